This design comes from an exercise in tuning for small area on the open sky130 flow, not from production work.
Where RTL was checked, it was by simulation tests only, not by an equivalence proof against the original.
Order is by start time. A run may have started before the one above it ended, and the first run may already hold edits.
The series may have gaps, and a smaller design here may also do less where the tests do not look.
Function not checked in runs 2 to 7, 30, 34 and 36: the RTL went through the layout flow alone.
The flow treats the clock pin as an ideal source, which a real chip does not have.
No activity file was given, so power comes from the tool's default toggle rates.

==> design.v <==
module c6288_top (clk,
    in256, in239, in222, in205, in188, in171, in154, in137, in120, in103, in86, in69, in52, in35, in18, in1, in528, in511, in494, in477, in460, in443, in426, in409, in392, in375, in358, in341, in324, in307, in290, in273,
    out6287, out6288, out6280, out6270, out6260, out6250, out6240, out6230, out6220, out6210, out6200, out6190, out6180, out6170, out6160, out6150, out6123, out5971, out5672, out5308, out4946, out4591, out4241, out3895, out3552, out3211, out2877, out2548, out2223, out1901, out1581, out545);
  input clk;
  input in256, in239, in222, in205, in188, in171, in154, in137, in120, in103, in86, in69, in52, in35, in18, in1, in528, in511, in494, in477, in460, in443, in426, in409, in392, in375, in358, in341, in324, in307, in290, in273;
  output reg out6287, out6288, out6280, out6270, out6260, out6250, out6240, out6230, out6220, out6210, out6200, out6190, out6180, out6170, out6160, out6150, out6123, out5971, out5672, out5308, out4946, out4591, out4241, out3895, out3552, out3211, out2877, out2548, out2223, out1901, out1581, out545;
  wire c_out6287;
  wire c_out6288;
  wire c_out6280;
  wire c_out6270;
  wire c_out6260;
  wire c_out6250;
  wire c_out6240;
  wire c_out6230;
  wire c_out6220;
  wire c_out6210;
  wire c_out6200;
  wire c_out6190;
  wire c_out6180;
  wire c_out6170;
  wire c_out6160;
  wire c_out6150;
  wire c_out6123;
  wire c_out5971;
  wire c_out5672;
  wire c_out5308;
  wire c_out4946;
  wire c_out4591;
  wire c_out4241;
  wire c_out3895;
  wire c_out3552;
  wire c_out3211;
  wire c_out2877;
  wire c_out2548;
  wire c_out2223;
  wire c_out1901;
  wire c_out1581;
  wire c_out545;
  Circuit6288h core (
    .in256(in256),
    .in239(in239),
    .in222(in222),
    .in205(in205),
    .in188(in188),
    .in171(in171),
    .in154(in154),
    .in137(in137),
    .in120(in120),
    .in103(in103),
    .in86(in86),
    .in69(in69),
    .in52(in52),
    .in35(in35),
    .in18(in18),
    .in1(in1),
    .in528(in528),
    .in511(in511),
    .in494(in494),
    .in477(in477),
    .in460(in460),
    .in443(in443),
    .in426(in426),
    .in409(in409),
    .in392(in392),
    .in375(in375),
    .in358(in358),
    .in341(in341),
    .in324(in324),
    .in307(in307),
    .in290(in290),
    .in273(in273),
    .out6287(c_out6287),
    .out6288(c_out6288),
    .out6280(c_out6280),
    .out6270(c_out6270),
    .out6260(c_out6260),
    .out6250(c_out6250),
    .out6240(c_out6240),
    .out6230(c_out6230),
    .out6220(c_out6220),
    .out6210(c_out6210),
    .out6200(c_out6200),
    .out6190(c_out6190),
    .out6180(c_out6180),
    .out6170(c_out6170),
    .out6160(c_out6160),
    .out6150(c_out6150),
    .out6123(c_out6123),
    .out5971(c_out5971),
    .out5672(c_out5672),
    .out5308(c_out5308),
    .out4946(c_out4946),
    .out4591(c_out4591),
    .out4241(c_out4241),
    .out3895(c_out3895),
    .out3552(c_out3552),
    .out3211(c_out3211),
    .out2877(c_out2877),
    .out2548(c_out2548),
    .out2223(c_out2223),
    .out1901(c_out1901),
    .out1581(c_out1581),
    .out545(c_out545)
  );
  always @(posedge clk) begin
    out6287 <= c_out6287;
    out6288 <= c_out6288;
    out6280 <= c_out6280;
    out6270 <= c_out6270;
    out6260 <= c_out6260;
    out6250 <= c_out6250;
    out6240 <= c_out6240;
    out6230 <= c_out6230;
    out6220 <= c_out6220;
    out6210 <= c_out6210;
    out6200 <= c_out6200;
    out6190 <= c_out6190;
    out6180 <= c_out6180;
    out6170 <= c_out6170;
    out6160 <= c_out6160;
    out6150 <= c_out6150;
    out6123 <= c_out6123;
    out5971 <= c_out5971;
    out5672 <= c_out5672;
    out5308 <= c_out5308;
    out4946 <= c_out4946;
    out4591 <= c_out4591;
    out4241 <= c_out4241;
    out3895 <= c_out3895;
    out3552 <= c_out3552;
    out3211 <= c_out3211;
    out2877 <= c_out2877;
    out2548 <= c_out2548;
    out2223 <= c_out2223;
    out1901 <= c_out1901;
    out1581 <= c_out1581;
    out545 <= c_out545;
  end
endmodule

module Circuit6288h (in256, in239, in222, in205, in188, in171, in154, in137, 
                 in120, in103, in86, in69, in52, in35, in18, in1,
                 in528, in511, in494, in477, in460, in443, in426, in409,
                 in392, in375, in358, in341, in324, in307, in290, in273,
                 out6287, out6288, out6280, out6270,
                 out6260, out6250, out6240, out6230, 
                 out6220, out6210, out6200, out6190, 
                 out6180, out6170, out6160, out6150, 
                 out6123, out5971, out5672, out5308, 
                 out4946, out4591, out4241, out3895,
                 out3552, out3211, out2877, out2548,
                 out2223, out1901, out1581, out545);
  input          in256, in239, in222, in205, in188, in171, in154, in137, 
                 in120, in103, in86, in69, in52, in35, in18, in1,
                 in528, in511, in494, in477, in460, in443, in426, in409,
                 in392, in375, in358, in341, in324, in307, in290, in273;
  output         out6287, out6288, out6280, out6270,
                 out6260, out6250, out6240, out6230, 
                 out6220, out6210, out6200, out6190, 
                 out6180, out6170, out6160, out6150, 
                 out6123, out5971, out5672, out5308, 
                 out4946, out4591, out4241, out3895,
                 out3552, out3211, out2877, out2548,
                 out2223, out1901, out1581, out545;
  wire [15:0]   A, B;
  wire [31:0]   P;
  assign
      A[15:0] = {in256, in239, in222, in205, in188, in171, in154, in137, 
                 in120, in103, in86, in69, in52, in35, in18, in1},
      B[15:0] = {in528, in511, in494, in477, in460, in443, in426, in409,
                 in392, in375, in358, in341, in324, in307, in290, in273},
      {out6287, out6288, out6280, out6270,
       out6260, out6250, out6240, out6230, 
       out6220, out6210, out6200, out6190, 
       out6180, out6170, out6160, out6150, 
       out6123, out5971, out5672, out5308, 
       out4946, out4591, out4241, out3895,
       out3552, out3211, out2877, out2548,
       out2223, out1901, out1581, out545} = P[31:0];
  TopLevel6288b Ckt6288b (A, B, P);
endmodule  
module TopLevel6288b (A, B, P);
  input[15:0]	A, B;
  output[31:0]	P;
  assign P = A*B;
endmodule  
==> run.sh <==
#!/bin/bash
# synth_recipe.tcl (not shown) runs the flow's synth.tcl, then flattens the netlist and writes it again
# the make line also repeats each setting of config.mk as NAME=value (left out here)
make -C /OpenROAD-flow-scripts/flow DESIGN_CONFIG=/design/flow/config.mk WORK_HOME=/design/flow/orfs CLKGATE_MAP_FILE= SYNTH_SCRIPT=/design/flow/synth_recipe.tcl finish
==> config.mk <==
export PLATFORM = sky130hd
export DESIGN_NAME = c6288_top
export DESIGN_NICKNAME = c6288_top
export VERILOG_FILES = /design/flow/design.v
export SDC_FILE = /design/flow/constraint.sdc
export NUM_CORES = 4
export LEC_CHECK = 0
export CAP_MARGIN = 20
export CORE_MARGIN = 2
export CORE_UTILIZATION = 40
export SLEW_MARGIN = 20
==> constraint.sdc <==
create_clock -name core_clock -period 10.0 [get_ports {clk}]
set_input_delay 2.0000 -clock core_clock [delete_from_list [all_inputs] [get_ports {clk}]]
set_output_delay 2.0000 -clock core_clock [all_outputs]
set_load 0.01 [all_outputs]
==> impl_metrics.tcl, run 1 <==
set metrics [dict create \
    routabilityCongestion 0.8820 \
    initial_core_util 0.4072 \
    drt_first_pass_iters 5 \
    most-common-layout-cells "inv_1, fa_1, nand2_1" \
    synth_area_um2 9191 \
    crit_path_cell_trace "clkdlybuf4s50_1 > and2_1 > fa_1 > inv_1 > fa_1 > fa_1 > inv_1 > fa_1 > fa_1 > inv_1 > fa_1 > inv_1 > ha_1 > a21oi_1 > a211oi_1 > o21a_1 > a211oi_1 > nor3_1 > o22ai_1 > xnor2_1" \
    yosys.area_share.adder 0.5641 \
    syn-num-nets 1357 \
    synth_compound_area_frac 0.06221 \
    arrival_ns 8.35 \
    n_fill_cell 2241 \
    clockBufferDepth 2 \
    setup_viol 0 \
    ys_top_cells_by_area "fa_1, ha_1, inv_1" \
    yosys.area_share.simple 0.1699 \
    n_antenna_cell 0 \
    ys_ff_latch 32 \
    timing.setup.tns_ns 0 \
    fp.dieW_um 155.6 \
    crit_buf_inv 5 \
    relSlewSlack 0.4187 \
    post_cts.repair.setup_buffers 0 \
    routed_wl_um 22240 \
    hp-class "in -> reg" \
    port_buffers 64 \
    hpwlAfterDp_um 17700 \
    via_per_inst 5.075 \
    hold_buffers 0 \
    wl_per_cell_um 16.57 \
    core_area_um2 22570 \
    drv_cap 0 \
    drt_first_iter_violations 323 \
    max_stage_delay_ns 0.87 \
    slowest_stage "clkdlybuf4s50_1" \
    status "complete, no violations" \
    cts_tree "yes" \
    final_common_cell "inv_1" \
    crit_fanout 16 \
    tightestPinTransition_ns 0.8692 \
    synth_cell_types 44 \
    htree_levels 2 \
    synth_top_area_frac 0.4225 \
    hold_viol 0 \
    netlist_instances 1026 \
    synth_area_per_cell_um2 8.958 \
    vias 6810 \
    grt_overflow 0 \
    dieArea_um2 24210 \
    required_ns 10.20 \
    ctsResizeCount 0 \
    layout-drive-gt1-share 0.01419 \
    rows 55 \
    yosysTopAreaCell "fa_1" \
    drv_slew 0 \
    grt_pass1_wl_um 36790 \
    nNetsFinal 1388 \
    synth_top_family_by_area "adder cells" \
    final_core_util 0.4514 \
    grt_pass1_vias 7165 \
    antenna_found_initial 0 \
    synth-xor-area-share 0.02573 \
    cts_sinks 32 \
    async_reset_ff_frac 0 \
    seq_area_um2 640.6 \
    rsz0062_at_grt "false" \
    track_usage 0.1927 \
    io_pins 65 \
    multi_input_area_um2 7555 \
    cts_buffers 5 \
    crit_path_start_kind "primary input" \
    muxShareOfSynthArea 0 \
    end_kind "register" \
    yosysWarnings 1 \
    fmax_mhz 122.7 \
    ant_nets 0 \
    cp_top_family "adder cells" \
    min_period_ns 8.148 \
    synth-edff-count 0 \
    remaining_drc_errors 0 \
    critPathKind "in -> reg" \
    whs_ns 2.807 \
    clockRootBuffer "clkbuf_16" \
    synth-main-ff-cell "dfxtp_1" \
    grt_max_degree 17 \
    clk_pin_slew_worst_paths_ns 0.05 \
    die_y_um 155.6 \
    synth.yosys.seq_area_share 0.06970 \
    cp_common_cell "fa_1" \
    period_share 0.8148 \
    syn_to_final_growth_pct 10.86 \
]
-- stage by stage --
step	std cells	setup WS (ns)	area [um2]
2_1_floorplan	1026	2.882	9191
3_3_place_gp	1335	1.548	10040
3_5_place_dp	1335	1.581	10040
4_1_cts	1342	1.861	10190
5_1_grt	1342	1.582	10190
6_report	1342	1.852	10190
-- cells by family (layout without fill, tap and decap cells) --
family / Yosys count / count (layout)
AO/OA/AOI/OAI: 88 / 88
XOR/XNOR: 27 / 27
adder cells (fa/ha/maj): 298 / 298
buffers and inverters: 264 / 295
flip-flops: 32 / 32
AND/OR/NAND/NOR: 317 / 317
-- cell type report --
type | instances | share of cell area
clock buffers | 7 | 0.01498
inverters | 223 | 0.08215
multi-input cells | 730 | 0.7414
flip-flops and latches | 32 | 0.06287
well taps | 285 | 0.03499
repair buffers | 65 | 0.06360
-- Yosys cell counts (all sizes together), types with 2 or more instances --
cell type / instances
inv: 223
fa: 194
nand2: 154
and2: 123
ha: 104
clkbuf: 39
dfxtp: 32
a21oi: 27
xnor2: 20
o21ai: 17
nor2: 14
a21o: 10
nand4: 7
xor2: 7
a211oi: 5
a31oi: 5
and3: 5
nor3: 5
nand3: 4
o21a: 4
o21bai: 3
o22ai: 3
a21boi: 2
a22oi: 2
buf: 2
-- path summary, 6_finish.rpt --
check,endpoint,cells past startpoint,slack (ns),start
setup / recovery,out6280,20,1.85,in171
hold / removal,out545,2,2.81,in273
-- routing by layer --
metal,vias up,share of wire,global-route usage
li1,3150,-,-
met1,3461,0.43,0.2543
met2,173,0.51,0.3407
met3,26,0.042,0.02722
met4,0,0.019,0.03582
met5,-,0,0
Power of run 1 is not shown: default switching activity piles up to over one toggle a cycle in this logic, so the estimate is an artifact.
==> run 2, diff against run 1 <==
--- a/design.v
+++ b/design.v
@@ -181,6 +181,959 @@
 endmodule  
 module TopLevel6288b (A, B, P);
-  input[15:0]	A, B;
-  output[31:0]	P;
-  assign P = A*B;
+  input  [15:0] A, B;
+  output [31:0] P;
+  wire pp_0_0 = A[0] & B[0];
+  wire pp_0_1 = A[1] & B[0];
+  wire pp_0_2 = A[2] & B[0];
+  wire pp_0_3 = A[3] & B[0];
+  wire pp_0_4 = A[4] & B[0];
+  wire pp_0_5 = A[5] & B[0];
+  wire pp_0_6 = A[6] & B[0];
+  wire pp_0_7 = A[7] & B[0];
+  wire pp_0_8 = A[8] & B[0];
+  wire pp_0_9 = A[9] & B[0];
+  wire pp_0_10 = A[10] & B[0];
+  wire pp_0_11 = A[11] & B[0];
+  wire pp_0_12 = A[12] & B[0];
+  wire pp_0_13 = A[13] & B[0];
+  wire pp_0_14 = A[14] & B[0];
+  wire pp_0_15 = A[15] & B[0];
+  wire pp_1_0 = A[0] & B[1];
+  wire pp_1_1 = A[1] & B[1];
+  wire pp_1_2 = A[2] & B[1];
+  wire pp_1_3 = A[3] & B[1];
+  wire pp_1_4 = A[4] & B[1];
+  wire pp_1_5 = A[5] & B[1];
+  wire pp_1_6 = A[6] & B[1];
+  wire pp_1_7 = A[7] & B[1];
+  wire pp_1_8 = A[8] & B[1];
+  wire pp_1_9 = A[9] & B[1];
+  wire pp_1_10 = A[10] & B[1];
+  wire pp_1_11 = A[11] & B[1];
+  wire pp_1_12 = A[12] & B[1];
+  wire pp_1_13 = A[13] & B[1];
+  wire pp_1_14 = A[14] & B[1];
+  wire pp_1_15 = A[15] & B[1];
+  wire pp_2_0 = A[0] & B[2];
+  wire pp_2_1 = A[1] & B[2];
+  wire pp_2_2 = A[2] & B[2];
+  wire pp_2_3 = A[3] & B[2];
+  wire pp_2_4 = A[4] & B[2];
+  wire pp_2_5 = A[5] & B[2];
+  wire pp_2_6 = A[6] & B[2];
+  wire pp_2_7 = A[7] & B[2];
+  wire pp_2_8 = A[8] & B[2];
+  wire pp_2_9 = A[9] & B[2];
+  wire pp_2_10 = A[10] & B[2];
+  wire pp_2_11 = A[11] & B[2];
+  wire pp_2_12 = A[12] & B[2];
+  wire pp_2_13 = A[13] & B[2];
+  wire pp_2_14 = A[14] & B[2];
+  wire pp_2_15 = A[15] & B[2];
+  wire pp_3_0 = A[0] & B[3];
+  wire pp_3_1 = A[1] & B[3];
+  wire pp_3_2 = A[2] & B[3];
+  wire pp_3_3 = A[3] & B[3];
+  wire pp_3_4 = A[4] & B[3];
+  wire pp_3_5 = A[5] & B[3];
+  wire pp_3_6 = A[6] & B[3];
+  wire pp_3_7 = A[7] & B[3];
+  wire pp_3_8 = A[8] & B[3];
+  wire pp_3_9 = A[9] & B[3];
+  wire pp_3_10 = A[10] & B[3];
+  wire pp_3_11 = A[11] & B[3];
+  wire pp_3_12 = A[12] & B[3];
+  wire pp_3_13 = A[13] & B[3];
+  wire pp_3_14 = A[14] & B[3];
+  wire pp_3_15 = A[15] & B[3];
+  wire pp_4_0 = A[0] & B[4];
+  wire pp_4_1 = A[1] & B[4];
+  wire pp_4_2 = A[2] & B[4];
+  wire pp_4_3 = A[3] & B[4];
+  wire pp_4_4 = A[4] & B[4];
+  wire pp_4_5 = A[5] & B[4];
+  wire pp_4_6 = A[6] & B[4];
+  wire pp_4_7 = A[7] & B[4];
+  wire pp_4_8 = A[8] & B[4];
+  wire pp_4_9 = A[9] & B[4];
+  wire pp_4_10 = A[10] & B[4];
+  wire pp_4_11 = A[11] & B[4];
+  wire pp_4_12 = A[12] & B[4];
+  wire pp_4_13 = A[13] & B[4];
+  wire pp_4_14 = A[14] & B[4];
+  wire pp_4_15 = A[15] & B[4];
+  wire pp_5_0 = A[0] & B[5];
+  wire pp_5_1 = A[1] & B[5];
+  wire pp_5_2 = A[2] & B[5];
+  wire pp_5_3 = A[3] & B[5];
+  wire pp_5_4 = A[4] & B[5];
+  wire pp_5_5 = A[5] & B[5];
+  wire pp_5_6 = A[6] & B[5];
+  wire pp_5_7 = A[7] & B[5];
+  wire pp_5_8 = A[8] & B[5];
+  wire pp_5_9 = A[9] & B[5];
+  wire pp_5_10 = A[10] & B[5];
+  wire pp_5_11 = A[11] & B[5];
+  wire pp_5_12 = A[12] & B[5];
+  wire pp_5_13 = A[13] & B[5];
+  wire pp_5_14 = A[14] & B[5];
+  wire pp_5_15 = A[15] & B[5];
+  wire pp_6_0 = A[0] & B[6];
+  wire pp_6_1 = A[1] & B[6];
+  wire pp_6_2 = A[2] & B[6];
+  wire pp_6_3 = A[3] & B[6];
+  wire pp_6_4 = A[4] & B[6];
+  wire pp_6_5 = A[5] & B[6];
+  wire pp_6_6 = A[6] & B[6];
+  wire pp_6_7 = A[7] & B[6];
+  wire pp_6_8 = A[8] & B[6];
+  wire pp_6_9 = A[9] & B[6];
+  wire pp_6_10 = A[10] & B[6];
+  wire pp_6_11 = A[11] & B[6];
+  wire pp_6_12 = A[12] & B[6];
+  wire pp_6_13 = A[13] & B[6];
+  wire pp_6_14 = A[14] & B[6];
+  wire pp_6_15 = A[15] & B[6];
+  wire pp_7_0 = A[0] & B[7];
+  wire pp_7_1 = A[1] & B[7];
+  wire pp_7_2 = A[2] & B[7];
+  wire pp_7_3 = A[3] & B[7];
+  wire pp_7_4 = A[4] & B[7];
+  wire pp_7_5 = A[5] & B[7];
+  wire pp_7_6 = A[6] & B[7];
+  wire pp_7_7 = A[7] & B[7];
+  wire pp_7_8 = A[8] & B[7];
+  wire pp_7_9 = A[9] & B[7];
+  wire pp_7_10 = A[10] & B[7];
+  wire pp_7_11 = A[11] & B[7];
+  wire pp_7_12 = A[12] & B[7];
+  wire pp_7_13 = A[13] & B[7];
+  wire pp_7_14 = A[14] & B[7];
+  wire pp_7_15 = A[15] & B[7];
+  wire pp_8_0 = A[0] & B[8];
+  wire pp_8_1 = A[1] & B[8];
+  wire pp_8_2 = A[2] & B[8];
+  wire pp_8_3 = A[3] & B[8];
+  wire pp_8_4 = A[4] & B[8];
+  wire pp_8_5 = A[5] & B[8];
+  wire pp_8_6 = A[6] & B[8];
+  wire pp_8_7 = A[7] & B[8];
+  wire pp_8_8 = A[8] & B[8];
+  wire pp_8_9 = A[9] & B[8];
+  wire pp_8_10 = A[10] & B[8];
+  wire pp_8_11 = A[11] & B[8];
+  wire pp_8_12 = A[12] & B[8];
+  wire pp_8_13 = A[13] & B[8];
+  wire pp_8_14 = A[14] & B[8];
+  wire pp_8_15 = A[15] & B[8];
+  wire pp_9_0 = A[0] & B[9];
+  wire pp_9_1 = A[1] & B[9];
+  wire pp_9_2 = A[2] & B[9];
+  wire pp_9_3 = A[3] & B[9];
+  wire pp_9_4 = A[4] & B[9];
+  wire pp_9_5 = A[5] & B[9];
+  wire pp_9_6 = A[6] & B[9];
+  wire pp_9_7 = A[7] & B[9];
+  wire pp_9_8 = A[8] & B[9];
+  wire pp_9_9 = A[9] & B[9];
+  wire pp_9_10 = A[10] & B[9];
+  wire pp_9_11 = A[11] & B[9];
+  wire pp_9_12 = A[12] & B[9];
+  wire pp_9_13 = A[13] & B[9];
+  wire pp_9_14 = A[14] & B[9];
+  wire pp_9_15 = A[15] & B[9];
+  wire pp_10_0 = A[0] & B[10];
+  wire pp_10_1 = A[1] & B[10];
+  wire pp_10_2 = A[2] & B[10];
+  wire pp_10_3 = A[3] & B[10];
+  wire pp_10_4 = A[4] & B[10];
+  wire pp_10_5 = A[5] & B[10];
+  wire pp_10_6 = A[6] & B[10];
+  wire pp_10_7 = A[7] & B[10];
+  wire pp_10_8 = A[8] & B[10];
+  wire pp_10_9 = A[9] & B[10];
+  wire pp_10_10 = A[10] & B[10];
+  wire pp_10_11 = A[11] & B[10];
+  wire pp_10_12 = A[12] & B[10];
+  wire pp_10_13 = A[13] & B[10];
+  wire pp_10_14 = A[14] & B[10];
+  wire pp_10_15 = A[15] & B[10];
+  wire pp_11_0 = A[0] & B[11];
+  wire pp_11_1 = A[1] & B[11];
+  wire pp_11_2 = A[2] & B[11];
+  wire pp_11_3 = A[3] & B[11];
+  wire pp_11_4 = A[4] & B[11];
+  wire pp_11_5 = A[5] & B[11];
+  wire pp_11_6 = A[6] & B[11];
+  wire pp_11_7 = A[7] & B[11];
+  wire pp_11_8 = A[8] & B[11];
+  wire pp_11_9 = A[9] & B[11];
+  wire pp_11_10 = A[10] & B[11];
+  wire pp_11_11 = A[11] & B[11];
+  wire pp_11_12 = A[12] & B[11];
+  wire pp_11_13 = A[13] & B[11];
+  wire pp_11_14 = A[14] & B[11];
+  wire pp_11_15 = A[15] & B[11];
+  wire pp_12_0 = A[0] & B[12];
+  wire pp_12_1 = A[1] & B[12];
+  wire pp_12_2 = A[2] & B[12];
+  wire pp_12_3 = A[3] & B[12];
+  wire pp_12_4 = A[4] & B[12];
+  wire pp_12_5 = A[5] & B[12];
+  wire pp_12_6 = A[6] & B[12];
+  wire pp_12_7 = A[7] & B[12];
+  wire pp_12_8 = A[8] & B[12];
+  wire pp_12_9 = A[9] & B[12];
+  wire pp_12_10 = A[10] & B[12];
+  wire pp_12_11 = A[11] & B[12];
+  wire pp_12_12 = A[12] & B[12];
+  wire pp_12_13 = A[13] & B[12];
+  wire pp_12_14 = A[14] & B[12];
+  wire pp_12_15 = A[15] & B[12];
+  wire pp_13_0 = A[0] & B[13];
+  wire pp_13_1 = A[1] & B[13];
+  wire pp_13_2 = A[2] & B[13];
+  wire pp_13_3 = A[3] & B[13];
+  wire pp_13_4 = A[4] & B[13];
+  wire pp_13_5 = A[5] & B[13];
+  wire pp_13_6 = A[6] & B[13];
+  wire pp_13_7 = A[7] & B[13];
+  wire pp_13_8 = A[8] & B[13];
+  wire pp_13_9 = A[9] & B[13];
+  wire pp_13_10 = A[10] & B[13];
+  wire pp_13_11 = A[11] & B[13];
+  wire pp_13_12 = A[12] & B[13];
+  wire pp_13_13 = A[13] & B[13];
+  wire pp_13_14 = A[14] & B[13];
+  wire pp_13_15 = A[15] & B[13];
+  wire pp_14_0 = A[0] & B[14];
+  wire pp_14_1 = A[1] & B[14];
+  wire pp_14_2 = A[2] & B[14];
+  wire pp_14_3 = A[3] & B[14];
+  wire pp_14_4 = A[4] & B[14];
+  wire pp_14_5 = A[5] & B[14];
+  wire pp_14_6 = A[6] & B[14];
+  wire pp_14_7 = A[7] & B[14];
+  wire pp_14_8 = A[8] & B[14];
+  wire pp_14_9 = A[9] & B[14];
+  wire pp_14_10 = A[10] & B[14];
+  wire pp_14_11 = A[11] & B[14];
+  wire pp_14_12 = A[12] & B[14];
+  wire pp_14_13 = A[13] & B[14];
+  wire pp_14_14 = A[14] & B[14];
+  wire pp_14_15 = A[15] & B[14];
+  wire pp_15_0 = A[0] & B[15];
+  wire pp_15_1 = A[1] & B[15];
+  wire pp_15_2 = A[2] & B[15];
+  wire pp_15_3 = A[3] & B[15];
+  wire pp_15_4 = A[4] & B[15];
+  wire pp_15_5 = A[5] & B[15];
+  wire pp_15_6 = A[6] & B[15];
+  wire pp_15_7 = A[7] & B[15];
+  wire pp_15_8 = A[8] & B[15];
+  wire pp_15_9 = A[9] & B[15];
+  wire pp_15_10 = A[10] & B[15];
+  wire pp_15_11 = A[11] & B[15];
+  wire pp_15_12 = A[12] & B[15];
+  wire pp_15_13 = A[13] & B[15];
+  wire pp_15_14 = A[14] & B[15];
+  wire pp_15_15 = A[15] & B[15];
+  wire s1;
+  wire c2;
+  ha u2 (.a(pp_0_1), .b(pp_1_0), .s(s1), .co(c2));
+  wire s3;
+  wire c4;
+  fa u4 (.a(pp_0_2), .b(pp_1_1), .c(pp_2_0), .s(s3), .co(c4));
+  wire s5;
+  wire c6;
+  ha u6 (.a(c2), .b(s3), .s(s5), .co(c6));
+  wire s7;
+  wire c8;
+  fa u8 (.a(pp_0_3), .b(pp_1_2), .c(pp_2_1), .s(s7), .co(c8));
+  wire s9;
+  wire c10;
+  fa u10 (.a(pp_3_0), .b(c4), .c(s7), .s(s9), .co(c10));
+  wire s11;
+  wire c12;
+  ha u12 (.a(c6), .b(s9), .s(s11), .co(c12));
+  wire s13;
+  wire c14;
+  fa u14 (.a(pp_0_4), .b(pp_1_3), .c(pp_2_2), .s(s13), .co(c14));
+  wire s15;
+  wire c16;
+  fa u16 (.a(pp_3_1), .b(pp_4_0), .c(c8), .s(s15), .co(c16));
+  wire s17;
+  wire c18;
+  fa u18 (.a(s13), .b(c10), .c(s15), .s(s17), .co(c18));
+  wire s19;
+  wire c20;
+  ha u20 (.a(c12), .b(s17), .s(s19), .co(c20));
+  wire s21;
+  wire c22;
+  fa u22 (.a(pp_0_5), .b(pp_1_4), .c(pp_2_3), .s(s21), .co(c22));
+  wire s23;
+  wire c24;
+  fa u24 (.a(pp_3_2), .b(pp_4_1), .c(pp_5_0), .s(s23), .co(c24));
+  wire s25;
+  wire c26;
+  fa u26 (.a(c14), .b(s21), .c(s23), .s(s25), .co(c26));
+  wire s27;
+  wire c28;
+  fa u28 (.a(c16), .b(s25), .c(c18), .s(s27), .co(c28));
+  wire s29;
+  wire c30;
+  ha u30 (.a(c20), .b(s27), .s(s29), .co(c30));
+  wire s31;
+  wire c32;
+  fa u32 (.a(pp_0_6), .b(pp_1_5), .c(pp_2_4), .s(s31), .co(c32));
+  wire s33;
+  wire c34;
+  fa u34 (.a(pp_3_3), .b(pp_4_2), .c(pp_5_1), .s(s33), .co(c34));
+  wire s35;
+  wire c36;
+  fa u36 (.a(pp_6_0), .b(c22), .c(c24), .s(s35), .co(c36));
+  wire s37;
+  wire c38;
+  fa u38 (.a(s31), .b(s33), .c(c26), .s(s37), .co(c38));
+  wire s39;
+  wire c40;
+  fa u40 (.a(s35), .b(s37), .c(c28), .s(s39), .co(c40));
+  wire s41;
+  wire c42;
+  ha u42 (.a(c30), .b(s39), .s(s41), .co(c42));
+  wire s43;
+  wire c44;
+  fa u44 (.a(pp_0_7), .b(pp_1_6), .c(pp_2_5), .s(s43), .co(c44));
+  wire s45;
+  wire c46;
+  fa u46 (.a(pp_3_4), .b(pp_4_3), .c(pp_5_2), .s(s45), .co(c46));
+  wire s47;
+  wire c48;
+  fa u48 (.a(pp_6_1), .b(pp_7_0), .c(c32), .s(s47), .co(c48));
+  wire s49;
+  wire c50;
+  fa u50 (.a(c34), .b(s43), .c(s45), .s(s49), .co(c50));
+  wire s51;
+  wire c52;
+  fa u52 (.a(c36), .b(s47), .c(s49), .s(s51), .co(c52));
+  wire s53;
+  wire c54;
+  fa u54 (.a(c38), .b(s51), .c(c40), .s(s53), .co(c54));
+  wire s55;
+  wire c56;
+  ha u56 (.a(c42), .b(s53), .s(s55), .co(c56));
+  wire s57;
+  wire c58;
+  fa u58 (.a(pp_0_8), .b(pp_1_7), .c(pp_2_6), .s(s57), .co(c58));
+  wire s59;
+  wire c60;
+  fa u60 (.a(pp_3_5), .b(pp_4_4), .c(pp_5_3), .s(s59), .co(c60));
+  wire s61;
+  wire c62;
+  fa u62 (.a(pp_6_2), .b(pp_7_1), .c(pp_8_0), .s(s61), .co(c62));
+  wire s63;
+  wire c64;
+  fa u64 (.a(c44), .b(c46), .c(s57), .s(s63), .co(c64));
+  wire s65;
+  wire c66;
+  fa u66 (.a(s59), .b(s61), .c(c48), .s(s65), .co(c66));
+  wire s67;
+  wire c68;
+  fa u68 (.a(c50), .b(s63), .c(s65), .s(s67), .co(c68));
+  wire s69;
+  wire c70;
+  fa u70 (.a(c52), .b(s67), .c(c54), .s(s69), .co(c70));
+  wire s71;
+  wire c72;
+  ha u72 (.a(c56), .b(s69), .s(s71), .co(c72));
+  wire s73;
+  wire c74;
+  fa u74 (.a(pp_0_9), .b(pp_1_8), .c(pp_2_7), .s(s73), .co(c74));
+  wire s75;
+  wire c76;
+  fa u76 (.a(pp_3_6), .b(pp_4_5), .c(pp_5_4), .s(s75), .co(c76));
+  wire s77;
+  wire c78;
+  fa u78 (.a(pp_6_3), .b(pp_7_2), .c(pp_8_1), .s(s77), .co(c78));
+  wire s79;
+  wire c80;
+  fa u80 (.a(pp_9_0), .b(c58), .c(c60), .s(s79), .co(c80));
+  wire s81;
+  wire c82;
+  fa u82 (.a(c62), .b(s73), .c(s75), .s(s81), .co(c82));
+  wire s83;
+  wire c84;
+  fa u84 (.a(s77), .b(c64), .c(s79), .s(s83), .co(c84));
+  wire s85;
+  wire c86;
+  fa u86 (.a(s81), .b(c66), .c(s83), .s(s85), .co(c86));
+  wire s87;
+  wire c88;
+  fa u88 (.a(c68), .b(s85), .c(c70), .s(s87), .co(c88));
+  wire s89;
+  wire c90;
+  ha u90 (.a(c72), .b(s87), .s(s89), .co(c90));
+  wire s91;
+  wire c92;
+  fa u92 (.a(pp_0_10), .b(pp_10_0), .c(pp_1_9), .s(s91), .co(c92));
+  wire s93;
+  wire c94;
+  fa u94 (.a(pp_2_8), .b(pp_3_7), .c(pp_4_6), .s(s93), .co(c94));
+  wire s95;
+  wire c96;
+  fa u96 (.a(pp_5_5), .b(pp_6_4), .c(pp_7_3), .s(s95), .co(c96));
+  wire s97;
+  wire c98;
+  fa u98 (.a(pp_8_2), .b(pp_9_1), .c(c74), .s(s97), .co(c98));
+  wire s99;
+  wire c100;
+  fa u100 (.a(c76), .b(c78), .c(s91), .s(s99), .co(c100));
+  wire s101;
+  wire c102;
+  fa u102 (.a(s93), .b(s95), .c(c80), .s(s101), .co(c102));
+  wire s103;
+  wire c104;
+  fa u104 (.a(s97), .b(c82), .c(s99), .s(s103), .co(c104));
+  wire s105;
+  wire c106;
+  fa u106 (.a(c84), .b(s101), .c(s103), .s(s105), .co(c106));
+  wire s107;
+  wire c108;
+  fa u108 (.a(c86), .b(s105), .c(c88), .s(s107), .co(c108));
+  wire s109;
+  wire c110;
+  ha u110 (.a(c90), .b(s107), .s(s109), .co(c110));
+  wire s111;
+  wire c112;
+  fa u112 (.a(pp_0_11), .b(pp_10_1), .c(pp_11_0), .s(s111), .co(c112));
+  wire s113;
+  wire c114;
+  fa u114 (.a(pp_1_10), .b(pp_2_9), .c(pp_3_8), .s(s113), .co(c114));
+  wire s115;
+  wire c116;
+  fa u116 (.a(pp_4_7), .b(pp_5_6), .c(pp_6_5), .s(s115), .co(c116));
+  wire s117;
+  wire c118;
+  fa u118 (.a(pp_7_4), .b(pp_8_3), .c(pp_9_2), .s(s117), .co(c118));
+  wire s119;
+  wire c120;
+  fa u120 (.a(c92), .b(c94), .c(c96), .s(s119), .co(c120));
+  wire s121;
+  wire c122;
+  fa u122 (.a(s111), .b(s113), .c(s115), .s(s121), .co(c122));
+  wire s123;
+  wire c124;
+  fa u124 (.a(s117), .b(c98), .c(c100), .s(s123), .co(c124));
+  wire s125;
+  wire c126;
+  fa u126 (.a(s119), .b(s121), .c(c102), .s(s125), .co(c126));
+  wire s127;
+  wire c128;
+  fa u128 (.a(c104), .b(s123), .c(s125), .s(s127), .co(c128));
+  wire s129;
+  wire c130;
+  fa u130 (.a(c106), .b(s127), .c(c108), .s(s129), .co(c130));
+  wire s131;
+  wire c132;
+  ha u132 (.a(c110), .b(s129), .s(s131), .co(c132));
+  wire s133;
+  wire c134;
+  fa u134 (.a(pp_0_12), .b(pp_10_2), .c(pp_11_1), .s(s133), .co(c134));
+  wire s135;
+  wire c136;
+  fa u136 (.a(pp_12_0), .b(pp_1_11), .c(pp_2_10), .s(s135), .co(c136));
+  wire s137;
+  wire c138;
+  fa u138 (.a(pp_3_9), .b(pp_4_8), .c(pp_5_7), .s(s137), .co(c138));
+  wire s139;
+  wire c140;
+  fa u140 (.a(pp_6_6), .b(pp_7_5), .c(pp_8_4), .s(s139), .co(c140));
+  wire s141;
+  wire c142;
+  fa u142 (.a(pp_9_3), .b(c112), .c(c114), .s(s141), .co(c142));
+  wire s143;
+  wire c144;
+  fa u144 (.a(c116), .b(c118), .c(s133), .s(s143), .co(c144));
+  wire s145;
+  wire c146;
+  fa u146 (.a(s135), .b(s137), .c(s139), .s(s145), .co(c146));
+  wire s147;
+  wire c148;
+  fa u148 (.a(c120), .b(s141), .c(c122), .s(s147), .co(c148));
+  wire s149;
+  wire c150;
+  fa u150 (.a(s143), .b(s145), .c(c124), .s(s149), .co(c150));
+  wire s151;
+  wire c152;
+  fa u152 (.a(s147), .b(c126), .c(s149), .s(s151), .co(c152));
+  wire s153;
+  wire c154;
+  fa u154 (.a(c128), .b(s151), .c(c130), .s(s153), .co(c154));
+  wire s155;
+  wire c156;
+  ha u156 (.a(c132), .b(s153), .s(s155), .co(c156));
+  wire s157;
+  wire c158;
+  fa u158 (.a(pp_0_13), .b(pp_10_3), .c(pp_11_2), .s(s157), .co(c158));
+  wire s159;
+  wire c160;
+  fa u160 (.a(pp_12_1), .b(pp_13_0), .c(pp_1_12), .s(s159), .co(c160));
+  wire s161;
+  wire c162;
+  fa u162 (.a(pp_2_11), .b(pp_3_10), .c(pp_4_9), .s(s161), .co(c162));
+  wire s163;
+  wire c164;
+  fa u164 (.a(pp_5_8), .b(pp_6_7), .c(pp_7_6), .s(s163), .co(c164));
+  wire s165;
+  wire c166;
+  fa u166 (.a(pp_8_5), .b(pp_9_4), .c(c134), .s(s165), .co(c166));
+  wire s167;
+  wire c168;
+  fa u168 (.a(c136), .b(c138), .c(c140), .s(s167), .co(c168));
+  wire s169;
+  wire c170;
+  fa u170 (.a(s157), .b(s159), .c(s161), .s(s169), .co(c170));
+  wire s171;
+  wire c172;
+  fa u172 (.a(s163), .b(c142), .c(c144), .s(s171), .co(c172));
+  wire s173;
+  wire c174;
+  fa u174 (.a(s165), .b(s167), .c(c146), .s(s173), .co(c174));
+  wire s175;
+  wire c176;
+  fa u176 (.a(s169), .b(c148), .c(s171), .s(s175), .co(c176));
+  wire s177;
+  wire c178;
+  fa u178 (.a(s173), .b(c150), .c(s175), .s(s177), .co(c178));
+  wire s179;
+  wire c180;
+  fa u180 (.a(c152), .b(s177), .c(c154), .s(s179), .co(c180));
+  wire s181;
+  wire c182;
+  ha u182 (.a(c156), .b(s179), .s(s181), .co(c182));
+  wire s183;
+  wire c184;
+  fa u184 (.a(pp_0_14), .b(pp_10_4), .c(pp_11_3), .s(s183), .co(c184));
+  wire s185;
+  wire c186;
+  fa u186 (.a(pp_12_2), .b(pp_13_1), .c(pp_14_0), .s(s185), .co(c186));
+  wire s187;
+  wire c188;
+  fa u188 (.a(pp_1_13), .b(pp_2_12), .c(pp_3_11), .s(s187), .co(c188));
+  wire s189;
+  wire c190;
+  fa u190 (.a(pp_4_10), .b(pp_5_9), .c(pp_6_8), .s(s189), .co(c190));
+  wire s191;
+  wire c192;
+  fa u192 (.a(pp_7_7), .b(pp_8_6), .c(pp_9_5), .s(s191), .co(c192));
+  wire s193;
+  wire c194;
+  fa u194 (.a(c158), .b(c160), .c(c162), .s(s193), .co(c194));
+  wire s195;
+  wire c196;
+  fa u196 (.a(c164), .b(s183), .c(s185), .s(s195), .co(c196));
+  wire s197;
+  wire c198;
+  fa u198 (.a(s187), .b(s189), .c(s191), .s(s197), .co(c198));
+  wire s199;
+  wire c200;
+  fa u200 (.a(c166), .b(c168), .c(s193), .s(s199), .co(c200));
+  wire s201;
+  wire c202;
+  fa u202 (.a(c170), .b(s195), .c(s197), .s(s201), .co(c202));
+  wire s203;
+  wire c204;
+  fa u204 (.a(c172), .b(c174), .c(s199), .s(s203), .co(c204));
+  wire s205;
+  wire c206;
+  fa u206 (.a(s201), .b(c176), .c(s203), .s(s205), .co(c206));
+  wire s207;
+  wire c208;
+  fa u208 (.a(c178), .b(s205), .c(c180), .s(s207), .co(c208));
+  wire s209;
+  wire c210;
+  fa u210 (.a(pp_0_15), .b(pp_10_5), .c(pp_11_4), .s(s209), .co(c210));
+  wire s211;
+  wire c212;
+  fa u212 (.a(pp_12_3), .b(pp_13_2), .c(pp_14_1), .s(s211), .co(c212));
+  wire s213;
+  wire c214;
+  fa u214 (.a(pp_15_0), .b(pp_1_14), .c(pp_2_13), .s(s213), .co(c214));
+  wire s215;
+  wire c216;
+  fa u216 (.a(pp_3_12), .b(pp_4_11), .c(pp_5_10), .s(s215), .co(c216));
+  wire s217;
+  wire c218;
+  fa u218 (.a(pp_6_9), .b(pp_7_8), .c(pp_8_7), .s(s217), .co(c218));
+  wire s219;
+  wire c220;
+  fa u220 (.a(pp_9_6), .b(c184), .c(c186), .s(s219), .co(c220));
+  wire s221;
+  wire c222;
+  fa u222 (.a(c188), .b(c190), .c(c192), .s(s221), .co(c222));
+  wire s223;
+  wire c224;
+  fa u224 (.a(s209), .b(s211), .c(s213), .s(s223), .co(c224));
+  wire s225;
+  wire c226;
+  fa u226 (.a(s215), .b(s217), .c(c194), .s(s225), .co(c226));
+  wire s227;
+  wire c228;
+  fa u228 (.a(c196), .b(s219), .c(s221), .s(s227), .co(c228));
+  wire s229;
+  wire c230;
+  fa u230 (.a(c198), .b(s223), .c(c200), .s(s229), .co(c230));
+  wire s231;
+  wire c232;
+  fa u232 (.a(s225), .b(c202), .c(s227), .s(s231), .co(c232));
+  wire s233;
+  wire c234;
+  fa u234 (.a(c204), .b(s229), .c(s231), .s(s233), .co(c234));
+  wire s235;
+  wire c236;
+  fa u236 (.a(c206), .b(s233), .c(c208), .s(s235), .co(c236));
+  wire s237;
+  wire c238;
+  fa u238 (.a(pp_10_6), .b(pp_11_5), .c(pp_12_4), .s(s237), .co(c238));
+  wire s239;
+  wire c240;
+  fa u240 (.a(pp_13_3), .b(pp_14_2), .c(pp_15_1), .s(s239), .co(c240));
+  wire s241;
+  wire c242;
+  fa u242 (.a(pp_1_15), .b(pp_2_14), .c(pp_3_13), .s(s241), .co(c242));
+  wire s243;
+  wire c244;
+  fa u244 (.a(pp_4_12), .b(pp_5_11), .c(pp_6_10), .s(s243), .co(c244));
+  wire s245;
+  wire c246;
+  fa u246 (.a(pp_7_9), .b(pp_8_8), .c(pp_9_7), .s(s245), .co(c246));
+  wire s247;
+  wire c248;
+  fa u248 (.a(c210), .b(c212), .c(c214), .s(s247), .co(c248));
+  wire s249;
+  wire c250;
+  fa u250 (.a(c216), .b(c218), .c(s237), .s(s249), .co(c250));
+  wire s251;
+  wire c252;
+  fa u252 (.a(s239), .b(s241), .c(s243), .s(s251), .co(c252));
+  wire s253;
+  wire c254;
+  fa u254 (.a(s245), .b(c220), .c(c222), .s(s253), .co(c254));
+  wire s255;
+  wire c256;
+  fa u256 (.a(s247), .b(c224), .c(s249), .s(s255), .co(c256));
+  wire s257;
+  wire c258;
+  fa u258 (.a(s251), .b(c226), .c(s253), .s(s257), .co(c258));
+  wire s259;
+  wire c260;
+  fa u260 (.a(c228), .b(s255), .c(c230), .s(s259), .co(c260));
+  wire s261;
+  wire c262;
+  fa u262 (.a(s257), .b(c232), .c(s259), .s(s261), .co(c262));
+  wire s263;
+  wire c264;
+  fa u264 (.a(c234), .b(s261), .c(c236), .s(s263), .co(c264));
+  wire s265;
+  wire c266;
+  fa u266 (.a(pp_10_7), .b(pp_11_6), .c(pp_12_5), .s(s265), .co(c266));
+  wire s267;
+  wire c268;
+  fa u268 (.a(pp_13_4), .b(pp_14_3), .c(pp_15_2), .s(s267), .co(c268));
+  wire s269;
+  wire c270;
+  fa u270 (.a(pp_2_15), .b(pp_3_14), .c(pp_4_13), .s(s269), .co(c270));
+  wire s271;
+  wire c272;
+  fa u272 (.a(pp_5_12), .b(pp_6_11), .c(pp_7_10), .s(s271), .co(c272));
+  wire s273;
+  wire c274;
+  fa u274 (.a(pp_8_9), .b(pp_9_8), .c(c238), .s(s273), .co(c274));
+  wire s275;
+  wire c276;
+  fa u276 (.a(c240), .b(c242), .c(c244), .s(s275), .co(c276));
+  wire s277;
+  wire c278;
+  fa u278 (.a(c246), .b(s265), .c(s267), .s(s277), .co(c278));
+  wire s279;
+  wire c280;
+  fa u280 (.a(s269), .b(s271), .c(c248), .s(s279), .co(c280));
+  wire s281;
+  wire c282;
+  fa u282 (.a(c250), .b(s273), .c(s275), .s(s281), .co(c282));
+  wire s283;
+  wire c284;
+  fa u284 (.a(c252), .b(s277), .c(c254), .s(s283), .co(c284));
+  wire s285;
+  wire c286;
+  fa u286 (.a(s279), .b(c256), .c(s281), .s(s285), .co(c286));
+  wire s287;
+  wire c288;
+  fa u288 (.a(s283), .b(c258), .c(s285), .s(s287), .co(c288));
+  wire s289;
+  wire c290;
+  fa u290 (.a(c260), .b(s287), .c(c262), .s(s289), .co(c290));
+  wire s291;
+  wire c292;
+  fa u292 (.a(pp_10_8), .b(pp_11_7), .c(pp_12_6), .s(s291), .co(c292));
+  wire s293;
+  wire c294;
+  fa u294 (.a(pp_13_5), .b(pp_14_4), .c(pp_15_3), .s(s293), .co(c294));
+  wire s295;
+  wire c296;
+  fa u296 (.a(pp_3_15), .b(pp_4_14), .c(pp_5_13), .s(s295), .co(c296));
+  wire s297;
+  wire c298;
+  fa u298 (.a(pp_6_12), .b(pp_7_11), .c(pp_8_10), .s(s297), .co(c298));
+  wire s299;
+  wire c300;
+  fa u300 (.a(pp_9_9), .b(c266), .c(c268), .s(s299), .co(c300));
+  wire s301;
+  wire c302;
+  fa u302 (.a(c270), .b(c272), .c(s291), .s(s301), .co(c302));
+  wire s303;
+  wire c304;
+  fa u304 (.a(s293), .b(s295), .c(s297), .s(s303), .co(c304));
+  wire s305;
+  wire c306;
+  fa u306 (.a(c274), .b(c276), .c(c278), .s(s305), .co(c306));
+  wire s307;
+  wire c308;
+  fa u308 (.a(s299), .b(s301), .c(s303), .s(s307), .co(c308));
+  wire s309;
+  wire c310;
+  fa u310 (.a(c280), .b(c282), .c(s305), .s(s309), .co(c310));
+  wire s311;
+  wire c312;
+  fa u312 (.a(s307), .b(c284), .c(c286), .s(s311), .co(c312));
+  wire s313;
+  wire c314;
+  fa u314 (.a(s309), .b(c288), .c(s311), .s(s313), .co(c314));
+  wire s315;
+  wire c316;
+  fa u316 (.a(pp_10_9), .b(pp_11_8), .c(pp_12_7), .s(s315), .co(c316));
+  wire s317;
+  wire c318;
+  fa u318 (.a(pp_13_6), .b(pp_14_5), .c(pp_15_4), .s(s317), .co(c318));
+  wire s319;
+  wire c320;
+  fa u320 (.a(pp_4_15), .b(pp_5_14), .c(pp_6_13), .s(s319), .co(c320));
+  wire s321;
+  wire c322;
+  fa u322 (.a(pp_7_12), .b(pp_8_11), .c(pp_9_10), .s(s321), .co(c322));
+  wire s323;
+  wire c324;
+  fa u324 (.a(c292), .b(c294), .c(c296), .s(s323), .co(c324));
+  wire s325;
+  wire c326;
+  fa u326 (.a(c298), .b(s315), .c(s317), .s(s325), .co(c326));
+  wire s327;
+  wire c328;
+  fa u328 (.a(s319), .b(s321), .c(c300), .s(s327), .co(c328));
+  wire s329;
+  wire c330;
+  fa u330 (.a(c302), .b(s323), .c(c304), .s(s329), .co(c330));
+  wire s331;
+  wire c332;
+  fa u332 (.a(s325), .b(c306), .c(s327), .s(s331), .co(c332));
+  wire s333;
+  wire c334;
+  fa u334 (.a(c308), .b(s329), .c(c310), .s(s333), .co(c334));
+  wire s335;
+  wire c336;
+  fa u336 (.a(s331), .b(c312), .c(s333), .s(s335), .co(c336));
+  wire s337;
+  wire c338;
+  fa u338 (.a(pp_10_10), .b(pp_11_9), .c(pp_12_8), .s(s337), .co(c338));
+  wire s339;
+  wire c340;
+  fa u340 (.a(pp_13_7), .b(pp_14_6), .c(pp_15_5), .s(s339), .co(c340));
+  wire s341;
+  wire c342;
+  fa u342 (.a(pp_5_15), .b(pp_6_14), .c(pp_7_13), .s(s341), .co(c342));
+  wire s343;
+  wire c344;
+  fa u344 (.a(pp_8_12), .b(pp_9_11), .c(c316), .s(s343), .co(c344));
+  wire s345;
+  wire c346;
+  fa u346 (.a(c318), .b(c320), .c(c322), .s(s345), .co(c346));
+  wire s347;
+  wire c348;
+  fa u348 (.a(s337), .b(s339), .c(s341), .s(s347), .co(c348));
+  wire s349;
+  wire c350;
+  fa u350 (.a(c324), .b(s343), .c(c326), .s(s349), .co(c350));
+  wire s351;
+  wire c352;
+  fa u352 (.a(s345), .b(s347), .c(c328), .s(s351), .co(c352));
+  wire s353;
+  wire c354;
+  fa u354 (.a(c330), .b(s349), .c(s351), .s(s353), .co(c354));
+  wire s355;
+  wire c356;
+  fa u356 (.a(c332), .b(c334), .c(s353), .s(s355), .co(c356));
+  wire s357;
+  wire c358;
+  fa u358 (.a(pp_10_11), .b(pp_11_10), .c(pp_12_9), .s(s357), .co(c358));
+  wire s359;
+  wire c360;
+  fa u360 (.a(pp_13_8), .b(pp_14_7), .c(pp_15_6), .s(s359), .co(c360));
+  wire s361;
+  wire c362;
+  fa u362 (.a(pp_6_15), .b(pp_7_14), .c(pp_8_13), .s(s361), .co(c362));
+  wire s363;
+  wire c364;
+  fa u364 (.a(pp_9_12), .b(c338), .c(c340), .s(s363), .co(c364));
+  wire s365;
+  wire c366;
+  fa u366 (.a(c342), .b(s357), .c(s359), .s(s365), .co(c366));
+  wire s367;
+  wire c368;
+  fa u368 (.a(s361), .b(c344), .c(c346), .s(s367), .co(c368));
+  wire s369;
+  wire c370;
+  fa u370 (.a(s363), .b(c348), .c(s365), .s(s369), .co(c370));
+  wire s371;
+  wire c372;
+  fa u372 (.a(c350), .b(s367), .c(s369), .s(s371), .co(c372));
+  wire s373;
+  wire c374;
+  fa u374 (.a(c352), .b(s371), .c(c354), .s(s373), .co(c374));
+  wire s375;
+  wire c376;
+  fa u376 (.a(pp_10_12), .b(pp_11_11), .c(pp_12_10), .s(s375), .co(c376));
+  wire s377;
+  wire c378;
+  fa u378 (.a(pp_13_9), .b(pp_14_8), .c(pp_15_7), .s(s377), .co(c378));
+  wire s379;
+  wire c380;
+  fa u380 (.a(pp_7_15), .b(pp_8_14), .c(pp_9_13), .s(s379), .co(c380));
+  wire s381;
+  wire c382;
+  fa u382 (.a(c358), .b(c360), .c(c362), .s(s381), .co(c382));
+  wire s383;
+  wire c384;
+  fa u384 (.a(s375), .b(s377), .c(s379), .s(s383), .co(c384));
+  wire s385;
+  wire c386;
+  fa u386 (.a(c364), .b(c366), .c(s381), .s(s385), .co(c386));
+  wire s387;
+  wire c388;
+  fa u388 (.a(s383), .b(c368), .c(c370), .s(s387), .co(c388));
+  wire s389;
+  wire c390;
+  fa u390 (.a(s385), .b(c372), .c(s387), .s(s389), .co(c390));
+  wire s391;
+  wire c392;
+  fa u392 (.a(pp_10_13), .b(pp_11_12), .c(pp_12_11), .s(s391), .co(c392));
+  wire s393;
+  wire c394;
+  fa u394 (.a(pp_13_10), .b(pp_14_9), .c(pp_15_8), .s(s393), .co(c394));
+  wire s395;
+  wire c396;
+  fa u396 (.a(pp_8_15), .b(pp_9_14), .c(c376), .s(s395), .co(c396));
+  wire s397;
+  wire c398;
+  fa u398 (.a(c378), .b(c380), .c(s391), .s(s397), .co(c398));
+  wire s399;
+  wire c400;
+  fa u400 (.a(s393), .b(c382), .c(s395), .s(s399), .co(c400));
+  wire s401;
+  wire c402;
+  fa u402 (.a(c384), .b(s397), .c(c386), .s(s401), .co(c402));
+  wire s403;
+  wire c404;
+  fa u404 (.a(s399), .b(c388), .c(s401), .s(s403), .co(c404));
+  wire s405;
+  wire c406;
+  fa u406 (.a(pp_10_14), .b(pp_11_13), .c(pp_12_12), .s(s405), .co(c406));
+  wire s407;
+  wire c408;
+  fa u408 (.a(pp_13_11), .b(pp_14_10), .c(pp_15_9), .s(s407), .co(c408));
+  wire s409;
+  wire c410;
+  fa u410 (.a(pp_9_15), .b(c392), .c(c394), .s(s409), .co(c410));
+  wire s411;
+  wire c412;
+  fa u412 (.a(s405), .b(s407), .c(c396), .s(s411), .co(c412));
+  wire s413;
+  wire c414;
+  fa u414 (.a(c398), .b(s409), .c(c400), .s(s413), .co(c414));
+  wire s415;
+  wire c416;
+  fa u416 (.a(s411), .b(c402), .c(s413), .s(s415), .co(c416));
+  wire s417;
+  wire c418;
+  fa u418 (.a(pp_10_15), .b(pp_11_14), .c(pp_12_13), .s(s417), .co(c418));
+  wire s419;
+  wire c420;
+  fa u420 (.a(pp_13_12), .b(pp_14_11), .c(pp_15_10), .s(s419), .co(c420));
+  wire s421;
+  wire c422;
+  fa u422 (.a(c406), .b(c408), .c(s417), .s(s421), .co(c422));
+  wire s423;
+  wire c424;
+  fa u424 (.a(s419), .b(c410), .c(s421), .s(s423), .co(c424));
+  wire s425;
+  wire c426;
+  fa u426 (.a(c412), .b(s423), .c(c414), .s(s425), .co(c426));
+  wire s427;
+  wire c428;
+  fa u428 (.a(pp_11_15), .b(pp_12_14), .c(pp_13_13), .s(s427), .co(c428));
+  wire s429;
+  wire c430;
+  fa u430 (.a(pp_14_12), .b(pp_15_11), .c(c418), .s(s429), .co(c430));
+  wire s431;
+  wire c432;
+  fa u432 (.a(c420), .b(s427), .c(c422), .s(s431), .co(c432));
+  wire s433;
+  wire c434;
+  fa u434 (.a(s429), .b(c424), .c(s431), .s(s433), .co(c434));
+  wire s435;
+  wire c436;
+  fa u436 (.a(pp_12_15), .b(pp_13_14), .c(pp_14_13), .s(s435), .co(c436));
+  wire s437;
+  wire c438;
+  fa u438 (.a(pp_15_12), .b(c428), .c(s435), .s(s437), .co(c438));
+  wire s439;
+  wire c440;
+  fa u440 (.a(c430), .b(s437), .c(c432), .s(s439), .co(c440));
+  wire s441;
+  wire c442;
+  fa u442 (.a(pp_13_15), .b(pp_14_14), .c(pp_15_13), .s(s441), .co(c442));
+  wire s443;
+  wire c444;
+  fa u444 (.a(c436), .b(s441), .c(c438), .s(s443), .co(c444));
+  wire s445;
+  wire c446;
+  fa u446 (.a(pp_14_15), .b(pp_15_14), .c(c442), .s(s445), .co(c446));
+  assign P[0] = pp_0_0;
+  assign P[1] = s1;
+  assign P[2] = s5;
+  assign P[3] = s11;
+  assign P[4] = s19;
+  assign P[5] = s29;
+  assign P[6] = s41;
+  assign P[7] = s55;
+  assign P[8] = s71;
+  assign P[9] = s89;
+  assign P[10] = s109;
+  assign P[11] = s131;
+  assign P[12] = s155;
+  assign P[13] = s181;
+  wire [17:0] fx = {1'b0, pp_15_15, s445, s443, s439, s433, c416, c404, c390, s389, s373, c336, c314, s313, s289, s263, s235, c182};
+  wire [17:0] fy = {1'b0, c446, c444, c440, c434, c426, s425, s415, s403, c374, c356, s355, s335, c290, c264, 1'b0, 1'b0, s207};
+  assign P[31:14] = fx + fy;
 endmodule  
+module fa (a, b, c, s, co);
+  input  a, b, c;
+  output s, co;
+  assign s  = a ^ b ^ c;
+  assign co = (a & b) | (c & (a ^ b));
+endmodule
+module ha (a, b, s, co);
+  input  a, b;
+  output s, co;
+  assign s  = a ^ b;
+  assign co = a & b;
+endmodule
==> impl_metrics.tcl, run 2 <==
set metrics [dict create \
    dp_slack_ns 0.1213 \
    grt_max_degree 17 \
    fmax_mhz 104.9 \
    routabilityCongestion 0.8471 \
    synth_area_per_cell_um2 9.611 \
    critPathKind "in -> reg" \
    synth-main-ff-cell "dfxtp_1" \
    tightestPinTransition_ns 0.7203 \
    hold_buffers 0 \
    dieArea_um2 20840 \
    ant_nets 0 \
    max-vdd-ir-drop_v 0.0002844 \
    min_period_ns 9.531 \
    vias 5547 \
    ys_top_cells_by_area "fa_1, and2_1, inv_1" \
    power_switching_w 0.001376 \
    drt_first_pass_iters 4 \
    required_ns 10.18 \
    timing.setup.tns_ns 0 \
    remaining_drc_errors 0 \
    grt_pass1_vias 6258 \
    clk_pin_slew_worst_paths_ns 0.06 \
    cp_common_cell "fa_1" \
    cts_tree "yes" \
    slowest_stage "clkdlybuf4s50_1" \
    netlist_instances 820 \
    yosysMostFrequentCell "fa_1" \
    max_stage_delay_ns 0.53 \
    crit_path_cell_trace "clkdlybuf4s50_1 > nand2_1 > fa_1 > fa_1 > fa_1 > fa_1 > fa_1 > fa_1 > fa_1 > fa_1 > fa_1 > fa_1 > fa_1 > fa_1 > inv_1 > fa_1 > fa_1 > fa_1 > nand3_2 > o2111ai_1 > and3b_1 > a2111oi_4 > a21oi_2 > xor2_1" \
    drt_first_iter_violations 274 \
    startpoint "in273" \
    clockRootBuffer "clkbuf_16" \
    ys_ff_latch 32 \
    crit_buf_inv 2 \
    io_pins 65 \
    final_common_cell "fa_1" \
    wl_per_cell_um 16.83 \
    syn-num-nets 1092 \
    antenna_found_initial 1 \
    routed_wl_um 19490 \
    htree_levels 2 \
    p_total_w 0.002848 \
    synth_area_um2 7881 \
    rows 51 \
    crit_fanout 4 \
    final_core_util 0.4724 \
    p_clk_frac 0.068 \
    drv_slew 0 \
    initial_core_util 0.4063 \
    synth_cell_types 34 \
    hpwlAfterDp_um 15610 \
    combPwrFrac 0.845 \
    yosysTopAreaCell "fa_1" \
    setup_viol 0 \
    ctsResizeCount 0 \
    powerDensity_nw_per_um2 310.7 \
    post_cts.repair.setup_buffers 0 \
    status "complete, no violations" \
    clockBufferDepth 2 \
    synth_top_area_frac 0.5334 \
    end_kind "register" \
    relSlewSlack 0.5183 \
    die_y_um 144.4 \
    nNetsFinal 1164 \
    most-common-layout-cells "fa_1, inv_1, and2_1" \
    via_per_inst 4.790 \
    period_share 0.9531 \
    port_buffers 64 \
    track_usage 0.2110 \
    synth-edff-count 0 \
    swShare 0.4831 \
    hp-class "in -> reg" \
    fp.dieW_um 144.4 \
    syn_to_final_growth_pct 16.27 \
    grt_pass1_wl_um 32780 \
    cts_buffers 5 \
    fin_ws_ns 0.4691 \
    cts_sinks 32 \
    cp_top_family "adder cells" \
    core_area_um2 19400 \
    n_antenna_cell 0 \
    hold_start "in1" \
    arrival_ns 9.71 \
    synth.yosys.seq_area_share 0.08128 \
    yosysWarnings 1 \
    grt_overflow 0 \
    p_leak_nw 4.332 \
    seq_power_share 0.087 \
    n_fill_cell 1927 \
    rsz0062_at_grt "false" \
    intPower_w 0.001472 \
    hold_viol 0 \
    layout-drive-gt1-share 0.05823 \
    async_reset_ff_frac 0 \
    synthTopCellsByCount "fa_1, inv_1, and2_1, nand2_1, clkbuf_1" \
    drv_cap 0 \
    crit_path_start_kind "primary input" \
]
-- run 2: per-stage QoR --
| step | cell area, um2 | hold WS (ns) | std cells |
|---|---|---|---|
| floorplan | 7881 | 2.122 | 820 |
| global placement | 8981 | 2.735 | 1150 |
| detailed placement | 8981 | 2.735 | 1150 |
| CTS | 9164 | 2.537 | 1158 |
| global route | 9164 | 2.570 | 1158 |
| finish | 9164 | 2.544 | 1158 |
-- run 2: final timing paths --
kind | cells past startpoint | slack [ns] | to
setup / recovery | 24 | 0.47 | out6280
hold / removal | 3 | 2.54 | out545
-- run 2: power groups by stage --
| stage | combinational, W | sequential, W | clock [W] |
|---|---|---|---|
| 3_3_place_gp | 0.00244 | 0.000251 | 0 |
| 3_5_place_dp | 0.00244 | 0.000250 | 0 |
| 6_report | 0.00241 | 0.000247 | 0.000193 |
| 4_1_cts | 0.00245 | 0.000248 | 0.000200 |
| 2_1_floorplan | 0.00175 | 0.000282 | 0 |
| 5_1_grt | 0.00277 | 0.000252 | 0.000204 |
-- run 2: cell families after synthesis --
group / count (synthesis) / synth area share
multiplexers: 1 / 0.001270
AND/OR/NAND/NOR: 288 / 0.1872
flip-flops: 32 / 0.08128
XOR/XNOR: 14 / 0.01556
adder cells (fa/ha/maj): 239 / 0.5795
buffers and inverters: 210 / 0.1010
AO/OA/AOI/OAI: 36 / 0.03429
-- run 2: cell type report --
cell class              instances  area (um2)  area share
clock buffers                   7       152.6     0.01666
clock inverters                 1       30.03    0.003277
inverters                     176       660.6     0.07209
multi-input cells             578        6445      0.7033
flip-flops and latches         32       640.6     0.06991
well taps                     265       331.6     0.03618
repair buffers                 99       903.4     0.09858
-- run 2: metal layers --
layer / global-route usage / vias up / wire [um]
met4: 0.07409 / 2 / 615
met3: 0.03543 / 39 / 1343
met2: 0.3607 / 166 / 9604
met1: 0.2723 / 2839 / 7912
met5: 0 / - / 19
li1: - / 2501 / -
==> run 3, diff against run 2 <==
--- a/design.v
+++ b/design.v
@@ -1124,5 +1124,42 @@
   wire [17:0] fx = {1'b0, pp_15_15, s445, s443, s439, s433, c416, c404, c390, s389, s373, c336, c314, s313, s289, s263, s235, c182};
   wire [17:0] fy = {1'b0, c446, c444, c440, c434, c426, s425, s415, s403, c374, c356, s355, s335, c290, c264, 1'b0, 1'b0, s207};
-  assign P[31:14] = fx + fy;
+  wire [18:0] rc;
+  assign rc[0] = 1'b0;
+  assign P[14] = fx[0] ^ fy[0] ^ rc[0];
+  assign rc[1] = (fx[0] & fy[0]) | (rc[0] & (fx[0] ^ fy[0]));
+  assign P[15] = fx[1] ^ fy[1] ^ rc[1];
+  assign rc[2] = (fx[1] & fy[1]) | (rc[1] & (fx[1] ^ fy[1]));
+  assign P[16] = fx[2] ^ fy[2] ^ rc[2];
+  assign rc[3] = (fx[2] & fy[2]) | (rc[2] & (fx[2] ^ fy[2]));
+  assign P[17] = fx[3] ^ fy[3] ^ rc[3];
+  assign rc[4] = (fx[3] & fy[3]) | (rc[3] & (fx[3] ^ fy[3]));
+  assign P[18] = fx[4] ^ fy[4] ^ rc[4];
+  assign rc[5] = (fx[4] & fy[4]) | (rc[4] & (fx[4] ^ fy[4]));
+  assign P[19] = fx[5] ^ fy[5] ^ rc[5];
+  assign rc[6] = (fx[5] & fy[5]) | (rc[5] & (fx[5] ^ fy[5]));
+  assign P[20] = fx[6] ^ fy[6] ^ rc[6];
+  assign rc[7] = (fx[6] & fy[6]) | (rc[6] & (fx[6] ^ fy[6]));
+  assign P[21] = fx[7] ^ fy[7] ^ rc[7];
+  assign rc[8] = (fx[7] & fy[7]) | (rc[7] & (fx[7] ^ fy[7]));
+  assign P[22] = fx[8] ^ fy[8] ^ rc[8];
+  assign rc[9] = (fx[8] & fy[8]) | (rc[8] & (fx[8] ^ fy[8]));
+  assign P[23] = fx[9] ^ fy[9] ^ rc[9];
+  assign rc[10] = (fx[9] & fy[9]) | (rc[9] & (fx[9] ^ fy[9]));
+  assign P[24] = fx[10] ^ fy[10] ^ rc[10];
+  assign rc[11] = (fx[10] & fy[10]) | (rc[10] & (fx[10] ^ fy[10]));
+  assign P[25] = fx[11] ^ fy[11] ^ rc[11];
+  assign rc[12] = (fx[11] & fy[11]) | (rc[11] & (fx[11] ^ fy[11]));
+  assign P[26] = fx[12] ^ fy[12] ^ rc[12];
+  assign rc[13] = (fx[12] & fy[12]) | (rc[12] & (fx[12] ^ fy[12]));
+  assign P[27] = fx[13] ^ fy[13] ^ rc[13];
+  assign rc[14] = (fx[13] & fy[13]) | (rc[13] & (fx[13] ^ fy[13]));
+  assign P[28] = fx[14] ^ fy[14] ^ rc[14];
+  assign rc[15] = (fx[14] & fy[14]) | (rc[14] & (fx[14] ^ fy[14]));
+  assign P[29] = fx[15] ^ fy[15] ^ rc[15];
+  assign rc[16] = (fx[15] & fy[15]) | (rc[15] & (fx[15] ^ fy[15]));
+  assign P[30] = fx[16] ^ fy[16] ^ rc[16];
+  assign rc[17] = (fx[16] & fy[16]) | (rc[16] & (fx[16] ^ fy[16]));
+  assign P[31] = fx[17] ^ fy[17] ^ rc[17];
+  assign rc[18] = (fx[17] & fy[17]) | (rc[17] & (fx[17] ^ fy[17]));
 endmodule  
 module fa (a, b, c, s, co);
==> impl_metrics.tcl, run 3 <==
set metrics [dict create \
    drv_slew 0 \
    status "failed layout checks" \
    n_antenna_cell 0 \
    grt_pass1_vias 5752 \
    synth-edff-count 0 \
    critPathKind "in -> reg" \
    p_total_w 0.002184 \
    fin_ws_ns -2.169 \
    cts_sinks 32 \
    synth.yosys.seq_area_share 0.08665 \
    syn_to_final_growth_pct 18.87 \
    period_share 1.217 \
    yosysTopAreaCell "fa_1" \
    cp_top_family "adder cells" \
    port_buffers 64 \
    required_ns 10.25 \
    final_common_cell "fa_1" \
    rows 49 \
    antenna_found_initial 0 \
    cts_tree "yes" \
    hp-class "in -> reg" \
    hold_buffers 0 \
    remaining_drc_errors 0 \
    slowest_stage "fa_2" \
    syn-num-nets 1003 \
    design_area_um2 8788 \
    wl_per_cell_um 18.15 \
    dp_slack_ns -3.082 \
    routabilityCongestion 0.9108 \
    async_reset_ff_frac 0 \
    arrival_ns 12.42 \
    multi_input_area_um2 5951 \
    cts_buffers 5 \
    synth_area_um2 7393 \
    synth-main-ff-cell "dfxtp_1" \
    nNetsFinal 1100 \
    ys_top_cells_by_area "fa_1, nand2_1, dfxtp_1" \
    max_stage_delay_ns 0.52 \
    synthTopCellsByCount "fa_1, nand2_1, inv_1, and2_1, dfxtp_1" \
    yosysWarnings 1 \
    vias 5081 \
    crit_path_start_kind "primary input" \
    p_leak_nw 4.364 \
    clockRootBuffer "clkbuf_16" \
    die_y_um 140.0 \
    initial_core_util 0.4102 \
    hpwlAfterDp_um 15590 \
    grt_max_degree 16 \
    drt_first_iter_violations 254 \
    drv_cap 0 \
    crit_fanout 2 \
    setup_viol 9 \
    grt_overflow 0 \
    most-common-layout-cells "fa_1, nand2_1, inv_1" \
    max-vdd-ir-drop_v 0.0002703 \
    final_core_util 0.4876 \
    place_area_um2 8554 \
    fmax_mhz 82.18 \
    synth_cell_types 8 \
    failed_checks "negative setup slack" \
    rsz0062_at_grt "true" \
    dieArea_um2 19590 \
    routed_wl_um 19180 \
    synth_top_area_frac 0.6065 \
    drt_first_pass_iters 4 \
    cp_common_cell "fa_2" \
    via_per_inst 4.807 \
    clk_pin_slew_worst_paths_ns 0.06 \
    io_pins 65 \
    hold_viol 0 \
    fp.dieW_um 140.0 \
    place_inst 1049 \
    ys_ff_latch 32 \
    netlist_instances 730 \
    seq_area_um2 640.6 \
    n_fill_cell 1742 \
    tightestPinTransition_ns 0.2622 \
    yosysMostFrequentCell "fa_1" \
    layout-drive-gt1-share 0.1486 \
    relSlewSlack 0.8247 \
    min_period_ns 12.17 \
    finalNonFillerCells 1057 \
    grt_pass1_wl_um 31180 \
    track_usage 0.2115 \
    post_cts.repair.setup_buffers 0 \
    htree_levels 2 \
    synth_area_per_cell_um2 10.13 \
    core_area_um2 18020 \
    clockBufferDepth 2 \
    ant_nets 0 \
    end_kind "register" \
    crit_buf_inv 8 \
    powerDensity_nw_per_um2 248.5 \
]
run 3: final cells by class:
type | instances | share of cell area
sequential | 32 | 0.07289
inverter | 170 | 0.07261
multi-input combinational | 496 | 0.6771
timing repair buffer | 122 | 0.1240
clock buffer | 7 | 0.01737
tap | 229 | 0.03260
clock inverter | 1 | 0.003417
run 3: cell families (layout without fill, tap and decap cells):
group | after synthesis | after routing | share of synthesized area
adder cells (fa/ha/maj) | 240 | 240 | 0.6336
buffers and inverters | 202 | 300 | 0.1224
AND/OR/NAND/NOR | 256 | 256 | 0.1574
flip-flops | 32 | 32 | 0.08665
run 3: path summary, 6_finish.rpt:
kind / start / to / slack, ns / cells after the start
setup / recovery: in273 / out6288 / -2.17 / 39
hold / removal: in273 / out545 / 2.03 / 3
run 3: metrics by stage:
step | setup TNS [ns] | hold WS [ns]
floorplan | -10.70 | 2.122
global placement | -19.87 | 2.734
detailed placement | -20.56 | 2.734
CTS | -11.76 | 2.044
global route | -13.11 | 2.048
finish | -10.84 | 2.031
run 3: routing by layer:
layer,share of wire,global-route usage,up-vias
met3,0.078,0.04274,27
li1,-,-,2202
met4,0.022,0.05895,0
met5,0,0,-
met1,0.42,0.2888,2680
met2,0.48,0.3474,172
run 3: report_power, final:
part | switching, W | internal, W
clock network | 0.0000700 | 0.000131
registers | 0.0000140 | 0.000231
logic | 0.000902 | 0.000835
run 3: what timing repair did:
item / in CTS / in global routing
resized for setup: 64 / 19
pin swaps: 11 / 3
endpoints found under the setup margin: 11 / 10
cloned: 0 / 0
==> run 4: too many edits to list; what changed since run 3 <==
design.v: 1176 -> 973 lines; modules unchanged: 3
  TopLevel6288b: edited, 983 -> 786 lines, shown in part
  removed: ha
==> module TopLevel6288b as of run 4, first 55 of 786 lines <==
module TopLevel6288b (A, B, P);
  input  [15:0] A, B;
  output [31:0] P;
  wire np_0_0 = ~(A[0] & B[0]);
  wire np_0_1 = ~(A[1] & B[0]);
  wire np_0_2 = ~(A[2] & B[0]);
  wire np_0_3 = ~(A[3] & B[0]);
  wire np_0_4 = ~(A[4] & B[0]);
  wire np_0_5 = ~(A[5] & B[0]);
  wire np_0_6 = ~(A[6] & B[0]);
  wire np_0_7 = ~(A[7] & B[0]);
  wire np_0_8 = ~(A[8] & B[0]);
  wire np_0_9 = ~(A[9] & B[0]);
  wire np_0_10 = ~(A[10] & B[0]);
  wire np_0_11 = ~(A[11] & B[0]);
  wire np_0_12 = ~(A[12] & B[0]);
  wire np_0_13 = ~(A[13] & B[0]);
  wire np_0_14 = ~(A[14] & B[0]);
  wire np_0_15 = ~(A[15] & B[0]);
  wire np_1_0 = ~(A[0] & B[1]);
  wire np_1_1 = ~(A[1] & B[1]);
  wire np_1_2 = ~(A[2] & B[1]);
  wire np_1_3 = ~(A[3] & B[1]);
  wire np_1_4 = ~(A[4] & B[1]);
  wire np_1_5 = ~(A[5] & B[1]);
  wire np_1_6 = ~(A[6] & B[1]);
  wire np_1_7 = ~(A[7] & B[1]);
  wire np_1_8 = ~(A[8] & B[1]);
  wire np_1_9 = ~(A[9] & B[1]);
  wire np_1_10 = ~(A[10] & B[1]);
  wire np_1_11 = ~(A[11] & B[1]);
  wire np_1_12 = ~(A[12] & B[1]);
  wire np_1_13 = ~(A[13] & B[1]);
  wire np_1_14 = ~(A[14] & B[1]);
  wire np_1_15 = ~(A[15] & B[1]);
  wire np_2_0 = ~(A[0] & B[2]);
  wire np_2_1 = ~(A[1] & B[2]);
  wire np_2_2 = ~(A[2] & B[2]);
  wire np_2_3 = ~(A[3] & B[2]);
  wire np_2_4 = ~(A[4] & B[2]);
  wire np_2_5 = ~(A[5] & B[2]);
  wire np_2_6 = ~(A[6] & B[2]);
  wire np_2_7 = ~(A[7] & B[2]);
  wire np_2_8 = ~(A[8] & B[2]);
  wire np_2_9 = ~(A[9] & B[2]);
  wire np_2_10 = ~(A[10] & B[2]);
  wire np_2_11 = ~(A[11] & B[2]);
  wire np_2_12 = ~(A[12] & B[2]);
  wire np_2_13 = ~(A[13] & B[2]);
  wire np_2_14 = ~(A[14] & B[2]);
  wire np_2_15 = ~(A[15] & B[2]);
  wire np_3_0 = ~(A[0] & B[3]);
  wire np_3_1 = ~(A[1] & B[3]);
  wire np_3_2 = ~(A[2] & B[3]);
  wire np_3_3 = ~(A[3] & B[3]);
==> impl_metrics.tcl, run 4 <==
set metrics [dict create \
    drt_first_pass_iters 4 \
    via_per_inst 5.031 \
    ant_nets 0 \
    grt_overflow 0 \
    timing.setup.tns_ns 0 \
    cts_buffers 5 \
    async_reset_ff_frac 0 \
    rsz0062_at_grt "false" \
    period_share 0.9599 \
    crit_fanout 5 \
    post_cts.repair.setup_buffers 0 \
    routed_wl_um 18970 \
    synth-xor-area-share 0.01530 \
    status "complete, no violations" \
    ctsResizeCount 0 \
    seq_power_share 0.101 \
    relSlewSlack 0.5292 \
    tightestPinTransition_ns 0.7039 \
    layout-drive-gt1-share 0.04708 \
    track_usage 0.2105 \
    synth_area_per_cell_um2 11.64 \
    power_switching_w 0.001168 \
    seq_area_um2 640.6 \
    synth-edff-count 0 \
    core_area_um2 18090 \
    initial_core_util 0.4114 \
    yosys.area_share.adder 0.6316 \
    clockRootBuffer "clkbuf_16" \
    multi_input_area_um2 6519 \
    n_fill_cell 1632 \
    hold_buffers 0 \
    ys_top_cells_by_area "fa_1, and2_1, dfxtp_1" \
    max-vdd-ir-drop_v 0.0002256 \
    die_y_um 140.4 \
    final_core_util 0.4754 \
    drv_cap 0 \
    dieArea_um2 19710 \
    synth-main-ff-cell "dfxtp_1" \
    clk_pin_slew_worst_paths_ns 0.06 \
    drv_slew 0 \
    yosys.area_share.simple 0.2225 \
    cts_sinks 32 \
    wl_per_cell_um 20.37 \
    grt_pass1_vias 5781 \
    combPwrFrac 0.819 \
    hold_viol 0 \
    fmax_mhz 104.2 \
    setup_viol 0 \
    routabilityCongestion 0.8428 \
    synth_cell_types 19 \
    met2_length_um 10160 \
    syn-num-nets 915 \
    p_leak_nw 3.866 \
    wl_met1_um 7872 \
    hp-class "in -> reg" \
    synthTopCellsByCount "and2_1, fa_1, inv_1, clkbuf_1, dfxtp_1" \
    grt_max_degree 17 \
    vias 4684 \
    nNetsFinal 976 \
    p_clk_frac 0.080 \
    grt_pass1_wl_um 31480 \
    antenna_found_initial 0 \
    synth_top_area_frac 0.5946 \
    yosysWarnings 1 \
    netlist_instances 639 \
    powerDensity_nw_per_um2 291.6 \
    yosysTopAreaCell "fa_1" \
    remaining_drc_errors 0 \
    htree_levels 2 \
    io_pins 65 \
    synth.yosys.seq_area_share 0.08609 \
    swShare 0.4658 \
    final_common_cell "and2_1" \
    syn_to_final_growth_pct 15.55 \
    highest_layer "met4" \
    wl_met3_um 458 \
    min_period_ns 9.599 \
    ys_ff_latch 32 \
    drt_first_iter_violations 176 \
    crit_path_start_kind "primary input" \
    end_kind "register" \
    arrival_ns 9.78 \
    muxShareOfSynthArea 0 \
    port_buffers 64 \
    most-common-layout-cells "and2_1, fa_1, clkdlybuf4s50_1" \
    synth_compound_area_frac 0.006726 \
    synth_top_family_by_area "adder cells" \
    intPower_w 0.001339 \
    cts_tree "yes" \
    yosysMostFrequentCell "and2_1" \
    required_ns 10.18 \
    synth_area_um2 7441 \
    fp.dieW_um 140.4 \
    hpwlAfterDp_um 14880 \
    critPathKind "in -> reg" \
    clockBufferDepth 2 \
    rows 49 \
]
-- run 4: area by class of cell --
type                       count  area share
sequential                    32     0.07451
timing repair buffer          86     0.09371
antenna                        1   0.0002910
tap                          229     0.03332
clock buffer                   7     0.01775
multi-input combinational    532      0.7581
clock inverter                 1    0.003492
inverter                      43     0.01877
-- run 4: logic make-up (layout without fill, tap and decap cells) --
kind of cell | count (synthesis) | in the layout
DFF | 32 | 32
other | 0 | 1
xor gates and xnor gates | 13 | 13
buffers and inverters | 75 | 137
and+or+nand+nor | 273 | 273
adders and majority gates | 243 | 243
AOI/OAI and AO/OA | 3 | 3
-- run 4: power by group through the flow --
stage | combinational (W) | sequential [W] | clock (W)
finish | 0.00205 | 0.000253 | 0.000201
global route | 0.00236 | 0.000259 | 0.000210
CTS | 0.00212 | 0.000255 | 0.000208
detailed placement | 0.00211 | 0.000257 | 0
global placement | 0.00206 | 0.000257 | 0
floorplan | 0.00145 | 0.000287 | 0
-- run 4: final timing paths --
kind / start / endpoint / slack (ns) / cells past startpoint
setup / recovery: in18 / out6230 / 0.40 / 22
hold / removal: in273 / out545 / 2.40 / 2
-- run 4: metrics by stage --
step	power (W)	area [um2]	worst slack, ns	cells	hold WS [ns]
after floorplan	0.001733	7441	0.8745	639	2.127
after global placement	0.002318	8413	0.1348	922	2.702
after detailed placement	0.002363	8413	0.1050	922	2.699
after CTS	0.002580	8596	0.3900	930	2.396
after global routing	0.002834	8596	0.1300	930	2.451
final	0.002507	8598	0.4009	931	2.401
-- run 4: metal layers --
| layer | vias to the layer above | GRT usage |
|---|---|---|
| met5 | - | 0 |
| met4 | 0 | 0.06911 |
| met3 | 30 | 0.02359 |
| met2 | 96 | 0.3689 |
| met1 | 2545 | 0.2742 |
| li1 | 2013 | - |
-- run 4: critical path, cell delays in order --
cell and delay [ns]:
clkdlybuf4s50_1 0.50, and2_1 0.21, ha_1 0.29, fa_1 0.42, fa_1 0.41, fa_1 0.44
fa_1 0.41, fa_1 0.40, fa_1 0.40, fa_1 0.39, fa_1 0.39, fa_1 0.40
fa_1 0.41, fa_1 0.42, fa_1 0.40, fa_1 0.39, fa_1 0.42, a31oi_2 0.29
nor4b_1 0.12, or2_2 0.29, ha_1 0.20, xor2_1 0.15
==> run 5, diff against run 4 <==
--- a/design.v
+++ b/design.v
@@ -904,34 +904,30 @@
   fa r15 (.a(tc390), .b(ts391), .c(rc14), .s(rs15), .co(rc15));
   assign P[15] = ~rs15;
-  wire bs16 = ~(tc392 ^ ts393);
-  wire bc16 = tc392 | ts393;
-  wire bs17, bc17;
-  fa b17 (.a(tc394), .b(ts395), .c(bc16), .s(bs17), .co(bc17));
-  assign P[16] = bs16 ^ rc15;
-  assign P[17] = ~(bs17 ^ ~(rc15 | bs16));
-  wire bu17 = bs16 | bs17;
-  wire bco0 = bc17 & (rc15 | bu17);
+  wire rs16, rc16;
+  fa r16 (.a(tc392), .b(ts393), .c(rc15), .s(rs16), .co(rc16));
+  assign P[16] = ~rs16;
+  wire rs17, rc17;
+  fa r17 (.a(tc394), .b(ts395), .c(rc16), .s(rs17), .co(rc17));
+  assign P[17] = ~rs17;
   wire bs18 = ~(tc396 ^ ts397);
   wire bc18 = tc396 | ts397;
   wire bs19, bc19;
   fa b19 (.a(tc398), .b(ts399), .c(bc18), .s(bs19), .co(bc19));
-  wire bs20, bc20;
-  fa b20 (.a(tc400), .b(ts401), .c(bc19), .s(bs20), .co(bc20));
+  assign P[18] = bs18 ^ rc17;
+  assign P[19] = ~(bs19 ^ ~(rc17 | bs18));
+  wire bu19 = bs18 | bs19;
+  wire bco0 = bc19 & (rc17 | bu19);
+  wire bs20 = ~(tc400 ^ ts401);
+  wire bc20 = tc400 | ts401;
   wire bs21, bc21;
   fa b21 (.a(tc402), .b(ts403), .c(bc20), .s(bs21), .co(bc21));
-  wire bs22, bc22;
-  fa b22 (.a(tc404), .b(ts405), .c(bc21), .s(bs22), .co(bc22));
-  assign P[18] = bs18 ^ bco0;
-  assign P[19] = ~(bs19 ^ ~(bco0 | bs18));
-  wire bu19 = bs18 | bs19;
-  assign P[20] = ~(bs20 ^ ~(bco0 | bu19));
-  wire bu20 = bu19 | bs20;
-  assign P[21] = ~(bs21 ^ ~(bco0 | bu20));
-  wire bu21 = bu20 | bs21;
-  assign P[22] = ~(bs22 ^ ~(bco0 | bu21));
-  wire bu22 = bu21 | bs22;
-  wire bco1 = bc22 & (bco0 | bu22);
-  wire bs23 = ~(tc406 ^ ts407);
-  wire bc23 = tc406 | ts407;
+  assign P[20] = bs20 ^ bco0;
+  assign P[21] = ~(bs21 ^ ~(bco0 | bs20));
+  wire bu21 = bs20 | bs21;
+  wire bco1 = bc21 & (bco0 | bu21);
+  wire bs22 = ~(tc404 ^ ts405);
+  wire bc22 = tc404 | ts405;
+  wire bs23, bc23;
+  fa b23 (.a(tc406), .b(ts407), .c(bc22), .s(bs23), .co(bc23));
   wire bs24, bc24;
   fa b24 (.a(tc408), .b(ts409), .c(bc23), .s(bs24), .co(bc24));
@@ -948,7 +944,9 @@
   wire bs30, bc30;
   fa b30 (.a(np_15_15), .b(tc420), .c(bc29), .s(bs30), .co(bc30));
-  assign P[23] = bs23 ^ bco1;
-  assign P[24] = ~(bs24 ^ ~(bco1 | bs23));
-  wire bu24 = bs23 | bs24;
+  assign P[22] = bs22 ^ bco1;
+  assign P[23] = ~(bs23 ^ ~(bco1 | bs22));
+  wire bu23 = bs22 | bs23;
+  assign P[24] = ~(bs24 ^ ~(bco1 | bu23));
+  wire bu24 = bu23 | bs24;
   assign P[25] = ~(bs25 ^ ~(bco1 | bu24));
   wire bu25 = bu24 | bs25;
==> impl_metrics.tcl, run 5 <==
set metrics [dict create \
    relSlewSlack 0.6019 \
    cts_sinks 32 \
    powerDensity_nw_per_um2 258.6 \
    required_ns 10.18 \
    yosysTopAreaCell "fa_1" \
    n_antenna_cell 0 \
    most-common-layout-cells "and2_1, fa_1, clkdlybuf4s50_1" \
    p_clk_frac 0.072 \
    via_per_inst 5.049 \
    antenna_found_initial 0 \
    ys_top_cells_by_area "fa_1, and2_1, dfxtp_1" \
    crit_path_end "out6220" \
    nNetsFinal 988 \
    synthTopCellsByCount "and2_1, fa_1, inv_1, clkbuf_1, dfxtp_1" \
    crit_path_start_kind "primary input" \
    wl_per_cell_um 19.92 \
    grt_pass1_wl_um 31050 \
    rows 49 \
    netlist_instances 635 \
    layout-drive-gt1-share 0.08275 \
    seq_power_share 0.112 \
    startpoint "in324" \
    swShare 0.4433 \
    whs_ns 2.157 \
    remaining_drc_errors 0 \
    routabilityCongestion 0.8217 \
    grt_pass1_vias 5696 \
    max-vdd-ir-drop_v 0.0002067 \
    hpwlAfterDp_um 15380 \
    clockRootBuffer "clkbuf_16" \
    place_inst 934 \
    cts_buffers 5 \
    critPathKind "in -> reg" \
    synth_area_um2 7426 \
    vias 4756 \
    post_cts.repair.setup_buffers 0 \
    initial_core_util 0.4106 \
    n_fill_cell 1652 \
    clk_pin_slew_worst_paths_ns 0.06 \
    cts_tree "yes" \
    place_area_um2 8514 \
    track_usage 0.2100 \
    drt_first_pass_iters 4 \
    fp.dieW_um 140.3 \
    hp-class "in -> reg" \
    drv_slew 0 \
    finalNonFillerCells 942 \
    routed_wl_um 18760 \
    grt_max_degree 16 \
    synth_area_per_cell_um2 11.69 \
    grt_overflow 0 \
    arrival_ns 9.92 \
    htree_levels 2 \
    syn-num-nets 911 \
    port_buffers 64 \
    core_area_um2 18090 \
    yosysWarnings 1 \
    design_area_um2 8677 \
    hold_buffers 0 \
    intPower_w 0.001249 \
    drv_cap 0 \
    tightestPinTransition_ns 0.5953 \
    dieArea_um2 19670 \
    die_y_um 140.3 \
    period_share 0.9740 \
    rsz0062_at_grt "false" \
    combPwrFrac 0.816 \
    synth-main-ff-cell "dfxtp_1" \
    timing.setup.tns_ns 0 \
    io_pins 65 \
    end_kind "register" \
    ys_ff_latch 32 \
    crit_fanout 4 \
    synth_cell_types 19 \
    drt_first_iter_violations 210 \
    clockBufferDepth 2 \
    setup_viol 0 \
    power_switching_w 0.0009947 \
    fmax_mhz 102.7 \
    final_common_cell "and2_1" \
    hold_viol 0 \
    synth_top_area_frac 0.5958 \
    status "complete, no violations" \
    syn_to_final_growth_pct 16.85 \
    synth.yosys.seq_area_share 0.08627 \
    p_leak_nw 3.940 \
    ant_nets 0 \
    min_period_ns 9.740 \
    async_reset_ff_frac 0 \
    yosysMostFrequentCell "and2_1" \
    synth-edff-count 0 \
]
[run 5: changes by cell type in the layout (fill, tap and decap cells not counted), moves of 4 or more]
cell / change
clkdlybuf4s50_1: -5
nand2_1: -5
dlygate4sd2_1: +4
inv_1: +4
fa_1: -6
buf_4: +17
fa_2: +6
[run 5: worst max-delay path, stage by stage]
cell and delay, ns:
clkdlybuf4s50_1 0.49, and2_1 0.21, fa_1 0.53, fa_1 0.45, fa_1 0.43, fa_2 0.36, fa_2 0.35, fa_1 0.40
fa_1 0.40, fa_2 0.37, fa_1 0.40, fa_1 0.39, fa_1 0.39, fa_2 0.37, fa_1 0.40, fa_2 0.35
fa_1 0.42, fa_2 0.37, a31o_4 0.25, a31o_2 0.24, ha_1 0.20, xor2_1 0.15
[run 5: cell families (layout without fill, tap and decap cells)]
kind of cell / after synthesis / after routing / share of synthesized area
xor gates and xnor gates: 11 / 11 / 0.01297
AOI/OAI and AO/OA: 4 / 4 / 0.006067
and+or+nand+nor: 265 / 265 / 0.2204
adders and majority gates: 243 / 243 / 0.6329
buffers and inverters: 80 / 158 / 0.04145
DFF: 32 / 32 / 0.08627
[run 5: timing repair]
item	CTS	global route
hold endpoints to repair	0	0
gates resized for setup	8	4
setup endpoints to repair	11	11
gates cloned	0	0
[run 5: layer usage]
layer	up-vias	share of wire	global-route usage
met3	34	0.041	0.03316
met4	0	0.034	0.08506
met2	126	0.53	0.3700
li1	2025	-	-
met5	-	0	0
met1	2571	0.40	0.2589
[run 5: metrics by stage]
step | utilization | setup WS (ns) | total power, W
floorplan | - | 0.2793 | 0.001560
global placement | 0.4708 | -0.4964 | 0.002074
detailed placement | 0.4708 | -0.6047 | 0.002106
CTS | 0.4792 | 0.01004 | 0.002306
global route | 0.4798 | 0.01920 | 0.002534
finish | 0.4798 | 0.2597 | 0.002244
[run 5: how the worst min path moves through the flow]
| stage | start | endpoint | depth (start not counted) |
|---|---|---|---|
| 2_1_floorplan | in1 | out545 | 1 |
| 6_report | in273 | out545 | 2 |
| 5_1_grt | in273 | out545 | 2 |
| 3_3_place_gp | in273 | out545 | 2 |
| 3_5_place_dp | in273 | out545 | 2 |
| 4_1_cts | in273 | out545 | 2 |
[run 5: cell type report]
class                      count  area, um2  share of cell area
sequential                    32      640.6             0.07383
inverter                      47      176.4             0.02033
tap                          229      286.5             0.03302
clock buffer                   6      138.9             0.01601
timing repair buffer         103      930.9              0.1073
clock inverter                 2      10.01            0.001154
multi-input combinational    523       6494              0.7484
[run 5: power by group through the flow]
stage	logic, W	registers (W)	clock network, W
after CTS	0.00189	0.000253	0.000167
after detailed placement	0.00185	0.000254	0
after floorplan	0.00127	0.000285	0
after global routing	0.00210	0.000257	0.000174
final	0.00183	0.000251	0.000161
after global placement	0.00182	0.000256	0
==> run 6, diff against run 5 <==
--- a/config.mk
+++ b/config.mk
@@ -10,2 +10,4 @@
 export CORE_UTILIZATION = 40
 export SLEW_MARGIN = 20
+export SYNTH_HIERARCHICAL = 1
+export SYNTH_MINIMUM_KEEP_SIZE = 0
==> impl_metrics.tcl, run 6 <==
set metrics [dict create \
    status "complete, no violations" \
    synth_area_um2 6970 \
    final_core_util 0.4864 \
    htree_levels 2 \
    fp.dieW_um 136.0 \
    place_area_um2 8139 \
    n_antenna_cell 0 \
    n_fill_cell 1609 \
    synth_cell_types 18 \
    rsz0062_at_grt "false" \
    routed_wl_um 18020 \
    hold_viol 0 \
    grt_max_degree 17 \
    syn_to_final_growth_pct 19.85 \
    yosysMostFrequentCell "nand2_1" \
    arrival_ns 9.97 \
    core_area_um2 17180 \
    seq_area_um2 640.6 \
    drt_first_pass_iters 5 \
    cts_sinks 32 \
    required_ns 10.18 \
    cts_buffers 5 \
    syn-num-nets 932 \
    cts_tree "yes" \
    powerDensity_nw_per_um2 289.6 \
    remaining_drc_errors 0 \
    drv_cap 0 \
    busiest_layer "met2" \
    yosysTopAreaCell "fa_1" \
    hold_buffers 0 \
    gr-usage-met1 0.2823 \
    synthTopCellsByCount "nand2_1, fa_1, inv_1, clkbuf_1, and2_1" \
    async_reset_ff_frac 0 \
    grt_pass1_vias 5563 \
    synth.yosys.seq_area_share 0.09190 \
    synth-main-ff-cell "dfxtp_1" \
    min_period_ns 9.789 \
    wl_per_cell_um 18.70 \
    drt_first_iter_violations 314 \
    grt_pass1_wl_um 29460 \
    layout-drive-gt1-share 0.09743 \
    crit_fanout 8 \
    ys_ff_latch 32 \
    synth-edff-count 0 \
    initial_core_util 0.4058 \
    antenna_found_initial 0 \
    via_per_inst 5.133 \
    p_total_w 0.002420 \
    whs_ns 2.398 \
    p_leak_nw 3.128 \
    dieArea_um2 18500 \
    io_pins 65 \
    rows 48 \
    crit_path_start_kind "primary input" \
    most-common-layout-cells "nand2_1, fa_1, clkdlybuf4s50_1" \
    routabilityCongestion 0.9085 \
    nNetsFinal 1014 \
    max-vdd-ir-drop_v 0.0002871 \
    die_y_um 136.0 \
    tightestPinTransition_ns 0.5563 \
    design_area_um2 8354 \
    port_buffers 64 \
    netlist_instances 656 \
    grt_overflow 0 \
    period_share 0.9789 \
    fmax_mhz 102.2 \
    multi_input_area_um2 6002 \
    clk_pin_slew_worst_paths_ns 0.06 \
    timing.setup.tns_ns 0 \
    synth_area_per_cell_um2 10.63 \
    clockRootBuffer "clkbuf_16" \
    synth_top_area_frac 0.6347 \
    hpwlAfterDp_um 15100 \
    gr-usage-met3 0.04139 \
    hp-class "in -> reg" \
    final_common_cell "nand2_1" \
    relSlewSlack 0.6280 \
    critPathKind "in -> reg" \
    yosysWarnings 7 \
    drv_slew 0 \
    ant_nets 0 \
    track_usage 0.2122 \
    vias 4948 \
    ys_top_cells_by_area "fa_1, nand2_1, dfxtp_1" \
    end_kind "register" \
    use_met2 0.3568 \
    setup_viol 0 \
    clockBufferDepth 2 \
]
run 6: cell count changes after synthesis, moves of 3 or more:
cell | before | now
nand2_1 | 15 | 226
and2_1 | 243 | 34
clkbuf_1 | 32 | 39
inv_1 | 47 | 57
nand2b_1 | 0 | 3
run 6: worst max-delay path, stage by stage:
cell and delay, ns:
clkdlybuf4s50_1 0.44, and2_1 0.15, ha_1 0.27, inv_1 0.04
fa_1 0.46, fa_2 0.39, fa_2 0.38, fa_2 0.36
fa_2 0.35, fa_2 0.35, fa_2 0.35, fa_2 0.35
fa_2 0.36, fa_2 0.36, fa_1 0.39, fa_2 0.35
fa_1 0.38, fa_2 0.35, fa_2 0.35, fa_2 0.37
or3b_4 0.40, a221oi_4 0.31, buf_12 0.16, nand4b_1 0.12
xor2_1 0.18
run 6: what timing repair did:
| item | 4_1_cts | 5_1_grt |
|---|---|---|
| setup buffers | 1 | 0 |
| cloned | 0 | 0 |
| endpoints found under the hold margin | 0 | 0 |
| pin swaps | 1 | 5 |
| endpoints found under the setup margin | 12 | 8 |
| gates resized for setup | 10 | 8 |
run 6: through the flow:
step	setup slack [ns]	instances
after floorplan	0.1234	656
after global placement	-0.6221	955
after detailed placement	-0.7664	955
after CTS	0.03658	964
after global routing	0.003491	964
final	0.2113	964
run 6: final cells by class:
cell class	count	area share
Multi-Input combinational cell	528	0.7184
Tap cell	225	0.03370
Inverter	57	0.02561
Clock buffer	6	0.01543
Clock inverter	2	0.004194
Timing Repair Buffer	114	0.1260
Sequential cell	32	0.07668
run 6: Yosys stat by module (local to each module, per instance), excerpt:
| module | area, um2 | times used | flip-flops and latches | cells inside |
|---|---|---|---|---|
| TopLevel6288b | 1906 | 1 | 0 | 403 |
| c6288_top | 640.6 | 1 | 32 | 32 |
| fa | 20.02 | 221 | 0 | 1 |
run 6: kinds of logic (layout without fill, tap and decap cells):
logic type               after synthesis  in the layout  share of synthesized area
adder cells (fa/ha/maj)              243            243                     0.6742
buffers and inverters                 96            179                    0.05170
flip-flops                            32             32                    0.09190
XOR/XNOR                              11             11                    0.01382
AND/OR/NAND/NOR                      273            273                     0.1646
AO/OA/AOI/OAI                          1              1                   0.003770
run 6: final timing paths:
path / endpoint / startpoint / depth (start not counted) / slack [ns]
worst max-delay path: out6280 / in290 / 25 / 0.21
worst min-delay path: out545 / in1 / 2 / 2.40
run 6: layer usage:
layer,wire length (um),vias up
met1,6945,2622
met2,9279,218
met4,338,0
met5,0,-
li1,-,2078
met3,1458,30
run 6: power by group:
| group | internal [W] | switching [W] |
|---|---|---|
| registers | 0.000236 | 0.0000145 |
| clock network | 0.000117 | 0.0000643 |
| logic | 0.00100 | 0.000988 |
==> run 7, diff against run 6 <==
--- a/config.mk
+++ b/config.mk
@@ -6,4 +6,5 @@
 export NUM_CORES = 4
 export LEC_CHECK = 0
+export ABC_AREA = 1
 export CAP_MARGIN = 20
 export CORE_MARGIN = 2
==> impl_metrics.tcl, run 7 <==
set metrics [dict create \
    fmax_mhz 103.3 \
    arrival_ns 9.91 \
    ys_ff_latch 32 \
    period_share 0.9680 \
    hp-class "in -> reg" \
    cts_sinks 32 \
    synth_area_um2 7191 \
    grt_max_degree 16 \
    synth_cell_types 17 \
    seq_area_um2 640.6 \
    crit_path_start_kind "primary input" \
    tightestPinTransition_ns 0.5965 \
    power_switching_w 0.001123 \
    rows 49 \
    netlist_instances 735 \
    syn_to_final_growth_pct 16.48 \
    startpoint "in18" \
    die_y_um 138.1 \
    vias 4972 \
    min_period_ns 9.680 \
    hold_start "in273" \
    fin_ws_ns 0.3197 \
    async_reset_ff_frac 0 \
    htree_levels 2 \
    ys_top_cells_by_area "fa_1, nand2_1, dfxtp_1" \
    use_met2 0.3319 \
    status "complete, no violations" \
    crit_fanout 12 \
    drv_cap 0 \
    most-common-layout-cells "nand2_1, fa_1, inv_1" \
    nNetsFinal 1064 \
    ant_nets 0 \
    routed_wl_um 17420 \
    routabilityCongestion 0.8718 \
    fp.dieW_um 138.1 \
    relSlewSlack 0.6011 \
    drv_slew 0 \
    synth_area_per_cell_um2 9.783 \
    drt_first_iter_violations 280 \
    clockRootBuffer "clkbuf_16" \
    grt_overflow 0 \
    yosysTopAreaCell "fa_1" \
    layout-drive-gt1-share 0.08238 \
    p_clk_frac 0.075 \
    drt_first_pass_iters 5 \
    p_total_w 0.002449 \
    synthTopCellsByCount "nand2_1, fa_1, inv_1, clkbuf_1, dfxtp_1" \
    via_per_inst 4.884 \
    synth-main-ff-cell "dfxtp_1" \
    dieArea_um2 19060 \
    dp_slack_ns -0.2807 \
    required_ns 10.23 \
    final_common_cell "nand2_1" \
    hpwlAfterDp_um 14600 \
    initial_core_util 0.4044 \
    wl_per_cell_um 17.11 \
    max-vdd-ir-drop_v 0.0003057 \
    p_leak_nw 3.442 \
    seq_power_share 0.102 \
    synth-edff-count 0 \
    core_area_um2 17780 \
    final_core_util 0.4711 \
    swShare 0.4588 \
    timing.setup.tns_ns 0 \
    n_antenna_cell 0 \
    setup_viol 0 \
    clk_pin_slew_worst_paths_ns 0.06 \
    remaining_drc_errors 0 \
    io_pins 65 \
    combPwrFrac 0.823 \
    yosysMostFrequentCell "nand2_1" \
    hold_viol 0 \
    antenna_found_initial 0 \
    grt_pass1_wl_um 29640 \
    syn-num-nets 1011 \
    n_fill_cell 1700 \
    rsz0062_at_grt "false" \
    gr-usage-met1 0.2603 \
    cts_buffers 5 \
    synth_top_area_frac 0.6153 \
    yosysWarnings 7 \
    busiest_layer "met2" \
    track_usage 0.1994 \
    critPathKind "in -> reg" \
    clockBufferDepth 2 \
    whs_ns 2.108 \
    cts_tree "yes" \
    synth.yosys.seq_area_share 0.08909 \
    grt_pass1_vias 5727 \
    end_kind "register" \
    port_buffers 64 \
    powerDensity_nw_per_um2 292.4 \
    intPower_w 0.001325 \
    gr-usage-met3 0.03949 \
    multi_input_area_um2 5897 \
]
==> run 7: changes by cell type after synthesis, sizes merged, moves of 2 or more <==
cell	before	now
and2	34	0
nor2	2	7
nand3	2	4
inv	57	99
clkbuf	39	34
nand4	0	3
buf	0	31
nand2b	3	0
nand4b	2	0
xnor2	5	3
nand2	226	273
==> run 7: per-stage QoR <==
| step | std cells | cell area, um2 |
|---|---|---|
| detailed placement | 1010 | 8194 |
| floorplan | 735 | 7191 |
| finish | 1018 | 8376 |
| CTS | 1018 | 8358 |
| global route | 1018 | 8376 |
| global placement | 1010 | 8194 |
==> run 7: worst paths after layout <==
path | to | cells after the start
setup / recovery | out6220 | 27
hold / removal | out1581 | 4
==> run 7: metal layers <==
metal / wire length, um / share of wire
met1: 7024 / 0.40
met2: 8919 / 0.51
met3: 932 / 0.053
met4: 544 / 0.031
met5: 0 / 0
==> run 7: layout make-up <==
type	count	share of cell area
timing repair buffer	111	0.1213
tap	229	0.03421
multi-input combinational	539	0.7041
clock buffer	6	0.01539
sequential	32	0.07649
clock inverter	2	0.004183
inverter	99	0.04437
==> run 7: critical path, stage by stage <==
cell             delay, ns
clkdlybuf4s50_1       0.51
buf_4                 0.15
nand2_1               0.07
fa_1                  0.53
fa_1                  0.44
fa_2                  0.40
fa_1                  0.39
fa_1                  0.40
fa_2                  0.35
fa_1                  0.40
fa_1                  0.40
fa_1                  0.39
fa_1                  0.40
fa_1                  0.39
fa_1                  0.39
fa_1                  0.38
fa_1                  0.39
fa_1                  0.39
fa_2                  0.36
nor2_1                0.09
nand2_1               0.07
nand2_2               0.07
nand2_2               0.05
nand2_2               0.07
buf_12                0.14
ha_1                  0.16
xnor2_1               0.11
==> run 7: timing repair <==
item | CTS | global route
hold buffers | 0 | 0
setup buffers | 0 | 0
gates resized for setup | 0 | 7
setup endpoints to repair | 0 | 12
==> run 7: Yosys stat by module, one instance, submodules excluded, excerpt <==
module / times used / cells / flip-flops and latches
TopLevel6288b: 1 / 482 / 0
c6288_top: 1 / 32 / 32
fa: 221 / 1 / 0
==> run 7: cells by family (layout without fill, tap and decap cells) <==
logic type    Yosys count  in the layout  synth area share
simple gates          288            288            0.1557
fa+ha+maj             243            243            0.6536
buf+inv               164            218           0.09187
flops                  32             32           0.08909
xor+xnor                8              8          0.009745
==> run 7: power groups by stage <==
stage	registers (W)	logic, W	clock network (W)
6_report	0.000251	0.00201	0.000184
5_1_grt	0.000257	0.00237	0.000194
4_1_cts	0.000252	0.00209	0.000192
3_5_place_dp	0.000255	0.00208	0
3_3_place_gp	0.000255	0.00205	0
2_1_floorplan	0.000286	0.00145	0
==> run 8: too many edits to list; what changed since run 7 <==
design.v: 971 -> 1518 lines; modules unchanged: 2
  TopLevel6288b: edited, 784 -> 1298 lines, shown in part
  nd: new, 4 lines
  iv: new, 4 lines
  fa: edited, 6 -> 5 lines
  ha: new, 5 lines
  xn: new, 4 lines
  o2: new, 4 lines
  incb: new, 5 lines
  incl: new, 4 lines
  cco: new, 4 lines
==> module TopLevel6288b as of run 8, first 64 of 1298 lines <==
module TopLevel6288b (A, B, P);
  input  [15:0] A, B;
  output [31:0] P;
  wire n_0_0;
  nd u1 (.a(A[0]), .b(B[0]), .y(n_0_0));
  wire n_0_1;
  nd u2 (.a(A[1]), .b(B[0]), .y(n_0_1));
  wire n_0_2;
  nd u3 (.a(A[2]), .b(B[0]), .y(n_0_2));
  wire n_0_3;
  nd u4 (.a(A[3]), .b(B[0]), .y(n_0_3));
  wire n_0_4;
  nd u5 (.a(A[4]), .b(B[0]), .y(n_0_4));
  wire n_0_5;
  nd u6 (.a(A[5]), .b(B[0]), .y(n_0_5));
  wire n_0_6;
  nd u7 (.a(A[6]), .b(B[0]), .y(n_0_6));
  wire n_0_7;
  nd u8 (.a(A[7]), .b(B[0]), .y(n_0_7));
  wire n_0_8;
  nd u9 (.a(A[8]), .b(B[0]), .y(n_0_8));
  wire n_0_9;
  nd u10 (.a(A[9]), .b(B[0]), .y(n_0_9));
  wire n_0_10;
  nd u11 (.a(A[10]), .b(B[0]), .y(n_0_10));
  wire n_0_11;
  nd u12 (.a(A[11]), .b(B[0]), .y(n_0_11));
  wire n_0_12;
  nd u13 (.a(A[12]), .b(B[0]), .y(n_0_12));
  wire n_0_13;
  nd u14 (.a(A[13]), .b(B[0]), .y(n_0_13));
  wire n_0_14;
  nd u15 (.a(A[14]), .b(B[0]), .y(n_0_14));
  wire n_0_15;
  nd u16 (.a(A[15]), .b(B[0]), .y(n_0_15));
  wire n_1_0;
  nd u17 (.a(A[0]), .b(B[1]), .y(n_1_0));
  wire n_1_1;
  nd u18 (.a(A[1]), .b(B[1]), .y(n_1_1));
  wire n_1_2;
  nd u19 (.a(A[2]), .b(B[1]), .y(n_1_2));
  wire n_1_3;
  nd u20 (.a(A[3]), .b(B[1]), .y(n_1_3));
  wire n_1_4;
  nd u21 (.a(A[4]), .b(B[1]), .y(n_1_4));
  wire n_1_5;
  nd u22 (.a(A[5]), .b(B[1]), .y(n_1_5));
  wire n_1_6;
  nd u23 (.a(A[6]), .b(B[1]), .y(n_1_6));
  wire n_1_7;
  nd u24 (.a(A[7]), .b(B[1]), .y(n_1_7));
  wire n_1_8;
  nd u25 (.a(A[8]), .b(B[1]), .y(n_1_8));
  wire n_1_9;
  nd u26 (.a(A[9]), .b(B[1]), .y(n_1_9));
  wire n_1_10;
  nd u27 (.a(A[10]), .b(B[1]), .y(n_1_10));
  wire n_1_11;
  nd u28 (.a(A[11]), .b(B[1]), .y(n_1_11));
  wire n_1_12;
  nd u29 (.a(A[12]), .b(B[1]), .y(n_1_12));
  wire n_1_13;
  nd u30 (.a(A[13]), .b(B[1]), .y(n_1_13));
  wire n_1_14;
==> module nd as of run 8 <==
module nd (a, b, y);
  input a, b; output y;
  assign y = ~(a & b);
endmodule
==> module iv as of run 8 <==
module iv (a, y);
  input a; output y;
  assign y = ~a;
endmodule
==> module fa as of run 8 <==
module fa (a, b, c, s, co);
  input a, b, c; output s, co;
  assign s  = a ^ b ^ c;
  assign co = (a & b) | (c & (a ^ b));
endmodule
==> module ha as of run 8 <==
module ha (a, b, s, co);
  input a, b; output s, co;
  assign s  = a ^ b;
  assign co = a & b;
endmodule
==> module xn as of run 8 <==
module xn (a, b, y);
  input a, b; output y;
  assign y = ~(a ^ b);
endmodule
==> module o2 as of run 8 <==
module o2 (a, b, y);
  input a, b; output y;
  assign y = a | b;
endmodule
==> module incb as of run 8 <==
module incb (s0, cin, t, p, tn);
  input s0, cin, t; output p, tn;
  assign p  = ~(s0 ^ (cin & t));
  assign tn = t & s0;
endmodule
==> module incl as of run 8 <==
module incl (s0, cin, t, p);
  input s0, cin, t; output p;
  assign p = ~(s0 ^ (cin & t));
endmodule
==> module cco as of run 8 <==
module cco (g, cin, t, y);
  input g, cin, t; output y;
  assign y = g | (cin & t);
endmodule
==> impl_metrics.tcl, run 8 <==
set metrics [dict create \
    via_per_inst 4.921 \
    cts_sinks 32 \
    htree_levels 2 \
    synth_area_um2 7014 \
    ctsResizeCount 0 \
    finalNonFillerCells 1091 \
    antenna_found_initial 0 \
    netlist_instances 759 \
    multi_input_area_um2 5957 \
    routed_wl_um 18760 \
    status "complete, no violations" \
    hold_buffers 0 \
    dieArea_um2 18610 \
    timing.setup.tns_ns 0 \
    synth-main-ff-cell "dfxtp_1" \
    setup_viol 0 \
    port_buffers 64 \
    clk_pin_slew_worst_paths_ns 0.06 \
    rsz0062_at_grt "false" \
    p_leak_nw 3.681 \
    clockRootBuffer "clkbuf_16" \
    required_ns 10.18 \
    synth.yosys.seq_area_share 0.09133 \
    relSlewSlack 0.5432 \
    p_total_w 0.002742 \
    crit_path_start_kind "primary input" \
    grt_overflow 0 \
    syn-num-nets 1016 \
    track_usage 0.2285 \
    hpwlAfterDp_um 15140 \
    min_period_ns 9.571 \
    drv_cap 0 \
    grt_max_degree 19 \
    drt_first_iter_violations 325 \
    nNetsFinal 1122 \
    place_inst 1083 \
    tightestPinTransition_ns 0.6831 \
    ant_nets 0 \
    end_kind "register" \
    cts_tree "yes" \
    synthTopCellsByCount "nand2_1, fa_1, inv_1, dfxtp_1, nand3_1" \
    core_area_um2 17240 \
    whs_ns 2.456 \
    drv_slew 0 \
    crit_fanout 18 \
    grt_pass1_wl_um 31340 \
    die_y_um 136.4 \
    period_share 0.9571 \
    initial_core_util 0.4069 \
    cts_buffers 5 \
    seq_area_um2 640.6 \
    synth_area_per_cell_um2 9.241 \
    ys_top_cells_by_area "fa_1, nand2_1, dfxtp_1" \
    ys_ff_latch 32 \
    io_pins 65 \
    drt_first_pass_iters 5 \
    yosysMostFrequentCell "nand2_1" \
    async_reset_ff_frac 0 \
    arrival_ns 9.76 \
    clockBufferDepth 2 \
    vias 5369 \
    grt_pass1_vias 5989 \
    hold_viol 0 \
    wl_per_cell_um 17.20 \
    rows 48 \
    routabilityCongestion 0.8675 \
    n_antenna_cell 0 \
    layout-drive-gt1-share 0.04965 \
    n_fill_cell 1617 \
    most-common-layout-cells "nand2_1, fa_1, inv_1" \
    hp-class "in -> reg" \
    fmax_mhz 104.5 \
    critPathKind "in -> reg" \
    max-vdd-ir-drop_v 0.0003425 \
    powerDensity_nw_per_um2 328.5 \
    yosysTopAreaCell "fa_1" \
    syn_to_final_growth_pct 19.02 \
    synth_cell_types 6 \
    synth_top_area_frac 0.6336 \
    final_common_cell "nand2_1" \
    synth-edff-count 0 \
    post_cts.repair.setup_buffers 0 \
    remaining_drc_errors 0 \
    yosysWarnings 7 \
    fp.dieW_um 136.4 \
]
## run 8: worst max-delay path, stage by stage
cell and delay [ns]:
clkdlybuf4s50_1 0.59, nand2_1 0.13, inv_1 0.07, nand2_1 0.05, nand2_1 0.06, fa_1 0.44
fa_1 0.39, fa_1 0.38, fa_1 0.38, fa_1 0.38, fa_1 0.39, fa_1 0.39
fa_1 0.38, fa_1 0.38, fa_1 0.38, fa_1 0.38, fa_1 0.40, fa_1 0.40
fa_1 0.45, fa_1 0.59, nand2_1 0.13, nand2_1 0.32, nand3_1 0.20, nand2_1 0.07
## run 8: layer usage
metal,part of all wire,vias up,track usage
met5,0,-,0
li1,-,2405,-
met1,0.40,2712,0.2942
met2,0.50,208,0.3914
met3,0.074,44,0.04325
met4,0.027,0,0.07234
## run 8: stage by stage
| stage | setup slack [ns] | area, um2 | util |
|---|---|---|---|
| 2_1_floorplan | 1.176 | 7014 | - |
| 3_3_place_gp | 0.2056 | 8199 | 0.4757 |
| 3_5_place_dp | 0.09966 | 8199 | 0.4757 |
| 4_1_cts | 0.4164 | 8348 | 0.4843 |
| 5_1_grt | 0.1259 | 8348 | 0.4843 |
| 6_report | 0.4286 | 8348 | 0.4843 |
## run 8: logic make-up (layout without fill, tap and decap cells)
logic type,after synthesis,in the layout,share of synthesized area
simple gates,392,392,0.2121
fa+ha+maj,224,224,0.6372
flops,32,32,0.09133
buf+inv,111,218,0.05940
## run 8: report_power, final
part	leakage, nW	internal (W)	switching, W	total, W
clock network	0.0766	0.0000981	0.0000621	0.000160
registers	0.270	0.000236	0.0000178	0.000253
logic	3.33	0.00102	0.00131	0.00233
total	3.68	0.00135	0.00139	0.00274
## run 8: layout make-up
| type | instances | share of cell area |
|---|---|---|
| Timing Repair Buffer | 99 | 0.1082 |
| Tap cell | 225 | 0.03372 |
| Inverter | 111 | 0.04991 |
| Sequential cell | 32 | 0.07674 |
| Clock buffer | 6 | 0.01664 |
| Clock inverter | 2 | 0.001199 |
| Multi-Input combinational cell | 616 | 0.7136 |
## run 8: worst paths after layout
check	startpoint	end	slack, ns	depth (start not counted)
worst min-delay path	in273	out545	2.46	3
worst max-delay path	in273	out6288	0.43	24
## run 8: per-module statistics from Yosys (local to each module, per instance), a selection
module | cell area [um2] | times used | cells | flops+latches
c6288_top | 640.6 | 1 | 32 | 32
cco | 11.26 | 1 | 3 | 0
fa | 20.02 | 222 | 1 | 0
ha | 12.51 | 2 | 1 | 0
incb | 27.53 | 12 | 7 | 0
incl | 20.02 | 1 | 5 | 0
iv | 3.754 | 17 | 1 | 0
nd | 3.754 | 256 | 1 | 0
o2 | 11.26 | 16 | 3 | 0
xn | 18.77 | 18 | 5 | 0
==> run 9, diff against run 8 <==
==> flow/run.sh (new file) <==
#!/bin/bash
set -euo pipefail
BUF=${PORT_BUF:-sky130_fd_sc_hd__buf_1}
bash standard.sh "BUFFER_PORTS_ARGS=-buffer_cell $BUF" finish > standard_flow.log 2>&1
==> standard.sh (new file) <==
#!/bin/bash
# synth_recipe.tcl (not shown) runs the flow's synth.tcl, then flattens the netlist and writes it again
# the make line also repeats each setting of config.mk as NAME=value (left out here)
make -C /OpenROAD-flow-scripts/flow DESIGN_CONFIG=/design/flow/config.mk WORK_HOME=/design/flow/orfs CLKGATE_MAP_FILE= SYNTH_SCRIPT=/design/flow/synth_recipe.tcl "${@:-finish}"
--- a/config.mk
+++ b/config.mk
@@ -6,5 +6,4 @@
 export NUM_CORES = 4
 export LEC_CHECK = 0
-export ABC_AREA = 1
 export CAP_MARGIN = 20
 export CORE_MARGIN = 2
removed: run.sh
==> impl_metrics.tcl, run 9 <==
set metrics [dict create \
    antenna_found_initial 0 \
    syn_to_final_growth_pct 14.22 \
    synth-edff-count 0 \
    rows 47 \
    synth-main-ff-cell "dfxtp_1" \
    yosysWarnings 7 \
    die_y_um 133.0 \
    place_area_um2 7431 \
    hold_buffers 0 \
    remaining_drc_errors 0 \
    synthTopCellsByCount "nand2_1, fa_1, dfxtp_1, xnor2_1, inv_1" \
    crit_fanout 10 \
    rsz0062_at_grt "false" \
    drt_first_iter_violations 385 \
    track_usage 0.2258 \
    grt_pass1_wl_um 30080 \
    fmax_mhz 107.5 \
    hold_start "in1" \
    critPathKind "in -> reg" \
    relSlewSlack 0.3791 \
    drv_slew 0 \
    setup_viol 0 \
    synth.yosys.seq_area_share 0.09629 \
    period_share 0.9301 \
    final_core_util 0.4631 \
    min_period_ns 9.301 \
    yosysTopAreaCell "fa_1" \
    cts_tree "yes" \
    ys_ff_latch 32 \
    grt_overflow 0 \
    cts_buffers 5 \
    timing.setup.tns_ns 0 \
    dieArea_um2 17680 \
    startpoint "in18" \
    max-vdd-ir-drop_v 0.0002727 \
    fin_ws_ns 0.6987 \
    n_fill_cell 1532 \
    ant_nets 0 \
    grt_pass1_vias 5788 \
    tightestPinTransition_ns 0.9314 \
    via_per_inst 5.258 \
    port_buffers 64 \
    wl_per_cell_um 19.54 \
    dp_slack_ns 0.3524 \
    routabilityCongestion 0.9041 \
    design_area_um2 7599 \
    grt_max_degree 17 \
    hold_end "out545" \
    hpwlAfterDp_um 14820 \
    synth_area_um2 6653 \
    most-common-layout-cells "nand2_1, fa_1, buf_1" \
    synth_cell_types 10 \
    synth_area_per_cell_um2 11.05 \
    htree_levels 2 \
    final_common_cell "nand2_1" \
    ctsResizeCount 0 \
    post_cts.repair.setup_buffers 0 \
    hold_viol 0 \
    synth_top_area_frac 0.6680 \
    ys_top_cells_by_area "fa_1, nand2_1, dfxtp_1" \
    yosysMostFrequentCell "nand2_1" \
    p_leak_nw 2.646 \
    drv_cap 0 \
    routed_wl_um 18150 \
    nNetsFinal 965 \
    vias 4885 \
    status "complete, no violations" \
    min_path_cells 3 \
    clockRootBuffer "clkbuf_16" \
    initial_core_util 0.4055 \
    netlist_instances 602 \
    drt_first_pass_iters 5 \
    layout-drive-gt1-share 0.07757 \
    crit_path_start_kind "primary input" \
    cts_sinks 32 \
    required_ns 10.22 \
    fp.dieW_um 133.0 \
    hp-class "in -> reg" \
    io_pins 65 \
    clk_pin_slew_worst_paths_ns 0.07 \
    syn-num-nets 859 \
    powerDensity_nw_per_um2 325.4 \
    arrival_ns 9.52 \
    clockBufferDepth 2 \
    n_antenna_cell 0 \
    end_kind "register" \
    core_area_um2 16410 \
    async_reset_ff_frac 0 \
]
[run 9: critical path, stage by stage]
cell     delay (ns)
buf_1          0.37
nand2_1        0.15
or2_1          0.25
fa_1           0.39
fa_1           0.43
fa_1           0.39
fa_1           0.39
fa_1           0.40
fa_1           0.40
fa_1           0.38
fa_1           0.38
fa_1           0.39
fa_1           0.38
fa_1           0.38
fa_1           0.40
fa_1           0.45
fa_1           0.42
fa_1           0.52
a21o_1         0.34
nand2_1        0.13
xor2_1         0.17
[run 9: logic make-up after synthesis]
| kind of cell | Yosys count | synth area share |
|---|---|---|
| AO/OA/AOI/OAI | 1 | 0.001129 |
| XOR/XNOR | 31 | 0.04081 |
| adder cells (fa/ha/maj) | 224 | 0.6718 |
| buffers and inverters | 17 | 0.009592 |
| flip-flops | 32 | 0.09629 |
| AND/OR/NAND/NOR | 297 | 0.1804 |
[run 9: power breakdown]
part	leakage, nW	switching, W	internal (W)
Combinational	2.30	0.00109	0.000936
Sequential	0.270	0.0000184	0.000243
Clock	0.0798	0.0000701	0.000117
Total	2.65	0.00118	0.00130
[run 9: worst max path at each step]
| stage | to | slack, ns |
|---|---|---|
| floorplan | out6230 | 1.32 |
| global placement | out6250 | 0.53 |
| detailed placement | out6287 | 0.35 |
| CTS | out6287 | 0.64 |
| global route | out6287 | 0.39 |
| finish | out6287 | 0.70 |
[run 9: final cells by class]
class                           instances  area (um2)  area share
Multi-Input combinational cell        553        5948      0.7828
Clock buffer                            5       125.1     0.01647
Tap cell                              220       275.3     0.03623
Clock inverter                          3       42.54    0.005599
Timing Repair Buffer                   99       503.0     0.06619
Sequential cell                        32       640.6     0.08431
Inverter                               17       63.81    0.008398
[run 9: metrics by stage]
step                std cells  hold slack [ns]  power (W)
global placement          921            2.276   0.002273
global route              929            1.990   0.002785
finish                    929            1.978   0.002472
detailed placement        921            2.283   0.002321
CTS                       929            1.972   0.002524
floorplan                 602            2.093   0.001742
[run 9: Yosys stat by module, one instance, submodules excluded, a selection]
module	flip-flops and latches	cells
fa	0	1
incl	0	2
o2	0	1
incb	0	3
iv	0	1
ha	0	1
xn	0	1
[run 9: per-layer routing]
metal  GRT usage  routed length [um]
met4     0.06511                 505
met2      0.3808                9135
met1      0.2953                6670
met5           0                   0
met3     0.05019                1838
==> run 10, diff against run 9 <==
==> run.sh (new file) <==
#!/bin/bash
# synth_recipe.tcl (not shown) runs the flow's synth.tcl, then flattens the netlist and writes it again
# the make line also repeats each setting of config.mk as NAME=value (left out here)
make -C /OpenROAD-flow-scripts/flow DESIGN_CONFIG=/design/flow/config.mk WORK_HOME=/design/flow/orfs CLKGATE_MAP_FILE= SYNTH_SCRIPT=/design/flow/synth_recipe.tcl finish
removed: flow/run.sh
removed: standard.sh
==> impl_metrics.tcl, run 10 <==
set metrics [dict create \
    yosysTopAreaCell "fa_1" \
    hold_viol 0 \
    drv_cap 0 \
    whs_ns 2.369 \
    synth_area_um2 6653 \
    remaining_drc_errors 0 \
    arrival_ns 9.57 \
    antenna_found_initial 0 \
    highest_layer "met4" \
    wl_met3_um 1520 \
    ys_top_cells_by_area "fa_1, nand2_1, dfxtp_1" \
    drv_slew 0 \
    ant_nets 0 \
    min_path_cells 3 \
    required_ns 10.22 \
    rows 47 \
    htree_levels 2 \
    syn-num-nets 859 \
    design_area_um2 8014 \
    hold_start "in273" \
    relSlewSlack 0.5518 \
    nNetsFinal 967 \
    place_area_um2 7846 \
    most-common-layout-cells "nand2_1, fa_1, clkdlybuf4s50_1" \
    io_pins 65 \
    ctsResizeCount 0 \
    period_share 0.9356 \
    hold_buffers 0 \
    drt_first_iter_violations 300 \
    layout-drive-gt1-share 0.08017 \
    grt_pass1_wl_um 30810 \
    multi_input_area_um2 5948 \
    status "complete, no violations" \
    track_usage 0.2305 \
    dieArea_um2 17680 \
    synth.yosys.seq_area_share 0.09629 \
    critPathKind "in -> reg" \
    yosysMostFrequentCell "nand2_1" \
    slowest_stage "clkdlybuf4s50_1" \
    fmax_mhz 106.9 \
    port_buffers 64 \
    tightestPinTransition_ns 0.6702 \
    post_cts.repair.setup_buffers 0 \
    max_stage_delay_ns 0.61 \
    timing.setup.tns_ns 0 \
    end_kind "register" \
    powerDensity_nw_per_um2 318.7 \
    setup_viol 0 \
    drt_first_pass_iters 4 \
    netlist_instances 602 \
    fp.dieW_um 133.0 \
    n_fill_cell 1477 \
    synthTopCellsByCount "nand2_1, fa_1, dfxtp_1, xnor2_1, inv_1" \
    crit_path_cell_trace "clkdlybuf4s50_1 > nand2_1 > fa_1 > fa_1 > fa_1 > fa_1 > fa_1 > fa_1 > fa_1 > fa_1 > fa_1 > fa_1 > fa_1 > fa_1 > fa_1 > fa_1 > fa_1 > a21o_1 > nand2_1 > xor2_1" \
    cts_sinks 32 \
    final_common_cell "nand2_1" \
    clockBufferDepth 2 \
    n_antenna_cell 0 \
    grt_overflow 0 \
    synth_area_per_cell_um2 11.05 \
    routabilityCongestion 0.8955 \
    crit_fanout 9 \
    synth_top_area_frac 0.6680 \
    die_y_um 133.0 \
    initial_core_util 0.4055 \
    async_reset_ff_frac 0 \
    min_period_ns 9.356 \
    ys_ff_latch 32 \
    grt_max_degree 16 \
    wl_met1_um 6691 \
    clockRootBuffer "clkbuf_16" \
    yosysWarnings 7 \
    wl_per_cell_um 19.52 \
    crit_path_start_kind "primary input" \
    met2_length_um 9445 \
    synth-edff-count 0 \
    max-vdd-ir-drop_v 0.0003687 \
    vias 4867 \
    synth_cell_types 10 \
    synth-main-ff-cell "dfxtp_1" \
    hpwlAfterDp_um 14670 \
    hp-class "in -> reg" \
    cts_buffers 5 \
    clk_pin_slew_worst_paths_ns 0.06 \
    cts_tree "yes" \
    grt_pass1_vias 6036 \
    cp_common_cell "fa_1" \
    core_area_um2 16410 \
    hold_end "out545" \
    seq_area_um2 640.6 \
    via_per_inst 5.228 \
    final_core_util 0.4884 \
    syn_to_final_growth_pct 20.46 \
    p_leak_nw 2.829 \
    rsz0062_at_grt "false" \
    routed_wl_um 18170 \
]
-- run 10: cell count changes in the layout (fill, tap and decap cells not counted), sizes merged --
cell | before | now
buf | 99 | 37
clkdlybuf4s50 | 0 | 64
-- run 10: kinds of logic (layout without fill, tap and decap cells) --
family	after synthesis	after routing	synth area share
XOR/XNOR	31	31	0.04081
AND/OR/NAND/NOR	297	297	0.1804
buffers and inverters	17	126	0.009592
AO/OA/AOI/OAI	1	1	0.001129
adder cells (fa/ha/maj)	224	224	0.6718
flip-flops	32	32	0.09629
-- run 10: stage by stage --
stage / std cells / setup slack [ns] / total power, W
6_report: 931 / 0.6443 / 0.002554
5_1_grt: 931 / 0.4167 / 0.002878
4_1_cts: 931 / 0.5861 / 0.002611
3_5_place_dp: 923 / 0.2939 / 0.002407
3_3_place_gp: 923 / 0.4068 / 0.002359
2_1_floorplan: 602 / 1.320 / 0.001742
-- run 10: per-layer routing --
layer,global-route usage,vias to the layer above
li1,-,2012
met1,0.2902,2581
met2,0.4016,239
met3,0.04138,35
met4,0.08124,0
met5,0,-
-- run 10: how the worst max path moves through the flow --
stage / from / end / slack [ns] / cells past startpoint
after floorplan: in1 / out6230 / 1.32 / 20
after global placement: in307 / out6288 / 0.41 / 20
after detailed placement: in307 / out6288 / 0.29 / 20
after CTS: in307 / out6288 / 0.59 / 20
after global routing: in307 / out6270 / 0.42 / 20
final: in307 / out6288 / 0.64 / 20
-- run 10: final cells by class --
type,instances,area share
clock buffers,5,0.01561
clock inverters,3,0.005308
inverters,17,0.007963
multi-input cells,553,0.7422
flip-flops and latches,32,0.07994
well taps,220,0.03435
repair buffers,101,0.1146
-- run 10: modules after synthesis, one instance, submodules excluded, excerpt --
module / copies in the design / flip-flops and latches / cells inside
iv: 17 / 0 / 1
incb: 12 / 0 / 3
nd: 256 / 0 / 1
xn: 18 / 0 / 1
ha: 2 / 0 / 1
fa: 222 / 0 / 1
-- run 10: report_power, final --
part           internal [W]  leakage (nW)  switching (W)  total (W)
Sequential         0.000243         0.270      0.0000177   0.000261
Combinational       0.00103          2.48        0.00108    0.00211
Clock              0.000117        0.0798      0.0000683   0.000186
Total               0.00139          2.83        0.00117    0.00255
-- run 10: critical path: cells and delay by family --
family                   cells  cell delay [ns]
XOR/XNOR                     1             0.16
adder cells (fa/ha/maj)     15             6.26
AO/OA/AOI/OAI                1             0.30
buffers and inverters        1             0.61
AND/OR/NAND/NOR              2             0.24
==> run 11, diff against run 10 <==
==> flow/run.sh (new file) <==
#!/bin/bash
set -euo pipefail
BUF=${PORT_BUF:-sky130_fd_sc_hd__buf_2}
bash standard.sh "BUFFER_PORTS_ARGS=-buffer_cell $BUF" finish > standard_flow.log 2>&1
==> standard.sh (new file) <==
#!/bin/bash
# synth_recipe.tcl (not shown) runs the flow's synth.tcl, then flattens the netlist and writes it again
# the make line also repeats each setting of config.mk as NAME=value (left out here)
make -C /OpenROAD-flow-scripts/flow DESIGN_CONFIG=/design/flow/config.mk WORK_HOME=/design/flow/orfs CLKGATE_MAP_FILE= SYNTH_SCRIPT=/design/flow/synth_recipe.tcl "${@:-finish}"
removed: run.sh
==> impl_metrics.tcl, run 11 <==
set metrics [dict create \
    yosysTopAreaCell "fa_1" \
    end_kind "register" \
    nNetsFinal 935 \
    fin_ws_ns 0.7059 \
    fp.dieW_um 133.0 \
    post_cts.repair.setup_buffers 0 \
    arrival_ns 9.51 \
    seq_power_share 0.107 \
    most-common-layout-cells "nand2_1, fa_1, buf_2" \
    place_area_um2 7286 \
    hold_start "in273" \
    core_area_um2 16410 \
    syn-num-nets 859 \
    drt_first_pass_iters 4 \
    layout-drive-gt1-share 0.1311 \
    required_ns 10.22 \
    grt_pass1_wl_um 29060 \
    netlist_instances 602 \
    power_switching_w 0.001136 \
    grt_max_degree 17 \
    p_total_w 0.002405 \
    synth-edff-count 0 \
    status "complete, no violations" \
    multi_input_area_um2 5948 \
    powerDensity_nw_per_um2 323.7 \
    yosysWarnings 7 \
    clk_pin_slew_worst_paths_ns 0.06 \
    hold_buffers 0 \
    yosysMostFrequentCell "nand2_1" \
    initial_core_util 0.4055 \
    p_leak_nw 2.675 \
    ys_top_cells_by_area "fa_1, nand2_1, dfxtp_1" \
    setup_viol 0 \
    dieArea_um2 17680 \
    hp-class "in -> reg" \
    antenna_found_initial 0 \
    io_pins 65 \
    finalNonFillerCells 899 \
    routed_wl_um 17400 \
    synth_area_um2 6653 \
    synth_cell_types 10 \
    wl_per_cell_um 19.35 \
    grt_pass1_vias 5537 \
    muxShareOfSynthArea 0 \
    max-vdd-ir-drop_v 0.0003714 \
    routabilityCongestion 0.8580 \
    htree_levels 2 \
    fmax_mhz 107.6 \
    drv_cap 0 \
    timing.setup.tns_ns 0 \
    synth_top_area_frac 0.6680 \
    drt_first_iter_violations 405 \
    n_fill_cell 1525 \
    clockBufferDepth 2 \
    crit_fanout 16 \
    ant_nets 0 \
    p_clk_frac 0.066 \
    synth_compound_area_frac 0.001128 \
    via_per_inst 5.270 \
    combPwrFrac 0.827 \
    syn_to_final_growth_pct 11.68 \
    min_period_ns 9.294 \
    min_path_cells 3 \
    synth.yosys.seq_area_share 0.09629 \
    hpwlAfterDp_um 13320 \
    period_share 0.9294 \
    die_y_um 133.0 \
    grt_overflow 0 \
    critPathKind "in -> reg" \
    hold_viol 0 \
    yosys.area_share.simple 0.1804 \
    place_inst 891 \
    vias 4738 \
    synth-xor-area-share 0.04081 \
    synth-main-ff-cell "dfxtp_1" \
    rsz0062_at_grt "false" \
    hold_end "out545" \
    final_common_cell "nand2_1" \
    intPower_w 0.001269 \
    cts_tree "yes" \
    tightestPinTransition_ns 0.4804 \
    port_buffers 64 \
    async_reset_ff_frac 0 \
    cts_sinks 32 \
    synthTopCellsByCount "nand2_1, fa_1, dfxtp_1, xnor2_1, inv_1" \
    ctsResizeCount 0 \
    rows 47 \
    design_area_um2 7430 \
    cts_buffers 5 \
    remaining_drc_errors 0 \
    crit_path_start_kind "primary input" \
    ys_ff_latch 32 \
    seq_area_um2 640.6 \
    track_usage 0.2173 \
    drv_slew 0 \
    relSlewSlack 0.6798 \
    swShare 0.4723 \
    clockRootBuffer "clkbuf_16" \
    n_antenna_cell 0 \
    synth_top_family_by_area "adder cells" \
    yosys.area_share.adder 0.6718 \
    synth_area_per_cell_um2 11.05 \
    dp_slack_ns 0.3735 \
]
run 11: power groups by stage:
stage / clock [W] / combinational [W] / sequential (W)
global placement: 0 / 0.00199 / 0.000260
CTS: 0.000166 / 0.00204 / 0.000258
floorplan: 0 / 0.00145 / 0.000294
detailed placement: 0 / 0.00202 / 0.000259
global route: 0.000169 / 0.00228 / 0.000263
finish: 0.000158 / 0.00199 / 0.000257
run 11: logic make-up (layout without fill, tap and decap cells):
logic type | Yosys count | after routing
AND/OR/NAND/NOR | 297 | 297
adder cells (fa/ha/maj) | 224 | 224
flip-flops | 32 | 32
XOR/XNOR | 31 | 31
buffers and inverters | 17 | 94
AO/OA/AOI/OAI | 1 | 1
run 11: area by class of cell:
type,instances,area share
clock buffer,5,0.01684
clock inverter,3,0.002526
inverter,17,0.008589
sequential,32,0.08622
multi-input combinational,553,0.8006
tap,220,0.03705
timing repair buffer,69,0.04816
run 11: metrics by stage:
stage               hold slack [ns]  utilization
finish                        2.085       0.4528
global route                  2.106       0.4528
CTS                           2.074       0.4528
detailed placement            2.393       0.4441
global placement              2.382       0.4441
floorplan                     2.093            -
run 11: worst max-delay path by stage:
stage / cells past startpoint / from / slack [ns] / to
floorplan: 20 / in1 / 1.32 / out6230
global placement: 21 / in290 / 0.53 / out6230
detailed placement: 21 / in290 / 0.37 / out6230
CTS: 21 / in290 / 0.66 / out6230
global route: 21 / in290 / 0.45 / out6260
finish: 21 / in290 / 0.71 / out6280
run 11: Yosys stat by module (local to each module, per instance), a selection:
module,cell area [um2],cells
xn,8.758,1
o2,6.256,1
incb,20.02,3
iv,3.754,1
cco,7.507,1
incl,12.51,2
c6288_top,640.6,32
ha,12.51,1
run 11: critical path: stages:
cell and delay [ns]:
buf_2 0.29, nand2_1 0.15, or2_1 0.26, fa_1 0.41, fa_1 0.42, fa_1 0.41
fa_1 0.41, fa_1 0.39, fa_1 0.39, fa_1 0.39, fa_1 0.39, fa_1 0.39
fa_1 0.39, fa_1 0.39, fa_1 0.39, fa_1 0.48, fa_1 0.43, fa_1 0.51
a21o_1 0.34, nand2_1 0.13, xor2_1 0.16
run 11: layer usage:
layer  global-route usage  up-vias  part of all wire
met1               0.2766     2495              0.37
li1                     -     1951                 -
met2               0.3641      257              0.51
met3              0.05517       35             0.093
met4              0.07348        0             0.026
met5                    0        -                 0
==> run 12, diff against run 11 <==
--- a/config.mk
+++ b/config.mk
@@ -9,4 +9,7 @@
 export CORE_MARGIN = 2
 export CORE_UTILIZATION = 40
+export CTS_BUF_LIST = sky130_fd_sc_hd__clkbuf_8
+export CTS_CLUSTER_DIAMETER = 200
+export CTS_CLUSTER_SIZE = 40
 export SLEW_MARGIN = 20
 export SYNTH_HIERARCHICAL = 1
==> impl_metrics.tcl, run 12 <==
set metrics [dict create \
    synth-edff-count 0 \
    critPathKind "in -> reg" \
    clockBufferDepth 2 \
    ant_nets 0 \
    gr-usage-met1 0.2778 \
    yosysWarnings 7 \
    fmax_mhz 107.7 \
    synth_compound_area_frac 0.001128 \
    yosysMostFrequentCell "nand2_1" \
    hp-class "in -> reg" \
    cts_tree "yes" \
    p_leak_nw 2.650 \
    tightestPinTransition_ns 0.4851 \
    timing.setup.tns_ns 0 \
    track_usage 0.2173 \
    busiest_layer "met2" \
    remaining_drc_errors 0 \
    clockRootBuffer "clkbuf_8" \
    post_cts.repair.setup_buffers 0 \
    syn_to_final_growth_pct 10.83 \
    setup_viol 0 \
    wl_per_cell_um 19.32 \
    period_share 0.9285 \
    dieArea_um2 17680 \
    yosys.area_share.simple 0.1804 \
    drv_slew 0 \
    crit_fanout 16 \
    most-common-layout-cells "nand2_1, fa_1, buf_2" \
    syn-num-nets 859 \
    synth_top_area_frac 0.6680 \
    grt_pass1_wl_um 29100 \
    hold_viol 0 \
    grt_overflow 0 \
    hold_buffers 0 \
    relSlewSlack 0.6766 \
    hpwlAfterDp_um 13320 \
    layout-drive-gt1-share 0.1311 \
    p_total_w 0.002355 \
    muxShareOfSynthArea 0 \
    initial_core_util 0.4055 \
    synth-xor-area-share 0.04081 \
    nNetsFinal 935 \
    netlist_instances 602 \
    grt_max_degree 17 \
    ctsResizeCount 0 \
    synth_area_um2 6653 \
    vias 4754 \
    synthTopCellsByCount "nand2_1, fa_1, dfxtp_1, xnor2_1, inv_1" \
    synth_cell_types 10 \
    cts_buffers 5 \
    clk_pin_slew_worst_paths_ns 0.08 \
    powerDensity_nw_per_um2 319.4 \
    core_area_um2 16410 \
    drt_first_iter_violations 377 \
    required_ns 10.23 \
    max-vdd-ir-drop_v 0.0003739 \
    drt_first_pass_iters 5 \
    min_period_ns 9.285 \
    io_pins 65 \
    gr-usage-met3 0.05556 \
    yosys.area_share.adder 0.6718 \
    async_reset_ff_frac 0 \
    status "complete, no violations" \
    rows 47 \
    whs_ns 2.065 \
    htree_levels 2 \
    synth.yosys.seq_area_share 0.09629 \
    routed_wl_um 17370 \
    synth-main-ff-cell "dfxtp_1" \
    use_met2 0.3621 \
    routabilityCongestion 0.8580 \
    crit_path_start_kind "primary input" \
    drv_cap 0 \
    port_buffers 64 \
    via_per_inst 5.288 \
    yosysTopAreaCell "fa_1" \
    synth_top_family_by_area "adder cells" \
    final_common_cell "nand2_1" \
    antenna_found_initial 0 \
    end_kind "register" \
    ys_ff_latch 32 \
    cts_sinks 32 \
    fp.dieW_um 133.0 \
    rsz0062_at_grt "false" \
    arrival_ns 9.52 \
    ys_top_cells_by_area "fa_1, nand2_1, dfxtp_1" \
    synth_area_per_cell_um2 11.05 \
    final_core_util 0.4494 \
    n_antenna_cell 0 \
    grt_pass1_vias 5551 \
    die_y_um 133.0 \
]
==> run 12: worst max-delay path: stages <==
cell	delay [ns]
buf_2	0.28
nand2_1	0.15
or2_1	0.26
fa_1	0.41
fa_1	0.42
fa_1	0.41
fa_1	0.41
fa_1	0.39
fa_1	0.39
fa_1	0.39
fa_1	0.39
fa_1	0.39
fa_1	0.39
fa_1	0.39
fa_1	0.39
fa_1	0.47
fa_1	0.43
fa_1	0.51
a21o_1	0.34
nand2_1	0.13
xor2_1	0.16
==> run 12: final timing paths <==
check             cells after the start  endpoint  startpoint  slack (ns)
hold / removal                        3    out545       in273        2.06
setup / recovery                     21   out6280       in290        0.72
==> run 12: area by class of cell <==
cell class	count	area (um2)
Fill cell	1528	9034
Multi-Input combinational cell	553	5948
Sequential cell	32	640.6
Timing Repair Buffer	69	357.8
Tap cell	220	275.3
Clock buffer	5	68.82
Inverter	17	63.81
Clock inverter	3	18.77
==> run 12: power breakdown <==
| part | internal [W] | switching (W) | leakage [nW] | total, W |
|---|---|---|---|---|
| logic | 0.000934 | 0.00106 | 2.33 | 0.00199 |
| registers | 0.000243 | 0.0000138 | 0.270 | 0.000256 |
| clock network | 0.0000486 | 0.0000609 | 0.0479 | 0.000110 |
| total | 0.00122 | 0.00113 | 2.65 | 0.00235 |
==> run 12: kinds of logic after synthesis <==
| group | after synthesis |
|---|---|
| and+or+nand+nor | 297 |
| adders and majority gates | 224 |
| DFF | 32 |
| xor gates and xnor gates | 31 |
| buffers and inverters | 17 |
| AOI/OAI and AO/OA | 1 |
==> run 12: Yosys stat by module (local to each module, per instance), a selection <==
module / times used / cell area (um2) / flops+latches
c6288_top: 1 / 640.6 / 32
cco: 1 / 7.507 / 0
fa: 222 / 20.02 / 0
ha: 2 / 12.51 / 0
incb: 12 / 20.02 / 0
incl: 1 / 12.51 / 0
iv: 17 / 3.754 / 0
nd: 256 / 3.754 / 0
xn: 18 / 8.758 / 0
==> run 12: metrics by stage <==
step	setup slack [ns]	cell area, um2	cells
CTS	0.6831	7373	899
floorplan	1.320	6653	602
finish	0.7154	7373	899
global placement	0.5294	7286	891
detailed placement	0.3735	7286	891
global route	0.4797	7373	899
==> run 12: routing by layer <==
metal | routed length, um | up-vias
met3 | 1776 | 40
li1 | - | 1950
met4 | 465 | 0
met2 | 8729 | 271
met1 | 6394 | 2493
met5 | 0 | -
==> run 13, diff against run 12 <==
==> flow/run.sh (replaced) <==
#!/bin/bash
set -euo pipefail
bash standard.sh \
  "BUFFER_PORTS_ARGS=-inputs -buffer_cell sky130_fd_sc_hd__buf_2" \
  "PRE_GLOBAL_PLACE_TCL=$PWD/flow/outbuf.tcl" \
  finish > standard_flow.log 2>&1
==> flow/outbuf.tcl (new file) <==
# Buffer every output port with the smallest buffer (inputs are buffered by
# the standard buffer_ports call that follows this hook).
buffer_ports -outputs -buffer_cell sky130_fd_sc_hd__buf_1
==> impl_metrics.tcl, run 13 <==
set metrics [dict create \
    wl_per_cell_um 20.05 \
    ctsResizeCount 0 \
    clockRootBuffer "clkbuf_8" \
    fp.dieW_um 133.0 \
    n_antenna_cell 0 \
    yosys.area_share.adder 0.6718 \
    ant_nets 0 \
    drv_slew 0 \
    synth_compound_area_frac 0.001128 \
    critPathKind "in -> reg" \
    clockBufferDepth 2 \
    setup_viol 0 \
    async_reset_ff_frac 0 \
    remaining_drc_errors 0 \
    drt_first_pass_iters 5 \
    port_buffers 64 \
    drt_first_iter_violations 290 \
    most-common-layout-cells "nand2_1, fa_1, buf_2, dfxtp_1, inv_1" \
    final_common_cell "nand2_1" \
    grt_max_degree 17 \
    cts_buffers 5 \
    synth-main-ff-cell "dfxtp_1" \
    yosysWarnings 7 \
    synth_area_um2 6653 \
    synth-xor-area-share 0.04081 \
    arrival_ns 9.47 \
    layout-drive-gt1-share 0.08359 \
    muxShareOfSynthArea 0 \
    synth.yosys.seq_area_share 0.09629 \
    rows 47 \
    relSlewSlack 0.6880 \
    yosysTopAreaCell "fa_1" \
    routabilityCongestion 0.8699 \
    clk_pin_slew_worst_paths_ns 0.08 \
    syn_to_final_growth_pct 8.351 \
    ys_top_cells_by_area "fa_1, nand2_1, dfxtp_1" \
    hold_buffers 0 \
    dp_slack_ns 0.4110 \
    nNetsFinal 902 \
    die_y_um 133.0 \
    max-vdd-ir-drop_v 0.0002793 \
    crit_fanout 16 \
    synth_top_area_frac 0.6680 \
    drv_cap 0 \
    min_period_ns 9.216 \
    antenna_found_initial 0 \
    cts_tree "yes" \
    fin_ws_ns 0.7843 \
    powerDensity_nw_per_um2 322.8 \
    core_area_um2 16410 \
    htree_levels 2 \
    fmax_mhz 108.5 \
    via_per_inst 5.321 \
    post_cts.repair.setup_buffers 0 \
    period_share 0.9216 \
    grt_pass1_wl_um 29060 \
    netlist_instances 602 \
    synthTopCellsByCount "nand2_1, fa_1, dfxtp_1, xnor2_1, inv_1" \
    min_path_cells 3 \
    routed_wl_um 17360 \
    synth_area_per_cell_um2 11.05 \
    synth-edff-count 0 \
    crit_path_start_kind "primary input" \
    syn-num-nets 859 \
    vias 4608 \
    dieArea_um2 17680 \
    final_core_util 0.4393 \
    yosys.area_share.simple 0.1804 \
    io_pins 65 \
    hpwlAfterDp_um 13360 \
    tightestPinTransition_ns 0.4680 \
    grt_overflow 0 \
    synth_cell_types 10 \
    grt_pass1_vias 5502 \
    required_ns 10.25 \
    end_kind "register" \
    synth_top_family_by_area "adder cells" \
    hp-class "in -> reg" \
    status "complete, no violations" \
    hold_viol 0 \
    cts_sinks 32 \
    rsz0062_at_grt "false" \
    ys_ff_latch 32 \
    track_usage 0.2180 \
    yosysMostFrequentCell "nand2_1" \
    p_leak_nw 2.521 \
    timing.setup.tns_ns 0 \
    initial_core_util 0.4055 \
]
-- run 13: Yosys stat by module, one instance, submodules excluded, a selection --
module / flops+latches / copies in the design / cell area (um2)
c6288_top: 32 / 1 / 640.6
incb: 0 / 12 / 20.02
incl: 0 / 1 / 12.51
fa: 0 / 222 / 20.02
iv: 0 / 17 / 3.754
xn: 0 / 18 / 8.758
nd: 0 / 256 / 3.754
ha: 0 / 2 / 12.51
cco: 0 / 1 / 7.507
o2: 0 / 16 / 6.256
-- run 13: cells by family (layout without fill, tap and decap cells) --
family,after synthesis,in the layout
compound gates,1,1
fa+ha+maj,224,224
flops,32,32
simple gates,297,297
buf+inv,17,61
xor+xnor,31,31
-- run 13: worst max-delay path: stages --
cell,delay [ns]
buf_2,0.28
nand2_1,0.14
or2_1,0.26
fa_1,0.39
fa_1,0.43
fa_1,0.41
fa_1,0.41
fa_1,0.39
fa_1,0.39
fa_1,0.39
fa_1,0.38
fa_1,0.38
fa_1,0.38
fa_1,0.39
fa_1,0.38
fa_1,0.47
fa_1,0.43
fa_1,0.51
a21o_1,0.35
nand2_1,0.14
xor2_1,0.14
-- run 13: power by group --
part / internal [W] / total, W / switching (W)
sequential: 0.000244 / 0.000299 / 0.0000545
clock: 0.0000543 / 0.000115 / 0.0000605
combinational: 0.000902 / 0.00191 / 0.00101
-- run 13: routing by layer --
metal,up-vias,share of wire,track usage
met5,-,0,0
met1,2452,0.37,0.2785
li1,1881,-,-
met2,233,0.50,0.3621
met4,0,0.037,0.08542
met3,42,0.090,0.05096
-- run 13: path summary, 6_finish.rpt --
| kind | start | endpoint | slack (ns) |
|---|---|---|---|
| max | in290 | out6240 | 0.78 |
| min | in1 | out545 | 2.08 |
-- run 13: per-stage QoR --
stage	area [um2]	instances	hold slack (ns)	total power, W
after floorplan	6653	602	2.093	0.001742
after global placement	7118	858	2.307	0.002225
after detailed placement	7118	858	2.306	0.002270
after CTS	7208	866	2.065	0.002399
after global routing	7208	866	2.095	0.002638
final	7208	866	2.075	0.002327
-- run 13: cell type report --
| type | count | area, um2 |
|---|---|---|
| multi-input combinational | 553 | 5948 |
| clock buffer | 6 | 82.58 |
| fill | 1537 | 9199 |
| timing repair buffer | 36 | 190.2 |
| sequential | 32 | 640.6 |
| inverter | 17 | 63.81 |
| clock inverter | 2 | 7.507 |
| tap | 220 | 275.3 |
==> run 14, diff against run 13 <==
==> flow/outbuf.tcl (replaced) <==
# Buffer every output port with the smallest buffer and keep those buffers
# (global_place.tcl's remove_buffers would otherwise take them out again).
# The inputs are buffered by the standard buffer_ports call after this hook.
buffer_ports -outputs -buffer_cell sky130_fd_sc_hd__buf_1
foreach port [get_ports out*] {
  foreach pin [get_pins -of_objects [get_nets -of_objects $port] -filter "direction == output"] {
    set_dont_touch [get_cells -of_objects $pin]
  }
}
==> impl_metrics.tcl, run 14 <==
set metrics [dict create \
    syn-num-nets 859 \
    yosysTopAreaCell "fa_1" \
    synthTopCellsByCount "nand2_1, fa_1, dfxtp_1, xnor2_1, inv_1" \
    synth_area_per_cell_um2 11.05 \
    yosysMostFrequentCell "nand2_1" \
    netlist_instances 602 \
    ys_ff_latch 32 \
    port_buffers 32 \
    ys_top_cells_by_area "fa_1, nand2_1, dfxtp_1" \
    tool.error "[ERROR STA-0100] unsupported object type Port." \
    io_pins 65 \
    synth-edff-count 0 \
    die_y_um 133.0 \
    status "did not finish" \
    fp.dieW_um 133.0 \
    synth_area_um2 6653 \
    synth-main-ff-cell "dfxtp_1" \
    synth.yosys.seq_area_share 0.09629 \
    async_reset_ff_frac 0 \
    stop_stage "global placement" \
    yosysWarnings 7 \
    synth_cell_types 10 \
    rows 47 \
    initial_core_util 0.4055 \
    synth_top_area_frac 0.6680 \
]
[run 14: cell families after synthesis]
| logic type | share of synthesized area |
|---|---|
| compound gates | 0.001129 |
| xor+xnor | 0.04081 |
| fa+ha+maj | 0.6718 |
| buf+inv | 0.009592 |
| flops | 0.09629 |
| simple gates | 0.1804 |
[run 14: modules after synthesis, one instance, submodules excluded, excerpt]
module	times used	cells inside	area [um2]	flops+latches
cco	1	1	7.507	0
o2	16	1	6.256	0
xn	18	1	8.758	0
ha	2	1	12.51	0
c6288_top	1	32	640.6	32
incl	1	2	12.51	0
iv	17	1	3.754	0
incb	12	3	20.02	0
fa	222	1	20.02	0
nd	256	1	3.754	0
==> run 15, diff against run 14 <==
==> flow/outbuf.tcl (replaced) <==
# Buffer every output port with the smallest buffer and keep those buffers
# (global_place.tcl's remove_buffers would otherwise take them out again).
# The inputs are buffered by the standard buffer_ports call after this hook.
buffer_ports -outputs -buffer_cell sky130_fd_sc_hd__buf_1
set n 0
foreach port [get_ports out*] {
  set net [get_nets [get_full_name $port]]
  foreach pin [get_pins -of_objects $net -filter "direction == output"] {
    set_dont_touch [get_cells -of_objects $pin]
    incr n
  }
}
puts "dont_touch set on $n output buffers"
if { $n != 32 } { error "expected 32 output buffers, found $n" }
==> impl_metrics.tcl, run 15 <==
set metrics [dict create \
    syn_to_final_growth_pct 10.01 \
    slowest_stage "fa_1" \
    synth.yosys.seq_area_share 0.09629 \
    netlist_instances 602 \
    wl_per_cell_um 18.84 \
    rows 47 \
    clockRootBuffer "clkbuf_8" \
    setup_viol 0 \
    critPathKind "in -> reg" \
    synth-edff-count 0 \
    yosysTopAreaCell "fa_1" \
    wl_met1_um 6389 \
    initial_core_util 0.4055 \
    p_leak_nw 2.548 \
    max-vdd-ir-drop_v 0.0002979 \
    crit_path_cell_trace "buf_2 > nand2_1 > xnor2_1 > fa_1 > fa_1 > fa_1 > fa_1 > fa_1 > fa_1 > fa_1 > fa_1 > fa_1 > fa_1 > fa_1 > fa_1 > fa_1 > fa_1 > fa_1 > a21o_1 > nand2_1 > xor2_1" \
    met2_length_um 8638 \
    arrival_ns 9.50 \
    synth-xor-area-share 0.04081 \
    wl_met3_um 1500 \
    n_fill_cell 1563 \
    cts_buffers 5 \
    min_period_ns 9.263 \
    fin_ws_ns 0.7367 \
    io_pins 65 \
    max_stage_delay_ns 0.51 \
    tightestPinTransition_ns 0.4723 \
    highest_layer "met4" \
    layout-drive-gt1-share 0.08124 \
    synth-main-ff-cell "dfxtp_1" \
    hold_buffers 0 \
    synth_area_um2 6653 \
    synth_compound_area_frac 0.001128 \
    synth_cell_types 10 \
    grt_pass1_wl_um 28990 \
    period_share 0.9263 \
    final_core_util 0.4460 \
    clockBufferDepth 2 \
    cts_sinks 32 \
    end_kind "register" \
    async_reset_ff_frac 0 \
    synth_area_per_cell_um2 11.05 \
    vias 4708 \
    dieArea_um2 17680 \
    ys_top_cells_by_area "fa_1, nand2_1, dfxtp_1" \
    crit_buf_inv 1 \
    most-common-layout-cells "nand2_1, fa_1, buf_2, dfxtp_1, buf_1" \
    remaining_drc_errors 0 \
    htree_levels 2 \
    powerDensity_nw_per_um2 318.6 \
    final_common_cell "nand2_1" \
    fp.dieW_um 133.0 \
    drt_first_pass_iters 5 \
    muxShareOfSynthArea 0 \
    hp-class "in -> reg" \
    clk_pin_slew_worst_paths_ns 0.09 \
    design_area_um2 7318 \
    post_cts.repair.setup_buffers 0 \
    timing.setup.tns_ns 0 \
    hold_viol 0 \
    routed_wl_um 16900 \
    synth_top_family_by_area "adder cells" \
    ctsResizeCount 0 \
    cp_common_cell "fa_1" \
    n_antenna_cell 0 \
    relSlewSlack 0.6851 \
    synthTopCellsByCount "nand2_1, fa_1, dfxtp_1, xnor2_1, inv_1" \
    port_buffers 64 \
    cts_tree "yes" \
    yosysMostFrequentCell "nand2_1" \
    die_y_um 133.0 \
    core_area_um2 16410 \
    yosys.area_share.simple 0.1804 \
    via_per_inst 5.249 \
    drt_first_iter_violations 245 \
    synth_top_area_frac 0.6680 \
    syn-num-nets 859 \
    cp_top_family "adder cells" \
    drv_slew 0 \
    crit_path_start_kind "primary input" \
    hpwlAfterDp_um 13040 \
    place_area_um2 7231 \
    fmax_mhz 108.0 \
    dp_slack_ns 0.3873 \
    yosys.area_share.adder 0.6718 \
    crit_fanout 16 \
    nNetsFinal 933 \
    drv_cap 0 \
    grt_max_degree 17 \
    yosysWarnings 7 \
    antenna_found_initial 0 \
    seq_area_um2 640.6 \
    rsz0062_at_grt "false" \
    grt_overflow 0 \
    routabilityCongestion 0.8344 \
    track_usage 0.2144 \
    grt_pass1_vias 5684 \
    ant_nets 0 \
    multi_input_area_um2 5948 \
    required_ns 10.24 \
    ys_ff_latch 32 \
    status "complete, no violations" \
]
==> run 15: cell counts after synthesis <==
No cell type changed its count.
==> run 15: final timing paths <==
| check | slack (ns) | start | depth (start not counted) | endpoint |
|---|---|---|---|---|
| worst max-delay path | 0.74 | in290 | 21 | out6240 |
| worst min-delay path | 2.05 | in273 | 3 | out545 |
==> run 15: cell type report <==
class / count / area share
Multi-Input combinational cell: 553 / 0.8128
Timing Repair Buffer: 67 / 0.04137
Clock inverter: 3 / 0.002565
Tap cell: 220 / 0.03761
Sequential cell: 32 / 0.08754
Inverter: 17 / 0.008719
Clock buffer: 5 / 0.009403
==> run 15: kinds of logic after synthesis <==
logic type	after synthesis
flip-flops	32
AND/OR/NAND/NOR	297
XOR/XNOR	31
buffers and inverters	17
AO/OA/AOI/OAI	1
adder cells (fa/ha/maj)	224
==> run 15: power breakdown <==
part	total [W]	switching, W	internal (W)
combinational	0.00196	0.00105	0.000914
clock	0.000111	0.0000627	0.0000486
sequential	0.000258	0.0000148	0.000243
==> run 15: stage by stage <==
stage                     hold WS (ns)  std cells  total power, W
final                            2.045        897        0.002332
after global routing             2.068        897        0.002661
after CTS                        2.035        897        0.002395
after detailed placement         2.385        889        0.002268
after global placement           2.381        889        0.002242
after floorplan                  2.093        602        0.001742
==> run 15: layer usage <==
metal / vias up / global-route usage
met1: 2498 / 0.2776
met3: 30 / 0.04828
met5: - / 0
met4: 0 / 0.05795
met2: 236 / 0.3656
li1: 1944 / -
==> run 15: Yosys stat by module, one instance, submodules excluded, a selection <==
module | flops+latches | area, um2
c6288_top | 32 | 640.6
cco | 0 | 7.507
fa | 0 | 20.02
ha | 0 | 12.51
incb | 0 | 20.02
incl | 0 | 12.51
iv | 0 | 3.754
nd | 0 | 3.754
o2 | 0 | 6.256
xn | 0 | 8.758
==> run 16, diff against run 15 <==
==> flow/run.sh (replaced) <==
#!/bin/bash
set -euo pipefail
bash standard.sh \
  "BUFFER_PORTS_ARGS=-inputs -buffer_cell sky130_fd_sc_hd__buf_2" \
  "PRE_GLOBAL_PLACE_TCL=$PWD/flow/outbuf.tcl" \
  "CTS_ARGS=-sink_clustering_enable -repair_clock_nets -buf_list sky130_fd_sc_hd__clkbuf_8 -root_buf sky130_fd_sc_hd__clkbuf_8 -sink_clustering_size 32 -sink_clustering_max_diameter 400 -dont_use_dummy_load" \
  finish > standard_flow.log 2>&1
==> impl_metrics.tcl, run 16 <==
set metrics [dict create \
    status "complete, no violations" \
    port_buffers 64 \
    multi_input_area_um2 5948 \
    intPower_w 0.001201 \
    async_reset_ff_frac 0 \
    hold_buffers 0 \
    antenna_found_initial 0 \
    design_area_um2 7300 \
    die_y_um 133.0 \
    startpoint "in290" \
    yosysWarnings 7 \
    drv_slew 0 \
    end_kind "register" \
    fp.dieW_um 133.0 \
    remaining_drc_errors 0 \
    rows 47 \
    power_switching_w 0.001116 \
    synthTopCellsByCount "nand2_1, fa_1, dfxtp_1, xnor2_1, inv_1" \
    htree_levels 2 \
    ctsResizeCount 0 \
    core_area_um2 16410 \
    crit_path_end "out6240" \
    ys_top_cells_by_area "fa_1, nand2_1, dfxtp_1" \
    seq_power_share 0.111 \
    cts_sinks 32 \
    ys_ff_latch 32 \
    arrival_ns 9.50 \
    place_inst 889 \
    finalNonFillerCells 894 \
    grt_max_degree 17 \
    synth_area_um2 6653 \
    synth.yosys.seq_area_share 0.09629 \
    setup_viol 0 \
    cp_common_cell "fa_1" \
    crit_path_cell_trace "buf_2 > nand2_1 > xnor2_1 > fa_1 > fa_1 > fa_1 > fa_1 > fa_1 > fa_1 > fa_1 > fa_1 > fa_1 > fa_1 > fa_1 > fa_1 > fa_1 > fa_1 > fa_1 > a21o_1 > nand2_1 > xor2_1" \
    relSlewSlack 0.6857 \
    min_period_ns 9.283 \
    powerDensity_nw_per_um2 317.5 \
    synth_area_per_cell_um2 11.05 \
    hold_viol 0 \
    io_pins 65 \
    whs_ns 2.057 \
    n_fill_cell 1563 \
    synth_top_area_frac 0.6680 \
    vias 4708 \
    combPwrFrac 0.846 \
    p_leak_nw 2.537 \
    crit_fanout 16 \
    final_common_cell "nand2_1" \
    clockRootBuffer "clkbuf_8" \
    drt_first_pass_iters 5 \
    clk_pin_slew_worst_paths_ns 0.07 \
    place_area_um2 7231 \
    drt_first_iter_violations 281 \
    fmax_mhz 107.7 \
    timing.setup.tns_ns 0 \
    nNetsFinal 933 \
    layout-drive-gt1-share 0.07715 \
    cp.depth 21 \
    initial_core_util 0.4055 \
    slowest_stage "fa_1" \
    p_clk_frac 0.043 \
    period_share 0.9283 \
    n_antenna_cell 0 \
    cp_top_family "adder cells" \
    hp-class "in -> reg" \
    seq_area_um2 640.6 \
    grt_pass1_vias 5659 \
    hpwlAfterDp_um 13040 \
    ant_nets 0 \
    max_stage_delay_ns 0.51 \
    synth-main-ff-cell "dfxtp_1" \
    cts_buffers 5 \
    crit_buf_inv 1 \
    netlist_instances 602 \
    swShare 0.4817 \
    drv_cap 0 \
    most-common-layout-cells "nand2_1, fa_1, buf_2, dfxtp_1, buf_1" \
    routabilityCongestion 0.8344 \
    grt_pass1_wl_um 28890 \
    synth-edff-count 0 \
    via_per_inst 5.266 \
    crit_path_start_kind "primary input" \
    grt_overflow 0 \
    clockBufferDepth 2 \
    rsz0062_at_grt "false" \
    syn_to_final_growth_pct 9.724 \
    synth_cell_types 10 \
    yosysMostFrequentCell "nand2_1" \
    syn-num-nets 859 \
    required_ns 10.22 \
    max-vdd-ir-drop_v 0.0002979 \
    track_usage 0.2137 \
    yosysTopAreaCell "fa_1" \
    post_cts.repair.setup_buffers 0 \
    dieArea_um2 17680 \
    routed_wl_um 16880 \
    wl_per_cell_um 18.88 \
    tightestPinTransition_ns 0.4715 \
    cts_tree "yes" \
    critPathKind "in -> reg" \
]
## run 16: cell counts after synthesis
No cell type changed its count.
## run 16: cells by family (layout without fill, tap and decap cells)
logic type | after synthesis | after routing | synth area share
simple gates | 297 | 297 | 0.1804
fa+ha+maj | 224 | 224 | 0.6718
flops | 32 | 32 | 0.09629
xor+xnor | 31 | 31 | 0.04081
buf+inv | 17 | 89 | 0.009592
compound gates | 1 | 1 | 0.001129
## run 16: power by group through the flow
stage / Combinational, W / Sequential (W) / Clock, W
2_1_floorplan: 0.00145 / 0.000294 / 0
3_3_place_gp: 0.00198 / 0.000261 / 0
3_5_place_dp: 0.00201 / 0.000261 / 0
4_1_cts: 0.00202 / 0.000259 / 0.000105
5_1_grt: 0.00228 / 0.000264 / 0.000109
6_report: 0.00196 / 0.000258 / 0.0000994
## run 16: per-layer routing
metal | track usage | part of all wire | up-vias
met3 | 0.04828 | 0.091 | 29
met4 | 0.05795 | 0.022 | 0
met5 | 0 | 0 | -
li1 | - | - | 1942
met2 | 0.3633 | 0.51 | 256
met1 | 0.2777 | 0.38 | 2481
## run 16: worst min-delay path by stage
stage	startpoint	endpoint	depth (start not counted)	slack (ns)
floorplan	in273	out545	2	2.09
CTS	in273	out545	3	2.05
global route	in273	out545	3	2.08
finish	in273	out545	3	2.06
global placement	in273	out545	3	2.38
detailed placement	out2223	out2223	1	2.38
## run 16: final cells by class
class / instances / share of cell area
Clock buffer: 5 / 0.009427
Tap cell: 220 / 0.03771
Sequential cell: 32 / 0.08776
Inverter: 17 / 0.008742
Multi-Input combinational cell: 553 / 0.8149
Timing Repair Buffer: 67 / 0.04148
## run 16: worst min-delay path: cells and delay by family
family / cells / cell delay [ns]
and+or+nand+nor: 1 / 0.09
buffers and inverters: 2 / 0.23
## run 16: through the flow
stage | power, W | setup slack (ns) | util
after global placement | 0.002242 | 0.5333 | 0.4407
after floorplan | 0.001742 | 1.320 | -
after detailed placement | 0.002268 | 0.3873 | 0.4407
final | 0.002318 | 0.7167 | 0.4449
after global routing | 0.002649 | 0.4121 | 0.4449
after CTS | 0.002383 | 0.6973 | 0.4449
## run 16: per-module statistics from Yosys, one instance, submodules excluded, excerpt
module	copies in the design	area, um2
ha	2	12.51
fa	222	20.02
c6288_top	1	640.6
o2	16	6.256
iv	17	3.754
xn	18	8.758
nd	256	3.754
cco	1	7.507
incb	12	20.02
incl	1	12.51
==> run 17, diff against run 16 <==
--- a/design.v
+++ b/design.v
@@ -1412,69 +1412,71 @@
   wire c972;
   fa u973 (.a(c864), .b(s866), .c(c969), .s(s971), .co(c972));
-  wire s974;
-  wire c975;
-  fa u976 (.a(c867), .b(s869), .c(c972), .s(s974), .co(c975));
-  wire s977;
-  wire c978;
-  fa u979 (.a(c870), .b(s872), .c(c975), .s(s977), .co(c978));
-  wire s980;
-  wire c981;
-  fa u982 (.a(c873), .b(s875), .c(c978), .s(s980), .co(c981));
-  wire s983;
-  wire c984;
-  fa u985 (.a(c876), .b(s878), .c(c981), .s(s983), .co(c984));
-  xn u986 (.a(s968), .b(c949), .y(P[17]));
-  wire t987;
-  incb u988 (.s0(s971), .cin(c949), .t(s968), .p(P[18]), .tn(t987));
-  wire t989;
-  incb u990 (.s0(s974), .cin(c949), .t(t987), .p(P[19]), .tn(t989));
-  wire t991;
-  incb u992 (.s0(s977), .cin(c949), .t(t989), .p(P[20]), .tn(t991));
-  wire t993;
-  incb u994 (.s0(s980), .cin(c949), .t(t991), .p(P[21]), .tn(t993));
-  wire t995;
-  incb u996 (.s0(s983), .cin(c949), .t(t993), .p(P[22]), .tn(t995));
-  wire bco997;
-  cco u998 (.g(c984), .cin(c949), .t(t995), .y(bco997));
+  xn u974 (.a(s968), .b(c949), .y(P[17]));
+  wire t975;
+  incb u976 (.s0(s971), .cin(c949), .t(s968), .p(P[18]), .tn(t975));
+  wire bco977;
+  cco u978 (.g(c972), .cin(c949), .t(t975), .y(bco977));
+  wire s979;
+  wire c980;
+  ha u981 (.a(c867), .b(s869), .s(s979), .co(c980));
+  wire s982;
+  wire c983;
+  fa u984 (.a(c870), .b(s872), .c(c980), .s(s982), .co(c983));
+  xn u985 (.a(s979), .b(bco977), .y(P[19]));
+  wire t986;
+  incb u987 (.s0(s982), .cin(bco977), .t(s979), .p(P[20]), .tn(t986));
+  wire bco988;
+  cco u989 (.g(c983), .cin(bco977), .t(t986), .y(bco988));
+  wire s990;
+  wire c991;
+  ha u992 (.a(c873), .b(s875), .s(s990), .co(c991));
+  wire s993;
+  wire c994;
+  fa u995 (.a(c876), .b(s878), .c(c991), .s(s993), .co(c994));
+  wire s996;
+  wire c997;
+  fa u998 (.a(c879), .b(s881), .c(c994), .s(s996), .co(c997));
   wire s999;
   wire c1000;
-  ha u1001 (.a(c879), .b(s881), .s(s999), .co(c1000));
-  wire s1002;
-  wire c1003;
-  fa u1004 (.a(c882), .b(s884), .c(c1000), .s(s1002), .co(c1003));
-  wire s1005;
-  wire c1006;
-  fa u1007 (.a(s887), .b(c885), .c(c1003), .s(s1005), .co(c1006));
-  wire s1008;
-  wire c1009;
-  fa u1010 (.a(s890), .b(c888), .c(c1006), .s(s1008), .co(c1009));
+  fa u1001 (.a(c882), .b(s884), .c(c997), .s(s999), .co(c1000));
+  xn u1002 (.a(s990), .b(bco988), .y(P[21]));
+  wire t1003;
+  incb u1004 (.s0(s993), .cin(bco988), .t(s990), .p(P[22]), .tn(t1003));
+  wire t1005;
+  incb u1006 (.s0(s996), .cin(bco988), .t(t1003), .p(P[23]), .tn(t1005));
+  wire t1007;
+  incb u1008 (.s0(s999), .cin(bco988), .t(t1005), .p(P[24]), .tn(t1007));
+  wire bco1009;
+  cco u1010 (.g(c1000), .cin(bco988), .t(t1007), .y(bco1009));
   wire s1011;
   wire c1012;
-  fa u1013 (.a(s893), .b(c891), .c(c1009), .s(s1011), .co(c1012));
+  ha u1013 (.a(s887), .b(c885), .s(s1011), .co(c1012));
   wire s1014;
   wire c1015;
-  fa u1016 (.a(s896), .b(c894), .c(c1012), .s(s1014), .co(c1015));
+  fa u1016 (.a(s890), .b(c888), .c(c1012), .s(s1014), .co(c1015));
   wire s1017;
   wire c1018;
-  fa u1019 (.a(s899), .b(c897), .c(c1015), .s(s1017), .co(c1018));
+  fa u1019 (.a(s893), .b(c891), .c(c1015), .s(s1017), .co(c1018));
   wire s1020;
   wire c1021;
-  fa u1022 (.a(n_15_15), .b(c900), .c(c1018), .s(s1020), .co(c1021));
-  xn u1023 (.a(s999), .b(bco997), .y(P[23]));
-  wire t1024;
-  incb u1025 (.s0(s1002), .cin(bco997), .t(s999), .p(P[24]), .tn(t1024));
-  wire t1026;
-  incb u1027 (.s0(s1005), .cin(bco997), .t(t1024), .p(P[25]), .tn(t1026));
-  wire t1028;
-  incb u1029 (.s0(s1008), .cin(bco997), .t(t1026), .p(P[26]), .tn(t1028));
+  fa u1022 (.a(s896), .b(c894), .c(c1018), .s(s1020), .co(c1021));
+  wire s1023;
+  wire c1024;
+  fa u1025 (.a(s899), .b(c897), .c(c1021), .s(s1023), .co(c1024));
+  wire s1026;
+  wire c1027;
+  fa u1028 (.a(n_15_15), .b(c900), .c(c1024), .s(s1026), .co(c1027));
+  xn u1029 (.a(s1011), .b(bco1009), .y(P[25]));
   wire t1030;
-  incb u1031 (.s0(s1011), .cin(bco997), .t(t1028), .p(P[27]), .tn(t1030));
+  incb u1031 (.s0(s1014), .cin(bco1009), .t(s1011), .p(P[26]), .tn(t1030));
   wire t1032;
-  incb u1033 (.s0(s1014), .cin(bco997), .t(t1030), .p(P[28]), .tn(t1032));
+  incb u1033 (.s0(s1017), .cin(bco1009), .t(t1030), .p(P[27]), .tn(t1032));
   wire t1034;
-  incb u1035 (.s0(s1017), .cin(bco997), .t(t1032), .p(P[29]), .tn(t1034));
+  incb u1035 (.s0(s1020), .cin(bco1009), .t(t1032), .p(P[28]), .tn(t1034));
   wire t1036;
-  incb u1037 (.s0(s1020), .cin(bco997), .t(t1034), .p(P[30]), .tn(t1036));
-  incl u1038 (.s0(c1021), .cin(bco997), .t(t1036), .p(P[31]));
+  incb u1037 (.s0(s1023), .cin(bco1009), .t(t1034), .p(P[29]), .tn(t1036));
+  wire t1038;
+  incb u1039 (.s0(s1026), .cin(bco1009), .t(t1036), .p(P[30]), .tn(t1038));
+  incl u1040 (.s0(c1027), .cin(bco1009), .t(t1038), .p(P[31]));
 endmodule  
 module nd (a, b, y);
==> flow/run.sh (replaced) <==
#!/bin/bash
set -euo pipefail
bash standard.sh \
  "BUFFER_PORTS_ARGS=-inputs -buffer_cell sky130_fd_sc_hd__buf_2" \
  "PRE_GLOBAL_PLACE_TCL=$PWD/flow/outbuf.tcl" \
  finish > standard_flow.log 2>&1
==> impl_metrics.tcl, run 17 <==
set metrics [dict create \
    hp-class "in -> reg" \
    drv_slew 0 \
    syn_to_final_growth_pct 12.44 \
    synth_top_area_frac 0.6643 \
    dieArea_um2 17620 \
    drt_first_iter_violations 249 \
    most-common-layout-cells "nand2_1, fa_1, buf_2, dfxtp_1, buf_1" \
    p_leak_nw 2.653 \
    synth_cell_types 10 \
    ant_nets 0 \
    end_kind "register" \
    grt_pass1_vias 5534 \
    routabilityCongestion 0.8690 \
    relSlewSlack 0.7319 \
    period_share 0.9338 \
    drt_first_pass_iters 5 \
    layout-drive-gt1-share 0.09986 \
    track_usage 0.2150 \
    ys_ff_latch 32 \
    n_antenna_cell 0 \
    clockBufferDepth 2 \
    crit_fanout 12 \
    clk_pin_slew_worst_paths_ns 0.08 \
    yosysMostFrequentCell "nand2_1" \
    fin_ws_ns 0.6618 \
    ys_top_cells_by_area "fa_1, nand2_1, dfxtp_1" \
    drv_cap 0 \
    remaining_drc_errors 0 \
    hold_buffers 0 \
    syn-num-nets 857 \
    fmax_mhz 107.1 \
    synth.yosys.seq_area_share 0.09662 \
    required_ns 10.24 \
    io_pins 65 \
    timing.setup.tns_ns 0 \
    synthTopCellsByCount "nand2_1, fa_1, dfxtp_1, xnor2_1, inv_1" \
    core_area_um2 16410 \
    async_reset_ff_frac 0 \
    rsz0062_at_grt "false" \
    routed_wl_um 17560 \
    yosysWarnings 7 \
    crit_path_start_kind "primary input" \
    vias 4813 \
    status "complete, no violations" \
    setup_viol 0 \
    synth-main-ff-cell "dfxtp_1" \
    port_buffers 64 \
    synth_area_per_cell_um2 11.05 \
    ctsResizeCount 0 \
    hold_start "in273" \
    die_y_um 132.7 \
    via_per_inst 5.283 \
    rows 47 \
    grt_pass1_wl_um 28950 \
    htree_levels 2 \
    crit_path_end "out6260" \
    post_cts.repair.setup_buffers 0 \
    netlist_instances 600 \
    seq_area_um2 640.6 \
    initial_core_util 0.4041 \
    cts_tree "yes" \
    hold_viol 0 \
    n_fill_cell 1557 \
    antenna_found_initial 0 \
    grt_max_degree 17 \
    synth-edff-count 0 \
    grt_overflow 0 \
    arrival_ns 9.57 \
    min_period_ns 9.338 \
    dp_slack_ns 0.2704 \
    cts_buffers 5 \
    powerDensity_nw_per_um2 306.5 \
    tightestPinTransition_ns 0.4021 \
    nNetsFinal 947 \
    max-vdd-ir-drop_v 0.0002676 \
    yosysTopAreaCell "fa_1" \
    final_common_cell "nand2_1" \
    wl_per_cell_um 19.28 \
    clockRootBuffer "clkbuf_8" \
    hpwlAfterDp_um 14180 \
    cts_sinks 32 \
    multi_input_area_um2 5926 \
    startpoint "in18" \
    fp.dieW_um 132.7 \
    critPathKind "in -> reg" \
    synth_area_um2 6630 \
]
==> run 17: worst min-delay path by stage <==
stage / to / slack (ns) / cells after the start
4_1_cts: out545 / 1.93 / 3
6_report: out545 / 1.95 / 3
5_1_grt: out545 / 1.95 / 3
3_5_place_dp: out545 / 2.28 / 3
2_1_floorplan: out545 / 2.09 / 2
3_3_place_gp: out545 / 2.27 / 3
==> run 17: critical path: stages <==
cell and delay, ns:
buf_2 0.15, buf_4 0.21, nand2_1 0.09, xnor2_1 0.26
fa_1 0.48, fa_1 0.47, fa_1 0.42, fa_1 0.41
fa_1 0.40, fa_1 0.40, fa_1 0.39, fa_1 0.42
fa_1 0.42, fa_1 0.39, fa_1 0.39, fa_1 0.39
fa_1 0.39, fa_1 0.43, a21o_1 0.24, a21o_1 0.25
a21o_1 0.31, nand2_1 0.13, xor2_1 0.15
==> run 17: kinds of logic (layout without fill, tap and decap cells) <==
logic type | after synthesis | in the layout | share of synthesized area
xor+xnor | 31 | 31 | 0.04095
flops | 32 | 32 | 0.09662
buf+inv | 17 | 108 | 0.009624
fa+ha+maj | 224 | 224 | 0.6718
simple gates | 293 | 293 | 0.1776
compound gates | 3 | 3 | 0.003397
==> run 17: through the flow <==
stage               area (um2)  hold slack, ns  total power (W)  std cells    util
floorplan                 6630           2.093         0.001727        600       -
global placement          7328           2.274         0.002154        903  0.4467
detailed placement        7328           2.276         0.002192        903  0.4467
CTS                       7455           1.934         0.002354        911  0.4544
global route              7455           1.946         0.002613        911  0.4544
finish                    7455           1.950         0.002285        911  0.4544
==> run 17: area by class of cell <==
class	count	area share
well taps	220	0.03693
multi-input cells	551	0.7949
repair buffers	83	0.05673
clock inverters	1	0.004028
flip-flops and latches	32	0.08593
inverters	17	0.008560
clock buffers	7	0.01292
==> run 17: where the power goes <==
group | switching [W] | internal, W | total (W)
registers | 0.0000165 | 0.000244 | 0.000260
clock network | 0.0000565 | 0.0000880 | 0.000144
logic | 0.000982 | 0.000898 | 0.00188
==> run 17: Yosys stat by module, one instance, submodules excluded, excerpt <==
module,flops+latches,times used,cells inside,cell area (um2)
nd,0,256,1,3.754
incb,0,10,3,20.02
xn,0,20,1,8.758
ha,0,4,1,12.51
iv,0,17,1,3.754
fa,0,220,1,20.02
o2,0,16,1,6.256
c6288_top,32,1,32,640.6
cco,0,3,1,7.507
incl,0,1,2,12.51
==> run 17: metal layers <==
layer | vias up | global-route usage | part of all wire
li1 | 1976 | - | -
met2 | 236 | 0.3598 | 0.51
met5 | - | 0 | 0
met3 | 43 | 0.04176 | 0.075
met4 | 0 | 0.08483 | 0.036
met1 | 2558 | 0.2775 | 0.38
==> run 18, diff against run 17 <==
==> design.v: back to that of run 8 <==
==> flow/run.sh (replaced) <==
#!/bin/bash
set -euo pipefail
bash standard.sh \
  "BUFFER_PORTS_ARGS=-inputs -buffer_cell sky130_fd_sc_hd__buf_2" \
  "PRE_GLOBAL_PLACE_TCL=$PWD/flow/outbuf.tcl" \
  "CTS_ARGS=-sink_clustering_enable -repair_clock_nets -buf_list sky130_fd_sc_hd__clkbuf_8 -root_buf sky130_fd_sc_hd__clkbuf_8 -sink_clustering_size 32 -sink_clustering_max_diameter 400 -dont_use_dummy_load" \
  finish > standard_flow.log 2>&1
--- a/config.mk
+++ b/config.mk
@@ -9,7 +9,5 @@
 export CORE_MARGIN = 2
 export CORE_UTILIZATION = 40
-export CTS_BUF_LIST = sky130_fd_sc_hd__clkbuf_8
-export CTS_CLUSTER_DIAMETER = 200
-export CTS_CLUSTER_SIZE = 40
+export GPL_TIMING_DRIVEN = 0
 export SLEW_MARGIN = 20
 export SYNTH_HIERARCHICAL = 1
==> impl_metrics.tcl, run 18 <==
set metrics [dict create \
    status "complete, no violations" \
    antenna_found_initial 0 \
    fp.dieW_um 133.0 \
    timing.setup.tns_ns 0 \
    ys_ff_latch 32 \
    cts_buffers 5 \
    clk_pin_slew_worst_paths_ns 0.08 \
    p_leak_nw 2.522 \
    end_kind "register" \
    track_usage 0.2084 \
    synth_area_um2 6653 \
    routabilityCongestion 0.8585 \
    drv_slew 0 \
    most-common-layout-cells "nand2_1, fa_1, buf_2, dfxtp_1, buf_1" \
    hold_buffers 0 \
    synth_top_area_frac 0.6680 \
    gr-usage-met1 0.2677 \
    crit_fanout 16 \
    async_reset_ff_frac 0 \
    nNetsFinal 930 \
    tightestPinTransition_ns 0.4405 \
    vias 4740 \
    dieArea_um2 17680 \
    use_met2 0.3549 \
    wl_per_cell_um 18.71 \
    fin_ws_ns 0.6258 \
    yosysMostFrequentCell "nand2_1" \
    syn-num-nets 859 \
    via_per_inst 5.320 \
    drt_first_pass_iters 5 \
    crit_path_start_kind "primary input" \
    grt_pass1_vias 5568 \
    setup_viol 0 \
    syn_to_final_growth_pct 9.385 \
    cts_sinks 32 \
    grt_overflow 0 \
    rsz0062_at_grt "false" \
    grt_max_degree 17 \
    powerDensity_nw_per_um2 310.4 \
    min_period_ns 9.374 \
    critPathKind "in -> reg" \
    hold_viol 0 \
    post_cts.repair.setup_buffers 0 \
    htree_levels 2 \
    n_fill_cell 1528 \
    netlist_instances 602 \
    io_pins 65 \
    synthTopCellsByCount "nand2_1, fa_1, dfxtp_1, xnor2_1, inv_1" \
    ys_top_cells_by_area "fa_1, nand2_1, dfxtp_1" \
    period_share 0.9374 \
    remaining_drc_errors 0 \
    rows 47 \
    ctsResizeCount 0 \
    gr-usage-met3 0.03946 \
    initial_core_util 0.4055 \
    seq_area_um2 640.6 \
    synth.yosys.seq_area_share 0.09629 \
    hp-class "in -> reg" \
    drt_first_iter_violations 331 \
    clockRootBuffer "clkbuf_8" \
    hpwlAfterDp_um 12470 \
    die_y_um 133.0 \
    layout-drive-gt1-share 0.07303 \
    multi_input_area_um2 5948 \
    ant_nets 0 \
    grt_pass1_wl_um 28040 \
    synth-main-ff-cell "dfxtp_1" \
    arrival_ns 9.62 \
    yosysTopAreaCell "fa_1" \
    max-vdd-ir-drop_v 0.0003041 \
    drv_cap 0 \
    fmax_mhz 106.7 \
    synth_cell_types 10 \
    cts_tree "yes" \
    busiest_layer "met2" \
    routed_wl_um 16670 \
    port_buffers 64 \
    clockBufferDepth 2 \
    synth_area_per_cell_um2 11.05 \
    relSlewSlack 0.7064 \
    dp_slack_ns 0.2378 \
    n_antenna_cell 0 \
    final_common_cell "nand2_1" \
    core_area_um2 16410 \
    synth-edff-count 0 \
    required_ns 10.24 \
    yosysWarnings 7 \
]
[run 18: changes by cell type after synthesis]
cell     before  now
ha_1          4    2
and2_2       10   12
xnor2_1      20   18
fa_1        220  222
nand2_1     267  269
xor2_1       11   13
a21o_1        3    1
[run 18: logic make-up (layout without fill, tap and decap cells)]
group                      Yosys count  after routing  synth area share
xor gates and xnor gates            31             31           0.04081
buffers and inverters               17             86          0.009592
DFF                                 32             32           0.09629
adders and majority gates          224            224            0.6718
AOI/OAI and AO/OA                    1              1          0.001129
and+or+nand+nor                    297            297            0.1804
[run 18: path summary, 6_finish.rpt]
| check | startpoint | end | slack, ns | cells past startpoint |
|---|---|---|---|---|
| worst max-delay path | in35 | out6250 | 0.63 | 21 |
| worst min-delay path | in273 | out545 | 2.07 | 3 |
[run 18: modules after synthesis, one instance, submodules excluded, a selection]
module / cell area (um2) / cells inside / copies in the design / flip-flops and latches
iv: 3.754 / 1 / 17 / 0
o2: 6.256 / 1 / 16 / 0
incl: 12.51 / 2 / 1 / 0
c6288_top: 640.6 / 32 / 1 / 32
ha: 12.51 / 1 / 2 / 0
cco: 7.507 / 1 / 1 / 0
xn: 8.758 / 1 / 18 / 0
incb: 20.02 / 3 / 12 / 0
nd: 3.754 / 1 / 256 / 0
fa: 20.02 / 1 / 222 / 0
[run 18: final cells by class]
| cell class | count | share of cell area |
|---|---|---|
| Clock buffer | 5 | 0.009457 |
| Inverter | 17 | 0.008769 |
| Multi-Input combinational cell | 553 | 0.8174 |
| Sequential cell | 32 | 0.08803 |
| Tap cell | 220 | 0.03783 |
| Timing Repair Buffer | 64 | 0.03851 |
[run 18: critical path, stage by stage]
cell	delay (ns)
buf_2	0.34
nand2_1	0.16
xnor2_1	0.22
fa_1	0.45
fa_1	0.40
fa_1	0.40
fa_1	0.41
fa_1	0.39
fa_1	0.39
fa_1	0.39
fa_1	0.39
fa_1	0.38
fa_1	0.38
fa_1	0.38
fa_1	0.46
fa_1	0.44
fa_1	0.41
fa_1	0.52
a21o_1	0.36
nand2_1	0.14
xor2_1	0.16
[run 18: power breakdown]
| group | switching (W) | internal [W] | leakage (nW) |
|---|---|---|---|
| clock | 0.0000565 | 0.0000450 | 0.0359 |
| combinational | 0.00101 | 0.000888 | 2.22 |
| sequential | 0.0000147 | 0.000243 | 0.270 |
[run 18: layer usage]
layer  vias up  routed length, um
li1       1936                  -
met1      2523               6284
met2       243               8419
met3        38               1440
met4         0                529
met5         -                  0
[run 18: through the flow]
stage          utilization  area, um2  total power [W]  hold WS (ns)  cells
4_1_cts             0.4435       7277         0.002327         2.064    891
6_report            0.4435       7277         0.002259         2.075    891
3_3_place_gp        0.4393       7208         0.002158         2.388    886
5_1_grt             0.4435       7277         0.002590         2.108    891
2_1_floorplan            -       6653         0.001742         2.093    602
3_5_place_dp        0.4393       7208         0.002210         2.384    886
==> run 19, diff against run 18 <==
==> design.v: back to that of run 17 <==
==> flow/run.sh (replaced) <==
#!/bin/bash
set -euo pipefail
bash standard.sh \
  "BUFFER_PORTS_ARGS=-inputs -buffer_cell sky130_fd_sc_hd__buf_2" \
  "PRE_GLOBAL_PLACE_TCL=$PWD/flow/outbuf.tcl" \
  "CTS_ARGS=-sink_clustering_enable -repair_clock_nets -buf_list sky130_fd_sc_hd__clkbuf_16 -root_buf sky130_fd_sc_hd__clkbuf_16 -sink_clustering_size 32 -sink_clustering_max_diameter 1000 -dont_use_dummy_load" \
  finish > standard_flow.log 2>&1
==> impl_metrics.tcl, run 19 <==
set metrics [dict create \
    hold_viol 0 \
    status "complete, no violations" \
    synthTopCellsByCount "nand2_1, fa_1, dfxtp_1, xnor2_1, inv_1" \
    grt_overflow 0 \
    yosysWarnings 7 \
    initial_core_util 0.4041 \
    dp_slack_ns -0.04407 \
    max_stage_delay_ns 0.46 \
    io_pins 65 \
    cts_buffers 5 \
    via_per_inst 5.316 \
    htree_levels 2 \
    fmax_mhz 102.8 \
    cp_common_cell "fa_1" \
    max-vdd-ir-drop_v 0.0002293 \
    clockBufferDepth 2 \
    netlist_instances 600 \
    clockRootBuffer "clkbuf_16" \
    ctsResizeCount 0 \
    hold_buffers 0 \
    ys_ff_latch 32 \
    cts_tree "yes" \
    hold_start "in273" \
    antenna_found_initial 0 \
    post_cts.repair.setup_buffers 0 \
    dieArea_um2 17620 \
    min_period_ns 9.727 \
    final_common_cell "nand2_1" \
    synth_area_um2 6630 \
    period_share 0.9727 \
    final_core_util 0.4456 \
    die_y_um 132.7 \
    required_ns 10.21 \
    crit_buf_inv 1 \
    fp.dieW_um 132.7 \
    synth_area_per_cell_um2 11.05 \
    powerDensity_nw_per_um2 304.4 \
    drt_first_pass_iters 4 \
    routabilityCongestion 0.8490 \
    slowest_stage "fa_1" \
    yosysMostFrequentCell "nand2_1" \
    tightestPinTransition_ns 0.4583 \
    yosysTopAreaCell "fa_1" \
    ys_top_cells_by_area "fa_1, nand2_1, dfxtp_1" \
    async_reset_ff_frac 0 \
    synth-edff-count 0 \
    nNetsFinal 928 \
    synth-main-ff-cell "dfxtp_1" \
    routed_wl_um 16550 \
    clk_pin_slew_worst_paths_ns 0.06 \
    core_area_um2 16410 \
    syn_to_final_growth_pct 10.27 \
    vias 4726 \
    cp_top_family "adder cells" \
    rows 47 \
    synth_top_area_frac 0.6643 \
    end_kind "register" \
    port_buffers 64 \
    ant_nets 0 \
    p_leak_nw 2.558 \
    setup_viol 0 \
    fin_ws_ns 0.2735 \
    most-common-layout-cells "nand2_1, fa_1, buf_2, dfxtp_1, buf_1" \
    synth.yosys.seq_area_share 0.09662 \
    crit_path_cell_trace "buf_2 > nand2_1 > xnor2_1 > fa_1 > fa_1 > fa_1 > fa_1 > fa_1 > fa_1 > fa_1 > fa_1 > fa_1 > fa_1 > fa_1 > fa_1 > fa_1 > fa_1 > fa_1 > a21o_1 > a21o_1 > a21o_1 > nand2_1 > xor2_1" \
    drt_first_iter_violations 273 \
    cts_sinks 32 \
    layout-drive-gt1-share 0.07025 \
    hpwlAfterDp_um 12510 \
    rsz0062_at_grt "false" \
    grt_pass1_wl_um 27880 \
    crit_path_start_kind "primary input" \
    synth_cell_types 10 \
    critPathKind "in -> reg" \
    n_antenna_cell 0 \
    grt_pass1_vias 5531 \
    drv_cap 0 \
    wl_per_cell_um 18.62 \
    remaining_drc_errors 0 \
    startpoint "in35" \
    crit_fanout 16 \
    hp-class "in -> reg" \
    track_usage 0.2061 \
    relSlewSlack 0.6945 \
    syn-num-nets 857 \
    grt_max_degree 17 \
    drv_slew 0 \
    arrival_ns 9.94 \
]
[run 19: cell types whose count changed after synthesis, sizes merged]
| cell | change |
|---|---|
| a21o | +2 |
| and2 | -2 |
| fa | -2 |
| ha | +2 |
| nand2 | -2 |
| xnor2 | +2 |
| xor2 | -2 |
[run 19: worst paths after layout]
kind      end  slack [ns]  cells after the start
max   out6280        0.27                     23
min    out545        2.10                      3
[run 19: final cells by class]
class	count	area (um2)
timing repair buffer	64	280.3
inverter	17	63.81
tap	220	275.3
multi-input combinational	551	5926
fill	1554	9096
clock buffer	5	125.1
sequential	32	640.6
[run 19: kinds of logic (layout without fill, tap and decap cells)]
family,count (synthesis),in the layout,synth area share
simple gates,293,293,0.1776
buf+inv,17,86,0.009624
flops,32,32,0.09662
xor+xnor,31,31,0.04095
compound gates,3,3,0.003397
fa+ha+maj,224,224,0.6718
[run 19: modules after synthesis (local to each module, per instance), a selection]
module | cell area [um2] | copies in the design | flip-flops and latches | cells
c6288_top | 640.6 | 1 | 32 | 32
fa | 20.02 | 220 | 0 | 1
incb | 20.02 | 10 | 0 | 3
ha | 12.51 | 4 | 0 | 1
incl | 12.51 | 1 | 0 | 2
xn | 8.758 | 20 | 0 | 1
cco | 7.507 | 3 | 0 | 1
o2 | 6.256 | 16 | 0 | 1
iv | 3.754 | 17 | 0 | 1
nd | 3.754 | 256 | 0 | 1
[run 19: stage by stage]
stage          setup TNS [ns]  total power [W]  hold WS, ns  instances  instance area (um2)
2_1_floorplan               0         0.001727        2.093        600                 6630
3_3_place_gp                0         0.002099        2.389        884                 7186
6_report                    0         0.002226        2.101        889                 7311
4_1_cts                     0         0.002303        2.083        889                 7311
3_5_place_dp          -0.1113         0.002142        2.385        884                 7186
5_1_grt                     0         0.002572        2.135        889                 7311
[run 19: metal layers]
layer	share of wire	routed length, um	track usage
met4	0.029	476	0.07766
met5	0	0	0
met3	0.082	1352	0.03793
met2	0.51	8514	0.3451
met1	0.37	6205	0.2689
[run 19: worst min-delay path: stages]
cell and delay (ns):
buf_2 0.21, nand2_1 0.09, inv_1 0.04
[run 19: power by group]
part	switching (W)	internal (W)	total [W]
clock	0.0000546	0.0000877	0.000142
combinational	0.000947	0.000878	0.00182
sequential	0.0000148	0.000244	0.000259
total	0.00102	0.00121	0.00223
==> run 20, diff against run 19 <==
==> flow/run.sh (replaced) <==
#!/bin/bash
set -euo pipefail
bash standard.sh \
  "BUFFER_PORTS_ARGS=-inputs -buffer_cell sky130_fd_sc_hd__buf_2" \
  "PRE_GLOBAL_PLACE_TCL=$PWD/flow/outbuf.tcl" \
  "CTS_ARGS=-repair_clock_nets -buf_list sky130_fd_sc_hd__clkbuf_8 -root_buf sky130_fd_sc_hd__clkbuf_8 -dont_use_dummy_load" \
  finish > standard_flow.log 2>&1
==> impl_metrics.tcl, run 20 <==
set metrics [dict create \
    yosysMostFrequentCell "nand2_1" \
    setup_viol 0 \
    fmax_mhz 103.1 \
    final_common_cell "nand2_1" \
    grt_overflow 0 \
    die_y_um 132.7 \
    drv_cap 0 \
    period_share 0.9703 \
    hpwlAfterDp_um 12510 \
    status "complete, no violations" \
    synth_top_area_frac 0.6643 \
    hp-class "in -> reg" \
    rows 47 \
    hold_start "in273" \
    remaining_drc_errors 0 \
    min_period_ns 9.703 \
    min_path_cells 3 \
    dieArea_um2 17620 \
    track_usage 0.2060 \
    cts_tree "yes" \
    synth-edff-count 0 \
    drt_first_pass_iters 4 \
    fin_ws_ns 0.2969 \
    via_per_inst 5.251 \
    hold_end "out545" \
    yosysTopAreaCell "fa_1" \
    syn-num-nets 857 \
    crit_fanout 16 \
    synth_cell_types 10 \
    arrival_ns 9.93 \
    most-common-layout-cells "nand2_1, fa_1, buf_2, dfxtp_1, buf_1" \
    cts_buffers 5 \
    clockBufferDepth 2 \
    core_area_um2 16410 \
    io_pins 65 \
    critPathKind "in -> reg" \
    wl_per_cell_um 18.55 \
    ys_top_cells_by_area "fa_1, nand2_1, dfxtp_1" \
    grt_max_degree 17 \
    htree_levels 2 \
    drv_slew 0 \
    ctsResizeCount 0 \
    clockRootBuffer "clkbuf_8" \
    async_reset_ff_frac 0 \
    swShare 0.4648 \
    routabilityCongestion 0.8490 \
    hold_buffers 0 \
    ys_ff_latch 32 \
    post_cts.repair.setup_buffers 0 \
    antenna_found_initial 0 \
    routed_wl_um 16490 \
    combPwrFrac 0.837 \
    yosysWarnings 7 \
    synth.yosys.seq_area_share 0.09662 \
    cts_sinks 32 \
    crit_path_start_kind "primary input" \
    layout-drive-gt1-share 0.07025 \
    synth-main-ff-cell "dfxtp_1" \
    port_buffers 64 \
    netlist_instances 600 \
    n_fill_cell 1560 \
    max-vdd-ir-drop_v 0.0002291 \
    power_switching_w 0.001013 \
    initial_core_util 0.4041 \
    relSlewSlack 0.7125 \
    end_kind "register" \
    synthTopCellsByCount "nand2_1, fa_1, dfxtp_1, xnor2_1, inv_1" \
    place_area_um2 7186 \
    seq_area_um2 640.6 \
    p_clk_frac 0.044 \
    hold_viol 0 \
    grt_pass1_vias 5534 \
    fp.dieW_um 132.7 \
    seq_power_share 0.119 \
    intPower_w 0.001166 \
    tightestPinTransition_ns 0.4312 \
    drt_first_iter_violations 304 \
    n_antenna_cell 0 \
    synth_area_um2 6630 \
    p_leak_nw 2.533 \
    design_area_um2 7254 \
    synth_area_per_cell_um2 11.05 \
    dp_slack_ns -0.04407 \
    nNetsFinal 928 \
    ant_nets 0 \
    required_ns 10.23 \
    rsz0062_at_grt "false" \
    grt_pass1_wl_um 27930 \
    multi_input_area_um2 5926 \
    powerDensity_nw_per_um2 300.4 \
    syn_to_final_growth_pct 9.417 \
    vias 4668 \
    clk_pin_slew_worst_paths_ns 0.08 \
]
run 20: layout make-up:
class                      count  share of cell area
clock buffer                   5            0.009486
inverter                      17            0.008796
multi-input combinational    551              0.8168
sequential                    32             0.08831
tap                          220             0.03794
timing repair buffer          64             0.03863
run 20: cell families after synthesis:
group | synth area share
and+or+nand+nor | 0.1776
adders and majority gates | 0.6718
DFF | 0.09662
xor gates and xnor gates | 0.04095
buffers and inverters | 0.009624
AOI/OAI and AO/OA | 0.003397
run 20: power groups by stage:
stage               sequential [W]  clock [W]  combinational, W
finish                    0.000258  0.0000962           0.00182
global route              0.000263   0.000105           0.00216
CTS                       0.000260   0.000103           0.00189
detailed placement        0.000262          0           0.00188
global placement          0.000262          0           0.00184
floorplan                 0.000295          0           0.00143
run 20: how the worst max path moves through the flow:
stage	start	endpoint	slack, ns	cells past startpoint
after CTS	in35	out6280	0.25	23
final	in35	out6280	0.30	23
after detailed placement	in35	out6280	-0.04	23
after global placement	in52	out6270	0.009	23
after floorplan	in1	out6250	0.97	22
after global routing	in1	out6287	0.03	23
run 20: metal layers:
metal	wire length, um	GRT usage
met1	6057	0.2683
met2	8623	0.3483
met3	1381	0.03831
met4	428	0.07109
met5	0	0
run 20: critical path, cell delays in order:
cell	delay (ns)
buf_2	0.32
nand2_1	0.15
xnor2_1	0.23
fa_1	0.46
fa_1	0.39
fa_1	0.41
fa_1	0.41
fa_1	0.41
fa_1	0.41
fa_1	0.39
fa_1	0.42
fa_1	0.43
fa_1	0.42
fa_1	0.41
fa_1	0.39
fa_1	0.39
fa_1	0.39
fa_1	0.43
a21o_1	0.24
a21o_1	0.25
a21o_1	0.30
nand2_1	0.12
xor2_1	0.16
run 20: stage by stage:
stage / power [W] / TNS, ns / hold slack, ns / utilization / instances
after floorplan: 0.001727 / 0 / 2.093 / - / 600
final: 0.002179 / 0 / 2.076 / 0.4422 / 889
after global routing: 0.002526 / 0 / 2.109 / 0.4422 / 889
after global placement: 0.002099 / 0 / 2.389 / 0.4380 / 884
after CTS: 0.002255 / 0 / 2.054 / 0.4422 / 889
after detailed placement: 0.002142 / -0.1113 / 2.385 / 0.4380 / 884
run 20: Yosys stat by module, one instance, submodules excluded, excerpt:
module	cell area (um2)	copies in the design	cells	flops+latches
c6288_top	640.6	1	32	32
fa	20.02	220	1	0
incb	20.02	10	3	0
ha	12.51	4	1	0
incl	12.51	1	2	0
xn	8.758	20	1	0
cco	7.507	3	1	0
o2	6.256	16	1	0
iv	3.754	17	1	0
nd	3.754	256	1	0
==> run 21, diff against run 20 <==
==> flow/run.sh (replaced) <==
#!/bin/bash
set -euo pipefail
bash standard.sh \
  "BUFFER_PORTS_ARGS=-inputs -buffer_cell sky130_fd_sc_hd__buf_1" \
  "PRE_GLOBAL_PLACE_TCL=$PWD/flow/outbuf.tcl" \
  "CTS_ARGS=-sink_clustering_enable -repair_clock_nets -buf_list sky130_fd_sc_hd__clkbuf_8 -root_buf sky130_fd_sc_hd__clkbuf_8 -sink_clustering_size 32 -sink_clustering_max_diameter 400 -dont_use_dummy_load" \
  finish > standard_flow.log 2>&1
==> impl_metrics.tcl, run 21 <==
set metrics [dict create \
    status "complete, no violations" \
    port_buffers 64 \
    synth_area_um2 6630 \
    setup_viol 0 \
    critPathKind "in -> reg" \
    yosysTopAreaCell "fa_1" \
    core_area_um2 16410 \
    slowest_stage "buf_1" \
    end_kind "register" \
    htree_levels 2 \
    timing.setup.tns_ns 0 \
    synth_compound_area_frac 0.003397 \
    hpwlAfterDp_um 12350 \
    cp_common_cell "fa_1" \
    ys_ff_latch 32 \
    ant_nets 0 \
    netlist_instances 600 \
    grt_max_degree 17 \
    muxShareOfSynthArea 0 \
    drt_first_pass_iters 5 \
    synth_cell_types 10 \
    fp.dieW_um 132.7 \
    tightestPinTransition_ns 1.088 \
    synth_top_area_frac 0.6643 \
    async_reset_ff_frac 0 \
    track_usage 0.2048 \
    most-common-layout-cells "nand2_1, fa_1, buf_1" \
    finalNonFillerCells 889 \
    yosys.area_share.simple 0.1776 \
    synth-edff-count 0 \
    routed_wl_um 16460 \
    ys_top_cells_by_area "fa_1, nand2_1, dfxtp_1" \
    p_leak_nw 2.477 \
    multi_input_area_um2 5926 \
    crit_path_cell_trace "buf_1 > nand2_1 > fa_1 > fa_1 > fa_1 > fa_1 > fa_1 > fa_1 > fa_1 > fa_1 > fa_1 > fa_1 > fa_1 > fa_1 > fa_1 > fa_1 > a21o_1 > a21o_1 > a21o_1 > nand2_1 > xor2_1" \
    routabilityCongestion 0.8580 \
    synthTopCellsByCount "nand2_1, fa_1, dfxtp_1, xnor2_1, inv_1" \
    die_y_um 132.7 \
    synth.yosys.seq_area_share 0.09662 \
    syn-num-nets 857 \
    cts_tree "yes" \
    dieArea_um2 17620 \
    grt_overflow 0 \
    max-vdd-ir-drop_v 0.0002220 \
    nNetsFinal 928 \
    powerDensity_nw_per_um2 302.7 \
    required_ns 10.24 \
    arrival_ns 9.95 \
    yosysMostFrequentCell "nand2_1" \
    initial_core_util 0.4041 \
    cts_sinks 32 \
    vias 4739 \
    n_fill_cell 1582 \
    fmax_mhz 103.0 \
    max_stage_delay_ns 0.70 \
    final_core_util 0.4410 \
    min_period_ns 9.711 \
    clk_pin_slew_worst_paths_ns 0.08 \
    intPower_w 0.001166 \
    synth-xor-area-share 0.04095 \
    seq_area_um2 640.6 \
    rsz0062_at_grt "false" \
    hp-class "in -> reg" \
    layout-drive-gt1-share 0.03886 \
    antenna_found_initial 0 \
    via_per_inst 5.331 \
    crit_path_start_kind "primary input" \
    yosys.area_share.adder 0.6718 \
    remaining_drc_errors 0 \
    p_clk_frac 0.047 \
    yosysWarnings 7 \
    min_path_cells 3 \
    clockBufferDepth 2 \
    wl_per_cell_um 18.52 \
    post_cts.repair.setup_buffers 0 \
    grt_pass1_vias 5462 \
    clockRootBuffer "clkbuf_8" \
    period_share 0.9711 \
    synth_top_family_by_area "adder cells" \
    n_antenna_cell 0 \
    power_switching_w 0.001024 \
    final_common_cell "nand2_1" \
    drv_slew 0 \
    seq_power_share 0.118 \
    swShare 0.4677 \
    syn_to_final_growth_pct 9.134 \
    combPwrFrac 0.835 \
    hold_buffers 0 \
    grt_pass1_wl_um 27610 \
    io_pins 65 \
    drv_cap 0 \
    cts_buffers 5 \
    place_inst 884 \
    drt_first_iter_violations 318 \
    synth-main-ff-cell "dfxtp_1" \
    synth_area_per_cell_um2 11.05 \
    rows 47 \
    hold_viol 0 \
    relSlewSlack 0.2749 \
    crit_fanout 16 \
]
[run 21: cell counts after synthesis]
No cell type changed its count.
[run 21: area by class of cell]
| class | count | area share |
|---|---|---|
| inverter | 17 | 0.008819 |
| timing repair buffer | 64 | 0.03614 |
| tap | 220 | 0.03804 |
| clock buffer | 5 | 0.009511 |
| multi-input combinational | 551 | 0.8190 |
| sequential | 32 | 0.08854 |
[run 21: power groups by stage]
stage | registers (W) | clock network (W) | logic (W)
floorplan | 0.000295 | 0 | 0.00143
global placement | 0.000262 | 0 | 0.00184
detailed placement | 0.000262 | 0 | 0.00188
CTS | 0.000260 | 0.000111 | 0.00189
global route | 0.000265 | 0.000112 | 0.00214
finish | 0.000258 | 0.000102 | 0.00183
[run 21: path summary, 6_finish.rpt]
kind | from | end | slack (ns)
setup / recovery | in358 | out6270 | 0.29
hold / removal | in273 | out545 | 2.08
[run 21: layer usage]
metal	up-vias	routed length (um)	track usage
met5	-	0	0
met4	0	545	0.08961
met3	34	1254	0.03602
met2	237	8494	0.3414
met1	2531	6170	0.2644
li1	1937	-	-
[run 21: logic make-up (layout without fill, tap and decap cells)]
kind of cell,count (synthesis),count (layout)
and+or+nand+nor,293,293
adders and majority gates,224,224
DFF,32,32
xor gates and xnor gates,31,31
buffers and inverters,17,86
AOI/OAI and AO/OA,3,3
[run 21: what timing repair did]
item                       CTS  global route
gates resized for setup     14            17
hold endpoints to repair     0             0
setup endpoints to repair    7             7
[run 21: through the flow]
stage / power, W / cell area [um2] / worst slack (ns) / hold WS, ns
5_1_grt: 0.002516 / 7236 / 0.008888 / 2.113
3_3_place_gp: 0.002097 / 7146 / -0.3867 / 2.389
4_1_cts: 0.002264 / 7257 / 0.06347 / 2.060
6_report: 0.002190 / 7236 / 0.2893 / 2.077
2_1_floorplan: 0.001727 / 6630 / 0.9735 / 2.093
3_5_place_dp: 0.002146 / 7146 / -0.4672 / 2.384
[run 21: per-module statistics from Yosys, one instance, submodules excluded, excerpt]
module,cell area [um2],copies in the design,cells
c6288_top,640.6,1,32
cco,7.507,3,1
ha,12.51,4,1
fa,20.02,220,1
incl,12.51,1,2
incb,20.02,10,3
nd,3.754,256,1
xn,8.758,20,1
o2,6.256,16,1
iv,3.754,17,1
[run 21: critical path, delay by kind of cell]
family / cells / cell delay, ns
AO/OA/AOI/OAI: 3 / 0.79
XOR/XNOR: 1 / 0.15
adder cells (fa/ha/maj): 14 / 5.97
buffers and inverters: 1 / 0.70
AND/OR/NAND/NOR: 2 / 0.32
==> run 22, diff against run 21 <==
--- a/flow/outbuf.tcl
+++ b/flow/outbuf.tcl
@@ -3,4 +3,6 @@
 # The inputs are buffered by the standard buffer_ports call after this hook.
 buffer_ports -outputs -buffer_cell sky130_fd_sc_hd__buf_1
+# connect the new buffers' power and ground pins by the design's global rules
+global_connect
 set n 0
 foreach port [get_ports out*] {
==> impl_metrics.tcl, run 22 <==
set metrics [dict create \
    remaining_drc_errors 0 \
    p_leak_nw 2.477 \
    intPower_w 0.001166 \
    design_area_um2 7236 \
    port_buffers 64 \
    crit_fanout 16 \
    ys_ff_latch 32 \
    async_reset_ff_frac 0 \
    place_area_um2 7146 \
    combPwrFrac 0.835 \
    synth-main-ff-cell "dfxtp_1" \
    tightestPinTransition_ns 1.088 \
    fin_ws_ns 0.2893 \
    p_total_w 0.002190 \
    dieArea_um2 17620 \
    most-common-layout-cells "nand2_1, fa_1, buf_1" \
    die_y_um 132.7 \
    vias 4739 \
    hpwlAfterDp_um 12350 \
    hp-class "in -> reg" \
    drv_slew 0 \
    io_pins 65 \
    fmax_mhz 103.0 \
    core_area_um2 16410 \
    grt_pass1_wl_um 27610 \
    synth_cell_types 10 \
    min_period_ns 9.711 \
    ant_nets 0 \
    syn-num-nets 857 \
    drt_first_iter_violations 318 \
    synth.yosys.seq_area_share 0.09662 \
    required_ns 10.24 \
    initial_core_util 0.4041 \
    critPathKind "in -> reg" \
    synth_area_um2 6630 \
    end_kind "register" \
    hold_viol 0 \
    routabilityCongestion 0.8580 \
    arrival_ns 9.95 \
    met2_length_um 8494 \
    seq_power_share 0.118 \
    clockRootBuffer "clkbuf_8" \
    grt_max_degree 17 \
    cts_sinks 32 \
    rsz0062_at_grt "false" \
    synth-edff-count 0 \
    track_usage 0.2048 \
    dp_slack_ns -0.4672 \
    setup_viol 0 \
    p_clk_frac 0.047 \
    swShare 0.4677 \
    max-vdd-ir-drop_v 0.0002220 \
    fp.dieW_um 132.7 \
    grt_overflow 0 \
    n_antenna_cell 0 \
    wl_met1_um 6170 \
    grt_pass1_vias 5462 \
    rows 47 \
    ys_top_cells_by_area "fa_1, nand2_1, dfxtp_1" \
    clk_pin_slew_worst_paths_ns 0.08 \
    cts_buffers 5 \
    clockBufferDepth 2 \
    post_cts.repair.setup_buffers 0 \
    period_share 0.9711 \
    synth_top_area_frac 0.6643 \
    drt_first_pass_iters 5 \
    layout-drive-gt1-share 0.03886 \
    relSlewSlack 0.2749 \
    final_common_cell "nand2_1" \
    syn_to_final_growth_pct 9.134 \
    powerDensity_nw_per_um2 302.7 \
    power_switching_w 0.001024 \
    via_per_inst 5.331 \
    cts_tree "yes" \
    yosysMostFrequentCell "nand2_1" \
    highest_layer "met4" \
    wl_met3_um 1254 \
    netlist_instances 600 \
    hold_buffers 0 \
    htree_levels 2 \
    synthTopCellsByCount "nand2_1, fa_1, dfxtp_1, xnor2_1, inv_1" \
    wl_per_cell_um 18.52 \
    routed_wl_um 16460 \
    yosysWarnings 7 \
    crit_path_start_kind "primary input" \
    antenna_found_initial 0 \
    drv_cap 0 \
    yosysTopAreaCell "fa_1" \
    synth_area_per_cell_um2 11.05 \
    status "complete, no violations" \
    nNetsFinal 928 \
]
## run 22: cell counts in the layout (fill, tap and decap cells not counted)
No cell type changed its count.
## run 22: per-module statistics from Yosys (local to each module, per instance), excerpt
module     flip-flops and latches  area (um2)  copies in the design  cells inside
o2                              0       6.256                    16             1
nd                              0       3.754                   256             1
xn                              0       8.758                    20             1
ha                              0       12.51                     4             1
fa                              0       20.02                   220             1
c6288_top                      32       640.6                     1            32
iv                              0       3.754                    17             1
cco                             0       7.507                     3             1
incb                            0       20.02                    10             3
incl                            0       12.51                     1             2
## run 22: stage by stage
stage          setup TNS, ns  hold slack (ns)    util  std cells
2_1_floorplan              0            2.093       -        600
3_5_place_dp          -3.479            2.384  0.4355        884
6_report                   0            2.077  0.4410        889
5_1_grt                    0            2.113  0.4410        889
3_3_place_gp          -2.630            2.389  0.4355        884
4_1_cts                    0            2.060  0.4423        889
## run 22: routing by layer
metal,track usage,up-vias
met5,0,-
met4,0.08961,0
met3,0.03602,34
met2,0.3414,237
met1,0.2644,2531
li1,-,1937
## run 22: power by group through the flow
stage          clock (W)  combinational, W  sequential [W]
2_1_floorplan          0           0.00143        0.000295
3_3_place_gp           0           0.00184        0.000262
3_5_place_dp           0           0.00188        0.000262
4_1_cts         0.000111           0.00189        0.000260
5_1_grt         0.000112           0.00214        0.000265
6_report        0.000102           0.00183        0.000258
## run 22: cells by family after synthesis
kind of cell,Yosys count,synth area share
and+or+nand+nor,293,0.1776
AOI/OAI and AO/OA,3,0.003397
adders and majority gates,224,0.6718
DFF,32,0.09662
buffers and inverters,17,0.009624
xor gates and xnor gates,31,0.04095
## run 22: final timing paths
kind | start | end | cells after the start
worst max-delay path | in358 | out6270 | 21
worst min-delay path | in273 | out545 | 3
## run 22: worst max-delay path, cell delays in order
cell	delay, ns
buf_1	0.70
nand2_1	0.20
fa_1	0.60
fa_1	0.44
fa_1	0.44
fa_1	0.41
fa_1	0.42
fa_1	0.39
fa_1	0.40
fa_1	0.43
fa_1	0.41
fa_1	0.41
fa_1	0.39
fa_1	0.39
fa_1	0.39
fa_1	0.45
a21o_1	0.24
a21o_1	0.25
a21o_1	0.30
nand2_1	0.12
xor2_1	0.15
## run 22: timing repair
action | 4_1_cts | 5_1_grt
gates resized for setup | 14 | 17
gates cloned | 0 | 0
endpoints found under the setup margin | 7 | 7
pin swaps | 0 | 0
## run 22: cell type report
| type | count | area (um2) |
|---|---|---|
| Multi-Input combinational cell | 551 | 5926 |
| Inverter | 17 | 63.81 |
| Clock buffer | 5 | 68.82 |
| Sequential cell | 32 | 640.6 |
| Fill cell | 1582 | 9171 |
| Tap cell | 220 | 275.3 |
| Timing Repair Buffer | 64 | 261.5 |
==> run 23, diff against run 22 <==
--- a/config.mk
+++ b/config.mk
@@ -8,5 +8,5 @@
 export CAP_MARGIN = 20
 export CORE_MARGIN = 2
-export CORE_UTILIZATION = 40
+export CORE_UTILIZATION = 60
 export GPL_TIMING_DRIVEN = 0
 export SLEW_MARGIN = 20
==> impl_metrics.tcl, run 23 <==
set metrics [dict create \
    final_core_util 0.6616 \
    ys_ff_latch 32 \
    drt_first_iter_violations 315 \
    end_kind "register" \
    async_reset_ff_frac 0 \
    netlist_instances 600 \
    hold_viol 0 \
    required_ns 10.24 \
    ys_top_cells_by_area "fa_1, nand2_1, dfxtp_1" \
    clk_pin_slew_worst_paths_ns 0.07 \
    yosysTopAreaCell "fa_1" \
    vias 4647 \
    slowest_stage "fa_1" \
    period_share 0.9693 \
    dieArea_um2 11910 \
    cts_buffers 5 \
    p_leak_nw 2.478 \
    arrival_ns 9.93 \
    core_area_um2 10790 \
    most-common-layout-cells "nand2_1, fa_1, buf_1" \
    clockBufferDepth 2 \
    cts_tree "yes" \
    cp_top_family "adder cells" \
    grt_overflow 0 \
    synth-main-ff-cell "dfxtp_1" \
    ant_nets 0 \
    io_pins 65 \
    hp-class "in -> reg" \
    grt_pass1_wl_um 26810 \
    via_per_inst 5.744 \
    status "complete, no violations" \
    initial_core_util 0.6143 \
    hpwlAfterDp_um 12070 \
    final_common_cell "nand2_1" \
    drt_first_pass_iters 5 \
    critPathKind "in -> reg" \
    powerDensity_nw_per_um2 308.6 \
    fmax_mhz 103.2 \
    routed_wl_um 15850 \
    setup_viol 0 \
    htree_levels 2 \
    syn-num-nets 857 \
    crit_buf_inv 1 \
    drv_slew 0 \
    synthTopCellsByCount "nand2_1, fa_1, dfxtp_1, xnor2_1, inv_1" \
    layout-drive-gt1-share 0.03737 \
    rsz0062_at_grt "false" \
    max-vdd-ir-drop_v 0.0006162 \
    max_stage_delay_ns 0.58 \
    antenna_found_initial 0 \
    yosysMostFrequentCell "nand2_1" \
    crit_path_cell_trace "buf_2 > nand2_1 > fa_1 > fa_1 > fa_1 > fa_1 > fa_1 > fa_1 > fa_1 > fa_1 > fa_1 > fa_1 > fa_1 > fa_1 > fa_1 > fa_1 > fa_1 > a21o_1 > a21o_1 > a21o_1 > nand2_1 > xor2_1" \
    synth.yosys.seq_area_share 0.09662 \
    syn_to_final_growth_pct 7.700 \
    grt_pass1_vias 5225 \
    remaining_drc_errors 0 \
    crit_path_start_kind "primary input" \
    relSlewSlack 0.2606 \
    track_usage 0.3106 \
    timing.setup.tns_ns 0 \
    cts_sinks 32 \
    min_period_ns 9.693 \
    fp.dieW_um 109.1 \
    yosysWarnings 7 \
    nNetsFinal 928 \
    synth-edff-count 0 \
    wl_per_cell_um 19.59 \
    drv_cap 0 \
    routabilityCongestion 0.8030 \
    synth_area_per_cell_um2 11.05 \
    crit_fanout 16 \
    synth_top_area_frac 0.6643 \
    synth_cell_types 10 \
    clockRootBuffer "clkbuf_8" \
    port_buffers 64 \
    synth_area_um2 6630 \
    post_cts.repair.setup_buffers 0 \
    grt_max_degree 17 \
    cp_common_cell "fa_1" \
    tightestPinTransition_ns 1.109 \
    rows 38 \
    die_y_um 109.1 \
    n_antenna_cell 0 \
]
## run 23: cell counts after synthesis
Identical to the previous run, type by type.
## run 23: routing by layer
metal	routed length, um	vias up	global-route usage	part of all wire
met2	8096	216	0.5240	0.51
met1	6056	2459	0.4144	0.38
met4	456	0	0.1081	0.029
li1	-	1931	-	-
met3	1240	41	0.04782	0.078
met5	0	-	0	0
## run 23: cell type report
cell class,count,area (um2)
clock buffers,5,68.82
flip-flops and latches,32,640.6
well taps,140,175.2
repair buffers,64,266.5
fillers,878,3652
inverters,17,63.81
multi-input cells,551,5926
## run 23: kinds of logic after synthesis
kind of cell,Yosys count,share of synthesized area
and+or+nand+nor,293,0.1776
buffers and inverters,17,0.009624
adders and majority gates,224,0.6718
DFF,32,0.09662
AOI/OAI and AO/OA,3,0.003397
xor gates and xnor gates,31,0.04095
## run 23: worst paths after layout
check             start       to  slack [ns]  depth (start not counted)
setup / recovery  in307  out6260        0.31                         22
hold / removal      in1   out545        2.08                          3
## run 23: per-stage QoR
step | area [um2] | std cells | worst slack, ns | total power, W | hold WS [ns]
floorplan | 6630 | 600 | 0.9735 | 0.001727 | 2.093
global placement | 7046 | 804 | -0.3374 | 0.002090 | 2.387
detailed placement | 7046 | 804 | -0.4383 | 0.002157 | 2.385
CTS | 7144 | 809 | 0.1452 | 0.002265 | 2.078
global route | 7141 | 809 | 0.004417 | 0.002543 | 2.108
finish | 7141 | 809 | 0.3072 | 0.002203 | 2.081
## run 23: power by group
part | switching (W) | total [W] | internal, W
clock network | 0.0000486 | 0.0000933 | 0.0000447
logic | 0.000971 | 0.00185 | 0.000883
registers | 0.0000124 | 0.000256 | 0.000243
total | 0.00103 | 0.00220 | 0.00117
## run 23: Yosys stat by module, one instance, submodules excluded, a selection
| module | cells inside | times used | flops+latches |
|---|---|---|---|
| c6288_top | 32 | 1 | 32 |
| incb | 3 | 10 | 0 |
| incl | 2 | 1 | 0 |
| xn | 1 | 20 | 0 |
| cco | 1 | 3 | 0 |
| o2 | 1 | 16 | 0 |
| iv | 1 | 17 | 0 |
| nd | 1 | 256 | 0 |
## run 23: worst min-delay path: stages
cell and delay [ns]:
clkbuf_4 0.21, nand2_1 0.11, inv_1 0.04
## run 23: repair_timing
item / 4_1_cts / 5_1_grt
setup endpoints to repair: 7 / 7
cloned: 0 / 0
resized for setup: 12 / 12
hold buffers: 0 / 0
==> run 24, diff against run 23 <==
--- a/config.mk
+++ b/config.mk
@@ -6,7 +6,8 @@
 export NUM_CORES = 4
 export LEC_CHECK = 0
+export ABC_AREA = 1
 export CAP_MARGIN = 20
 export CORE_MARGIN = 2
-export CORE_UTILIZATION = 60
+export CORE_UTILIZATION = 40
 export GPL_TIMING_DRIVEN = 0
 export SLEW_MARGIN = 20
==> impl_metrics.tcl, run 24 <==
set metrics [dict create \
    finalNonFillerCells 1055 \
    final_core_util 0.4421 \
    slowest_stage "fa_1" \
    end_kind "register" \
    fmax_mhz 103.9 \
    max-vdd-ir-drop_v 0.0002442 \
    htree_levels 2 \
    final_common_cell "nand2_1" \
    synth.yosys.seq_area_share 0.09146 \
    layout-drive-gt1-share 0.02289 \
    arrival_ns 9.82 \
    busiest_layer "met2" \
    hold_viol 0 \
    vias 5250 \
    die_y_um 136.3 \
    nNetsFinal 1089 \
    grt_pass1_wl_um 29570 \
    rows 48 \
    cp_common_cell "fa_1" \
    netlist_instances 761 \
    port_buffers 64 \
    hp-class "in -> reg" \
    antenna_found_initial 0 \
    drv_slew 0 \
    async_reset_ff_frac 0 \
    synthTopCellsByCount "nand2_1, fa_1, inv_1, dfxtp_1, nand3_1" \
    synth_top_area_frac 0.6288 \
    relSlewSlack 0.2678 \
    use_met2 0.3760 \
    yosysTopAreaCell "fa_1" \
    drt_first_pass_iters 5 \
    gr-usage-met3 0.03132 \
    required_ns 10.19 \
    rsz0062_at_grt "false" \
    routabilityCongestion 0.7930 \
    synth_area_per_cell_um2 9.204 \
    synth-main-ff-cell "dfxtp_1" \
    crit_buf_inv 1 \
    cts_sinks 32 \
    status "complete, no violations" \
    routed_wl_um 17420 \
    most-common-layout-cells "nand2_1, fa_1, inv_1" \
    ys_ff_latch 32 \
    cp_top_family "adder cells" \
    yosysWarnings 7 \
    clockBufferDepth 2 \
    period_share 0.9628 \
    tightestPinTransition_ns 1.098 \
    clk_pin_slew_worst_paths_ns 0.08 \
    ys_top_cells_by_area "fa_1, nand2_1, dfxtp_1" \
    syn_to_final_growth_pct 8.789 \
    critPathKind "in -> reg" \
    max_stage_delay_ns 0.51 \
    synth-edff-count 0 \
    core_area_um2 17240 \
    n_antenna_cell 0 \
    gr-usage-met1 0.2751 \
    hpwlAfterDp_um 12880 \
    ant_nets 0 \
    dieArea_um2 18580 \
    wl_per_cell_um 16.51 \
    syn-num-nets 1018 \
    synth_cell_types 6 \
    min_period_ns 9.628 \
    fp.dieW_um 136.3 \
    initial_core_util 0.4064 \
    remaining_drc_errors 0 \
    hold_buffers 0 \
    cts_tree "yes" \
    powerDensity_nw_per_um2 311.8 \
    drt_first_iter_violations 349 \
    grt_max_degree 17 \
    yosysMostFrequentCell "nand2_1" \
    grt_overflow 0 \
    place_inst 1050 \
    crit_path_start_kind "primary input" \
    grt_pass1_vias 5841 \
    p_leak_nw 3.350 \
    drv_cap 0 \
    clockRootBuffer "clkbuf_8" \
    post_cts.repair.setup_buffers 0 \
    crit_fanout 16 \
    via_per_inst 4.976 \
    setup_viol 0 \
    track_usage 0.2112 \
    synth_area_um2 7004 \
    cts_buffers 5 \
    io_pins 65 \
]
## run 24: cell count changes after synthesis, sizes merged
cell / change
xor2: -11
inv: +96
a21o: -3
and2: -10
or2: -16
nand2: +114
xnor2: -20
nand3: +11
## run 24: per-module statistics from Yosys, one instance, submodules excluded, excerpt
module,cells,times used
cco,3,3
incl,5,1
xn,5,20
c6288_top,32,1
incb,7,10
nd,1,256
ha,1,4
o2,3,16
fa,1,220
iv,1,17
## run 24: kinds of logic (layout without fill, tap and decap cells)
kind of cell / after synthesis / in the layout / share of synthesized area
buf+inv: 113 / 182 / 0.06056
fa+ha+maj: 224 / 224 / 0.6359
flops: 32 / 32 / 0.09146
simple gates: 392 / 392 / 0.2120
## run 24: layout make-up
cell class | instances | area (um2)
fillers | 1685 | 9617
multi-input cells | 616 | 5944
flip-flops and latches | 32 | 640.6
inverters | 113 | 424.2
well taps | 225 | 281.5
repair buffers | 64 | 260.3
clock buffers | 5 | 68.82
## run 24: final timing paths
check	end	startpoint	cells past startpoint	slack (ns)
max	out6280	in341	25	0.37
min	out545	in273	3	2.09
## run 24: per-stage QoR
step	power [W]	setup WS, ns	hold slack (ns)	cell area [um2]	setup TNS [ns]
2_1_floorplan	0.001863	0.9687	2.093	7004	0
3_3_place_gp	0.002273	-0.6347	2.385	7526	-4.938
3_5_place_dp	0.002319	-0.6864	2.385	7526	-5.435
4_1_cts	0.002437	0.08577	2.080	7650	0
5_1_grt	0.002798	0.008671	2.104	7620	0
6_report	0.002376	0.3716	2.094	7620	0
## run 24: layer usage
metal,vias to the layer above,share of wire
met1,2700,0.41
met2,201,0.51
li1,2331,-
met3,18,0.064
met4,0,0.012
met5,-,0
## run 24: timing repair
| item | in CTS | in global routing |
|---|---|---|
| pin swaps | 0 | 0 |
| resized for setup | 19 | 18 |
| setup endpoints to repair | 7 | 7 |
## run 24: report_power, final
part	switching (W)	total [W]	leakage [nW]	internal (W)
registers	0.0000132	0.000247	0.270	0.000234
clock network	0.0000562	0.000101	0.0359	0.0000451
logic	0.00119	0.00203	3.04	0.000839
==> run 25, diff against run 24 <==
==> flow/run.sh (replaced) <==
#!/bin/bash
set -euo pipefail
bash standard.sh \
  "BUFFER_PORTS_ARGS=-inputs -buffer_cell sky130_fd_sc_hd__buf_1" \
  "PRE_GLOBAL_PLACE_TCL=$PWD/flow/outbuf.tcl" \
  "PRE_CTS_TCL=$PWD/flow/clkbuf.tcl" \
  "CTS_ARGS=-sink_clustering_enable -repair_clock_nets -buf_list sky130_fd_sc_hd__clkbuf_8 -root_buf sky130_fd_sc_hd__clkbuf_8 -sink_clustering_size 32 -sink_clustering_max_diameter 400 -dont_use_dummy_load" \
  finish > standard_flow.log 2>&1
==> flow/clkbuf.tcl (new file) <==
# Drive all flip-flop clock pins from one clkbuf_16 at the middle of the core,
# so that the clock port feeds a single buffer.
set block [ord::get_db_block]
set core [$block getCoreArea]
set dbu [$block getDbUnitsPerMicron]
set x [expr { ([$core xMin] + [$core xMax]) / 2.0 / $dbu }]
set y [expr { ([$core yMin] + [$core yMax]) / 2.0 / $dbu }]
insert_buffer -buffer_cell sky130_fd_sc_hd__clkbuf_16 -net clk -location [list $x $y] -buffer_name clkroot -net_name clk_root
global_connect
detailed_placement
--- a/config.mk
+++ b/config.mk
@@ -6,5 +6,4 @@
 export NUM_CORES = 4
 export LEC_CHECK = 0
-export ABC_AREA = 1
 export CAP_MARGIN = 20
 export CORE_MARGIN = 2
==> impl_metrics.tcl, run 25 <==
set metrics [dict create \
    max-vdd-ir-drop_v 0.0002224 \
    finalNonFillerCells 890 \
    relSlewSlack 0.2692 \
    place_inst 884 \
    seq_area_um2 640.6 \
    wl_per_cell_um 18.53 \
    antenna_found_initial 0 \
    grt_pass1_wl_um 27610 \
    yosysTopAreaCell "fa_1" \
    powerDensity_nw_per_um2 304.2 \
    end_kind "register" \
    dieArea_um2 17620 \
    most-common-layout-cells "nand2_1, fa_1, buf_1" \
    core_area_um2 16410 \
    clk_pin_slew_worst_paths_ns 0.07 \
    rows 47 \
    port_buffers 64 \
    routabilityCongestion 0.8580 \
    tightestPinTransition_ns 1.096 \
    grt_overflow 0 \
    combPwrFrac 0.828 \
    fp.dieW_um 132.7 \
    arrival_ns 9.98 \
    remaining_drc_errors 0 \
    yosysMostFrequentCell "nand2_1" \
    io_pins 65 \
    min_path_cells 3 \
    track_usage 0.2022 \
    intPower_w 0.001181 \
    ys_ff_latch 32 \
    period_share 0.9634 \
    hp-class "in -> reg" \
    synth_top_area_frac 0.6643 \
    critPathKind "in -> reg" \
    syn_to_final_growth_pct 9.379 \
    gr-usage-met3 0.02797 \
    hold_viol 0 \
    timing.setup.tns_ns 0 \
    busiest_layer "met2" \
    crit_path_start_kind "primary input" \
    power_switching_w 0.001025 \
    die_y_um 132.7 \
    setup_viol 0 \
    n_fill_cell 1579 \
    cp_common_cell "fa_1" \
    vias 4733 \
    seq_power_share 0.117 \
    synth_cell_types 10 \
    cts_tree "yes" \
    hpwlAfterDp_um 12350 \
    p_clk_frac 0.055 \
    crit_path_cell_trace "buf_1 > nand2_1 > fa_1 > fa_1 > fa_1 > fa_1 > fa_1 > fa_1 > fa_1 > fa_1 > fa_1 > fa_1 > fa_1 > fa_1 > fa_1 > fa_1 > a21o_1 > a21o_1 > a21o_1 > nand2_1 > xor2_1" \
    multi_input_area_um2 5926 \
    ys_top_cells_by_area "fa_1, nand2_1, dfxtp_1" \
    use_met2 0.3431 \
    nNetsFinal 929 \
    syn-num-nets 857 \
    status "complete, no violations" \
    synth_area_per_cell_um2 11.05 \
    max_stage_delay_ns 0.72 \
    ant_nets 0 \
    post_cts.repair.setup_buffers 0 \
    grt_pass1_vias 5469 \
    swShare 0.4646 \
    via_per_inst 5.318 \
    cts_buffers 5 \
    initial_core_util 0.4041 \
    synth_area_um2 6630 \
    synth-main-ff-cell "dfxtp_1" \
    grt_max_degree 17 \
    cts_sinks 32 \
    crit_fanout 16 \
    drt_first_iter_violations 282 \
    slowest_stage "buf_1" \
    required_ns 10.35 \
    rsz0062_at_grt "false" \
    yosysWarnings 7 \
    gr-usage-met1 0.2653 \
    synth-edff-count 0 \
    final_common_cell "nand2_1" \
    netlist_instances 600 \
    p_leak_nw 2.486 \
    layout-drive-gt1-share 0.03881 \
    synth.yosys.seq_area_share 0.09662 \
    n_antenna_cell 0 \
    drv_cap 0 \
    async_reset_ff_frac 0 \
    min_period_ns 9.634 \
    routed_wl_um 16490 \
    fmax_mhz 103.8 \
    drt_first_pass_iters 5 \
    drv_slew 0 \
    synthTopCellsByCount "nand2_1, fa_1, dfxtp_1, xnor2_1, inv_1" \
]
-- run 25: changes by cell type after synthesis --
cell	delta
a21o_1	+3
and2_2	+10
inv_1	-96
nand2_1	-114
nand3_1	-11
or2_1	+16
xnor2_1	+20
xor2_1	+11
-- run 25: final timing paths --
check             startpoint      end  slack [ns]
setup / recovery        in86  out6270        0.37
hold / removal         in273   out545        2.06
-- run 25: kinds of logic (layout without fill, tap and decap cells) --
family                   after synthesis  count (layout)  synth area share
AO/OA/AOI/OAI                          3               3          0.003397
XOR/XNOR                              31              31           0.04095
adder cells (fa/ha/maj)              224             224            0.6718
buffers and inverters                 17              87          0.009624
flip-flops                            32              32           0.09662
AND/OR/NAND/NOR                      293             293            0.1776
-- run 25: cell type report, without the clock buffers --
| class | count | share of cell area |
|---|---|---|
| multi-input combinational | 551 | 0.8171 |
| sequential | 32 | 0.08834 |
| inverter | 17 | 0.008799 |
| tap | 220 | 0.03796 |
| timing repair buffer | 64 | 0.03485 |
-- run 25: metal layers --
metal,share of wire,vias to the layer above
met2,0.52,201
li1,-,1938
met1,0.39,2565
met4,0.029,0
met3,0.065,29
met5,0,-
-- run 25: stage by stage --
| stage | hold slack, ns | instance area [um2] | total power (W) | setup slack (ns) | util |
|---|---|---|---|---|---|
| floorplan | 2.093 | 6630 | 0.001727 | 0.9735 | - |
| global route | 2.105 | 7252 | 0.002532 | 0.04632 | 0.4420 |
| CTS | 2.148 | 7261 | 0.002282 | 0.01012 | 0.4425 |
| global placement | 2.389 | 7146 | 0.002097 | -0.3867 | 0.4355 |
| finish | 2.057 | 7252 | 0.002206 | 0.3655 | 0.4420 |
| detailed placement | 2.384 | 7146 | 0.002146 | -0.4672 | 0.4355 |
-- run 25: Yosys stat by module (local to each module, per instance), excerpt --
module	cells	flops+latches	area, um2
c6288_top	32	32	640.6
fa	1	0	20.02
incb	3	0	20.02
ha	1	0	12.51
incl	2	0	12.51
xn	1	0	8.758
cco	1	0	7.507
o2	1	0	6.256
iv	1	0	3.754
nd	1	0	3.754
-- run 25: power groups by stage --
stage / Sequential [W] / Clock [W] / Combinational [W]
floorplan: 0.000295 / 0 / 0.00143
global placement: 0.000262 / 0 / 0.00184
detailed placement: 0.000262 / 0 / 0.00188
CTS: 0.000260 / 0.000129 / 0.00189
global route: 0.000265 / 0.000130 / 0.00214
finish: 0.000258 / 0.000120 / 0.00183
-- run 25: worst max-delay path, delay by kind of cell --
family / cells / cell delay, ns
AOI/OAI and AO/OA: 3 / 0.79
xor gates and xnor gates: 1 / 0.15
adders and majority gates: 14 / 6.00
buffers and inverters: 1 / 0.72
and+or+nand+nor: 2 / 0.30
-- run 25: what timing repair did --
item	CTS	global route
hold buffers	0	0
gates resized for setup	5	19
setup endpoints to repair	6	7
==> run 26, diff against run 25 <==
==> flow/run.sh (replaced) <==
#!/bin/bash
set -euo pipefail
bash standard.sh \
  "BUFFER_PORTS_ARGS=-inputs -buffer_cell sky130_fd_sc_hd__buf_1" \
  "PRE_GLOBAL_PLACE_TCL=$PWD/flow/outbuf.tcl" \
  "PRE_CTS_TCL=$PWD/flow/clkbuf.tcl" \
  "CTS_ARGS=-clk_nets clk -dont_use_dummy_load" \
  finish > standard_flow.log 2>&1
==> flow/clkbuf.tcl (replaced) <==
# Clock tree by hand: the clock port drives two clock buffers, each driving the
# flip-flops of one half of the core (split at the median x), placed at the
# centre of its flip-flops.  TritonCTS is then told to skip the clock net.
set block [ord::get_db_block]
set dbu [$block getDbUnitsPerMicron]
set sinks {}
foreach pin [get_pins -of_objects [get_nets clk] -filter "direction == input"] {
  set inst [[ord::get_db_block] findInst [get_full_name [get_cells -of_objects $pin]]]
  set loc [$inst getLocation]
  lappend sinks [list [lindex $loc 0] [lindex $loc 1] [get_full_name $pin]]
}
set sinks [lsort -real -index 0 $sinks]
set n [llength $sinks]
set half [expr { $n / 2 }]
set groups [list [lrange $sinks 0 [expr { $half - 1 }]] [lrange $sinks $half end]]
set i 0
foreach g $groups {
  set sx 0.0; set sy 0.0; set pins {}
  foreach s $g {
    set sx [expr { $sx + [lindex $s 0] }]
    set sy [expr { $sy + [lindex $s 1] }]
    lappend pins [get_pins [lindex $s 2]]
  }
  set x [expr { $sx / [llength $g] / $dbu }]
  set y [expr { $sy / [llength $g] / $dbu }]
  insert_buffer -buffer_cell sky130_fd_sc_hd__clkbuf_8 -net clk -load_pins $pins \
    -location [list $x $y] -buffer_name clkbuf_h$i -net_name clk_h$i
  incr i
}
puts "clock split into $i buffers over $n flip-flops"
global_connect
detailed_placement
==> impl_metrics.tcl, run 26 <==
set metrics [dict create \
    track_usage 0.1971 \
    rsz0062_at_grt "false" \
    cp_top_family "adder cells" \
    rows 47 \
    tightestPinTransition_ns 1.048 \
    arrival_ns 9.83 \
    max_stage_delay_ns 0.51 \
    io_pins 65 \
    antenna_found_initial 0 \
    most-common-layout-cells "nand2_1, fa_1, buf_1" \
    combPwrFrac 0.852 \
    setup_viol 0 \
    yosysWarnings 7 \
    netlist_instances 600 \
    yosysMostFrequentCell "nand2_1" \
    final_core_util 0.4406 \
    grt_overflow 0 \
    min_period_ns 9.724 \
    yosys.area_share.simple 0.1776 \
    synth_cell_types 10 \
    fp.dieW_um 132.7 \
    wl_per_cell_um 18.41 \
    drv_slew 0 \
    status "complete, no violations" \
    seq_power_share 0.120 \
    crit_buf_inv 1 \
    n_antenna_cell 0 \
    cp.depth 22 \
    synthTopCellsByCount "nand2_1, fa_1, dfxtp_1, xnor2_1, inv_1" \
    dp_slack_ns -0.4672 \
    drt_first_pass_iters 5 \
    layout-drive-gt1-share 0.03754 \
    hold_viol 0 \
    swShare 0.4688 \
    grt_max_degree 17 \
    drt_first_iter_violations 293 \
    grt_pass1_wl_um 27480 \
    powerDensity_nw_per_um2 297.6 \
    async_reset_ff_frac 0 \
    initial_core_util 0.4041 \
    routed_wl_um 16310 \
    nNetsFinal 925 \
    crit_path_cell_trace "buf_2 > nand2_1 > fa_1 > fa_1 > fa_1 > fa_1 > fa_1 > fa_1 > fa_1 > fa_1 > fa_1 > fa_1 > fa_1 > fa_1 > fa_1 > fa_1 > fa_1 > a21o_1 > a21o_1 > a21o_2 > nand2_1 > xor2_1" \
    muxShareOfSynthArea 0 \
    hp-class "in -> reg" \
    port_buffers 64 \
    critPathKind "in -> reg" \
    dieArea_um2 17620 \
    clk_pin_slew_worst_paths_ns 0.12 \
    required_ns 10.11 \
    hold_end "out545" \
    synth_top_area_frac 0.6643 \
    ant_nets 0 \
    ys_ff_latch 32 \
    p_leak_nw 2.465 \
    synth_compound_area_frac 0.003397 \
    yosysTopAreaCell "fa_1" \
    die_y_um 132.7 \
    p_clk_frac 0.028 \
    crit_fanout 16 \
    final_common_cell "nand2_1" \
    synth_area_um2 6630 \
    syn_to_final_growth_pct 9.021 \
    drv_cap 0 \
    crit_path_start_kind "primary input" \
    max-vdd-ir-drop_v 0.0002233 \
    routabilityCongestion 0.8580 \
    core_area_um2 16410 \
    syn-num-nets 857 \
    n_fill_cell 1574 \
    power_switching_w 0.001008 \
    period_share 0.9724 \
    min_path_cells 3 \
    remaining_drc_errors 0 \
    vias 4702 \
    hold_start "in273" \
    synth-xor-area-share 0.04095 \
    synth-main-ff-cell "dfxtp_1" \
    grt_pass1_vias 5439 \
    fmax_mhz 102.8 \
    via_per_inst 5.307 \
    end_kind "register" \
    yosys.area_share.adder 0.6718 \
    relSlewSlack 0.3013 \
    synth_top_family_by_area "adder cells" \
    synth_area_per_cell_um2 11.05 \
    slowest_stage "fa_1" \
    intPower_w 0.001143 \
    synth-edff-count 0 \
    cp_common_cell "fa_1" \
    fin_ws_ns 0.2759 \
    ys_top_cells_by_area "fa_1, nand2_1, dfxtp_1" \
    synth.yosys.seq_area_share 0.09662 \
    hpwlAfterDp_um 12350 \
]
## run 26: cell types whose count changed in the layout (fill, tap and decap cells not counted), sizes merged
cell           previous run  this run
clkdlybuf4s15             0         3
buf                      56        61
clkbuf                   14         2
## run 26: kinds of logic (layout without fill, tap and decap cells)
family | after synthesis | in the layout
and+or+nand+nor | 293 | 293
adders and majority gates | 224 | 224
DFF | 32 | 32
xor gates and xnor gates | 31 | 31
buffers and inverters | 17 | 83
AOI/OAI and AO/OA | 3 | 3
## run 26: how the worst max path moves through the flow
stage,start,end
6_report,in341,out6270
5_1_grt,in290,out6270
4_1_cts,in341,out6270
3_5_place_dp,in52,out6270
3_3_place_gp,in52,out6270
2_1_floorplan,in1,out6250
## run 26: Yosys stat by module (local to each module, per instance), a selection
module,cells,flip-flops and latches
incl,2,0
incb,3,0
xn,1,0
fa,1,0
o2,1,0
nd,1,0
ha,1,0
cco,1,0
iv,1,0
c6288_top,32,32
## run 26: metal layers
metal,share of wire,global-route usage,vias to the layer above
met1,0.38,0.2669,2532
met2,0.52,0.3451,211
met5,0,0,-
met4,0.024,0.04779,0
met3,0.075,0.01877,29
li1,-,-,1930
## run 26: layout make-up, without the clock buffers
cell class,instances,area [um2],area share
Tap cell,220,275.3,0.03808
Multi-Input combinational cell,551,5927,0.8200
Timing Repair Buffer,64,294.0,0.04068
Sequential cell,32,640.6,0.08863
Inverter,17,63.81,0.008828
## run 26: power groups by stage
stage | Sequential [W] | Combinational, W | Clock (W)
floorplan | 0.000295 | 0.00143 | 0
global placement | 0.000262 | 0.00184 | 0
detailed placement | 0.000262 | 0.00188 | 0
CTS | 0.000263 | 0.00189 | 0.0000377
global route | 0.000264 | 0.00214 | 0.0000682
finish | 0.000258 | 0.00183 | 0.0000599
## run 26: tightest hold or removal path: cells and delay by family
family	cells	cell delay (ns)
buf+inv	2	0.22
simple gates	1	0.08
## run 26: what timing repair did
item,CTS,global route
hold buffers,0,0
gates resized for setup,38,1
buffers inserted,0,0
gates cloned,0,0
pin swaps,0,0
setup endpoints to repair,11,1
## run 26: stage by stage
stage          cell area, um2  power, W  instances  hold WS (ns)  setup TNS, ns
6_report                 7228  0.002151        886         2.154              0
3_5_place_dp             7146  0.002146        884         2.384         -3.479
5_1_grt                  7228  0.002475        886         2.164              0
2_1_floorplan            6630  0.001727        600         2.093              0
4_1_cts                  7227  0.002195        886         2.348              0
3_3_place_gp             7146  0.002097        884         2.389         -2.630
==> run 27, diff against run 26 <==
--- a/design.v
+++ b/design.v
@@ -1423,60 +1423,59 @@
   wire c983;
   fa u984 (.a(c870), .b(s872), .c(c980), .s(s982), .co(c983));
-  xn u985 (.a(s979), .b(bco977), .y(P[19]));
-  wire t986;
-  incb u987 (.s0(s982), .cin(bco977), .t(s979), .p(P[20]), .tn(t986));
-  wire bco988;
-  cco u989 (.g(c983), .cin(bco977), .t(t986), .y(bco988));
-  wire s990;
-  wire c991;
-  ha u992 (.a(c873), .b(s875), .s(s990), .co(c991));
-  wire s993;
-  wire c994;
-  fa u995 (.a(c876), .b(s878), .c(c991), .s(s993), .co(c994));
-  wire s996;
-  wire c997;
-  fa u998 (.a(c879), .b(s881), .c(c994), .s(s996), .co(c997));
-  wire s999;
-  wire c1000;
-  fa u1001 (.a(c882), .b(s884), .c(c997), .s(s999), .co(c1000));
-  xn u1002 (.a(s990), .b(bco988), .y(P[21]));
-  wire t1003;
-  incb u1004 (.s0(s993), .cin(bco988), .t(s990), .p(P[22]), .tn(t1003));
-  wire t1005;
-  incb u1006 (.s0(s996), .cin(bco988), .t(t1003), .p(P[23]), .tn(t1005));
-  wire t1007;
-  incb u1008 (.s0(s999), .cin(bco988), .t(t1005), .p(P[24]), .tn(t1007));
-  wire bco1009;
-  cco u1010 (.g(c1000), .cin(bco988), .t(t1007), .y(bco1009));
-  wire s1011;
-  wire c1012;
-  ha u1013 (.a(s887), .b(c885), .s(s1011), .co(c1012));
-  wire s1014;
-  wire c1015;
-  fa u1016 (.a(s890), .b(c888), .c(c1012), .s(s1014), .co(c1015));
-  wire s1017;
-  wire c1018;
-  fa u1019 (.a(s893), .b(c891), .c(c1015), .s(s1017), .co(c1018));
-  wire s1020;
-  wire c1021;
-  fa u1022 (.a(s896), .b(c894), .c(c1018), .s(s1020), .co(c1021));
-  wire s1023;
-  wire c1024;
-  fa u1025 (.a(s899), .b(c897), .c(c1021), .s(s1023), .co(c1024));
-  wire s1026;
-  wire c1027;
-  fa u1028 (.a(n_15_15), .b(c900), .c(c1024), .s(s1026), .co(c1027));
-  xn u1029 (.a(s1011), .b(bco1009), .y(P[25]));
-  wire t1030;
-  incb u1031 (.s0(s1014), .cin(bco1009), .t(s1011), .p(P[26]), .tn(t1030));
-  wire t1032;
-  incb u1033 (.s0(s1017), .cin(bco1009), .t(t1030), .p(P[27]), .tn(t1032));
-  wire t1034;
-  incb u1035 (.s0(s1020), .cin(bco1009), .t(t1032), .p(P[28]), .tn(t1034));
-  wire t1036;
-  incb u1037 (.s0(s1023), .cin(bco1009), .t(t1034), .p(P[29]), .tn(t1036));
-  wire t1038;
-  incb u1039 (.s0(s1026), .cin(bco1009), .t(t1036), .p(P[30]), .tn(t1038));
-  incl u1040 (.s0(c1027), .cin(bco1009), .t(t1038), .p(P[31]));
+  wire s985;
+  wire c986;
+  fa u987 (.a(c873), .b(s875), .c(c983), .s(s985), .co(c986));
+  wire s988;
+  wire c989;
+  fa u990 (.a(c876), .b(s878), .c(c986), .s(s988), .co(c989));
+  xn u991 (.a(s979), .b(bco977), .y(P[19]));
+  wire t992;
+  incb u993 (.s0(s982), .cin(bco977), .t(s979), .p(P[20]), .tn(t992));
+  wire t994;
+  incb u995 (.s0(s985), .cin(bco977), .t(t992), .p(P[21]), .tn(t994));
+  wire t996;
+  incb u997 (.s0(s988), .cin(bco977), .t(t994), .p(P[22]), .tn(t996));
+  wire bco998;
+  cco u999 (.g(c989), .cin(bco977), .t(t996), .y(bco998));
+  wire s1000;
+  wire c1001;
+  ha u1002 (.a(c879), .b(s881), .s(s1000), .co(c1001));
+  wire s1003;
+  wire c1004;
+  fa u1005 (.a(c882), .b(s884), .c(c1001), .s(s1003), .co(c1004));
+  wire s1006;
+  wire c1007;
+  fa u1008 (.a(s887), .b(c885), .c(c1004), .s(s1006), .co(c1007));
+  wire s1009;
+  wire c1010;
+  fa u1011 (.a(s890), .b(c888), .c(c1007), .s(s1009), .co(c1010));
+  wire s1012;
+  wire c1013;
+  fa u1014 (.a(s893), .b(c891), .c(c1010), .s(s1012), .co(c1013));
+  wire s1015;
+  wire c1016;
+  fa u1017 (.a(s896), .b(c894), .c(c1013), .s(s1015), .co(c1016));
+  wire s1018;
+  wire c1019;
+  fa u1020 (.a(s899), .b(c897), .c(c1016), .s(s1018), .co(c1019));
+  wire s1021;
+  wire c1022;
+  fa u1023 (.a(n_15_15), .b(c900), .c(c1019), .s(s1021), .co(c1022));
+  xn u1024 (.a(s1000), .b(bco998), .y(P[23]));
+  wire t1025;
+  incb u1026 (.s0(s1003), .cin(bco998), .t(s1000), .p(P[24]), .tn(t1025));
+  wire t1027;
+  incb u1028 (.s0(s1006), .cin(bco998), .t(t1025), .p(P[25]), .tn(t1027));
+  wire t1029;
+  incb u1030 (.s0(s1009), .cin(bco998), .t(t1027), .p(P[26]), .tn(t1029));
+  wire t1031;
+  incb u1032 (.s0(s1012), .cin(bco998), .t(t1029), .p(P[27]), .tn(t1031));
+  wire t1033;
+  incb u1034 (.s0(s1015), .cin(bco998), .t(t1031), .p(P[28]), .tn(t1033));
+  wire t1035;
+  incb u1036 (.s0(s1018), .cin(bco998), .t(t1033), .p(P[29]), .tn(t1035));
+  wire t1037;
+  incb u1038 (.s0(s1021), .cin(bco998), .t(t1035), .p(P[30]), .tn(t1037));
+  incl u1039 (.s0(c1022), .cin(bco998), .t(t1037), .p(P[31]));
 endmodule  
 module nd (a, b, y);
==> impl_metrics.tcl, run 27 <==
set metrics [dict create \
    max-vdd-ir-drop_v 0.0002327 \
    drv_cap 0 \
    crit_fanout 16 \
    hpwlAfterDp_um 12620 \
    remaining_drc_errors 0 \
    final_common_cell "nand2_1" \
    vias 4687 \
    port_buffers 64 \
    dp_slack_ns -0.2940 \
    grt_max_degree 17 \
    most-common-layout-cells "nand2_1, fa_1, buf_1" \
    via_per_inst 5.284 \
    powerDensity_nw_per_um2 304.5 \
    rsz0062_at_grt "false" \
    hold_buffers 0 \
    async_reset_ff_frac 0 \
    required_ns 10.12 \
    highest_layer "met4" \
    startpoint "in324" \
    place_area_um2 7157 \
    yosysMostFrequentCell "nand2_1" \
    cp_common_cell "fa_1" \
    wl_met3_um 1251 \
    crit_buf_inv 1 \
    yosysTopAreaCell "fa_1" \
    synthTopCellsByCount "nand2_1, fa_1, dfxtp_1, xnor2_1, inv_1" \
    place_inst 885 \
    synth-edff-count 0 \
    layout-drive-gt1-share 0.03448 \
    met2_length_um 8539 \
    relSlewSlack 0.2794 \
    ys_top_cells_by_area "fa_1, nand2_1, dfxtp_1" \
    critPathKind "in -> reg" \
    initial_core_util 0.4048 \
    grt_pass1_wl_um 28520 \
    p_leak_nw 2.453 \
    end_kind "register" \
    status "complete, no violations" \
    n_fill_cell 1526 \
    synth_area_um2 6641 \
    core_area_um2 16410 \
    cp_top_family "adder cells" \
    clk_pin_slew_worst_paths_ns 0.13 \
    io_pins 65 \
    antenna_found_initial 0 \
    arrival_ns 9.85 \
    nNetsFinal 926 \
    crit_path_cell_trace "clkdlybuf4s18_2 > nand2_1 > fa_1 > fa_1 > fa_1 > fa_1 > fa_1 > fa_1 > fa_1 > fa_1 > fa_1 > fa_1 > fa_1 > fa_1 > fa_1 > fa_1 > fa_1 > a21o_1 > a21o_1 > nand2_1 > xor2_1" \
    track_usage 0.2041 \
    wl_met1_um 6472 \
    fmax_mhz 102.8 \
    ys_ff_latch 32 \
    hold_viol 0 \
    hp-class "in -> reg" \
    die_y_um 132.9 \
    dieArea_um2 17650 \
    fp.dieW_um 132.9 \
    min_period_ns 9.731 \
    synth_top_area_frac 0.6662 \
    crit_path_start_kind "primary input" \
    period_share 0.9731 \
    ant_nets 0 \
    grt_pass1_vias 5531 \
    synth_cell_types 10 \
    syn-num-nets 858 \
    cp.depth 21 \
    routed_wl_um 16690 \
    fin_ws_ns 0.2693 \
    n_antenna_cell 0 \
    max_stage_delay_ns 0.55 \
    tightestPinTransition_ns 1.081 \
    wl_per_cell_um 18.82 \
    setup_viol 0 \
    synth_area_per_cell_um2 11.05 \
    crit_path_end "out6280" \
    netlist_instances 601 \
    synth.yosys.seq_area_share 0.09646 \
    drt_first_iter_violations 311 \
    drv_slew 0 \
    yosysWarnings 7 \
    grt_overflow 0 \
    syn_to_final_growth_pct 8.723 \
    slowest_stage "fa_1" \
    synth-main-ff-cell "dfxtp_1" \
    drt_first_pass_iters 4 \
    routabilityCongestion 0.8238 \
    design_area_um2 7221 \
    finalNonFillerCells 887 \
    rows 47 \
]
[run 27: cell count changes in the layout (fill, tap and decap cells not counted), moves of 2 or more]
cell             before  now
buf_4                 8    0
buf_2                 1    8
clkdlybuf4s15_1       0    2
clkdlybuf4s15_2       3    1
[run 27: power breakdown]
part           leakage, nW  total (W)  internal (W)  switching [W]
Combinational         2.17    0.00188      0.000884       0.000996
Sequential           0.270   0.000256      0.000242      0.0000138
Clock               0.0144  0.0000622     0.0000189      0.0000434
[run 27: timing repair]
item	in CTS	in global routing
setup endpoints to repair	9	6
gates resized for setup	22	5
pin swaps	0	0
buffers inserted	0	0
[run 27: layer usage]
| layer | global-route usage | up-vias |
|---|---|---|
| met5 | 0 | - |
| met1 | 0.2777 | 2512 |
| li1 | - | 1928 |
| met3 | 0.02261 | 29 |
| met4 | 0.05078 | 0 |
| met2 | 0.3529 | 218 |
[run 27: layout make-up, without the clock buffers]
| cell class | count | area (um2) | share of cell area |
|---|---|---|---|
| Multi-Input combinational cell | 552 | 5937 | 0.8222 |
| Tap cell | 220 | 275.3 | 0.03812 |
| Sequential cell | 32 | 640.6 | 0.08872 |
| Inverter | 17 | 63.81 | 0.008837 |
| Timing Repair Buffer | 64 | 276.5 | 0.03829 |
[run 27: per-stage QoR]
stage / hold slack (ns) / power, W / TNS (ns) / utilization
floorplan: 2.093 / 0.001735 / 0 / -
global placement: 2.387 / 0.002138 / -1.833 / 0.4362
detailed placement: 2.384 / 0.002190 / -2.458 / 0.4362
CTS: 2.385 / 0.002245 / 0 / 0.4398
global route: 2.201 / 0.002539 / 0 / 0.4401
finish: 2.203 / 0.002199 / 0 / 0.4401
[run 27: logic make-up after synthesis]
family,after synthesis,share of synthesized area
DFF,32,0.09646
and+or+nand+nor,295,0.1790
adders and majority gates,224,0.6718
xor gates and xnor gates,31,0.04088
AOI/OAI and AO/OA,2,0.002260
buffers and inverters,17,0.009608
[run 27: worst min-delay path, stage by stage]
cell and delay [ns]:
buf_2 0.22, nand2_1 0.10, inv_1 0.03
[run 27: worst min-delay path by stage]
stage | start | endpoint | cells after the start
floorplan | in273 | out545 | 2
global placement | out4241 | out4241 | 1
detailed placement | out6240 | out6240 | 1
CTS | out5308 | out5308 | 1
global route | in273 | out545 | 3
finish | in273 | out545 | 3
[run 27: Yosys stat by module, one instance, submodules excluded, a selection]
module | times used | cells | flip-flops and latches
c6288_top | 1 | 32 | 32
fa | 221 | 1 | 0
incb | 11 | 3 | 0
ha | 3 | 1 | 0
incl | 1 | 2 | 0
xn | 19 | 1 | 0
cco | 2 | 1 | 0
o2 | 16 | 1 | 0
iv | 17 | 1 | 0
nd | 256 | 1 | 0
==> run 28, diff against run 27 <==
==> flow/clkbuf.tcl (replaced) <==
# Clock tree by hand: the clock port drives 3 clock buffers; the
# flip-flops are split into 3 sectors by their angle around the core
# centre, and each buffer sits at the centre of its sector's flip-flops and
# drives them.  TritonCTS is then told to skip the clock net (CTS_ARGS).
set ngroups 3
set bufcell sky130_fd_sc_hd__clkbuf_8
set block [ord::get_db_block]
set dbu [$block getDbUnitsPerMicron]
set core [$block getCoreArea]
set cx [expr { ([$core xMin] + [$core xMax]) / 2.0 }]
set cy [expr { ([$core yMin] + [$core yMax]) / 2.0 }]
set sinks {}
foreach pin [get_pins -of_objects [get_nets clk] -filter "direction == input"] {
  set inst [$block findInst [get_full_name [get_cells -of_objects $pin]]]
  set loc [$inst getLocation]
  set a [expr { atan2([lindex $loc 1] - $cy, [lindex $loc 0] - $cx) }]
  lappend sinks [list $a [lindex $loc 0] [lindex $loc 1] [get_full_name $pin]]
}
set sinks [lsort -real -index 0 $sinks]
set n [llength $sinks]
# rotate the start so that the largest angular gap separates the first and last sector
set best 0; set gap -1
for {set k 0} {$k < $n} {incr k} {
  set a0 [lindex $sinks [expr { ($k + $n - 1) % $n }] 0]
  set a1 [lindex $sinks $k 0]
  set d [expr { $a1 - $a0 }]
  if { $d < 0 } { set d [expr { $d + 2 * 3.14159265 }] }
  if { $d > $gap } { set gap $d; set best $k }
}
set sinks [concat [lrange $sinks $best end] [lrange $sinks 0 [expr { $best - 1 }]]]
for {set i 0} {$i < $ngroups} {incr i} {
  set lo [expr { $i * $n / $ngroups }]
  set hi [expr { ($i + 1) * $n / $ngroups - 1 }]
  set sx 0.0; set sy 0.0; set pins {}
  foreach s [lrange $sinks $lo $hi] {
    set sx [expr { $sx + [lindex $s 1] }]
    set sy [expr { $sy + [lindex $s 2] }]
    lappend pins [get_pins [lindex $s 3]]
  }
  set m [llength $pins]
  insert_buffer -buffer_cell $bufcell -net clk -load_pins $pins \
    -location [list [expr { $sx / $m / $dbu }] [expr { $sy / $m / $dbu }]] \
    -buffer_name clkbuf_s$i -net_name clk_s$i
}
puts "clock split into $ngroups buffers over $n flip-flops"
global_connect
detailed_placement
==> impl_metrics.tcl, run 28 <==
set metrics [dict create \
    status "complete, no violations" \
    antenna_found_initial 0 \
    ys_ff_latch 32 \
    syn_to_final_growth_pct 8.817 \
    intPower_w 0.001154 \
    timing.setup.tns_ns 0 \
    tightestPinTransition_ns 1.084 \
    dieArea_um2 17650 \
    drv_cap 0 \
    min_period_ns 9.715 \
    yosysMostFrequentCell "nand2_1" \
    arrival_ns 9.80 \
    critPathKind "in -> reg" \
    most-common-layout-cells "nand2_1, fa_1, buf_1" \
    rsz0062_at_grt "false" \
    core_area_um2 16410 \
    grt_max_degree 17 \
    place_inst 885 \
    synth.yosys.seq_area_share 0.09646 \
    synth_area_um2 6641 \
    drt_first_iter_violations 353 \
    whs_ns 2.251 \
    power_switching_w 0.001048 \
    crit_path_start_kind "primary input" \
    yosysWarnings 7 \
    track_usage 0.2043 \
    clk_pin_slew_worst_paths_ns 0.09 \
    p_clk_frac 0.030 \
    post_cts.repair.setup_buffers 0 \
    hpwlAfterDp_um 12620 \
    final_core_util 0.4405 \
    n_antenna_cell 0 \
    min_path_cells 3 \
    initial_core_util 0.4048 \
    layout-drive-gt1-share 0.03743 \
    crit_fanout 16 \
    yosysTopAreaCell "fa_1" \
    ant_nets 0 \
    end_kind "register" \
    powerDensity_nw_per_um2 304.7 \
    synthTopCellsByCount "nand2_1, fa_1, dfxtp_1, xnor2_1, inv_1" \
    rows 47 \
    finalNonFillerCells 888 \
    drv_slew 0 \
    vias 4695 \
    hold_viol 0 \
    fp.dieW_um 132.9 \
    nNetsFinal 927 \
    grt_overflow 0 \
    wl_met1_um 6353 \
    synth-main-ff-cell "dfxtp_1" \
    routabilityCongestion 0.8238 \
    required_ns 10.09 \
    io_pins 65 \
    met2_length_um 8481 \
    remaining_drc_errors 0 \
    synth_top_area_frac 0.6662 \
    grt_pass1_wl_um 28550 \
    port_buffers 64 \
    p_leak_nw 2.460 \
    synth_cell_types 10 \
    seq_power_share 0.117 \
    drt_first_pass_iters 5 \
    hp-class "in -> reg" \
    fmax_mhz 102.9 \
    max-vdd-ir-drop_v 0.0002330 \
    die_y_um 132.9 \
    synth_area_per_cell_um2 11.05 \
    relSlewSlack 0.2774 \
    final_common_cell "nand2_1" \
    startpoint "in358" \
    netlist_instances 601 \
    async_reset_ff_frac 0 \
    wl_per_cell_um 18.61 \
    setup_viol 0 \
    ys_top_cells_by_area "fa_1, nand2_1, dfxtp_1" \
    swShare 0.4760 \
    synth-edff-count 0 \
    syn-num-nets 858 \
    hold_end "out545" \
    hold_start "in273" \
    highest_layer "met4" \
    n_fill_cell 1534 \
    via_per_inst 5.287 \
    wl_met3_um 1269 \
    routed_wl_um 16530 \
    period_share 0.9715 \
    grt_pass1_vias 5527 \
    combPwrFrac 0.854 \
]
==> run 28: cell count changes in the layout (fill, tap and decap cells not counted) <==
cell and delta:
clkdlybuf4s18_2 -1, clkbuf_8 +1, clkdlybuf4s15_1 -1, clkbuf_2 +1
clkbuf_4 +1
==> run 28: metal layers <==
layer  up-vias  GRT usage
met2       207     0.3489
met4         0    0.05257
met5         -          0
met1      2534     0.2787
met3        25    0.02605
li1       1929          -
==> run 28: critical path, cell delays in order <==
cell	delay (ns)
clkdlybuf4s15_1	0.74
nand2_1	0.18
fa_1	0.59
fa_1	0.44
fa_1	0.42
fa_1	0.43
fa_1	0.41
fa_1	0.41
fa_1	0.41
fa_1	0.39
fa_1	0.42
fa_1	0.43
fa_1	0.39
fa_1	0.39
fa_1	0.39
fa_1	0.44
a21o_1	0.27
a21o_1	0.33
nand2_1	0.14
xor2_1	0.15
==> run 28: worst max path at each step <==
stage                    to  slack, ns
floorplan           out6230       1.15
global placement    out6230      -0.21
detailed placement  out6280      -0.29
CTS                 out6280      0.007
global route        out6230      0.004
finish              out6280       0.28
==> run 28: stage by stage <==
step           setup slack [ns]  total power [W]  cell area (um2)
3_5_place_dp            -0.2940         0.002190             7157
4_1_cts                0.006661         0.002253             7229
5_1_grt                0.004243         0.002543             7227
6_report                 0.2850         0.002202             7227
3_3_place_gp            -0.2146         0.002138             7157
2_1_floorplan             1.155         0.001735             6641
==> run 28: per-module statistics from Yosys (local to each module, per instance), excerpt <==
module / times used / cells
iv: 17 / 1
o2: 16 / 1
incb: 11 / 3
fa: 221 / 1
incl: 1 / 2
c6288_top: 1 / 32
==> run 28: logic make-up (layout without fill, tap and decap cells) <==
group / Yosys count / after routing / share of synthesized area
simple gates: 295 / 295 / 0.1790
buf+inv: 17 / 84 / 0.009608
xor+xnor: 31 / 31 / 0.04088
fa+ha+maj: 224 / 224 / 0.6718
compound gates: 2 / 2 / 0.002260
flops: 32 / 32 / 0.09646
==> run 28: power by group through the flow <==
stage	combinational, W	clock, W	sequential, W
finish	0.00188	0.0000659	0.000257
global route	0.00221	0.0000761	0.000262
CTS	0.00195	0.0000464	0.000261
detailed placement	0.00193	0	0.000260
global placement	0.00188	0	0.000261
floorplan	0.00144	0	0.000294
==> run 28: final cells by class, without the clock buffers <==
type | count | area (um2) | share of cell area
timing repair buffer | 64 | 269.0 | 0.03722
multi-input combinational | 552 | 5937 | 0.8215
sequential | 32 | 640.6 | 0.08864
inverter | 17 | 63.81 | 0.008830
tap | 220 | 275.3 | 0.03809
==> run 28: timing repair <==
item                                    in CTS  in global routing
endpoints found under the setup margin       9                  7
gates cloned                                 0                  0
endpoints found under the hold margin        0                  0
hold buffers                                 0                  0
gates resized for setup                     22                  8
==> run 29, diff against run 28 <==
--- a/flow/clkbuf.tcl
+++ b/flow/clkbuf.tcl
@@ -1,8 +1,8 @@
-# Clock tree by hand: the clock port drives 3 clock buffers; the
-# flip-flops are split into 3 sectors by their angle around the core
+# Clock tree by hand: the clock port drives 4 clock buffers; the
+# flip-flops are split into 4 sectors by their angle around the core
 # centre, and each buffer sits at the centre of its sector's flip-flops and
 # drives them.  TritonCTS is then told to skip the clock net (CTS_ARGS).
-set ngroups 3
-set bufcell sky130_fd_sc_hd__clkbuf_8
+set ngroups 4
+set bufcell sky130_fd_sc_hd__clkbuf_4
 set block [ord::get_db_block]
 set dbu [$block getDbUnitsPerMicron]
==> impl_metrics.tcl, run 29 <==
set metrics [dict create \
    status "complete, no violations" \
    drt_first_pass_iters 4 \
    wl_per_cell_um 18.62 \
    slowest_stage "fa_1" \
    layout-drive-gt1-share 0.03886 \
    antenna_found_initial 1 \
    hpwlAfterDp_um 12620 \
    vias 4696 \
    io_pins 65 \
    ys_ff_latch 32 \
    p_leak_nw 2.457 \
    fmax_mhz 103.1 \
    syn_to_final_growth_pct 8.647 \
    p_total_w 0.002193 \
    final_core_util 0.4398 \
    track_usage 0.2041 \
    synth.yosys.seq_area_share 0.09646 \
    drv_cap 0 \
    crit_path_cell_trace "buf_2 > nand2_1 > fa_1 > fa_1 > fa_1 > fa_1 > fa_1 > fa_1 > fa_1 > fa_1 > fa_1 > fa_1 > fa_1 > fa_1 > fa_1 > fa_1 > fa_1 > a21o_1 > a21o_1 > nand2_1 > xor2_1" \
    core_area_um2 16410 \
    rows 47 \
    finalNonFillerCells 889 \
    tightestPinTransition_ns 1.062 \
    power_switching_w 0.001048 \
    ant_nets 0 \
    hold_viol 0 \
    synth-edff-count 0 \
    powerDensity_nw_per_um2 303.9 \
    grt_overflow 0 \
    die_y_um 132.9 \
    initial_core_util 0.4048 \
    setup_viol 0 \
    async_reset_ff_frac 0 \
    p_clk_frac 0.026 \
    synth_cell_types 10 \
    crit_path_start_kind "primary input" \
    grt_pass1_wl_um 28530 \
    remaining_drc_errors 0 \
    place_inst 885 \
    cp_common_cell "fa_1" \
    fp.dieW_um 132.9 \
    whs_ns 2.229 \
    crit_fanout 16 \
    yosysMostFrequentCell "nand2_1" \
    max-vdd-ir-drop_v 0.0002332 \
    synthTopCellsByCount "nand2_1, fa_1, dfxtp_1, xnor2_1, inv_1" \
    swShare 0.4778 \
    period_share 0.9697 \
    timing.setup.tns_ns 0 \
    critPathKind "in -> reg" \
    seq_power_share 0.117 \
    relSlewSlack 0.2917 \
    grt_max_degree 17 \
    intPower_w 0.001145 \
    clk_pin_slew_worst_paths_ns 0.09 \
    hold_start "in273" \
    hold_buffers 0 \
    arrival_ns 9.79 \
    synth_top_area_frac 0.6662 \
    hold_end "out545" \
    post_cts.repair.setup_buffers 0 \
    min_period_ns 9.697 \
    synth-main-ff-cell "dfxtp_1" \
    netlist_instances 601 \
    yosysWarnings 7 \
    hp-class "in -> reg" \
    end_kind "register" \
    routed_wl_um 16560 \
    grt_pass1_vias 5540 \
    yosysTopAreaCell "fa_1" \
    drt_first_iter_violations 345 \
    startpoint "in307" \
    min_path_cells 3 \
    via_per_inst 5.282 \
    nNetsFinal 928 \
    ys_top_cells_by_area "fa_1, nand2_1, dfxtp_1" \
    routabilityCongestion 0.8238 \
    drv_slew 0 \
    dieArea_um2 17650 \
    synth_area_per_cell_um2 11.05 \
    port_buffers 64 \
    combPwrFrac 0.857 \
    required_ns 10.09 \
    rsz0062_at_grt "false" \
    max_stage_delay_ns 0.58 \
    syn-num-nets 858 \
    n_antenna_cell 0 \
    synth_area_um2 6641 \
    final_common_cell "nand2_1" \
    most-common-layout-cells "nand2_1, fa_1, buf_1" \
]
-- run 29: cell counts after synthesis --
Identical to the previous run, type by type.
-- run 29: stage by stage --
stage,setup WS (ns),cell area [um2]
2_1_floorplan,1.155,6641
3_3_place_gp,-0.2146,7157
3_5_place_dp,-0.2940,7157
4_1_cts,0.006661,7218
5_1_grt,0.01457,7216
6_report,0.3030,7216
-- run 29: critical path: cells and delay by family --
kind	cells	cell delay [ns]
xor gates and xnor gates	1	0.15
and+or+nand+nor	2	0.28
AOI/OAI and AO/OA	2	0.60
buffers and inverters	1	0.33
adders and majority gates	15	6.40
-- run 29: per-layer routing --
metal	track usage	share of wire	vias up
met2	0.3472	0.51	206
met1	0.2787	0.39	2527
met5	0	0.00060	-
met4	0.05257	0.026	2
met3	0.02759	0.078	27
li1	-	-	1934
-- run 29: kinds of logic (layout without fill, tap and decap cells) --
kind of cell	after synthesis	in the layout	synth area share
AND/OR/NAND/NOR	295	295	0.1790
adder cells (fa/ha/maj)	224	224	0.6718
flip-flops	32	32	0.09646
XOR/XNOR	31	31	0.04088
buffers and inverters	17	85	0.009608
AO/OA/AOI/OAI	2	2	0.002260
-- run 29: worst max path at each step --
stage	endpoint	slack, ns
after floorplan	out6230	1.15
after detailed placement	out6280	-0.29
after CTS	out6280	0.007
after global routing	out6230	0.01
after global placement	out6230	-0.21
final	out6280	0.30
-- run 29: layout make-up, without the clock buffers --
type                            count  area [um2]
Fill cell                        1540        9191
Inverter                           17       63.81
Multi-Input combinational cell    552        5937
Sequential cell                    32       640.6
Tap cell                          220       275.3
Timing Repair Buffer               64       269.0
-- run 29: power by group through the flow --
stage / logic [W] / clock network, W / registers [W]
2_1_floorplan: 0.00144 / 0 / 0.000294
3_3_place_gp: 0.00188 / 0 / 0.000261
3_5_place_dp: 0.00193 / 0 / 0.000260
4_1_cts: 0.00195 / 0.0000384 / 0.000261
5_1_grt: 0.00221 / 0.0000661 / 0.000262
6_report: 0.00188 / 0.0000567 / 0.000256
-- run 29: timing repair --
item / in CTS / in global routing
gates resized for setup: 22 / 8
pin swaps: 0 / 0
endpoints found under the setup margin: 9 / 7
-- run 29: per-module statistics from Yosys, one instance, submodules excluded, excerpt --
| module | cells | copies in the design | flops+latches |
|---|---|---|---|
| nd | 1 | 256 | 0 |
| incb | 3 | 11 | 0 |
| c6288_top | 32 | 1 | 32 |
| cco | 1 | 2 | 0 |
| iv | 1 | 17 | 0 |
| ha | 1 | 3 | 0 |
| o2 | 1 | 16 | 0 |
| xn | 1 | 19 | 0 |
| incl | 2 | 1 | 0 |
| fa | 1 | 221 | 0 |
==> run 30, diff against run 29 <==
--- a/design.v
+++ b/design.v
@@ -1359,123 +1359,158 @@
   wire c919;
   fa u920 (.a(c828), .b(s830), .c(c916), .s(s918), .co(c919));
-  wire s921;
-  wire c922;
-  fa u923 (.a(c831), .b(s833), .c(c919), .s(s921), .co(c922));
-  wire s924;
-  wire c925;
-  fa u926 (.a(c834), .b(s836), .c(c922), .s(s924), .co(c925));
-  wire s927;
-  wire c928;
-  fa u929 (.a(c837), .b(s839), .c(c925), .s(s927), .co(c928));
-  wire s930;
-  wire c931;
-  fa u932 (.a(c840), .b(s842), .c(c928), .s(s930), .co(c931));
-  wire s933;
-  wire c934;
-  fa u935 (.a(c843), .b(s845), .c(c931), .s(s933), .co(c934));
-  wire s936;
-  wire c937;
-  fa u938 (.a(c846), .b(s848), .c(c934), .s(s936), .co(c937));
-  wire s939;
-  wire c940;
-  fa u941 (.a(c849), .b(s851), .c(c937), .s(s939), .co(c940));
-  wire s942;
-  wire c943;
-  fa u944 (.a(c852), .b(s854), .c(c940), .s(s942), .co(c943));
-  wire s945;
-  wire c946;
-  fa u947 (.a(c855), .b(s857), .c(c943), .s(s945), .co(c946));
-  wire s948;
-  wire c949;
-  fa u950 (.a(c858), .b(s860), .c(c946), .s(s948), .co(c949));
-  iv u951 (.a(n_0_0), .y(P[0]));
-  iv u952 (.a(s902), .y(P[1]));
-  iv u953 (.a(s906), .y(P[2]));
-  iv u954 (.a(s909), .y(P[3]));
-  iv u955 (.a(s912), .y(P[4]));
-  iv u956 (.a(s915), .y(P[5]));
-  iv u957 (.a(s918), .y(P[6]));
-  iv u958 (.a(s921), .y(P[7]));
-  iv u959 (.a(s924), .y(P[8]));
-  iv u960 (.a(s927), .y(P[9]));
-  iv u961 (.a(s930), .y(P[10]));
-  iv u962 (.a(s933), .y(P[11]));
-  iv u963 (.a(s936), .y(P[12]));
-  iv u964 (.a(s939), .y(P[13]));
-  iv u965 (.a(s942), .y(P[14]));
-  iv u966 (.a(s945), .y(P[15]));
-  iv u967 (.a(s948), .y(P[16]));
-  wire s968;
-  wire c969;
-  ha u970 (.a(c861), .b(s863), .s(s968), .co(c969));
-  wire s971;
-  wire c972;
-  fa u973 (.a(c864), .b(s866), .c(c969), .s(s971), .co(c972));
-  xn u974 (.a(s968), .b(c949), .y(P[17]));
-  wire t975;
-  incb u976 (.s0(s971), .cin(c949), .t(s968), .p(P[18]), .tn(t975));
-  wire bco977;
-  cco u978 (.g(c972), .cin(c949), .t(t975), .y(bco977));
-  wire s979;
-  wire c980;
-  ha u981 (.a(c867), .b(s869), .s(s979), .co(c980));
-  wire s982;
-  wire c983;
-  fa u984 (.a(c870), .b(s872), .c(c980), .s(s982), .co(c983));
-  wire s985;
-  wire c986;
-  fa u987 (.a(c873), .b(s875), .c(c983), .s(s985), .co(c986));
-  wire s988;
-  wire c989;
-  fa u990 (.a(c876), .b(s878), .c(c986), .s(s988), .co(c989));
-  xn u991 (.a(s979), .b(bco977), .y(P[19]));
-  wire t992;
-  incb u993 (.s0(s982), .cin(bco977), .t(s979), .p(P[20]), .tn(t992));
-  wire t994;
-  incb u995 (.s0(s985), .cin(bco977), .t(t992), .p(P[21]), .tn(t994));
-  wire t996;
-  incb u997 (.s0(s988), .cin(bco977), .t(t994), .p(P[22]), .tn(t996));
-  wire bco998;
-  cco u999 (.g(c989), .cin(bco977), .t(t996), .y(bco998));
-  wire s1000;
-  wire c1001;
-  ha u1002 (.a(c879), .b(s881), .s(s1000), .co(c1001));
-  wire s1003;
+  iv u921 (.a(n_0_0), .y(P[0]));
+  iv u922 (.a(s902), .y(P[1]));
+  iv u923 (.a(s906), .y(P[2]));
+  iv u924 (.a(s909), .y(P[3]));
+  iv u925 (.a(s912), .y(P[4]));
+  iv u926 (.a(s915), .y(P[5]));
+  iv u927 (.a(s918), .y(P[6]));
+  wire p928;
+  wire g929;
+  ha u930 (.a(c831), .b(s833), .s(p928), .co(g929));
+  xn u931 (.a(p928), .b(c919), .y(P[7]));
+  wire cb932;
+  aoi u933 (.a(p928), .b(c919), .c(g929), .y(cb932));
+  wire pb934;
+  wire gb935;
+  xn u936 (.a(c834), .b(s836), .y(pb934));
+  nd u937 (.a(c834), .b(s836), .y(gb935));
+  xn u938 (.a(pb934), .b(cb932), .y(P[8]));
+  wire c939;
+  oai u940 (.a(pb934), .b(cb932), .c(gb935), .y(c939));
+  wire p941;
+  wire g942;
+  ha u943 (.a(c837), .b(s839), .s(p941), .co(g942));
+  xn u944 (.a(p941), .b(c939), .y(P[9]));
+  wire cb945;
+  aoi u946 (.a(p941), .b(c939), .c(g942), .y(cb945));
+  wire pb947;
+  wire gb948;
+  xn u949 (.a(c840), .b(s842), .y(pb947));
+  nd u950 (.a(c840), .b(s842), .y(gb948));
+  xn u951 (.a(pb947), .b(cb945), .y(P[10]));
+  wire c952;
+  oai u953 (.a(pb947), .b(cb945), .c(gb948), .y(c952));
+  wire p954;
+  wire g955;
+  ha u956 (.a(c843), .b(s845), .s(p954), .co(g955));
+  xn u957 (.a(p954), .b(c952), .y(P[11]));
+  wire cb958;
+  aoi u959 (.a(p954), .b(c952), .c(g955), .y(cb958));
+  wire pb960;
+  wire gb961;
+  xn u962 (.a(c846), .b(s848), .y(pb960));
+  nd u963 (.a(c846), .b(s848), .y(gb961));
+  xn u964 (.a(pb960), .b(cb958), .y(P[12]));
+  wire c965;
+  oai u966 (.a(pb960), .b(cb958), .c(gb961), .y(c965));
+  wire p967;
+  wire g968;
+  ha u969 (.a(c849), .b(s851), .s(p967), .co(g968));
+  xn u970 (.a(p967), .b(c965), .y(P[13]));
+  wire cb971;
+  aoi u972 (.a(p967), .b(c965), .c(g968), .y(cb971));
+  wire pb973;
+  wire gb974;
+  xn u975 (.a(c852), .b(s854), .y(pb973));
+  nd u976 (.a(c852), .b(s854), .y(gb974));
+  xn u977 (.a(pb973), .b(cb971), .y(P[14]));
+  wire c978;
+  oai u979 (.a(pb973), .b(cb971), .c(gb974), .y(c978));
+  wire p980;
+  wire g981;
+  ha u982 (.a(c855), .b(s857), .s(p980), .co(g981));
+  xn u983 (.a(p980), .b(c978), .y(P[15]));
+  wire cb984;
+  aoi u985 (.a(p980), .b(c978), .c(g981), .y(cb984));
+  wire pb986;
+  wire gb987;
+  xn u988 (.a(c858), .b(s860), .y(pb986));
+  nd u989 (.a(c858), .b(s860), .y(gb987));
+  xn u990 (.a(pb986), .b(cb984), .y(P[16]));
+  wire c991;
+  oai u992 (.a(pb986), .b(cb984), .c(gb987), .y(c991));
+  wire p993;
+  wire g994;
+  ha u995 (.a(c861), .b(s863), .s(p993), .co(g994));
+  xn u996 (.a(p993), .b(c991), .y(P[17]));
+  wire cb997;
+  aoi u998 (.a(p993), .b(c991), .c(g994), .y(cb997));
+  wire pb999;
+  wire gb1000;
+  xn u1001 (.a(c864), .b(s866), .y(pb999));
+  nd u1002 (.a(c864), .b(s866), .y(gb1000));
+  xn u1003 (.a(pb999), .b(cb997), .y(P[18]));
   wire c1004;
-  fa u1005 (.a(c882), .b(s884), .c(c1001), .s(s1003), .co(c1004));
-  wire s1006;
-  wire c1007;
-  fa u1008 (.a(s887), .b(c885), .c(c1004), .s(s1006), .co(c1007));
-  wire s1009;
-  wire c1010;
-  fa u1011 (.a(s890), .b(c888), .c(c1007), .s(s1009), .co(c1010));
-  wire s1012;
-  wire c1013;
-  fa u1014 (.a(s893), .b(c891), .c(c1010), .s(s1012), .co(c1013));
-  wire s1015;
-  wire c1016;
-  fa u1017 (.a(s896), .b(c894), .c(c1013), .s(s1015), .co(c1016));
-  wire s1018;
-  wire c1019;
-  fa u1020 (.a(s899), .b(c897), .c(c1016), .s(s1018), .co(c1019));
-  wire s1021;
-  wire c1022;
-  fa u1023 (.a(n_15_15), .b(c900), .c(c1019), .s(s1021), .co(c1022));
-  xn u1024 (.a(s1000), .b(bco998), .y(P[23]));
-  wire t1025;
-  incb u1026 (.s0(s1003), .cin(bco998), .t(s1000), .p(P[24]), .tn(t1025));
-  wire t1027;
-  incb u1028 (.s0(s1006), .cin(bco998), .t(t1025), .p(P[25]), .tn(t1027));
-  wire t1029;
-  incb u1030 (.s0(s1009), .cin(bco998), .t(t1027), .p(P[26]), .tn(t1029));
-  wire t1031;
-  incb u1032 (.s0(s1012), .cin(bco998), .t(t1029), .p(P[27]), .tn(t1031));
-  wire t1033;
-  incb u1034 (.s0(s1015), .cin(bco998), .t(t1031), .p(P[28]), .tn(t1033));
-  wire t1035;
-  incb u1036 (.s0(s1018), .cin(bco998), .t(t1033), .p(P[29]), .tn(t1035));
-  wire t1037;
-  incb u1038 (.s0(s1021), .cin(bco998), .t(t1035), .p(P[30]), .tn(t1037));
-  incl u1039 (.s0(c1022), .cin(bco998), .t(t1037), .p(P[31]));
+  oai u1005 (.a(pb999), .b(cb997), .c(gb1000), .y(c1004));
+  wire p1006;
+  wire g1007;
+  ha u1008 (.a(c867), .b(s869), .s(p1006), .co(g1007));
+  xn u1009 (.a(p1006), .b(c1004), .y(P[19]));
+  wire cb1010;
+  aoi u1011 (.a(p1006), .b(c1004), .c(g1007), .y(cb1010));
+  wire pb1012;
+  wire gb1013;
+  xn u1014 (.a(c870), .b(s872), .y(pb1012));
+  nd u1015 (.a(c870), .b(s872), .y(gb1013));
+  xn u1016 (.a(pb1012), .b(cb1010), .y(P[20]));
+  wire c1017;
+  oai u1018 (.a(pb1012), .b(cb1010), .c(gb1013), .y(c1017));
+  wire p1019;
+  wire g1020;
+  ha u1021 (.a(c873), .b(s875), .s(p1019), .co(g1020));
+  xn u1022 (.a(p1019), .b(c1017), .y(P[21]));
+  wire cb1023;
+  aoi u1024 (.a(p1019), .b(c1017), .c(g1020), .y(cb1023));
+  wire pb1025;
+  wire gb1026;
+  xn u1027 (.a(c876), .b(s878), .y(pb1025));
+  nd u1028 (.a(c876), .b(s878), .y(gb1026));
+  xn u1029 (.a(pb1025), .b(cb1023), .y(P[22]));
+  wire c1030;
+  oai u1031 (.a(pb1025), .b(cb1023), .c(gb1026), .y(c1030));
+  wire p1032;
+  wire g1033;
+  ha u1034 (.a(c879), .b(s881), .s(p1032), .co(g1033));
+  xn u1035 (.a(p1032), .b(c1030), .y(P[23]));
+  wire cb1036;
+  aoi u1037 (.a(p1032), .b(c1030), .c(g1033), .y(cb1036));
+  wire pb1038;
+  wire gb1039;
+  xn u1040 (.a(c882), .b(s884), .y(pb1038));
+  nd u1041 (.a(c882), .b(s884), .y(gb1039));
+  xn u1042 (.a(pb1038), .b(cb1036), .y(P[24]));
+  wire c1043;
+  oai u1044 (.a(pb1038), .b(cb1036), .c(gb1039), .y(c1043));
+  wire s1045;
+  wire c1046;
+  ha u1047 (.a(s887), .b(c885), .s(s1045), .co(c1046));
+  wire s1048;
+  wire c1049;
+  fa u1050 (.a(s890), .b(c888), .c(c1046), .s(s1048), .co(c1049));
+  wire s1051;
+  wire c1052;
+  fa u1053 (.a(s893), .b(c891), .c(c1049), .s(s1051), .co(c1052));
+  wire s1054;
+  wire c1055;
+  fa u1056 (.a(s896), .b(c894), .c(c1052), .s(s1054), .co(c1055));
+  wire s1057;
+  wire c1058;
+  fa u1059 (.a(s899), .b(c897), .c(c1055), .s(s1057), .co(c1058));
+  wire s1060;
+  wire c1061;
+  fa u1062 (.a(n_15_15), .b(c900), .c(c1058), .s(s1060), .co(c1061));
+  xn u1063 (.a(s1045), .b(c1043), .y(P[25]));
+  wire t1064;
+  incb u1065 (.s0(s1048), .cin(c1043), .t(s1045), .p(P[26]), .tn(t1064));
+  wire t1066;
+  incb u1067 (.s0(s1051), .cin(c1043), .t(t1064), .p(P[27]), .tn(t1066));
+  wire t1068;
+  incb u1069 (.s0(s1054), .cin(c1043), .t(t1066), .p(P[28]), .tn(t1068));
+  wire t1070;
+  incb u1071 (.s0(s1057), .cin(c1043), .t(t1068), .p(P[29]), .tn(t1070));
+  wire t1072;
+  incb u1073 (.s0(s1060), .cin(c1043), .t(t1070), .p(P[30]), .tn(t1072));
+  incl u1074 (.s0(c1061), .cin(c1043), .t(t1072), .p(P[31]));
 endmodule  
 module nd (a, b, y);
@@ -1514,4 +1549,20 @@
   assign p = ~(s0 ^ (cin & t));
 endmodule
+module aoi (a, b, c, y);
+  input a, b, c; output y;
+  assign y = ~((a & b) | c);
+endmodule
+module oai (a, b, c, y);
+  input a, b, c; output y;
+  assign y = ~((a | b) & c);
+endmodule
+module xo (a, b, y);
+  input a, b; output y;
+  assign y = a ^ b;
+endmodule
+module ndb (an, b, y);
+  input an, b; output y;
+  assign y = ~(~an & b);
+endmodule
 module cco (g, cin, t, y);
   input g, cin, t; output y;
==> impl_metrics.tcl, run 30 <==
set metrics [dict create \
    status "complete, no violations" \
    die_y_um 132.6 \
    synth-edff-count 0 \
    n_fill_cell 1641 \
    fmax_mhz 114.0 \
    dieArea_um2 17580 \
    core_area_um2 16350 \
    synth.yosys.seq_area_share 0.09688 \
    crit_fanout 16 \
    nNetsFinal 932 \
    synth-main-ff-cell "dfxtp_1" \
    drt_first_pass_iters 5 \
    synthTopCellsByCount "nand2_1, fa_1, xnor2_1, dfxtp_1, or2_1" \
    synth_area_um2 6613 \
    yosysTopAreaCell "fa_1" \
    ant_nets 0 \
    io_pins 65 \
    synth_area_per_cell_um2 10.77 \
    crit_path_start_kind "primary input" \
    rsz0062_at_grt "false" \
    syn-num-nets 862 \
    min_period_ns 8.769 \
    final_core_util 0.4379 \
    grt_overflow 0 \
    end_kind "register" \
    grt_pass1_wl_um 28270 \
    drv_cap 0 \
    port_buffers 64 \
    hp-class "in -> reg" \
    vias 4783 \
    ctsResizeCount 0 \
    design_area_um2 7158 \
    yosysMostFrequentCell "nand2_1" \
    track_usage 0.2034 \
    post_cts.repair.setup_buffers 0 \
    yosysWarnings 7 \
    n_antenna_cell 0 \
    antenna_found_initial 1 \
    routabilityCongestion 0.8463 \
    fp.dieW_um 132.6 \
    setup_viol 0 \
    relSlewSlack 0.2201 \
    routed_wl_um 16880 \
    grt_pass1_vias 5510 \
    max-vdd-ir-drop_v 0.0002539 \
    powerDensity_nw_per_um2 311.7 \
    initial_core_util 0.4045 \
    hpwlAfterDp_um 12730 \
    ys_ff_latch 32 \
    most-common-layout-cells "nand2_1, fa_1, buf_1" \
    synth_top_area_frac 0.6206 \
    critPathKind "in -> reg" \
    synth_cell_types 11 \
    p_leak_nw 2.357 \
    layout-drive-gt1-share 0.02639 \
    grt_max_degree 17 \
    wl_per_cell_um 18.71 \
    remaining_drc_errors 0 \
    final_common_cell "nand2_1" \
    clk_pin_slew_worst_paths_ns 0.09 \
    syn_to_final_growth_pct 8.250 \
    timing.setup.tns_ns 0 \
    ys_top_cells_by_area "fa_1, nand2_1, dfxtp_1" \
    arrival_ns 8.82 \
    tightestPinTransition_ns 1.170 \
    rows 47 \
    async_reset_ff_frac 0 \
    whs_ns 2.410 \
    hold_buffers 0 \
    required_ns 10.05 \
    period_share 0.8769 \
    hold_viol 0 \
    netlist_instances 614 \
    place_area_um2 7128 \
    via_per_inst 5.303 \
    drv_slew 0 \
    drt_first_iter_violations 297 \
]
[run 30: cell count changes after synthesis, sizes merged, moves of 7 or more]
cell   previous run  this run
ha                3        10
o21ai             0         9
xnor2            19        44
inv              17         7
fa              221       205
a21oi             0         9
[run 30: kinds of logic (layout without fill, tap and decap cells)]
family / after synthesis / count (layout) / synth area share
and+or+nand+nor: 292 / 292 / 0.1746
adders and majority gates: 215 / 215 / 0.6395
xor gates and xnor gates: 50 / 50 / 0.06623
DFF: 32 / 32 / 0.09688
AOI/OAI and AO/OA: 18 / 18 / 0.01873
buffers and inverters: 7 / 75 / 0.003974
[run 30: worst paths after layout]
kind | depth (start not counted) | start | slack, ns | endpoint
setup / recovery | 26 | in86 | 1.23 | out6280
hold / removal | 3 | in273 | 2.41 | out545
[run 30: stage by stage]
stage	instances	power [W]	setup WS, ns
3_3_place_gp	898	0.002175	1.125
2_1_floorplan	614	0.001842	2.723
3_5_place_dp	898	0.002215	1.051
5_1_grt	902	0.002514	0.6934
4_1_cts	902	0.002265	1.021
6_report	902	0.002231	1.231
[run 30: layout make-up, without the clock buffers]
| type | instances | area [um2] | area share |
|---|---|---|---|
| repair buffers | 64 | 240.2 | 0.03356 |
| inverters | 7 | 26.28 | 0.003671 |
| multi-input cells | 575 | 5946 | 0.8306 |
| flip-flops and latches | 32 | 640.6 | 0.08949 |
| well taps | 220 | 275.3 | 0.03845 |
[run 30: per-layer routing]
metal  global-route usage  wire length [um]
met2               0.3417              8473
met4              0.06750               499
met5                    0                10
met1               0.2746              6570
met3              0.02682              1326
[run 30: power by group]
part	switching, W	total (W)	internal [W]
registers	0.0000165	0.000257	0.000240
clock network	0.0000371	0.0000563	0.0000192
logic	0.000992	0.00192	0.000926
[run 30: worst max-delay path: stages]
cell	delay [ns]
buf_1	0.73
nand2_1	0.16
fa_1	0.49
fa_1	0.42
fa_1	0.51
fa_1	0.45
xnor2_1	0.17
o21ai_1	0.23
a21oi_2	0.10
o21ai_1	0.31
a21oi_2	0.12
o21ai_1	0.28
a21oi_2	0.11
o21ai_1	0.25
a21oi_2	0.11
o21ai_1	0.27
a21oi_2	0.11
o21ai_1	0.26
a21oi_2	0.11
o21ai_1	0.24
a21oi_2	0.10
o21ai_1	0.25
a21oi_2	0.11
o21ai_1	0.58
nand2_1	0.16
xor2_1	0.17
[run 30: modules after synthesis, one instance, submodules excluded, excerpt]
module,copies in the design,flops+latches
incb,5,0
ha,10,0
aoi,9,0
nd,265,0
iv,7,0
c6288_top,1,32
incl,1,0
o2,16,0
oai,9,0
xn,44,0
==> run 31, diff against run 30 <==
--- a/design.v
+++ b/design.v
@@ -1356,161 +1356,173 @@
   wire c916;
   fa u917 (.a(c825), .b(s827), .c(c913), .s(s915), .co(c916));
-  wire s918;
-  wire c919;
-  fa u920 (.a(c828), .b(s830), .c(c916), .s(s918), .co(c919));
-  iv u921 (.a(n_0_0), .y(P[0]));
-  iv u922 (.a(s902), .y(P[1]));
-  iv u923 (.a(s906), .y(P[2]));
-  iv u924 (.a(s909), .y(P[3]));
-  iv u925 (.a(s912), .y(P[4]));
-  iv u926 (.a(s915), .y(P[5]));
-  iv u927 (.a(s918), .y(P[6]));
-  wire p928;
-  wire g929;
-  ha u930 (.a(c831), .b(s833), .s(p928), .co(g929));
-  xn u931 (.a(p928), .b(c919), .y(P[7]));
-  wire cb932;
-  aoi u933 (.a(p928), .b(c919), .c(g929), .y(cb932));
-  wire pb934;
-  wire gb935;
-  xn u936 (.a(c834), .b(s836), .y(pb934));
-  nd u937 (.a(c834), .b(s836), .y(gb935));
-  xn u938 (.a(pb934), .b(cb932), .y(P[8]));
-  wire c939;
-  oai u940 (.a(pb934), .b(cb932), .c(gb935), .y(c939));
-  wire p941;
-  wire g942;
-  ha u943 (.a(c837), .b(s839), .s(p941), .co(g942));
-  xn u944 (.a(p941), .b(c939), .y(P[9]));
-  wire cb945;
-  aoi u946 (.a(p941), .b(c939), .c(g942), .y(cb945));
-  wire pb947;
-  wire gb948;
-  xn u949 (.a(c840), .b(s842), .y(pb947));
-  nd u950 (.a(c840), .b(s842), .y(gb948));
-  xn u951 (.a(pb947), .b(cb945), .y(P[10]));
-  wire c952;
-  oai u953 (.a(pb947), .b(cb945), .c(gb948), .y(c952));
-  wire p954;
-  wire g955;
-  ha u956 (.a(c843), .b(s845), .s(p954), .co(g955));
-  xn u957 (.a(p954), .b(c952), .y(P[11]));
-  wire cb958;
-  aoi u959 (.a(p954), .b(c952), .c(g955), .y(cb958));
-  wire pb960;
-  wire gb961;
-  xn u962 (.a(c846), .b(s848), .y(pb960));
-  nd u963 (.a(c846), .b(s848), .y(gb961));
-  xn u964 (.a(pb960), .b(cb958), .y(P[12]));
-  wire c965;
-  oai u966 (.a(pb960), .b(cb958), .c(gb961), .y(c965));
-  wire p967;
-  wire g968;
-  ha u969 (.a(c849), .b(s851), .s(p967), .co(g968));
-  xn u970 (.a(p967), .b(c965), .y(P[13]));
-  wire cb971;
-  aoi u972 (.a(p967), .b(c965), .c(g968), .y(cb971));
-  wire pb973;
-  wire gb974;
-  xn u975 (.a(c852), .b(s854), .y(pb973));
-  nd u976 (.a(c852), .b(s854), .y(gb974));
-  xn u977 (.a(pb973), .b(cb971), .y(P[14]));
-  wire c978;
-  oai u979 (.a(pb973), .b(cb971), .c(gb974), .y(c978));
-  wire p980;
-  wire g981;
-  ha u982 (.a(c855), .b(s857), .s(p980), .co(g981));
-  xn u983 (.a(p980), .b(c978), .y(P[15]));
-  wire cb984;
-  aoi u985 (.a(p980), .b(c978), .c(g981), .y(cb984));
-  wire pb986;
-  wire gb987;
-  xn u988 (.a(c858), .b(s860), .y(pb986));
-  nd u989 (.a(c858), .b(s860), .y(gb987));
-  xn u990 (.a(pb986), .b(cb984), .y(P[16]));
-  wire c991;
-  oai u992 (.a(pb986), .b(cb984), .c(gb987), .y(c991));
-  wire p993;
-  wire g994;
-  ha u995 (.a(c861), .b(s863), .s(p993), .co(g994));
-  xn u996 (.a(p993), .b(c991), .y(P[17]));
-  wire cb997;
-  aoi u998 (.a(p993), .b(c991), .c(g994), .y(cb997));
-  wire pb999;
-  wire gb1000;
-  xn u1001 (.a(c864), .b(s866), .y(pb999));
-  nd u1002 (.a(c864), .b(s866), .y(gb1000));
-  xn u1003 (.a(pb999), .b(cb997), .y(P[18]));
-  wire c1004;
-  oai u1005 (.a(pb999), .b(cb997), .c(gb1000), .y(c1004));
-  wire p1006;
-  wire g1007;
-  ha u1008 (.a(c867), .b(s869), .s(p1006), .co(g1007));
-  xn u1009 (.a(p1006), .b(c1004), .y(P[19]));
-  wire cb1010;
-  aoi u1011 (.a(p1006), .b(c1004), .c(g1007), .y(cb1010));
-  wire pb1012;
-  wire gb1013;
-  xn u1014 (.a(c870), .b(s872), .y(pb1012));
-  nd u1015 (.a(c870), .b(s872), .y(gb1013));
-  xn u1016 (.a(pb1012), .b(cb1010), .y(P[20]));
-  wire c1017;
-  oai u1018 (.a(pb1012), .b(cb1010), .c(gb1013), .y(c1017));
-  wire p1019;
-  wire g1020;
-  ha u1021 (.a(c873), .b(s875), .s(p1019), .co(g1020));
-  xn u1022 (.a(p1019), .b(c1017), .y(P[21]));
-  wire cb1023;
-  aoi u1024 (.a(p1019), .b(c1017), .c(g1020), .y(cb1023));
-  wire pb1025;
-  wire gb1026;
-  xn u1027 (.a(c876), .b(s878), .y(pb1025));
-  nd u1028 (.a(c876), .b(s878), .y(gb1026));
-  xn u1029 (.a(pb1025), .b(cb1023), .y(P[22]));
-  wire c1030;
-  oai u1031 (.a(pb1025), .b(cb1023), .c(gb1026), .y(c1030));
-  wire p1032;
-  wire g1033;
-  ha u1034 (.a(c879), .b(s881), .s(p1032), .co(g1033));
-  xn u1035 (.a(p1032), .b(c1030), .y(P[23]));
-  wire cb1036;
-  aoi u1037 (.a(p1032), .b(c1030), .c(g1033), .y(cb1036));
-  wire pb1038;
-  wire gb1039;
-  xn u1040 (.a(c882), .b(s884), .y(pb1038));
-  nd u1041 (.a(c882), .b(s884), .y(gb1039));
-  xn u1042 (.a(pb1038), .b(cb1036), .y(P[24]));
-  wire c1043;
-  oai u1044 (.a(pb1038), .b(cb1036), .c(gb1039), .y(c1043));
-  wire s1045;
-  wire c1046;
-  ha u1047 (.a(s887), .b(c885), .s(s1045), .co(c1046));
-  wire s1048;
-  wire c1049;
-  fa u1050 (.a(s890), .b(c888), .c(c1046), .s(s1048), .co(c1049));
-  wire s1051;
+  iv u918 (.a(n_0_0), .y(P[0]));
+  iv u919 (.a(s902), .y(P[1]));
+  iv u920 (.a(s906), .y(P[2]));
+  iv u921 (.a(s909), .y(P[3]));
+  iv u922 (.a(s912), .y(P[4]));
+  iv u923 (.a(s915), .y(P[5]));
+  wire p924;
+  wire g925;
+  ha u926 (.a(c828), .b(s830), .s(p924), .co(g925));
+  xn u927 (.a(p924), .b(c916), .y(P[6]));
+  wire cb928;
+  aoi u929 (.a(p924), .b(c916), .c(g925), .y(cb928));
+  wire pb930;
+  wire gb931;
+  xn u932 (.a(c831), .b(s833), .y(pb930));
+  nd u933 (.a(c831), .b(s833), .y(gb931));
+  xn u934 (.a(pb930), .b(cb928), .y(P[7]));
+  wire c935;
+  oai u936 (.a(pb930), .b(cb928), .c(gb931), .y(c935));
+  wire p937;
+  wire g938;
+  ha u939 (.a(c834), .b(s836), .s(p937), .co(g938));
+  xn u940 (.a(p937), .b(c935), .y(P[8]));
+  wire cb941;
+  aoi u942 (.a(p937), .b(c935), .c(g938), .y(cb941));
+  wire pb943;
+  wire gb944;
+  xn u945 (.a(c837), .b(s839), .y(pb943));
+  nd u946 (.a(c837), .b(s839), .y(gb944));
+  xn u947 (.a(pb943), .b(cb941), .y(P[9]));
+  wire c948;
+  oai u949 (.a(pb943), .b(cb941), .c(gb944), .y(c948));
+  wire p950;
+  wire g951;
+  ha u952 (.a(c840), .b(s842), .s(p950), .co(g951));
+  xn u953 (.a(p950), .b(c948), .y(P[10]));
+  wire cb954;
+  aoi u955 (.a(p950), .b(c948), .c(g951), .y(cb954));
+  wire pb956;
+  wire gb957;
+  xn u958 (.a(c843), .b(s845), .y(pb956));
+  nd u959 (.a(c843), .b(s845), .y(gb957));
+  xn u960 (.a(pb956), .b(cb954), .y(P[11]));
+  wire c961;
+  oai u962 (.a(pb956), .b(cb954), .c(gb957), .y(c961));
+  wire p963;
+  wire g964;
+  ha u965 (.a(c846), .b(s848), .s(p963), .co(g964));
+  xn u966 (.a(p963), .b(c961), .y(P[12]));
+  wire cb967;
+  aoi u968 (.a(p963), .b(c961), .c(g964), .y(cb967));
+  wire pb969;
+  wire gb970;
+  xn u971 (.a(c849), .b(s851), .y(pb969));
+  nd u972 (.a(c849), .b(s851), .y(gb970));
+  xn u973 (.a(pb969), .b(cb967), .y(P[13]));
+  wire c974;
+  oai u975 (.a(pb969), .b(cb967), .c(gb970), .y(c974));
+  wire p976;
+  wire g977;
+  ha u978 (.a(c852), .b(s854), .s(p976), .co(g977));
+  xn u979 (.a(p976), .b(c974), .y(P[14]));
+  wire cb980;
+  aoi u981 (.a(p976), .b(c974), .c(g977), .y(cb980));
+  wire pb982;
+  wire gb983;
+  xn u984 (.a(c855), .b(s857), .y(pb982));
+  nd u985 (.a(c855), .b(s857), .y(gb983));
+  xn u986 (.a(pb982), .b(cb980), .y(P[15]));
+  wire c987;
+  oai u988 (.a(pb982), .b(cb980), .c(gb983), .y(c987));
+  wire p989;
+  wire g990;
+  ha u991 (.a(c858), .b(s860), .s(p989), .co(g990));
+  xn u992 (.a(p989), .b(c987), .y(P[16]));
+  wire cb993;
+  aoi u994 (.a(p989), .b(c987), .c(g990), .y(cb993));
+  wire pb995;
+  wire gb996;
+  xn u997 (.a(c861), .b(s863), .y(pb995));
+  nd u998 (.a(c861), .b(s863), .y(gb996));
+  xn u999 (.a(pb995), .b(cb993), .y(P[17]));
+  wire c1000;
+  oai u1001 (.a(pb995), .b(cb993), .c(gb996), .y(c1000));
+  wire p1002;
+  wire g1003;
+  ha u1004 (.a(c864), .b(s866), .s(p1002), .co(g1003));
+  xn u1005 (.a(p1002), .b(c1000), .y(P[18]));
+  wire cb1006;
+  aoi u1007 (.a(p1002), .b(c1000), .c(g1003), .y(cb1006));
+  wire pb1008;
+  wire gb1009;
+  xn u1010 (.a(c867), .b(s869), .y(pb1008));
+  nd u1011 (.a(c867), .b(s869), .y(gb1009));
+  xn u1012 (.a(pb1008), .b(cb1006), .y(P[19]));
+  wire c1013;
+  oai u1014 (.a(pb1008), .b(cb1006), .c(gb1009), .y(c1013));
+  wire p1015;
+  wire g1016;
+  ha u1017 (.a(c870), .b(s872), .s(p1015), .co(g1016));
+  xn u1018 (.a(p1015), .b(c1013), .y(P[20]));
+  wire cb1019;
+  aoi u1020 (.a(p1015), .b(c1013), .c(g1016), .y(cb1019));
+  wire pb1021;
+  wire gb1022;
+  xn u1023 (.a(c873), .b(s875), .y(pb1021));
+  nd u1024 (.a(c873), .b(s875), .y(gb1022));
+  xn u1025 (.a(pb1021), .b(cb1019), .y(P[21]));
+  wire c1026;
+  oai u1027 (.a(pb1021), .b(cb1019), .c(gb1022), .y(c1026));
+  wire p1028;
+  wire g1029;
+  ha u1030 (.a(c876), .b(s878), .s(p1028), .co(g1029));
+  xn u1031 (.a(p1028), .b(c1026), .y(P[22]));
+  wire cb1032;
+  aoi u1033 (.a(p1028), .b(c1026), .c(g1029), .y(cb1032));
+  wire pb1034;
+  wire gb1035;
+  xn u1036 (.a(c879), .b(s881), .y(pb1034));
+  nd u1037 (.a(c879), .b(s881), .y(gb1035));
+  xn u1038 (.a(pb1034), .b(cb1032), .y(P[23]));
+  wire c1039;
+  oai u1040 (.a(pb1034), .b(cb1032), .c(gb1035), .y(c1039));
+  wire p1041;
+  wire g1042;
+  ha u1043 (.a(c882), .b(s884), .s(p1041), .co(g1042));
+  xn u1044 (.a(p1041), .b(c1039), .y(P[24]));
+  wire cb1045;
+  aoi u1046 (.a(p1041), .b(c1039), .c(g1042), .y(cb1045));
+  wire pb1047;
+  wire gb1048;
+  xn u1049 (.a(s887), .b(c885), .y(pb1047));
+  nd u1050 (.a(s887), .b(c885), .y(gb1048));
+  xn u1051 (.a(pb1047), .b(cb1045), .y(P[25]));
   wire c1052;
-  fa u1053 (.a(s893), .b(c891), .c(c1049), .s(s1051), .co(c1052));
-  wire s1054;
-  wire c1055;
-  fa u1056 (.a(s896), .b(c894), .c(c1052), .s(s1054), .co(c1055));
-  wire s1057;
-  wire c1058;
-  fa u1059 (.a(s899), .b(c897), .c(c1055), .s(s1057), .co(c1058));
-  wire s1060;
-  wire c1061;
-  fa u1062 (.a(n_15_15), .b(c900), .c(c1058), .s(s1060), .co(c1061));
-  xn u1063 (.a(s1045), .b(c1043), .y(P[25]));
-  wire t1064;
-  incb u1065 (.s0(s1048), .cin(c1043), .t(s1045), .p(P[26]), .tn(t1064));
-  wire t1066;
-  incb u1067 (.s0(s1051), .cin(c1043), .t(t1064), .p(P[27]), .tn(t1066));
-  wire t1068;
-  incb u1069 (.s0(s1054), .cin(c1043), .t(t1066), .p(P[28]), .tn(t1068));
-  wire t1070;
-  incb u1071 (.s0(s1057), .cin(c1043), .t(t1068), .p(P[29]), .tn(t1070));
-  wire t1072;
-  incb u1073 (.s0(s1060), .cin(c1043), .t(t1070), .p(P[30]), .tn(t1072));
-  incl u1074 (.s0(c1061), .cin(c1043), .t(t1072), .p(P[31]));
+  oai u1053 (.a(pb1047), .b(cb1045), .c(gb1048), .y(c1052));
+  wire p1054;
+  wire g1055;
+  ha u1056 (.a(s890), .b(c888), .s(p1054), .co(g1055));
+  xn u1057 (.a(p1054), .b(c1052), .y(P[26]));
+  wire cb1058;
+  aoi u1059 (.a(p1054), .b(c1052), .c(g1055), .y(cb1058));
+  wire pb1060;
+  wire gb1061;
+  xn u1062 (.a(s893), .b(c891), .y(pb1060));
+  nd u1063 (.a(s893), .b(c891), .y(gb1061));
+  xn u1064 (.a(pb1060), .b(cb1058), .y(P[27]));
+  wire c1065;
+  oai u1066 (.a(pb1060), .b(cb1058), .c(gb1061), .y(c1065));
+  wire p1067;
+  wire g1068;
+  ha u1069 (.a(s896), .b(c894), .s(p1067), .co(g1068));
+  xn u1070 (.a(p1067), .b(c1065), .y(P[28]));
+  wire cb1071;
+  aoi u1072 (.a(p1067), .b(c1065), .c(g1068), .y(cb1071));
+  wire pb1073;
+  wire gb1074;
+  xn u1075 (.a(s899), .b(c897), .y(pb1073));
+  nd u1076 (.a(s899), .b(c897), .y(gb1074));
+  xn u1077 (.a(pb1073), .b(cb1071), .y(P[29]));
+  wire c1078;
+  oai u1079 (.a(pb1073), .b(cb1071), .c(gb1074), .y(c1078));
+  wire p1080;
+  wire g1081;
+  ha u1082 (.a(n_15_15), .b(c900), .s(p1080), .co(g1081));
+  xn u1083 (.a(p1080), .b(c1078), .y(P[30]));
+  wire cb1084;
+  aoi u1085 (.a(p1080), .b(c1078), .c(g1081), .y(cb1084));
+  assign P[31] = cb1084;
 endmodule  
 module nd (a, b, y);
==> impl_metrics.tcl, run 31 <==
set metrics [dict create \
    status "complete, no violations" \
    grt_overflow 0 \
    grt_max_degree 17 \
    timing.setup.tns_ns 0 \
    netlist_instances 613 \
    nNetsFinal 928 \
    hold_buffers 0 \
    grt_pass1_wl_um 27860 \
    multi_input_area_um2 5891 \
    fmax_mhz 105.8 \
    remaining_drc_errors 0 \
    min_path_cells 3 \
    cp_common_cell "a21oi_2" \
    synth-main-ff-cell "dfxtp_1" \
    final_core_util 0.4455 \
    drt_first_pass_iters 5 \
    routed_wl_um 16420 \
    drv_cap 0 \
    max_stage_delay_ns 0.75 \
    powerDensity_nw_per_um2 308.1 \
    max-vdd-ir-drop_v 0.0002211 \
    grt_pass1_vias 5458 \
    port_buffers 64 \
    synth_area_um2 6561 \
    synth_cell_types 10 \
    tightestPinTransition_ns 1.066 \
    wl_per_cell_um 18.31 \
    rows 46 \
    layout-drive-gt1-share 0.02643 \
    slowest_stage "buf_1" \
    core_area_um2 15940 \
    place_area_um2 7072 \
    required_ns 10.06 \
    yosysTopAreaCell "fa_1" \
    ys_ff_latch 32 \
    yosysWarnings 7 \
    period_share 0.9451 \
    arrival_ns 9.51 \
    whs_ns 2.386 \
    critPathKind "in -> reg" \
    via_per_inst 5.328 \
    routabilityCongestion 0.8468 \
    n_antenna_cell 0 \
    track_usage 0.1996 \
    ant_nets 0 \
    async_reset_ff_frac 0 \
    io_pins 65 \
    synth_area_per_cell_um2 10.70 \
    syn_to_final_growth_pct 8.238 \
    hold_viol 0 \
    clk_pin_slew_worst_paths_ns 0.11 \
    yosysMostFrequentCell "nand2_1" \
    crit_fanout 16 \
    relSlewSlack 0.2896 \
    synth-edff-count 0 \
    synth_top_area_frac 0.6072 \
    hold_end "out545" \
    most-common-layout-cells "nand2_1, fa_1, buf_1" \
    hpwlAfterDp_um 12390 \
    setup_viol 0 \
    drt_first_iter_violations 303 \
    die_y_um 132.1 \
    hp-class "in -> reg" \
    antenna_found_initial 1 \
    ys_top_cells_by_area "fa_1, nand2_1, dfxtp_1" \
    synth.yosys.seq_area_share 0.09764 \
    syn-num-nets 858 \
    design_area_um2 7102 \
    vias 4779 \
    dieArea_um2 17440 \
    p_leak_nw 2.345 \
    initial_core_util 0.4116 \
    rsz0062_at_grt "false" \
    n_fill_cell 1551 \
    min_period_ns 9.451 \
    fp.dieW_um 132.1 \
    end_kind "register" \
    synthTopCellsByCount "nand2_1, fa_1, xnor2_1, dfxtp_1, or2_1" \
    post_cts.repair.setup_buffers 0 \
    ctsResizeCount 0 \
    hold_start "in273" \
    drv_slew 0 \
    seq_area_um2 640.6 \
    crit_path_start_kind "primary input" \
    final_common_cell "nand2_1" \
]
==> run 31: layout make-up, without the clock buffers <==
type	count	area share
buffer	1	0.001057
inverter	6	0.003171
timing repair buffer	64	0.03383
multi-input combinational	574	0.8295
tap	216	0.03805
sequential	32	0.09020
==> run 31: routing by layer <==
metal	track usage	vias to the layer above	wire length, um
met5	0	-	10
met4	0.06280	2	591
met3	0.03422	33	1391
met2	0.3304	231	8076
met1	0.2696	2498	6351
li1	-	2015	-
==> run 31: report_power, final <==
| group | switching (W) | internal [W] | leakage [nW] |
|---|---|---|---|
| registers | 0.0000149 | 0.000238 | 0.270 |
| clock network | 0.0000357 | 0.0000192 | 0.0184 |
| logic | 0.000970 | 0.000911 | 2.06 |
==> run 31: worst max-delay path: cells and delay by family <==
kind / cells / cell delay (ns)
AO/OA/AOI/OAI: 23 / 4.19
adder cells (fa/ha/maj): 5 / 2.21
buffers and inverters: 2 / 0.88
AND/OR/NAND/NOR: 1 / 0.19
==> run 31: worst max path at each step <==
stage / startpoint / end / slack, ns / depth (start not counted)
2_1_floorplan: in120 / out6287 / 2.16 / 30
3_3_place_gp: in120 / out6287 / 0.42 / 31
3_5_place_dp: in120 / out6287 / 0.35 / 31
4_1_cts: in120 / out6287 / 0.33 / 31
5_1_grt: in86 / out6287 / 0.04 / 32
6_report: in120 / out6287 / 0.55 / 31
==> run 31: metrics by stage <==
step,setup slack (ns),cells,power (W)
floorplan,2.163,613,0.001813
global placement,0.4228,893,0.002132
detailed placement,0.3485,893,0.002171
CTS,0.3342,897,0.002222
global route,0.04004,897,0.002464
finish,0.5487,897,0.002188
==> run 31: cells by family (layout without fill, tap and decap cells) <==
family	after synthesis	count (layout)	synth area share
AND/OR/NAND/NOR	284	284	0.1686
adder cells (fa/ha/maj)	212	212	0.6320
flip-flops	32	32	0.09763
AO/OA/AOI/OAI	25	25	0.02651
buffers and inverters	7	75	0.004577
XOR/XNOR	53	53	0.07075
==> run 31: per-module statistics from Yosys, one instance, submodules excluded, a selection <==
module	cell area (um2)	cells	flops+latches	copies in the design
c6288_top	640.6	32	32	1
fa	20.02	1	0	199
ha	12.51	1	0	13
aoi	8.758	1	0	13
xn	8.758	1	0	53
TopLevel6288b	7.507	1	0	1
o2	6.256	1	0	16
oai	5.005	1	0	12
iv	3.754	1	0	6
nd	3.754	1	0	268
==> run 32, diff against run 31 <==
--- a/config.mk
+++ b/config.mk
@@ -6,4 +6,5 @@
 export NUM_CORES = 4
 export LEC_CHECK = 0
+export ABC_CLOCK_PERIOD_IN_PS = 10000
 export CAP_MARGIN = 20
 export CORE_MARGIN = 2
==> impl_metrics.tcl, run 32 <==
set metrics [dict create \
    max_stage_delay_ns 0.75 \
    drv_cap 0 \
    crit_fanout 16 \
    hpwlAfterDp_um 12390 \
    io_pins 65 \
    routed_wl_um 16420 \
    synth_top_area_frac 0.6072 \
    p_leak_nw 2.345 \
    place_area_um2 7072 \
    hold_start "in273" \
    tightestPinTransition_ns 1.066 \
    fp.dieW_um 132.1 \
    period_share 0.9451 \
    track_usage 0.1996 \
    post_cts.repair.setup_buffers 0 \
    grt_pass1_vias 5458 \
    initial_core_util 0.4116 \
    end_kind "register" \
    drt_first_iter_violations 303 \
    via_per_inst 5.328 \
    min_period_ns 9.451 \
    layout-drive-gt1-share 0.02643 \
    timing.setup.tns_ns 0 \
    synth.yosys.seq_area_share 0.09764 \
    vias 4779 \
    final_common_cell "nand2_1" \
    critPathKind "in -> reg" \
    hold_viol 0 \
    core_area_um2 15940 \
    most-common-layout-cells "nand2_1, fa_1, buf_1" \
    yosysTopAreaCell "fa_1" \
    clk_pin_slew_worst_paths_ns 0.11 \
    synth-main-ff-cell "dfxtp_1" \
    synth-edff-count 0 \
    fmax_mhz 105.8 \
    netlist_instances 613 \
    syn-num-nets 858 \
    drv_slew 0 \
    remaining_drc_errors 0 \
    hold_end "out545" \
    synth_area_um2 6561 \
    setup_viol 0 \
    ant_nets 0 \
    dieArea_um2 17440 \
    yosysMostFrequentCell "nand2_1" \
    grt_max_degree 17 \
    nNetsFinal 928 \
    arrival_ns 9.51 \
    ys_ff_latch 32 \
    max-vdd-ir-drop_v 0.0002211 \
    synth_cell_types 10 \
    syn_to_final_growth_pct 8.238 \
    min_path_cells 3 \
    powerDensity_nw_per_um2 308.1 \
    ctsResizeCount 0 \
    required_ns 10.06 \
    crit_path_start_kind "primary input" \
    drt_first_pass_iters 5 \
    grt_pass1_wl_um 27860 \
    yosysWarnings 7 \
    port_buffers 64 \
    routabilityCongestion 0.8468 \
    rsz0062_at_grt "false" \
    hp-class "in -> reg" \
    die_y_um 132.1 \
    hold_buffers 0 \
    async_reset_ff_frac 0 \
    antenna_found_initial 1 \
    synth_area_per_cell_um2 10.70 \
    status "complete, no violations" \
    cp_common_cell "a21oi_2" \
    design_area_um2 7102 \
    wl_per_cell_um 18.31 \
    slowest_stage "buf_1" \
    n_antenna_cell 0 \
    relSlewSlack 0.2896 \
    ys_top_cells_by_area "fa_1, nand2_1, dfxtp_1" \
    synthTopCellsByCount "nand2_1, fa_1, xnor2_1, dfxtp_1, or2_1" \
    rows 46 \
    grt_overflow 0 \
]
-- run 32: worst max-delay path by stage --
stage,cells past startpoint,start,slack [ns],endpoint
2_1_floorplan,30,in120,2.16,out6287
3_3_place_gp,31,in120,0.42,out6287
3_5_place_dp,31,in120,0.35,out6287
4_1_cts,31,in120,0.33,out6287
5_1_grt,32,in86,0.04,out6287
6_report,31,in120,0.55,out6287
-- run 32: metal layers --
layer	GRT usage	part of all wire	up-vias
met1	0.2696	0.39	2498
met5	0	0.00061	-
met3	0.03422	0.085	33
met4	0.06280	0.036	2
met2	0.3304	0.49	231
li1	-	-	2015
-- run 32: critical path, delay by kind of cell --
family / cells / cell delay (ns)
simple gates: 1 / 0.19
fa+ha+maj: 5 / 2.21
buf+inv: 2 / 0.88
compound gates: 23 / 4.19
-- run 32: cells by family (layout without fill, tap and decap cells) --
| kind of cell | Yosys count | count (layout) | share of synthesized area |
|---|---|---|---|
| fa+ha+maj | 212 | 212 | 0.6320 |
| xor+xnor | 53 | 53 | 0.07075 |
| buf+inv | 7 | 75 | 0.004577 |
| flops | 32 | 32 | 0.09763 |
| simple gates | 284 | 284 | 0.1686 |
| compound gates | 25 | 25 | 0.02651 |
-- run 32: cell type report, without the clock buffers --
class | instances | area [um2]
plain buffers | 1 | 7.507
fillers | 1551 | 8841
inverters | 6 | 22.52
multi-input cells | 574 | 5891
flip-flops and latches | 32 | 640.6
well taps | 216 | 270.3
repair buffers | 64 | 240.2
-- run 32: through the flow --
stage               hold WS, ns  worst slack [ns]  std cells  total power [W]  utilization
floorplan                 2.093             2.163        613         0.001813            -
global placement          2.389            0.4228        893         0.002132       0.4436
detailed placement        2.385            0.3485        893         0.002171       0.4436
CTS                       2.385            0.3342        897         0.002222       0.4455
global route              2.448           0.04004        897         0.002464       0.4455
finish                    2.386            0.5487        897         0.002188       0.4455
-- run 32: modules after synthesis (local to each module, per instance), excerpt --
| module | copies in the design | cells | cell area [um2] | flip-flops and latches |
|---|---|---|---|---|
| fa | 199 | 1 | 20.02 | 0 |
| ha | 13 | 1 | 12.51 | 0 |
| o2 | 16 | 1 | 6.256 | 0 |
| oai | 12 | 1 | 5.005 | 0 |
| iv | 6 | 1 | 3.754 | 0 |
| nd | 268 | 1 | 3.754 | 0 |
-- run 32: report_power, final --
group          leakage, nW  switching [W]  internal, W
clock network       0.0184      0.0000357    0.0000192
logic                 2.06       0.000970     0.000911
registers            0.270      0.0000149     0.000238
==> run 33, diff against run 32 <==
--- a/design.v
+++ b/design.v
@@ -1356,173 +1356,168 @@
   wire c916;
   fa u917 (.a(c825), .b(s827), .c(c913), .s(s915), .co(c916));
-  iv u918 (.a(n_0_0), .y(P[0]));
-  iv u919 (.a(s902), .y(P[1]));
-  iv u920 (.a(s906), .y(P[2]));
-  iv u921 (.a(s909), .y(P[3]));
-  iv u922 (.a(s912), .y(P[4]));
-  iv u923 (.a(s915), .y(P[5]));
-  wire p924;
-  wire g925;
-  ha u926 (.a(c828), .b(s830), .s(p924), .co(g925));
-  xn u927 (.a(p924), .b(c916), .y(P[6]));
-  wire cb928;
-  aoi u929 (.a(p924), .b(c916), .c(g925), .y(cb928));
-  wire pb930;
-  wire gb931;
-  xn u932 (.a(c831), .b(s833), .y(pb930));
-  nd u933 (.a(c831), .b(s833), .y(gb931));
-  xn u934 (.a(pb930), .b(cb928), .y(P[7]));
-  wire c935;
-  oai u936 (.a(pb930), .b(cb928), .c(gb931), .y(c935));
-  wire p937;
-  wire g938;
-  ha u939 (.a(c834), .b(s836), .s(p937), .co(g938));
-  xn u940 (.a(p937), .b(c935), .y(P[8]));
-  wire cb941;
-  aoi u942 (.a(p937), .b(c935), .c(g938), .y(cb941));
-  wire pb943;
-  wire gb944;
-  xn u945 (.a(c837), .b(s839), .y(pb943));
-  nd u946 (.a(c837), .b(s839), .y(gb944));
-  xn u947 (.a(pb943), .b(cb941), .y(P[9]));
-  wire c948;
-  oai u949 (.a(pb943), .b(cb941), .c(gb944), .y(c948));
-  wire p950;
-  wire g951;
-  ha u952 (.a(c840), .b(s842), .s(p950), .co(g951));
-  xn u953 (.a(p950), .b(c948), .y(P[10]));
-  wire cb954;
-  aoi u955 (.a(p950), .b(c948), .c(g951), .y(cb954));
-  wire pb956;
-  wire gb957;
-  xn u958 (.a(c843), .b(s845), .y(pb956));
-  nd u959 (.a(c843), .b(s845), .y(gb957));
-  xn u960 (.a(pb956), .b(cb954), .y(P[11]));
-  wire c961;
-  oai u962 (.a(pb956), .b(cb954), .c(gb957), .y(c961));
-  wire p963;
-  wire g964;
-  ha u965 (.a(c846), .b(s848), .s(p963), .co(g964));
-  xn u966 (.a(p963), .b(c961), .y(P[12]));
-  wire cb967;
-  aoi u968 (.a(p963), .b(c961), .c(g964), .y(cb967));
-  wire pb969;
-  wire gb970;
-  xn u971 (.a(c849), .b(s851), .y(pb969));
-  nd u972 (.a(c849), .b(s851), .y(gb970));
-  xn u973 (.a(pb969), .b(cb967), .y(P[13]));
-  wire c974;
-  oai u975 (.a(pb969), .b(cb967), .c(gb970), .y(c974));
-  wire p976;
-  wire g977;
-  ha u978 (.a(c852), .b(s854), .s(p976), .co(g977));
-  xn u979 (.a(p976), .b(c974), .y(P[14]));
-  wire cb980;
-  aoi u981 (.a(p976), .b(c974), .c(g977), .y(cb980));
-  wire pb982;
-  wire gb983;
-  xn u984 (.a(c855), .b(s857), .y(pb982));
-  nd u985 (.a(c855), .b(s857), .y(gb983));
-  xn u986 (.a(pb982), .b(cb980), .y(P[15]));
-  wire c987;
-  oai u988 (.a(pb982), .b(cb980), .c(gb983), .y(c987));
-  wire p989;
-  wire g990;
-  ha u991 (.a(c858), .b(s860), .s(p989), .co(g990));
-  xn u992 (.a(p989), .b(c987), .y(P[16]));
-  wire cb993;
-  aoi u994 (.a(p989), .b(c987), .c(g990), .y(cb993));
-  wire pb995;
-  wire gb996;
-  xn u997 (.a(c861), .b(s863), .y(pb995));
-  nd u998 (.a(c861), .b(s863), .y(gb996));
-  xn u999 (.a(pb995), .b(cb993), .y(P[17]));
-  wire c1000;
-  oai u1001 (.a(pb995), .b(cb993), .c(gb996), .y(c1000));
-  wire p1002;
-  wire g1003;
-  ha u1004 (.a(c864), .b(s866), .s(p1002), .co(g1003));
-  xn u1005 (.a(p1002), .b(c1000), .y(P[18]));
-  wire cb1006;
-  aoi u1007 (.a(p1002), .b(c1000), .c(g1003), .y(cb1006));
-  wire pb1008;
-  wire gb1009;
-  xn u1010 (.a(c867), .b(s869), .y(pb1008));
-  nd u1011 (.a(c867), .b(s869), .y(gb1009));
-  xn u1012 (.a(pb1008), .b(cb1006), .y(P[19]));
-  wire c1013;
-  oai u1014 (.a(pb1008), .b(cb1006), .c(gb1009), .y(c1013));
-  wire p1015;
-  wire g1016;
-  ha u1017 (.a(c870), .b(s872), .s(p1015), .co(g1016));
-  xn u1018 (.a(p1015), .b(c1013), .y(P[20]));
-  wire cb1019;
-  aoi u1020 (.a(p1015), .b(c1013), .c(g1016), .y(cb1019));
-  wire pb1021;
-  wire gb1022;
-  xn u1023 (.a(c873), .b(s875), .y(pb1021));
-  nd u1024 (.a(c873), .b(s875), .y(gb1022));
-  xn u1025 (.a(pb1021), .b(cb1019), .y(P[21]));
-  wire c1026;
-  oai u1027 (.a(pb1021), .b(cb1019), .c(gb1022), .y(c1026));
-  wire p1028;
-  wire g1029;
-  ha u1030 (.a(c876), .b(s878), .s(p1028), .co(g1029));
-  xn u1031 (.a(p1028), .b(c1026), .y(P[22]));
-  wire cb1032;
-  aoi u1033 (.a(p1028), .b(c1026), .c(g1029), .y(cb1032));
-  wire pb1034;
-  wire gb1035;
-  xn u1036 (.a(c879), .b(s881), .y(pb1034));
-  nd u1037 (.a(c879), .b(s881), .y(gb1035));
-  xn u1038 (.a(pb1034), .b(cb1032), .y(P[23]));
-  wire c1039;
-  oai u1040 (.a(pb1034), .b(cb1032), .c(gb1035), .y(c1039));
-  wire p1041;
-  wire g1042;
-  ha u1043 (.a(c882), .b(s884), .s(p1041), .co(g1042));
-  xn u1044 (.a(p1041), .b(c1039), .y(P[24]));
-  wire cb1045;
-  aoi u1046 (.a(p1041), .b(c1039), .c(g1042), .y(cb1045));
-  wire pb1047;
-  wire gb1048;
-  xn u1049 (.a(s887), .b(c885), .y(pb1047));
-  nd u1050 (.a(s887), .b(c885), .y(gb1048));
-  xn u1051 (.a(pb1047), .b(cb1045), .y(P[25]));
-  wire c1052;
-  oai u1053 (.a(pb1047), .b(cb1045), .c(gb1048), .y(c1052));
-  wire p1054;
-  wire g1055;
-  ha u1056 (.a(s890), .b(c888), .s(p1054), .co(g1055));
-  xn u1057 (.a(p1054), .b(c1052), .y(P[26]));
-  wire cb1058;
-  aoi u1059 (.a(p1054), .b(c1052), .c(g1055), .y(cb1058));
-  wire pb1060;
-  wire gb1061;
-  xn u1062 (.a(s893), .b(c891), .y(pb1060));
-  nd u1063 (.a(s893), .b(c891), .y(gb1061));
-  xn u1064 (.a(pb1060), .b(cb1058), .y(P[27]));
-  wire c1065;
-  oai u1066 (.a(pb1060), .b(cb1058), .c(gb1061), .y(c1065));
-  wire p1067;
-  wire g1068;
-  ha u1069 (.a(s896), .b(c894), .s(p1067), .co(g1068));
-  xn u1070 (.a(p1067), .b(c1065), .y(P[28]));
-  wire cb1071;
-  aoi u1072 (.a(p1067), .b(c1065), .c(g1068), .y(cb1071));
-  wire pb1073;
-  wire gb1074;
-  xn u1075 (.a(s899), .b(c897), .y(pb1073));
-  nd u1076 (.a(s899), .b(c897), .y(gb1074));
-  xn u1077 (.a(pb1073), .b(cb1071), .y(P[29]));
-  wire c1078;
-  oai u1079 (.a(pb1073), .b(cb1071), .c(gb1074), .y(c1078));
-  wire p1080;
-  wire g1081;
-  ha u1082 (.a(n_15_15), .b(c900), .s(p1080), .co(g1081));
-  xn u1083 (.a(p1080), .b(c1078), .y(P[30]));
-  wire cb1084;
-  aoi u1085 (.a(p1080), .b(c1078), .c(g1081), .y(cb1084));
-  assign P[31] = cb1084;
+  wire s918;
+  wire c919;
+  fa u920 (.a(c828), .b(s830), .c(c916), .s(s918), .co(c919));
+  wire s921;
+  wire c922;
+  fa u923 (.a(c831), .b(s833), .c(c919), .s(s921), .co(c922));
+  iv u924 (.a(n_0_0), .y(P[0]));
+  iv u925 (.a(s902), .y(P[1]));
+  iv u926 (.a(s906), .y(P[2]));
+  iv u927 (.a(s909), .y(P[3]));
+  iv u928 (.a(s912), .y(P[4]));
+  iv u929 (.a(s915), .y(P[5]));
+  iv u930 (.a(s918), .y(P[6]));
+  iv u931 (.a(s921), .y(P[7]));
+  wire p932;
+  wire g933;
+  ha u934 (.a(c834), .b(s836), .s(p932), .co(g933));
+  xn u935 (.a(p932), .b(c922), .y(P[8]));
+  wire cb936;
+  aoi u937 (.a(p932), .b(c922), .c(g933), .y(cb936));
+  wire pb938;
+  wire gb939;
+  xn u940 (.a(c837), .b(s839), .y(pb938));
+  nd u941 (.a(c837), .b(s839), .y(gb939));
+  xn u942 (.a(pb938), .b(cb936), .y(P[9]));
+  wire c943;
+  oai u944 (.a(pb938), .b(cb936), .c(gb939), .y(c943));
+  wire p945;
+  wire g946;
+  ha u947 (.a(c840), .b(s842), .s(p945), .co(g946));
+  xn u948 (.a(p945), .b(c943), .y(P[10]));
+  wire cb949;
+  aoi u950 (.a(p945), .b(c943), .c(g946), .y(cb949));
+  wire pb951;
+  wire gb952;
+  xn u953 (.a(c843), .b(s845), .y(pb951));
+  nd u954 (.a(c843), .b(s845), .y(gb952));
+  xn u955 (.a(pb951), .b(cb949), .y(P[11]));
+  wire c956;
+  oai u957 (.a(pb951), .b(cb949), .c(gb952), .y(c956));
+  wire p958;
+  wire g959;
+  ha u960 (.a(c846), .b(s848), .s(p958), .co(g959));
+  xn u961 (.a(p958), .b(c956), .y(P[12]));
+  wire cb962;
+  aoi u963 (.a(p958), .b(c956), .c(g959), .y(cb962));
+  wire pb964;
+  wire gb965;
+  xn u966 (.a(c849), .b(s851), .y(pb964));
+  nd u967 (.a(c849), .b(s851), .y(gb965));
+  xn u968 (.a(pb964), .b(cb962), .y(P[13]));
+  wire c969;
+  oai u970 (.a(pb964), .b(cb962), .c(gb965), .y(c969));
+  wire p971;
+  wire g972;
+  ha u973 (.a(c852), .b(s854), .s(p971), .co(g972));
+  xn u974 (.a(p971), .b(c969), .y(P[14]));
+  wire cb975;
+  aoi u976 (.a(p971), .b(c969), .c(g972), .y(cb975));
+  wire pb977;
+  wire gb978;
+  xn u979 (.a(c855), .b(s857), .y(pb977));
+  nd u980 (.a(c855), .b(s857), .y(gb978));
+  xn u981 (.a(pb977), .b(cb975), .y(P[15]));
+  wire c982;
+  oai u983 (.a(pb977), .b(cb975), .c(gb978), .y(c982));
+  wire p984;
+  wire g985;
+  ha u986 (.a(c858), .b(s860), .s(p984), .co(g985));
+  xn u987 (.a(p984), .b(c982), .y(P[16]));
+  wire cb988;
+  aoi u989 (.a(p984), .b(c982), .c(g985), .y(cb988));
+  wire pb990;
+  wire gb991;
+  xn u992 (.a(c861), .b(s863), .y(pb990));
+  nd u993 (.a(c861), .b(s863), .y(gb991));
+  xn u994 (.a(pb990), .b(cb988), .y(P[17]));
+  wire c995;
+  oai u996 (.a(pb990), .b(cb988), .c(gb991), .y(c995));
+  wire p997;
+  wire g998;
+  ha u999 (.a(c864), .b(s866), .s(p997), .co(g998));
+  xn u1000 (.a(p997), .b(c995), .y(P[18]));
+  wire cb1001;
+  aoi u1002 (.a(p997), .b(c995), .c(g998), .y(cb1001));
+  wire pb1003;
+  wire gb1004;
+  xn u1005 (.a(c867), .b(s869), .y(pb1003));
+  nd u1006 (.a(c867), .b(s869), .y(gb1004));
+  xn u1007 (.a(pb1003), .b(cb1001), .y(P[19]));
+  wire c1008;
+  oai u1009 (.a(pb1003), .b(cb1001), .c(gb1004), .y(c1008));
+  wire p1010;
+  wire g1011;
+  ha u1012 (.a(c870), .b(s872), .s(p1010), .co(g1011));
+  xn u1013 (.a(p1010), .b(c1008), .y(P[20]));
+  wire cb1014;
+  aoi u1015 (.a(p1010), .b(c1008), .c(g1011), .y(cb1014));
+  wire pb1016;
+  wire gb1017;
+  xn u1018 (.a(c873), .b(s875), .y(pb1016));
+  nd u1019 (.a(c873), .b(s875), .y(gb1017));
+  xn u1020 (.a(pb1016), .b(cb1014), .y(P[21]));
+  wire c1021;
+  oai u1022 (.a(pb1016), .b(cb1014), .c(gb1017), .y(c1021));
+  wire p1023;
+  wire g1024;
+  ha u1025 (.a(c876), .b(s878), .s(p1023), .co(g1024));
+  xn u1026 (.a(p1023), .b(c1021), .y(P[22]));
+  wire cb1027;
+  aoi u1028 (.a(p1023), .b(c1021), .c(g1024), .y(cb1027));
+  wire pb1029;
+  wire gb1030;
+  xn u1031 (.a(c879), .b(s881), .y(pb1029));
+  nd u1032 (.a(c879), .b(s881), .y(gb1030));
+  xn u1033 (.a(pb1029), .b(cb1027), .y(P[23]));
+  wire c1034;
+  oai u1035 (.a(pb1029), .b(cb1027), .c(gb1030), .y(c1034));
+  wire p1036;
+  wire g1037;
+  ha u1038 (.a(c882), .b(s884), .s(p1036), .co(g1037));
+  xn u1039 (.a(p1036), .b(c1034), .y(P[24]));
+  wire cb1040;
+  aoi u1041 (.a(p1036), .b(c1034), .c(g1037), .y(cb1040));
+  wire pb1042;
+  wire gb1043;
+  xn u1044 (.a(s887), .b(c885), .y(pb1042));
+  nd u1045 (.a(s887), .b(c885), .y(gb1043));
+  xn u1046 (.a(pb1042), .b(cb1040), .y(P[25]));
+  wire c1047;
+  oai u1048 (.a(pb1042), .b(cb1040), .c(gb1043), .y(c1047));
+  wire p1049;
+  wire g1050;
+  ha u1051 (.a(s890), .b(c888), .s(p1049), .co(g1050));
+  xn u1052 (.a(p1049), .b(c1047), .y(P[26]));
+  wire cb1053;
+  aoi u1054 (.a(p1049), .b(c1047), .c(g1050), .y(cb1053));
+  wire pb1055;
+  wire gb1056;
+  xn u1057 (.a(s893), .b(c891), .y(pb1055));
+  nd u1058 (.a(s893), .b(c891), .y(gb1056));
+  xn u1059 (.a(pb1055), .b(cb1053), .y(P[27]));
+  wire c1060;
+  oai u1061 (.a(pb1055), .b(cb1053), .c(gb1056), .y(c1060));
+  wire p1062;
+  wire g1063;
+  ha u1064 (.a(s896), .b(c894), .s(p1062), .co(g1063));
+  xn u1065 (.a(p1062), .b(c1060), .y(P[28]));
+  wire cb1066;
+  aoi u1067 (.a(p1062), .b(c1060), .c(g1063), .y(cb1066));
+  wire pb1068;
+  wire gb1069;
+  xn u1070 (.a(s899), .b(c897), .y(pb1068));
+  nd u1071 (.a(s899), .b(c897), .y(gb1069));
+  xn u1072 (.a(pb1068), .b(cb1066), .y(P[29]));
+  wire c1073;
+  oai u1074 (.a(pb1068), .b(cb1066), .c(gb1069), .y(c1073));
+  wire p1075;
+  wire g1076;
+  ha u1077 (.a(n_15_15), .b(c900), .s(p1075), .co(g1076));
+  xn u1078 (.a(p1075), .b(c1073), .y(P[30]));
+  wire cb1079;
+  aoi u1080 (.a(p1075), .b(c1073), .c(g1076), .y(cb1079));
+  assign P[31] = cb1079;
 endmodule  
 module nd (a, b, y);
--- a/config.mk
+++ b/config.mk
@@ -6,5 +6,4 @@
 export NUM_CORES = 4
 export LEC_CHECK = 0
-export ABC_CLOCK_PERIOD_IN_PS = 10000
 export CAP_MARGIN = 20
 export CORE_MARGIN = 2
==> impl_metrics.tcl, run 33 <==
set metrics [dict create \
    synthTopCellsByCount "nand2_1, fa_1, xnor2_1, dfxtp_1, or2_1" \
    grt_pass1_vias 5439 \
    async_reset_ff_frac 0 \
    hold_viol 0 \
    layout-drive-gt1-share 0.02507 \
    final_common_cell "nand2_1" \
    grt_pass1_wl_um 27790 \
    core_area_um2 15940 \
    seq_power_share 0.116 \
    remaining_drc_errors 0 \
    multi_input_area_um2 5874 \
    routed_wl_um 16390 \
    grt_overflow 0 \
    hp-class "in -> reg" \
    port_buffers 64 \
    dieArea_um2 17420 \
    ant_nets 0 \
    place_area_um2 7063 \
    drv_slew 0 \
    initial_core_util 0.4110 \
    slowest_stage "buf_1" \
    io_pins 65 \
    post_cts.repair.setup_buffers 0 \
    end_kind "register" \
    relSlewSlack 0.2724 \
    synth.yosys.seq_area_share 0.09777 \
    design_area_um2 7099 \
    timing.setup.tns_ns 0 \
    wl_per_cell_um 18.33 \
    cp_top_family "compound AO/OA/AOI/OAI gates" \
    hold_buffers 0 \
    p_clk_frac 0.026 \
    drt_first_iter_violations 271 \
    intPower_w 0.001158 \
    routabilityCongestion 0.8223 \
    swShare 0.4638 \
    yosysMostFrequentCell "nand2_1" \
    synth_top_area_frac 0.6141 \
    grt_max_degree 17 \
    drv_cap 0 \
    fp.dieW_um 132.0 \
    max_stage_delay_ns 0.69 \
    cp_common_cell "a21oi_2" \
    critPathKind "in -> reg" \
    syn-num-nets 856 \
    vias 4750 \
    antenna_found_initial 1 \
    powerDensity_nw_per_um2 304.3 \
    power_switching_w 0.001002 \
    arrival_ns 9.47 \
    track_usage 0.1994 \
    n_antenna_cell 0 \
    required_ns 10.10 \
    synth_cell_types 10 \
    fmax_mhz 106.8 \
    synth_area_um2 6553 \
    synth-main-ff-cell "dfxtp_1" \
    nNetsFinal 926 \
    synth_area_per_cell_um2 10.74 \
    min_period_ns 9.361 \
    startpoint "in307" \
    crit_fanout 16 \
    drt_first_pass_iters 5 \
    ys_top_cells_by_area "fa_1, nand2_1, dfxtp_1" \
    seq_area_um2 640.6 \
    syn_to_final_growth_pct 8.344 \
    tightestPinTransition_ns 1.091 \
    hpwlAfterDp_um 12380 \
    period_share 0.9361 \
    status "complete, no violations" \
    max-vdd-ir-drop_v 0.0002180 \
    crit_path_start_kind "primary input" \
    ys_ff_latch 32 \
    rows 46 \
    yosysTopAreaCell "fa_1" \
    p_leak_nw 2.351 \
    rsz0062_at_grt "false" \
    most-common-layout-cells "nand2_1, fa_1, buf_1" \
    ctsResizeCount 0 \
    n_fill_cell 1558 \
    finalNonFillerCells 894 \
    die_y_um 132.0 \
    yosysWarnings 7 \
    synth-edff-count 0 \
    setup_viol 0 \
    clk_pin_slew_worst_paths_ns 0.08 \
    via_per_inst 5.313 \
    crit_buf_inv 2 \
    place_inst 890 \
    combPwrFrac 0.858 \
    netlist_instances 610 \
    hold_start "in273" \
]
==> run 33: path summary, 6_finish.rpt <==
path	to	slack [ns]	cells past startpoint
setup / recovery	out6287	0.64	32
hold / removal	out545	2.43	3
==> run 33: tightest hold or removal path: stages <==
cell and delay (ns):
buf_1 0.32, nand2_1 0.17, inv_1 0.04
==> run 33: area by class of cell, without the clock buffers <==
| type | instances | area share |
|---|---|---|
| multi-input cells | 569 | 0.8275 |
| flip-flops and latches | 32 | 0.09024 |
| well taps | 216 | 0.03807 |
| repair buffers | 64 | 0.03472 |
| inverters | 8 | 0.004230 |
| plain buffers | 1 | 0.001057 |
==> run 33: power by group through the flow <==
stage / registers [W] / logic (W) / clock network (W)
final: 0.000251 / 0.00185 / 0.0000555
after global routing: 0.000257 / 0.00213 / 0.0000657
after CTS: 0.000256 / 0.00191 / 0.0000384
after detailed placement: 0.000256 / 0.00190 / 0
after global placement: 0.000256 / 0.00186 / 0
after floorplan: 0.000288 / 0.00151 / 0
==> run 33: kinds of logic (layout without fill, tap and decap cells) <==
group	Yosys count	count (layout)	synth area share
AND/OR/NAND/NOR	283	283	0.1682
adder cells (fa/ha/maj)	213	213	0.6370
XOR/XNOR	50	50	0.06683
flip-flops	32	32	0.09777
AO/OA/AOI/OAI	23	23	0.02444
buffers and inverters	9	77	0.005729
==> run 33: routing by layer <==
metal / routed length, um / part of all wire / global-route usage / vias up
met5: 10 / 0.00061 / 0 / -
met2: 8314 / 0.51 / 0.3490 / 215
met3: 1161 / 0.071 / 0.01730 / 35
met1: 6395 / 0.39 / 0.2669 / 2498
met4: 505 / 0.031 / 0.05616 / 2
li1: - / - / - / 2000
==> run 33: metrics by stage <==
| step | util | hold slack (ns) | power, W | setup slack (ns) |
|---|---|---|---|---|
| global placement | 0.4430 | 2.389 | 0.002115 | 0.4744 |
| floorplan | - | 2.093 | 0.001798 | 2.025 |
| finish | 0.4453 | 2.429 | 0.002161 | 0.6388 |
| detailed placement | 0.4430 | 2.388 | 0.002154 | 0.4576 |
| global route | 0.4453 | 2.467 | 0.002449 | 0.01494 |
| CTS | 0.4449 | 2.388 | 0.002202 | 0.4215 |
==> run 33: modules after synthesis, one instance, submodules excluded, excerpt <==
module | flip-flops and latches | cells inside
TopLevel6288b | 0 | 1
aoi | 0 | 1
c6288_top | 32 | 32
fa | 0 | 1
ha | 0 | 1
iv | 0 | 1
nd | 0 | 1
o2 | 0 | 1
oai | 0 | 1
xn | 0 | 1
==> run 34, diff against run 33 <==
--- a/design.v
+++ b/design.v
@@ -1362,162 +1362,157 @@
   wire c922;
   fa u923 (.a(c831), .b(s833), .c(c919), .s(s921), .co(c922));
-  iv u924 (.a(n_0_0), .y(P[0]));
-  iv u925 (.a(s902), .y(P[1]));
-  iv u926 (.a(s906), .y(P[2]));
-  iv u927 (.a(s909), .y(P[3]));
-  iv u928 (.a(s912), .y(P[4]));
-  iv u929 (.a(s915), .y(P[5]));
-  iv u930 (.a(s918), .y(P[6]));
-  iv u931 (.a(s921), .y(P[7]));
-  wire p932;
-  wire g933;
-  ha u934 (.a(c834), .b(s836), .s(p932), .co(g933));
-  xn u935 (.a(p932), .b(c922), .y(P[8]));
-  wire cb936;
-  aoi u937 (.a(p932), .b(c922), .c(g933), .y(cb936));
-  wire pb938;
-  wire gb939;
-  xn u940 (.a(c837), .b(s839), .y(pb938));
-  nd u941 (.a(c837), .b(s839), .y(gb939));
-  xn u942 (.a(pb938), .b(cb936), .y(P[9]));
-  wire c943;
-  oai u944 (.a(pb938), .b(cb936), .c(gb939), .y(c943));
-  wire p945;
-  wire g946;
-  ha u947 (.a(c840), .b(s842), .s(p945), .co(g946));
-  xn u948 (.a(p945), .b(c943), .y(P[10]));
-  wire cb949;
-  aoi u950 (.a(p945), .b(c943), .c(g946), .y(cb949));
-  wire pb951;
-  wire gb952;
-  xn u953 (.a(c843), .b(s845), .y(pb951));
-  nd u954 (.a(c843), .b(s845), .y(gb952));
-  xn u955 (.a(pb951), .b(cb949), .y(P[11]));
-  wire c956;
-  oai u957 (.a(pb951), .b(cb949), .c(gb952), .y(c956));
-  wire p958;
-  wire g959;
-  ha u960 (.a(c846), .b(s848), .s(p958), .co(g959));
-  xn u961 (.a(p958), .b(c956), .y(P[12]));
-  wire cb962;
-  aoi u963 (.a(p958), .b(c956), .c(g959), .y(cb962));
-  wire pb964;
-  wire gb965;
-  xn u966 (.a(c849), .b(s851), .y(pb964));
-  nd u967 (.a(c849), .b(s851), .y(gb965));
-  xn u968 (.a(pb964), .b(cb962), .y(P[13]));
-  wire c969;
-  oai u970 (.a(pb964), .b(cb962), .c(gb965), .y(c969));
-  wire p971;
-  wire g972;
-  ha u973 (.a(c852), .b(s854), .s(p971), .co(g972));
-  xn u974 (.a(p971), .b(c969), .y(P[14]));
-  wire cb975;
-  aoi u976 (.a(p971), .b(c969), .c(g972), .y(cb975));
-  wire pb977;
-  wire gb978;
-  xn u979 (.a(c855), .b(s857), .y(pb977));
-  nd u980 (.a(c855), .b(s857), .y(gb978));
-  xn u981 (.a(pb977), .b(cb975), .y(P[15]));
-  wire c982;
-  oai u983 (.a(pb977), .b(cb975), .c(gb978), .y(c982));
-  wire p984;
-  wire g985;
-  ha u986 (.a(c858), .b(s860), .s(p984), .co(g985));
-  xn u987 (.a(p984), .b(c982), .y(P[16]));
-  wire cb988;
-  aoi u989 (.a(p984), .b(c982), .c(g985), .y(cb988));
-  wire pb990;
-  wire gb991;
-  xn u992 (.a(c861), .b(s863), .y(pb990));
-  nd u993 (.a(c861), .b(s863), .y(gb991));
-  xn u994 (.a(pb990), .b(cb988), .y(P[17]));
-  wire c995;
-  oai u996 (.a(pb990), .b(cb988), .c(gb991), .y(c995));
-  wire p997;
-  wire g998;
-  ha u999 (.a(c864), .b(s866), .s(p997), .co(g998));
-  xn u1000 (.a(p997), .b(c995), .y(P[18]));
-  wire cb1001;
-  aoi u1002 (.a(p997), .b(c995), .c(g998), .y(cb1001));
-  wire pb1003;
-  wire gb1004;
-  xn u1005 (.a(c867), .b(s869), .y(pb1003));
-  nd u1006 (.a(c867), .b(s869), .y(gb1004));
-  xn u1007 (.a(pb1003), .b(cb1001), .y(P[19]));
-  wire c1008;
-  oai u1009 (.a(pb1003), .b(cb1001), .c(gb1004), .y(c1008));
-  wire p1010;
-  wire g1011;
-  ha u1012 (.a(c870), .b(s872), .s(p1010), .co(g1011));
-  xn u1013 (.a(p1010), .b(c1008), .y(P[20]));
-  wire cb1014;
-  aoi u1015 (.a(p1010), .b(c1008), .c(g1011), .y(cb1014));
-  wire pb1016;
-  wire gb1017;
-  xn u1018 (.a(c873), .b(s875), .y(pb1016));
-  nd u1019 (.a(c873), .b(s875), .y(gb1017));
-  xn u1020 (.a(pb1016), .b(cb1014), .y(P[21]));
-  wire c1021;
-  oai u1022 (.a(pb1016), .b(cb1014), .c(gb1017), .y(c1021));
-  wire p1023;
-  wire g1024;
-  ha u1025 (.a(c876), .b(s878), .s(p1023), .co(g1024));
-  xn u1026 (.a(p1023), .b(c1021), .y(P[22]));
-  wire cb1027;
-  aoi u1028 (.a(p1023), .b(c1021), .c(g1024), .y(cb1027));
-  wire pb1029;
-  wire gb1030;
-  xn u1031 (.a(c879), .b(s881), .y(pb1029));
-  nd u1032 (.a(c879), .b(s881), .y(gb1030));
-  xn u1033 (.a(pb1029), .b(cb1027), .y(P[23]));
-  wire c1034;
-  oai u1035 (.a(pb1029), .b(cb1027), .c(gb1030), .y(c1034));
-  wire p1036;
-  wire g1037;
-  ha u1038 (.a(c882), .b(s884), .s(p1036), .co(g1037));
-  xn u1039 (.a(p1036), .b(c1034), .y(P[24]));
-  wire cb1040;
-  aoi u1041 (.a(p1036), .b(c1034), .c(g1037), .y(cb1040));
-  wire pb1042;
-  wire gb1043;
-  xn u1044 (.a(s887), .b(c885), .y(pb1042));
-  nd u1045 (.a(s887), .b(c885), .y(gb1043));
-  xn u1046 (.a(pb1042), .b(cb1040), .y(P[25]));
-  wire c1047;
-  oai u1048 (.a(pb1042), .b(cb1040), .c(gb1043), .y(c1047));
-  wire p1049;
-  wire g1050;
-  ha u1051 (.a(s890), .b(c888), .s(p1049), .co(g1050));
-  xn u1052 (.a(p1049), .b(c1047), .y(P[26]));
-  wire cb1053;
-  aoi u1054 (.a(p1049), .b(c1047), .c(g1050), .y(cb1053));
-  wire pb1055;
-  wire gb1056;
-  xn u1057 (.a(s893), .b(c891), .y(pb1055));
-  nd u1058 (.a(s893), .b(c891), .y(gb1056));
-  xn u1059 (.a(pb1055), .b(cb1053), .y(P[27]));
-  wire c1060;
-  oai u1061 (.a(pb1055), .b(cb1053), .c(gb1056), .y(c1060));
-  wire p1062;
-  wire g1063;
-  ha u1064 (.a(s896), .b(c894), .s(p1062), .co(g1063));
-  xn u1065 (.a(p1062), .b(c1060), .y(P[28]));
-  wire cb1066;
-  aoi u1067 (.a(p1062), .b(c1060), .c(g1063), .y(cb1066));
-  wire pb1068;
-  wire gb1069;
-  xn u1070 (.a(s899), .b(c897), .y(pb1068));
-  nd u1071 (.a(s899), .b(c897), .y(gb1069));
-  xn u1072 (.a(pb1068), .b(cb1066), .y(P[29]));
-  wire c1073;
-  oai u1074 (.a(pb1068), .b(cb1066), .c(gb1069), .y(c1073));
-  wire p1075;
-  wire g1076;
-  ha u1077 (.a(n_15_15), .b(c900), .s(p1075), .co(g1076));
-  xn u1078 (.a(p1075), .b(c1073), .y(P[30]));
-  wire cb1079;
-  aoi u1080 (.a(p1075), .b(c1073), .c(g1076), .y(cb1079));
-  assign P[31] = cb1079;
+  wire s924;
+  wire c925;
+  fa u926 (.a(c834), .b(s836), .c(c922), .s(s924), .co(c925));
+  wire s927;
+  wire c928;
+  fa u929 (.a(c837), .b(s839), .c(c925), .s(s927), .co(c928));
+  iv u930 (.a(n_0_0), .y(P[0]));
+  iv u931 (.a(s902), .y(P[1]));
+  iv u932 (.a(s906), .y(P[2]));
+  iv u933 (.a(s909), .y(P[3]));
+  iv u934 (.a(s912), .y(P[4]));
+  iv u935 (.a(s915), .y(P[5]));
+  iv u936 (.a(s918), .y(P[6]));
+  iv u937 (.a(s921), .y(P[7]));
+  iv u938 (.a(s924), .y(P[8]));
+  iv u939 (.a(s927), .y(P[9]));
+  wire p940;
+  wire g941;
+  ha u942 (.a(c840), .b(s842), .s(p940), .co(g941));
+  xn u943 (.a(p940), .b(c928), .y(P[10]));
+  wire cb944;
+  aoi u945 (.a(p940), .b(c928), .c(g941), .y(cb944));
+  wire pb946;
+  wire gb947;
+  xn u948 (.a(c843), .b(s845), .y(pb946));
+  nd u949 (.a(c843), .b(s845), .y(gb947));
+  xn u950 (.a(pb946), .b(cb944), .y(P[11]));
+  wire c951;
+  oai u952 (.a(pb946), .b(cb944), .c(gb947), .y(c951));
+  wire p953;
+  wire g954;
+  ha u955 (.a(c846), .b(s848), .s(p953), .co(g954));
+  xn u956 (.a(p953), .b(c951), .y(P[12]));
+  wire cb957;
+  aoi u958 (.a(p953), .b(c951), .c(g954), .y(cb957));
+  wire pb959;
+  wire gb960;
+  xn u961 (.a(c849), .b(s851), .y(pb959));
+  nd u962 (.a(c849), .b(s851), .y(gb960));
+  xn u963 (.a(pb959), .b(cb957), .y(P[13]));
+  wire c964;
+  oai u965 (.a(pb959), .b(cb957), .c(gb960), .y(c964));
+  wire p966;
+  wire g967;
+  ha u968 (.a(c852), .b(s854), .s(p966), .co(g967));
+  xn u969 (.a(p966), .b(c964), .y(P[14]));
+  wire cb970;
+  aoi u971 (.a(p966), .b(c964), .c(g967), .y(cb970));
+  wire pb972;
+  wire gb973;
+  xn u974 (.a(c855), .b(s857), .y(pb972));
+  nd u975 (.a(c855), .b(s857), .y(gb973));
+  xn u976 (.a(pb972), .b(cb970), .y(P[15]));
+  wire c977;
+  oai u978 (.a(pb972), .b(cb970), .c(gb973), .y(c977));
+  wire p979;
+  wire g980;
+  ha u981 (.a(c858), .b(s860), .s(p979), .co(g980));
+  xn u982 (.a(p979), .b(c977), .y(P[16]));
+  wire cb983;
+  aoi u984 (.a(p979), .b(c977), .c(g980), .y(cb983));
+  wire pb985;
+  wire gb986;
+  xn u987 (.a(c861), .b(s863), .y(pb985));
+  nd u988 (.a(c861), .b(s863), .y(gb986));
+  xn u989 (.a(pb985), .b(cb983), .y(P[17]));
+  wire c990;
+  oai u991 (.a(pb985), .b(cb983), .c(gb986), .y(c990));
+  wire p992;
+  wire g993;
+  ha u994 (.a(c864), .b(s866), .s(p992), .co(g993));
+  xn u995 (.a(p992), .b(c990), .y(P[18]));
+  wire cb996;
+  aoi u997 (.a(p992), .b(c990), .c(g993), .y(cb996));
+  wire pb998;
+  wire gb999;
+  xn u1000 (.a(c867), .b(s869), .y(pb998));
+  nd u1001 (.a(c867), .b(s869), .y(gb999));
+  xn u1002 (.a(pb998), .b(cb996), .y(P[19]));
+  wire c1003;
+  oai u1004 (.a(pb998), .b(cb996), .c(gb999), .y(c1003));
+  wire p1005;
+  wire g1006;
+  ha u1007 (.a(c870), .b(s872), .s(p1005), .co(g1006));
+  xn u1008 (.a(p1005), .b(c1003), .y(P[20]));
+  wire cb1009;
+  aoi u1010 (.a(p1005), .b(c1003), .c(g1006), .y(cb1009));
+  wire pb1011;
+  wire gb1012;
+  xn u1013 (.a(c873), .b(s875), .y(pb1011));
+  nd u1014 (.a(c873), .b(s875), .y(gb1012));
+  xn u1015 (.a(pb1011), .b(cb1009), .y(P[21]));
+  wire c1016;
+  oai u1017 (.a(pb1011), .b(cb1009), .c(gb1012), .y(c1016));
+  wire p1018;
+  wire g1019;
+  ha u1020 (.a(c876), .b(s878), .s(p1018), .co(g1019));
+  xn u1021 (.a(p1018), .b(c1016), .y(P[22]));
+  wire cb1022;
+  aoi u1023 (.a(p1018), .b(c1016), .c(g1019), .y(cb1022));
+  wire pb1024;
+  wire gb1025;
+  xn u1026 (.a(c879), .b(s881), .y(pb1024));
+  nd u1027 (.a(c879), .b(s881), .y(gb1025));
+  xn u1028 (.a(pb1024), .b(cb1022), .y(P[23]));
+  wire c1029;
+  oai u1030 (.a(pb1024), .b(cb1022), .c(gb1025), .y(c1029));
+  wire p1031;
+  wire g1032;
+  ha u1033 (.a(c882), .b(s884), .s(p1031), .co(g1032));
+  xn u1034 (.a(p1031), .b(c1029), .y(P[24]));
+  wire cb1035;
+  aoi u1036 (.a(p1031), .b(c1029), .c(g1032), .y(cb1035));
+  wire pb1037;
+  wire gb1038;
+  xn u1039 (.a(s887), .b(c885), .y(pb1037));
+  nd u1040 (.a(s887), .b(c885), .y(gb1038));
+  xn u1041 (.a(pb1037), .b(cb1035), .y(P[25]));
+  wire c1042;
+  oai u1043 (.a(pb1037), .b(cb1035), .c(gb1038), .y(c1042));
+  wire p1044;
+  wire g1045;
+  ha u1046 (.a(s890), .b(c888), .s(p1044), .co(g1045));
+  xn u1047 (.a(p1044), .b(c1042), .y(P[26]));
+  wire cb1048;
+  aoi u1049 (.a(p1044), .b(c1042), .c(g1045), .y(cb1048));
+  wire pb1050;
+  wire gb1051;
+  xn u1052 (.a(s893), .b(c891), .y(pb1050));
+  nd u1053 (.a(s893), .b(c891), .y(gb1051));
+  xn u1054 (.a(pb1050), .b(cb1048), .y(P[27]));
+  wire c1055;
+  oai u1056 (.a(pb1050), .b(cb1048), .c(gb1051), .y(c1055));
+  wire p1057;
+  wire g1058;
+  ha u1059 (.a(s896), .b(c894), .s(p1057), .co(g1058));
+  xn u1060 (.a(p1057), .b(c1055), .y(P[28]));
+  wire cb1061;
+  aoi u1062 (.a(p1057), .b(c1055), .c(g1058), .y(cb1061));
+  wire pb1063;
+  wire gb1064;
+  xn u1065 (.a(s899), .b(c897), .y(pb1063));
+  nd u1066 (.a(s899), .b(c897), .y(gb1064));
+  xn u1067 (.a(pb1063), .b(cb1061), .y(P[29]));
+  wire c1068;
+  oai u1069 (.a(pb1063), .b(cb1061), .c(gb1064), .y(c1068));
+  wire p1070;
+  wire g1071;
+  ha u1072 (.a(n_15_15), .b(c900), .s(p1070), .co(g1071));
+  xn u1073 (.a(p1070), .b(c1068), .y(P[30]));
+  wire cb1074;
+  aoi u1075 (.a(p1070), .b(c1068), .c(g1071), .y(cb1074));
+  assign P[31] = cb1074;
 endmodule  
 module nd (a, b, y);
==> impl_metrics.tcl, run 34 <==
set metrics [dict create \
    max_stage_delay_ns 0.46 \
    most-common-layout-cells "nand2_1, fa_1, buf_1" \
    yosysWarnings 7 \
    die_y_um 131.9 \
    grt_max_degree 17 \
    cp_common_cell "a21oi_2" \
    synth-main-ff-cell "dfxtp_1" \
    crit_path_start_kind "primary input" \
    min_period_ns 9.421 \
    yosysTopAreaCell "fa_1" \
    initial_core_util 0.4105 \
    p_leak_nw 2.384 \
    drt_first_iter_violations 322 \
    synth_area_per_cell_um2 10.78 \
    layout-drive-gt1-share 0.04148 \
    setup_viol 0 \
    drv_cap 0 \
    end_kind "register" \
    fp.dieW_um 131.9 \
    core_area_um2 15940 \
    tightestPinTransition_ns 1.054 \
    slowest_stage "fa_1" \
    yosysMostFrequentCell "nand2_1" \
    max-vdd-ir-drop_v 0.0002275 \
    n_fill_cell 1566 \
    syn-num-nets 854 \
    io_pins 65 \
    routabilityCongestion 0.8346 \
    rows 46 \
    remaining_drc_errors 0 \
    clk_pin_slew_worst_paths_ns 0.09 \
    crit_fanout 16 \
    port_buffers 64 \
    netlist_instances 607 \
    syn_to_final_growth_pct 8.490 \
    hp-class "in -> reg" \
    hpwlAfterDp_um 12340 \
    ant_nets 0 \
    final_common_cell "nand2_1" \
    synth-edff-count 0 \
    synth.yosys.seq_area_share 0.09790 \
    synthTopCellsByCount "nand2_1, fa_1, xnor2_1, dfxtp_1, or2_1" \
    place_area_um2 7054 \
    grt_pass1_wl_um 27590 \
    ys_top_cells_by_area "fa_1, nand2_1, dfxtp_1" \
    wl_per_cell_um 18.32 \
    drv_slew 0 \
    dieArea_um2 17400 \
    design_area_um2 7099 \
    powerDensity_nw_per_um2 301.1 \
    n_antenna_cell 0 \
    async_reset_ff_frac 0 \
    via_per_inst 5.285 \
    nNetsFinal 924 \
    synth_area_um2 6544 \
    post_cts.repair.setup_buffers 0 \
    grt_pass1_vias 5428 \
    ys_ff_latch 32 \
    rsz0062_at_grt "false" \
    critPathKind "in -> reg" \
    required_ns 10.11 \
    vias 4709 \
    fmax_mhz 106.1 \
    period_share 0.9421 \
    relSlewSlack 0.2973 \
    hold_viol 0 \
    final_core_util 0.4453 \
    drt_first_pass_iters 5 \
    status "complete, no violations" \
    routed_wl_um 16320 \
    synth_top_area_frac 0.6210 \
    grt_overflow 0 \
    track_usage 0.1976 \
    antenna_found_initial 1 \
    synth_cell_types 10 \
    arrival_ns 9.53 \
]
==> run 34: cell types whose count changed after synthesis, sizes merged <==
cell   before  now
xnor2      50   47
fa        201  203
ha         12   11
o21ai      11   10
inv         8   10
nand2     267  266
a21oi      12   11
==> run 34: cell families (layout without fill, tap and decap cells) <==
logic type | after synthesis | count (layout) | share of synthesized area
xor+xnor | 47 | 47 | 0.06291
fa+ha+maj | 214 | 214 | 0.6421
simple gates | 282 | 282 | 0.1679
buf+inv | 11 | 79 | 0.006884
flops | 32 | 32 | 0.09790
compound gates | 21 | 21 | 0.02237
==> run 34: final cells by class, without the clock buffers <==
class                      count  area, um2  area share
buffer                         1      7.507    0.001057
inverter                      10      37.54    0.005287
multi-input combinational    564       5858      0.8252
sequential                    32      640.6     0.09024
tap                          216      270.3     0.03807
timing repair buffer          64      255.2     0.03595
==> run 34: metrics by stage <==
| step | setup slack (ns) | setup TNS, ns | std cells | power [W] | hold slack [ns] |
|---|---|---|---|---|---|
| after global routing | 0.01159 | 0 | 891 | 0.002413 | 2.264 |
| final | 0.5790 | 0 | 891 | 0.002138 | 2.256 |
| after global placement | 0.04265 | 0 | 887 | 0.002089 | 2.388 |
| after detailed placement | -0.03187 | -0.03457 | 887 | 0.002122 | 2.384 |
| after floorplan | 1.544 | 0 | 607 | 0.001773 | 2.093 |
| after CTS | 0.01626 | 0 | 891 | 0.002173 | 2.385 |
==> run 34: power breakdown <==
part           switching [W]  internal (W)  leakage [nW]
clock network      0.0000353     0.0000192        0.0184
logic               0.000944      0.000888          2.10
registers          0.0000149      0.000237         0.270
total               0.000994       0.00114          2.38
==> run 34: per-layer routing <==
| layer | track usage | wire, um |
|---|---|---|
| met1 | 0.2632 | 6196 |
| met2 | 0.3406 | 8353 |
| met3 | 0.03460 | 1462 |
| met4 | 0.04287 | 306 |
| met5 | 0 | 0 |
==> run 34: modules after synthesis, one instance, submodules excluded, excerpt <==
module | cells | copies in the design
aoi | 1 | 11
o2 | 1 | 16
fa | 1 | 203
oai | 1 | 10
xn | 1 | 47
iv | 1 | 10
nd | 1 | 266
c6288_top | 32 | 1
TopLevel6288b | 1 | 1
ha | 1 | 11
==> run 34: final timing paths <==
check             startpoint       to  slack, ns  cells after the start
hold / removal           in1   out545       2.26                      3
setup / recovery        in52  out6287       0.58                     33
==> run 34: critical path, delay by kind of cell <==
family | cells | cell delay, ns
buffers and inverters | 2 | 0.44
AOI/OAI and AO/OA | 21 | 3.42
adders and majority gates | 8 | 3.30
and+or+nand+nor | 1 | 0.15
xor gates and xnor gates | 1 | 0.20
==> run 34: what timing repair did <==
action / 4_1_cts / 5_1_grt
resized for setup: 11 / 17
endpoints found under the setup margin: 2 / 3
hold buffers: 0 / 0
cloned: 0 / 0
==> run 35, diff against run 34 <==
==> design.v: back to that of run 33 <==
--- a/flow/run.sh
+++ b/flow/run.sh
@@ -4,4 +4,5 @@
   "BUFFER_PORTS_ARGS=-inputs -buffer_cell sky130_fd_sc_hd__buf_1" \
   "PRE_GLOBAL_PLACE_TCL=$PWD/flow/outbuf.tcl" \
+  "POST_FLOORPLAN_TCL=$PWD/flow/downsize.tcl" \
   "PRE_CTS_TCL=$PWD/flow/clkbuf.tcl" \
   "CTS_ARGS=-clk_nets clk -dont_use_dummy_load" \
==> flow/downsize.tcl (new file) <==
# Area recovery after synthesis: ABC sizes some logic gates up for a load it
# assumes; set every such gate back to its smallest (_1) size with the same
# function.  The later timing repairs size gates up again where a path needs it.
set n 0
foreach inst [[ord::get_db_block] getInsts] {
  set m [[$inst getMaster] getName]
  if { [regexp {^(sky130_fd_sc_hd__(a21oi|a21o|and2|or2|o21ai|nand2|nor2|xnor2|xor2|inv|ha|fa))_[248]$} $m -> base] } {
    replace_cell [$inst getName] ${base}_1
    incr n
  }
}
puts "downsized $n gates"
==> impl_metrics.tcl, run 35 <==
set metrics [dict create \
    wl_per_cell_um 18.00 \
    ys_top_cells_by_area "fa_1, nand2_1, dfxtp_1" \
    max_stage_delay_ns 0.72 \
    relSlewSlack 0.3075 \
    place_area_um2 7018 \
    fp.dieW_um 132.0 \
    rows 46 \
    setup_viol 0 \
    synthTopCellsByCount "nand2_1, fa_1, xnor2_1, dfxtp_1, or2_1" \
    io_pins 65 \
    p_total_w 0.002088 \
    remaining_drc_errors 0 \
    grt_pass1_wl_um 27340 \
    end_kind "register" \
    drv_cap 0 \
    yosysTopAreaCell "fa_1" \
    required_ns 10.08 \
    hold_viol 0 \
    routed_wl_um 16110 \
    final_core_util 0.4458 \
    via_per_inst 5.315 \
    min_period_ns 9.372 \
    crit_fanout 16 \
    arrival_ns 9.45 \
    ys_ff_latch 32 \
    drv_slew 0 \
    netlist_instances 610 \
    design_area_um2 7108 \
    dieArea_um2 17420 \
    nNetsFinal 926 \
    port_buffers 64 \
    synth_cell_types 10 \
    clk_pin_slew_worst_paths_ns 0.11 \
    final_common_cell "nand2_1" \
    rsz0062_at_grt "false" \
    grt_overflow 0 \
    tightestPinTransition_ns 1.039 \
    hp-class "in -> reg" \
    synth_area_per_cell_um2 10.74 \
    critPathKind "in -> reg" \
    synth_top_area_frac 0.6141 \
    timing.setup.tns_ns 0 \
    n_fill_cell 1553 \
    post_cts.repair.setup_buffers 0 \
    synth_area_um2 6553 \
    synth-edff-count 0 \
    period_share 0.9372 \
    whs_ns 2.213 \
    cp_common_cell "o21ai_1" \
    antenna_found_initial 1 \
    max-vdd-ir-drop_v 0.0002121 \
    drt_first_iter_violations 277 \
    ant_nets 0 \
    fmax_mhz 106.7 \
    most-common-layout-cells "nand2_1, fa_1, xnor2_1, buf_1, dfxtp_1" \
    grt_max_degree 17 \
    yosysWarnings 7 \
    p_leak_nw 2.391 \
    track_usage 0.1960 \
    layout-drive-gt1-share 0.02802 \
    hpwlAfterDp_um 12350 \
    routabilityCongestion 0.8444 \
    yosysMostFrequentCell "nand2_1" \
    syn-num-nets 856 \
    core_area_um2 15940 \
    synth-main-ff-cell "dfxtp_1" \
    powerDensity_nw_per_um2 293.8 \
    die_y_um 132.0 \
    hold_start "in273" \
    grt_pass1_vias 5282 \
    synth.yosys.seq_area_share 0.09777 \
    status "complete, no violations" \
    slowest_stage "clkdlybuf4s15_1" \
    syn_to_final_growth_pct 8.478 \
    vias 4757 \
    crit_path_start_kind "primary input" \
    async_reset_ff_frac 0 \
    drt_first_pass_iters 4 \
    hold_end "out545" \
    initial_core_util 0.4110 \
    min_path_cells 3 \
]
-- run 35: changes by cell type after synthesis --
cell / delta
a21oi_2: +1
inv_1: -2
ha_1: +1
nand2_1: +1
fa_1: -2
o21ai_1: +1
xnor2_1: +3
-- run 35: per-module statistics from Yosys, one instance, submodules excluded, a selection --
module	cell area [um2]	flip-flops and latches	times used
TopLevel6288b	7.507	0	1
aoi	8.758	0	12
c6288_top	640.6	32	1
fa	20.02	0	201
ha	12.51	0	12
iv	3.754	0	8
nd	3.754	0	267
o2	6.256	0	16
oai	5.005	0	11
xn	8.758	0	50
-- run 35: worst max path at each step --
stage | start | endpoint | slack [ns]
floorplan | in1 | out6287 | 2.02
global placement | in307 | out6287 | -0.07
detailed placement | in1 | out6287 | -0.16
CTS | in1 | out6287 | 0.04
global route | in307 | out6287 | 0.007
finish | in120 | out6287 | 0.63
-- run 35: logic make-up (layout without fill, tap and decap cells) --
logic type	Yosys count	count (layout)	synth area share
AND/OR/NAND/NOR	283	283	0.1682
adder cells (fa/ha/maj)	213	213	0.6370
XOR/XNOR	50	50	0.06683
flip-flops	32	32	0.09777
AO/OA/AOI/OAI	23	23	0.02444
buffers and inverters	9	77	0.005729
other	0	1	0
-- run 35: repair_timing --
action | CTS | global route
hold buffers | 0 | 0
resized for setup | 15 | 31
endpoints found under the setup margin | 2 | 3
-- run 35: worst max-delay path: cells and delay by family --
kind / cells / cell delay (ns)
AOI/OAI and AO/OA: 23 / 4.24
adders and majority gates: 5 / 2.17
buffers and inverters: 2 / 0.85
and+or+nand+nor: 1 / 0.18
-- run 35: routing by layer --
metal,up-vias,global-route usage,routed length [um]
met5,-,0,0
met4,0,0.05012,478
met3,30,0.01807,1084
met2,195,0.3345,8118
met1,2524,0.2714,6427
li1,2008,-,-
-- run 35: power by group --
| group | leakage, nW | total [W] | internal [W] | switching [W] |
|---|---|---|---|---|
| clock | 0.0184 | 0.0000589 | 0.0000192 | 0.0000397 |
| combinational | 2.10 | 0.00178 | 0.000865 | 0.000913 |
| sequential | 0.270 | 0.000251 | 0.000237 | 0.0000141 |
-- run 35: per-stage QoR --
stage | setup slack, ns | instances
after CTS | 0.04401 | 894
after detailed placement | -0.1644 | 890
after global routing | 0.006735 | 894
final | 0.6284 | 895
after floorplan | 2.025 | 610
after global placement | -0.06829 | 890
-- run 35: cell type report, without the clock buffers --
class                   instances  area, um2  area share
multi-input cells             569       5837      0.8212
flip-flops and latches         32      640.6     0.09012
plain buffers                   1      7.507    0.001056
well taps                     216      270.3     0.03802
repair buffers                 64      290.3     0.04084
diodes                          1      2.502   0.0003521
inverters                       8      30.03    0.004225
==> run 36, diff against run 35 <==
==> design.v: back to that of run 34 <==
--- a/config.mk
+++ b/config.mk
@@ -10,4 +10,5 @@
 export CORE_UTILIZATION = 40
 export GPL_TIMING_DRIVEN = 0
+export SETUP_SLACK_MARGIN = -0.4
 export SLEW_MARGIN = 20
 export SYNTH_HIERARCHICAL = 1
==> impl_metrics.tcl, run 36 <==
set metrics [dict create \
    p_leak_nw 2.396 \
    synth_cell_types 10 \
    n_fill_cell 1549 \
    timing.setup.tns_ns 0 \
    antenna_found_initial 1 \
    fp.dieW_um 131.9 \
    routabilityCongestion 0.8148 \
    final_common_cell "nand2_1" \
    final_core_util 0.4465 \
    max-vdd-ir-drop_v 0.0002163 \
    grt_pass1_vias 5585 \
    drv_cap 0 \
    hold_buffers 0 \
    core_area_um2 15940 \
    drt_first_pass_iters 4 \
    netlist_instances 607 \
    wl_per_cell_um 18.85 \
    synth.yosys.seq_area_share 0.09790 \
    port_buffers 64 \
    grt_pass1_wl_um 28620 \
    hpwlAfterDp_um 12810 \
    setup_viol 0 \
    vias 4741 \
    syn_to_final_growth_pct 8.776 \
    track_usage 0.2045 \
    yosysTopAreaCell "fa_1" \
    dieArea_um2 17400 \
    p_total_w 0.002121 \
    routed_wl_um 16810 \
    slowest_stage "fa_1" \
    synth_area_um2 6544 \
    yosysWarnings 7 \
    drv_slew 0 \
    fmax_mhz 102.7 \
    async_reset_ff_frac 0 \
    crit_path_start_kind "primary input" \
    synthTopCellsByCount "nand2_1, fa_1, xnor2_1, dfxtp_1, or2_1" \
    die_y_um 131.9 \
    nNetsFinal 925 \
    synth-edff-count 0 \
    initial_core_util 0.4105 \
    arrival_ns 9.86 \
    rows 46 \
    hp-class "in -> reg" \
    layout-drive-gt1-share 0.03402 \
    synth_top_area_frac 0.6210 \
    drt_first_iter_violations 365 \
    via_per_inst 5.315 \
    required_ns 10.12 \
    grt_overflow 0 \
    post_cts.repair.setup_buffers 0 \
    startpoint "in341" \
    ant_nets 0 \
    status "complete, no violations" \
    wl_met3_um 1089 \
    syn-num-nets 854 \
    crit_fanout 16 \
    ys_ff_latch 32 \
    whs_ns 2.214 \
    grt_max_degree 17 \
    yosysMostFrequentCell "nand2_1" \
    relSlewSlack 0.2742 \
    period_share 0.9740 \
    cp_common_cell "o21ai_1" \
    remaining_drc_errors 0 \
    wl_met1_um 6514 \
    design_area_um2 7118 \
    hold_viol 0 \
    place_area_um2 7013 \
    hold_start "in273" \
    max_stage_delay_ns 0.52 \
    met2_length_um 8812 \
    io_pins 65 \
    synth_area_per_cell_um2 10.78 \
    highest_layer "met5" \
    tightestPinTransition_ns 1.089 \
    critPathKind "in -> reg" \
    most-common-layout-cells "nand2_1, fa_1, buf_1" \
    synth-main-ff-cell "dfxtp_1" \
    min_period_ns 9.740 \
    ys_top_cells_by_area "fa_1, nand2_1, dfxtp_1" \
    n_antenna_cell 0 \
    clk_pin_slew_worst_paths_ns 0.10 \
    end_kind "register" \
    min_path_cells 3 \
    powerDensity_nw_per_um2 298.0 \
]
run 36: routing by layer:
metal / vias to the layer above / track usage
li1: 1991 / -
met1: 2536 / 0.2708
met2: 186 / 0.3643
met3: 26 / 0.01769
met4: 2 / 0.05072
met5: - / 0
run 36: what timing repair did:
item                                   CTS  global route
pin swaps                                0             0
setup endpoints to repair                3             3
resized for setup                       31            18
endpoints found under the hold margin    0             0
run 36: path summary, 6_finish.rpt:
kind / end / slack, ns
worst max-delay path: out6287 / 0.26
worst min-delay path: out545 / 2.21
run 36: logic make-up after synthesis:
kind of cell | share of synthesized area
adders and majority gates | 0.6421
buffers and inverters | 0.006884
xor gates and xnor gates | 0.06291
DFF | 0.09790
and+or+nand+nor | 0.1679
AOI/OAI and AO/OA | 0.02237
run 36: critical path: cells and delay by family:
family | cells | cell delay, ns
buffers and inverters | 2 | 0.45
and+or+nand+nor | 1 | 0.12
AOI/OAI and AO/OA | 21 | 3.80
adders and majority gates | 8 | 3.49
run 36: layout make-up, without the clock buffers:
type / instances / area, um2 / share of cell area
Sequential cell: 32 / 640.6 / 0.09000
Inverter: 10 / 37.54 / 0.005273
Tap cell: 216 / 270.3 / 0.03797
Buffer: 1 / 7.507 / 0.001055
Multi-Input combinational cell: 564 / 5836 / 0.8198
Timing Repair Buffer: 65 / 296.5 / 0.04166
run 36: stage by stage:
stage / setup WS (ns) / std cells
finish: 0.2600 / 892
global route: -0.3595 / 892
CTS: -0.3888 / 891
detailed placement: -0.7396 / 887
global placement: -0.5650 / 887
floorplan: 1.544 / 607
run 36: modules after synthesis (local to each module, per instance), a selection:
module	flops+latches	area, um2	times used	cells
TopLevel6288b	0	7.507	1	1
aoi	0	8.758	11	1
c6288_top	32	640.6	1	32
fa	0	20.02	203	1
ha	0	12.51	11	1
iv	0	3.754	10	1
nd	0	3.754	266	1
o2	0	6.256	16	1
oai	0	5.005	10	1
xn	0	8.758	47	1
run 36: report_power, final:
part / switching (W) / internal, W
registers: 0.0000155 / 0.000237
clock network: 0.0000396 / 0.0000192
logic: 0.000937 / 0.000872
total: 0.000993 / 0.00113
==> run 37, diff against run 36 <==
==> design.v: back to that of run 33 <==
==> impl_metrics.tcl, run 37 <==
set metrics [dict create \
    max-vdd-ir-drop_v 0.0002070 \
    synth-main-ff-cell "dfxtp_1" \
    die_y_um 132.0 \
    synth_cell_types 10 \
    relSlewSlack 0.3056 \
    yosysTopAreaCell "fa_1" \
    synth_compound_area_frac 0.02444 \
    post_cts.repair.setup_buffers 0 \
    via_per_inst 5.308 \
    grt_overflow 0 \
    powerDensity_nw_per_um2 293.2 \
    slowest_stage "buf_1" \
    arrival_ns 9.78 \
    netlist_instances 610 \
    grt_max_degree 17 \
    most-common-layout-cells "nand2_1, fa_1, buf_1" \
    ys_top_cells_by_area "fa_1, nand2_1, dfxtp_1" \
    io_pins 65 \
    crit_path_start_kind "primary input" \
    syn-num-nets 856 \
    hp-class "in -> reg" \
    synth.yosys.seq_area_share 0.09777 \
    hold_end "out545" \
    antenna_found_initial 1 \
    hpwlAfterDp_um 12350 \
    vias 4745 \
    synth-edff-count 0 \
    port_buffers 64 \
    yosys.area_share.simple 0.1682 \
    async_reset_ff_frac 0 \
    drv_cap 0 \
    drt_first_iter_violations 330 \
    max_stage_delay_ns 0.65 \
    final_common_cell "nand2_1" \
    intPower_w 0.001113 \
    synth_area_per_cell_um2 10.74 \
    routabilityCongestion 0.8444 \
    grt_pass1_vias 5280 \
    dp_slack_ns -0.1644 \
    yosysMostFrequentCell "nand2_1" \
    synth_top_area_frac 0.6141 \
    grt_pass1_wl_um 27320 \
    hold_start "in273" \
    cp_common_cell "a21oi_1" \
    drv_slew 0 \
    tightestPinTransition_ns 1.042 \
    p_clk_frac 0.028 \
    ctsResizeCount 0 \
    critPathKind "in -> reg" \
    layout-drive-gt1-share 0.02065 \
    clk_pin_slew_worst_paths_ns 0.10 \
    status "complete, no violations" \
    yosys.area_share.adder 0.6370 \
    cp_top_family "compound AO/OA/AOI/OAI gates" \
    crit_buf_inv 2 \
    final_core_util 0.4428 \
    end_kind "register" \
    seq_power_share 0.121 \
    n_antenna_cell 0 \
    routed_wl_um 16090 \
    dieArea_um2 17420 \
    syn_to_final_growth_pct 7.733 \
    period_share 0.9655 \
    remaining_drc_errors 0 \
    nNetsFinal 926 \
    swShare 0.4623 \
    hold_buffers 0 \
    fmax_mhz 103.6 \
    yosysWarnings 7 \
    fin_ws_ns 0.3453 \
    crit_fanout 16 \
    track_usage 0.1957 \
    rows 46 \
    wl_per_cell_um 17.99 \
    p_leak_nw 2.370 \
    initial_core_util 0.4110 \
    drt_first_pass_iters 5 \
    core_area_um2 15940 \
    timing.setup.tns_ns 0 \
    muxShareOfSynthArea 0 \
    min_path_cells 3 \
    combPwrFrac 0.850 \
    fp.dieW_um 132.0 \
    ant_nets 0 \
    ys_ff_latch 32 \
    synth-xor-area-share 0.06683 \
    synth_top_family_by_area "adder cells" \
    required_ns 10.12 \
    synthTopCellsByCount "nand2_1, fa_1, xnor2_1, dfxtp_1, or2_1" \
    hold_viol 0 \
    min_period_ns 9.655 \
    synth_area_um2 6553 \
    setup_viol 0 \
    power_switching_w 0.0009567 \
]
[run 37: per-module statistics from Yosys (local to each module, per instance), excerpt]
module	times used	cells	flops+latches
iv	8	1	0
c6288_top	1	32	32
aoi	12	1	0
fa	201	1	0
ha	12	1	0
o2	16	1	0
[run 37: power by group through the flow]
stage	Sequential (W)	Combinational, W	Clock, W
after floorplan	0.000288	0.00151	0
after global placement	0.000256	0.00176	0
after detailed placement	0.000255	0.00179	0
after CTS	0.000256	0.00181	0.0000384
after global routing	0.000257	0.00202	0.0000671
final	0.000251	0.00176	0.0000589
[run 37: area by class of cell, without the clock buffers]
class,instances,area [um2]
fillers,1549,8884
multi-input cells,569,5829
flip-flops and latches,32,640.6
well taps,216,270.3
repair buffers,64,251.5
inverters,8,30.03
plain buffers,1,7.507
[run 37: how the worst max path moves through the flow]
stage	start	end	slack [ns]	cells past startpoint
3_3_place_gp	in307	out6287	-0.07	32
4_1_cts	in324	out6287	-0.22	32
6_report	in69	out6287	0.35	32
2_1_floorplan	in1	out6287	2.02	32
5_1_grt	in69	out6287	-0.40	32
3_5_place_dp	in1	out6287	-0.16	33
[run 37: metal layers]
| layer | share of wire | GRT usage | up-vias |
|---|---|---|---|
| met5 | 0.0012 | 0 | - |
| met4 | 0.030 | 0.05012 | 2 |
| met2 | 0.51 | 0.3354 | 198 |
| met3 | 0.069 | 0.01845 | 33 |
| met1 | 0.39 | 0.2694 | 2505 |
| li1 | - | - | 2007 |
[run 37: through the flow]
stage	cell area [um2]	instances	power, W	hold WS, ns
3_5_place_dp	7018	890	0.002048	2.385
3_3_place_gp	7018	890	0.002015	2.388
5_1_grt	7059	894	0.002346	2.339
6_report	7059	894	0.002070	2.293
4_1_cts	7048	894	0.002102	2.385
2_1_floorplan	6553	610	0.001798	2.093
[run 37: tightest hold or removal path: cells and delay by family]
kind / cells / cell delay, ns
buf+inv: 2 / 0.29
simple gates: 1 / 0.12
[run 37: kinds of logic (layout without fill, tap and decap cells)]
group | Yosys count | after routing
XOR/XNOR | 50 | 50
adder cells (fa/ha/maj) | 213 | 213
AND/OR/NAND/NOR | 283 | 283
AO/OA/AOI/OAI | 23 | 23
flip-flops | 32 | 32
buffers and inverters | 9 | 77
==> run 38, diff against run 37 <==
--- a/config.mk
+++ b/config.mk
@@ -8,5 +8,5 @@
 export CAP_MARGIN = 20
 export CORE_MARGIN = 2
-export CORE_UTILIZATION = 40
+export CORE_UTILIZATION = 50
 export GPL_TIMING_DRIVEN = 0
 export SETUP_SLACK_MARGIN = -0.4
==> impl_metrics.tcl, run 38 <==
set metrics [dict create \
    syn_to_final_growth_pct 7.027 \
    synth.yosys.seq_area_share 0.09777 \
    clk_pin_slew_worst_paths_ns 0.10 \
    hold_start "in273" \
    max-vdd-ir-drop_v 0.0003041 \
    min_path_cells 3 \
    cp_common_cell "a21oi_1" \
    tightestPinTransition_ns 1.124 \
    hold_buffers 0 \
    hp-class "in -> reg" \
    grt_pass1_vias 5362 \
    muxShareOfSynthArea 0 \
    netlist_instances 610 \
    final_common_cell "nand2_1" \
    grt_pass1_wl_um 27770 \
    crit_path_start_kind "primary input" \
    wl_per_cell_um 19.18 \
    remaining_drc_errors 0 \
    seq_power_share 0.120 \
    design_area_um2 7013 \
    synth-main-ff-cell "dfxtp_1" \
    yosys.area_share.simple 0.1682 \
    grt_max_degree 17 \
    status "complete, no violations" \
    synth_area_um2 6553 \
    nNetsFinal 926 \
    drv_slew 0 \
    synth_top_area_frac 0.6141 \
    synth-edff-count 0 \
    routed_wl_um 16320 \
    place_area_um2 6963 \
    slowest_stage "clkdlybuf4s15_1" \
    synth-xor-area-share 0.06683 \
    p_clk_frac 0.028 \
    async_reset_ff_frac 0 \
    yosysWarnings 7 \
    p_leak_nw 2.374 \
    track_usage 0.2494 \
    min_period_ns 9.657 \
    initial_core_util 0.5150 \
    drv_cap 0 \
    period_share 0.9657 \
    synth_area_per_cell_um2 10.74 \
    crit_buf_inv 2 \
    port_buffers 64 \
    layout-drive-gt1-share 0.02065 \
    vias 4708 \
    powerDensity_nw_per_um2 297.6 \
    critPathKind "in -> reg" \
    required_ns 10.12 \
    yosys.area_share.adder 0.6370 \
    ant_nets 0 \
    most-common-layout-cells "nand2_1, fa_1, buf_1" \
    io_pins 65 \
    setup_viol 0 \
    routabilityCongestion 0.7908 \
    drt_first_iter_violations 242 \
    ys_ff_latch 32 \
    yosysMostFrequentCell "nand2_1" \
    intPower_w 0.001118 \
    end_kind "register" \
    antenna_found_initial 1 \
    synth_top_family_by_area "adder cells" \
    whs_ns 2.285 \
    ys_top_cells_by_area "fa_1, nand2_1, dfxtp_1" \
    die_y_um 118.5 \
    crit_fanout 16 \
    dieArea_um2 14040 \
    cp_top_family "compound AO/OA/AOI/OAI gates" \
    hold_end "out545" \
    via_per_inst 5.532 \
    fin_ws_ns 0.3427 \
    timing.setup.tns_ns 0 \
    relSlewSlack 0.2503 \
    synthTopCellsByCount "nand2_1, fa_1, xnor2_1, dfxtp_1, or2_1" \
    arrival_ns 9.78 \
    power_switching_w 0.0009693 \
    syn-num-nets 856 \
    grt_overflow 0 \
    rows 41 \
    hpwlAfterDp_um 12180 \
    swShare 0.4644 \
    synth_compound_area_frac 0.02444 \
    drt_first_pass_iters 5 \
    dp_slack_ns -0.1716 \
    yosysTopAreaCell "fa_1" \
    core_area_um2 12720 \
    synth_cell_types 10 \
    hold_viol 0 \
    combPwrFrac 0.852 \
    fp.dieW_um 118.5 \
    max_stage_delay_ns 0.67 \
    startpoint "in69" \
    fmax_mhz 103.5 \
]
run 38: cell families after synthesis:
kind of cell	count (synthesis)
AO/OA/AOI/OAI	23
XOR/XNOR	50
adder cells (fa/ha/maj)	213
buffers and inverters	9
flip-flops	32
AND/OR/NAND/NOR	283
run 38: area by class of cell, without the clock buffers:
type / instances / area [um2]
Inverter: 8 / 30.03
Buffer: 1 / 7.507
Antenna cell: 1 / 2.502
Timing Repair Buffer: 64 / 257.7
Sequential cell: 32 / 640.6
Tap cell: 172 / 215.2
Fill cell: 1162 / 5709
Multi-Input combinational cell: 569 / 5829
run 38: routing by layer:
layer	vias to the layer above	global-route usage	routed length, um
met5	-	0	0
met2	199	0.4296	8148
met4	0	0.04688	340
met3	27	0.01737	1077
li1	2002	-	-
met1	2480	0.3551	6753
run 38: Yosys stat by module, one instance, submodules excluded, excerpt:
module | cells inside | times used
c6288_top | 32 | 1
fa | 1 | 201
ha | 1 | 12
aoi | 1 | 12
xn | 1 | 50
TopLevel6288b | 1 | 1
o2 | 1 | 16
oai | 1 | 11
iv | 1 | 8
nd | 1 | 267
run 38: metrics by stage:
stage | power, W | std cells | util
final | 0.002087 | 851 | 0.5512
after global routing | 0.002376 | 851 | 0.5512
after floorplan | 0.001798 | 610 | -
after CTS | 0.002108 | 850 | 0.5497
after global placement | 0.002007 | 846 | 0.5473
after detailed placement | 0.002057 | 846 | 0.5473
run 38: how the worst max path moves through the flow:
stage / cells past startpoint / slack, ns / endpoint
floorplan: 32 / 2.02 / out6287
global placement: 33 / -0.12 / out6287
detailed placement: 33 / -0.17 / out6287
CTS: 33 / -0.26 / out6287
global route: 32 / -0.40 / out6287
finish: 32 / 0.34 / out6287
run 38: repair_timing:
action | in CTS | in global routing
endpoints found under the setup margin | 0 | 3
endpoints found under the hold margin | 0 | 0
buffers inserted | 0 | 0
gates resized for setup | 0 | 18
run 38: power by group through the flow:
stage | registers [W] | logic (W) | clock network, W
final | 0.000251 | 0.00178 | 0.0000581
after global routing | 0.000258 | 0.00205 | 0.0000661
after CTS | 0.000256 | 0.00181 | 0.0000384
after detailed placement | 0.000254 | 0.00180 | 0
after global placement | 0.000253 | 0.00175 | 0
after floorplan | 0.000288 | 0.00151 | 0
==> run 39, diff against run 38 <==
==> design.v: back to that of run 31 <==
--- a/config.mk
+++ b/config.mk
@@ -8,5 +8,5 @@
 export CAP_MARGIN = 20
 export CORE_MARGIN = 2
-export CORE_UTILIZATION = 50
+export CORE_UTILIZATION = 40
 export GPL_TIMING_DRIVEN = 0
 export SETUP_SLACK_MARGIN = -0.4
==> impl_metrics.tcl, run 39 <==
set metrics [dict create \
    async_reset_ff_frac 0 \
    antenna_found_initial 0 \
    yosysTopAreaCell "fa_1" \
    synth-edff-count 0 \
    ant_nets 0 \
    track_usage 0.1989 \
    required_ns 10.11 \
    swShare 0.4611 \
    drt_first_pass_iters 5 \
    fp.dieW_um 132.1 \
    ys_top_cells_by_area "fa_1, nand2_1, dfxtp_1" \
    syn_to_final_growth_pct 7.532 \
    max_stage_delay_ns 0.65 \
    relSlewSlack 0.2698 \
    die_y_um 132.1 \
    power_switching_w 0.0009586 \
    layout-drive-gt1-share 0.007342 \
    syn-num-nets 858 \
    p_leak_nw 2.341 \
    core_area_um2 15940 \
    critPathKind "in -> reg" \
    min_period_ns 9.525 \
    dieArea_um2 17440 \
    most-common-layout-cells "nand2_1, fa_1, buf_1" \
    yosysWarnings 7 \
    p_total_w 0.002079 \
    grt_overflow 0 \
    routabilityCongestion 0.8266 \
    synth_top_area_frac 0.6072 \
    hp-class "in -> reg" \
    io_pins 65 \
    end_kind "register" \
    remaining_drc_errors 0 \
    synth-main-ff-cell "dfxtp_1" \
    place_inst 893 \
    final_common_cell "nand2_1" \
    intPower_w 0.001120 \
    crit_path_start_kind "primary input" \
    drv_cap 0 \
    powerDensity_nw_per_um2 294.7 \
    timing.setup.tns_ns 0 \
    post_cts.repair.setup_buffers 0 \
    synth.yosys.seq_area_share 0.09764 \
    port_buffers 64 \
    ctsResizeCount 0 \
    grt_max_degree 17 \
    hold_buffers 0 \
    synthTopCellsByCount "nand2_1, fa_1, xnor2_1, dfxtp_1, or2_1" \
    hpwlAfterDp_um 12360 \
    n_fill_cell 1547 \
    slowest_stage "buf_1" \
    finalNonFillerCells 898 \
    period_share 0.9525 \
    wl_per_cell_um 18.47 \
    status "complete, no violations" \
    routed_wl_um 16590 \
    cp_common_cell "a21oi_1" \
    via_per_inst 5.378 \
    hold_viol 0 \
    rows 46 \
    drt_first_iter_violations 331 \
    grt_pass1_vias 5432 \
    synth_area_per_cell_um2 10.70 \
    max-vdd-ir-drop_v 0.0002917 \
    combPwrFrac 0.852 \
    initial_core_util 0.4116 \
    p_clk_frac 0.027 \
    arrival_ns 9.64 \
    setup_viol 0 \
    yosysMostFrequentCell "nand2_1" \
    ys_ff_latch 32 \
    tightestPinTransition_ns 1.095 \
    synth_cell_types 10 \
    netlist_instances 613 \
    nNetsFinal 928 \
    crit_fanout 16 \
    vias 4829 \
    crit_buf_inv 2 \
    fmax_mhz 105.0 \
    seq_power_share 0.121 \
    drv_slew 0 \
    cp_top_family "compound AO/OA/AOI/OAI gates" \
    clk_pin_slew_worst_paths_ns 0.09 \
    grt_pass1_wl_um 27660 \
    synth_area_um2 6561 \
]
[run 39: cell types whose count changed after synthesis]
cell	previous run	this run
ha_1	12	13
o21ai_1	11	12
a21oi_2	12	13
inv_1	8	6
nand2_1	267	268
xnor2_1	50	53
fa_1	201	199
[run 39: path summary, 6_finish.rpt]
kind | from | end | slack (ns) | cells after the start
max | in290 | out6287 | 0.48 | 33
min | in1 | out545 | 2.45 | 3
[run 39: power by group through the flow]
| stage | registers [W] | logic [W] | clock network, W |
|---|---|---|---|
| 6_report | 0.000252 | 0.00177 | 0.0000561 |
| 5_1_grt | 0.000258 | 0.00204 | 0.0000654 |
| 4_1_cts | 0.000257 | 0.00182 | 0.0000384 |
| 3_5_place_dp | 0.000256 | 0.00180 | 0 |
| 3_3_place_gp | 0.000256 | 0.00177 | 0 |
| 2_1_floorplan | 0.000288 | 0.00152 | 0 |
[run 39: modules after synthesis, one instance, submodules excluded, a selection]
| module | area, um2 | flops+latches |
|---|---|---|
| oai | 5.005 | 0 |
| o2 | 6.256 | 0 |
| TopLevel6288b | 7.507 | 0 |
| c6288_top | 640.6 | 32 |
| iv | 3.754 | 0 |
| ha | 12.51 | 0 |
| fa | 20.02 | 0 |
| xn | 8.758 | 0 |
[run 39: stage by stage]
step	utilization	setup WS [ns]	hold WS, ns	area [um2]
final	0.4426	0.4751	2.451	7056
after global routing	0.4424	-0.3061	2.484	7053
after CTS	0.4424	0.2031	2.387	7053
after detailed placement	0.4405	0.2509	2.385	7023
after global placement	0.4405	0.3464	2.388	7023
after floorplan	-	2.163	2.093	6561
[run 39: logic make-up (layout without fill, tap and decap cells)]
family	count (synthesis)	count (layout)	share of synthesized area
AOI/OAI and AO/OA	25	25	0.02651
xor gates and xnor gates	53	53	0.07075
adders and majority gates	212	212	0.6320
buffers and inverters	7	75	0.004577
DFF	32	32	0.09763
other	0	1	0
and+or+nand+nor	284	284	0.1686
[run 39: metal layers]
metal	up-vias	wire length, um	global-route usage
li1	2017	-	-
met4	0	349	0.04408
met1	2549	6278	0.2752
met3	21	1379	0.01769
met2	242	8577	0.3432
met5	-	0	0
[run 39: final cells by class, without the clock buffers]
class	count	area (um2)	area share
multi-input combinational	574	5842	0.8280
sequential	32	640.6	0.09080
tap	216	270.3	0.03830
timing repair buffer	64	240.2	0.03405
inverter	6	22.52	0.003192
buffer	1	7.507	0.001064
antenna	1	2.502	0.0003547

## re-timing with driven ports
Ports are ideal in the flow. The routed layouts listed here were re-timed in OpenROAD. Step 1: set_driving_cell puts a clkbuf_16 on clk and a buf_2 on each other input, an assumption about the parent block. Step 2 times the ports against the registers' clock, not the clock port: input delays grow and output delays shrink by t, the midpoint of the rising clock arrivals with the driver on. a / b / c = ideal / step 1 / step 2; a / b = the first two.
run	t, ns	setup slack, ns	worst register clock-pin slew, ns
run 1	0.302	1.852 / 1.850 / 1.548	0.05 / 0.05
run 2	0.330	0.469 / 0.483 / 0.153	0.06 / 0.06
run 3	0.337	-2.169 / -2.185 / -2.522	0.06 / 0.06
run 4	0.340	0.401 / 0.419 / 0.080	0.06 / 0.06
run 5	0.339	0.260 / 0.284 / -0.055	0.06 / 0.06
run 6	0.332	0.211 / 0.227 / -0.105	0.06 / 0.06
run 7	0.338	0.320 / 0.338 / 0.001	0.06 / 0.06
run 8	0.324	0.429 / 0.443 / 0.119	0.06 / 0.06
run 9	0.333	0.699 / 0.714 / 0.382	0.07 / 0.07
run 10	0.335	0.644 / 0.661 / 0.327	0.06 / 0.06
run 11	0.332	0.706 / 0.722 / 0.390	0.06 / 0.06
run 12	0.344	0.715 / 0.727 / 0.383	0.08 / 0.08
run 13	0.351	0.784 / 0.801 / 0.450	0.08 / 0.08
run 15	0.348	0.737 / 0.749 / 0.402	0.09 / 0.09
run 16	0.341	0.717 / 0.731 / 0.390	0.09 / 0.09
run 17	0.343	0.662 / 0.668 / 0.325	0.08 / 0.08
run 18	0.343	0.626 / 0.636 / 0.293	0.08 / 0.08
run 19	0.324	0.273 / 0.287 / -0.037	0.06 / 0.06
run 20	0.341	0.297 / 0.307 / -0.033	0.08 / 0.08
run 21	0.349	0.289 / 0.298 / -0.052	0.08 / 0.08
run 22	0.349	0.289 / 0.298 / -0.052	0.08 / 0.08
run 23	0.336	0.307 / 0.315 / -0.021	0.07 / 0.07
run 24	0.335	0.372 / 0.383 / 0.048	0.08 / 0.08
run 25	0.458	0.366 / 0.381 / -0.077	0.08 / 0.08
run 26	0.226	0.276 / 0.300 / 0.074	0.12 / 0.12
run 27	0.228	0.269 / 0.292 / 0.064	0.13 / 0.13
run 28	0.207	0.285 / 0.322 / 0.116	0.09 / 0.09
run 29	0.227	0.303 / 0.346 / 0.119	0.11 / 0.11
run 30	0.236	1.231 / 1.261 / 1.024	0.12 / 0.12
run 31	0.234	0.549 / 0.595 / 0.361	0.11 / 0.11
run 32	0.234	0.549 / 0.595 / 0.361	0.11 / 0.11
run 33	0.231	0.639 / 0.679 / 0.448	0.11 / 0.11
run 34	0.224	0.579 / 0.613 / 0.389	0.11 / 0.11
run 35	0.237	0.628 / 0.662 / 0.425	0.12 / 0.12
run 36	0.228	0.260 / 0.301 / 0.073	0.12 / 0.12
run 37	0.237	0.345 / 0.386 / 0.149	0.12 / 0.12
run 38	0.232	0.343 / 0.383 / 0.151	0.11 / 0.11
run 39	0.231	0.475 / 0.514 / 0.282	0.11 / 0.11
Met with ideal ports but missed after step 2: setup timing in 8 of these runs. For run 25, which loses most, drivers alone change the setup slack by +0.015 ns; drivers and shift together by -0.443 ns.
